This design comes from an exercise in tuning for small area, a short achievable clock period and few clock cycles per item on the open sky130 flow, not from production work.
Where RTL was checked, it was by simulation tests only, not by an equivalence proof against the original.
Order is by start time. A run may have started before the one above it ended, and the first run may already hold edits.
Not every run is shown, and edits may drop behaviour that the tests do not exercise.
No functional check of the RTL was part of runs 2 to 10, 17 to 19, 26 and 27.
In runs 14 to 33 the design's own scripts or RTL, not TritonCTS, make the clock network.
No driver is modelled on the clock port, so clock power and skew are understated where the tree is cut down; a real chip needs a root buffer or a tree.
Power and IR drop assume default switching activity.

**flow/run.sh**
```bash
#!/bin/bash
# synth_recipe.tcl (not shown) runs the flow's synth.tcl, then flattens the netlist and writes it again
# the make line also repeats each setting of config.mk as NAME=value (left out here)
make -C /OpenROAD-flow-scripts/flow DESIGN_CONFIG=/design/flow/config.mk WORK_HOME=/design/flow/orfs CLKGATE_MAP_FILE= SYNTH_SCRIPT=/design/flow/synth_recipe.tcl finish
```
**flow/constraint.sdc**
```tcl
create_clock -name core_clock -period 11.0 [get_ports {clk}]
set_input_delay 2.2000 -clock core_clock [delete_from_list [all_inputs] [get_ports {clk}]]
set_output_delay 2.2000 -clock core_clock [all_outputs]
set_load 0.01 [all_outputs]
```
**flow/config.mk**
```make
export PLATFORM = sky130hd
export DESIGN_NAME = mac_neuron
export DESIGN_NICKNAME = mac_neuron
export VERILOG_FILES = /design/flow/design.v
export SDC_FILE = /design/flow/constraint.sdc
export NUM_CORES = 4
export LEC_CHECK = 0
export CAP_MARGIN = 20
export CORE_MARGIN = 2
export CORE_UTILIZATION = 40
export PLACE_DENSITY = 0.6
export SLEW_MARGIN = 20
```
**flow/design.v**
```verilog
module mac_neuron(
	input clk,
	input rst,
	input in_valid,
	output in_ready,
	input [15:0] in_x,
	input [15:0] in_w,
	input in_last,
	output reg out_valid,
	output [15:0] out_data
);
reg [15:0] mult;
reg mult_valid, mult_last;
reg first;
reg [15:0] result;
assign in_ready = 1'b1;
assign out_data = result;
always @(posedge clk) begin
	if (rst) begin
		mult_valid <= 1'b0;
		out_valid <= 1'b0;
		first <= 1'b1;
	end
	else begin
		mult_valid <= in_valid;
		if (in_valid) begin
			mult <= multiplication(in_x, in_w);
			mult_last <= in_last;
		end
		out_valid <= mult_valid & mult_last;
		if (mult_valid) begin
			result <= signed_addition(first ? 16'h0000 : result, mult);
			first <= mult_last;
		end
	end
end
function [15:0] signed_addition(input [15:0] a, b);
reg signed [16:0] sum;
begin
	sum = $signed({a[15], a}) + $signed({b[15], b});
	if (sum > 17'sd32767) signed_addition = 16'h7FFF;
	else if (sum < -17'sd32767) signed_addition = 16'h8001;
	else signed_addition = sum[15:0];
end
endfunction
function [15:0] multiplication(input [15:0] a, b);
reg signed [31:0] temp;
reg signed [22:0] q;
reg round_up;
begin
	temp = $signed(a) * $signed(b);
	round_up = temp[8] & (temp[9] | (|temp[7:0]));
	q = $signed(temp[31:9]) + $signed({22'd0, round_up});
	if (q > 23'sd32767) multiplication = 16'h7FFF;
	else if (q < -23'sd32767) multiplication = 16'h8001;
	else multiplication = q[15:0];
end
endfunction
endmodule
```
==> flow_metrics.env, run 1 <==
export IMPL_outcome="complete, no violations"
export IMPL_timing_hold_ws_ns=0.477
export IMPL_synth_warnings=1
export IMPL_die_w_um=187
export IMPL_avgSynthCellArea_um2=9.07
export IMPL_worstPathRequired_ns=11.03
export IMPL_worstSetupPathType="input port to flop"
export IMPL_cts_made_buffers=5
export IMPL_dp_hpwl_um=25400
export IMPL_viasPerCell=5.09
export IMPL_grt_pass1_wl_um=52800
export IMPL_crit_path_end_kind="flop"
export IMPL_slew_limit_headroom=0.494
export IMPL_drive_gt1_frac=0.0494
export IMPL_drcViolationCount=0
export IMPL_cp_max_fo=16
export IMPL_clock_sinks=36
export IMPL_min_path_type="flop to flop"
export IMPL_fin_nets=1896
export IMPL_synth_cell_types=91
export IMPL_antenna_found_initial=0
export IMPL_dpl_instance_area_um2=14300
export IMPL_mostFrequentLayoutCell="inv_1"
export IMPL_slowest_delay_ns=0.70
export IMPL_antenna_cells=0
export IMPL_track_usage=0.182
export IMPL_yosysSeqAreaShare=0.0786
export IMPL_grt_pass1_vias=10700
export IMPL_synthCells=1474
export IMPL_ant_nets=0
export IMPL_wl_per_cell_um=15.4
export IMPL_initial_core_util=0.409
export IMPL_clock_skew_ns=0.00589
export IMPL_post_route_period_util=0.943
export IMPL_multiInputGateArea_um2=10900
export IMPL_rsz0062_at_grt="no"
export IMPL_num_vias=9887
export IMPL_grt_max_degree=18
export IMPL_firstDrtPassIters=5
export IMPL_cts_tree="done"
export IMPL_area_growth_pct=8.55
export IMPL_wl_um=29900
export IMPL_cp_slowest_cell="clkdlybuf4s50_1"
export IMPL_ys_ff_latch=36
export IMPL_pin_count=54
export IMPL_drtIter0Drc=503
export IMPL_cap_violations=0
export IMPL_die_area_um2=34900
export IMPL_crit_family="adder cells"
export IMPL_clock_latency_ns=0.28
export IMPL_die_h_um=187
export IMPL_final_area_um2=14500
export IMPL_path_common_cell="fa_1"
export IMPL_cts_setup_buffers=0
export IMPL_coreArea_um2=32700
export IMPL_synth_area_um2=13400
export IMPL_synthArstFlopShare=0
export IMPL_cp_arrival_ns=10.41
export IMPL_fillers=3273
export IMPL_cts_buffer_depth=2
export IMPL_final_cell_mix="inv_1 (325), fa_1 (263), nand2_1 (158)"
export IMPL_critPathBufInv=7
export IMPL_clk_pin_slew_ns=0.06
export IMPL_final_seq_area_um2=1050
export IMPL_tightest_slew_ns=0.757
export IMPL_finalSetupViolCount=0
export IMPL_yosys_most_used_dff="edfxtp_1"
export IMPL_setup_worst_path_start_class="input port"
export IMPL_tns_ns=0
export IMPL_portBuffers=52
export IMPL_synth_edff_count=33
export IMPL_h_tree_depth=2
export IMPL_slew_viol_final=0
export IMPL_hold_violations=0
export IMPL_gp_congestion=0.860
export IMPL_min_period_ns=10.38
export IMPL_fp_row_count=66
export IMPL_root_buffer="clkbuf_16"
export IMPL_fmax_mhz=96.4
export IMPL_grt_remaining_overflow=0
==> registers in the layout (all words and copies together) (netlist names) <==
| name | count |
|---|---|
| out_valid | 1 |
| mult_valid | 1 |
| mult | 16 |
| first | 1 |
| result | 16 |
| mult_last | 1 |
==> synth_stat cells (6+ instances only) <==
master      n  area, um2
a21o_1     13       97.6
a21oi_1    53        265
a21oi_2    11       96.3
and2_1    116        726
and3_1      7       43.8
buf_2       6       30.0
clkbuf_1   41        154
edfxtp_1   33        991
fa_1      263       5270
ha_1       99       1240
inv_1     325       1220
maj3_1      7       70.1
nand2_1   158        593
nand2b_1    9       56.3
nand3_1    22        110
nand4_1    10       62.6
nor2_1     43        161
nor2b_1    24        150
nor3_1      6       30.0
o21ai_0    27        135
o21bai_1    6       45.0
or3_1       6       37.5
xnor2_1    39        342
xor2_1     19        166
==> final timing paths <==
check / startpoint / end / slack (ns) / cells past startpoint
setup / recovery: in_x[15] / mult[0] / 0.62 / 27
hold / removal: mult_last / first / 0.48 / 1
setup reg to reg: first / result[2] / 6.02 / 15
hold reg to reg: mult_last / first / 0.48 / 1
==> worst reg2reg max path: stages, from the launching register on <==
cell	delay [ns]
dfxtp_1	0.75
nor2b_1	0.13
ha_1	0.24
fa_1	0.41
a21o_1	0.19
a21oi_1	0.21
o21bai_1	0.08
a21oi_1	0.24
o21ba_2	0.19
o21bai_1	0.08
xor2_1	0.16
nor3_1	0.22
nor4bb_1	0.47
or4b_2	0.66
a21oi_1	0.56
nor2_1	0.11
==> routing by layer <==
metal / vias up / GRT usage / wire length (um)
li1: 4643 / - / -
met1: 5029 / 0.244 / 13100
met2: 187 / 0.330 / 15400
met3: 28 / 0.0111 / 961
met4: 0 / 0.0284 / 433
met5: - / 0 / 0
==> cell families (layout without fill, tap and decap cells) <==
kind of cell,Yosys count,in the layout,share of synthesized area
AND/OR/NAND/NOR,439,439,0.173
buffers and inverters,377,402,0.108
adder cells (fa/ha/maj),369,369,0.492
AO/OA/AOI/OAI,187,187,0.102
XOR/XNOR,61,61,0.0433
flip-flops,36,36,0.0786
multiplexers,4,4,0.00300
other,1,1,0.000281
==> timing repair <==
action	4_1_cts	5_1_grt
gates resized for setup	0	1
hold buffers	0	0
setup endpoints to repair	0	1
==> metrics by stage <==
stage	worst slack, ns	std cells	utilization
2_1_floorplan	1.56	1474	-
3_3_place_gp	0.369	1933	0.438
3_5_place_dp	0.215	1933	0.438
4_1_cts	0.477	1941	0.443
5_1_grt	0.0721	1941	0.444
6_report	0.623	1941	0.444
==> area by class of cell <==
| type | instances | share of cell area |
|---|---|---|
| inverter | 326 | 0.0843 |
| multi-input combinational | 1061 | 0.750 |
| sequential | 36 | 0.0724 |
| clock buffer | 6 | 0.00888 |
| clock inverter | 2 | 0.00241 |
| timing repair buffer | 68 | 0.0442 |
| tap | 442 | 0.0381 |
Testbench counts, summed over its fixed seeds: cycles 8,208, items 8,192.
Power of run 1 is left out: the tool's default activity adds up to more than one toggle a clock period on the data nets, which glitch-free logic cannot reach.
==> inputs of run 2 (changes only) <==
==> flow/design.v (replaced) <==
module mac_neuron(
	input clk,
	input rst,
	input in_valid,
	output in_ready,
	input [15:0] in_x,
	input [15:0] in_w,
	input in_last,
	output reg out_valid,
	output [15:0] out_data
);
assign in_ready = 1'b1;
reg [15:0] xr, wr;
reg v0, l0;
always @(posedge clk) begin
	xr <= in_x;
	wr <= in_w;
	l0 <= in_last;
	v0 <= in_valid & ~rst;
end
wire b1_1;
wire b2_2;
wire bn_3;
wire pp4;
wire pp5;
wire pp6;
wire pp7;
wire pp8;
wire pp9;
wire pp10;
wire pp11;
wire pp12;
wire pp13;
wire pp14;
wire pp15;
wire pp16;
wire pp17;
wire pp18;
wire pp19;
wire pp20;
wire pp21;
wire b1_22;
wire b2_23;
wire bn_24;
wire pp25;
wire pp26;
wire pp27;
wire pp28;
wire pp29;
wire pp30;
wire pp31;
wire pp32;
wire pp33;
wire pp34;
wire pp35;
wire pp36;
wire pp37;
wire pp38;
wire pp39;
wire pp40;
wire pp41;
wire pp42;
wire b1_43;
wire b2_44;
wire bn_45;
wire pp46;
wire pp47;
wire pp48;
wire pp49;
wire pp50;
wire pp51;
wire pp52;
wire pp53;
wire pp54;
wire pp55;
wire pp56;
wire pp57;
wire pp58;
wire pp59;
wire pp60;
wire pp61;
wire pp62;
wire pp63;
wire b1_64;
wire b2_65;
wire bn_66;
wire pp67;
wire pp68;
wire pp69;
wire pp70;
wire pp71;
wire pp72;
wire pp73;
wire pp74;
wire pp75;
wire pp76;
wire pp77;
wire pp78;
wire pp79;
wire pp80;
wire pp81;
wire pp82;
wire pp83;
wire pp84;
wire b1_85;
wire b2_86;
wire bn_87;
wire pp88;
wire pp89;
wire pp90;
wire pp91;
wire pp92;
wire pp93;
wire pp94;
wire pp95;
wire pp96;
wire pp97;
wire pp98;
wire pp99;
wire pp100;
wire pp101;
wire pp102;
wire pp103;
wire pp104;
wire pp105;
wire b1_106;
wire b2_107;
wire bn_108;
wire pp109;
wire pp110;
wire pp111;
wire pp112;
wire pp113;
wire pp114;
wire pp115;
wire pp116;
wire pp117;
wire pp118;
wire pp119;
wire pp120;
wire pp121;
wire pp122;
wire pp123;
wire pp124;
wire pp125;
wire pp126;
wire b1_127;
wire b2_128;
wire bn_129;
wire pp130;
wire pp131;
wire pp132;
wire pp133;
wire pp134;
wire pp135;
wire pp136;
wire pp137;
wire pp138;
wire pp139;
wire pp140;
wire pp141;
wire pp142;
wire pp143;
wire pp144;
wire pp145;
wire pp146;
wire pp147;
wire b1_148;
wire b2_149;
wire bn_150;
wire pp151;
wire pp152;
wire pp153;
wire pp154;
wire pp155;
wire pp156;
wire pp157;
wire pp158;
wire pp159;
wire pp160;
wire pp161;
wire pp162;
wire pp163;
wire pp164;
wire pp165;
wire pp166;
wire pp167;
wire pp168;
wire s169;
wire s170;
wire c171;
wire s172;
wire c173;
wire s174;
wire c175;
wire s176;
wire c177;
wire s178;
wire c179;
wire s180;
wire c181;
wire s182;
wire c183;
wire s184;
wire c185;
wire s186;
wire c187;
wire s188;
wire c189;
wire s190;
wire c191;
wire s192;
wire c193;
wire s194;
wire c195;
wire s196;
wire c197;
wire s198;
wire c199;
wire s200;
wire c201;
wire s202;
wire c203;
wire s204;
wire c205;
wire s206;
wire c207;
wire s208;
wire c209;
wire s210;
wire c211;
wire s212;
wire c213;
wire s214;
wire c215;
wire s216;
wire s217;
wire c218;
wire s219;
wire c220;
wire s221;
wire c222;
wire s223;
wire c224;
wire s225;
wire c226;
wire s227;
wire c228;
wire s229;
wire c230;
wire s231;
wire c232;
wire s233;
wire c234;
wire s235;
wire c236;
wire s237;
wire c238;
wire s239;
wire c240;
wire s241;
wire c242;
wire s243;
wire c244;
wire s245;
wire c246;
wire s247;
wire c248;
wire s249;
wire c250;
wire s251;
wire c252;
wire s253;
wire c254;
wire s255;
wire c256;
wire s257;
wire c258;
wire s259;
wire c260;
wire s261;
wire c262;
wire s263;
wire c264;
wire s265;
wire c266;
wire s267;
wire c268;
wire s269;
wire c270;
wire s271;
wire c272;
wire s273;
wire c274;
wire s275;
wire c276;
wire s277;
wire c278;
wire s279;
wire c280;
wire s281;
wire c282;
wire s283;
wire c284;
wire s285;
wire c286;
wire s287;
wire s288;
wire c289;
wire s290;
wire c291;
wire s292;
wire c293;
wire s294;
wire c295;
wire s296;
wire c297;
wire s298;
wire c299;
wire s300;
wire c301;
wire s302;
wire c303;
wire s304;
wire c305;
wire s306;
wire c307;
wire s308;
wire c309;
wire s310;
wire c311;
wire s312;
wire c313;
wire s314;
wire c315;
wire s316;
wire c317;
wire s318;
wire c319;
wire s320;
wire c321;
wire s322;
wire c323;
wire s324;
wire c325;
wire s326;
wire c327;
wire s328;
wire c329;
wire s330;
wire c331;
wire s332;
wire c333;
wire s334;
wire s335;
wire c336;
wire s337;
wire c338;
wire s339;
wire c340;
wire s341;
wire c342;
wire s343;
wire c344;
wire s345;
wire c346;
wire s347;
wire c348;
wire s349;
wire c350;
wire s351;
wire c352;
wire s353;
wire c354;
wire s355;
wire c356;
wire s357;
wire c358;
wire s359;
wire c360;
wire s361;
wire c362;
wire s363;
wire c364;
wire s365;
wire c366;
wire s367;
wire c368;
wire s369;
wire c370;
wire s371;
wire c372;
wire s373;
wire c374;
wire s375;
wire c376;
wire s377;
wire c378;
wire s379;
wire c380;
wire s381;
wire c382;
wire s383;
wire c384;
wire s385;
wire c386;
wire s387;
wire c388;
wire s389;
assign b1_1 = wr[0] ^ 1'b0;
assign b2_2 = (wr[1] & ~wr[0] & ~1'b0) | (~wr[1] & wr[0] & 1'b0);
assign bn_3 = wr[1];
assign pp4 = ((b1_1 & xr[0]) | (b2_2 & 1'b0)) ^ bn_3;
assign pp5 = ((b1_1 & xr[1]) | (b2_2 & xr[0])) ^ bn_3;
assign pp6 = ((b1_1 & xr[2]) | (b2_2 & xr[1])) ^ bn_3;
assign pp7 = ((b1_1 & xr[3]) | (b2_2 & xr[2])) ^ bn_3;
assign pp8 = ((b1_1 & xr[4]) | (b2_2 & xr[3])) ^ bn_3;
assign pp9 = ((b1_1 & xr[5]) | (b2_2 & xr[4])) ^ bn_3;
assign pp10 = ((b1_1 & xr[6]) | (b2_2 & xr[5])) ^ bn_3;
assign pp11 = ((b1_1 & xr[7]) | (b2_2 & xr[6])) ^ bn_3;
assign pp12 = ((b1_1 & xr[8]) | (b2_2 & xr[7])) ^ bn_3;
assign pp13 = ((b1_1 & xr[9]) | (b2_2 & xr[8])) ^ bn_3;
assign pp14 = ((b1_1 & xr[10]) | (b2_2 & xr[9])) ^ bn_3;
assign pp15 = ((b1_1 & xr[11]) | (b2_2 & xr[10])) ^ bn_3;
assign pp16 = ((b1_1 & xr[12]) | (b2_2 & xr[11])) ^ bn_3;
assign pp17 = ((b1_1 & xr[13]) | (b2_2 & xr[12])) ^ bn_3;
assign pp18 = ((b1_1 & xr[14]) | (b2_2 & xr[13])) ^ bn_3;
assign pp19 = ((b1_1 & xr[15]) | (b2_2 & xr[14])) ^ bn_3;
assign pp20 = ((b1_1 & xr[15]) | (b2_2 & xr[15])) ^ bn_3;
assign pp21 = ~pp20;
assign b1_22 = wr[2] ^ wr[1];
assign b2_23 = (wr[3] & ~wr[2] & ~wr[1]) | (~wr[3] & wr[2] & wr[1]);
assign bn_24 = wr[3];
assign pp25 = ((b1_22 & xr[0]) | (b2_23 & 1'b0)) ^ bn_24;
assign pp26 = ((b1_22 & xr[1]) | (b2_23 & xr[0])) ^ bn_24;
assign pp27 = ((b1_22 & xr[2]) | (b2_23 & xr[1])) ^ bn_24;
assign pp28 = ((b1_22 & xr[3]) | (b2_23 & xr[2])) ^ bn_24;
assign pp29 = ((b1_22 & xr[4]) | (b2_23 & xr[3])) ^ bn_24;
assign pp30 = ((b1_22 & xr[5]) | (b2_23 & xr[4])) ^ bn_24;
assign pp31 = ((b1_22 & xr[6]) | (b2_23 & xr[5])) ^ bn_24;
assign pp32 = ((b1_22 & xr[7]) | (b2_23 & xr[6])) ^ bn_24;
assign pp33 = ((b1_22 & xr[8]) | (b2_23 & xr[7])) ^ bn_24;
assign pp34 = ((b1_22 & xr[9]) | (b2_23 & xr[8])) ^ bn_24;
assign pp35 = ((b1_22 & xr[10]) | (b2_23 & xr[9])) ^ bn_24;
assign pp36 = ((b1_22 & xr[11]) | (b2_23 & xr[10])) ^ bn_24;
assign pp37 = ((b1_22 & xr[12]) | (b2_23 & xr[11])) ^ bn_24;
assign pp38 = ((b1_22 & xr[13]) | (b2_23 & xr[12])) ^ bn_24;
assign pp39 = ((b1_22 & xr[14]) | (b2_23 & xr[13])) ^ bn_24;
assign pp40 = ((b1_22 & xr[15]) | (b2_23 & xr[14])) ^ bn_24;
assign pp41 = ((b1_22 & xr[15]) | (b2_23 & xr[15])) ^ bn_24;
assign pp42 = ~pp41;
assign b1_43 = wr[4] ^ wr[3];
assign b2_44 = (wr[5] & ~wr[4] & ~wr[3]) | (~wr[5] & wr[4] & wr[3]);
assign bn_45 = wr[5];
assign pp46 = ((b1_43 & xr[0]) | (b2_44 & 1'b0)) ^ bn_45;
assign pp47 = ((b1_43 & xr[1]) | (b2_44 & xr[0])) ^ bn_45;
assign pp48 = ((b1_43 & xr[2]) | (b2_44 & xr[1])) ^ bn_45;
assign pp49 = ((b1_43 & xr[3]) | (b2_44 & xr[2])) ^ bn_45;
assign pp50 = ((b1_43 & xr[4]) | (b2_44 & xr[3])) ^ bn_45;
assign pp51 = ((b1_43 & xr[5]) | (b2_44 & xr[4])) ^ bn_45;
assign pp52 = ((b1_43 & xr[6]) | (b2_44 & xr[5])) ^ bn_45;
assign pp53 = ((b1_43 & xr[7]) | (b2_44 & xr[6])) ^ bn_45;
assign pp54 = ((b1_43 & xr[8]) | (b2_44 & xr[7])) ^ bn_45;
assign pp55 = ((b1_43 & xr[9]) | (b2_44 & xr[8])) ^ bn_45;
assign pp56 = ((b1_43 & xr[10]) | (b2_44 & xr[9])) ^ bn_45;
assign pp57 = ((b1_43 & xr[11]) | (b2_44 & xr[10])) ^ bn_45;
assign pp58 = ((b1_43 & xr[12]) | (b2_44 & xr[11])) ^ bn_45;
assign pp59 = ((b1_43 & xr[13]) | (b2_44 & xr[12])) ^ bn_45;
assign pp60 = ((b1_43 & xr[14]) | (b2_44 & xr[13])) ^ bn_45;
assign pp61 = ((b1_43 & xr[15]) | (b2_44 & xr[14])) ^ bn_45;
assign pp62 = ((b1_43 & xr[15]) | (b2_44 & xr[15])) ^ bn_45;
assign pp63 = ~pp62;
assign b1_64 = wr[6] ^ wr[5];
assign b2_65 = (wr[7] & ~wr[6] & ~wr[5]) | (~wr[7] & wr[6] & wr[5]);
assign bn_66 = wr[7];
assign pp67 = ((b1_64 & xr[0]) | (b2_65 & 1'b0)) ^ bn_66;
assign pp68 = ((b1_64 & xr[1]) | (b2_65 & xr[0])) ^ bn_66;
assign pp69 = ((b1_64 & xr[2]) | (b2_65 & xr[1])) ^ bn_66;
assign pp70 = ((b1_64 & xr[3]) | (b2_65 & xr[2])) ^ bn_66;
assign pp71 = ((b1_64 & xr[4]) | (b2_65 & xr[3])) ^ bn_66;
assign pp72 = ((b1_64 & xr[5]) | (b2_65 & xr[4])) ^ bn_66;
assign pp73 = ((b1_64 & xr[6]) | (b2_65 & xr[5])) ^ bn_66;
assign pp74 = ((b1_64 & xr[7]) | (b2_65 & xr[6])) ^ bn_66;
assign pp75 = ((b1_64 & xr[8]) | (b2_65 & xr[7])) ^ bn_66;
assign pp76 = ((b1_64 & xr[9]) | (b2_65 & xr[8])) ^ bn_66;
assign pp77 = ((b1_64 & xr[10]) | (b2_65 & xr[9])) ^ bn_66;
assign pp78 = ((b1_64 & xr[11]) | (b2_65 & xr[10])) ^ bn_66;
assign pp79 = ((b1_64 & xr[12]) | (b2_65 & xr[11])) ^ bn_66;
assign pp80 = ((b1_64 & xr[13]) | (b2_65 & xr[12])) ^ bn_66;
assign pp81 = ((b1_64 & xr[14]) | (b2_65 & xr[13])) ^ bn_66;
assign pp82 = ((b1_64 & xr[15]) | (b2_65 & xr[14])) ^ bn_66;
assign pp83 = ((b1_64 & xr[15]) | (b2_65 & xr[15])) ^ bn_66;
assign pp84 = ~pp83;
assign b1_85 = wr[8] ^ wr[7];
assign b2_86 = (wr[9] & ~wr[8] & ~wr[7]) | (~wr[9] & wr[8] & wr[7]);
assign bn_87 = wr[9];
assign pp88 = ((b1_85 & xr[0]) | (b2_86 & 1'b0)) ^ bn_87;
assign pp89 = ((b1_85 & xr[1]) | (b2_86 & xr[0])) ^ bn_87;
assign pp90 = ((b1_85 & xr[2]) | (b2_86 & xr[1])) ^ bn_87;
assign pp91 = ((b1_85 & xr[3]) | (b2_86 & xr[2])) ^ bn_87;
assign pp92 = ((b1_85 & xr[4]) | (b2_86 & xr[3])) ^ bn_87;
assign pp93 = ((b1_85 & xr[5]) | (b2_86 & xr[4])) ^ bn_87;
assign pp94 = ((b1_85 & xr[6]) | (b2_86 & xr[5])) ^ bn_87;
assign pp95 = ((b1_85 & xr[7]) | (b2_86 & xr[6])) ^ bn_87;
assign pp96 = ((b1_85 & xr[8]) | (b2_86 & xr[7])) ^ bn_87;
assign pp97 = ((b1_85 & xr[9]) | (b2_86 & xr[8])) ^ bn_87;
assign pp98 = ((b1_85 & xr[10]) | (b2_86 & xr[9])) ^ bn_87;
assign pp99 = ((b1_85 & xr[11]) | (b2_86 & xr[10])) ^ bn_87;
assign pp100 = ((b1_85 & xr[12]) | (b2_86 & xr[11])) ^ bn_87;
assign pp101 = ((b1_85 & xr[13]) | (b2_86 & xr[12])) ^ bn_87;
assign pp102 = ((b1_85 & xr[14]) | (b2_86 & xr[13])) ^ bn_87;
assign pp103 = ((b1_85 & xr[15]) | (b2_86 & xr[14])) ^ bn_87;
assign pp104 = ((b1_85 & xr[15]) | (b2_86 & xr[15])) ^ bn_87;
assign pp105 = ~pp104;
assign b1_106 = wr[10] ^ wr[9];
assign b2_107 = (wr[11] & ~wr[10] & ~wr[9]) | (~wr[11] & wr[10] & wr[9]);
assign bn_108 = wr[11];
assign pp109 = ((b1_106 & xr[0]) | (b2_107 & 1'b0)) ^ bn_108;
assign pp110 = ((b1_106 & xr[1]) | (b2_107 & xr[0])) ^ bn_108;
assign pp111 = ((b1_106 & xr[2]) | (b2_107 & xr[1])) ^ bn_108;
assign pp112 = ((b1_106 & xr[3]) | (b2_107 & xr[2])) ^ bn_108;
assign pp113 = ((b1_106 & xr[4]) | (b2_107 & xr[3])) ^ bn_108;
assign pp114 = ((b1_106 & xr[5]) | (b2_107 & xr[4])) ^ bn_108;
assign pp115 = ((b1_106 & xr[6]) | (b2_107 & xr[5])) ^ bn_108;
assign pp116 = ((b1_106 & xr[7]) | (b2_107 & xr[6])) ^ bn_108;
assign pp117 = ((b1_106 & xr[8]) | (b2_107 & xr[7])) ^ bn_108;
assign pp118 = ((b1_106 & xr[9]) | (b2_107 & xr[8])) ^ bn_108;
assign pp119 = ((b1_106 & xr[10]) | (b2_107 & xr[9])) ^ bn_108;
assign pp120 = ((b1_106 & xr[11]) | (b2_107 & xr[10])) ^ bn_108;
assign pp121 = ((b1_106 & xr[12]) | (b2_107 & xr[11])) ^ bn_108;
assign pp122 = ((b1_106 & xr[13]) | (b2_107 & xr[12])) ^ bn_108;
assign pp123 = ((b1_106 & xr[14]) | (b2_107 & xr[13])) ^ bn_108;
assign pp124 = ((b1_106 & xr[15]) | (b2_107 & xr[14])) ^ bn_108;
assign pp125 = ((b1_106 & xr[15]) | (b2_107 & xr[15])) ^ bn_108;
assign pp126 = ~pp125;
assign b1_127 = wr[12] ^ wr[11];
assign b2_128 = (wr[13] & ~wr[12] & ~wr[11]) | (~wr[13] & wr[12] & wr[11]);
assign bn_129 = wr[13];
assign pp130 = ((b1_127 & xr[0]) | (b2_128 & 1'b0)) ^ bn_129;
assign pp131 = ((b1_127 & xr[1]) | (b2_128 & xr[0])) ^ bn_129;
assign pp132 = ((b1_127 & xr[2]) | (b2_128 & xr[1])) ^ bn_129;
assign pp133 = ((b1_127 & xr[3]) | (b2_128 & xr[2])) ^ bn_129;
assign pp134 = ((b1_127 & xr[4]) | (b2_128 & xr[3])) ^ bn_129;
assign pp135 = ((b1_127 & xr[5]) | (b2_128 & xr[4])) ^ bn_129;
assign pp136 = ((b1_127 & xr[6]) | (b2_128 & xr[5])) ^ bn_129;
assign pp137 = ((b1_127 & xr[7]) | (b2_128 & xr[6])) ^ bn_129;
assign pp138 = ((b1_127 & xr[8]) | (b2_128 & xr[7])) ^ bn_129;
assign pp139 = ((b1_127 & xr[9]) | (b2_128 & xr[8])) ^ bn_129;
assign pp140 = ((b1_127 & xr[10]) | (b2_128 & xr[9])) ^ bn_129;
assign pp141 = ((b1_127 & xr[11]) | (b2_128 & xr[10])) ^ bn_129;
assign pp142 = ((b1_127 & xr[12]) | (b2_128 & xr[11])) ^ bn_129;
assign pp143 = ((b1_127 & xr[13]) | (b2_128 & xr[12])) ^ bn_129;
assign pp144 = ((b1_127 & xr[14]) | (b2_128 & xr[13])) ^ bn_129;
assign pp145 = ((b1_127 & xr[15]) | (b2_128 & xr[14])) ^ bn_129;
assign pp146 = ((b1_127 & xr[15]) | (b2_128 & xr[15])) ^ bn_129;
assign pp147 = ~pp146;
assign b1_148 = wr[14] ^ wr[13];
assign b2_149 = (wr[15] & ~wr[14] & ~wr[13]) | (~wr[15] & wr[14] & wr[13]);
assign bn_150 = wr[15];
assign pp151 = ((b1_148 & xr[0]) | (b2_149 & 1'b0)) ^ bn_150;
assign pp152 = ((b1_148 & xr[1]) | (b2_149 & xr[0])) ^ bn_150;
assign pp153 = ((b1_148 & xr[2]) | (b2_149 & xr[1])) ^ bn_150;
assign pp154 = ((b1_148 & xr[3]) | (b2_149 & xr[2])) ^ bn_150;
assign pp155 = ((b1_148 & xr[4]) | (b2_149 & xr[3])) ^ bn_150;
assign pp156 = ((b1_148 & xr[5]) | (b2_149 & xr[4])) ^ bn_150;
assign pp157 = ((b1_148 & xr[6]) | (b2_149 & xr[5])) ^ bn_150;
assign pp158 = ((b1_148 & xr[7]) | (b2_149 & xr[6])) ^ bn_150;
assign pp159 = ((b1_148 & xr[8]) | (b2_149 & xr[7])) ^ bn_150;
assign pp160 = ((b1_148 & xr[9]) | (b2_149 & xr[8])) ^ bn_150;
assign pp161 = ((b1_148 & xr[10]) | (b2_149 & xr[9])) ^ bn_150;
assign pp162 = ((b1_148 & xr[11]) | (b2_149 & xr[10])) ^ bn_150;
assign pp163 = ((b1_148 & xr[12]) | (b2_149 & xr[11])) ^ bn_150;
assign pp164 = ((b1_148 & xr[13]) | (b2_149 & xr[12])) ^ bn_150;
assign pp165 = ((b1_148 & xr[14]) | (b2_149 & xr[13])) ^ bn_150;
assign pp166 = ((b1_148 & xr[15]) | (b2_149 & xr[14])) ^ bn_150;
assign pp167 = ((b1_148 & xr[15]) | (b2_149 & xr[15])) ^ bn_150;
assign pp168 = ~pp167;
assign s169 = ~pp12;
assign s170 = pp14 ^ pp33;
assign c171 = pp14 & pp33;
assign s172 = pp15 ^ pp34;
assign c173 = pp15 & pp34;
assign s174 = pp16 ^ pp35 ^ pp54;
assign c175 = (pp16 & pp35) | (pp16 & pp54) | (pp35 & pp54);
assign s176 = pp73 ^ pp92;
assign c177 = pp73 & pp92;
assign s178 = pp17 ^ pp36 ^ pp55;
assign c179 = (pp17 & pp36) | (pp17 & pp55) | (pp36 & pp55);
assign s180 = pp74 ^ pp93;
assign c181 = pp74 & pp93;
assign s182 = pp18 ^ pp37 ^ pp56;
assign c183 = (pp18 & pp37) | (pp18 & pp56) | (pp37 & pp56);
assign s184 = pp75 ^ pp94 ^ pp113;
assign c185 = (pp75 & pp94) | (pp75 & pp113) | (pp94 & pp113);
assign s186 = pp132 ^ pp151;
assign c187 = pp132 & pp151;
assign s188 = pp19 ^ pp38 ^ pp57;
assign c189 = (pp19 & pp38) | (pp19 & pp57) | (pp38 & pp57);
assign s190 = pp76 ^ pp95 ^ pp114;
assign c191 = (pp76 & pp95) | (pp76 & pp114) | (pp95 & pp114);
assign s192 = pp133 ^ pp152;
assign c193 = pp133 & pp152;
assign s194 = ~(pp21 ^ pp39);
assign c195 = pp21 | pp39;
assign s196 = pp58 ^ pp77 ^ pp96;
assign c197 = (pp58 & pp77) | (pp58 & pp96) | (pp77 & pp96);
assign s198 = pp115 ^ pp134 ^ pp153;
assign c199 = (pp115 & pp134) | (pp115 & pp153) | (pp134 & pp153);
assign s200 = ~(pp40 ^ pp59);
assign c201 = pp40 | pp59;
assign s202 = pp78 ^ pp97 ^ pp116;
assign c203 = (pp78 & pp97) | (pp78 & pp116) | (pp97 & pp116);
assign s204 = pp135 ^ pp154;
assign c205 = pp135 & pp154;
assign s206 = pp42 ^ pp60 ^ pp79;
assign c207 = (pp42 & pp60) | (pp42 & pp79) | (pp60 & pp79);
assign s208 = pp98 ^ pp117 ^ pp136;
assign c209 = (pp98 & pp117) | (pp98 & pp136) | (pp117 & pp136);
assign s210 = ~(pp61 ^ pp80);
assign c211 = pp61 | pp80;
assign s212 = pp99 ^ pp118;
assign c213 = pp99 & pp118;
assign s214 = pp63 ^ pp81 ^ pp100;
assign c215 = (pp63 & pp81) | (pp63 & pp100) | (pp81 & pp100);
assign s216 = ~pp82;
assign s217 = pp10 ^ pp29;
assign c218 = pp10 & pp29;
assign s219 = pp11 ^ pp30;
assign c220 = pp11 & pp30;
assign s221 = pp31 ^ pp50 ^ pp69;
assign c222 = (pp31 & pp50) | (pp31 & pp69) | (pp50 & pp69);
assign s223 = pp88 ^ bn_87;
assign c224 = pp88 & bn_87;
assign s225 = pp12 ^ pp13 ^ pp32;
assign c226 = (pp12 & pp13) | (pp12 & pp32) | (pp13 & pp32);
assign s227 = pp51 ^ pp70 ^ pp89;
assign c228 = (pp51 & pp70) | (pp51 & pp89) | (pp70 & pp89);
assign s229 = pp52 ^ pp71 ^ pp90;
assign c230 = (pp52 & pp71) | (pp52 & pp90) | (pp71 & pp90);
assign s231 = pp109 ^ bn_108 ^ s170;
assign c232 = (pp109 & bn_108) | (pp109 & s170) | (bn_108 & s170);
assign s233 = c171 ^ pp53 ^ pp72;
assign c234 = (c171 & pp53) | (c171 & pp72) | (pp53 & pp72);
assign s235 = pp91 ^ pp110 ^ s172;
assign c236 = (pp91 & pp110) | (pp91 & s172) | (pp110 & s172);
assign s237 = c173 ^ pp111 ^ pp130;
assign c238 = (c173 & pp111) | (c173 & pp130) | (pp111 & pp130);
assign s239 = bn_129 ^ s174 ^ s176;
assign c240 = (bn_129 & s174) | (bn_129 & s176) | (s174 & s176);
assign s241 = c175 ^ c177 ^ pp112;
assign c242 = (c175 & c177) | (c175 & pp112) | (c177 & pp112);
assign s243 = pp131 ^ s178 ^ s180;
assign c244 = (pp131 & s178) | (pp131 & s180) | (s178 & s180);
assign s245 = c179 ^ c181 ^ bn_150;
assign c246 = (c179 & c181) | (c179 & bn_150) | (c181 & bn_150);
assign s247 = s182 ^ s184 ^ s186;
assign c248 = (s182 & s184) | (s182 & s186) | (s184 & s186);
assign s249 = c183 ^ c185 ^ c187;
assign c250 = (c183 & c185) | (c183 & c187) | (c185 & c187);
assign s251 = s188 ^ s190 ^ s192;
assign c252 = (s188 & s190) | (s188 & s192) | (s190 & s192);
assign s253 = c189 ^ c191 ^ c193;
assign c254 = (c189 & c191) | (c189 & c193) | (c191 & c193);
assign s255 = s194 ^ s196 ^ s198;
assign c256 = (s194 & s196) | (s194 & s198) | (s196 & s198);
assign s257 = c195 ^ c197 ^ c199;
assign c258 = (c195 & c197) | (c195 & c199) | (c197 & c199);
assign s259 = s200 ^ s202 ^ s204;
assign c260 = (s200 & s202) | (s200 & s204) | (s202 & s204);
assign s261 = c201 ^ c203 ^ c205;
assign c262 = (c201 & c203) | (c201 & c205) | (c203 & c205);
assign s263 = pp155 ^ s206 ^ s208;
assign c264 = (pp155 & s206) | (pp155 & s208) | (s206 & s208);
assign s265 = c207 ^ c209 ^ pp137;
assign c266 = (c207 & c209) | (c207 & pp137) | (c209 & pp137);
assign s267 = pp156 ^ s210 ^ s212;
assign c268 = (pp156 & s210) | (pp156 & s212) | (s210 & s212);
assign s269 = c211 ^ c213 ^ pp119;
assign c270 = (c211 & c213) | (c211 & pp119) | (c213 & pp119);
assign s271 = pp138 ^ pp157 ^ s214;
assign c272 = (pp138 & pp157) | (pp138 & s214) | (pp157 & s214);
assign s273 = c215 ^ pp101 ^ pp120;
assign c274 = (c215 & pp101) | (c215 & pp120) | (pp101 & pp120);
assign s275 = pp139 ^ pp158 ^ s216;
assign c276 = (pp139 & pp158) | (pp139 & s216) | (pp158 & s216);
assign s277 = pp82 ^ pp84 ^ pp102;
assign c278 = (pp82 & pp84) | (pp82 & pp102) | (pp84 & pp102);
assign s279 = pp121 ^ pp140 ^ pp159;
assign c280 = (pp121 & pp140) | (pp121 & pp159) | (pp140 & pp159);
assign s281 = ~(pp103 ^ pp122);
assign c282 = pp103 | pp122;
assign s283 = pp141 ^ pp160;
assign c284 = pp141 & pp160;
assign s285 = pp105 ^ pp123 ^ pp142;
assign c286 = (pp105 & pp123) | (pp105 & pp142) | (pp123 & pp142);
assign s287 = ~pp124;
assign s288 = pp8 ^ pp27;
assign c289 = pp8 & pp27;
assign s290 = pp9 ^ pp28;
assign c291 = pp9 & pp28;
assign s292 = pp48 ^ pp67 ^ bn_66;
assign c293 = (pp48 & pp67) | (pp48 & bn_66) | (pp67 & bn_66);
assign s294 = c218 ^ pp49 ^ pp68;
assign c295 = (c218 & pp49) | (c218 & pp68) | (pp49 & pp68);
assign s296 = c220 ^ s169 ^ s221;
assign c297 = (c220 & s169) | (c220 & s221) | (s169 & s221);
assign s298 = c222 ^ c224 ^ s225;
assign c299 = (c222 & c224) | (c222 & s225) | (c224 & s225);
assign s300 = c226 ^ c228 ^ s229;
assign c301 = (c226 & c228) | (c226 & s229) | (c228 & s229);
assign s302 = c230 ^ c232 ^ s233;
assign c303 = (c230 & c232) | (c230 & s233) | (c232 & s233);
assign s304 = c234 ^ c236 ^ s237;
assign c305 = (c234 & c236) | (c234 & s237) | (c236 & s237);
assign s306 = c238 ^ c240 ^ s241;
assign c307 = (c238 & c240) | (c238 & s241) | (c240 & s241);
assign s308 = c242 ^ c244 ^ s245;
assign c309 = (c242 & c244) | (c242 & s245) | (c244 & s245);
assign s310 = c246 ^ c248 ^ s249;
assign c311 = (c246 & c248) | (c246 & s249) | (c248 & s249);
assign s312 = c250 ^ c252 ^ s253;
assign c313 = (c250 & c252) | (c250 & s253) | (c252 & s253);
assign s314 = c254 ^ c256 ^ s257;
assign c315 = (c254 & c256) | (c254 & s257) | (c256 & s257);
assign s316 = c258 ^ c260 ^ s261;
assign c317 = (c258 & c260) | (c258 & s261) | (c260 & s261);
assign s318 = c262 ^ c264 ^ s265;
assign c319 = (c262 & c264) | (c262 & s265) | (c264 & s265);
assign s320 = c266 ^ c268 ^ s269;
assign c321 = (c266 & c268) | (c266 & s269) | (c268 & s269);
assign s322 = c270 ^ c272 ^ s273;
assign c323 = (c270 & c272) | (c270 & s273) | (c272 & s273);
assign s324 = c274 ^ c276 ^ s277;
assign c325 = (c274 & c276) | (c274 & s277) | (c276 & s277);
assign s326 = c278 ^ c280 ^ s281;
assign c327 = (c278 & c280) | (c278 & s281) | (c280 & s281);
assign s328 = c282 ^ c284 ^ pp161;
assign c329 = (c282 & c284) | (c282 & pp161) | (c284 & pp161);
assign s330 = c286 ^ pp143 ^ pp162;
assign c331 = (c286 & pp143) | (c286 & pp162) | (pp143 & pp162);
assign s332 = pp124 ^ pp126 ^ pp144;
assign c333 = (pp124 & pp126) | (pp124 & pp144) | (pp126 & pp144);
assign s334 = ~pp145;
assign s335 = pp6 ^ pp25;
assign c336 = pp6 & pp25;
assign s337 = pp7 ^ pp26;
assign c338 = pp7 & pp26;
assign s339 = pp46 ^ bn_45 ^ s288;
assign c340 = (pp46 & bn_45) | (pp46 & s288) | (bn_45 & s288);
assign s341 = c289 ^ pp47 ^ s290;
assign c342 = (c289 & pp47) | (c289 & s290) | (pp47 & s290);
assign s343 = c291 ^ s217 ^ s292;
assign c344 = (c291 & s217) | (c291 & s292) | (s217 & s292);
assign s345 = c293 ^ s219 ^ s294;
assign c346 = (c293 & s219) | (c293 & s294) | (s219 & s294);
assign s347 = c295 ^ s223 ^ s296;
assign c348 = (c295 & s223) | (c295 & s296) | (s223 & s296);
assign s349 = c297 ^ s227 ^ s298;
assign c350 = (c297 & s227) | (c297 & s298) | (s227 & s298);
assign s351 = c299 ^ s231 ^ s300;
assign c352 = (c299 & s231) | (c299 & s300) | (s231 & s300);
assign s353 = c301 ^ s235 ^ s302;
assign c354 = (c301 & s235) | (c301 & s302) | (s235 & s302);
assign s355 = c303 ^ s239 ^ s304;
assign c356 = (c303 & s239) | (c303 & s304) | (s239 & s304);
assign s357 = c305 ^ s243 ^ s306;
assign c358 = (c305 & s243) | (c305 & s306) | (s243 & s306);
assign s359 = c307 ^ s247 ^ s308;
assign c360 = (c307 & s247) | (c307 & s308) | (s247 & s308);
assign s361 = c309 ^ s251 ^ s310;
assign c362 = (c309 & s251) | (c309 & s310) | (s251 & s310);
assign s363 = c311 ^ s255 ^ s312;
assign c364 = (c311 & s255) | (c311 & s312) | (s255 & s312);
assign s365 = c313 ^ s259 ^ s314;
assign c366 = (c313 & s259) | (c313 & s314) | (s259 & s314);
assign s367 = c315 ^ s263 ^ s316;
assign c368 = (c315 & s263) | (c315 & s316) | (s263 & s316);
assign s369 = c317 ^ s267 ^ s318;
assign c370 = (c317 & s267) | (c317 & s318) | (s267 & s318);
assign s371 = c319 ^ s271 ^ s320;
assign c372 = (c319 & s271) | (c319 & s320) | (s271 & s320);
assign s373 = c321 ^ s275 ^ s322;
assign c374 = (c321 & s275) | (c321 & s322) | (s275 & s322);
assign s375 = c323 ^ s279 ^ s324;
assign c376 = (c323 & s279) | (c323 & s324) | (s279 & s324);
assign s377 = c325 ^ s283 ^ s326;
assign c378 = (c325 & s283) | (c325 & s326) | (s283 & s326);
assign s379 = c327 ^ s285 ^ s328;
assign c380 = (c327 & s285) | (c327 & s328) | (s285 & s328);
assign s381 = c329 ^ s287 ^ s330;
assign c382 = (c329 & s287) | (c329 & s330) | (s287 & s330);
assign s383 = c331 ^ pp163 ^ s332;
assign c384 = (c331 & pp163) | (c331 & s332) | (pp163 & s332);
assign s385 = c333 ^ pp164 ^ s334;
assign c386 = (c333 & pp164) | (c333 & s334) | (pp164 & s334);
assign s387 = pp145 ^ pp147 ^ pp165;
assign c388 = (pp145 & pp147) | (pp145 & pp165) | (pp147 & pp165);
assign s389 = ~pp166;
wire [8:0] lowsum = {1'b0, c344, c342, c340, c338, c336, bn_24, pp5, pp4} + {1'b0, s345, s343, s341, s339, s337, s335, 1'b0, bn_3};
wire zlow = ~|lowsum[7:0];
wire c_low = lowsum[8];
reg [23:0] ha_r, hb_r;
reg cl_r, zl_r, v1, l1;
always @(posedge clk) begin
	ha_r <= {1'b1, pp166, c388, c386, c384, c382, c380, c378, c376, c374, c372, c370, c368, c366, c364, c362, c360, c358, c356, c354, c352, c350, c348, c346};
	hb_r <= {1'b0, pp168, s389, s387, s385, s383, s381, s379, s377, s375, s373, s371, s369, s367, s365, s363, s361, s359, s357, s355, s353, s351, s349, s347};
	cl_r <= c_low;
	zl_r <= zlow;
	l1 <= l0;
	v1 <= v0 & ~rst;
end
wire [23:0] s_hi = ha_r + hb_r + {23'd0, cl_r};
wire tie = zl_r & ~s_hi[0];
wire [22:0] q = {s_hi[23:2], s_hi[1] & ~tie};
wire q_pos = ~q[22] & (|q[21:15]);
wire q_neg = q[22] & (~&q[21:15] | ~|q[14:0]);
wire [15:0] m = q_pos ? 16'h7FFF : q_neg ? 16'h8001 : q[15:0];
reg [15:0] m_r;
reg v2, l2;
always @(posedge clk) begin
	m_r <= v1 ? m : 16'h0000;
	l2 <= l1;
	v2 <= v1 & ~rst;
end
reg [15:0] acc;
reg first;
wire signed [16:0] sum = $signed({acc[15], acc}) + $signed({m_r[15], m_r});
wire [15:0] acc_sat = (sum > 17'sd32767) ? 16'h7FFF : (sum < -17'sd32767) ? 16'h8001 : sum[15:0];
always @(posedge clk) begin
	acc <= first ? m_r : acc_sat;
	if (rst) begin
		first <= 1'b1;
		out_valid <= 1'b0;
	end else begin
		if (v2) first <= l2;
		out_valid <= v2 & l2;
	end
end
assign out_data = acc;
endmodule
--- a/flow/config.mk
+++ b/flow/config.mk
@@ -6,4 +6,5 @@
 export NUM_CORES = 4
 export LEC_CHECK = 0
+export ABC_AREA = 1
 export CAP_MARGIN = 20
 export CORE_MARGIN = 2
==> run 2 against run 1 <==
  * Via count fell by 7.0%
  * Clock skew increased by 0.014 ns
  * Hold slack got worse by 0.15 ns
  * Largest cell class unchanged
  * Highest routed layer unchanged
  * Clock-buffer cell count is 13 higher
  * Synthesized cell count is 2.5% lower
  * Critical path type is now flop to flop
==> flow_metrics.env, run 2 <==
export IMPL_outcome="complete, no violations"
export IMPL_cp_arrival_ns=5.18
export IMPL_cp_max_fo=15
export IMPL_dpl_instance_area_um2=11600
export IMPL_pin_count=54
export IMPL_r2r_start="wr[5]"
export IMPL_synth_top_family_by_area="adder cells"
export IMPL_crit_path_end_kind="flop"
export IMPL_fillers=2666
export IMPL_mostFrequentLayoutCell="nand2_1"
export IMPL_track_usage=0.199
export IMPL_final_cell_mix="nand2_1 (293), inv_1 (254), xor2_1 (132)"
export IMPL_avgSynthCellArea_um2=7.56
export IMPL_slew_limit_headroom=0.238
export IMPL_synth_simple_gate_area_share=0.193
export IMPL_cts_tree="done"
export IMPL_synthXorXnorAreaFrac=0.112
export IMPL_yosys_most_used_dff="dfxtp_1"
export IMPL_ir_drop_mv=0.107
export IMPL_h_tree_depth=4
export IMPL_grt_pass1_wl_um=45300
export IMPL_min_path_type="flop to flop"
export IMPL_cts_setup_buffers=0
export IMPL_ys_top_cells_by_area="dfxtp_1 (22%), fa_1 (16%), xor2_1 (11%)"
export IMPL_yosys_area_top_type="dfxtp_1"
export IMPL_synth_area_um2=10900
export IMPL_min_from="l1"
export IMPL_ys_ff_latch=120
export IMPL_area_growth_pct=12.6
export IMPL_antenna_found_initial=0
export IMPL_coreArea_um2=26800
export IMPL_initial_core_util=0.405
export IMPL_grt_max_degree=19
export IMPL_drive_gt1_frac=0.0619
export IMPL_grt_pass1_vias=9122
export IMPL_final_area_um2=12200
export IMPL_synthMuxAreaShare=0.00184
export IMPL_drtIter0Drc=718
export IMPL_synthCells=1437
export IMPL_leakagePower_uw=0.00611
export IMPL_synthArstFlopShare=0
export IMPL_fp_row_count=60
export IMPL_num_vias=9191
export IMPL_finalSetupViolCount=0
export IMPL_clock_sinks=120
export IMPL_synth_compound_area_frac=0.119
export IMPL_clk_pin_slew_ns=0.07
export IMPL_hold_violations=0
export IMPL_firstDrtPassIters=5
export IMPL_timing_rr_end="hb_r[11]"
export IMPL_synth_warnings=1
export IMPL_tightest_slew_ns=1.14
export IMPL_wl_per_cell_um=15.0
export IMPL_cts_made_buffers=17
export IMPL_worstPathRequired_ns=11.29
export IMPL_fmax_mhz=204
export IMPL_cts_buffer_depth=2
export IMPL_viasPerCell=5.08
export IMPL_clock_skew_ns=0.0202
export IMPL_fin_nets=1646
export IMPL_top_regs="ha_r (23), hb_r (23)"
export IMPL_min_path_cells=0
export IMPL_tns_ns=0
export IMPL_reg2reg_depth=10
export IMPL_slew_viol_final=0
export IMPL_wl_um=27100
export IMPL_synthAdderAreaFrac=0.238
export IMPL_synth_most_common_cell="nand2_1"
export IMPL_post_route_period_util=0.445
export IMPL_die_h_um=169
export IMPL_ff2ff_setup_slack_ns=6.11
export IMPL_power_density_nw_per_um2=258
export IMPL_yosysTopAreaCellShare=0.221
export IMPL_root_buffer="clkbuf_16"
export IMPL_worstSetupPathType="flop to flop"
export IMPL_portBuffers=52
export IMPL_gp_congestion=0.901
export IMPL_synth_edff_count=0
export IMPL_yosysSeqAreaShare=0.221
export IMPL_cap_violations=0
export IMPL_drcViolationCount=0
export IMPL_die_area_um2=28500
export IMPL_synth_cell_types=46
export IMPL_clock_latency_ns=0.43
export IMPL_grt_remaining_overflow=0
export IMPL_post_route_util=0.456
export IMPL_min_period_ns=4.89
export IMPL_die_w_um=169
export IMPL_ant_nets=0
export IMPL_dp_hpwl_um=20800
export IMPL_cts_resized=0
export IMPL_antenna_cells=0
export IMPL_rsz0062_at_grt="no"
export IMPL_hold_buffers=0
export IMPL_setup_worst_path_start_class="flop"
export IMPL_yosys_top_cells_count="nand2_1 (293), inv_1 (254), xor2_1 (132)"
export IMPL_finalPower_uw=3160
export IMPL_hold_path_endpoint="l2"
export IMPL_timing_hold_ws_ns=0.323
-- run 2: changes by cell type after synthesis, sizes merged, moves of 45 or more --
cell	before	now
and2	117	3
nand2	159	316
inv	326	262
nor2	43	88
o22ai	3	118
fa	263	88
xor2	20	132
dfxtp	3	120
-- run 2: layer usage --
| layer | track usage | wire (um) | vias to the layer above |
|---|---|---|---|
| li1 | - | - | 4565 |
| met1 | 0.253 | 12000 | 4282 |
| met2 | 0.334 | 12600 | 290 |
| met3 | 0.0435 | 1660 | 54 |
| met4 | 0.0723 | 823 | 0 |
| met5 | 0 | 0 | - |
-- run 2: final cells by class --
cell class / instances / area (um2) / area share
Clock inverter: 13 / 194 / 0.0159
Multi-Input combinational cell: 997 / 7220 / 0.591
Tap cell: 341 / 427 / 0.0349
Sequential cell: 120 / 2400 / 0.197
Clock buffer: 19 / 443 / 0.0362
Timing Repair Buffer: 55 / 543 / 0.0444
Inverter: 265 / 995 / 0.0814
-- run 2: power breakdown --
part | leakage [uW] | switching (uW) | total, uW | internal, uW
Clock | 0.000308 | 228 | 616 | 388
Combinational | 0.00480 | 1200 | 1920 | 724
Sequential | 0.00100 | 52.8 | 616 | 563
Total | 0.00611 | 1480 | 3160 | 1680
-- run 2: metrics by stage --
step | worst slack [ns] | std cells
global route | 5.93 | 1810
finish | 6.11 | 1810
CTS | 6.22 | 1810
floorplan | 7.44 | 1437
detailed placement | 6.25 | 1778
global placement | 6.41 | 1778
-- run 2: cells by family after synthesis --
logic type                 Yosys count
other                                1
AOI/OAI and AO/OA                  214
buffers and inverters              320
muxes                                2
adders and majority gates          154
DFF                                120
xor gates and xnor gates           139
and+or+nand+nor                    487
-- run 2: worst max-delay path by stage --
stage	start	end	slack (ns)	cells after the start
final	wr[5]	hb_r[11]	6.11	10
after global routing	wr[5]	hb_r[11]	5.93	10
after CTS	wr[5]	hb_r[11]	6.22	10
after detailed placement	wr[5]	hb_r[11]	6.25	10
after global placement	wr[5]	hb_r[11]	6.41	10
after floorplan	wr[5]	hb_r[9]	7.44	13
-- run 2: critical path, stage by stage (launching register included) --
cell and delay, ns:
dfxtp_1 0.63, clkinv_1 0.62, o21ai_1 1.02, o22ai_1 0.19, xor2_1 0.24, fa_1 0.54
inv_1 0.06, fa_1 0.43, fa_1 0.54, inv_1 0.05, fa_1 0.43
==> inputs of run 3 (changes only) <==
--- a/flow/config.mk
+++ b/flow/config.mk
@@ -6,5 +6,4 @@
 export NUM_CORES = 4
 export LEC_CHECK = 0
-export ABC_AREA = 1
 export CAP_MARGIN = 20
 export CORE_MARGIN = 2
==> run 3 against run 2 <==
  * Critical path type unchanged
  * Non-clock buffer count rose by 26
  * Maximum frequency rose by 4.7%
  * Sequential power rose by 0.6%
  * Worst setup slack improved by 0.22 ns
  * Sequential cell count did not move
  * Highest routed layer unchanged
  * Hold slack improved by 0.0057 ns
  * Clock skew fell by 0.0083 ns
  * Synthesized cell count rose by 22%
==> flow_metrics.env, run 3 <==
export IMPL_synthArstFlopShare=0
export IMPL_grt_met3_usage=0.0364
export IMPL_pin_count=54
export IMPL_num_vias=12100
export IMPL_drtIter0Drc=1032
export IMPL_antenna_cells=0
export IMPL_mostFrequentLayoutCell="nand2_1"
export IMPL_ir_drop_mv=0.137
export IMPL_yosys_top_cells_count="nand2_1 (192), a21oi_1 (167), nor2_1 (148)"
export IMPL_cp_arrival_ns=5.01
export IMPL_clock_skew_ns=0.0119
export IMPL_min_path_type="flop to flop"
export IMPL_antenna_found_initial=0
export IMPL_use_met1=0.282
export IMPL_wl_um=35200
export IMPL_final_area_um2=14200
export IMPL_coreArea_um2=32400
export IMPL_p_clk_frac=0.184
export IMPL_power_density_nw_per_um2=206
export IMPL_synth_warnings=1
export IMPL_setup_ws_ns=6.33
export IMPL_die_area_um2=34200
export IMPL_grt_busiest_layer="met2"
export IMPL_wl_per_cell_um=16.5
export IMPL_synth_area_um2=13100
export IMPL_dpl_worst_slack_ns=6.44
export IMPL_cts_tree="done"
export IMPL_swShare=0.461
export IMPL_cts_buffer_depth=2
export IMPL_initial_core_util=0.404
export IMPL_drcViolationCount=0
export IMPL_final_cell_mix="nand2_1 (192), a21oi_1 (167), nor2_1 (147)"
export IMPL_min_from="l0"
export IMPL_cp_max_fo=32
export IMPL_yosysSeqAreaShare=0.184
export IMPL_avgSynthCellArea_um2=7.45
export IMPL_clock_sinks=120
export IMPL_p_switching_uw=1350
export IMPL_rsz0062_at_grt="no"
export IMPL_r2r_start="wr[2]"
export IMPL_grt_max_degree=111
export IMPL_yosysTopAreaCellShare=0.184
export IMPL_outcome="complete, no violations"
export IMPL_leakagePower_uw=0.00570
export IMPL_clk_pin_slew_ns=0.06
export IMPL_grt_met2_usage=0.342
export IMPL_slew_limit_headroom=0.262
export IMPL_synth_most_common_cell="nand2_1"
export IMPL_portBuffers=52
export IMPL_ff2ff_setup_slack_ns=6.33
export IMPL_dpl_instance_area_um2=13700
export IMPL_tightest_slew_ns=1.10
export IMPL_synthCells=1757
export IMPL_cts_made_buffers=17
export IMPL_grt_pass1_wl_um=57000
export IMPL_fillers=3287
export IMPL_combPwrFrac=0.605
export IMPL_ant_nets=0
export IMPL_fin_nets=1869
export IMPL_gp_congestion=0.883
export IMPL_dp_hpwl_um=24700
export IMPL_synth_cell_types=80
export IMPL_grt_remaining_overflow=0
export IMPL_viasPerCell=5.68
export IMPL_critPathLaunch="wr[2]"
export IMPL_area_growth_pct=8.84
export IMPL_setup_worst_path_start_class="flop"
export IMPL_worstPathRequired_ns=11.34
export IMPL_ys_top_cells_by_area="dfxtp_1 (18%), fa_1 (13%), a21oi_1 (6.4%)"
export IMPL_top_regs="ha_r (23), hb_r (23)"
export IMPL_yosys_most_used_dff="dfxtp_1"
export IMPL_tns_ns=0
export IMPL_crit_path_end_kind="flop"
export IMPL_grt_pass1_vias=11100
export IMPL_min_period_ns=4.67
export IMPL_clock_latency_ns=0.44
export IMPL_p_int_uw=1580
export IMPL_yosys_area_top_type="dfxtp_1"
export IMPL_die_w_um=185
export IMPL_post_route_period_util=0.425
export IMPL_cts_setup_buffers=0
export IMPL_synth_edff_count=0
export IMPL_drive_gt1_frac=0.0567
export IMPL_hold_buffers=0
export IMPL_finalSetupViolCount=0
export IMPL_root_buffer="clkbuf_16"
export IMPL_cts_resized=0
export IMPL_slew_viol_final=0
export IMPL_cap_violations=0
export IMPL_finalPower_uw=2930
export IMPL_ys_ff_latch=120
export IMPL_fp_row_count=66
export IMPL_fmax_mhz=214
export IMPL_seq_power_share=0.211
export IMPL_hold_violations=0
export IMPL_worstSetupPathType="flop to flop"
export IMPL_track_usage=0.210
export IMPL_die_h_um=185
export IMPL_h_tree_depth=4
export IMPL_firstDrtPassIters=5
[run 3: cell types whose count changed in the layout (fill, tap and decap cells not counted), moves of 35 or more]
cell	delta
a21oi_1	+117
inv_1	-126
maj3_1	+46
nand2_1	-101
nor2_1	+68
nor2b_1	+35
o21ai_0	+122
o22ai_1	-54
xor2_1	-117
[run 3: cell families (layout without fill, tap and decap cells)]
family,after synthesis,after routing,synth area share
multiplexers,20,20,0.0158
XOR/XNOR,42,42,0.0281
adder cells (fa/ha/maj),200,200,0.233
AO/OA/AOI/OAI,586,586,0.284
flip-flops,120,120,0.184
other,1,1,0.000286
AND/OR/NAND/NOR,482,482,0.164
buffers and inverters,306,241,0.0907
[run 3: layer usage]
layer / vias up / wire (um) / part of all wire
li1: 5983 / - / -
met1: 5732 / 16000 / 0.46
met2: 372 / 16500 / 0.47
met3: 36 / 2080 / 0.059
met4: 0 / 600 / 0.017
met5: - / 0 / 0
[run 3: area by class of cell]
| cell class | count | area (um2) | share of cell area |
|---|---|---|---|
| multi-input cells | 1331 | 9500 | 0.667 |
| flip-flops and latches | 120 | 2410 | 0.169 |
| repair buffers | 81 | 738 | 0.0518 |
| well taps | 442 | 553 | 0.0388 |
| inverters | 128 | 480 | 0.0337 |
| clock buffers | 19 | 453 | 0.0318 |
| clock inverters | 13 | 110 | 0.00773 |
[run 3: worst paths after layout]
| path | endpoint | cells after the start |
|---|---|---|
| min | l1 | 0 |
| min reg2reg | l1 | 0 |
| max reg2reg | zl_r | 15 |
| max | zl_r | 15 |
[run 3: worst max-delay path: stages, from the launching register on]
cell,delay [ns]
dfxtp_1,0.98
nand2_1,0.56
o22ai_1,0.26
nor2_1,0.07
nor2_1,0.10
a221oi_1,0.07
ha_1,0.26
inv_1,0.06
fa_1,0.46
fa_1,0.55
inv_1,0.04
ha_1,0.30
inv_1,0.06
a2111oi_0,0.38
o2111ai_1,0.18
nor4_1,0.27
[run 3: power groups by stage]
stage / sequential [uW] / combinational, uW / clock (uW)
after floorplan: 606 / 1380 / 0
after CTS: 620 / 1770 / 552
final: 620 / 1770 / 539
after global placement: 627 / 1740 / 0
after detailed placement: 629 / 1760 / 0
after global routing: 632 / 2010 / 572
[run 3: per-stage QoR]
stage | utilization | hold WS [ns] | std cells
6_report | 0.440 | 0.328 | 2134
5_1_grt | 0.440 | 0.348 | 2134
4_1_cts | 0.440 | 0.331 | 2134
3_5_place_dp | 0.423 | 0.316 | 2102
3_3_place_gp | 0.423 | 0.316 | 2102
2_1_floorplan | - | 0.310 | 1757
==> inputs of run 4 (changes only) <==
--- a/flow/config.mk
+++ b/flow/config.mk
@@ -6,7 +6,9 @@
 export NUM_CORES = 4
 export LEC_CHECK = 0
-export CAP_MARGIN = 20
+export ABC_AREA = 1
+export CAP_MARGIN = 50
 export CORE_MARGIN = 2
 export CORE_UTILIZATION = 40
 export PLACE_DENSITY = 0.6
-export SLEW_MARGIN = 20
+export SETUP_SLACK_MARGIN = 5
+export SLEW_MARGIN = 50
==> run 4 against run 3 <==
  * Via count down 24%
  * Final area down 14%
  * Sequential cell count unchanged
  * Routed wire length down 22%
  * Sequential share of layout area up 2.8 points
  * First-iteration DRC count down 41%
  * Final cell count down 15%
  * Hold slack worse by 0.0070 ns
  * Maximum frequency up 1.5%
  * Clock power up 8.0%
  * Largest power group unchanged
  * Combinational power up 8%
  * Global-route usage down 0.93 points
  * Critical endpoint is now hb_r[11]
==> flow_metrics.env, run 4 <==
export IMPL_outcome="complete, no violations"
export IMPL_min_from="l1"
export IMPL_tns_ns=0
export IMPL_wl_per_cell_um=15.1
export IMPL_drcViolationCount=0
export IMPL_antenna_found_initial=0
export IMPL_ff2ff_setup_slack_ns=6.40
export IMPL_rsz0062_at_grt="no"
export IMPL_cts_setup_buffers=0
export IMPL_dpl_instance_area_um2=11600
export IMPL_leakagePower_uw=0.00609
export IMPL_finalSetupViolCount=0
export IMPL_mostFrequentLayoutCell="nand2_1"
export IMPL_antenna_cells=0
export IMPL_critPathLaunch="wr[5]"
export IMPL_grt_max_degree=19
export IMPL_die_h_um=169
export IMPL_yosysSeqAreaShare=0.221
export IMPL_ant_nets=0
export IMPL_worstSetupPathType="flop to flop"
export IMPL_final_cell_count_no_fill=1809
export IMPL_fmax_mhz=217
export IMPL_yosys_area_top_type="dfxtp_1"
export IMPL_cts_buffer_depth=2
export IMPL_min_period_ns=4.60
export IMPL_hold_violations=0
export IMPL_synth_most_common_cell="nand2_1"
export IMPL_yosys_top_cells_count="nand2_1 (293), inv_1 (254), xor2_1 (132)"
export IMPL_initial_core_util=0.405
export IMPL_root_buffer="clkbuf_16"
export IMPL_synth_edff_count=0
export IMPL_final_cell_mix="nand2_1 (293), inv_1 (254), xor2_1 (132)"
export IMPL_drtIter0Drc=613
export IMPL_die_w_um=169
export IMPL_track_usage=0.200
export IMPL_tightest_slew_ns=0.730
export IMPL_gp_congestion=0.901
export IMPL_cp_max_fo=15
export IMPL_clk_pin_slew_ns=0.06
export IMPL_hold_buffers=0
export IMPL_num_vias=9179
export IMPL_clock_latency_ns=0.43
export IMPL_worstPathRequired_ns=11.30
export IMPL_cts_made_buffers=17
export IMPL_synth_cell_types=46
export IMPL_portBuffers=52
export IMPL_die_area_um2=28500
export IMPL_clock_skew_ns=0.0133
export IMPL_synthArstFlopShare=0
export IMPL_synth_warnings=1
export IMPL_crit_path_end_kind="flop"
export IMPL_pin_count=54
export IMPL_avgSynthCellArea_um2=7.56
export IMPL_grt_remaining_overflow=0
export IMPL_ys_top_cells_by_area="dfxtp_1 (22%), fa_1 (16%), xor2_1 (11%)"
export IMPL_yosysTopAreaCellShare=0.221
export IMPL_dp_hpwl_um=20900
export IMPL_synth_area_um2=10900
export IMPL_post_place_cells=1778
export IMPL_ys_ff_latch=120
export IMPL_drive_gt1_frac=0.0661
export IMPL_clock_sinks=120
export IMPL_cts_tree="done"
export IMPL_wl_um=27400
export IMPL_viasPerCell=5.07
export IMPL_coreArea_um2=26800
export IMPL_fin_nets=1646
export IMPL_min_path_type="flop to flop"
export IMPL_synthCells=1437
export IMPL_cts_resized=0
export IMPL_r2r_start="wr[5]"
export IMPL_slew_limit_headroom=0.513
export IMPL_post_route_util=0.456
export IMPL_cp_arrival_ns=4.90
export IMPL_firstDrtPassIters=5
export IMPL_finalPower_uw=3120
export IMPL_slew_viol_final=0
export IMPL_fillers=2653
export IMPL_fp_row_count=60
export IMPL_yosys_most_used_dff="dfxtp_1"
export IMPL_ir_drop_mv=0.106
export IMPL_grt_pass1_vias=9152
export IMPL_area_growth_pct=12.4
export IMPL_power_density_nw_per_um2=256
export IMPL_post_route_period_util=0.418
export IMPL_setup_worst_path_start_class="flop"
export IMPL_final_area_um2=12200
export IMPL_grt_pass1_wl_um=45300
export IMPL_h_tree_depth=4
export IMPL_cap_violations=0
export IMPL_top_regs="ha_r (23), hb_r (23)"
==> run 4: changes by cell type after synthesis, moves of 33 or more <==
cell,change
maj3_1,-46
xor2_1,+117
a21oi_1,-117
o22ai_1,+54
nor2_1,-69
nor2b_1,-35
a22oi_1,-33
o21ai_0,-122
inv_1,+126
nand2_1,+101
clkbuf_1,-93
==> run 4: metrics by stage <==
stage | setup slack (ns) | hold slack, ns
after floorplan | 7.44 | 0.310
after global placement | 6.41 | 0.314
after detailed placement | 6.55 | 0.312
after global routing | 6.26 | 0.351
final | 6.40 | 0.321
after CTS | 6.49 | 0.326
==> run 4: worst max-delay path, stage by stage (launching register included) <==
cell and delay, ns:
dfxtp_1 0.61, clkinv_1 0.66, o21ai_2 0.75, o22ai_1 0.16
xor2_1 0.22, fa_1 0.47, fa_1 0.56, inv_1 0.07
fa_1 0.49, inv_1 0.05, fa_1 0.41
==> run 4: routing by layer <==
layer  vias up  global-route usage  part of all wire
met3        51              0.0367             0.057
li1       4584                   -                 -
met5         -                   0                 0
met2       275               0.333              0.46
met1      4269               0.258              0.45
met4         0              0.0817             0.029
==> run 4: worst paths after layout <==
kind	to	depth (start not counted)
max	hb_r[11]	10
min	l2	0
max reg2reg	hb_r[11]	10
min reg2reg	l2	0
==> run 4: layout make-up <==
cell class              instances  area [um2]  area share
repair buffers                 55         543      0.0445
flip-flops and latches        120        2410       0.197
well taps                     341         427      0.0349
clock inverters                12         151      0.0124
inverters                     265         995      0.0815
clock buffers                  19         443      0.0363
multi-input cells             997        7240       0.593
==> run 4: logic make-up (layout without fill, tap and decap cells) <==
| family | after synthesis | after routing | share of synthesized area |
|---|---|---|---|
| AND/OR/NAND/NOR | 487 | 487 | 0.193 |
| buffers and inverters | 320 | 351 | 0.114 |
| AO/OA/AOI/OAI | 214 | 214 | 0.119 |
| adder cells (fa/ha/maj) | 154 | 154 | 0.238 |
| XOR/XNOR | 139 | 139 | 0.112 |
| flip-flops | 120 | 120 | 0.221 |
| multiplexers | 2 | 2 | 0.00184 |
| other | 1 | 1 | 0.000345 |
==> run 4: where the power goes <==
group	total, uW	switching (uW)	internal [uW]	leakage [uW]
Combinational	1920	1200	723	0.00480
Sequential	617	53.4	563	0.00100
Clock	582	221	360	0.000289
==> inputs of run 5 (changes only) <==
--- a/flow/config.mk
+++ b/flow/config.mk
@@ -7,8 +7,8 @@
 export LEC_CHECK = 0
 export ABC_AREA = 1
-export CAP_MARGIN = 50
+export CAP_MARGIN = 20
 export CORE_MARGIN = 2
 export CORE_UTILIZATION = 40
 export PLACE_DENSITY = 0.6
 export SETUP_SLACK_MARGIN = 5
-export SLEW_MARGIN = 50
+export SLEW_MARGIN = 70
==> run 5 against run 4 <==
  * Via count is 0.70% lower
  * Utilization grew 0.63 points
  * Worst setup slack gained 0.64 ns
  * Largest cell class unchanged
  * Routed wire length shrank 1.5%
  * Final cell count grew 0.33%
  * Sequential power hardly changed
  * Clock skew hardly changed
  * Global-route usage fell by 0.098 points
  * Final area up 1.4%
  * Total power rose by 1.3%
  * Area after synthesis unchanged
  * Non-clock buffer count up 5
==> flow_metrics.env, run 5 <==
export IMPL_outcome="complete, no violations"
export IMPL_synthCells=1437
export IMPL_num_vias=9115
export IMPL_viasPerCell=5.02
export IMPL_hold_violations=0
export IMPL_synth_warnings=1
export IMPL_yosys_most_used_dff="dfxtp_1"
export IMPL_drive_gt1_frac=0.0950
export IMPL_tns_ns=0
export IMPL_cts_resized=0
export IMPL_yosysTopAreaCellShare=0.221
export IMPL_pin_count=54
export IMPL_slew_viol_final=0
export IMPL_post_route_period_util=0.360
export IMPL_yosys_top_cells_count="nand2_1 (293), inv_1 (254), xor2_1 (132)"
export IMPL_min_period_ns=3.96
export IMPL_synth_area_um2=10900
export IMPL_leakagePower_uw=0.00613
export IMPL_fin_nets=1651
export IMPL_cts_buffer_depth=2
export IMPL_crit_path_end_kind="flop"
export IMPL_power_density_nw_per_um2=255
export IMPL_fp_row_count=60
export IMPL_synth_most_common_cell="nand2_1"
export IMPL_grt_pass1_wl_um=45500
export IMPL_die_area_um2=28500
export IMPL_coreArea_um2=26800
export IMPL_cts_made_buffers=17
export IMPL_yosys_area_top_type="dfxtp_1"
export IMPL_mostFrequentLayoutCell="nand2_1"
export IMPL_timing_hold_ws_ns=0.321
export IMPL_hold_buffers=0
export IMPL_setup_worst_path_start_class="flop"
export IMPL_initial_core_util=0.405
export IMPL_antenna_cells=0
export IMPL_top_regs="ha_r (23), hb_r (23)"
export IMPL_cp_arrival_ns=4.28
export IMPL_dp_hpwl_um=20800
export IMPL_gp_congestion=0.901
export IMPL_die_w_um=169
export IMPL_rsz0062_at_grt="no"
export IMPL_root_buffer="clkbuf_16"
export IMPL_wl_um=27000
export IMPL_ant_nets=0
export IMPL_h_tree_depth=4
export IMPL_finalSetupViolCount=0
export IMPL_worstSetupPathType="flop to flop"
export IMPL_ys_top_cells_by_area="dfxtp_1 (22%), fa_1 (16%), xor2_1 (11%)"
export IMPL_cts_tree="done"
export IMPL_grt_remaining_overflow=0
export IMPL_fillers=2637
export IMPL_drtIter0Drc=639
export IMPL_firstDrtPassIters=5
export IMPL_synthArstFlopShare=0
export IMPL_yosysSeqAreaShare=0.221
export IMPL_grt_max_degree=19
export IMPL_die_h_um=169
export IMPL_synth_edff_count=0
export IMPL_track_usage=0.199
export IMPL_avgSynthCellArea_um2=7.56
export IMPL_cp_max_fo=15
export IMPL_ir_drop_mv=0.111
export IMPL_cap_violations=0
export IMPL_portBuffers=52
export IMPL_final_cell_mix="nand2_1 (284), inv_1 (234), xor2_1 (131)"
export IMPL_synth_cell_types=46
export IMPL_cts_setup_buffers=0
export IMPL_clk_pin_slew_ns=0.06
export IMPL_ys_ff_latch=120
export IMPL_min_path_type="flop to flop"
export IMPL_grt_pass1_vias=9198
export IMPL_clock_latency_ns=0.43
export IMPL_antenna_found_initial=0
export IMPL_clock_skew_ns=0.0138
export IMPL_drcViolationCount=0
export IMPL_clock_sinks=120
export IMPL_fmax_mhz=252
export IMPL_worstPathRequired_ns=11.32
export IMPL_wl_per_cell_um=14.9
export IMPL_area_growth_pct=14.0
[run 5: cell counts after synthesis]
No cell type changed its count.
[run 5: critical path: stages, from the launching register on]
cell and delay, ns:
dfxtp_2 0.57, inv_2 0.22, o21ai_4 0.42, o22ai_1 0.14, xor2_1 0.17, ha_1 0.34
xor2_1 0.18, ha_1 0.34, nand2_1 0.10, inv_1 0.06, a221oi_1 0.23, clkdlybuf4s50_1 0.55
nand2_1 0.06, nand2_1 0.07, nand2_1 0.05, a21oi_1 0.15, nand2_1 0.07, nand3_1 0.08
nor2_1 0.04
[run 5: kinds of logic (layout without fill, tap and decap cells)]
kind of cell    Yosys count  in the layout  synth area share
simple gates            487            487             0.193
buf+inv                 320            357             0.114
compound gates          214            214             0.119
fa+ha+maj               154            154             0.238
xor+xnor                139            139             0.112
flops                   120            120             0.221
mux                       2              2           0.00184
other cells               1              1          0.000345
[run 5: routing by layer]
layer  global-route usage  wire length (um)  part of all wire
met1                0.259             12200              0.45
met2                0.331             12300              0.46
met3               0.0320              1540             0.057
met4               0.0832               930             0.035
met5                    0                 0                 0
[run 5: worst paths after layout]
path	slack, ns	depth (start not counted)	end	from
worst max register to register	7.04	18	zl_r	wr[3]
worst min-delay path	0.32	0	l1	l0
worst max-delay path	7.04	18	zl_r	wr[3]
worst min register to register	0.32	0	l1	l0
[run 5: area by class of cell]
cell class              count  area, um2  share of cell area
clock buffers              19        443              0.0358
clock inverters            13        193              0.0156
multi-input cells         997       7320               0.591
flip-flops and latches    120       2410               0.195
well taps                 341        427              0.0345
inverters                 265        997              0.0806
repair buffers             60        583              0.0471
[run 5: metrics by stage]
stage / setup slack (ns) / std cells / cell area, um2 / utilization / total power (uW)
6_report: 7.04 / 1815 / 12400 / 0.462 / 3160
5_1_grt: 6.74 / 1815 / 12400 / 0.462 / 3530
4_1_cts: 7.25 / 1810 / 12300 / 0.460 / 3180
3_5_place_dp: 7.28 / 1778 / 11700 / 0.436 / 2550
3_3_place_gp: 6.41 / 1778 / 11600 / 0.432 / 2510
2_1_floorplan: 7.44 / 1437 / 10900 / - / 2100
[run 5: report_power, final]
| part | switching (uW) | internal [uW] | leakage [uW] |
|---|---|---|---|
| registers | 54.7 | 563 | 0.00100 |
| clock network | 229 | 388 | 0.000305 |
| logic | 1190 | 730 | 0.00482 |
| total | 1480 | 1680 | 0.00613 |
==> inputs of run 6 (changes only) <==
--- a/flow/design.v
+++ b/flow/design.v
@@ -577,223 +577,119 @@
 assign pp168 = ~pp167;
 assign s169 = ~pp12;
-assign s170 = pp14 ^ pp33;
-assign c171 = pp14 & pp33;
-assign s172 = pp15 ^ pp34;
-assign c173 = pp15 & pp34;
-assign s174 = pp16 ^ pp35 ^ pp54;
-assign c175 = (pp16 & pp35) | (pp16 & pp54) | (pp35 & pp54);
-assign s176 = pp73 ^ pp92;
-assign c177 = pp73 & pp92;
-assign s178 = pp17 ^ pp36 ^ pp55;
-assign c179 = (pp17 & pp36) | (pp17 & pp55) | (pp36 & pp55);
-assign s180 = pp74 ^ pp93;
-assign c181 = pp74 & pp93;
-assign s182 = pp18 ^ pp37 ^ pp56;
-assign c183 = (pp18 & pp37) | (pp18 & pp56) | (pp37 & pp56);
-assign s184 = pp75 ^ pp94 ^ pp113;
-assign c185 = (pp75 & pp94) | (pp75 & pp113) | (pp94 & pp113);
-assign s186 = pp132 ^ pp151;
-assign c187 = pp132 & pp151;
-assign s188 = pp19 ^ pp38 ^ pp57;
-assign c189 = (pp19 & pp38) | (pp19 & pp57) | (pp38 & pp57);
-assign s190 = pp76 ^ pp95 ^ pp114;
-assign c191 = (pp76 & pp95) | (pp76 & pp114) | (pp95 & pp114);
-assign s192 = pp133 ^ pp152;
-assign c193 = pp133 & pp152;
+ha_cell u_s170 (.a(pp14), .b(pp33), .s(s170), .co(c171));
+ha_cell u_s172 (.a(pp15), .b(pp34), .s(s172), .co(c173));
+fa_cell u_s174 (.a(pp16), .b(pp35), .c(pp54), .s(s174), .co(c175));
+ha_cell u_s176 (.a(pp73), .b(pp92), .s(s176), .co(c177));
+fa_cell u_s178 (.a(pp17), .b(pp36), .c(pp55), .s(s178), .co(c179));
+ha_cell u_s180 (.a(pp74), .b(pp93), .s(s180), .co(c181));
+fa_cell u_s182 (.a(pp18), .b(pp37), .c(pp56), .s(s182), .co(c183));
+fa_cell u_s184 (.a(pp75), .b(pp94), .c(pp113), .s(s184), .co(c185));
+ha_cell u_s186 (.a(pp132), .b(pp151), .s(s186), .co(c187));
+fa_cell u_s188 (.a(pp19), .b(pp38), .c(pp57), .s(s188), .co(c189));
+fa_cell u_s190 (.a(pp76), .b(pp95), .c(pp114), .s(s190), .co(c191));
+ha_cell u_s192 (.a(pp133), .b(pp152), .s(s192), .co(c193));
 assign s194 = ~(pp21 ^ pp39);
 assign c195 = pp21 | pp39;
-assign s196 = pp58 ^ pp77 ^ pp96;
-assign c197 = (pp58 & pp77) | (pp58 & pp96) | (pp77 & pp96);
-assign s198 = pp115 ^ pp134 ^ pp153;
-assign c199 = (pp115 & pp134) | (pp115 & pp153) | (pp134 & pp153);
+fa_cell u_s196 (.a(pp58), .b(pp77), .c(pp96), .s(s196), .co(c197));
+fa_cell u_s198 (.a(pp115), .b(pp134), .c(pp153), .s(s198), .co(c199));
 assign s200 = ~(pp40 ^ pp59);
 assign c201 = pp40 | pp59;
-assign s202 = pp78 ^ pp97 ^ pp116;
-assign c203 = (pp78 & pp97) | (pp78 & pp116) | (pp97 & pp116);
-assign s204 = pp135 ^ pp154;
-assign c205 = pp135 & pp154;
-assign s206 = pp42 ^ pp60 ^ pp79;
-assign c207 = (pp42 & pp60) | (pp42 & pp79) | (pp60 & pp79);
-assign s208 = pp98 ^ pp117 ^ pp136;
-assign c209 = (pp98 & pp117) | (pp98 & pp136) | (pp117 & pp136);
+fa_cell u_s202 (.a(pp78), .b(pp97), .c(pp116), .s(s202), .co(c203));
+ha_cell u_s204 (.a(pp135), .b(pp154), .s(s204), .co(c205));
+fa_cell u_s206 (.a(pp42), .b(pp60), .c(pp79), .s(s206), .co(c207));
+fa_cell u_s208 (.a(pp98), .b(pp117), .c(pp136), .s(s208), .co(c209));
 assign s210 = ~(pp61 ^ pp80);
 assign c211 = pp61 | pp80;
-assign s212 = pp99 ^ pp118;
-assign c213 = pp99 & pp118;
-assign s214 = pp63 ^ pp81 ^ pp100;
-assign c215 = (pp63 & pp81) | (pp63 & pp100) | (pp81 & pp100);
+ha_cell u_s212 (.a(pp99), .b(pp118), .s(s212), .co(c213));
+fa_cell u_s214 (.a(pp63), .b(pp81), .c(pp100), .s(s214), .co(c215));
 assign s216 = ~pp82;
-assign s217 = pp10 ^ pp29;
-assign c218 = pp10 & pp29;
-assign s219 = pp11 ^ pp30;
-assign c220 = pp11 & pp30;
-assign s221 = pp31 ^ pp50 ^ pp69;
-assign c222 = (pp31 & pp50) | (pp31 & pp69) | (pp50 & pp69);
-assign s223 = pp88 ^ bn_87;
-assign c224 = pp88 & bn_87;
-assign s225 = pp12 ^ pp13 ^ pp32;
-assign c226 = (pp12 & pp13) | (pp12 & pp32) | (pp13 & pp32);
-assign s227 = pp51 ^ pp70 ^ pp89;
-assign c228 = (pp51 & pp70) | (pp51 & pp89) | (pp70 & pp89);
-assign s229 = pp52 ^ pp71 ^ pp90;
-assign c230 = (pp52 & pp71) | (pp52 & pp90) | (pp71 & pp90);
-assign s231 = pp109 ^ bn_108 ^ s170;
-assign c232 = (pp109 & bn_108) | (pp109 & s170) | (bn_108 & s170);
-assign s233 = c171 ^ pp53 ^ pp72;
-assign c234 = (c171 & pp53) | (c171 & pp72) | (pp53 & pp72);
-assign s235 = pp91 ^ pp110 ^ s172;
-assign c236 = (pp91 & pp110) | (pp91 & s172) | (pp110 & s172);
-assign s237 = c173 ^ pp111 ^ pp130;
-assign c238 = (c173 & pp111) | (c173 & pp130) | (pp111 & pp130);
-assign s239 = bn_129 ^ s174 ^ s176;
-assign c240 = (bn_129 & s174) | (bn_129 & s176) | (s174 & s176);
-assign s241 = c175 ^ c177 ^ pp112;
-assign c242 = (c175 & c177) | (c175 & pp112) | (c177 & pp112);
-assign s243 = pp131 ^ s178 ^ s180;
-assign c244 = (pp131 & s178) | (pp131 & s180) | (s178 & s180);
-assign s245 = c179 ^ c181 ^ bn_150;
-assign c246 = (c179 & c181) | (c179 & bn_150) | (c181 & bn_150);
-assign s247 = s182 ^ s184 ^ s186;
-assign c248 = (s182 & s184) | (s182 & s186) | (s184 & s186);
-assign s249 = c183 ^ c185 ^ c187;
-assign c250 = (c183 & c185) | (c183 & c187) | (c185 & c187);
-assign s251 = s188 ^ s190 ^ s192;
-assign c252 = (s188 & s190) | (s188 & s192) | (s190 & s192);
-assign s253 = c189 ^ c191 ^ c193;
-assign c254 = (c189 & c191) | (c189 & c193) | (c191 & c193);
-assign s255 = s194 ^ s196 ^ s198;
-assign c256 = (s194 & s196) | (s194 & s198) | (s196 & s198);
-assign s257 = c195 ^ c197 ^ c199;
-assign c258 = (c195 & c197) | (c195 & c199) | (c197 & c199);
-assign s259 = s200 ^ s202 ^ s204;
-assign c260 = (s200 & s202) | (s200 & s204) | (s202 & s204);
-assign s261 = c201 ^ c203 ^ c205;
-assign c262 = (c201 & c203) | (c201 & c205) | (c203 & c205);
-assign s263 = pp155 ^ s206 ^ s208;
-assign c264 = (pp155 & s206) | (pp155 & s208) | (s206 & s208);
-assign s265 = c207 ^ c209 ^ pp137;
-assign c266 = (c207 & c209) | (c207 & pp137) | (c209 & pp137);
-assign s267 = pp156 ^ s210 ^ s212;
-assign c268 = (pp156 & s210) | (pp156 & s212) | (s210 & s212);
-assign s269 = c211 ^ c213 ^ pp119;
-assign c270 = (c211 & c213) | (c211 & pp119) | (c213 & pp119);
-assign s271 = pp138 ^ pp157 ^ s214;
-assign c272 = (pp138 & pp157) | (pp138 & s214) | (pp157 & s214);
-assign s273 = c215 ^ pp101 ^ pp120;
-assign c274 = (c215 & pp101) | (c215 & pp120) | (pp101 & pp120);
-assign s275 = pp139 ^ pp158 ^ s216;
-assign c276 = (pp139 & pp158) | (pp139 & s216) | (pp158 & s216);
-assign s277 = pp82 ^ pp84 ^ pp102;
-assign c278 = (pp82 & pp84) | (pp82 & pp102) | (pp84 & pp102);
-assign s279 = pp121 ^ pp140 ^ pp159;
-assign c280 = (pp121 & pp140) | (pp121 & pp159) | (pp140 & pp159);
+ha_cell u_s217 (.a(pp10), .b(pp29), .s(s217), .co(c218));
+ha_cell u_s219 (.a(pp11), .b(pp30), .s(s219), .co(c220));
+fa_cell u_s221 (.a(pp31), .b(pp50), .c(pp69), .s(s221), .co(c222));
+ha_cell u_s223 (.a(pp88), .b(bn_87), .s(s223), .co(c224));
+fa_cell u_s225 (.a(pp12), .b(pp13), .c(pp32), .s(s225), .co(c226));
+fa_cell u_s227 (.a(pp51), .b(pp70), .c(pp89), .s(s227), .co(c228));
+fa_cell u_s229 (.a(pp52), .b(pp71), .c(pp90), .s(s229), .co(c230));
+fa_cell u_s231 (.a(pp109), .b(bn_108), .c(s170), .s(s231), .co(c232));
+fa_cell u_s233 (.a(c171), .b(pp53), .c(pp72), .s(s233), .co(c234));
+fa_cell u_s235 (.a(pp91), .b(pp110), .c(s172), .s(s235), .co(c236));
+fa_cell u_s237 (.a(c173), .b(pp111), .c(pp130), .s(s237), .co(c238));
+fa_cell u_s239 (.a(bn_129), .b(s174), .c(s176), .s(s239), .co(c240));
+fa_cell u_s241 (.a(c175), .b(c177), .c(pp112), .s(s241), .co(c242));
+fa_cell u_s243 (.a(pp131), .b(s178), .c(s180), .s(s243), .co(c244));
+fa_cell u_s245 (.a(c179), .b(c181), .c(bn_150), .s(s245), .co(c246));
+fa_cell u_s247 (.a(s182), .b(s184), .c(s186), .s(s247), .co(c248));
+fa_cell u_s249 (.a(c183), .b(c185), .c(c187), .s(s249), .co(c250));
+fa_cell u_s251 (.a(s188), .b(s190), .c(s192), .s(s251), .co(c252));
+fa_cell u_s253 (.a(c189), .b(c191), .c(c193), .s(s253), .co(c254));
+fa_cell u_s255 (.a(s194), .b(s196), .c(s198), .s(s255), .co(c256));
+fa_cell u_s257 (.a(c195), .b(c197), .c(c199), .s(s257), .co(c258));
+fa_cell u_s259 (.a(s200), .b(s202), .c(s204), .s(s259), .co(c260));
+fa_cell u_s261 (.a(c201), .b(c203), .c(c205), .s(s261), .co(c262));
+fa_cell u_s263 (.a(pp155), .b(s206), .c(s208), .s(s263), .co(c264));
+fa_cell u_s265 (.a(c207), .b(c209), .c(pp137), .s(s265), .co(c266));
+fa_cell u_s267 (.a(pp156), .b(s210), .c(s212), .s(s267), .co(c268));
+fa_cell u_s269 (.a(c211), .b(c213), .c(pp119), .s(s269), .co(c270));
+fa_cell u_s271 (.a(pp138), .b(pp157), .c(s214), .s(s271), .co(c272));
+fa_cell u_s273 (.a(c215), .b(pp101), .c(pp120), .s(s273), .co(c274));
+fa_cell u_s275 (.a(pp139), .b(pp158), .c(s216), .s(s275), .co(c276));
+fa_cell u_s277 (.a(pp82), .b(pp84), .c(pp102), .s(s277), .co(c278));
+fa_cell u_s279 (.a(pp121), .b(pp140), .c(pp159), .s(s279), .co(c280));
 assign s281 = ~(pp103 ^ pp122);
 assign c282 = pp103 | pp122;
-assign s283 = pp141 ^ pp160;
-assign c284 = pp141 & pp160;
-assign s285 = pp105 ^ pp123 ^ pp142;
-assign c286 = (pp105 & pp123) | (pp105 & pp142) | (pp123 & pp142);
+ha_cell u_s283 (.a(pp141), .b(pp160), .s(s283), .co(c284));
+fa_cell u_s285 (.a(pp105), .b(pp123), .c(pp142), .s(s285), .co(c286));
 assign s287 = ~pp124;
-assign s288 = pp8 ^ pp27;
-assign c289 = pp8 & pp27;
-assign s290 = pp9 ^ pp28;
-assign c291 = pp9 & pp28;
-assign s292 = pp48 ^ pp67 ^ bn_66;
-assign c293 = (pp48 & pp67) | (pp48 & bn_66) | (pp67 & bn_66);
-assign s294 = c218 ^ pp49 ^ pp68;
-assign c295 = (c218 & pp49) | (c218 & pp68) | (pp49 & pp68);
-assign s296 = c220 ^ s169 ^ s221;
-assign c297 = (c220 & s169) | (c220 & s221) | (s169 & s221);
-assign s298 = c222 ^ c224 ^ s225;
-assign c299 = (c222 & c224) | (c222 & s225) | (c224 & s225);
-assign s300 = c226 ^ c228 ^ s229;
-assign c301 = (c226 & c228) | (c226 & s229) | (c228 & s229);
-assign s302 = c230 ^ c232 ^ s233;
-assign c303 = (c230 & c232) | (c230 & s233) | (c232 & s233);
-assign s304 = c234 ^ c236 ^ s237;
-assign c305 = (c234 & c236) | (c234 & s237) | (c236 & s237);
-assign s306 = c238 ^ c240 ^ s241;
-assign c307 = (c238 & c240) | (c238 & s241) | (c240 & s241);
-assign s308 = c242 ^ c244 ^ s245;
-assign c309 = (c242 & c244) | (c242 & s245) | (c244 & s245);
-assign s310 = c246 ^ c248 ^ s249;
-assign c311 = (c246 & c248) | (c246 & s249) | (c248 & s249);
-assign s312 = c250 ^ c252 ^ s253;
-assign c313 = (c250 & c252) | (c250 & s253) | (c252 & s253);
-assign s314 = c254 ^ c256 ^ s257;
-assign c315 = (c254 & c256) | (c254 & s257) | (c256 & s257);
-assign s316 = c258 ^ c260 ^ s261;
-assign c317 = (c258 & c260) | (c258 & s261) | (c260 & s261);
-assign s318 = c262 ^ c264 ^ s265;
-assign c319 = (c262 & c264) | (c262 & s265) | (c264 & s265);
-assign s320 = c266 ^ c268 ^ s269;
-assign c321 = (c266 & c268) | (c266 & s269) | (c268 & s269);
-assign s322 = c270 ^ c272 ^ s273;
-assign c323 = (c270 & c272) | (c270 & s273) | (c272 & s273);
-assign s324 = c274 ^ c276 ^ s277;
-assign c325 = (c274 & c276) | (c274 & s277) | (c276 & s277);
-assign s326 = c278 ^ c280 ^ s281;
-assign c327 = (c278 & c280) | (c278 & s281) | (c280 & s281);
-assign s328 = c282 ^ c284 ^ pp161;
-assign c329 = (c282 & c284) | (c282 & pp161) | (c284 & pp161);
-assign s330 = c286 ^ pp143 ^ pp162;
-assign c331 = (c286 & pp143) | (c286 & pp162) | (pp143 & pp162);
-assign s332 = pp124 ^ pp126 ^ pp144;
-assign c333 = (pp124 & pp126) | (pp124 & pp144) | (pp126 & pp144);
+ha_cell u_s288 (.a(pp8), .b(pp27), .s(s288), .co(c289));
+ha_cell u_s290 (.a(pp9), .b(pp28), .s(s290), .co(c291));
+fa_cell u_s292 (.a(pp48), .b(pp67), .c(bn_66), .s(s292), .co(c293));
+fa_cell u_s294 (.a(c218), .b(pp49), .c(pp68), .s(s294), .co(c295));
+fa_cell u_s296 (.a(c220), .b(s169), .c(s221), .s(s296), .co(c297));
+fa_cell u_s298 (.a(c222), .b(c224), .c(s225), .s(s298), .co(c299));
+fa_cell u_s300 (.a(c226), .b(c228), .c(s229), .s(s300), .co(c301));
+fa_cell u_s302 (.a(c230), .b(c232), .c(s233), .s(s302), .co(c303));
+fa_cell u_s304 (.a(c234), .b(c236), .c(s237), .s(s304), .co(c305));
+fa_cell u_s306 (.a(c238), .b(c240), .c(s241), .s(s306), .co(c307));
+fa_cell u_s308 (.a(c242), .b(c244), .c(s245), .s(s308), .co(c309));
+fa_cell u_s310 (.a(c246), .b(c248), .c(s249), .s(s310), .co(c311));
+fa_cell u_s312 (.a(c250), .b(c252), .c(s253), .s(s312), .co(c313));
+fa_cell u_s314 (.a(c254), .b(c256), .c(s257), .s(s314), .co(c315));
+fa_cell u_s316 (.a(c258), .b(c260), .c(s261), .s(s316), .co(c317));
+fa_cell u_s318 (.a(c262), .b(c264), .c(s265), .s(s318), .co(c319));
+fa_cell u_s320 (.a(c266), .b(c268), .c(s269), .s(s320), .co(c321));
+fa_cell u_s322 (.a(c270), .b(c272), .c(s273), .s(s322), .co(c323));
+fa_cell u_s324 (.a(c274), .b(c276), .c(s277), .s(s324), .co(c325));
+fa_cell u_s326 (.a(c278), .b(c280), .c(s281), .s(s326), .co(c327));
+fa_cell u_s328 (.a(c282), .b(c284), .c(pp161), .s(s328), .co(c329));
+fa_cell u_s330 (.a(c286), .b(pp143), .c(pp162), .s(s330), .co(c331));
+fa_cell u_s332 (.a(pp124), .b(pp126), .c(pp144), .s(s332), .co(c333));
 assign s334 = ~pp145;
-assign s335 = pp6 ^ pp25;
-assign c336 = pp6 & pp25;
-assign s337 = pp7 ^ pp26;
-assign c338 = pp7 & pp26;
-assign s339 = pp46 ^ bn_45 ^ s288;
-assign c340 = (pp46 & bn_45) | (pp46 & s288) | (bn_45 & s288);
-assign s341 = c289 ^ pp47 ^ s290;
-assign c342 = (c289 & pp47) | (c289 & s290) | (pp47 & s290);
-assign s343 = c291 ^ s217 ^ s292;
-assign c344 = (c291 & s217) | (c291 & s292) | (s217 & s292);
-assign s345 = c293 ^ s219 ^ s294;
-assign c346 = (c293 & s219) | (c293 & s294) | (s219 & s294);
-assign s347 = c295 ^ s223 ^ s296;
-assign c348 = (c295 & s223) | (c295 & s296) | (s223 & s296);
-assign s349 = c297 ^ s227 ^ s298;
-assign c350 = (c297 & s227) | (c297 & s298) | (s227 & s298);
-assign s351 = c299 ^ s231 ^ s300;
-assign c352 = (c299 & s231) | (c299 & s300) | (s231 & s300);
-assign s353 = c301 ^ s235 ^ s302;
-assign c354 = (c301 & s235) | (c301 & s302) | (s235 & s302);
-assign s355 = c303 ^ s239 ^ s304;
-assign c356 = (c303 & s239) | (c303 & s304) | (s239 & s304);
-assign s357 = c305 ^ s243 ^ s306;
-assign c358 = (c305 & s243) | (c305 & s306) | (s243 & s306);
-assign s359 = c307 ^ s247 ^ s308;
-assign c360 = (c307 & s247) | (c307 & s308) | (s247 & s308);
-assign s361 = c309 ^ s251 ^ s310;
-assign c362 = (c309 & s251) | (c309 & s310) | (s251 & s310);
-assign s363 = c311 ^ s255 ^ s312;
-assign c364 = (c311 & s255) | (c311 & s312) | (s255 & s312);
-assign s365 = c313 ^ s259 ^ s314;
-assign c366 = (c313 & s259) | (c313 & s314) | (s259 & s314);
-assign s367 = c315 ^ s263 ^ s316;
-assign c368 = (c315 & s263) | (c315 & s316) | (s263 & s316);
-assign s369 = c317 ^ s267 ^ s318;
-assign c370 = (c317 & s267) | (c317 & s318) | (s267 & s318);
-assign s371 = c319 ^ s271 ^ s320;
-assign c372 = (c319 & s271) | (c319 & s320) | (s271 & s320);
-assign s373 = c321 ^ s275 ^ s322;
-assign c374 = (c321 & s275) | (c321 & s322) | (s275 & s322);
-assign s375 = c323 ^ s279 ^ s324;
-assign c376 = (c323 & s279) | (c323 & s324) | (s279 & s324);
-assign s377 = c325 ^ s283 ^ s326;
-assign c378 = (c325 & s283) | (c325 & s326) | (s283 & s326);
-assign s379 = c327 ^ s285 ^ s328;
-assign c380 = (c327 & s285) | (c327 & s328) | (s285 & s328);
-assign s381 = c329 ^ s287 ^ s330;
-assign c382 = (c329 & s287) | (c329 & s330) | (s287 & s330);
-assign s383 = c331 ^ pp163 ^ s332;
-assign c384 = (c331 & pp163) | (c331 & s332) | (pp163 & s332);
-assign s385 = c333 ^ pp164 ^ s334;
-assign c386 = (c333 & pp164) | (c333 & s334) | (pp164 & s334);
-assign s387 = pp145 ^ pp147 ^ pp165;
-assign c388 = (pp145 & pp147) | (pp145 & pp165) | (pp147 & pp165);
+ha_cell u_s335 (.a(pp6), .b(pp25), .s(s335), .co(c336));
+ha_cell u_s337 (.a(pp7), .b(pp26), .s(s337), .co(c338));
+fa_cell u_s339 (.a(pp46), .b(bn_45), .c(s288), .s(s339), .co(c340));
+fa_cell u_s341 (.a(c289), .b(pp47), .c(s290), .s(s341), .co(c342));
+fa_cell u_s343 (.a(c291), .b(s217), .c(s292), .s(s343), .co(c344));
+fa_cell u_s345 (.a(c293), .b(s219), .c(s294), .s(s345), .co(c346));
+fa_cell u_s347 (.a(c295), .b(s223), .c(s296), .s(s347), .co(c348));
+fa_cell u_s349 (.a(c297), .b(s227), .c(s298), .s(s349), .co(c350));
+fa_cell u_s351 (.a(c299), .b(s231), .c(s300), .s(s351), .co(c352));
+fa_cell u_s353 (.a(c301), .b(s235), .c(s302), .s(s353), .co(c354));
+fa_cell u_s355 (.a(c303), .b(s239), .c(s304), .s(s355), .co(c356));
+fa_cell u_s357 (.a(c305), .b(s243), .c(s306), .s(s357), .co(c358));
+fa_cell u_s359 (.a(c307), .b(s247), .c(s308), .s(s359), .co(c360));
+fa_cell u_s361 (.a(c309), .b(s251), .c(s310), .s(s361), .co(c362));
+fa_cell u_s363 (.a(c311), .b(s255), .c(s312), .s(s363), .co(c364));
+fa_cell u_s365 (.a(c313), .b(s259), .c(s314), .s(s365), .co(c366));
+fa_cell u_s367 (.a(c315), .b(s263), .c(s316), .s(s367), .co(c368));
+fa_cell u_s369 (.a(c317), .b(s267), .c(s318), .s(s369), .co(c370));
+fa_cell u_s371 (.a(c319), .b(s271), .c(s320), .s(s371), .co(c372));
+fa_cell u_s373 (.a(c321), .b(s275), .c(s322), .s(s373), .co(c374));
+fa_cell u_s375 (.a(c323), .b(s279), .c(s324), .s(s375), .co(c376));
+fa_cell u_s377 (.a(c325), .b(s283), .c(s326), .s(s377), .co(c378));
+fa_cell u_s379 (.a(c327), .b(s285), .c(s328), .s(s379), .co(c380));
+fa_cell u_s381 (.a(c329), .b(s287), .c(s330), .s(s381), .co(c382));
+fa_cell u_s383 (.a(c331), .b(pp163), .c(s332), .s(s383), .co(c384));
+fa_cell u_s385 (.a(c333), .b(pp164), .c(s334), .s(s385), .co(c386));
+fa_cell u_s387 (.a(pp145), .b(pp147), .c(pp165), .s(s387), .co(c388));
 assign s389 = ~pp166;
 wire [8:0] lowsum = {1'b0, c344, c342, c340, c338, c336, bn_24, pp5, pp4} + {1'b0, s345, s343, s341, s339, s337, s335, 1'b0, bn_3};
@@ -839,2 +735,10 @@
 assign out_data = acc;
 endmodule
+module fa_cell(input a, input b, input c, output s, output co);
+assign s = a ^ b ^ c;
+assign co = (a & b) | (a & c) | (b & c);
+endmodule
+module ha_cell(input a, input b, output s, output co);
+assign s = a ^ b;
+assign co = a & b;
+endmodule
==> flow/flow/run.sh (new file) <==
#!/bin/bash
set -euo pipefail
MARGIN=$(cat flow/margin.txt)
export SETUP_SLACK_MARGIN=$MARGIN
bash standard.sh > std_flow.log 2>&1
==> flow/flow/margin.txt (new file) <==
7.6
==> flow/standard.sh (new file) <==
#!/bin/bash
# synth_recipe.tcl (not shown) runs the flow's synth.tcl, then flattens the netlist and writes it again
# the make line also repeats each setting of config.mk as NAME=value (left out here)
make -C /OpenROAD-flow-scripts/flow DESIGN_CONFIG=/design/flow/config.mk WORK_HOME=/design/flow/orfs CLKGATE_MAP_FILE= SYNTH_SCRIPT=/design/flow/synth_recipe.tcl "${@:-finish}"
--- a/flow/config.mk
+++ b/flow/config.mk
@@ -11,4 +11,4 @@
 export CORE_UTILIZATION = 40
 export PLACE_DENSITY = 0.6
-export SETUP_SLACK_MARGIN = 5
-export SLEW_MARGIN = 70
+export SLEW_MARGIN = 20
+export SYNTH_HIERARCHICAL = 1
removed: flow/run.sh
==> run 6 against run 5 <==
  * Worst setup slack improved by 0.59 ns
  * Sequential share of layout area down 0.50 points
  * Global-route usage fell by 0.45 points
  * Utilization up 3.1 points
  * Still clean
  * Clock skew down 0.00056 ns
==> flow_metrics.env, run 6 <==
export IMPL_outcome="complete, no violations"
export IMPL_cp_slowest_cell="fa_1"
export IMPL_grt_remaining_overflow=0
export IMPL_yosysSeqAreaShare=0.229
export IMPL_yosysTopAreaCellShare=0.229
export IMPL_r2r_start="wr[7]"
export IMPL_yosys_top_cells_count="nand2_1 (292), inv_1 (186), xor2_1 (130)"
export IMPL_path_cells="buf_12, clkinvlp_4, nand2_2, o21ai_4, buf_12, o22ai_1, xor2_1, fa_2, fa_2, fa_1, fa_1"
export IMPL_rsz0062_at_grt="yes"
export IMPL_top_regs="ha_r (23), hb_r (23)"
export IMPL_h_tree_depth=4
export IMPL_min_path_type="flop to flop"
export IMPL_final_seq_area_um2=2430
export IMPL_antenna_cells=0
export IMPL_cap_violations=0
export IMPL_final_cell_mix="nand2_1 (281), inv_1 (177), xor2_1 (129)"
export IMPL_critPathLaunch="wr[7]"
export IMPL_power_density_nw_per_um2=241
export IMPL_avgSynthCellArea_um2=7.72
export IMPL_track_usage=0.195
export IMPL_wl_per_cell_um=15.7
export IMPL_firstDrtPassIters=8
export IMPL_tns_ns=0
export IMPL_grt_pass1_wl_um=43400
export IMPL_worstPathRequired_ns=11.30
export IMPL_setup_worst_path_start_class="flop"
export IMPL_ant_nets=0
export IMPL_cp_max_fo=8
export IMPL_clock_sinks=120
export IMPL_fp_row_count=59
export IMPL_drtIter0Drc=726
export IMPL_yosys_most_used_dff="dfxtp_1"
export IMPL_cts_tree="done"
export IMPL_slew_limit_headroom=0.523
export IMPL_dp_hpwl_um=20000
export IMPL_die_h_um=166
export IMPL_cts_buffer_depth=2
export IMPL_crit_path_end_kind="flop"
export IMPL_die_w_um=166
export IMPL_min_from="l0"
export IMPL_finalSetupViolCount=0
export IMPL_root_buffer="clkbuf_16"
export IMPL_num_vias=9397
export IMPL_leakagePower_uw=0.00612
export IMPL_tightest_slew_ns=0.714
export IMPL_cts_made_buffers=17
export IMPL_area_growth_pct=21.9
export IMPL_fillers=2491
export IMPL_ys_top_cells_by_area="dfxtp_1 (23%), fa_1 (17%), xor2_1 (11%)"
export IMPL_drive_gt1_frac=0.127
export IMPL_antenna_found_initial=0
export IMPL_worstSetupPathType="flop to flop"
export IMPL_multiInputGateArea_um2=7400
export IMPL_coreArea_um2=25900
export IMPL_grt_max_degree=23
export IMPL_viasPerCell=5.26
export IMPL_fin_nets=1633
export IMPL_clock_latency_ns=0.43
export IMPL_synth_edff_count=0
export IMPL_ir_drop_mv=0.113
export IMPL_synth_area_um2=10500
export IMPL_synthArstFlopShare=0
export IMPL_final_area_um2=12800
export IMPL_synth_cell_types=38
export IMPL_cp_arrival_ns=3.67
export IMPL_timing_hold_ws_ns=0.325
export IMPL_gp_congestion=0.871
export IMPL_slew_viol_final=0
export IMPL_yosys_area_top_type="dfxtp_1"
export IMPL_synthCells=1357
export IMPL_synth_warnings=7
export IMPL_grt_pass1_vias=8872
export IMPL_dpl_instance_area_um2=11200
export IMPL_pin_count=54
export IMPL_die_area_um2=27500
export IMPL_fmax_mhz=296
export IMPL_wl_um=28100
export IMPL_post_route_period_util=0.307
export IMPL_clock_skew_ns=0.0132
export IMPL_hold_violations=0
export IMPL_ys_ff_latch=120
export IMPL_synth_most_common_cell="nand2_1"
export IMPL_initial_core_util=0.405
export IMPL_portBuffers=52
export IMPL_clk_pin_slew_ns=0.06
export IMPL_mostFrequentLayoutCell="nand2_1"
export IMPL_slowest_delay_ns=0.53
export IMPL_drcViolationCount=0
export IMPL_min_period_ns=3.37
==> run 6: path summary, 6_finish.rpt <==
path,endpoint,slack [ns],depth (start not counted)
hold / removal,l1,0.33,0
setup / recovery,hb_r[9],7.63,11
hold reg to reg,l1,0.33,0
setup reg to reg,hb_r[9],7.63,11
==> run 6: layout make-up <==
class | count | area share
Clock buffer | 20 | 0.0357
Clock inverter | 11 | 0.00970
Inverter | 189 | 0.0580
Timing Repair inverter | 1 | 0.000392
Tap cell | 335 | 0.0328
Multi-Input combinational cell | 991 | 0.579
Timing Repair Buffer | 120 | 0.0941
Sequential cell | 120 | 0.190
==> run 6: through the flow <==
| stage | util | total power [uW] | instances | setup slack (ns) |
|---|---|---|---|---|
| after detailed placement | 0.433 | 2450 | 1691 | 6.57 |
| after floorplan | - | 2020 | 1357 | 7.58 |
| after global placement | 0.433 | 2420 | 1691 | 6.64 |
| after global routing | 0.493 | 3400 | 1787 | 7.55 |
| final | 0.493 | 3070 | 1787 | 7.63 |
| after CTS | 0.471 | 3040 | 1743 | 7.58 |
==> run 6: layer usage <==
layer / up-vias / wire length [um] / global-route usage / part of all wire
met2: 346 / 13600 / 0.338 / 0.49
met5: - / 0 / 0 / 0
li1: 4571 / - / - / -
met3: 61 / 1680 / 0.0307 / 0.060
met1: 4419 / 12000 / 0.246 / 0.43
met4: 0 / 749 / 0.0696 / 0.027
==> run 6: worst max-delay path, delay by kind of cell (launching register included) <==
kind                     cells  cell delay [ns]
flip-flops                   1             0.35
AND/OR/NAND/NOR              1             0.12
AO/OA/AOI/OAI                2             0.26
adder cells (fa/ha/maj)      4             1.81
buffers and inverters        3             0.42
XOR/XNOR                     1             0.28
==> run 6: modules after synthesis, one instance, submodules excluded <==
module	cell area, um2	copies in the design	cells	flip-flops and latches
ha_cell	12.5	16	1	0
fa_cell	20.0	88	1	0
mac_neuron	8520	1	1253	120
==> run 6: timing repair <==
| item | in CTS | in global routing |
|---|---|---|
| buffers inserted | 19 | 41 |
| pin swaps | 13 | 30 |
| endpoints found under the setup margin | 60 | 25 |
| hold buffers | 0 | 0 |
| gates cloned | 2 | 3 |
| gates resized for setup | 67 | 47 |
==> run 6: where the power goes <==
| group | internal (uW) | switching [uW] |
|---|---|---|
| sequential | 563 | 58.2 |
| combinational | 741 | 1160 |
| clock | 344 | 212 |
==> run 6: logic make-up after synthesis <==
kind of cell    synth area share
flops                      0.229
simple gates               0.187
compound gates             0.128
buf+inv                   0.0906
other cells             0.000358
xor+xnor                   0.112
fa+ha+maj                  0.253
--- run 7: outline of the changes from run 6 ---
flow/design.v: 744 -> 1463 lines; modules unchanged: 2
  mac_neuron: edited, 736 -> 1412 lines, shown in part
  booth_enc: new, 7 lines
  inv_c: new, 3 lines
  nand2_c: new, 3 lines
  nor2_c: new, 3 lines
  or2_c: new, 3 lines
  xor2_c: new, 3 lines
  xnor2_c: new, 3 lines
  a22oi_c: new, 3 lines
  a21oi_c: new, 3 lines
  o21ai_c: new, 3 lines
  o22ai_c: new, 3 lines
  a21o_c: new, 3 lines
  and2_c: new, 3 lines
==> module mac_neuron, changes in run 7, first 140 of 1851 lines <==
@@ -11,299 +11,300 @@
 );
 assign in_ready = 1'b1;
-reg [15:0] xr, wr;
+reg [15:0] xn;
 reg v0, l0;
-always @(posedge clk) begin
-	xr <= in_x;
-	wr <= in_w;
-	l0 <= in_last;
-	v0 <= in_valid & ~rst;
-end
-wire b1_1;
-wire b2_2;
-wire bn_3;
+reg [7:0] b_onen, b_twon, b_neg;
+reg [23:0] ha_r, hb_r;
+reg cl_r, zl_r, v1, l1;
+reg [15:0] m_r;
+reg v2, l2;
+reg [15:0] acc;
+reg first;
+wire bs1;
+wire pp2;
+wire bs3;
 wire pp4;
-wire pp5;
+wire bs5;
 wire pp6;
-wire pp7;
+wire bs7;
 wire pp8;
-wire pp9;
+wire bs9;
 wire pp10;
-wire pp11;
+wire bs11;
 wire pp12;
-wire pp13;
+wire bs13;
 wire pp14;
-wire pp15;
+wire bs15;
 wire pp16;
-wire pp17;
+wire bs17;
 wire pp18;
-wire pp19;
+wire bs19;
 wire pp20;
-wire pp21;
-wire b1_22;
-wire b2_23;
-wire bn_24;
-wire pp25;
+wire bs21;
+wire pp22;
+wire bs23;
+wire pp24;
+wire bs25;
 wire pp26;
-wire pp27;
+wire bs27;
 wire pp28;
-wire pp29;
+wire bs29;
 wire pp30;
-wire pp31;
+wire bs31;
 wire pp32;
-wire pp33;
+wire bs33;
 wire pp34;
-wire pp35;
+wire bs35;
 wire pp36;
-wire pp37;
+wire bs37;
 wire pp38;
-wire pp39;
+wire bs39;
 wire pp40;
-wire pp41;
+wire bs41;
 wire pp42;
-wire b1_43;
-wire b2_44;
-wire bn_45;
+wire bs43;
+wire pp44;
+wire bs45;
 wire pp46;
-wire pp47;
+wire bs47;
 wire pp48;
-wire pp49;
+wire bs49;
 wire pp50;
-wire pp51;
+wire bs51;
 wire pp52;
-wire pp53;
+wire bs53;
 wire pp54;
-wire pp55;
+wire bs55;
 wire pp56;
-wire pp57;
+wire bs57;
 wire pp58;
-wire pp59;
+wire bs59;
 wire pp60;
-wire pp61;
+wire bs61;
 wire pp62;
-wire pp63;
-wire b1_64;
-wire b2_65;
-wire bn_66;
-wire pp67;
+wire bs63;
+wire pp64;
+wire bs65;
+wire pp66;
+wire bs67;
 wire pp68;
-wire pp69;
+wire bs69;
 wire pp70;
-wire pp71;
+wire bs71;
 wire pp72;
-wire pp73;
+wire bs73;
 wire pp74;
-wire pp75;
+wire bs75;
 wire pp76;
-wire pp77;
==> module booth_enc as of run 7 <==
module booth_enc(input [2:0] w, output onen, output twon, output neg);
wire t;
xnor2_c u_one (.a(w[1]), .b(w[0]), .y(onen));
xor2_c u_t (.a(w[2]), .b(w[1]), .y(t));
nand2_c u_two (.a(t), .b(onen), .y(twon));
assign neg = w[2];
endmodule
==> module inv_c as of run 7 <==
module inv_c(input a, output y);
assign y = ~a;
endmodule
==> module nand2_c as of run 7 <==
module nand2_c(input a, input b, output y);
assign y = ~(a & b);
endmodule
==> module nor2_c as of run 7 <==
module nor2_c(input a, input b, output y);
assign y = ~(a | b);
endmodule
==> module or2_c as of run 7 <==
module or2_c(input a, input b, output y);
assign y = a | b;
endmodule
==> module xor2_c as of run 7 <==
module xor2_c(input a, input b, output y);
assign y = a ^ b;
endmodule
==> module xnor2_c as of run 7 <==
module xnor2_c(input a, input b, output y);
assign y = ~(a ^ b);
endmodule
==> module a22oi_c as of run 7 <==
module a22oi_c(input a1, input a2, input b1, input b2, output y);
assign y = ~((a1 & a2) | (b1 & b2));
endmodule
==> module a21oi_c as of run 7 <==
module a21oi_c(input a1, input a2, input b1, output y);
assign y = ~((a1 & a2) | b1);
endmodule
==> module o21ai_c as of run 7 <==
module o21ai_c(input a1, input a2, input b1, output y);
assign y = ~((a1 | a2) & b1);
endmodule
==> module o22ai_c as of run 7 <==
module o22ai_c(input a1, input a2, input b1, input b2, output y);
assign y = ~((a1 | a2) & (b1 | b2));
endmodule
==> module a21o_c as of run 7 <==
module a21o_c(input a1, input a2, input b1, output y);
assign y = (a1 & a2) | b1;
endmodule
==> module and2_c as of run 7 <==
module and2_c(input a, input b, output y);
assign y = a & b;
endmodule
==> flow/flow/margin.txt (replaced) <==
7.7
--- a/flow/config.mk
+++ b/flow/config.mk
@@ -6,8 +6,9 @@
 export NUM_CORES = 4
 export LEC_CHECK = 0
-export ABC_AREA = 1
 export CAP_MARGIN = 20
 export CORE_MARGIN = 2
 export CORE_UTILIZATION = 40
+export CTS_BUF_LIST = sky130_fd_sc_hd__clkbuf_4 sky130_fd_sc_hd__clkbuf_8
+export CTS_CLUSTER_SIZE = 40
 export PLACE_DENSITY = 0.6
 export SLEW_MARGIN = 20
==> run 7 against run 6 <==
  * Critical path depth up 1
  * Sequential cell count grew 8
  * Global-route usage shrank 0.84 points
  * Utilization fell by 2.0 points
  * Sequential share of layout area up 5.1 points
  * Hold slack improved by 0.0073 ns
  * Area after synthesis is 10% lower
  * Clock skew rose by 0.011 ns
  * First-iteration DRC count is 33% lower
  * Non-clock buffer count down 45
  * Final cell count shrank 27%
  * Critical endpoint is now m_r[9]
==> flow_metrics.env, run 7 <==
export IMPL_leakagePower_uw=0.00503
export IMPL_cp_arrival_ns=3.64
export IMPL_drive_gt1_frac=0.120
export IMPL_clock_skew_ns=0.0241
export IMPL_rsz0062_at_grt="yes"
export IMPL_drcViolationCount=0
export IMPL_gp_congestion=0.863
export IMPL_ys_ff_latch=128
export IMPL_avgSynthCellArea_um2=10.6
export IMPL_ant_nets=0
export IMPL_synth_simple_gate_area_share=0.0526
export IMPL_clk_pin_slew_ns=0.08
export IMPL_hold_buffers=0
export IMPL_fin_nets=1158
export IMPL_cap_violations=0
export IMPL_synth_area_um2=9410
export IMPL_coreArea_um2=23300
export IMPL_mostFrequentLayoutCell="xor2_1"
export IMPL_die_w_um=157
export IMPL_synthArstFlopShare=0
export IMPL_synth_warnings=7
export IMPL_post_route_period_util=0.300
export IMPL_hold_path_endpoint="l2"
export IMPL_slew_viol_final=0
export IMPL_yosysTopAreaCellShare=0.272
export IMPL_ys_top_cells_by_area="dfxtp_1 (27%), fa_1 (19%), xor2_1 (17%)"
export IMPL_yosys_most_used_dff="dfxtp_1"
export IMPL_pin_count=54
export IMPL_synthCells=892
export IMPL_fp_row_count=56
export IMPL_final_cell_mix="xor2_1 (181), o22ai_1 (127), fa_1 (88), dfxtp_1 (88), a21o_1 (75)"
export IMPL_synthAdderAreaFrac=0.272
export IMPL_grt_pass1_vias=6903
export IMPL_tightest_slew_ns=0.959
export IMPL_worstSetupPathType="flop to flop"
export IMPL_synthMuxAreaShare=0
export IMPL_track_usage=0.186
export IMPL_crit_path_end_kind="flop"
export IMPL_setup_worst_path_start_class="flop"
export IMPL_min_from="l1"
export IMPL_viasPerCell=5.40
export IMPL_grt_busiest_layer="met2"
export IMPL_wl_um=22600
export IMPL_reg2reg_depth=12
export IMPL_yosys_area_top_type="dfxtp_1"
export IMPL_firstDrtPassIters=5
export IMPL_synth_compound_area_frac=0.192
export IMPL_hold_violations=0
export IMPL_cts_buffer_depth=2
export IMPL_area_growth_pct=16.9
export IMPL_grt_met3_usage=0.0347
export IMPL_die_h_um=157
export IMPL_synth_cell_types=35
export IMPL_cts_made_buffers=17
export IMPL_cp_slowest_cell="or4_4"
export IMPL_yosys_top_cells_count="xor2_1 (182), o22ai_1 (129), dfxtp_1 (128)"
export IMPL_tns_ns=0
export IMPL_path_common_cell="a21o_1"
export IMPL_min_path_type="flop to flop"
export IMPL_grt_remaining_overflow=0
export IMPL_finalSetupViolCount=0
export IMPL_num_vias=7022
export IMPL_grt_pass1_wl_um=35900
export IMPL_clock_latency_ns=0.46
export IMPL_root_buffer="clkbuf_8"
export IMPL_ir_drop_mv=0.110
export IMPL_worstPathRequired_ns=11.34
export IMPL_slew_limit_headroom=0.360
export IMPL_cts_tree="done"
export IMPL_portBuffers=52
export IMPL_setup_ws_ns=7.70
export IMPL_die_area_um2=24800
export IMPL_h_tree_depth=4
export IMPL_min_period_ns=3.30
export IMPL_synth_most_common_cell="xor2_1"
export IMPL_use_met1=0.258
export IMPL_timing_rr_end="m_r[9]"
export IMPL_power_density_nw_per_um2=264
export IMPL_antenna_cells=0
export IMPL_ff2ff_setup_slack_ns=7.70
export IMPL_wl_per_cell_um=17.4
export IMPL_yosysSeqAreaShare=0.272
export IMPL_drtIter0Drc=490
export IMPL_initial_core_util=0.405
export IMPL_grt_max_degree=31
export IMPL_top_regs="ha_r (23), hb_r (23)"
export IMPL_outcome="complete, no violations"
export IMPL_synth_top_family_by_area="adder cells"
export IMPL_synth_edff_count=0
export IMPL_r2r_start="ha_r[6]"
export IMPL_min_path_cells=0
export IMPL_antenna_found_initial=0
export IMPL_synthXorXnorAreaFrac=0.188
export IMPL_dpl_worst_slack_ns=7.30
export IMPL_cp_max_fo=7
export IMPL_path_cells="ha_1, and2_4, and2_1, a21o_1, a21o_1, a21o_1, buf_6, a21o_1, xor2_2, or4_4, o41a_4, o21a_1"
export IMPL_slowest_delay_ns=0.58
export IMPL_grt_met2_usage=0.294
export IMPL_dp_hpwl_um=15400
export IMPL_fmax_mhz=303
export IMPL_clock_sinks=128
run 7: changes by cell type in the layout (fill, tap and decap cells not counted), moves of 24 or more:
cell     before  now
dfxtp_1     112   88
a21oi_1      67    3
buf_4        54   22
inv_1       177   24
a21o_1        2   75
nand3_1      54    1
nand2_1     281   25
and2_1        0   29
nor2_1       72   13
xor2_1      129  181
run 7: per-layer routing:
layer / vias up / part of all wire
li1: 3333 / -
met1: 3358 / 0.47
met2: 296 / 0.45
met3: 35 / 0.061
met4: 0 / 0.021
met5: - / 0
run 7: power by group:
part / internal (uW) / switching, uW / total (uW)
combinational: 816 / 935 / 1750
sequential: 611 / 120 / 732
clock: 213 / 208 / 421
total: 1640 / 1260 / 2900
run 7: cells by family after synthesis:
| logic type | count (synthesis) |
|---|---|
| AOI/OAI and AO/OA | 271 |
| xor gates and xnor gates | 202 |
| adders and majority gates | 152 |
| buffers and inverters | 44 |
| DFF | 128 |
| other | 2 |
| and+or+nand+nor | 93 |
run 7: modules after synthesis (local to each module, per instance), a selection:
module,flip-flops and latches,times used,cells inside
mac_neuron,128,1,273
ha_cell,0,64,1
and2_c,0,30,1
or2_c,0,4,1
nand2_c,0,8,1
inv_c,0,5,1
fa_cell,0,88,1
nor2_c,0,8,1
xnor2_c,0,20,1
run 7: per-stage QoR:
step                power [uW]  area (um2)  hold slack (ns)  cells  utilization
detailed placement        2350       10300            0.313   1250        0.441
global placement          2300       10300            0.315   1250        0.441
CTS                       2860       10800            0.337   1289        0.464
global route              3170       11000            0.342   1301        0.473
finish                    2900       11000            0.333   1301        0.473
floorplan                 1930        9430            0.310    895            -
run 7: worst max path at each step:
stage | startpoint | end | slack (ns)
6_report | ha_r[6] | m_r[9] | 7.70
2_1_floorplan | b_neg[1] | zl_r | 7.70
3_5_place_dp | b_neg[1] | zl_r | 7.30
4_1_cts | b_twon[1] | zl_r | 7.44
5_1_grt | xn[3] | zl_r | 7.57
3_3_place_gp | b_neg[2] | zl_r | 7.43
run 7: cell type report:
type / count / area [um2]
Fill cell: 2224 / 12300
Tap cell: 319 / 399
Clock inverter: 12 / 134
Sequential cell: 128 / 2660
Timing Repair Buffer: 75 / 659
Inverter: 24 / 90.1
Multi-Input combinational cell: 724 / 6810
Clock buffer: 19 / 262
run 7: critical path: cells and delay by family, from the launching register on:
kind / cells / cell delay (ns)
buf+inv: 1 / 0.12
xor+xnor: 1 / 0.18
fa+ha+maj: 1 / 0.33
simple gates: 3 / 0.89
flops: 1 / 0.30
compound gates: 6 / 1.37
run 7: repair_timing:
item                       4_1_cts  5_1_grt
pin swaps                        8        7
gates cloned                     1        0
buffers inserted                 7       12
resized for setup               63       49
setup endpoints to repair       67       57
==> inputs of run 8 (changes only) <==
--- a/flow/config.mk
+++ b/flow/config.mk
@@ -9,6 +9,4 @@
 export CORE_MARGIN = 2
 export CORE_UTILIZATION = 40
-export CTS_BUF_LIST = sky130_fd_sc_hd__clkbuf_4 sky130_fd_sc_hd__clkbuf_8
-export CTS_CLUSTER_SIZE = 40
 export PLACE_DENSITY = 0.6
 export SLEW_MARGIN = 20
==> run 8 against run 7 <==
  * Critical path depth down 3
  * Clock-buffer cell count unchanged
  * Register-to-register slack got worse by 0.02 ns
  * Area after synthesis unchanged
  * Clock power rose by 35%
  * Maximum frequency shrank 0.62%
  * Combinational power down 3%
  * Sequential cell count unchanged
  * Largest power group unchanged
==> flow_metrics.env, run 8 <==
export IMPL_yosysTopAreaCellShare=0.272
export IMPL_drtIter0Drc=472
export IMPL_synth_edff_count=0
export IMPL_cp_slowest_cell="dfxtp_2"
export IMPL_synth_most_common_cell="xor2_1"
export IMPL_slowest_delay_ns=0.56
export IMPL_worstPathRequired_ns=11.34
export IMPL_antenna_found_initial=0
export IMPL_finalSetupViolCount=0
export IMPL_drcViolationCount=0
export IMPL_synth_area_um2=9410
export IMPL_die_h_um=157
export IMPL_clk_pin_slew_ns=0.06
export IMPL_grt_max_degree=31
export IMPL_die_area_um2=24800
export IMPL_gp_congestion=0.863
export IMPL_slew_viol_final=0
export IMPL_wl_um=22400
export IMPL_ys_ff_latch=128
export IMPL_yosys_top_cells_count="xor2_1 (182), o22ai_1 (129), dfxtp_1 (128)"
export IMPL_timing_hold_ws_ns=0.326
export IMPL_rsz0062_at_grt="yes"
export IMPL_fillers=2222
export IMPL_area_growth_pct=17.7
export IMPL_post_route_period_util=0.302
export IMPL_dp_hpwl_um=15400
export IMPL_cp_max_fo=16
export IMPL_final_cell_count_no_fill=1296
export IMPL_fmax_mhz=301
export IMPL_pin_count=54
export IMPL_crit_path_end_kind="flop"
export IMPL_grt_remaining_overflow=0
export IMPL_slew_limit_headroom=0.347
export IMPL_dpl_worst_slack_ns=7.30
export IMPL_tightest_slew_ns=0.980
export IMPL_synthArstFlopShare=0
export IMPL_cts_made_buffers=17
export IMPL_wl_per_cell_um=17.3
export IMPL_mostFrequentLayoutCell="xor2_1"
export IMPL_grt_pass1_wl_um=36000
export IMPL_power_density_nw_per_um2=270
export IMPL_h_tree_depth=4
export IMPL_initial_core_util=0.405
export IMPL_grt_pass1_vias=6913
export IMPL_setup_ws_ns=7.68
export IMPL_post_place_cells=1250
export IMPL_ant_nets=0
export IMPL_viasPerCell=5.35
export IMPL_dpl_instance_area_um2=10300
export IMPL_worstSetupPathType="flop to flop"
export IMPL_final_cell_mix="xor2_1 (182), o22ai_1 (127), dfxtp_1 (89)"
export IMPL_die_w_um=157
export IMPL_fp_row_count=56
export IMPL_leakagePower_uw=0.00513
export IMPL_synth_warnings=7
export IMPL_top_regs="ha_r (23), hb_r (23)"
export IMPL_hold_violations=0
export IMPL_portBuffers=52
export IMPL_ys_top_cells_by_area="dfxtp_1 (27%), fa_1 (19%), xor2_1 (17%)"
export IMPL_synthCells=892
export IMPL_drive_gt1_frac=0.100
export IMPL_yosys_area_top_type="dfxtp_1"
export IMPL_min_period_ns=3.32
export IMPL_min_path_type="flop to flop"
export IMPL_setup_worst_path_start_class="flop"
export IMPL_yosysSeqAreaShare=0.272
export IMPL_yosys_most_used_dff="dfxtp_1"
export IMPL_track_usage=0.187
export IMPL_clock_skew_ns=0.0127
export IMPL_firstDrtPassIters=5
export IMPL_ir_drop_mv=0.131
export IMPL_tns_ns=0
export IMPL_cp_arrival_ns=3.66
export IMPL_synth_cell_types=35
export IMPL_multiInputGateArea_um2=6730
export IMPL_cts_buffer_depth=2
export IMPL_final_seq_area_um2=2650
export IMPL_root_buffer="clkbuf_16"
export IMPL_final_area_um2=11100
export IMPL_fin_nets=1153
export IMPL_cts_tree="done"
export IMPL_antenna_cells=0
export IMPL_clock_latency_ns=0.42
export IMPL_path_cells="o22ai_1, xor2_1, ha_1, fa_1, fa_1, ha_1, xor2_1, or4_1, nor2_1"
export IMPL_avgSynthCellArea_um2=10.6
export IMPL_hold_buffers=0
export IMPL_clock_sinks=128
export IMPL_outcome="complete, no violations"
export IMPL_coreArea_um2=23300
export IMPL_num_vias=6937
export IMPL_cap_violations=0
-- run 8: final timing paths --
kind              start   end  slack [ns]  depth (start not counted)
hold / removal       l0    l1        0.33                          0
hold reg to reg      l0    l1        0.33                          0
setup reg to reg  xn[6]  zl_r        7.68                          9
setup / recovery  xn[6]  zl_r        7.68                          9
-- run 8: report_power, final --
part | switching [uW] | internal [uW]
Combinational | 922 | 783
Sequential | 111 | 612
Clock | 223 | 345
-- run 8: logic make-up after synthesis --
group	count (synthesis)	share of synthesized area
compound gates	271	0.192
fa+ha+maj	152	0.272
xor+xnor	202	0.188
buf+inv	44	0.0219
simple gates	93	0.0526
other cells	2	0.000798
flops	128	0.272
-- run 8: repair_timing --
action / 4_1_cts / 5_1_grt
resized for setup: 56 / 24
buffers inserted: 7 / 7
cloned: 1 / 0
endpoints found under the setup margin: 67 / 39
pin swaps: 4 / 0
-- run 8: area by class of cell --
cell class | instances | area share
Clock buffer | 19 | 0.0409
Clock inverter | 12 | 0.0121
Inverter | 24 | 0.00813
Multi-Input combinational cell | 724 | 0.607
Sequential cell | 128 | 0.239
Tap cell | 319 | 0.0360
Timing Repair Buffer | 70 | 0.0570
-- run 8: layer usage --
| layer | global-route usage | vias up | share of wire |
|---|---|---|---|
| met4 | 0.0684 | 0 | 0.017 |
| li1 | - | 3330 | - |
| met1 | 0.257 | 3318 | 0.47 |
| met2 | 0.297 | 265 | 0.46 |
| met3 | 0.0297 | 24 | 0.057 |
| met5 | 0 | - | 0 |
-- run 8: Yosys stat by module (local to each module, per instance) --
module / flip-flops and latches / cell area [um2] / copies in the design / cells inside
mac_neuron: 128 / 3370 / 1 / 273
fa_cell: 0 / 20.0 / 88 / 1
ha_cell: 0 / 12.5 / 64 / 1
xnor2_c: 0 / 8.76 / 20 / 1
xor2_c: 0 / 8.76 / 182 / 1
a21o_c: 0 / 7.51 / 74 / 1
booth_enc: 0 / 7.51 / 8 / 1
and2_c: 0 / 6.26 / 30 / 1
o22ai_c: 0 / 6.26 / 128 / 1
or2_c: 0 / 6.26 / 4 / 1
inv_c: 0 / 3.75 / 5 / 1
nand2_c: 0 / 3.75 / 8 / 1
nor2_c: 0 / 3.75 / 8 / 1
-- run 8: critical path, delay by kind of cell (launching register included) --
kind	cells	cell delay (ns)
AO/OA/AOI/OAI	1	0.16
XOR/XNOR	2	0.32
adder cells (fa/ha/maj)	4	1.60
flip-flops	1	0.56
AND/OR/NAND/NOR	2	0.61
-- run 8: stage by stage --
stage / power [uW] / util
after global routing: 3260 / 0.476
after detailed placement: 2350 / 0.441
after global placement: 2300 / 0.441
after floorplan: 1930 / -
after CTS: 3010 / 0.472
final: 2990 / 0.476
==> inputs of run 9 (changes only) <==
--- a/flow/design.v
+++ b/flow/design.v
@@ -16,4 +16,5 @@
 reg [23:0] ha_r, hb_r;
 reg cl_r, zl_r, v1, l1;
+reg zl0;
 reg [15:0] m_r;
 reg v2, l2;
@@ -293,51 +294,51 @@
 wire pp272;
 wire s273;
-wire s274;
-wire c275;
-wire s276;
-wire c277;
-wire s278;
-wire c279;
-wire s280;
-wire c281;
-wire s282;
-wire c283;
-wire s284;
-wire c285;
-wire s286;
-wire c287;
-wire s288;
-wire c289;
-wire s290;
-wire c291;
-wire s292;
-wire c293;
-wire s294;
-wire c295;
-wire s296;
-wire c297;
-wire s298;
-wire c299;
-wire s300;
-wire c301;
-wire s302;
-wire c303;
-wire s304;
-wire c305;
-wire s306;
-wire c307;
-wire s308;
-wire c309;
-wire s310;
-wire c311;
-wire s312;
-wire c313;
-wire s314;
-wire c315;
-wire s316;
-wire c317;
-wire s318;
-wire c319;
-wire s320;
+wire c274;
+wire s275;
+wire c276;
+wire s277;
+wire c278;
+wire s279;
+wire c280;
+wire s281;
+wire c282;
+wire s283;
+wire c284;
+wire s285;
+wire c286;
+wire s287;
+wire c288;
+wire s289;
+wire c290;
+wire s291;
+wire c292;
+wire s293;
+wire c294;
+wire s295;
+wire c296;
+wire s297;
+wire c298;
+wire s299;
+wire c300;
+wire s301;
+wire c302;
+wire s303;
+wire c304;
+wire s305;
+wire c306;
+wire s307;
+wire c308;
+wire s309;
+wire c310;
+wire s311;
+wire c312;
+wire s313;
+wire c314;
+wire s315;
+wire c316;
+wire s317;
+wire c318;
+wire s319;
+wire c320;
 wire s321;
 wire c322;
@@ -355,60 +356,60 @@
 wire c334;
 wire s335;
-wire c336;
-wire s337;
-wire c338;
-wire s339;
-wire c340;
-wire s341;
-wire c342;
-wire s343;
-wire c344;
-wire s345;
-wire c346;
-wire s347;
-wire c348;
-wire s349;
-wire c350;
-wire s351;
-wire c352;
-wire s353;
-wire c354;
-wire s355;
-wire c356;
-wire s357;
-wire c358;
-wire s359;
-wire c360;
-wire s361;
-wire c362;
-wire s363;
-wire c364;
-wire s365;
-wire c366;
-wire s367;
-wire c368;
-wire s369;
-wire c370;
-wire s371;
-wire c372;
-wire s373;
-wire c374;
-wire s375;
-wire c376;
-wire s377;
-wire c378;
-wire s379;
-wire c380;
-wire s381;
-wire c382;
-wire s383;
-wire c384;
-wire s385;
-wire c386;
-wire s387;
-wire c388;
-wire s389;
-wire c390;
-wire s391;
+wire s336;
+wire c337;
+wire s338;
+wire c339;
+wire s340;
+wire c341;
+wire s342;
+wire c343;
+wire s344;
+wire c345;
+wire s346;
+wire c347;
+wire s348;
+wire c349;
+wire s350;
+wire c351;
+wire s352;
+wire c353;
+wire s354;
+wire c355;
+wire s356;
+wire c357;
+wire s358;
+wire c359;
+wire s360;
+wire c361;
+wire s362;
+wire c363;
+wire s364;
+wire c365;
+wire s366;
+wire c367;
+wire s368;
+wire c369;
+wire s370;
+wire c371;
+wire s372;
+wire c373;
+wire s374;
+wire c375;
+wire s376;
+wire c377;
+wire s378;
+wire c379;
+wire s380;
+wire c381;
+wire s382;
+wire c383;
+wire s384;
+wire c385;
+wire s386;
+wire c387;
+wire s388;
+wire c389;
+wire s390;
+wire c391;
 wire s392;
 wire c393;
@@ -430,32 +431,32 @@
 wire c409;
 wire s410;
-wire c411;
-wire s412;
-wire c413;
-wire s414;
-wire c415;
-wire s416;
-wire c417;
-wire s418;
-wire c419;
-wire s420;
-wire c421;
-wire s422;
-wire c423;
-wire s424;
-wire c425;
-wire s426;
-wire c427;
-wire s428;
-wire c429;
-wire s430;
-wire c431;
-wire s432;
-wire c433;
-wire s434;
-wire c435;
-wire s436;
-wire c437;
-wire s438;
+wire s411;
+wire c412;
+wire s413;
+wire c414;
+wire s415;
+wire c416;
+wire s417;
+wire c418;
+wire s419;
+wire c420;
+wire s421;
+wire c422;
+wire s423;
+wire c424;
+wire s425;
+wire c426;
+wire s427;
+wire c428;
+wire s429;
+wire c430;
+wire s431;
+wire c432;
+wire s433;
+wire c434;
+wire s435;
+wire c436;
+wire s437;
+wire c438;
 wire s439;
 wire c440;
@@ -471,84 +472,84 @@
 wire c450;
 wire s451;
-wire c452;
-wire s453;
-wire c454;
-wire s455;
-wire c456;
-wire s457;
-wire c458;
-wire s459;
-wire c460;
-wire s461;
-wire c462;
-wire s463;
-wire c464;
-wire s465;
-wire c466;
-wire s467;
-wire c468;
-wire s469;
-wire c470;
-wire s471;
-wire c472;
-wire s473;
-wire c474;
-wire s475;
-wire c476;
-wire s477;
-wire c478;
-wire s479;
-wire c480;
-wire s481;
-wire c482;
-wire s483;
-wire c484;
-wire s485;
-wire c486;
-wire s487;
-wire c488;
-wire s489;
-wire c490;
-wire s491;
-wire c492;
-wire s493;
+wire s452;
+wire c453;
+wire s454;
+wire c455;
+wire s456;
+wire c457;
+wire s458;
+wire c459;
+wire s460;
+wire c461;
+wire s462;
+wire c463;
+wire s464;
+wire c465;
+wire s466;
+wire c467;
+wire s468;
+wire c469;
+wire s470;
+wire c471;
+wire s472;
+wire c473;
+wire s474;
+wire c475;
+wire s476;
+wire c477;
+wire s478;
+wire c479;
+wire s480;
+wire c481;
+wire s482;
+wire c483;
+wire s484;
+wire c485;
+wire s486;
+wire c487;
+wire s488;
+wire c489;
+wire s490;
+wire c491;
+wire s492;
+wire c493;
 wire s494;
-wire c495;
-wire s496;
-wire c497;
-wire s498;
-wire c499;
-wire s500;
-wire c501;
-wire s502;
-wire c503;
-wire s504;
-wire c505;
-wire s506;
-wire c507;
-wire s508;
-wire c509;
-wire g510;
+wire s495;
+wire c496;
+wire s497;
+wire c498;
+wire s499;
+wire c500;
+wire s501;
+wire c502;
+wire s503;
+wire c504;
+wire s505;
+wire c506;
+wire s507;
+wire c508;
+wire s509;
+wire c510;
 wire g511;
-wire p512;
-wire g513;
-wire p514;
-wire g515;
-wire p516;
-wire g517;
+wire g512;
+wire p513;
+wire g514;
+wire p515;
+wire g516;
+wire p517;
 wire g518;
-wire p519;
-wire g520;
+wire g519;
+wire p520;
 wire g521;
 wire g522;
 wire g523;
 wire g524;
-wire sm525;
-wire sm526;
-wire sm527;
-wire sm528;
-wire sm529;
-wire sm530;
-wire sm531;
+wire g525;
+wire s526;
+wire c527;
+wire s528;
+wire c529;
+wire s530;
+wire c531;
 wire s532;
 wire c533;
@@ -593,11 +594,11 @@
 wire s572;
 wire c573;
-wire s574;
-wire c575;
-wire s576;
-wire c577;
-wire s578;
-wire c579;
-wire g580;
+wire g574;
+wire g575;
+wire p576;
+wire g577;
+wire p578;
+wire g579;
+wire p580;
 wire g581;
 wire p582;
@@ -617,10 +618,10 @@
 wire p596;
 wire g597;
-wire p598;
-wire g599;
-wire p600;
-wire g601;
-wire p602;
-wire g603;
+wire g598;
+wire p599;
+wire g600;
+wire p601;
+wire g602;
+wire p603;
 wire g604;
 wire p605;
@@ -628,14 +629,14 @@
 wire p607;
 wire g608;
-wire p609;
-wire g610;
-wire p611;
-wire g612;
-wire p613;
+wire g609;
+wire p610;
+wire g611;
+wire p612;
+wire g613;
 wire g614;
 wire g615;
-wire p616;
+wire g616;
 wire g617;
-wire p618;
+wire g618;
 wire g619;
 wire g620;
@@ -653,10 +654,10 @@
 wire g632;
 wire g633;
-wire g634;
-wire g635;
-wire g636;
-wire g637;
-wire g638;
-wire g639;
+wire sm634;
+wire sm635;
+wire sm636;
+wire sm637;
+wire sm638;
+wire sm639;
 wire sm640;
 wire sm641;
@@ -677,10 +678,10 @@
 wire sm656;
 wire sm657;
-wire sm658;
-wire sm659;
-wire sm660;
-wire sm661;
-wire sm662;
-wire sm663;
+wire s658;
+wire c659;
+wire s660;
+wire c661;
+wire s662;
+wire c663;
 wire s664;
 wire c665;
@@ -709,11 +710,11 @@
 wire s688;
 wire c689;
-wire s690;
-wire c691;
-wire s692;
-wire c693;
-wire s694;
-wire c695;
-wire g696;
+wire g690;
+wire g691;
+wire p692;
+wire g693;
+wire p694;
+wire g695;
+wire p696;
 wire g697;
 wire p698;
@@ -725,19 +726,19 @@
 wire p704;
 wire g705;
-wire p706;
-wire g707;
-wire p708;
-wire g709;
-wire p710;
-wire g711;
+wire g706;
+wire p707;
+wire g708;
+wire p709;
+wire g710;
+wire p711;
 wire g712;
-wire p713;
-wire g714;
-wire p715;
+wire g713;
+wire p714;
+wire g715;
 wire g716;
-wire p717;
+wire g717;
 wire g718;
 wire g719;
-wire p720;
+wire g720;
 wire g721;
 wire g722;
@@ -746,10 +747,10 @@
 wire g725;
 wire g726;
-wire g727;
-wire g728;
-wire g729;
-wire g730;
-wire g731;
-wire g732;
+wire sm727;
+wire sm728;
+wire sm729;
+wire sm730;
+wire sm731;
+wire sm732;
 wire sm733;
 wire sm734;
@@ -761,10 +762,4 @@
 wire sm740;
 wire sm741;
-wire sm742;
-wire sm743;
-wire sm744;
-wire sm745;
-wire sm746;
-wire sm747;
 wire [7:0] e_onen, e_twon, e_neg;
 genvar gj;
@@ -772,4 +767,12 @@
 	booth_enc u_enc (.w({in_w[2*gj+1], in_w[2*gj], (gj == 0) ? 1'b0 : in_w[(gj == 0) ? 0 : 2*gj-1]}), .onen(e_onen[gj]), .twon(e_twon[gj]), .neg(e_neg[gj]));
 end endgenerate
+wire [8:0] zx, zw;
+assign zx[0] = 1'b1;
+assign zw[0] = 1'b1;
+generate for (gj = 1; gj < 9; gj = gj + 1) begin : tz
+	assign zx[gj] = zx[gj-1] & ~in_x[gj-1];
+	assign zw[gj] = zw[gj-1] & ~in_w[gj-1];
+end endgenerate
+wire zlow = |(zx & {zw[0], zw[1], zw[2], zw[3], zw[4], zw[5], zw[6], zw[7], zw[8]});
 always @(posedge clk) begin
 	b_onen <= e_onen;
@@ -777,4 +780,5 @@
 	b_neg <= e_neg;
 	xn <= ~in_x;
+	zl0 <= zlow;
 	l0 <= in_last;
 	v0 <= in_valid & ~rst;
@@ -1052,335 +1056,328 @@
 o22ai_c u_bs271 (.a1(b_onen[7]), .a2(xn[15]), .b1(b_twon[7]), .b2(xn[15]), .y(bs271));
 xnor2_c u_pp272 (.a(bs271), .b(b_neg[7]), .y(pp272));
-inv_c u_s273 (.a(pp18), .y(s273));
-ha_cell u_s274 (.a(pp22), .b(pp52), .s(s274), .co(c275));
-ha_cell u_s276 (.a(pp24), .b(pp54), .s(s276), .co(c277));
-fa_cell u_s278 (.a(pp26), .b(pp56), .c(pp86), .s(s278), .co(c279));
-ha_cell u_s280 (.a(pp116), .b(pp146), .s(s280), .co(c281));
-fa_cell u_s282 (.a(pp28), .b(pp58), .c(pp88), .s(s282), .co(c283));
-ha_cell u_s284 (.a(pp118), .b(pp148), .s(s284), .co(c285));
-fa_cell u_s286 (.a(pp30), .b(pp60), .c(pp90), .s(s286), .co(c287));
-fa_cell u_s288 (.a(pp120), .b(pp150), .c(pp180), .s(s288), .co(c289));
-ha_cell u_s290 (.a(pp210), .b(pp240), .s(s290), .co(c291));
-fa_cell u_s292 (.a(pp32), .b(pp62), .c(pp92), .s(s292), .co(c293));
-fa_cell u_s294 (.a(pp122), .b(pp152), .c(pp182), .s(s294), .co(c295));
-ha_cell u_s296 (.a(pp212), .b(pp242), .s(s296), .co(c297));
-xnor2_c u_s298 (.a(pp34), .b(pp64), .y(s298));
-or2_c u_c299 (.a(pp34), .b(pp64), .y(c299));
-fa_cell u_s300 (.a(pp94), .b(pp124), .c(pp154), .s(s300), .co(c301));
-fa_cell u_s302 (.a(pp184), .b(pp214), .c(pp244), .s(s302), .co(c303));
-xnor2_c u_s304 (.a(pp66), .b(pp96), .y(s304));
-or2_c u_c305 (.a(pp66), .b(pp96), .y(c305));
-fa_cell u_s306 (.a(pp126), .b(pp156), .c(pp186), .s(s306), .co(c307));
-ha_cell u_s308 (.a(pp216), .b(pp246), .s(s308), .co(c309));
-fa_cell u_s310 (.a(pp68), .b(pp98), .c(pp128), .s(s310), .co(c311));
-fa_cell u_s312 (.a(pp158), .b(pp188), .c(pp218), .s(s312), .co(c313));
-xnor2_c u_s314 (.a(pp100), .b(pp130), .y(s314));
-or2_c u_c315 (.a(pp100), .b(pp130), .y(c315));
-ha_cell u_s316 (.a(pp160), .b(pp190), .s(s316), .co(c317));
-fa_cell u_s318 (.a(pp102), .b(pp132), .c(pp162), .s(s318), .co(c319));
-inv_c u_s320 (.a(pp134), .y(s320));
-ha_cell u_s321 (.a(pp14), .b(pp44), .s(s321), .co(c322));
-ha_cell u_s323 (.a(pp16), .b(pp46), .s(s323), .co(c324));
-fa_cell u_s325 (.a(pp48), .b(pp78), .c(pp108), .s(s325), .co(c326));
-ha_cell u_s327 (.a(pp138), .b(b_neg[4]), .s(s327), .co(c328));
-fa_cell u_s329 (.a(pp20), .b(pp50), .c(pp80), .s(s329), .co(c330));
-fa_cell u_s331 (.a(pp110), .b(pp140), .c(pp18), .s(s331), .co(c332));
-fa_cell u_s333 (.a(pp82), .b(pp112), .c(pp142), .s(s333), .co(c334));
-fa_cell u_s335 (.a(pp172), .b(b_neg[5]), .c(s274), .s(s335), .co(c336));
-fa_cell u_s337 (.a(pp84), .b(pp114), .c(pp144), .s(s337), .co(c338));
-fa_cell u_s339 (.a(pp174), .b(s276), .c(c275), .s(s339), .co(c340));
-fa_cell u_s341 (.a(pp176), .b(pp206), .c(b_neg[6]), .s(s341), .co(c342));
-fa_cell u_s343 (.a(s278), .b(s280), .c(c277), .s(s343), .co(c344));
-fa_cell u_s345 (.a(pp178), .b(pp208), .c(s282), .s(s345), .co(c346));
-fa_cell u_s347 (.a(s284), .b(c279), .c(c281), .s(s347), .co(c348));
-fa_cell u_s349 (.a(b_neg[7]), .b(s286), .c(s288), .s(s349), .co(c350));
-fa_cell u_s351 (.a(s290), .b(c283), .c(c285), .s(s351), .co(c352));
-fa_cell u_s353 (.a(s292), .b(s294), .c(s296), .s(s353), .co(c354));
-fa_cell u_s355 (.a(c287), .b(c289), .c(c291), .s(s355), .co(c356));
-fa_cell u_s357 (.a(s298), .b(s300), .c(s302), .s(s357), .co(c358));
-fa_cell u_s359 (.a(c293), .b(c295), .c(c297), .s(s359), .co(c360));
-fa_cell u_s361 (.a(s304), .b(s306), .c(s308), .s(s361), .co(c362));
-fa_cell u_s363 (.a(c299), .b(c301), .c(c303), .s(s363), .co(c364));
-fa_cell u_s365 (.a(pp248), .b(s310), .c(s312), .s(s365), .co(c366));
-fa_cell u_s367 (.a(c305), .b(c307), .c(c309), .s(s367), .co(c368));
-fa_cell u_s369 (.a(pp220), .b(pp250), .c(s314), .s(s369), .co(c370));
-fa_cell u_s371 (.a(s316), .b(c311), .c(c313), .s(s371), .co(c372));
-fa_cell u_s373 (.a(pp192), .b(pp222), .c(pp252), .s(s373), .co(c374));
-fa_cell u_s375 (.a(s318), .b(c315), .c(c317), .s(s375), .co(c376));
-fa_cell u_s377 (.a(pp164), .b(pp194), .c(pp224), .s(s377), .co(c378));
-fa_cell u_s379 (.a(pp254), .b(s320), .c(c319), .s(s379), .co(c380));
-fa_cell u_s381 (.a(pp136), .b(pp166), .c(pp196), .s(s381), .co(c382));
-fa_cell u_s383 (.a(pp226), .b(pp256), .c(pp134), .s(s383), .co(c384));
-xnor2_c u_s385 (.a(pp168), .b(pp198), .y(s385));
-or2_c u_c386 (.a(pp168), .b(pp198), .y(c386));
-ha_cell u_s387 (.a(pp228), .b(pp258), .s(s387), .co(c388));
-fa_cell u_s389 (.a(pp170), .b(pp200), .c(pp230), .s(s389), .co(c390));
-inv_c u_s391 (.a(pp202), .y(s391));
-ha_cell u_s392 (.a(pp10), .b(pp40), .s(s392), .co(c393));
-ha_cell u_s394 (.a(pp12), .b(pp42), .s(s394), .co(c395));
-fa_cell u_s396 (.a(pp74), .b(pp104), .c(b_neg[3]), .s(s396), .co(c397));
-fa_cell u_s398 (.a(pp76), .b(pp106), .c(s323), .s(s398), .co(c399));
-fa_cell u_s400 (.a(s273), .b(s325), .c(s327), .s(s400), .co(c401));
-fa_cell u_s402 (.a(s329), .b(s331), .c(c326), .s(s402), .co(c403));
-fa_cell u_s404 (.a(s333), .b(s335), .c(c330), .s(s404), .co(c405));
-fa_cell u_s406 (.a(s337), .b(s339), .c(c334), .s(s406), .co(c407));
-fa_cell u_s408 (.a(s341), .b(s343), .c(c338), .s(s408), .co(c409));
-fa_cell u_s410 (.a(s345), .b(s347), .c(c342), .s(s410), .co(c411));
-fa_cell u_s412 (.a(s349), .b(s351), .c(c346), .s(s412), .co(c413));
-fa_cell u_s414 (.a(s353), .b(s355), .c(c350), .s(s414), .co(c415));
-fa_cell u_s416 (.a(s357), .b(s359), .c(c354), .s(s416), .co(c417));
-fa_cell u_s418 (.a(s361), .b(s363), .c(c358), .s(s418), .co(c419));
-fa_cell u_s420 (.a(s365), .b(s367), .c(c362), .s(s420), .co(c421));
-fa_cell u_s422 (.a(s369), .b(s371), .c(c366), .s(s422), .co(c423));
-fa_cell u_s424 (.a(s373), .b(s375), .c(c370), .s(s424), .co(c425));
-fa_cell u_s426 (.a(s377), .b(s379), .c(c374), .s(s426), .co(c427));
-fa_cell u_s428 (.a(s381), .b(s383), .c(c378), .s(s428), .co(c429));
-fa_cell u_s430 (.a(s385), .b(s387), .c(c382), .s(s430), .co(c431));
-fa_cell u_s432 (.a(pp260), .b(s389), .c(c386), .s(s432), .co(c433));
-fa_cell u_s434 (.a(pp232), .b(pp262), .c(s391), .s(s434), .co(c435));
-fa_cell u_s436 (.a(pp204), .b(pp234), .c(pp264), .s(s436), .co(c437));
-inv_c u_s438 (.a(pp236), .y(s438));
-ha_cell u_s439 (.a(pp6), .b(pp36), .s(s439), .co(c440));
-ha_cell u_s441 (.a(pp8), .b(pp38), .s(s441), .co(c442));
-fa_cell u_s443 (.a(pp70), .b(b_neg[2]), .c(s392), .s(s443), .co(c444));
-fa_cell u_s445 (.a(pp72), .b(s394), .c(c393), .s(s445), .co(c446));
-fa_cell u_s447 (.a(s321), .b(s396), .c(c395), .s(s447), .co(c448));
-fa_cell u_s449 (.a(c322), .b(s398), .c(c397), .s(s449), .co(c450));
-fa_cell u_s451 (.a(c324), .b(s400), .c(c399), .s(s451), .co(c452));
-fa_cell u_s453 (.a(c328), .b(s402), .c(c401), .s(s453), .co(c454));
-fa_cell u_s455 (.a(c332), .b(s404), .c(c403), .s(s455), .co(c456));
-fa_cell u_s457 (.a(c336), .b(s406), .c(c405), .s(s457), .co(c458));
-fa_cell u_s459 (.a(c340), .b(s408), .c(c407), .s(s459), .co(c460));
-fa_cell u_s461 (.a(c344), .b(s410), .c(c409), .s(s461), .co(c462));
-fa_cell u_s463 (.a(c348), .b(s412), .c(c411), .s(s463), .co(c464));
-fa_cell u_s465 (.a(c352), .b(s414), .c(c413), .s(s465), .co(c466));
-fa_cell u_s467 (.a(c356), .b(s416), .c(c415), .s(s467), .co(c468));
-fa_cell u_s469 (.a(c360), .b(s418), .c(c417), .s(s469), .co(c470));
-fa_cell u_s471 (.a(c364), .b(s420), .c(c419), .s(s471), .co(c472));
-fa_cell u_s473 (.a(c368), .b(s422), .c(c421), .s(s473), .co(c474));
-fa_cell u_s475 (.a(c372), .b(s424), .c(c423), .s(s475), .co(c476));
-fa_cell u_s477 (.a(c376), .b(s426), .c(c425), .s(s477), .co(c478));
-fa_cell u_s479 (.a(c380), .b(s428), .c(c427), .s(s479), .co(c480));
-fa_cell u_s481 (.a(c384), .b(s430), .c(c429), .s(s481), .co(c482));
-fa_cell u_s483 (.a(c388), .b(s432), .c(c431), .s(s483), .co(c484));
-fa_cell u_s485 (.a(c390), .b(s434), .c(c433), .s(s485), .co(c486));
-fa_cell u_s487 (.a(pp202), .b(s436), .c(c435), .s(s487), .co(c488));
-fa_cell u_s489 (.a(pp266), .b(s438), .c(c437), .s(s489), .co(c490));
-fa_cell u_s491 (.a(pp238), .b(pp268), .c(pp236), .s(s491), .co(c492));
-inv_c u_s493 (.a(pp270), .y(s493));
-ha_cell u_s494 (.a(pp2), .b(b_neg[0]), .s(s494), .co(c495));
-ha_cell u_s496 (.a(pp4), .b(1'b0), .s(s496), .co(c497));
-ha_cell u_s498 (.a(b_neg[1]), .b(s439), .s(s498), .co(c499));
-ha_cell u_s500 (.a(s441), .b(c440), .s(s500), .co(c501));
-ha_cell u_s502 (.a(s443), .b(c442), .s(s502), .co(c503));
-ha_cell u_s504 (.a(s445), .b(c444), .s(s504), .co(c505));
-ha_cell u_s506 (.a(s447), .b(c446), .s(s506), .co(c507));
-ha_cell u_s508 (.a(s449), .b(c448), .s(s508), .co(c509));
-a21o_c u_g510 (.a1(s496), .a2(c495), .b1(c497), .y(g510));
-a21o_c u_g511 (.a1(s500), .a2(c499), .b1(c501), .y(g511));
-and2_c u_p512 (.a(s500), .b(s498), .y(p512));
-a21o_c u_g513 (.a1(s504), .a2(c503), .b1(c505), .y(g513));
-and2_c u_p514 (.a(s504), .b(s502), .y(p514));
-a21o_c u_g515 (.a1(s508), .a2(c507), .b1(c509), .y(g515));
-and2_c u_p516 (.a(s508), .b(s506), .y(p516));
-a21o_c u_g517 (.a1(p512), .a2(g510), .b1(g511), .y(g517));
-a21o_c u_g518 (.a1(p516), .a2(g513), .b1(g515), .y(g518));
-and2_c u_p519 (.a(p516), .b(p514), .y(p519));
-a21o_c u_g520 (.a1(p519), .a2(g517), .b1(g518), .y(g520));
-a21o_c u_g521 (.a1(p514), .a2(g517), .b1(g513), .y(g521));
-a21o_c u_g522 (.a1(s498), .a2(g510), .b1(c499), .y(g522));
-a21o_c u_g523 (.a1(s502), .a2(g517), .b1(c503), .y(g523));
-a21o_c u_g524 (.a1(s506), .a2(g521), .b1(c507), .y(g524));
-xor2_c u_sm525 (.a(s496), .b(c495), .y(sm525));
-xor2_c u_sm526 (.a(s498), .b(g510), .y(sm526));
-xor2_c u_sm527 (.a(s500), .b(g522), .y(sm527));
-xor2_c u_sm528 (.a(s502), .b(g517), .y(sm528));
-xor2_c u_sm529 (.a(s504), .b(g523), .y(sm529));
-xor2_c u_sm530 (.a(s506), .b(g521), .y(sm530));
-xor2_c u_sm531 (.a(s508), .b(g524), .y(sm531));
-ha_cell u_s532 (.a(ha_r[0]), .b(hb_r[0]), .s(s532), .co(c533));
-ha_cell u_s534 (.a(ha_r[1]), .b(hb_r[1]), .s(s534), .co(c535));
-ha_cell u_s536 (.a(ha_r[2]), .b(hb_r[2]), .s(s536), .co(c537));
-ha_cell u_s538 (.a(ha_r[3]), .b(hb_r[3]), .s(s538), .co(c539));
-ha_cell u_s540 (.a(ha_r[4]), .b(hb_r[4]), .s(s540), .co(c541));
-ha_cell u_s542 (.a(ha_r[5]), .b(hb_r[5]), .s(s542), .co(c543));
-ha_cell u_s544 (.a(ha_r[6]), .b(hb_r[6]), .s(s544), .co(c545));
-ha_cell u_s546 (.a(ha_r[7]), .b(hb_r[7]), .s(s546), .co(c547));
-ha_cell u_s548 (.a(ha_r[8]), .b(hb_r[8]), .s(s548), .co(c549));
-ha_cell u_s550 (.a(ha_r[9]), .b(hb_r[9]), .s(s550), .co(c551));
-ha_cell u_s552 (.a(ha_r[10]), .b(hb_r[10]), .s(s552), .co(c553));
-ha_cell u_s554 (.a(ha_r[11]), .b(hb_r[11]), .s(s554), .co(c555));
-ha_cell u_s556 (.a(ha_r[12]), .b(hb_r[12]), .s(s556), .co(c557));
-ha_cell u_s558 (.a(ha_r[13]), .b(hb_r[13]), .s(s558), .co(c559));
-ha_cell u_s560 (.a(ha_r[14]), .b(hb_r[14]), .s(s560), .co(c561));
-ha_cell u_s562 (.a(ha_r[15]), .b(hb_r[15]), .s(s562), .co(c563));
-ha_cell u_s564 (.a(ha_r[16]), .b(hb_r[16]), .s(s564), .co(c565));
-ha_cell u_s566 (.a(ha_r[17]), .b(hb_r[17]), .s(s566), .co(c567));
-ha_cell u_s568 (.a(ha_r[18]), .b(hb_r[18]), .s(s568), .co(c569));
-ha_cell u_s570 (.a(ha_r[19]), .b(hb_r[19]), .s(s570), .co(c571));
-ha_cell u_s572 (.a(ha_r[20]), .b(hb_r[20]), .s(s572), .co(c573));
-ha_cell u_s574 (.a(ha_r[21]), .b(hb_r[21]), .s(s574), .co(c575));
-ha_cell u_s576 (.a(ha_r[22]), .b(hb_r[22]), .s(s576), .co(c577));
-ha_cell u_s578 (.a(ha_r[23]), .b(hb_r[23]), .s(s578), .co(c579));
-a21o_c u_g580 (.a1(s532), .a2(cl_r), .b1(c533), .y(g580));
-a21o_c u_g581 (.a1(s536), .a2(c535), .b1(c537), .y(g581));
-and2_c u_p582 (.a(s536), .b(s534), .y(p582));
-a21o_c u_g583 (.a1(s540), .a2(c539), .b1(c541), .y(g583));
-and2_c u_p584 (.a(s540), .b(s538), .y(p584));
-a21o_c u_g585 (.a1(s544), .a2(c543), .b1(c545), .y(g585));
-and2_c u_p586 (.a(s544), .b(s542), .y(p586));
-a21o_c u_g587 (.a1(s548), .a2(c547), .b1(c549), .y(g587));
-and2_c u_p588 (.a(s548), .b(s546), .y(p588));
-a21o_c u_g589 (.a1(s552), .a2(c551), .b1(c553), .y(g589));
-and2_c u_p590 (.a(s552), .b(s550), .y(p590));
-a21o_c u_g591 (.a1(s556), .a2(c555), .b1(c557), .y(g591));
-and2_c u_p592 (.a(s556), .b(s554), .y(p592));
-a21o_c u_g593 (.a1(s560), .a2(c559), .b1(c561), .y(g593));
-and2_c u_p594 (.a(s560), .b(s558), .y(p594));
-a21o_c u_g595 (.a1(s564), .a2(c563), .b1(c565), .y(g595));
-and2_c u_p596 (.a(s564), .b(s562), .y(p596));
-a21o_c u_g597 (.a1(s568), .a2(c567), .b1(c569), .y(g597));
-and2_c u_p598 (.a(s568), .b(s566), .y(p598));
-a21o_c u_g599 (.a1(s572), .a2(c571), .b1(c573), .y(g599));
-and2_c u_p600 (.a(s572), .b(s570), .y(p600));
-a21o_c u_g601 (.a1(s576), .a2(c575), .b1(c577), .y(g601));
-and2_c u_p602 (.a(s576), .b(s574), .y(p602));
-a21o_c u_g603 (.a1(p582), .a2(g580), .b1(g581), .y(g603));
-a21o_c u_g604 (.a1(p586), .a2(g583), .b1(g585), .y(g604));
-and2_c u_p605 (.a(p586), .b(p584), .y(p605));
-a21o_c u_g606 (.a1(p590), .a2(g587), .b1(g589), .y(g606));
-and2_c u_p607 (.a(p590), .b(p588), .y(p607));
-a21o_c u_g608 (.a1(p594), .a2(g591), .b1(g593), .y(g608));
-and2_c u_p609 (.a(p594), .b(p592), .y(p609));
-a21o_c u_g610 (.a1(p598), .a2(g595), .b1(g597), .y(g610));
-and2_c u_p611 (.a(p598), .b(p596), .y(p611));
-a21o_c u_g612 (.a1(p602), .a2(g599), .b1(g601), .y(g612));
-and2_c u_p613 (.a(p602), .b(p600), .y(p613));
-a21o_c u_g614 (.a1(p605), .a2(g603), .b1(g604), .y(g614));
-a21o_c u_g615 (.a1(p609), .a2(g606), .b1(g608), .y(g615));
-and2_c u_p616 (.a(p609), .b(p607), .y(p616));
-a21o_c u_g617 (.a1(p613), .a2(g610), .b1(g612), .y(g617));
-and2_c u_p618 (.a(p613), .b(p611), .y(p618));
-a21o_c u_g619 (.a1(p616), .a2(g614), .b1(g615), .y(g619));
-a21o_c u_g620 (.a1(p618), .a2(g619), .b1(g617), .y(g620));
-a21o_c u_g621 (.a1(p607), .a2(g614), .b1(g606), .y(g621));
-a21o_c u_g622 (.a1(p611), .a2(g619), .b1(g610), .y(g622));
-a21o_c u_g623 (.a1(p584), .a2(g603), .b1(g583), .y(g623));
-a21o_c u_g624 (.a1(p588), .a2(g614), .b1(g587), .y(g624));
-a21o_c u_g625 (.a1(p592), .a2(g621), .b1(g591), .y(g625));
-a21o_c u_g626 (.a1(p596), .a2(g619), .b1(g595), .y(g626));
-a21o_c u_g627 (.a1(p600), .a2(g622), .b1(g599), .y(g627));
-a21o_c u_g628 (.a1(s534), .a2(g580), .b1(c535), .y(g628));
-a21o_c u_g629 (.a1(s538), .a2(g603), .b1(c539), .y(g629));
-a21o_c u_g630 (.a1(s542), .a2(g623), .b1(c543), .y(g630));
-a21o_c u_g631 (.a1(s546), .a2(g614), .b1(c547), .y(g631));
-a21o_c u_g632 (.a1(s550), .a2(g624), .b1(c551), .y(g632));
-a21o_c u_g633 (.a1(s554), .a2(g621), .b1(c555), .y(g633));
-a21o_c u_g634 (.a1(s558), .a2(g625), .b1(c559), .y(g634));
-a21o_c u_g635 (.a1(s562), .a2(g619), .b1(c563), .y(g635));
-a21o_c u_g636 (.a1(s566), .a2(g626), .b1(c567), .y(g636));
-a21o_c u_g637 (.a1(s570), .a2(g622), .b1(c571), .y(g637));
-a21o_c u_g638 (.a1(s574), .a2(g627), .b1(c575), .y(g638));
-a21o_c u_g639 (.a1(s578), .a2(g620), .b1(c579), .y(g639));
-xor2_c u_sm640 (.a(s532), .b(cl_r), .y(sm640));
-xor2_c u_sm641 (.a(s534), .b(g580), .y(sm641));
-xor2_c u_sm642 (.a(s536), .b(g628), .y(sm642));
-xor2_c u_sm643 (.a(s538), .b(g603), .y(sm643));
-xor2_c u_sm644 (.a(s540), .b(g629), .y(sm644));
-xor2_c u_sm645 (.a(s542), .b(g623), .y(sm645));
-xor2_c u_sm646 (.a(s544), .b(g630), .y(sm646));
-xor2_c u_sm647 (.a(s546), .b(g614), .y(sm647));
-xor2_c u_sm648 (.a(s548), .b(g631), .y(sm648));
-xor2_c u_sm649 (.a(s550), .b(g624), .y(sm649));
-xor2_c u_sm650 (.a(s552), .b(g632), .y(sm650));
-xor2_c u_sm651 (.a(s554), .b(g621), .y(sm651));
-xor2_c u_sm652 (.a(s556), .b(g633), .y(sm652));
-xor2_c u_sm653 (.a(s558), .b(g625), .y(sm653));
-xor2_c u_sm654 (.a(s560), .b(g634), .y(sm654));
-xor2_c u_sm655 (.a(s562), .b(g619), .y(sm655));
-xor2_c u_sm656 (.a(s564), .b(g635), .y(sm656));
-xor2_c u_sm657 (.a(s566), .b(g626), .y(sm657));
-xor2_c u_sm658 (.a(s568), .b(g636), .y(sm658));
-xor2_c u_sm659 (.a(s570), .b(g622), .y(sm659));
-xor2_c u_sm660 (.a(s572), .b(g637), .y(sm660));
-xor2_c u_sm661 (.a(s574), .b(g627), .y(sm661));
-xor2_c u_sm662 (.a(s576), .b(g638), .y(sm662));
-xor2_c u_sm663 (.a(s578), .b(g620), .y(sm663));
-ha_cell u_s664 (.a(acc[0]), .b(m_r[0]), .s(s664), .co(c665));
-ha_cell u_s666 (.a(acc[1]), .b(m_r[1]), .s(s666), .co(c667));
-ha_cell u_s668 (.a(acc[2]), .b(m_r[2]), .s(s668), .co(c669));
-ha_cell u_s670 (.a(acc[3]), .b(m_r[3]), .s(s670), .co(c671));
-ha_cell u_s672 (.a(acc[4]), .b(m_r[4]), .s(s672), .co(c673));
-ha_cell u_s674 (.a(acc[5]), .b(m_r[5]), .s(s674), .co(c675));
-ha_cell u_s676 (.a(acc[6]), .b(m_r[6]), .s(s676), .co(c677));
-ha_cell u_s678 (.a(acc[7]), .b(m_r[7]), .s(s678), .co(c679));
-ha_cell u_s680 (.a(acc[8]), .b(m_r[8]), .s(s680), .co(c681));
-ha_cell u_s682 (.a(acc[9]), .b(m_r[9]), .s(s682), .co(c683));
-ha_cell u_s684 (.a(acc[10]), .b(m_r[10]), .s(s684), .co(c685));
-ha_cell u_s686 (.a(acc[11]), .b(m_r[11]), .s(s686), .co(c687));
-ha_cell u_s688 (.a(acc[12]), .b(m_r[12]), .s(s688), .co(c689));
-ha_cell u_s690 (.a(acc[13]), .b(m_r[13]), .s(s690), .co(c691));
-ha_cell u_s692 (.a(acc[14]), .b(m_r[14]), .s(s692), .co(c693));
-ha_cell u_s694 (.a(acc[15]), .b(m_r[15]), .s(s694), .co(c695));
-a21o_c u_g696 (.a1(s666), .a2(c665), .b1(c667), .y(g696));
-a21o_c u_g697 (.a1(s670), .a2(c669), .b1(c671), .y(g697));
-and2_c u_p698 (.a(s670), .b(s668), .y(p698));
-a21o_c u_g699 (.a1(s674), .a2(c673), .b1(c675), .y(g699));
-and2_c u_p700 (.a(s674), .b(s672), .y(p700));
-a21o_c u_g701 (.a1(s678), .a2(c677), .b1(c679), .y(g701));
-and2_c u_p702 (.a(s678), .b(s676), .y(p702));
-a21o_c u_g703 (.a1(s682), .a2(c681), .b1(c683), .y(g703));
-and2_c u_p704 (.a(s682), .b(s680), .y(p704));
-a21o_c u_g705 (.a1(s686), .a2(c685), .b1(c687), .y(g705));
-and2_c u_p706 (.a(s686), .b(s684), .y(p706));
-a21o_c u_g707 (.a1(s690), .a2(c689), .b1(c691), .y(g707));
-and2_c u_p708 (.a(s690), .b(s688), .y(p708));
-a21o_c u_g709 (.a1(s694), .a2(c693), .b1(c695), .y(g709));
-and2_c u_p710 (.a(s694), .b(s692), .y(p710));
-a21o_c u_g711 (.a1(p698), .a2(g696), .b1(g697), .y(g711));
-a21o_c u_g712 (.a1(p702), .a2(g699), .b1(g701), .y(g712));
-and2_c u_p713 (.a(p702), .b(p700), .y(p713));
-a21o_c u_g714 (.a1(p706), .a2(g703), .b1(g705), .y(g714));
-and2_c u_p715 (.a(p706), .b(p704), .y(p715));
-a21o_c u_g716 (.a1(p710), .a2(g707), .b1(g709), .y(g716));
-and2_c u_p717 (.a(p710), .b(p708), .y(p717));
-a21o_c u_g718 (.a1(p713), .a2(g711), .b1(g712), .y(g718));
-a21o_c u_g719 (.a1(p717), .a2(g714), .b1(g716), .y(g719));
-and2_c u_p720 (.a(p717), .b(p715), .y(p720));
-a21o_c u_g721 (.a1(p720), .a2(g718), .b1(g719), .y(g721));
-a21o_c u_g722 (.a1(p715), .a2(g718), .b1(g714), .y(g722));
-a21o_c u_g723 (.a1(p700), .a2(g711), .b1(g699), .y(g723));
-a21o_c u_g724 (.a1(p704), .a2(g718), .b1(g703), .y(g724));
-a21o_c u_g725 (.a1(p708), .a2(g722), .b1(g707), .y(g725));
-a21o_c u_g726 (.a1(s668), .a2(g696), .b1(c669), .y(g726));
-a21o_c u_g727 (.a1(s672), .a2(g711), .b1(c673), .y(g727));
-a21o_c u_g728 (.a1(s676), .a2(g723), .b1(c677), .y(g728));
-a21o_c u_g729 (.a1(s680), .a2(g718), .b1(c681), .y(g729));
-a21o_c u_g730 (.a1(s684), .a2(g724), .b1(c685), .y(g730));
-a21o_c u_g731 (.a1(s688), .a2(g722), .b1(c689), .y(g731));
-a21o_c u_g732 (.a1(s692), .a2(g725), .b1(c693), .y(g732));
-xor2_c u_sm733 (.a(s666), .b(c665), .y(sm733));
-xor2_c u_sm734 (.a(s668), .b(g696), .y(sm734));
-xor2_c u_sm735 (.a(s670), .b(g726), .y(sm735));
-xor2_c u_sm736 (.a(s672), .b(g711), .y(sm736));
-xor2_c u_sm737 (.a(s674), .b(g727), .y(sm737));
-xor2_c u_sm738 (.a(s676), .b(g723), .y(sm738));
-xor2_c u_sm739 (.a(s678), .b(g728), .y(sm739));
-xor2_c u_sm740 (.a(s680), .b(g718), .y(sm740));
-xor2_c u_sm741 (.a(s682), .b(g729), .y(sm741));
-xor2_c u_sm742 (.a(s684), .b(g724), .y(sm742));
-xor2_c u_sm743 (.a(s686), .b(g730), .y(sm743));
-xor2_c u_sm744 (.a(s688), .b(g722), .y(sm744));
-xor2_c u_sm745 (.a(s690), .b(g731), .y(sm745));
-xor2_c u_sm746 (.a(s692), .b(g725), .y(sm746));
-xor2_c u_sm747 (.a(s694), .b(g732), .y(sm747));
-wire [7:0] lo_sum = {sm531, sm530, sm529, sm528, sm527, sm526, sm525, s494};
-wire [23:0] s_hi = {sm663, sm662, sm661, sm660, sm659, sm658, sm657, sm656, sm655, sm654, sm653, sm652, sm651, sm650, sm649, sm648, sm647, sm646, sm645, sm644, sm643, sm642, sm641, sm640};
-wire [15:0] a_s = {sm747, sm746, sm745, sm744, sm743, sm742, sm741, sm740, sm739, sm738, sm737, sm736, sm735, sm734, sm733, s664};
+ha_cell u_s273 (.a(pp6), .b(pp36), .s(s273), .co(c274));
+ha_cell u_s275 (.a(pp8), .b(pp38), .s(s275), .co(c276));
+fa_cell u_s277 (.a(pp10), .b(pp40), .c(pp70), .s(s277), .co(c278));
+fa_cell u_s279 (.a(pp12), .b(pp42), .c(pp72), .s(s279), .co(c280));
+fa_cell u_s281 (.a(pp14), .b(pp44), .c(pp74), .s(s281), .co(c282));
+ha_cell u_s283 (.a(pp104), .b(b_neg[3]), .s(s283), .co(c284));
+fa_cell u_s285 (.a(pp16), .b(pp46), .c(pp76), .s(s285), .co(c286));
+xnor2_c u_s287 (.a(pp18), .b(pp48), .y(s287));
+or2_c u_c288 (.a(pp18), .b(pp48), .y(c288));
+ha_cell u_s289 (.a(pp22), .b(pp52), .s(s289), .co(c290));
+ha_cell u_s291 (.a(pp24), .b(pp54), .s(s291), .co(c292));
+fa_cell u_s293 (.a(pp26), .b(pp56), .c(pp86), .s(s293), .co(c294));
+ha_cell u_s295 (.a(pp116), .b(pp146), .s(s295), .co(c296));
+fa_cell u_s297 (.a(pp28), .b(pp58), .c(pp88), .s(s297), .co(c298));
+ha_cell u_s299 (.a(pp118), .b(pp148), .s(s299), .co(c300));
+fa_cell u_s301 (.a(pp30), .b(pp60), .c(pp90), .s(s301), .co(c302));
+fa_cell u_s303 (.a(pp120), .b(pp150), .c(pp180), .s(s303), .co(c304));
+ha_cell u_s305 (.a(pp210), .b(pp240), .s(s305), .co(c306));
+fa_cell u_s307 (.a(pp32), .b(pp62), .c(pp92), .s(s307), .co(c308));
+fa_cell u_s309 (.a(pp122), .b(pp152), .c(pp182), .s(s309), .co(c310));
+ha_cell u_s311 (.a(pp212), .b(pp242), .s(s311), .co(c312));
+xnor2_c u_s313 (.a(pp34), .b(pp64), .y(s313));
+or2_c u_c314 (.a(pp34), .b(pp64), .y(c314));
+fa_cell u_s315 (.a(pp94), .b(pp124), .c(pp154), .s(s315), .co(c316));
+fa_cell u_s317 (.a(pp184), .b(pp214), .c(pp244), .s(s317), .co(c318));
+xnor2_c u_s319 (.a(pp66), .b(pp96), .y(s319));
+or2_c u_c320 (.a(pp66), .b(pp96), .y(c320));
+fa_cell u_s321 (.a(pp126), .b(pp156), .c(pp186), .s(s321), .co(c322));
+ha_cell u_s323 (.a(pp216), .b(pp246), .s(s323), .co(c324));
+fa_cell u_s325 (.a(pp68), .b(pp98), .c(pp128), .s(s325), .co(c326));
+fa_cell u_s327 (.a(pp158), .b(pp188), .c(pp218), .s(s327), .co(c328));
+xnor2_c u_s329 (.a(pp100), .b(pp130), .y(s329));
+or2_c u_c330 (.a(pp100), .b(pp130), .y(c330));
+ha_cell u_s331 (.a(pp160), .b(pp190), .s(s331), .co(c332));
+fa_cell u_s333 (.a(pp102), .b(pp132), .c(pp162), .s(s333), .co(c334));
+inv_c u_s335 (.a(pp134), .y(s335));
+ha_cell u_s336 (.a(b_neg[2]), .b(s277), .s(s336), .co(c337));
+ha_cell u_s338 (.a(s279), .b(c278), .s(s338), .co(c339));
+fa_cell u_s340 (.a(s281), .b(s283), .c(c280), .s(s340), .co(c341));
+fa_cell u_s342 (.a(pp106), .b(s285), .c(c282), .s(s342), .co(c343));
+fa_cell u_s344 (.a(pp78), .b(pp108), .c(pp138), .s(s344), .co(c345));
+ha_cell u_s346 (.a(b_neg[4]), .b(s287), .s(s346), .co(c347));
+fa_cell u_s348 (.a(pp20), .b(pp50), .c(pp80), .s(s348), .co(c349));
+fa_cell u_s350 (.a(pp110), .b(pp140), .c(c288), .s(s350), .co(c351));
+fa_cell u_s352 (.a(pp82), .b(pp112), .c(pp142), .s(s352), .co(c353));
+fa_cell u_s354 (.a(pp172), .b(b_neg[5]), .c(s289), .s(s354), .co(c355));
+fa_cell u_s356 (.a(pp84), .b(pp114), .c(pp144), .s(s356), .co(c357));
+fa_cell u_s358 (.a(pp174), .b(s291), .c(c290), .s(s358), .co(c359));
+fa_cell u_s360 (.a(pp176), .b(pp206), .c(b_neg[6]), .s(s360), .co(c361));
+fa_cell u_s362 (.a(s293), .b(s295), .c(c292), .s(s362), .co(c363));
+fa_cell u_s364 (.a(pp178), .b(pp208), .c(s297), .s(s364), .co(c365));
+fa_cell u_s366 (.a(s299), .b(c294), .c(c296), .s(s366), .co(c367));
+fa_cell u_s368 (.a(b_neg[7]), .b(s301), .c(s303), .s(s368), .co(c369));
+fa_cell u_s370 (.a(s305), .b(c298), .c(c300), .s(s370), .co(c371));
+fa_cell u_s372 (.a(s307), .b(s309), .c(s311), .s(s372), .co(c373));
+fa_cell u_s374 (.a(c302), .b(c304), .c(c306), .s(s374), .co(c375));
+fa_cell u_s376 (.a(s313), .b(s315), .c(s317), .s(s376), .co(c377));
+fa_cell u_s378 (.a(c308), .b(c310), .c(c312), .s(s378), .co(c379));
+fa_cell u_s380 (.a(s319), .b(s321), .c(s323), .s(s380), .co(c381));
+fa_cell u_s382 (.a(c314), .b(c316), .c(c318), .s(s382), .co(c383));
+fa_cell u_s384 (.a(pp248), .b(s325), .c(s327), .s(s384), .co(c385));
+fa_cell u_s386 (.a(c320), .b(c322), .c(c324), .s(s386), .co(c387));
+fa_cell u_s388 (.a(pp220), .b(pp250), .c(s329), .s(s388), .co(c389));
+fa_cell u_s390 (.a(s331), .b(c326), .c(c328), .s(s390), .co(c391));
+fa_cell u_s392 (.a(pp192), .b(pp222), .c(pp252), .s(s392), .co(c393));
+fa_cell u_s394 (.a(s333), .b(c330), .c(c332), .s(s394), .co(c395));
+fa_cell u_s396 (.a(pp164), .b(pp194), .c(pp224), .s(s396), .co(c397));
+fa_cell u_s398 (.a(pp254), .b(s335), .c(c334), .s(s398), .co(c399));
+fa_cell u_s400 (.a(pp136), .b(pp166), .c(pp196), .s(s400), .co(c401));
+fa_cell u_s402 (.a(pp226), .b(pp256), .c(pp134), .s(s402), .co(c403));
+xnor2_c u_s404 (.a(pp168), .b(pp198), .y(s404));
+or2_c u_c405 (.a(pp168), .b(pp198), .y(c405));
+ha_cell u_s406 (.a(pp228), .b(pp258), .s(s406), .co(c407));
+fa_cell u_s408 (.a(pp170), .b(pp200), .c(pp230), .s(s408), .co(c409));
+inv_c u_s410 (.a(pp202), .y(s410));
+ha_cell u_s411 (.a(c284), .b(s342), .s(s411), .co(c412));
+fa_cell u_s413 (.a(c286), .b(s344), .c(s346), .s(s413), .co(c414));
+fa_cell u_s415 (.a(s348), .b(s350), .c(c345), .s(s415), .co(c416));
+fa_cell u_s417 (.a(s352), .b(s354), .c(c349), .s(s417), .co(c418));
+fa_cell u_s419 (.a(s356), .b(s358), .c(c353), .s(s419), .co(c420));
+fa_cell u_s421 (.a(s360), .b(s362), .c(c357), .s(s421), .co(c422));
+fa_cell u_s423 (.a(s364), .b(s366), .c(c361), .s(s423), .co(c424));
+fa_cell u_s425 (.a(s368), .b(s370), .c(c365), .s(s425), .co(c426));
+fa_cell u_s427 (.a(s372), .b(s374), .c(c369), .s(s427), .co(c428));
+fa_cell u_s429 (.a(s376), .b(s378), .c(c373), .s(s429), .co(c430));
+fa_cell u_s431 (.a(s380), .b(s382), .c(c377), .s(s431), .co(c432));
+fa_cell u_s433 (.a(s384), .b(s386), .c(c381), .s(s433), .co(c434));
+fa_cell u_s435 (.a(s388), .b(s390), .c(c385), .s(s435), .co(c436));
+fa_cell u_s437 (.a(s392), .b(s394), .c(c389), .s(s437), .co(c438));
+fa_cell u_s439 (.a(s396), .b(s398), .c(c393), .s(s439), .co(c440));
+fa_cell u_s441 (.a(s400), .b(s402), .c(c397), .s(s441), .co(c442));
+fa_cell u_s443 (.a(s404), .b(s406), .c(c401), .s(s443), .co(c444));
+fa_cell u_s445 (.a(pp260), .b(s408), .c(c405), .s(s445), .co(c446));
+fa_cell u_s447 (.a(pp232), .b(pp262), .c(s410), .s(s447), .co(c448));
+fa_cell u_s449 (.a(pp204), .b(pp234), .c(pp264), .s(s449), .co(c450));
+inv_c u_s451 (.a(pp236), .y(s451));
+ha_cell u_s452 (.a(c343), .b(s413), .s(s452), .co(c453));
+fa_cell u_s454 (.a(c347), .b(s415), .c(c414), .s(s454), .co(c455));
+fa_cell u_s456 (.a(c351), .b(s417), .c(c416), .s(s456), .co(c457));
+fa_cell u_s458 (.a(c355), .b(s419), .c(c418), .s(s458), .co(c459));
+fa_cell u_s460 (.a(c359), .b(s421), .c(c420), .s(s460), .co(c461));
+fa_cell u_s462 (.a(c363), .b(s423), .c(c422), .s(s462), .co(c463));
+fa_cell u_s464 (.a(c367), .b(s425), .c(c424), .s(s464), .co(c465));
+fa_cell u_s466 (.a(c371), .b(s427), .c(c426), .s(s466), .co(c467));
+fa_cell u_s468 (.a(c375), .b(s429), .c(c428), .s(s468), .co(c469));
+fa_cell u_s470 (.a(c379), .b(s431), .c(c430), .s(s470), .co(c471));
+fa_cell u_s472 (.a(c383), .b(s433), .c(c432), .s(s472), .co(c473));
+fa_cell u_s474 (.a(c387), .b(s435), .c(c434), .s(s474), .co(c475));
+fa_cell u_s476 (.a(c391), .b(s437), .c(c436), .s(s476), .co(c477));
+fa_cell u_s478 (.a(c395), .b(s439), .c(c438), .s(s478), .co(c479));
+fa_cell u_s480 (.a(c399), .b(s441), .c(c440), .s(s480), .co(c481));
+fa_cell u_s482 (.a(c403), .b(s443), .c(c442), .s(s482), .co(c483));
+fa_cell u_s484 (.a(c407), .b(s445), .c(c444), .s(s484), .co(c485));
+fa_cell u_s486 (.a(c409), .b(s447), .c(c446), .s(s486), .co(c487));
+fa_cell u_s488 (.a(pp202), .b(s449), .c(c448), .s(s488), .co(c489));
+fa_cell u_s490 (.a(pp266), .b(s451), .c(c450), .s(s490), .co(c491));
+fa_cell u_s492 (.a(pp238), .b(pp268), .c(pp236), .s(s492), .co(c493));
+inv_c u_s494 (.a(pp270), .y(s494));
+ha_cell u_s495 (.a(pp2), .b(b_neg[0]), .s(s495), .co(c496));
+ha_cell u_s497 (.a(pp4), .b(1'b0), .s(s497), .co(c498));
+ha_cell u_s499 (.a(b_neg[1]), .b(s273), .s(s499), .co(c500));
+ha_cell u_s501 (.a(s275), .b(c274), .s(s501), .co(c502));
+ha_cell u_s503 (.a(c276), .b(s336), .s(s503), .co(c504));
+ha_cell u_s505 (.a(s338), .b(c337), .s(s505), .co(c506));
+ha_cell u_s507 (.a(s340), .b(c339), .s(s507), .co(c508));
+ha_cell u_s509 (.a(c341), .b(s411), .s(s509), .co(c510));
+a21o_c u_g511 (.a1(s497), .a2(c496), .b1(c498), .y(g511));
+a21o_c u_g512 (.a1(s501), .a2(c500), .b1(c502), .y(g512));
+and2_c u_p513 (.a(s501), .b(s499), .y(p513));
+a21o_c u_g514 (.a1(s505), .a2(c504), .b1(c506), .y(g514));
+and2_c u_p515 (.a(s505), .b(s503), .y(p515));
+a21o_c u_g516 (.a1(s509), .a2(c508), .b1(c510), .y(g516));
+and2_c u_p517 (.a(s509), .b(s507), .y(p517));
+a21o_c u_g518 (.a1(p513), .a2(g511), .b1(g512), .y(g518));
+a21o_c u_g519 (.a1(p517), .a2(g514), .b1(g516), .y(g519));
+and2_c u_p520 (.a(p517), .b(p515), .y(p520));
+a21o_c u_g521 (.a1(p520), .a2(g518), .b1(g519), .y(g521));
+a21o_c u_g522 (.a1(p515), .a2(g518), .b1(g514), .y(g522));
+a21o_c u_g523 (.a1(s499), .a2(g511), .b1(c500), .y(g523));
+a21o_c u_g524 (.a1(s503), .a2(g518), .b1(c504), .y(g524));
+a21o_c u_g525 (.a1(s507), .a2(g522), .b1(c508), .y(g525));
+ha_cell u_s526 (.a(ha_r[0]), .b(hb_r[0]), .s(s526), .co(c527));
+ha_cell u_s528 (.a(ha_r[1]), .b(hb_r[1]), .s(s528), .co(c529));
+ha_cell u_s530 (.a(ha_r[2]), .b(hb_r[2]), .s(s530), .co(c531));
+ha_cell u_s532 (.a(ha_r[3]), .b(hb_r[3]), .s(s532), .co(c533));
+ha_cell u_s534 (.a(ha_r[4]), .b(hb_r[4]), .s(s534), .co(c535));
+ha_cell u_s536 (.a(ha_r[5]), .b(hb_r[5]), .s(s536), .co(c537));
+ha_cell u_s538 (.a(ha_r[6]), .b(hb_r[6]), .s(s538), .co(c539));
+ha_cell u_s540 (.a(ha_r[7]), .b(hb_r[7]), .s(s540), .co(c541));
+ha_cell u_s542 (.a(ha_r[8]), .b(hb_r[8]), .s(s542), .co(c543));
+ha_cell u_s544 (.a(ha_r[9]), .b(hb_r[9]), .s(s544), .co(c545));
+ha_cell u_s546 (.a(ha_r[10]), .b(hb_r[10]), .s(s546), .co(c547));
+ha_cell u_s548 (.a(ha_r[11]), .b(hb_r[11]), .s(s548), .co(c549));
+ha_cell u_s550 (.a(ha_r[12]), .b(hb_r[12]), .s(s550), .co(c551));
+ha_cell u_s552 (.a(ha_r[13]), .b(hb_r[13]), .s(s552), .co(c553));
+ha_cell u_s554 (.a(ha_r[14]), .b(hb_r[14]), .s(s554), .co(c555));
+ha_cell u_s556 (.a(ha_r[15]), .b(hb_r[15]), .s(s556), .co(c557));
+ha_cell u_s558 (.a(ha_r[16]), .b(hb_r[16]), .s(s558), .co(c559));
+ha_cell u_s560 (.a(ha_r[17]), .b(hb_r[17]), .s(s560), .co(c561));
+ha_cell u_s562 (.a(ha_r[18]), .b(hb_r[18]), .s(s562), .co(c563));
+ha_cell u_s564 (.a(ha_r[19]), .b(hb_r[19]), .s(s564), .co(c565));
+ha_cell u_s566 (.a(ha_r[20]), .b(hb_r[20]), .s(s566), .co(c567));
+ha_cell u_s568 (.a(ha_r[21]), .b(hb_r[21]), .s(s568), .co(c569));
+ha_cell u_s570 (.a(ha_r[22]), .b(hb_r[22]), .s(s570), .co(c571));
+ha_cell u_s572 (.a(ha_r[23]), .b(hb_r[23]), .s(s572), .co(c573));
+a21o_c u_g574 (.a1(s526), .a2(cl_r), .b1(c527), .y(g574));
+a21o_c u_g575 (.a1(s530), .a2(c529), .b1(c531), .y(g575));
+and2_c u_p576 (.a(s530), .b(s528), .y(p576));
+a21o_c u_g577 (.a1(s534), .a2(c533), .b1(c535), .y(g577));
+and2_c u_p578 (.a(s534), .b(s532), .y(p578));
+a21o_c u_g579 (.a1(s538), .a2(c537), .b1(c539), .y(g579));
+and2_c u_p580 (.a(s538), .b(s536), .y(p580));
+a21o_c u_g581 (.a1(s542), .a2(c541), .b1(c543), .y(g581));
+and2_c u_p582 (.a(s542), .b(s540), .y(p582));
+a21o_c u_g583 (.a1(s546), .a2(c545), .b1(c547), .y(g583));
+and2_c u_p584 (.a(s546), .b(s544), .y(p584));
+a21o_c u_g585 (.a1(s550), .a2(c549), .b1(c551), .y(g585));
+and2_c u_p586 (.a(s550), .b(s548), .y(p586));
+a21o_c u_g587 (.a1(s554), .a2(c553), .b1(c555), .y(g587));
+and2_c u_p588 (.a(s554), .b(s552), .y(p588));
+a21o_c u_g589 (.a1(s558), .a2(c557), .b1(c559), .y(g589));
+and2_c u_p590 (.a(s558), .b(s556), .y(p590));
+a21o_c u_g591 (.a1(s562), .a2(c561), .b1(c563), .y(g591));
+and2_c u_p592 (.a(s562), .b(s560), .y(p592));
+a21o_c u_g593 (.a1(s566), .a2(c565), .b1(c567), .y(g593));
+and2_c u_p594 (.a(s566), .b(s564), .y(p594));
+a21o_c u_g595 (.a1(s570), .a2(c569), .b1(c571), .y(g595));
+and2_c u_p596 (.a(s570), .b(s568), .y(p596));
+a21o_c u_g597 (.a1(p576), .a2(g574), .b1(g575), .y(g597));
+a21o_c u_g598 (.a1(p580), .a2(g577), .b1(g579), .y(g598));
+and2_c u_p599 (.a(p580), .b(p578), .y(p599));
+a21o_c u_g600 (.a1(p584), .a2(g581), .b1(g583), .y(g600));
+and2_c u_p601 (.a(p584), .b(p582), .y(p601));
+a21o_c u_g602 (.a1(p588), .a2(g585), .b1(g587), .y(g602));
+and2_c u_p603 (.a(p588), .b(p586), .y(p603));
+a21o_c u_g604 (.a1(p592), .a2(g589), .b1(g591), .y(g604));
+and2_c u_p605 (.a(p592), .b(p590), .y(p605));
+a21o_c u_g606 (.a1(p596), .a2(g593), .b1(g595), .y(g606));
+and2_c u_p607 (.a(p596), .b(p594), .y(p607));
+a21o_c u_g608 (.a1(p599), .a2(g597), .b1(g598), .y(g608));
+a21o_c u_g609 (.a1(p603), .a2(g600), .b1(g602), .y(g609));
+and2_c u_p610 (.a(p603), .b(p601), .y(p610));
+a21o_c u_g611 (.a1(p607), .a2(g604), .b1(g606), .y(g611));
+and2_c u_p612 (.a(p607), .b(p605), .y(p612));
+a21o_c u_g613 (.a1(p610), .a2(g608), .b1(g609), .y(g613));
+a21o_c u_g614 (.a1(p612), .a2(g613), .b1(g611), .y(g614));
+a21o_c u_g615 (.a1(p601), .a2(g608), .b1(g600), .y(g615));
+a21o_c u_g616 (.a1(p605), .a2(g613), .b1(g604), .y(g616));
+a21o_c u_g617 (.a1(p578), .a2(g597), .b1(g577), .y(g617));
+a21o_c u_g618 (.a1(p582), .a2(g608), .b1(g581), .y(g618));
+a21o_c u_g619 (.a1(p586), .a2(g615), .b1(g585), .y(g619));
+a21o_c u_g620 (.a1(p590), .a2(g613), .b1(g589), .y(g620));
+a21o_c u_g621 (.a1(p594), .a2(g616), .b1(g593), .y(g621));
+a21o_c u_g622 (.a1(s528), .a2(g574), .b1(c529), .y(g622));
+a21o_c u_g623 (.a1(s532), .a2(g597), .b1(c533), .y(g623));
+a21o_c u_g624 (.a1(s536), .a2(g617), .b1(c537), .y(g624));
+a21o_c u_g625 (.a1(s540), .a2(g608), .b1(c541), .y(g625));
+a21o_c u_g626 (.a1(s544), .a2(g618), .b1(c545), .y(g626));
+a21o_c u_g627 (.a1(s548), .a2(g615), .b1(c549), .y(g627));
+a21o_c u_g628 (.a1(s552), .a2(g619), .b1(c553), .y(g628));
+a21o_c u_g629 (.a1(s556), .a2(g613), .b1(c557), .y(g629));
+a21o_c u_g630 (.a1(s560), .a2(g620), .b1(c561), .y(g630));
+a21o_c u_g631 (.a1(s564), .a2(g616), .b1(c565), .y(g631));
+a21o_c u_g632 (.a1(s568), .a2(g621), .b1(c569), .y(g632));
+a21o_c u_g633 (.a1(s572), .a2(g614), .b1(c573), .y(g633));
+xor2_c u_sm634 (.a(s526), .b(cl_r), .y(sm634));
+xor2_c u_sm635 (.a(s528), .b(g574), .y(sm635));
+xor2_c u_sm636 (.a(s530), .b(g622), .y(sm636));
+xor2_c u_sm637 (.a(s532), .b(g597), .y(sm637));
+xor2_c u_sm638 (.a(s534), .b(g623), .y(sm638));
+xor2_c u_sm639 (.a(s536), .b(g617), .y(sm639));
+xor2_c u_sm640 (.a(s538), .b(g624), .y(sm640));
+xor2_c u_sm641 (.a(s540), .b(g608), .y(sm641));
+xor2_c u_sm642 (.a(s542), .b(g625), .y(sm642));
+xor2_c u_sm643 (.a(s544), .b(g618), .y(sm643));
+xor2_c u_sm644 (.a(s546), .b(g626), .y(sm644));
+xor2_c u_sm645 (.a(s548), .b(g615), .y(sm645));
+xor2_c u_sm646 (.a(s550), .b(g627), .y(sm646));
+xor2_c u_sm647 (.a(s552), .b(g619), .y(sm647));
+xor2_c u_sm648 (.a(s554), .b(g628), .y(sm648));
+xor2_c u_sm649 (.a(s556), .b(g613), .y(sm649));
+xor2_c u_sm650 (.a(s558), .b(g629), .y(sm650));
+xor2_c u_sm651 (.a(s560), .b(g620), .y(sm651));
+xor2_c u_sm652 (.a(s562), .b(g630), .y(sm652));
+xor2_c u_sm653 (.a(s564), .b(g616), .y(sm653));
+xor2_c u_sm654 (.a(s566), .b(g631), .y(sm654));
+xor2_c u_sm655 (.a(s568), .b(g621), .y(sm655));
+xor2_c u_sm656 (.a(s570), .b(g632), .y(sm656));
+xor2_c u_sm657 (.a(s572), .b(g614), .y(sm657));
+ha_cell u_s658 (.a(acc[0]), .b(m_r[0]), .s(s658), .co(c659));
+ha_cell u_s660 (.a(acc[1]), .b(m_r[1]), .s(s660), .co(c661));
+ha_cell u_s662 (.a(acc[2]), .b(m_r[2]), .s(s662), .co(c663));
+ha_cell u_s664 (.a(acc[3]), .b(m_r[3]), .s(s664), .co(c665));
+ha_cell u_s666 (.a(acc[4]), .b(m_r[4]), .s(s666), .co(c667));
+ha_cell u_s668 (.a(acc[5]), .b(m_r[5]), .s(s668), .co(c669));
+ha_cell u_s670 (.a(acc[6]), .b(m_r[6]), .s(s670), .co(c671));
+ha_cell u_s672 (.a(acc[7]), .b(m_r[7]), .s(s672), .co(c673));
+ha_cell u_s674 (.a(acc[8]), .b(m_r[8]), .s(s674), .co(c675));
+ha_cell u_s676 (.a(acc[9]), .b(m_r[9]), .s(s676), .co(c677));
+ha_cell u_s678 (.a(acc[10]), .b(m_r[10]), .s(s678), .co(c679));
+ha_cell u_s680 (.a(acc[11]), .b(m_r[11]), .s(s680), .co(c681));
+ha_cell u_s682 (.a(acc[12]), .b(m_r[12]), .s(s682), .co(c683));
+ha_cell u_s684 (.a(acc[13]), .b(m_r[13]), .s(s684), .co(c685));
+ha_cell u_s686 (.a(acc[14]), .b(m_r[14]), .s(s686), .co(c687));
+ha_cell u_s688 (.a(acc[15]), .b(m_r[15]), .s(s688), .co(c689));
+a21o_c u_g690 (.a1(s660), .a2(c659), .b1(c661), .y(g690));
+a21o_c u_g691 (.a1(s664), .a2(c663), .b1(c665), .y(g691));
+and2_c u_p692 (.a(s664), .b(s662), .y(p692));
+a21o_c u_g693 (.a1(s668), .a2(c667), .b1(c669), .y(g693));
+and2_c u_p694 (.a(s668), .b(s666), .y(p694));
+a21o_c u_g695 (.a1(s672), .a2(c671), .b1(c673), .y(g695));
+and2_c u_p696 (.a(s672), .b(s670), .y(p696));
+a21o_c u_g697 (.a1(s676), .a2(c675), .b1(c677), .y(g697));
+and2_c u_p698 (.a(s676), .b(s674), .y(p698));
+a21o_c u_g699 (.a1(s680), .a2(c679), .b1(c681), .y(g699));
+and2_c u_p700 (.a(s680), .b(s678), .y(p700));
+a21o_c u_g701 (.a1(s684), .a2(c683), .b1(c685), .y(g701));
+and2_c u_p702 (.a(s684), .b(s682), .y(p702));
+a21o_c u_g703 (.a1(s688), .a2(c687), .b1(c689), .y(g703));
+and2_c u_p704 (.a(s688), .b(s686), .y(p704));
+a21o_c u_g705 (.a1(p692), .a2(g690), .b1(g691), .y(g705));
+a21o_c u_g706 (.a1(p696), .a2(g693), .b1(g695), .y(g706));
+and2_c u_p707 (.a(p696), .b(p694), .y(p707));
+a21o_c u_g708 (.a1(p700), .a2(g697), .b1(g699), .y(g708));
+and2_c u_p709 (.a(p700), .b(p698), .y(p709));
+a21o_c u_g710 (.a1(p704), .a2(g701), .b1(g703), .y(g710));
+and2_c u_p711 (.a(p704), .b(p702), .y(p711));
+a21o_c u_g712 (.a1(p707), .a2(g705), .b1(g706), .y(g712));
+a21o_c u_g713 (.a1(p711), .a2(g708), .b1(g710), .y(g713));
+and2_c u_p714 (.a(p711), .b(p709), .y(p714));
+a21o_c u_g715 (.a1(p714), .a2(g712), .b1(g713), .y(g715));
+a21o_c u_g716 (.a1(p709), .a2(g712), .b1(g708), .y(g716));
+a21o_c u_g717 (.a1(p694), .a2(g705), .b1(g693), .y(g717));
+a21o_c u_g718 (.a1(p698), .a2(g712), .b1(g697), .y(g718));
+a21o_c u_g719 (.a1(p702), .a2(g716), .b1(g701), .y(g719));
+a21o_c u_g720 (.a1(s662), .a2(g690), .b1(c663), .y(g720));
+a21o_c u_g721 (.a1(s666), .a2(g705), .b1(c667), .y(g721));
+a21o_c u_g722 (.a1(s670), .a2(g717), .b1(c671), .y(g722));
+a21o_c u_g723 (.a1(s674), .a2(g712), .b1(c675), .y(g723));
+a21o_c u_g724 (.a1(s678), .a2(g718), .b1(c679), .y(g724));
+a21o_c u_g725 (.a1(s682), .a2(g716), .b1(c683), .y(g725));
+a21o_c u_g726 (.a1(s686), .a2(g719), .b1(c687), .y(g726));
+xor2_c u_sm727 (.a(s660), .b(c659), .y(sm727));
+xor2_c u_sm728 (.a(s662), .b(g690), .y(sm728));
+xor2_c u_sm729 (.a(s664), .b(g720), .y(sm729));
+xor2_c u_sm730 (.a(s666), .b(g705), .y(sm730));
+xor2_c u_sm731 (.a(s668), .b(g721), .y(sm731));
+xor2_c u_sm732 (.a(s670), .b(g717), .y(sm732));
+xor2_c u_sm733 (.a(s672), .b(g722), .y(sm733));
+xor2_c u_sm734 (.a(s674), .b(g712), .y(sm734));
+xor2_c u_sm735 (.a(s676), .b(g723), .y(sm735));
+xor2_c u_sm736 (.a(s678), .b(g718), .y(sm736));
+xor2_c u_sm737 (.a(s680), .b(g724), .y(sm737));
+xor2_c u_sm738 (.a(s682), .b(g716), .y(sm738));
+xor2_c u_sm739 (.a(s684), .b(g725), .y(sm739));
+xor2_c u_sm740 (.a(s686), .b(g719), .y(sm740));
+xor2_c u_sm741 (.a(s688), .b(g726), .y(sm741));
+wire [23:0] s_hi = {sm657, sm656, sm655, sm654, sm653, sm652, sm651, sm650, sm649, sm648, sm647, sm646, sm645, sm644, sm643, sm642, sm641, sm640, sm639, sm638, sm637, sm636, sm635, sm634};
+wire [15:0] a_s = {sm741, sm740, sm739, sm738, sm737, sm736, sm735, sm734, sm733, sm732, sm731, sm730, sm729, sm728, sm727, s658};
 always @(posedge clk) begin
-	ha_r <= {1'b1, pp272, s493, s491, s489, s487, s485, s483, s481, s479, s477, s475, s473, s471, s469, s467, s465, s463, s461, s459, s457, s455, s453, s451};
-	hb_r <= {1'b0, pp270, c492, c490, c488, c486, c484, c482, c480, c478, c476, c474, c472, c470, c468, c466, c464, c462, c460, c458, c456, c454, c452, c450};
-	cl_r <= g520;
-	zl_r <= ~|lo_sum;
+	ha_r <= {1'b1, pp272, s494, s492, s490, s488, s486, s484, s482, s480, s478, s476, s474, s472, s470, s468, s466, s464, s462, s460, s458, s456, s454, c412};
+	hb_r <= {1'b0, pp270, c493, c491, c489, c487, c485, c483, c481, c479, c477, c475, c473, c471, c469, c467, c465, c463, c461, c459, c457, c455, c453, s452};
+	cl_r <= g521;
+	zl_r <= zl0;
 	l1 <= l0;
 	v1 <= v0 & ~rst;
==> flow/flow/run.sh (replaced) <==
#!/bin/bash
set -euo pipefail
source flow/env.sh
bash standard.sh > std_flow.log 2>&1
==> flow/flow/env.sh (new file) <==
export SETUP_SLACK_MARGIN=7.7
--- a/flow/config.mk
+++ b/flow/config.mk
@@ -9,4 +9,6 @@
 export CORE_MARGIN = 2
 export CORE_UTILIZATION = 40
+export CTS_BUF_LIST = sky130_fd_sc_hd__clkbuf_4 sky130_fd_sc_hd__clkbuf_8
+export CTS_CLUSTER_SIZE = 40
 export PLACE_DENSITY = 0.6
 export SLEW_MARGIN = 20
removed: flow/flow/margin.txt
==> run 9 against run 8 <==
  * Total power fell by 7.8%
  * Largest power group unchanged
  * Critical endpoint is now m_r[9]
  * Die area fell by 1.1%
  * Worst setup slack improved by 0.049 ns
  * Utilization fell by 0.36 points
  * Still clean on timing, DRC and antenna
==> flow_metrics.env, run 9 <==
export IMPL_reg2reg_depth=12
export IMPL_die_area_um2=24500
export IMPL_post_route_period_util=0.297
export IMPL_setup_ws_ns=7.73
export IMPL_drtIter0Drc=524
export IMPL_dpl_instance_area_um2=10100
export IMPL_num_vias=6760
export IMPL_top_regs="ha_r (23), hb_r (23)"
export IMPL_clock_sinks=129
export IMPL_coreArea_um2=22700
export IMPL_min_period_ns=3.27
export IMPL_grt_met3_usage=0.0379
export IMPL_yosys_top_cells_count="xor2_1 (175), o22ai_1 (130), dfxtp_1 (129)"
export IMPL_die_w_um=157
export IMPL_cap_violations=0
export IMPL_clock_latency_ns=0.45
export IMPL_slew_viol_final=0
export IMPL_finalPower_uw=2760
export IMPL_fillers=2136
export IMPL_fp_row_count=55
export IMPL_slew_limit_headroom=0.565
export IMPL_root_buffer="clkbuf_8"
export IMPL_min_from="l1"
export IMPL_clk_pin_slew_ns=0.08
export IMPL_initial_core_util=0.410
export IMPL_slowest_delay_ns=0.47
export IMPL_final_cell_count_no_fill=1230
export IMPL_synth_most_common_cell="xor2_1"
export IMPL_synthAdderAreaFrac=0.275
export IMPL_wl_um=21800
export IMPL_cp_arrival_ns=3.61
export IMPL_dpl_worst_slack_ns=7.44
export IMPL_ys_ff_latch=129
export IMPL_cts_made_buffers=17
export IMPL_synth_warnings=7
export IMPL_path_common_cell="a21o_1"
export IMPL_area_growth_pct=15.4
export IMPL_synthMuxAreaShare=0
export IMPL_yosysTopAreaCellShare=0.278
export IMPL_cts_buffer_depth=2
export IMPL_yosys_most_used_dff="dfxtp_1"
export IMPL_pin_count=54
export IMPL_grt_met2_usage=0.291
export IMPL_leakagePower_uw=0.00502
export IMPL_hold_buffers=0
export IMPL_path_cells="ha_1, a21o_1, a21o_1, a21o_1, a21o_1, a21o_1, a21o_1, a21o_1, xor2_1, or4_4, o41a_4, o21a_1"
export IMPL_grt_pass1_wl_um=35200
export IMPL_avgSynthCellArea_um2=10.8
export IMPL_synthArstFlopShare=0
export IMPL_grt_busiest_layer="met2"
export IMPL_yosys_area_top_type="dfxtp_1"
export IMPL_tns_ns=0
export IMPL_cp_slowest_cell="or4_4"
export IMPL_min_path_type="flop to flop"
export IMPL_hold_violations=0
export IMPL_post_place_cells=1188
export IMPL_min_path_cells=0
export IMPL_setup_worst_path_start_class="flop"
export IMPL_portBuffers=52
export IMPL_critPathLaunch="ha_r[0]"
export IMPL_synthCells=860
export IMPL_grt_pass1_vias=6672
export IMPL_synth_compound_area_frac=0.184
export IMPL_tightest_slew_ns=0.652
export IMPL_grt_max_degree=25
export IMPL_fin_nets=1120
export IMPL_gp_congestion=0.841
export IMPL_viasPerCell=5.50
export IMPL_firstDrtPassIters=5
export IMPL_drive_gt1_frac=0.102
export IMPL_worstPathRequired_ns=11.34
export IMPL_synth_top_family_by_area="adder cells"
export IMPL_synth_area_um2=9310
export IMPL_clock_skew_ns=0.0146
export IMPL_ant_nets=0
export IMPL_rsz0062_at_grt="yes"
export IMPL_die_h_um=157
export IMPL_use_met1=0.255
export IMPL_grt_remaining_overflow=0
export IMPL_drcViolationCount=0
export IMPL_track_usage=0.183
export IMPL_wl_per_cell_um=17.7
export IMPL_synth_edff_count=0
export IMPL_ir_drop_mv=0.102
export IMPL_antenna_cells=0
export IMPL_h_tree_depth=4
export IMPL_synthXorXnorAreaFrac=0.184
export IMPL_worstSetupPathType="flop to flop"
export IMPL_synth_cell_types=37
export IMPL_crit_path_end_kind="flop"
export IMPL_final_area_um2=10700
export IMPL_r2r_start="ha_r[0]"
export IMPL_cts_tree="done"
export IMPL_dp_hpwl_um=15000
export IMPL_final_cell_mix="xor2_1 (175), o22ai_1 (129), dfxtp_1 (91)"
export IMPL_finalSetupViolCount=0
export IMPL_power_density_nw_per_um2=257
export IMPL_cp_max_fo=7
export IMPL_mostFrequentLayoutCell="xor2_1"
export IMPL_outcome="complete, no violations"
export IMPL_yosysSeqAreaShare=0.278
export IMPL_fmax_mhz=306
export IMPL_ys_top_cells_by_area="dfxtp_1 (28%), fa_1 (19%), xor2_1 (16%)"
export IMPL_synth_simple_gate_area_share=0.0580
export IMPL_antenna_found_initial=0
run 9: cell count changes in the layout (fill, tap and decap cells not counted), sizes merged, moves of 3 or more:
| cell | before | now |
|---|---|---|
| o21ai | 31 | 5 |
| nand2 | 25 | 10 |
| o211a | 0 | 14 |
| o211ai | 14 | 0 |
| or3 | 0 | 14 |
| dlygate4sd2 | 15 | 5 |
| clkdlybuf4s15 | 1 | 9 |
| xor2 | 182 | 175 |
| buf | 18 | 12 |
| a21o | 75 | 70 |
| clkbuf | 20 | 23 |
| nor3 | 1 | 4 |
run 9: cell type report:
cell class,instances,area [um2],share of cell area
Clock buffer,20,263,0.0245
Clock inverter,12,159,0.0148
Inverter,26,97.6,0.00909
Multi-Input combinational cell,694,6640,0.618
Sequential cell,129,2630,0.245
Tap cell,285,357,0.0332
Timing Repair Buffer,64,589,0.0549
run 9: power breakdown:
group          internal (uW)  switching (uW)
clock network            236             195
logic                    757             843
registers                613             119
run 9: cell families (layout without fill, tap and decap cells):
logic type | Yosys count | in the layout
AO/OA/AOI/OAI | 245 | 246
XOR/XNOR | 196 | 196
adder cells (fa/ha/maj) | 152 | 152
flip-flops | 129 | 129
AND/OR/NAND/NOR | 95 | 95
buffers and inverters | 41 | 122
other | 2 | 5
run 9: metal layers:
metal  up-vias  part of all wire  wire (um)
li1       3221                 -          -
met1      3252              0.47      10200
met2       264              0.46       9940
met3        23             0.067       1460
met4         0             0.010        221
met5         -                 0          0
run 9: timing repair:
action / CTS / global route
gates resized for setup: 53 / 26
setup buffers: 5 / 4
cloned: 1 / 0
pin swaps: 0 / 0
endpoints found under the setup margin: 52 / 52
run 9: final timing paths:
kind,slack (ns),endpoint
setup / recovery,7.73,m_r[9]
hold / removal,0.33,l2
setup reg to reg,7.73,m_r[9]
hold reg to reg,0.33,l2
run 9: worst max-delay path, delay by kind of cell, from the launching register on:
family                     cells  cell delay (ns)
AOI/OAI and AO/OA              9             1.92
and+or+nand+nor                1             0.47
DFF                            1             0.31
adders and majority gates      1             0.30
xor gates and xnor gates       1             0.17
run 9: per-stage QoR:
step                      hold WS [ns]   util
final                            0.330  0.473
after detailed placement         0.315  0.446
after floorplan                  0.310      -
after global routing             0.337  0.473
after CTS                        0.334  0.468
after global placement           0.314  0.446
run 9: modules after synthesis, one instance, submodules excluded, a selection:
module	copies in the design	flip-flops and latches
a21o_c	70	0
and2_c	30	0
booth_enc	8	0
fa_cell	87	0
ha_cell	65	0
inv_c	4	0
mac_neuron	1	129
nand2_c	8	0
nor2_c	8	0
or2_c	5	0
xnor2_c	21	0
==> inputs of run 10 (changes only) <==
==> flow/flow/env.sh (replaced) <==
export SETUP_SLACK_MARGIN=7.7
export BUFFER_PORTS_ARGS="-buffer_cell sky130_fd_sc_hd__buf_1"
==> run 10 against run 9 <==
  * Utilization fell by 1.2 points
  * Sequential power barely moved
  * Hold slack barely moved
  * Total power fell by 0.39%
  * Non-clock buffer count rose by 3
  * Final area fell by 2.6%
  * Largest cell class unchanged
  * Clock-buffer cell count rose by 1
  * Synthesized cell count did not move
  * Clock power barely moved
  * Sequential share of layout area rose by 0.63 points
==> flow_metrics.env, run 10 <==
export IMPL_outcome="complete, no violations"
export IMPL_cp_arrival_ns=3.62
export IMPL_finalSetupViolCount=0
export IMPL_drcViolationCount=0
export IMPL_synthCells=860
export IMPL_hold_violations=0
export IMPL_yosysSeqAreaShare=0.278
export IMPL_clock_skew_ns=0.0208
export IMPL_cts_made_buffers=17
export IMPL_p_int_uw=1600
export IMPL_track_usage=0.184
export IMPL_fp_row_count=55
export IMPL_h_tree_depth=4
export IMPL_crit_path_end_kind="flop"
export IMPL_cp_max_fo=7
export IMPL_post_place_cells=1190
export IMPL_grt_pass1_vias=6755
export IMPL_synth_edff_count=0
export IMPL_ir_drop_mv=0.112
export IMPL_cts_buffer_depth=2
export IMPL_min_path_type="flop to flop"
export IMPL_area_growth_pct=12.5
export IMPL_drtIter0Drc=349
export IMPL_pin_count=54
export IMPL_root_buffer="clkbuf_8"
export IMPL_p_clk_frac=0.156
export IMPL_tns_ns=0
export IMPL_finalPower_uw=2750
export IMPL_firstDrtPassIters=5
export IMPL_synth_area_um2=9310
export IMPL_portBuffers=52
export IMPL_yosys_most_used_dff="dfxtp_1"
export IMPL_min_period_ns=3.28
export IMPL_gp_congestion=0.845
export IMPL_final_area_um2=10500
export IMPL_mostFrequentLayoutCell="xor2_1"
export IMPL_cap_violations=0
export IMPL_crit_family="compound AO/OA/AOI/OAI gates"
export IMPL_synthArstFlopShare=0
export IMPL_tightest_slew_ns=0.677
export IMPL_yosys_area_top_type="dfxtp_1"
export IMPL_seq_power_share=0.266
export IMPL_ys_top_cells_by_area="dfxtp_1 (28%), fa_1 (19%), xor2_1 (16%)"
export IMPL_antenna_found_initial=0
export IMPL_critPathBufInv=0
export IMPL_fillers=2190
export IMPL_drive_gt1_frac=0.100
export IMPL_ys_ff_latch=129
export IMPL_grt_max_degree=25
export IMPL_path_common_cell="a21o_1"
export IMPL_coreArea_um2=22700
export IMPL_leakagePower_uw=0.00487
export IMPL_synth_cell_types=37
export IMPL_worstPathRequired_ns=11.34
export IMPL_wl_per_cell_um=17.6
export IMPL_dpl_instance_area_um2=9810
export IMPL_slowest_delay_ns=0.46
export IMPL_ant_nets=0
export IMPL_yosysTopAreaCellShare=0.278
export IMPL_initial_core_util=0.410
export IMPL_fin_nets=1123
export IMPL_final_cell_count_no_fill=1232
export IMPL_p_switching_uw=1150
export IMPL_rsz0062_at_grt="yes"
export IMPL_grt_pass1_wl_um=35400
export IMPL_viasPerCell=5.47
export IMPL_final_cell_mix="xor2_1 (175), o22ai_1 (129), dfxtp_1 (92)"
export IMPL_swShare=0.418
export IMPL_cp_slowest_cell="or4_4"
export IMPL_post_route_period_util=0.298
export IMPL_wl_um=21700
export IMPL_die_area_um2=24500
export IMPL_worstSetupPathType="flop to flop"
export IMPL_clk_pin_slew_ns=0.09
export IMPL_top_regs="ha_r (23), hb_r (23)"
export IMPL_power_density_nw_per_um2=263
export IMPL_synth_most_common_cell="xor2_1"
export IMPL_combPwrFrac=0.577
export IMPL_antenna_cells=0
export IMPL_post_route_util=0.461
export IMPL_fmax_mhz=305
export IMPL_avgSynthCellArea_um2=10.8
export IMPL_num_vias=6734
export IMPL_clock_sinks=129
export IMPL_die_h_um=157
export IMPL_setup_worst_path_start_class="flop"
export IMPL_path_cells="ha_4, a21o_1, a21o_1, a21o_1, a21o_1, a21o_1, a21o_1, a21o_1, xor2_1, or4_4, o41a_4, o21a_1"
export IMPL_cts_tree="done"
export IMPL_synth_warnings=7
export IMPL_slew_viol_final=0
export IMPL_grt_remaining_overflow=0
export IMPL_yosys_top_cells_count="xor2_1 (175), o22ai_1 (130), dfxtp_1 (129)"
export IMPL_clock_latency_ns=0.45
export IMPL_dp_hpwl_um=14900
export IMPL_slew_limit_headroom=0.548
export IMPL_die_w_um=157
run 10: cell count changes in the layout (fill, tap and decap cells not counted), moves of 2 or more:
| cell | change |
|---|---|
| buf_1 | +52 |
| clkdlybuf4s50_1 | -35 |
| clkdlybuf4s15_1 | -9 |
| dlygate4sd2_1 | -5 |
| buf_4 | +3 |
| clkbuf_2 | -3 |
| clkinv_2 | +3 |
| clkinvlp_4 | -3 |
| clkbuf_8 | +2 |
run 10: cell families (layout without fill, tap and decap cells):
family	count (synthesis)	after routing	synth area share
AO/OA/AOI/OAI	245	246	0.184
XOR/XNOR	196	196	0.184
adder cells (fa/ha/maj)	152	152	0.275
flip-flops	129	129	0.278
AND/OR/NAND/NOR	95	95	0.0580
buffers and inverters	41	124	0.0210
other	2	5	0.000807
run 10: final timing paths:
path / from / end / slack (ns) / cells after the start
max reg2reg: ha_r[0] / m_r[13] / 7.72 / 12
max: ha_r[0] / m_r[13] / 7.72 / 12
min: l1 / l2 / 0.33 / 0
min reg2reg: l1 / l2 / 0.33 / 0
run 10: layer usage:
metal  track usage  up-vias  wire (um)
met1         0.251     3267      10300
met5             0        -          0
met3        0.0487       31       1280
li1              -     3235          -
met2         0.291      201       9730
met4        0.0507        0        411
run 10: cell type report:
cell class	count	area (um2)	area share
Inverter	26	97.6	0.00933
Timing Repair Buffer	67	308	0.0294
Clock inverter	10	134	0.0128
Sequential cell	129	2630	0.251
Tap cell	285	357	0.0341
Multi-Input combinational cell	694	6650	0.636
Clock buffer	21	283	0.0270
run 10: worst reg2reg max path: cells and delay by family, from the launching register on:
family | cells | cell delay, ns
compound gates | 9 | 1.96
xor+xnor | 1 | 0.17
fa+ha+maj | 1 | 0.23
flops | 1 | 0.34
simple gates | 1 | 0.46
run 10: metrics by stage:
stage	worst slack, ns	hold WS [ns]
2_1_floorplan	7.71	0.310
3_3_place_gp	7.46	0.314
3_5_place_dp	7.45	0.312
4_1_cts	7.65	0.331
5_1_grt	7.61	0.355
6_report	7.72	0.331
run 10: power groups by stage:
| stage | combinational, uW | clock, uW | sequential [uW] |
|---|---|---|---|
| floorplan | 1150 | 0 | 696 |
| global placement | 1460 | 0 | 724 |
| detailed placement | 1490 | 0 | 725 |
| CTS | 1570 | 442 | 716 |
| global route | 1830 | 461 | 745 |
| finish | 1590 | 430 | 733 |
run 10: timing repair:
item,CTS,global route
hold buffers,0,0
buffers inserted,6,4
pin swaps,0,1
gates resized for setup,26,21
endpoints found under the setup margin,37,38
hold endpoints to repair,0,0
gates cloned,1,0
run 10: modules after synthesis, one instance, submodules excluded:
module      cell area, um2  times used
mac_neuron            3350           1
fa_cell               20.0          87
ha_cell               12.5          65
xnor2_c               8.76          21
xor2_c                8.76         175
a21o_c                7.51          70
booth_enc             7.51           8
and2_c                6.26          30
o22ai_c               6.26         128
or2_c                 6.26           5
inv_c                 3.75           4
nand2_c               3.75           8
nor2_c                3.75           8
==> inputs of run 11 (changes only) <==
--- a/flow/design.v
+++ b/flow/design.v
@@ -16,5 +16,5 @@
 reg [23:0] ha_r, hb_r;
 reg cl_r, zl_r, v1, l1;
-reg zl0;
+reg zl0, sg0, sg1;
 reg [15:0] m_r;
 reg v2, l2;
@@ -779,6 +779,7 @@
 	b_twon <= e_twon;
 	b_neg <= e_neg;
-	xn <= ~in_x;
+	xn <= ~(in_x & {16{in_valid & ~rst}});
 	zl0 <= zlow;
+	sg0 <= in_x[15] ^ in_w[15];
 	l0 <= in_last;
 	v0 <= in_valid & ~rst;
@@ -1380,4 +1381,5 @@
 	cl_r <= g521;
 	zl_r <= zl0;
+	sg1 <= sg0;
 	l1 <= l0;
 	v1 <= v0 & ~rst;
@@ -1385,9 +1387,17 @@
 wire tie = zl_r & ~s_hi[0];
 wire [22:0] q = {s_hi[23:2], s_hi[1] & ~tie};
-wire q_pos = ~q[22] & (|q[21:15]);
-wire q_neg = q[22] & (~&q[21:15] | ~|q[14:0]);
+wire [23:0] hp = {s572, s570, s568, s566, s564, s562, s560, s558, s556, s554, s552, s550, s548, s546, s544, s542, s540, s538, s536, s534, s532, s530, s528, s526};
+wire [23:0] hg = {c573, c571, c569, c567, c565, c563, c561, c559, c557, c555, c553, c551, c549, c547, c545, c543, c541, c539, c537, c535, c533, c531, c529, c527};
+wire [23:0] hor = ha_r | hb_r;
+wire z15 = (hp[2] == g622) & (hp[15:3] == hor[14:2]) & ~q[0];
+wire top_z = (hp[23:17] == hor[22:16]);
+wire top_o = (hp[23:17] == ~hg[22:16]);
+wire t16 = s_hi[16];
+wire top_eq = t16 ? top_o : top_z;
+wire q_pos = ~top_eq & ~sg1;
+wire q_neg = (~top_eq & sg1) | (t16 & top_o & z15);
 wire [15:0] m = q_pos ? 16'h7FFF : q_neg ? 16'h8001 : q[15:0];
 always @(posedge clk) begin
-	m_r <= v1 ? m : 16'h0000;
+	m_r <= m;
 	l2 <= l1;
 	v2 <= v1 & ~rst;
==> run 11 against run 10 <==
  * Via count is 4.5% higher
  * First-iteration DRC count is 40% higher
  * Global-route usage is 0.65 points lower
  * Worst setup slack better by 0.086 ns
  * Critical endpoint is now out_data[15]
  * Highest routed layer unchanged
  * Combinational power is 19% lower
==> flow_metrics.env, run 11 <==
export IMPL_synth_edff_count=0
export IMPL_gp_congestion=0.884
export IMPL_yosys_area_top_type="dfxtp_1"
export IMPL_initial_core_util=0.408
export IMPL_portBuffers=52
export IMPL_dp_hpwl_um=15900
export IMPL_finalPower_uw=2440
export IMPL_r2r_start="xn[15]"
export IMPL_outcome="complete, no violations"
export IMPL_grt_pass1_wl_um=36300
export IMPL_tns_ns=0
export IMPL_yosys_top_cells_count="xor2_1 (174), o22ai_1 (136), dfxtp_1 (131)"
export IMPL_worstPathRequired_ns=8.80
export IMPL_tightest_slew_ns=0.783
export IMPL_drtIter0Drc=490
export IMPL_synth_most_common_cell="xor2_1"
export IMPL_die_w_um=159
export IMPL_cts_setup_buffers=0
export IMPL_finalSetupViolCount=0
export IMPL_yosysSeqAreaShare=0.273
export IMPL_worstSetupPathType="flop to output port"
export IMPL_dpl_instance_area_um2=10100
export IMPL_clock_skew_ns=0.0192
export IMPL_clock_latency_ns=0.45
export IMPL_post_route_period_util=0.290
export IMPL_antenna_found_initial=0
export IMPL_critPathBufInv=1
export IMPL_rsz0062_at_grt="yes"
export IMPL_cts_tree="done"
export IMPL_viasPerCell=5.33
export IMPL_h_tree_depth=4
export IMPL_clock_sinks=131
export IMPL_p_int_uw=1430
export IMPL_ir_drop_mv=0.0782
export IMPL_die_h_um=159
export IMPL_min_from="l0"
export IMPL_wl_per_cell_um=16.7
export IMPL_cp_slowest_cell="dfxtp_2"
export IMPL_drcViolationCount=0
export IMPL_hold_violations=0
export IMPL_wl_um=22000
export IMPL_top_regs="ha_r (23), hb_r (23)"
export IMPL_fillers=2286
export IMPL_synth_area_um2=9600
export IMPL_yosys_most_used_dff="dfxtp_1"
export IMPL_mostFrequentLayoutCell="xor2_1"
export IMPL_ant_nets=0
export IMPL_synthArstFlopShare=0
export IMPL_p_clk_frac=0.174
export IMPL_grt_pass1_vias=7000
export IMPL_synth_cell_types=39
export IMPL_fin_nets=1179
export IMPL_firstDrtPassIters=5
export IMPL_root_buffer="clkbuf_8"
export IMPL_slew_viol_final=0
export IMPL_track_usage=0.178
export IMPL_hold_buffers=0
export IMPL_yosysTopAreaCellShare=0.273
export IMPL_pin_count=54
export IMPL_ys_ff_latch=131
export IMPL_crit_family="flip-flops"
export IMPL_post_route_util=0.449
export IMPL_slowest_delay_ns=0.38
export IMPL_coreArea_um2=23500
export IMPL_cts_made_buffers=17
export IMPL_drive_gt1_frac=0.0778
export IMPL_cap_violations=0
export IMPL_path_cells="buf_1"
export IMPL_crit_path_end_kind="output port"
export IMPL_final_cell_mix="xor2_1 (174), o22ai_1 (136), dfxtp_1 (93)"
export IMPL_area_growth_pct=10.1
export IMPL_combPwrFrac=0.525
export IMPL_grt_max_degree=25
export IMPL_slew_limit_headroom=0.474
export IMPL_leakagePower_uw=0.00463
export IMPL_setup_worst_path_start_class="flop"
export IMPL_p_switching_uw=1010
export IMPL_synthCells=932
export IMPL_seq_power_share=0.301
export IMPL_fp_row_count=56
export IMPL_cts_buffer_depth=2
export IMPL_final_area_um2=10600
export IMPL_avgSynthCellArea_um2=10.3
export IMPL_min_period_ns=3.19
export IMPL_min_path_type="flop to flop"
export IMPL_clk_pin_slew_ns=0.08
export IMPL_synth_warnings=7
export IMPL_num_vias=7040
export IMPL_ys_top_cells_by_area="dfxtp_1 (27%), fa_1 (18%), xor2_1 (16%)"
export IMPL_critPathLaunch="acc[15]"
export IMPL_antenna_cells=0
export IMPL_grt_remaining_overflow=0
export IMPL_fmax_mhz=313
export IMPL_cp_arrival_ns=0.99
export IMPL_die_area_um2=25300
export IMPL_swShare=0.415
export IMPL_power_density_nw_per_um2=231
export IMPL_cp_max_fo=5
[run 11: cell count changes after synthesis, sizes merged, moves of 11 or more]
| cell | previous run | this run |
|---|---|---|
| a21o | 70 | 59 |
| a21oi | 4 | 35 |
| nand2 | 10 | 31 |
| nand3 | 1 | 14 |
| nor3 | 4 | 15 |
| o211a | 14 | 0 |
| o211ai | 0 | 14 |
| or3 | 14 | 1 |
[run 11: what timing repair did]
action / CTS / global route
pin swaps: 0 / 1
setup endpoints to repair: 20 / 35
resized for setup: 19 / 20
[run 11: power groups by stage]
stage	Sequential, uW	Clock (uW)	Combinational [uW]
finish	734	425	1280
global route	750	461	1480
CTS	731	439	1300
detailed placement	741	0	1290
global placement	738	0	1260
floorplan	707	0	1030
[run 11: cell families (layout without fill, tap and decap cells)]
family          after synthesis  after routing  share of synthesized area
compound gates              265            265                      0.181
xor+xnor                    203            203                      0.185
fa+ha+maj                   152            152                      0.266
flops                       131            131                      0.273
simple gates                127            127                     0.0689
buf+inv                      52            119                     0.0253
other cells                   2              5                   0.000782
[run 11: path summary, 6_finish.rpt]
path / end / cells after the start / slack [ns]
min: l1 / 0 / 0.33
max reg2reg: ha_r[10] / 6 / 7.84
max: out_data[15] / 1 / 7.81
min reg2reg: l1 / 0 / 0.33
[run 11: cell type report]
type                            instances  area, um2  share of cell area
Tap cell                              319        399              0.0378
Timing Repair Buffer                   56        225              0.0213
Clock buffer                           18        241              0.0228
Inverter                               33        124              0.0117
Clock inverter                         12        160              0.0151
Multi-Input combinational cell        752       6750               0.639
Sequential cell                       131       2670               0.253
[run 11: per-stage QoR]
stage / cells / worst slack (ns) / hold WS, ns
floorplan: 935 / 7.85 / 0.310
finish: 1321 / 7.81 / 0.334
global route: 1321 / 7.69 / 0.348
CTS: 1321 / 7.69 / 0.338
global placement: 1291 / 7.57 / 0.311
detailed placement: 1291 / 7.56 / 0.319
[run 11: per-layer routing]
metal,part of all wire,up-vias,wire (um),track usage
met5,0,-,0,0
met2,0.45,250,9860,0.275
met4,0.020,0,450,0.0649
met1,0.47,3316,10300,0.243
met3,0.067,29,1480,0.0435
li1,-,3445,-,-
[run 11: per-module statistics from Yosys, one instance, submodules excluded]
| module | times used | cell area [um2] |
|---|---|---|
| ha_cell | 65 | 12.5 |
| nor2_c | 8 | 3.75 |
| o22ai_c | 128 | 6.26 |
| booth_enc | 8 | 7.51 |
| inv_c | 4 | 3.75 |
| xor2_c | 168 | 8.76 |
| mac_neuron | 1 | 3860 |
| a21o_c | 56 | 7.51 |
| xnor2_c | 21 | 8.76 |
| fa_cell | 87 | 20.0 |
| and2_c | 23 | 6.26 |
| or2_c | 5 | 6.26 |
| nand2_c | 8 | 3.75 |
Testbench counts for the RTL of run 11, summed over its fixed seeds: cycles 8,224, items 8,192.
==> inputs of run 12 (changes only) <==
==> flow/flow/env.sh (replaced) <==
export SETUP_SLACK_MARGIN=8.1
export BUFFER_PORTS_ARGS="-buffer_cell sky130_fd_sc_hd__buf_1"
==> run 12 against run 11 <==
  * Still clean
  * Worst setup slack improved by 0.085 ns
  * Via count increased by 15%
  * Maximum frequency increased by 2.7%
  * Synthesized cell count unchanged
  * Register-to-register slack improved by 0.10 ns
  * Global-route usage increased by 2.6 points
  * Sequential share of layout area decreased by 3.5 points
  * Clock skew decreased by 0.00074 ns
  * Critical path type unchanged
==> flow_metrics.env, run 12 <==
export IMPL_initial_core_util=0.408
export IMPL_synthCells=932
export IMPL_cap_violations=0
export IMPL_top_regs="ha_r (23), hb_r (23)"
export IMPL_grt_remaining_overflow=0
export IMPL_synthMuxAreaShare=0
export IMPL_ys_ff_latch=131
export IMPL_hold_violations=0
export IMPL_synthAdderAreaFrac=0.266
export IMPL_yosys_most_used_dff="dfxtp_1"
export IMPL_rsz0062_at_grt="yes"
export IMPL_antenna_found_initial=0
export IMPL_pin_count=54
export IMPL_worstSetupPathType="flop to output port"
export IMPL_fin_nets=1331
export IMPL_grt_pass1_wl_um=41400
export IMPL_mostFrequentLayoutCell="xor2_1"
export IMPL_cp_slowest_cell="dfxtp_2"
export IMPL_min_path_type="flop to flop"
export IMPL_die_area_um2=25300
export IMPL_clock_skew_ns=0.0184
export IMPL_grt_max_degree=20
export IMPL_clk_pin_slew_ns=0.09
export IMPL_ant_nets=0
export IMPL_slew_limit_headroom=0.300
export IMPL_power_density_nw_per_um2=218
export IMPL_avgSynthCellArea_um2=10.3
export IMPL_yosysSeqAreaShare=0.273
export IMPL_post_route_period_util=0.282
export IMPL_wl_um=27900
export IMPL_cts_tree="done"
export IMPL_synth_most_common_cell="xor2_1"
export IMPL_tightest_slew_ns=1.04
export IMPL_finalSetupViolCount=0
export IMPL_cp_arrival_ns=0.91
export IMPL_clock_latency_ns=0.46
export IMPL_synth_cell_types=39
export IMPL_leakagePower_uw=0.00553
export IMPL_root_buffer="clkbuf_8"
export IMPL_setup_worst_path_start_class="flop"
export IMPL_grt_pass1_vias=8011
export IMPL_worstPathRequired_ns=8.80
export IMPL_yosys_area_top_type="dfxtp_1"
export IMPL_crit_family="flip-flops"
export IMPL_viasPerCell=5.50
export IMPL_clock_sinks=131
export IMPL_path_cells="buf_6"
export IMPL_firstDrtPassIters=5
export IMPL_synthXorXnorAreaFrac=0.185
export IMPL_dpl_worst_slack_ns=7.54
export IMPL_fp_row_count=56
export IMPL_outcome="complete, no violations"
export IMPL_coreArea_um2=23500
export IMPL_area_growth_pct=33.8
export IMPL_yosys_top_cells_count="xor2_1 (174), o22ai_1 (136), dfxtp_1 (131)"
export IMPL_h_tree_depth=4
export IMPL_synth_warnings=7
export IMPL_portBuffers=52
export IMPL_ir_drop_mv=0.108
export IMPL_die_w_um=159
export IMPL_min_period_ns=3.11
export IMPL_setup_ws_ns=7.89
export IMPL_critPathBufInv=1
export IMPL_drive_gt1_frac=0.322
export IMPL_yosysTopAreaCellShare=0.273
export IMPL_drtIter0Drc=819
export IMPL_final_cell_mix="xor2_1 (160), buf_4 (135), o22ai_1 (101)"
export IMPL_fmax_mhz=322
export IMPL_drcViolationCount=0
export IMPL_antenna_cells=0
export IMPL_die_h_um=159
export IMPL_tns_ns=0
export IMPL_synth_area_um2=9600
export IMPL_ys_top_cells_by_area="dfxtp_1 (27%), fa_1 (18%), xor2_1 (16%)"
export IMPL_slew_viol_final=0
export IMPL_gp_congestion=0.861
export IMPL_num_vias=8111
export IMPL_synth_compound_area_frac=0.181
export IMPL_cts_made_buffers=17
export IMPL_cp_max_fo=2
export IMPL_synth_edff_count=0
export IMPL_synth_simple_gate_area_share=0.0689
export IMPL_crit_path_end_kind="output port"
export IMPL_dp_hpwl_um=15800
export IMPL_slowest_delay_ns=0.35
export IMPL_wl_per_cell_um=18.9
export IMPL_synth_top_family_by_area="adder cells"
export IMPL_cts_buffer_depth=2
export IMPL_track_usage=0.204
export IMPL_synthArstFlopShare=0
run 12: cell types whose count changed in the layout (fill, tap and decap cells not counted), moves of 19 or more:
cell,previous run,this run
o22ai_1,136,101
fa_1,87,67
dfxtp_2,38,18
o22ai_2,0,25
fa_2,0,20
dfxtp_1,93,74
buf_6,0,26
buf_4,4,135
dfxtp_4,0,39
run 12: routing by layer:
metal / share of wire / GRT usage / vias to the layer above
li1: - / - / 3748
met1: 0.42 / 0.265 / 3805
met2: 0.46 / 0.327 / 449
met3: 0.081 / 0.0503 / 109
met4: 0.045 / 0.0839 / 0
met5: 0 / 0 / -
run 12: kinds of logic (layout without fill, tap and decap cells):
| group | after synthesis | in the layout |
|---|---|---|
| AOI/OAI and AO/OA | 265 | 267 |
| and+or+nand+nor | 127 | 128 |
| DFF | 131 | 131 |
| other | 2 | 5 |
| adders and majority gates | 152 | 152 |
| xor gates and xnor gates | 203 | 203 |
| buffers and inverters | 52 | 269 |
run 12: what timing repair did:
| action | in CTS | in global routing |
|---|---|---|
| pin swaps | 53 | 69 |
| hold buffers | 0 | 0 |
| setup buffers | 113 | 39 |
| setup endpoints to repair | 85 | 73 |
| gates resized for setup | 135 | 102 |
| cloned | 2 | 1 |
run 12: area by class of cell:
cell class	instances	area [um2]
Tap cell	319	399
Multi-Input combinational cell	755	7550
Clock buffer	19	262
Inverter	33	124
Sequential cell	131	2790
Timing Repair Buffer	205	1570
Clock inverter	12	155
Fill cell	2043	10700
run 12: final timing paths:
path	depth (start not counted)	startpoint	end	slack [ns]
worst max register to register	7	xn[12]	ha_r[10]	7.94
worst min-delay path	0	l0	l1	0.33
worst min register to register	0	l0	l1	0.33
worst max-delay path	1	acc[15]	out_data[15]	7.89
run 12: Yosys stat by module, one instance, submodules excluded, excerpt:
module	cells inside	copies in the design	area, um2	flops+latches
a21o_c	1	56	7.51	0
fa_cell	1	87	20.0	0
nand2_c	1	8	3.75	0
o22ai_c	1	128	6.26	0
or2_c	1	5	6.26	0
xnor2_c	1	21	8.76	0
xor2_c	1	168	8.76	0
run 12: report_power, final:
part           switching, uW  leakage, uW  internal [uW]
Sequential               134      0.00110            605
Clock                    203     0.000208            236
Combinational            820      0.00421            797
Total                   1160      0.00553           1640
run 12: through the flow:
stage | hold WS, ns | cell area (um2) | util | total power, uW | instances
2_1_floorplan | 0.310 | 9670 | - | 1740 | 935
3_3_place_gp | 0.313 | 10100 | 0.431 | 2020 | 1288
3_5_place_dp | 0.317 | 10100 | 0.431 | 2050 | 1288
4_1_cts | 0.339 | 11900 | 0.507 | 2610 | 1434
5_1_grt | 0.346 | 12800 | 0.546 | 3030 | 1474
6_report | 0.335 | 12800 | 0.546 | 2800 | 1474
==> inputs of run 13 (changes only) <==
==> flow/flow/env.sh (replaced) <==
export SETUP_SLACK_MARGIN=7.5
export BUFFER_PORTS_ARGS="-buffer_cell sky130_fd_sc_hd__buf_1"
==> run 13 against run 12 <==
  * Area after synthesis did not move
  * Synthesized cell count is the same
  * Via count fell by 13%
  * First-iteration DRC count shrank 39%
  * Maximum frequency fell by 8.2%
  * Sequential cell count unchanged
  * Clock-buffer cell count fell by 1
  * Still clean
==> flow_metrics.env, run 13 <==
export IMPL_grt_met2_usage=0.276
export IMPL_viasPerCell=5.33
export IMPL_cp_max_fo=16
export IMPL_antenna_found_initial=0
export IMPL_slowest_delay_ns=0.80
export IMPL_outcome="complete, no violations"
export IMPL_drive_gt1_frac=0.0489
export IMPL_drcViolationCount=0
export IMPL_wl_per_cell_um=16.6
export IMPL_dp_hpwl_um=15900
export IMPL_grt_met3_usage=0.0435
export IMPL_clock_latency_ns=0.45
export IMPL_cts_buffer_depth=2
export IMPL_synth_cell_types=39
export IMPL_critPathBufInv=0
export IMPL_ys_top_cells_by_area="dfxtp_1 (27%), fa_1 (18%), xor2_1 (16%)"
export IMPL_fin_nets=1179
export IMPL_use_met1=0.242
export IMPL_r2r_start="xn[9]"
export IMPL_final_seq_area_um2=2640
export IMPL_coreArea_um2=23500
export IMPL_final_cell_mix="xor2_1 (174), o22ai_1 (136), dfxtp_1 (121)"
export IMPL_avgSynthCellArea_um2=10.3
export IMPL_mostFrequentLayoutCell="xor2_1"
export IMPL_antenna_cells=0
export IMPL_rsz0062_at_grt="no"
export IMPL_clock_sinks=131
export IMPL_yosys_most_used_dff="dfxtp_1"
export IMPL_cts_tree="done"
export IMPL_yosysSeqAreaShare=0.273
export IMPL_crit_family="adder cells"
export IMPL_grt_pass1_wl_um=36300
export IMPL_initial_core_util=0.408
export IMPL_synth_warnings=7
export IMPL_slew_viol_final=0
export IMPL_ys_ff_latch=131
export IMPL_grt_busiest_layer="met2"
export IMPL_num_vias=7041
export IMPL_synth_most_common_cell="xor2_1"
export IMPL_die_h_um=159
export IMPL_die_area_um2=25300
export IMPL_gp_congestion=0.884
export IMPL_clk_pin_slew_ns=0.08
export IMPL_setup_ws_ns=7.61
export IMPL_leakagePower_uw=0.00463
export IMPL_post_route_period_util=0.308
export IMPL_cts_resized=0
export IMPL_top_regs="ha_r (23), hb_r (23)"
export IMPL_fp_row_count=56
export IMPL_pin_count=54
export IMPL_cts_setup_buffers=0
export IMPL_firstDrtPassIters=5
export IMPL_cp_slowest_cell="dfxtp_1"
export IMPL_multiInputGateArea_um2=6750
export IMPL_worstPathRequired_ns=11.32
export IMPL_yosysTopAreaCellShare=0.273
export IMPL_ant_nets=0
export IMPL_tightest_slew_ns=0.995
export IMPL_fmax_mhz=295
export IMPL_cap_violations=0
export IMPL_yosys_top_cells_count="xor2_1 (174), o22ai_1 (136), dfxtp_1 (131)"
export IMPL_dpl_worst_slack_ns=7.56
export IMPL_area_growth_pct=9.69
export IMPL_critPathLaunch="xn[9]"
export IMPL_power_density_nw_per_um2=232
export IMPL_finalSetupViolCount=0
export IMPL_drtIter0Drc=502
export IMPL_tns_ns=0
export IMPL_die_w_um=159
export IMPL_synth_area_um2=9600
export IMPL_ir_drop_mv=0.0780
export IMPL_synth_edff_count=0
export IMPL_path_common_cell="fa_1"
export IMPL_grt_remaining_overflow=0
export IMPL_wl_um=22000
export IMPL_grt_max_degree=25
export IMPL_yosys_area_top_type="dfxtp_1"
export IMPL_finalPower_uw=2440
export IMPL_crit_path_end_kind="flop"
export IMPL_portBuffers=52
export IMPL_hold_violations=0
export IMPL_min_from="l0"
export IMPL_setup_worst_path_start_class="flop"
export IMPL_worstSetupPathType="flop to flop"
export IMPL_track_usage=0.178
export IMPL_min_path_type="flop to flop"
export IMPL_synthArstFlopShare=0
export IMPL_path_cells="o22ai_1, xor2_1, fa_1, fa_1, fa_1, fa_1"
export IMPL_grt_pass1_vias=6996
export IMPL_clock_skew_ns=0.0196
export IMPL_hold_buffers=0
export IMPL_cp_arrival_ns=3.71
export IMPL_h_tree_depth=4
export IMPL_fillers=2296
export IMPL_min_period_ns=3.39
export IMPL_synthCells=932
export IMPL_slew_limit_headroom=0.336
export IMPL_root_buffer="clkbuf_8"
export IMPL_cts_made_buffers=17
==> run 13: cell counts after synthesis <==
No cell type changed its count.
==> run 13: final cells by class <==
cell class                      instances  share of cell area
Multi-Input combinational cell        752               0.641
Sequential cell                       131               0.250
Tap cell                              319              0.0379
Clock buffer                           18              0.0229
Timing Repair Buffer                   56              0.0214
Clock inverter                         12              0.0152
Inverter                               33              0.0118
==> run 13: kinds of logic (layout without fill, tap and decap cells) <==
kind of cell	Yosys count	count (layout)	synth area share
compound gates	265	265	0.181
xor+xnor	203	203	0.185
fa+ha+maj	152	152	0.266
flops	131	131	0.273
simple gates	127	127	0.0689
buf+inv	52	119	0.0253
other cells	2	5	0.000782
==> run 13: worst paths after layout <==
| kind | endpoint | slack, ns | cells past startpoint |
|---|---|---|---|
| max | ha_r[4] | 7.61 | 6 |
| min | l1 | 0.33 | 0 |
| max reg2reg | ha_r[4] | 7.61 | 6 |
| min reg2reg | l1 | 0.33 | 0 |
==> run 13: Yosys stat by module, one instance, submodules excluded <==
module | flip-flops and latches | cell area [um2] | copies in the design
or2_c | 0 | 6.26 | 5
and2_c | 0 | 6.26 | 23
fa_cell | 0 | 20.0 | 87
inv_c | 0 | 3.75 | 4
mac_neuron | 131 | 3860 | 1
ha_cell | 0 | 12.5 | 65
nand2_c | 0 | 3.75 | 8
xnor2_c | 0 | 8.76 | 21
nor2_c | 0 | 3.75 | 8
xor2_c | 0 | 8.76 | 168
o22ai_c | 0 | 6.26 | 128
booth_enc | 0 | 7.51 | 8
a21o_c | 0 | 7.51 | 56
==> run 13: power breakdown <==
group	switching, uW	leakage (uW)	total, uW	internal, uW
logic	683	0.00335	1280	600
registers	129	0.00110	732	603
clock network	201	0.000191	426	225
==> run 13: per-stage QoR <==
step	hold WS (ns)	utilization	instance area (um2)	std cells
floorplan	0.310	-	9620	935
global placement	0.311	0.430	10100	1291
detailed placement	0.319	0.430	10100	1291
CTS	0.338	0.447	10500	1321
global route	0.348	0.447	10500	1321
finish	0.334	0.447	10500	1321
==> run 13: routing by layer <==
layer / routed length, um / vias to the layer above
li1: - / 3442
met5: 0 / -
met4: 486 / 0
met1: 10200 / 3294
met3: 1520 / 34
met2: 9810 / 271
==> inputs of run 14 (changes only) <==
==> flow/flow/env.sh (replaced) <==
export SETUP_SLACK_MARGIN=7.7
export BUFFER_PORTS_ARGS="-buffer_cell sky130_fd_sc_hd__buf_1"
export PRE_CTS_TCL=$PWD/flow/manual_cts.tcl
export MCTS_NBUF=8
export MCTS_NROOT=2
==> flow/flow/manual_cts.tcl (new file) <==
# Clock tree of one or two levels: the clock port drives MCTS_NROOT buffers (or, with
# MCTS_NROOT 0, the leaf buffers directly); the leaf buffers each drive the flip-flops of
# one cluster (balanced k-means on their placement). Sourced as PRE_CTS_TCL: it replaces
# clock_tree_synthesis for this design.
rename clock_tree_synthesis orig_clock_tree_synthesis

# balanced k-means: returns {assign mx my used}
proc mcts_kmeans {xs ys k} {
  set n [llength $xs]
  set cx 0; set cy 0
  foreach x $xs y $ys { set cx [expr {$cx + $x}]; set cy [expr {$cy + $y}] }
  set cx [expr {$cx / $n}]; set cy [expr {$cy / $n}]
  set order {}
  for {set i 0} {$i < $n} {incr i} {
    lappend order [list $i [expr {atan2([lindex $ys $i] - $cy, [lindex $xs $i] - $cx)}]]
  }
  set order [lsort -real -index 1 $order]
  set assign [lrepeat $n 0]
  for {set j 0} {$j < $n} {incr j} { lset assign [lindex $order $j 0] [expr {$j * $k / $n}] }
  set cap [expr {int(ceil(double($n) / $k)) + 1}]
  set used [lrepeat $k 0]
  for {set iter 0} {$iter < 30} {incr iter} {
    set mx [lrepeat $k 0.0]; set my [lrepeat $k 0.0]; set cnt [lrepeat $k 0]
    for {set i 0} {$i < $n} {incr i} {
      set c [lindex $assign $i]
      lset mx $c [expr {[lindex $mx $c] + [lindex $xs $i]}]
      lset my $c [expr {[lindex $my $c] + [lindex $ys $i]}]
      lset cnt $c [expr {[lindex $cnt $c] + 1}]
    }
    for {set c 0} {$c < $k} {incr c} {
      if {[lindex $cnt $c] > 0} {
        lset mx $c [expr {[lindex $mx $c] / [lindex $cnt $c]}]
        lset my $c [expr {[lindex $my $c] / [lindex $cnt $c]}]
      }
    }
    set pairs {}
    for {set i 0} {$i < $n} {incr i} {
      for {set c 0} {$c < $k} {incr c} {
        set d [expr {abs([lindex $xs $i] - [lindex $mx $c]) + abs([lindex $ys $i] - [lindex $my $c])}]
        lappend pairs [list $d $i $c]
      }
    }
    set pairs [lsort -real -index 0 $pairs]
    set done [lrepeat $n 0]; set used [lrepeat $k 0]
    set new [lrepeat $n 0]
    foreach p $pairs {
      lassign $p d i c
      if {[lindex $done $i]} continue
      if {[lindex $used $c] >= $cap} continue
      lset new $i $c; lset done $i 1; lset used $c [expr {[lindex $used $c] + 1}]
    }
    set assign $new
  }
  return [list $assign $mx $my $used]
}

proc clock_tree_synthesis {args} {
  set nleaf [expr {[info exists ::env(MCTS_NBUF)] ? $::env(MCTS_NBUF) : 8}]
  set nroot [expr {[info exists ::env(MCTS_NROOT)] ? $::env(MCTS_NROOT) : 2}]
  set leafm [expr {[info exists ::env(MCTS_CELL)] ? $::env(MCTS_CELL) : "sky130_fd_sc_hd__clkbuf_16"}]
  set rootm [expr {[info exists ::env(MCTS_ROOT_CELL)] ? $::env(MCTS_ROOT_CELL) : "sky130_fd_sc_hd__clkbuf_16"}]
  set block [ord::get_db_block]
  set db [ord::get_db]
  set clknet [$block findNet clk]
  set sinks [$clknet getITerms]
  set n [llength $sinks]
  puts "manual cts: $n sinks, $nleaf leaf buffers ($leafm), $nroot root buffers ($rootm)"
  set xs {}; set ys {}
  foreach it $sinks {
    set bb [[$it getInst] getBBox]
    lappend xs [expr {([$bb xMin] + [$bb xMax]) / 2.0}]
    lappend ys [expr {([$bb yMin] + [$bb yMax]) / 2.0}]
  }
  lassign [mcts_kmeans $xs $ys $nleaf] assign mx my used
  puts "manual cts: leaf cluster sizes $used"
  set lnets {}
  for {set c 0} {$c < $nleaf} {incr c} {
    set inst [odb::dbInst_create $block [$db findMaster $leafm] "mcts_leaf_$c"]
    set net [odb::dbNet_create $block "mcts_clk_leaf_$c"]
    $net setSigType CLOCK
    [$inst findITerm X] connect $net
    $inst setLocation [expr {int([lindex $mx $c])}] [expr {int([lindex $my $c])}]
    $inst setPlacementStatus PLACED
    lappend leaves $inst
    set bnet($c) $net
  }
  for {set i 0} {$i < $n} {incr i} {
    set it [lindex $sinks $i]
    $it disconnect
    $it connect $bnet([lindex $assign $i])
  }
  if {$nroot == 0} {
    foreach inst $leaves { [$inst findITerm A] connect $clknet }
    return
  }
  lassign [mcts_kmeans $mx $my $nroot] rassign rx ry rused
  puts "manual cts: root cluster sizes $rused"
  for {set r 0} {$r < $nroot} {incr r} {
    set inst [odb::dbInst_create $block [$db findMaster $rootm] "mcts_root_$r"]
    set net [odb::dbNet_create $block "mcts_clk_root_$r"]
    $net setSigType CLOCK
    [$inst findITerm A] connect $clknet
    [$inst findITerm X] connect $net
    $inst setLocation [expr {int([lindex $rx $r])}] [expr {int([lindex $ry $r])}]
    $inst setPlacementStatus PLACED
    set rnet($r) $net
  }
  for {set c 0} {$c < $nleaf} {incr c} {
    [[lindex $leaves $c] findITerm A] connect $rnet([lindex $rassign $c])
  }
}
==> run 14 against run 13 <==
  * Still clean on timing, DRC and antenna
  * Worst setup slack improved by 0.24 ns
  * Global-route usage fell by 0.97 points
  * Die area did not move
  * First-iteration DRC count fell by 4.2%
  * Largest power group unchanged
==> flow_metrics.env, run 14 <==
export IMPL_synth_top_family_by_area="adder cells"
export IMPL_wl_met1_um=10100
export IMPL_synthXorXnorAreaFrac=0.185
export IMPL_ir_drop_mv=0.0918
export IMPL_yosysTopAreaCellShare=0.273
export IMPL_area_growth_pct=8.48
export IMPL_final_seq_area_um2=2670
export IMPL_gp_congestion=0.884
export IMPL_min_period_ns=3.14
export IMPL_yosysSeqAreaShare=0.273
export IMPL_pin_count=54
export IMPL_grt_pass1_wl_um=35700
export IMPL_post_route_period_util=0.286
export IMPL_drive_gt1_frac=0.0580
export IMPL_outcome="complete, no violations"
export IMPL_antenna_found_initial=0
export IMPL_die_h_um=159
export IMPL_synthMuxAreaShare=0
export IMPL_routed_wl_met2_um=9530
export IMPL_synth_edff_count=0
export IMPL_tightest_slew_ns=0.782
export IMPL_dp_hpwl_um=15900
export IMPL_firstDrtPassIters=5
export IMPL_timing_hold_ws_ns=0.332
export IMPL_die_w_um=159
export IMPL_grt_remaining_overflow=0
export IMPL_avgSynthCellArea_um2=10.3
export IMPL_fin_nets=1172
export IMPL_synthAdderAreaFrac=0.266
export IMPL_drcViolationCount=0
export IMPL_min_path_type="flop to flop"
export IMPL_synthArstFlopShare=0
export IMPL_cp_max_fo=24
export IMPL_drtIter0Drc=481
export IMPL_wl_um=21600
export IMPL_multiInputGateArea_um2=6750
export IMPL_power_density_nw_per_um2=224
export IMPL_met3RoutedLength_um=1470
export IMPL_synth_most_common_cell="xor2_1"
export IMPL_yosys_area_top_type="dfxtp_1"
export IMPL_coreArea_um2=23500
export IMPL_yosys_most_used_dff="dfxtp_1"
export IMPL_finalPower_uw=2330
export IMPL_wl_per_cell_um=16.6
export IMPL_synth_simple_gate_area_share=0.0689
export IMPL_fp_row_count=56
export IMPL_final_cell_mix="xor2_1 (174), o22ai_1 (136), dfxtp_1 (94)"
export IMPL_rsz0062_at_grt="no"
export IMPL_track_usage=0.168
export IMPL_hold_buffers=0
export IMPL_ys_ff_latch=131
export IMPL_slew_limit_headroom=0.475
export IMPL_path_cells="o22ai_1, xnor2_1, fa_1, fa_1, fa_1, fa_1"
export IMPL_synth_cell_types=39
export IMPL_top_layer_used="met4"
export IMPL_synth_warnings=7
export IMPL_ant_nets=0
export IMPL_slew_viol_final=0
export IMPL_worstPathRequired_ns=11.19
export IMPL_initial_core_util=0.408
export IMPL_hold_violations=0
export IMPL_die_area_um2=25300
export IMPL_worstSetupPathType="flop to flop"
export IMPL_grt_max_degree=25
export IMPL_crit_path_end_kind="flop"
export IMPL_ys_top_cells_by_area="dfxtp_1 (27%), fa_1 (18%), xor2_1 (16%)"
export IMPL_clk_pin_slew_ns=0.09
export IMPL_num_vias=6937
export IMPL_synth_compound_area_frac=0.181
export IMPL_synth_area_um2=9600
export IMPL_viasPerCell=5.33
export IMPL_path_common_cell="fa_1"
export IMPL_cp_slowest_cell="dfxtp_2"
export IMPL_tns_ns=0
export IMPL_leakagePower_uw=0.00456
export IMPL_clock_skew_ns=0.0350
export IMPL_synthCells=932
export IMPL_finalSetupViolCount=0
export IMPL_slowest_delay_ns=0.61
export IMPL_top_regs="ha_r (23), hb_r (23)"
export IMPL_portBuffers=52
export IMPL_fmax_mhz=318
export IMPL_antenna_cells=0
export IMPL_cap_violations=0
export IMPL_yosys_top_cells_count="xor2_1 (174), o22ai_1 (136), dfxtp_1 (131)"
export IMPL_clock_latency_ns=0.32
export IMPL_cp_arrival_ns=3.33
export IMPL_grt_pass1_vias=6868
export IMPL_fillers=2298
export IMPL_mostFrequentLayoutCell="xor2_1"
export IMPL_setup_worst_path_start_class="flop"
## run 14: per-stage QoR
step,cells,util,cell area [um2],setup WS (ns)
3_3_place_gp,1291,0.430,10100,7.57
4_1_cts,1301,0.442,10400,7.70
6_report,1301,0.443,10400,7.86
5_1_grt,1301,0.443,10400,7.70
2_1_floorplan,935,-,9620,7.85
3_5_place_dp,1291,0.430,10100,7.56
## run 14: per-module statistics from Yosys (local to each module, per instance)
module | cell area (um2) | cells | flops+latches
nand2_c | 3.75 | 1 | 0
or2_c | 6.26 | 1 | 0
ha_cell | 12.5 | 1 | 0
and2_c | 6.26 | 1 | 0
a21o_c | 7.51 | 1 | 0
nor2_c | 3.75 | 1 | 0
xnor2_c | 8.76 | 1 | 0
fa_cell | 20.0 | 1 | 0
o22ai_c | 6.26 | 1 | 0
xor2_c | 8.76 | 1 | 0
inv_c | 3.75 | 1 | 0
booth_enc | 7.51 | 1 | 0
mac_neuron | 3860 | 351 | 131
## run 14: repair_timing
item	CTS	global route
endpoints found under the hold margin	0	0
pin swaps	0	1
buffers inserted	0	0
endpoints found under the setup margin	17	34
gates resized for setup	19	19
## run 14: worst max-delay path: cells and delay by family, from the launching register on
family          cells  cell delay (ns)
fa+ha+maj           4             2.04
compound gates      1             0.18
flops               1             0.61
xor+xnor            1             0.18
## run 14: final cells by class
type / count / share of cell area
Buffer: 10 / 0.0240
Sequential cell: 131 / 0.256
Tap cell: 319 / 0.0383
Inverter: 33 / 0.0119
Multi-Input combinational cell: 752 / 0.648
Timing Repair Buffer: 56 / 0.0216
## run 14: per-layer routing
metal,global-route usage,vias to the layer above
met4,0.0372,0
li1,-,3411
met3,0.0224,30
met5,0,-
met2,0.271,243
met1,0.242,3253
## run 14: final timing paths
check	slack, ns	cells after the start	start	to
min	0.33	0	l0	l1
max reg2reg	7.86	6	xn[15]	ha_r[10]
max	7.86	6	xn[15]	ha_r[10]
min reg2reg	0.33	0	l0	l1
## run 14: kinds of logic after synthesis
group,count (synthesis)
adder cells (fa/ha/maj),152
AO/OA/AOI/OAI,265
XOR/XNOR,203
AND/OR/NAND/NOR,127
buffers and inverters,52
other,2
flip-flops,131
## run 14: power by group
part	leakage, uW	internal [uW]	switching (uW)
Clock	0.000123	162	157
Combinational	0.00335	599	682
Sequential	0.00109	605	129
Total	0.00456	1370	967
==> inputs of run 15 (changes only) <==
--- a/flow/config.mk
+++ b/flow/config.mk
@@ -8,8 +8,8 @@
 export CAP_MARGIN = 20
 export CORE_MARGIN = 2
-export CORE_UTILIZATION = 40
+export CORE_UTILIZATION = 60.0
 export CTS_BUF_LIST = sky130_fd_sc_hd__clkbuf_4 sky130_fd_sc_hd__clkbuf_8
 export CTS_CLUSTER_SIZE = 40
-export PLACE_DENSITY = 0.6
+export PLACE_DENSITY = 0.8
 export SLEW_MARGIN = 20
 export SYNTH_HIERARCHICAL = 1
==> run 15 against run 14 <==
  * Still clean
  * Sequential power about the same
  * Worst setup slack lost 0.077 ns
  * Hold slack better by 0.0017 ns
  * Register-to-register slack worse by 0.08 ns
  * Final cell count down 7.9%
  * Sequential share of layout area up 0.26 points
  * Die area down 33%
  * Area after synthesis stayed put
  * Routed wire length down 2.2%
  * Global-route usage increased by 8.5 points
  * Critical path type unchanged
  * Largest power group unchanged
==> flow_metrics.env, run 15 <==
export IMPL_fp_row_count=46
export IMPL_initial_core_util=0.609
export IMPL_grt_pass1_vias=7247
export IMPL_area_growth_pct=7.30
export IMPL_yosys_top_cells_count="xor2_1 (174), o22ai_1 (136), dfxtp_1 (131)"
export IMPL_die_h_um=131
export IMPL_synthCells=932
export IMPL_ys_top_cells_by_area="dfxtp_1 (27%), fa_1 (18%), xor2_1 (16%)"
export IMPL_wl_per_cell_um=17.7
export IMPL_cp_slowest_cell="dfxtp_1"
export IMPL_slew_viol_final=0
export IMPL_min_period_ns=3.22
export IMPL_track_usage=0.253
export IMPL_dp_hpwl_um=15300
export IMPL_slowest_delay_ns=0.76
export IMPL_top_regs="ha_r (23), hb_r (23)"
export IMPL_clock_latency_ns=0.31
export IMPL_cp_arrival_ns=3.40
export IMPL_finalPower_uw=2350
export IMPL_min_path_type="flop to flop"
export IMPL_setup_worst_path_start_class="flop"
export IMPL_critPathBufInv=0
export IMPL_cap_violations=0
export IMPL_synth_area_um2=9600
export IMPL_fmax_mhz=311
export IMPL_synth_most_common_cell="xor2_1"
export IMPL_final_cell_mix="xor2_1 (174), o22ai_1 (136), dfxtp_1 (96)"
export IMPL_ir_drop_mv=0.126
export IMPL_rsz0062_at_grt="yes"
export IMPL_ant_nets=0
export IMPL_clk_pin_slew_ns=0.07
export IMPL_drcViolationCount=0
export IMPL_grt_max_degree=25
export IMPL_avgSynthCellArea_um2=10.3
export IMPL_coreArea_um2=15800
export IMPL_yosys_most_used_dff="dfxtp_1"
export IMPL_path_common_cell="fa_1"
export IMPL_cp_max_fo=16
export IMPL_synth_edff_count=0
export IMPL_dpl_instance_area_um2=9980
export IMPL_drtIter0Drc=606
export IMPL_path_cells="o22ai_1, xor2_1, fa_1, fa_1, fa_1, fa_1"
export IMPL_grt_remaining_overflow=0
export IMPL_clock_skew_ns=0.0190
export IMPL_fin_nets=1172
export IMPL_finalSetupViolCount=0
export IMPL_synth_warnings=7
export IMPL_tns_ns=0
export IMPL_synthArstFlopShare=0
export IMPL_outcome="complete, no violations"
export IMPL_gp_congestion=0.951
export IMPL_hold_violations=0
export IMPL_drive_gt1_frac=0.0580
export IMPL_firstDrtPassIters=5
export IMPL_pin_count=54
export IMPL_dpl_worst_slack_ns=7.47
export IMPL_viasPerCell=6.01
export IMPL_antenna_cells=0
export IMPL_yosys_area_top_type="dfxtp_1"
export IMPL_leakagePower_uw=0.00457
export IMPL_wl_um=21100
export IMPL_setup_ws_ns=7.78
export IMPL_crit_family="adder cells"
export IMPL_synth_cell_types=39
export IMPL_num_vias=7195
export IMPL_yosysSeqAreaShare=0.273
export IMPL_grt_pass1_wl_um=34900
export IMPL_crit_path_end_kind="flop"
export IMPL_die_area_um2=17000
export IMPL_ys_ff_latch=131
export IMPL_portBuffers=52
export IMPL_worstSetupPathType="flop to flop"
export IMPL_antenna_found_initial=0
export IMPL_fillers=1263
export IMPL_slew_limit_headroom=0.531
export IMPL_die_w_um=131
export IMPL_post_route_period_util=0.293
export IMPL_yosysTopAreaCellShare=0.273
export IMPL_power_density_nw_per_um2=228
export IMPL_timing_hold_ws_ns=0.333
export IMPL_tightest_slew_ns=0.703
export IMPL_final_area_um2=10300
export IMPL_worstPathRequired_ns=11.18
export IMPL_mostFrequentLayoutCell="xor2_1"
==> run 15: cell types whose count changed in the layout (fill, tap and decap cells not counted) <==
cell / change
dfxtp_2: -2
nor2b_2: +1
buf_4: -1
dfxtp_1: +2
nor2b_1: -1
nand2_2: +1
nand2_1: -1
buf_12: +1
==> run 15: modules after synthesis, one instance, submodules excluded <==
module | flops+latches | cell area [um2] | cells inside
a21o_c | 0 | 7.51 | 1
o22ai_c | 0 | 6.26 | 1
xnor2_c | 0 | 8.76 | 1
nor2_c | 0 | 3.75 | 1
or2_c | 0 | 6.26 | 1
mac_neuron | 131 | 3860 | 351
ha_cell | 0 | 12.5 | 1
xor2_c | 0 | 8.76 | 1
fa_cell | 0 | 20.0 | 1
booth_enc | 0 | 7.51 | 1
nand2_c | 0 | 3.75 | 1
inv_c | 0 | 3.75 | 1
and2_c | 0 | 6.26 | 1
==> run 15: power breakdown <==
part           internal (uW)  switching, uW  leakage (uW)
clock                    162            147      0.000123
sequential               605            128       0.00109
combinational            609            700       0.00335
total                   1380            976       0.00457
==> run 15: worst paths after layout <==
kind / cells after the start / slack [ns] / endpoint / start
max: 6 / 7.78 / ha_r[10] / b_twon[6]
min: 0 / 0.33 / l1 / l0
max reg2reg: 6 / 7.78 / ha_r[10] / b_twon[6]
min reg2reg: 0 / 0.33 / l1 / l0
==> run 15: cells by family after synthesis <==
family                   count (synthesis)  share of synthesized area
AO/OA/AOI/OAI                          265                      0.181
XOR/XNOR                               203                      0.185
adder cells (fa/ha/maj)                152                      0.266
buffers and inverters                   52                     0.0253
flip-flops                             131                      0.273
other                                    2                   0.000782
AND/OR/NAND/NOR                        127                     0.0689
==> run 15: through the flow <==
| stage | cells | utilization |
|---|---|---|
| 2_1_floorplan | 935 | - |
| 3_3_place_gp | 1187 | 0.633 |
| 3_5_place_dp | 1187 | 0.633 |
| 4_1_cts | 1197 | 0.650 |
| 5_1_grt | 1198 | 0.653 |
| 6_report | 1198 | 0.653 |
==> run 15: layout make-up <==
cell class                      count  area, um2  area share
Multi-Input combinational cell    752       6760       0.656
Sequential cell                   131       2670       0.259
Tap cell                          216        270      0.0262
Buffer                             10        250      0.0243
Timing Repair Buffer               56        238      0.0231
Inverter                           33        124      0.0120
==> run 15: layer usage <==
| layer | share of wire | track usage | vias up |
|---|---|---|---|
| met4 | 0.029 | 0.0770 | 0 |
| li1 | - | - | 3413 |
| met5 | 0 | 0 | - |
| met2 | 0.47 | 0.441 | 349 |
| met1 | 0.42 | 0.323 | 3368 |
| met3 | 0.086 | 0.0448 | 65 |
==> run 15: what timing repair did <==
action | 4_1_cts | 5_1_grt
setup endpoints to repair | 39 | 33
gates resized for setup | 16 | 22
pin swaps | 0 | 1
hold buffers | 0 | 0
setup buffers | 0 | 1
==> inputs of run 16 (changes only) <==
--- a/flow/config.mk
+++ b/flow/config.mk
@@ -8,8 +8,8 @@
 export CAP_MARGIN = 20
 export CORE_MARGIN = 2
-export CORE_UTILIZATION = 60.0
+export CORE_UTILIZATION = 50.0
 export CTS_BUF_LIST = sky130_fd_sc_hd__clkbuf_4 sky130_fd_sc_hd__clkbuf_8
 export CTS_CLUSTER_SIZE = 40
-export PLACE_DENSITY = 0.8
+export PLACE_DENSITY = 0.7
 export SLEW_MARGIN = 20
 export SYNTH_HIERARCHICAL = 1
==> run 16 against run 15 <==
  * Still clean on timing, DRC and antenna
  * First-iteration DRC count down 4.8%
  * Total power down 0.81%
  * Routed wire length down 0.21%
  * Hold slack worse by 0.0089 ns
  * Register-to-register slack worse by 0.03 ns
  * Combinational power about the same
  * Critical endpoint is now ha_r[8]
  * Largest power group unchanged
==> flow_metrics.env, run 16 <==
export IMPL_post_route_period_util=0.296
export IMPL_die_h_um=143
export IMPL_initial_core_util=0.512
export IMPL_clock_latency_ns=0.31
export IMPL_final_cell_mix="xor2_1 (174), o22ai_1 (136), dfxtp_1 (95)"
export IMPL_synthCells=932
export IMPL_yosys_area_top_type="dfxtp_1"
export IMPL_worstSetupPathType="flop to flop"
export IMPL_power_density_nw_per_um2=226
export IMPL_gp_congestion=0.902
export IMPL_drive_gt1_frac=0.0622
export IMPL_dpl_instance_area_um2=10000
export IMPL_dp_hpwl_um=15000
export IMPL_slew_limit_headroom=0.495
export IMPL_drtIter0Drc=577
export IMPL_worstPathRequired_ns=11.18
export IMPL_grt_remaining_overflow=0
export IMPL_slowest_delay_ns=0.77
export IMPL_slew_viol_final=0
export IMPL_clock_skew_ns=0.0194
export IMPL_synth_edff_count=0
export IMPL_fmax_mhz=308
export IMPL_track_usage=0.210
export IMPL_leakagePower_uw=0.00456
export IMPL_ys_top_cells_by_area="dfxtp_1 (27%), fa_1 (18%), xor2_1 (16%)"
export IMPL_viasPerCell=5.83
export IMPL_firstDrtPassIters=5
export IMPL_grt_pass1_vias=7184
export IMPL_grt_pass1_wl_um=35200
export IMPL_top_regs="ha_r (23), hb_r (23)"
export IMPL_drcViolationCount=0
export IMPL_yosysSeqAreaShare=0.273
export IMPL_cp_max_fo=16
export IMPL_antenna_found_initial=0
export IMPL_crit_path_end_kind="flop"
export IMPL_wl_per_cell_um=17.4
export IMPL_post_place_cells=1205
export IMPL_mostFrequentLayoutCell="xor2_1"
export IMPL_finalPower_uw=2330
export IMPL_wl_um=21100
export IMPL_rsz0062_at_grt="no"
export IMPL_area_growth_pct=7.44
export IMPL_cp_slowest_cell="dfxtp_1"
export IMPL_synthArstFlopShare=0
export IMPL_min_path_cells=0
export IMPL_synth_most_common_cell="xor2_1"
export IMPL_reg2reg_depth=6
export IMPL_die_area_um2=20300
export IMPL_die_w_um=143
export IMPL_r2r_start="b_twon[7]"
export IMPL_hold_violations=0
export IMPL_cap_violations=0
export IMPL_outcome="complete, no violations"
export IMPL_portBuffers=52
export IMPL_yosys_top_cells_count="xor2_1 (174), o22ai_1 (136), dfxtp_1 (131)"
export IMPL_ff2ff_setup_slack_ns=7.75
export IMPL_cts_setup_buffers=0
export IMPL_finalSetupViolCount=0
export IMPL_grt_max_degree=25
export IMPL_pin_count=54
export IMPL_ys_ff_latch=131
export IMPL_min_from="l1"
export IMPL_yosysTopAreaCellShare=0.273
export IMPL_coreArea_um2=18800
export IMPL_fin_nets=1171
export IMPL_num_vias=7083
export IMPL_min_period_ns=3.25
export IMPL_path_cells="o22ai_1, xor2_1, fa_1, fa_1, fa_1, fa_1"
export IMPL_tns_ns=0
export IMPL_tightest_slew_ns=0.752
export IMPL_hold_buffers=0
export IMPL_path_common_cell="fa_1"
export IMPL_yosys_most_used_dff="dfxtp_1"
export IMPL_fp_row_count=50
export IMPL_avgSynthCellArea_um2=10.3
export IMPL_timing_rr_end="ha_r[8]"
export IMPL_synth_warnings=7
export IMPL_antenna_cells=0
export IMPL_ant_nets=0
export IMPL_clk_pin_slew_ns=0.08
export IMPL_setup_worst_path_start_class="flop"
export IMPL_hold_path_endpoint="l2"
export IMPL_min_path_type="flop to flop"
export IMPL_ir_drop_mv=0.117
export IMPL_final_cell_count_no_fill=1215
export IMPL_final_area_um2=10300
export IMPL_cp_arrival_ns=3.43
export IMPL_synth_cell_types=39
export IMPL_synth_area_um2=9600
-- run 16: routing by layer --
layer | up-vias | global-route usage | part of all wire
li1 | 3400 | - | -
met1 | 3349 | 0.283 | 0.45
met2 | 298 | 0.356 | 0.47
met3 | 36 | 0.0246 | 0.070
met4 | 0 | 0.0615 | 0.016
met5 | - | 0 | 0
-- run 16: final cells by class --
type / count / area, um2
plain buffers: 10 / 250
fillers: 1672 / 8450
inverters: 33 / 124
multi-input cells: 752 / 6760
flip-flops and latches: 131 / 2670
well taps: 234 / 293
repair buffers: 55 / 220
-- run 16: power breakdown --
group          internal [uW]  leakage, uW  switching [uW]  total, uW
registers                605      0.00109             129        734
clock network            162     0.000123             148        309
logic                    605      0.00335             685       1290
total                   1370      0.00456             962       2330
-- run 16: repair_timing --
item,4_1_cts,5_1_grt
endpoints found under the setup margin,22,36
gates resized for setup,25,18
pin swaps,2,1
-- run 16: worst max-delay path, delay by kind of cell (launching register included) --
family	cells	cell delay, ns
adders and majority gates	4	1.98
DFF	1	0.77
xor gates and xnor gates	1	0.22
AOI/OAI and AO/OA	1	0.17
-- run 16: cell families (layout without fill, tap and decap cells) --
group                    after synthesis  in the layout  share of synthesized area
buffers and inverters                 52             98                     0.0253
AO/OA/AOI/OAI                        265            265                      0.181
other                                  2              5                   0.000782
flip-flops                           131            131                      0.273
XOR/XNOR                             203            203                      0.185
adder cells (fa/ha/maj)              152            152                      0.266
AND/OR/NAND/NOR                      127            127                     0.0689
-- run 16: stage by stage --
step                setup WS, ns  utilization  hold WS [ns]
floorplan                   7.85            -         0.310
global placement            7.45        0.533         0.311
detailed placement          7.52        0.533         0.315
CTS                         7.70        0.549         0.317
global route                7.70        0.550         0.328
finish                      7.75        0.550         0.324
-- run 16: worst max path at each step --
| stage | to | start | cells past startpoint | slack [ns] |
|---|---|---|---|---|
| 5_1_grt | ha_r[8] | b_twon[7] | 6 | 7.70 |
| 2_1_floorplan | ha_r[7] | xn[15] | 6 | 7.85 |
| 3_5_place_dp | ha_r[7] | xn[15] | 6 | 7.52 |
| 3_3_place_gp | xn[14] | rst | 3 | 7.45 |
| 6_report | ha_r[8] | b_twon[7] | 6 | 7.75 |
| 4_1_cts | ha_r[7] | b_onen[1] | 6 | 7.70 |
-- run 16: Yosys stat by module, one instance, submodules excluded, a selection --
| module | flops+latches | cell area (um2) | copies in the design | cells inside |
|---|---|---|---|---|
| fa_cell | 0 | 20.0 | 87 | 1 |
| mac_neuron | 131 | 3860 | 1 | 351 |
| nor2_c | 0 | 3.75 | 8 | 1 |
| nand2_c | 0 | 3.75 | 8 | 1 |
| ha_cell | 0 | 12.5 | 65 | 1 |
| o22ai_c | 0 | 6.26 | 128 | 1 |
| inv_c | 0 | 3.75 | 4 | 1 |
| booth_enc | 0 | 7.51 | 8 | 1 |
| xor2_c | 0 | 8.76 | 168 | 1 |
| xnor2_c | 0 | 8.76 | 21 | 1 |
==> inputs of run 17 (changes only) <==
--- a/flow/design.v
+++ b/flow/design.v
@@ -1395,7 +1395,6 @@
 wire t16 = s_hi[16];
 wire top_eq = t16 ? top_o : top_z;
-wire q_pos = ~top_eq & ~sg1;
-wire q_neg = (~top_eq & sg1) | (t16 & top_o & z15);
-wire [15:0] m = q_pos ? 16'h7FFF : q_neg ? 16'h8001 : q[15:0];
+wire q_is8000 = t16 & top_o & z15;
+wire [15:0] m = top_eq ? {q[15:1], q[0] | q_is8000} : {sg1, {14{~sg1}}, 1'b1};
 always @(posedge clk) begin
 	m_r <= m;
@@ -1403,7 +1402,10 @@
 	v2 <= v1 & ~rst;
 end
-wire a_pos = ~acc[15] & ~m_r[15] & a_s[15];
-wire a_neg = acc[15] & m_r[15] & (~a_s[15] | ~|a_s[14:0]);
-wire [15:0] acc_sat = a_pos ? 16'h7FFF : a_neg ? 16'h8001 : a_s;
+wire [15:0] ap = {s688, s686, s684, s682, s680, s678, s676, s674, s672, s670, s668, s666, s664, s662, s660, s658};
+wire [15:0] aor = acc | m_r;
+wire a_ovf = ~ap[15] & (g726 ^ acc[15]);
+wire a_z15 = ~ap[0] & (ap[14:1] == aor[13:0]);
+wire a_is8000 = a_s[15] & a_z15;
+wire [15:0] acc_sat = a_ovf ? {acc[15], {14{~acc[15]}}, 1'b1} : {a_s[15:1], a_s[0] | a_is8000};
 always @(posedge clk) begin
 	acc <= first ? m_r : acc_sat;
--- a/flow/config.mk
+++ b/flow/config.mk
@@ -8,8 +8,8 @@
 export CAP_MARGIN = 20
 export CORE_MARGIN = 2
-export CORE_UTILIZATION = 50.0
+export CORE_UTILIZATION = 40
 export CTS_BUF_LIST = sky130_fd_sc_hd__clkbuf_4 sky130_fd_sc_hd__clkbuf_8
 export CTS_CLUSTER_SIZE = 40
-export PLACE_DENSITY = 0.7
+export PLACE_DENSITY = 0.6
 export SLEW_MARGIN = 20
 export SYNTH_HIERARCHICAL = 1
==> run 17 against run 16 <==
  * Still clean on timing, DRC and antenna
  * Maximum frequency increased by 1.7%
  * Area after synthesis increased by 0.34%
  * Synthesized cell count decreased by 0.21%
  * Sequential share of layout area decreased by 0.25 points
==> flow_metrics.env, run 17 <==
export IMPL_min_path_type="flop to flop"
export IMPL_yosysTopAreaCellShare=0.270
export IMPL_synth_area_um2=9640
export IMPL_die_h_um=159
export IMPL_outcome="complete, no violations"
export IMPL_tightest_slew_ns=1.01
export IMPL_avgSynthCellArea_um2=10.4
export IMPL_setup_worst_path_start_class="flop"
export IMPL_synthAdderAreaFrac=0.265
export IMPL_top_regs="ha_r (23), hb_r (23)"
export IMPL_hold_violations=0
export IMPL_timing_hold_ws_ns=0.329
export IMPL_crit_family="flip-flops"
export IMPL_wl_um=21500
export IMPL_mostFrequentLayoutCell="xor2_1"
export IMPL_yosys_area_top_type="dfxtp_1"
export IMPL_area_growth_pct=8.54
export IMPL_synth_top_family_by_area="adder cells"
export IMPL_ant_nets=0
export IMPL_seq_power_share=0.316
export IMPL_initial_core_util=0.409
export IMPL_p_int_uw=1380
export IMPL_synthCells=930
export IMPL_final_cell_mix="xor2_1 (191), o22ai_1 (133), dfxtp_1 (94)"
export IMPL_yosys_most_used_dff="dfxtp_1"
export IMPL_fmax_mhz=313
export IMPL_p_clk_frac=0.136
export IMPL_portBuffers=52
export IMPL_ys_top_cells_by_area="dfxtp_1 (27%), fa_1 (18%), xor2_1 (17%)"
export IMPL_antenna_found_initial=0
export IMPL_fillers=2340
export IMPL_grt_pass1_vias=6874
export IMPL_grt_pass1_wl_um=35600
export IMPL_grt_max_degree=35
export IMPL_yosysSeqAreaShare=0.273
export IMPL_finalSetupViolCount=0
export IMPL_drtIter0Drc=406
export IMPL_synth_simple_gate_area_share=0.0708
export IMPL_post_route_period_util=0.290
export IMPL_drcViolationCount=0
export IMPL_power_density_nw_per_um2=222
export IMPL_coreArea_um2=23500
export IMPL_synthArstFlopShare=0
export IMPL_p_switching_uw=941
export IMPL_ys_ff_latch=131
export IMPL_firstDrtPassIters=5
export IMPL_combPwrFrac=0.548
export IMPL_tns_ns=0
export IMPL_synth_edff_count=1
export IMPL_worstPathRequired_ns=8.80
export IMPL_cp_max_fo=4
export IMPL_cp_arrival_ns=1.00
export IMPL_synth_warnings=7
export IMPL_hold_buffers=0
export IMPL_ir_drop_mv=0.104
export IMPL_die_w_um=159
export IMPL_clock_skew_ns=0.0139
export IMPL_die_area_um2=25300
export IMPL_slowest_delay_ns=0.51
export IMPL_viasPerCell=5.30
export IMPL_synthXorXnorAreaFrac=0.205
export IMPL_worstSetupPathType="flop to output port"
export IMPL_antenna_cells=0
export IMPL_crit_path_end_kind="output port"
export IMPL_synth_cell_types=34
export IMPL_dp_hpwl_um=15400
export IMPL_min_period_ns=3.20
export IMPL_clock_latency_ns=0.31
export IMPL_post_route_util=0.444
export IMPL_track_usage=0.167
export IMPL_swShare=0.405
export IMPL_drive_gt1_frac=0.0592
export IMPL_fp_row_count=56
export IMPL_grt_remaining_overflow=0
export IMPL_path_cells="buf_1"
export IMPL_clk_pin_slew_ns=0.07
export IMPL_slew_limit_headroom=0.328
export IMPL_fin_nets=1170
export IMPL_pin_count=54
export IMPL_yosys_top_cells_count="xor2_1 (191), o22ai_1 (133), dfxtp_1 (130)"
export IMPL_synthMuxAreaShare=0
export IMPL_critPathBufInv=1
export IMPL_synth_compound_area_frac=0.168
export IMPL_num_vias=6879
export IMPL_wl_per_cell_um=16.5
export IMPL_leakagePower_uw=0.00464
export IMPL_slew_viol_final=0
export IMPL_gp_congestion=0.869
export IMPL_finalPower_uw=2320
export IMPL_rsz0062_at_grt="no"
export IMPL_cap_violations=0
export IMPL_cp_slowest_cell="edfxtp_1"
export IMPL_synth_most_common_cell="xor2_1"
-- run 17: cell types whose count changed after synthesis, moves of 4 or more --
cell      change
nor3_1        -7
a21oi_1      -30
nand4_1       +4
nand2_1      +13
o211ai_1     -12
xor2_1       +17
nor2_1       +21
o21ai_0      +26
nand3_1      -11
inv_1        -26
o21a_1        -8
a21o_1       +12
xnor2_1       +6
-- run 17: logic make-up after synthesis --
family	Yosys count
AOI/OAI and AO/OA	250
xor gates and xnor gates	226
adders and majority gates	152
buffers and inverters	27
DFF	131
other	2
and+or+nand+nor	142
-- run 17: repair_timing --
item	in CTS	in global routing
pin swaps	0	1
resized for setup	27	17
setup endpoints to repair	35	48
buffers inserted	0	1
-- run 17: power groups by stage --
stage | registers, uW | clock network, uW | logic (uW)
2_1_floorplan | 705 | 0 | 1020
3_3_place_gp | 737 | 0 | 1260
3_5_place_dp | 740 | 0 | 1270
4_1_cts | 742 | 252 | 1280
5_1_grt | 751 | 341 | 1460
6_report | 733 | 315 | 1270
-- run 17: final timing paths --
path | start | to | slack (ns) | cells past startpoint
max | acc[15] | out_data[15] | 7.80 | 1
min | l0 | l1 | 0.33 | 0
max reg2reg | xn[9] | ha_r[7] | 7.84 | 6
min reg2reg | l0 | l1 | 0.33 | 0
-- run 17: stage by stage --
stage          worst slack [ns]  area (um2)  std cells
6_report                   7.80       10500       1299
2_1_floorplan              7.85        9650        933
4_1_cts                    7.70       10400       1298
3_3_place_gp               7.29       10100       1288
3_5_place_dp               7.22       10100       1288
5_1_grt                    7.72       10500       1299
-- run 17: metal layers --
metal / global-route usage / up-vias / part of all wire
li1: - / 3370 / -
met1: 0.233 / 3242 / 0.47
met5: 0 / - / 0
met4: 0.0331 / 0 / 0.021
met3: 0.0198 / 41 / 0.061
met2: 0.280 / 226 / 0.45
-- run 17: area by class of cell --
type | count | area [um2] | share of cell area
multi-input cells | 775 | 6870 | 0.657
repair buffers | 57 | 235 | 0.0225
well taps | 319 | 399 | 0.0382
plain buffers | 10 | 250 | 0.0239
inverters | 7 | 26.3 | 0.00251
flip-flops and latches | 131 | 2680 | 0.256
-- run 17: per-module statistics from Yosys, one instance, submodules excluded --
module	cell area (um2)	copies in the design	cells inside	flops+latches
booth_enc	7.51	8	1	0
ha_cell	12.5	65	1	0
xnor2_c	8.76	21	1	0
xor2_c	8.76	168	1	0
and2_c	6.26	23	1	0
fa_cell	20.0	87	1	0
or2_c	6.26	5	1	0
nand2_c	3.75	8	1	0
nor2_c	3.75	8	1	0
mac_neuron	3890	1	349	131
o22ai_c	6.26	128	1	0
inv_c	3.75	4	1	0
a21o_c	7.51	56	1	0
==> inputs of run 18 (changes only) <==
==> flow/flow/env.sh (replaced) <==
export SETUP_SLACK_MARGIN=7.9
export BUFFER_PORTS_ARGS="-buffer_cell sky130_fd_sc_hd__buf_1"
export PRE_CTS_TCL=$PWD/flow/manual_cts.tcl
export MCTS_NBUF=8
export MCTS_NROOT=2
export MCTS_CELL=sky130_fd_sc_hd__clkbuf_8
==> run 18 against run 17 <==
  * Total power decreased by 2.2%
  * Still clean on timing, DRC and antenna
  * Critical path depth unchanged
  * Clock skew increased by 0.013 ns
==> flow_metrics.env, run 18 <==
export IMPL_synth_area_um2=9640
export IMPL_antenna_cells=0
export IMPL_die_w_um=159
export IMPL_synthXorXnorAreaFrac=0.205
export IMPL_pin_count=54
export IMPL_tns_ns=0
export IMPL_dpl_worst_slack_ns=7.16
export IMPL_ff2ff_setup_slack_ns=7.99
export IMPL_firstDrtPassIters=5
export IMPL_cap_violations=0
export IMPL_min_path_type="flop to flop"
export IMPL_path_cells="clkbuf_2"
export IMPL_yosys_area_top_type="dfxtp_1"
export IMPL_synth_top_family_by_area="adder cells"
export IMPL_slew_limit_headroom=0.319
export IMPL_cp_arrival_ns=0.93
export IMPL_yosys_most_used_dff="dfxtp_1"
export IMPL_crit_family="flip-flops"
export IMPL_ir_drop_mv=0.0971
export IMPL_grt_pass1_vias=6998
export IMPL_synth_warnings=7
export IMPL_setup_worst_path_start_class="flop"
export IMPL_worstSetupPathType="flop to output port"
export IMPL_synthCells=930
export IMPL_fillers=2270
export IMPL_clk_pin_slew_ns=0.11
export IMPL_avgSynthCellArea_um2=10.4
export IMPL_initial_core_util=0.409
export IMPL_portBuffers=52
export IMPL_coreArea_um2=23500
export IMPL_grt_remaining_overflow=0
export IMPL_outcome="complete, no violations"
export IMPL_finalPower_uw=2270
export IMPL_yosysSeqAreaShare=0.273
export IMPL_worstPathRequired_ns=8.80
export IMPL_min_period_ns=3.13
export IMPL_cp_max_fo=3
export IMPL_slowest_delay_ns=0.45
export IMPL_timing_hold_ws_ns=0.339
export IMPL_fin_nets=1176
export IMPL_die_h_um=159
export IMPL_drcViolationCount=0
export IMPL_viasPerCell=5.35
export IMPL_fmax_mhz=319
export IMPL_synthArstFlopShare=0
export IMPL_setup_ws_ns=7.87
export IMPL_dpl_instance_area_um2=10100
export IMPL_synthAdderAreaFrac=0.265
export IMPL_ys_top_cells_by_area="dfxtp_1 (27%), fa_1 (18%), xor2_1 (17%)"
export IMPL_num_vias=6976
export IMPL_final_area_um2=10600
export IMPL_yosysTopAreaCellShare=0.270
export IMPL_final_cell_mix="xor2_1 (190), o22ai_1 (131), fa_1 (87)"
export IMPL_track_usage=0.171
export IMPL_critPathBufInv=1
export IMPL_synth_cell_types=34
export IMPL_cp_slowest_cell="edfxtp_1"
export IMPL_wl_per_cell_um=16.9
export IMPL_ys_ff_latch=131
export IMPL_wl_um=22000
export IMPL_die_area_um2=25300
export IMPL_mostFrequentLayoutCell="xor2_1"
export IMPL_rsz0062_at_grt="yes"
export IMPL_tightest_slew_ns=1.02
export IMPL_slew_viol_final=0
export IMPL_power_density_nw_per_um2=214
export IMPL_yosys_top_cells_count="xor2_1 (191), o22ai_1 (133), dfxtp_1 (130)"
export IMPL_clock_skew_ns=0.0269
export IMPL_grt_max_degree=35
export IMPL_hold_buffers=0
export IMPL_drtIter0Drc=510
export IMPL_gp_congestion=0.846
export IMPL_crit_path_end_kind="output port"
export IMPL_area_growth_pct=9.79
export IMPL_fp_row_count=56
export IMPL_grt_pass1_wl_um=36500
export IMPL_leakagePower_uw=0.00469
export IMPL_top_regs="ha_r (23), hb_r (23)"
export IMPL_synth_simple_gate_area_share=0.0708
export IMPL_dp_hpwl_um=15700
export IMPL_antenna_found_initial=0
export IMPL_ant_nets=0
export IMPL_synth_edff_count=1
export IMPL_post_route_period_util=0.285
export IMPL_hold_violations=0
export IMPL_finalSetupViolCount=0
export IMPL_drive_gt1_frac=0.0943
export IMPL_synth_most_common_cell="xor2_1"
export IMPL_synthMuxAreaShare=0
export IMPL_synth_compound_area_frac=0.168
export IMPL_clock_latency_ns=0.32
[run 18: cell count changes in the layout (fill, tap and decap cells not counted), moves of 2 or more]
| cell | previous run | this run |
|---|---|---|
| dfxtp_4 | 1 | 33 |
| dfxtp_2 | 35 | 13 |
| buf_1 | 50 | 37 |
| clkbuf_2 | 0 | 12 |
| dfxtp_1 | 94 | 84 |
| clkbuf_16 | 10 | 2 |
| clkbuf_8 | 0 | 8 |
| buf_4 | 5 | 11 |
| o22ai_1 | 133 | 131 |
| o22ai_2 | 0 | 2 |
[run 18: per-module statistics from Yosys, one instance, submodules excluded, a selection]
module,copies in the design,cells inside,flops+latches,cell area (um2)
inv_c,4,1,0,3.75
fa_cell,87,1,0,20.0
nor2_c,8,1,0,3.75
ha_cell,65,1,0,12.5
and2_c,23,1,0,6.26
or2_c,5,1,0,6.26
mac_neuron,1,349,131,3890
xnor2_c,21,1,0,8.76
[run 18: worst paths after layout]
| path | to | from | cells after the start |
|---|---|---|---|
| setup / recovery | out_data[15] | acc[15] | 1 |
| hold / removal | l1 | l0 | 0 |
| setup reg to reg | ha_r[6] | b_onen[1] | 6 |
| hold reg to reg | l1 | l0 | 0 |
[run 18: per-stage QoR]
stage	instances	util
6_report	1305	0.449
3_5_place_dp	1288	0.431
3_3_place_gp	1288	0.431
4_1_cts	1299	0.442
2_1_floorplan	933	-
5_1_grt	1305	0.449
[run 18: layout make-up]
type,instances,area [um2],area share
Inverter,7,26.3,0.00248
Multi-Input combinational cell,775,6910,0.653
Sequential cell,131,2770,0.262
Buffer,10,160,0.0151
Tap cell,319,399,0.0377
Timing Repair Buffer,63,313,0.0296
[run 18: kinds of logic after synthesis]
group | after synthesis
AOI/OAI and AO/OA | 250
xor gates and xnor gates | 226
adders and majority gates | 152
and+or+nand+nor | 142
DFF | 131
buffers and inverters | 27
other | 2
[run 18: per-layer routing]
metal	up-vias	wire length (um)	GRT usage
li1	3377	-	-
met1	3318	10300	0.244
met2	253	9850	0.279
met3	28	1560	0.0276
met4	0	282	0.0244
met5	-	0	0
[run 18: what timing repair did]
item	4_1_cts	5_1_grt
resized for setup	48	57
pin swaps	3	5
endpoints found under the setup margin	55	61
setup buffers	1	6
gates cloned	0	0
[run 18: power breakdown]
part,switching [uW],total [uW],internal (uW)
Clock,144,244,99.1
Sequential,127,730,603
Combinational,669,1300,626
==> inputs of run 19 (changes only) <==
==> flow/flow/env.sh (replaced) <==
export SETUP_SLACK_MARGIN=8.0
export BUFFER_PORTS_ARGS="-buffer_cell sky130_fd_sc_hd__buf_1"
export PRE_CTS_TCL=$PWD/flow/manual_cts.tcl
export MCTS_NBUF=8
export MCTS_NROOT=2
export MCTS_CELL=sky130_fd_sc_hd__clkbuf_8
==> run 19 against run 18 <==
  * Global-route usage down 0.36 points
  * Via count increased by 3.3%
  * Worst setup slack got worse by 0.012 ns
  * Sequential power about the same
  * Register-to-register slack improved by 0.02 ns
  * Critical endpoint unchanged
  * Highest routed layer unchanged
==> flow_metrics.env, run 19 <==
export IMPL_ys_top_cells_by_area="dfxtp_1 (27%), fa_1 (18%), xor2_1 (17%)"
export IMPL_cap_violations=0
export IMPL_min_period_ns=3.14
export IMPL_yosys_most_used_dff="dfxtp_1"
export IMPL_die_area_um2=25300
export IMPL_setup_ws_ns=7.86
export IMPL_clock_skew_ns=0.0285
export IMPL_yosysSeqAreaShare=0.273
export IMPL_viasPerCell=5.31
export IMPL_slew_viol_final=0
export IMPL_p_switching_uw=960
export IMPL_combPwrFrac=0.585
export IMPL_drtIter0Drc=529
export IMPL_p_clk_frac=0.104
export IMPL_p_int_uw=1370
export IMPL_dp_hpwl_um=15700
export IMPL_synth_most_common_cell="xor2_1"
export IMPL_ys_ff_latch=131
export IMPL_area_growth_pct=17.5
export IMPL_cp_arrival_ns=0.94
export IMPL_min_path_type="flop to flop"
export IMPL_synth_edff_count=1
export IMPL_ir_drop_mv=0.0999
export IMPL_ant_nets=0
export IMPL_dpl_worst_slack_ns=7.24
export IMPL_grt_max_degree=35
export IMPL_clock_latency_ns=0.32
export IMPL_tns_ns=0
export IMPL_dpl_instance_area_um2=10100
export IMPL_seq_power_share=0.312
export IMPL_rsz0062_at_grt="yes"
export IMPL_wl_um=23000
export IMPL_yosys_area_top_type="dfxtp_1"
export IMPL_fillers=2260
export IMPL_antenna_cells=0
export IMPL_synth_cell_types=34
export IMPL_final_area_um2=11300
export IMPL_num_vias=7206
export IMPL_antenna_found_initial=0
export IMPL_grt_pass1_vias=6889
export IMPL_die_w_um=159
export IMPL_gp_congestion=0.832
export IMPL_slowest_delay_ns=0.46
export IMPL_yosys_top_cells_count="xor2_1 (191), o22ai_1 (133), dfxtp_1 (130)"
export IMPL_cp_slowest_cell="edfxtp_1"
export IMPL_synthCells=930
export IMPL_wl_per_cell_um=16.9
export IMPL_coreArea_um2=23500
export IMPL_yosysTopAreaCellShare=0.270
export IMPL_synthArstFlopShare=0
export IMPL_critPathBufInv=1
export IMPL_top_regs="ha_r (23), hb_r (23)"
export IMPL_worstSetupPathType="flop to output port"
export IMPL_die_h_um=159
export IMPL_final_cell_mix="xor2_1 (184), o22ai_1 (118), fa_1 (82)"
export IMPL_drcViolationCount=0
export IMPL_grt_pass1_wl_um=35800
export IMPL_synth_warnings=7
export IMPL_post_route_period_util=0.286
export IMPL_power_density_nw_per_um2=206
export IMPL_hold_violations=0
export IMPL_swShare=0.411
export IMPL_mostFrequentLayoutCell="xor2_1"
export IMPL_fp_row_count=56
export IMPL_tightest_slew_ns=1.05
export IMPL_slew_limit_headroom=0.296
export IMPL_finalSetupViolCount=0
export IMPL_hold_buffers=0
export IMPL_crit_path_end_kind="output port"
export IMPL_grt_remaining_overflow=0
export IMPL_portBuffers=52
export IMPL_track_usage=0.167
export IMPL_fmax_mhz=318
export IMPL_fin_nets=1229
export IMPL_cp_max_fo=3
export IMPL_drive_gt1_frac=0.180
export IMPL_firstDrtPassIters=5
export IMPL_crit_family="flip-flops"
export IMPL_setup_worst_path_start_class="flop"
export IMPL_pin_count=54
export IMPL_outcome="complete, no violations"
export IMPL_initial_core_util=0.409
export IMPL_worstPathRequired_ns=8.80
export IMPL_clk_pin_slew_ns=0.11
export IMPL_synth_area_um2=9640
export IMPL_avgSynthCellArea_um2=10.4
export IMPL_path_cells="clkbuf_2"
export IMPL_leakagePower_uw=0.00501
[run 19: cell count changes in the layout (fill, tap and decap cells not counted), moves of 6 or more]
cell	delta
buf_4	+46
buf_6	+16
o22ai_1	-13
clkbuf_2	-11
o22ai_2	+10
dfxtp_1	-9
dfxtp_4	+7
xor2_1	-6
xor2_2	+6
[run 19: cells by family after synthesis]
group                      share of synthesized area
AOI/OAI and AO/OA                              0.168
xor gates and xnor gates                       0.205
adders and majority gates                      0.265
buffers and inverters                         0.0166
DFF                                            0.273
other                                       0.000779
and+or+nand+nor                               0.0708
[run 19: what timing repair did]
action / 4_1_cts / 5_1_grt
setup endpoints to repair: 58 / 60
cloned: 0 / 1
setup buffers: 3 / 58
endpoints found under the hold margin: 0 / 0
resized for setup: 80 / 113
pin swaps: 4 / 29
[run 19: path summary, 6_finish.rpt]
| check | from | end | slack (ns) | cells after the start |
|---|---|---|---|---|
| hold reg to reg | zl0 | zl_r | 0.34 | 0 |
| hold / removal | zl0 | zl_r | 0.34 | 0 |
| setup / recovery | acc[15] | out_data[15] | 7.86 | 1 |
| setup reg to reg | b_twon[2] | cl_r | 8.01 | 9 |
[run 19: cell type report]
class                      count  area, um2  share of cell area
multi-input combinational    776       7120               0.629
sequential                   131       2800               0.247
timing repair buffer         115        820              0.0724
tap                          319        399              0.0352
buffer                        10        160              0.0141
inverter                       7       26.3             0.00232
[run 19: per-stage QoR]
step	util	std cells	power, uW	hold slack [ns]
2_1_floorplan	-	933	1720	0.310
5_1_grt	0.481	1358	2560	0.345
3_3_place_gp	0.431	1286	2000	0.311
4_1_cts	0.445	1299	2210	0.312
3_5_place_dp	0.431	1286	2020	0.312
6_report	0.481	1358	2330	0.339
[run 19: layer usage]
layer  vias up  share of wire  GRT usage
met2       248           0.46      0.279
met1      3446           0.46      0.238
met3        27          0.059     0.0175
li1       3485              -          -
met4         0          0.014     0.0260
met5         -              0          0
[run 19: Yosys stat by module (local to each module, per instance), a selection]
module | copies in the design | flip-flops and latches | cells inside
and2_c | 23 | 0 | 1
o22ai_c | 128 | 0 | 1
a21o_c | 56 | 0 | 1
or2_c | 5 | 0 | 1
mac_neuron | 1 | 131 | 349
nor2_c | 8 | 0 | 1
xor2_c | 168 | 0 | 1
inv_c | 4 | 0 | 1
xnor2_c | 21 | 0 | 1
booth_enc | 8 | 0 | 1
nand2_c | 8 | 0 | 1
[run 19: power by group through the flow]
| stage | combinational (uW) | clock (uW) | sequential [uW] |
|---|---|---|---|
| 4_1_cts | 1290 | 180 | 741 |
| 2_1_floorplan | 1020 | 0 | 706 |
| 5_1_grt | 1550 | 271 | 743 |
| 3_5_place_dp | 1270 | 0 | 742 |
| 6_report | 1370 | 242 | 727 |
| 3_3_place_gp | 1260 | 0 | 740 |
==> inputs of run 20 (changes only) <==
--- a/flow/design.v
+++ b/flow/design.v
@@ -1407,5 +1407,5 @@
 wire a_z15 = ~ap[0] & (ap[14:1] == aor[13:0]);
 wire a_is8000 = a_s[15] & a_z15;
-wire [15:0] acc_sat = a_ovf ? {acc[15], {14{~acc[15]}}, 1'b1} : {a_s[15:1], a_s[0] | a_is8000};
+wire [15:0] acc_sat = a_ovf ? {m_r[15], {14{~m_r[15]}}, 1'b1} : {a_s[15:1], a_s[0] | a_is8000};
 always @(posedge clk) begin
 	acc <= first ? m_r : acc_sat;
==> flow/flow/env.sh (replaced) <==
export SETUP_SLACK_MARGIN=7.8
export BUFFER_PORTS_ARGS="-buffer_cell sky130_fd_sc_hd__buf_1"
export PRE_CTS_TCL=$PWD/flow/manual_cts.tcl
export MCTS_NBUF=8
export MCTS_NROOT=2
==> run 20 against run 19 <==
  * Routed wire length is 5.6% lower
  * Sequential cell count did not move
  * Clock power grew 29%
  * Global-route usage is 0.93 points higher
  * Critical path depth up 4
  * Register-to-register slack got worse by 0.14 ns
  * Hold slack worse by 0.0089 ns
  * Worst setup slack improved by 0.011 ns
  * Largest cell class unchanged
==> flow_metrics.env, run 20 <==
export IMPL_grt_max_degree=25
export IMPL_setup_ws_ns=7.87
export IMPL_hold_violations=0
export IMPL_pin_count=54
export IMPL_path_cells="xor2_1, fa_1, fa_1, fa_1, fa_1"
export IMPL_critPathBufInv=0
export IMPL_synthArstFlopShare=0
export IMPL_synthMuxAreaShare=0.00118
export IMPL_cp_max_fo=18
export IMPL_yosys_area_top_type="dfxtp_1"
export IMPL_yosys_top_cells_count="xor2_1 (191), o22ai_1 (133), dfxtp_1 (131)"
export IMPL_synthAdderAreaFrac=0.267
export IMPL_cap_violations=0
export IMPL_tightest_slew_ns=0.806
export IMPL_wl_met1_um=10200
export IMPL_grt_pass1_wl_um=35900
export IMPL_yosys_most_used_dff="dfxtp_1"
export IMPL_yosysTopAreaCellShare=0.274
export IMPL_grt_pass1_vias=6899
export IMPL_portBuffers=52
export IMPL_post_place_cells=1259
export IMPL_rsz0062_at_grt="no"
export IMPL_synth_simple_gate_area_share=0.0642
export IMPL_synth_area_um2=9560
export IMPL_initial_core_util=0.407
export IMPL_leakagePower_uw=0.00464
export IMPL_clk_pin_slew_ns=0.07
export IMPL_track_usage=0.176
export IMPL_outcome="complete, no violations"
export IMPL_synth_top_family_by_area="adder cells"
export IMPL_coreArea_um2=23500
export IMPL_cp_slowest_cell="dfxtp_2"
export IMPL_avgSynthCellArea_um2=10.7
export IMPL_path_common_cell="fa_1"
export IMPL_hold_buffers=0
export IMPL_crit_path_end_kind="flop"
export IMPL_ant_nets=0
export IMPL_ir_drop_mv=0.0862
export IMPL_final_cell_mix="xor2_1 (190), o22ai_1 (133), dfxtp_1 (94)"
export IMPL_die_h_um=159
export IMPL_finalSetupViolCount=0
export IMPL_num_vias=6838
export IMPL_synth_warnings=7
export IMPL_fmax_mhz=319
export IMPL_synth_cell_types=36
export IMPL_clock_skew_ns=0.0188
export IMPL_area_growth_pct=9.75
export IMPL_yosysSeqAreaShare=0.274
export IMPL_synth_most_common_cell="xor2_1"
export IMPL_die_w_um=159
export IMPL_ys_top_cells_by_area="dfxtp_1 (27%), fa_1 (18%), xor2_1 (17%)"
export IMPL_worstPathRequired_ns=11.18
export IMPL_firstDrtPassIters=5
export IMPL_antenna_cells=0
export IMPL_antenna_found_initial=0
export IMPL_synth_compound_area_frac=0.169
export IMPL_clock_latency_ns=0.32
export IMPL_grt_remaining_overflow=0
export IMPL_top_regs="ha_r (23), hb_r (23)"
export IMPL_min_period_ns=3.13
export IMPL_min_path_type="flop to flop"
export IMPL_die_area_um2=25200
export IMPL_met3RoutedLength_um=1320
export IMPL_post_route_period_util=0.285
export IMPL_top_layer_used="met4"
export IMPL_final_cell_count_no_fill=1273
export IMPL_dp_hpwl_um=15700
export IMPL_ys_ff_latch=131
export IMPL_routed_wl_met2_um=9840
export IMPL_slew_limit_headroom=0.462
export IMPL_crit_family="adder cells"
export IMPL_setup_worst_path_start_class="flop"
export IMPL_wl_per_cell_um=17.0
export IMPL_mostFrequentLayoutCell="xor2_1"
export IMPL_drtIter0Drc=449
export IMPL_drive_gt1_frac=0.0713
export IMPL_synthXorXnorAreaFrac=0.207
export IMPL_viasPerCell=5.37
export IMPL_dpl_worst_slack_ns=7.50
export IMPL_power_density_nw_per_um2=220
export IMPL_fp_row_count=56
export IMPL_gp_congestion=0.861
export IMPL_tns_ns=0
export IMPL_slowest_delay_ns=0.73
export IMPL_synth_edff_count=0
export IMPL_cp_arrival_ns=3.31
export IMPL_worstSetupPathType="flop to flop"
export IMPL_drcViolationCount=0
export IMPL_wl_um=21700
export IMPL_fin_nets=1144
export IMPL_slew_viol_final=0
export IMPL_synthCells=898
run 20: where the power goes:
group	switching [uW]	internal [uW]	total (uW)	leakage, uW
registers	126	604	731	0.00109
logic	656	615	1270	0.00342
clock network	151	162	313	0.000123
run 20: path summary, 6_finish.rpt:
| check | from | to | slack (ns) | depth (start not counted) |
|---|---|---|---|---|
| max | b_neg[6] | ha_r[10] | 7.87 | 5 |
| min | l1 | l2 | 0.33 | 0 |
| max reg2reg | b_neg[6] | ha_r[10] | 7.87 | 5 |
| min reg2reg | l1 | l2 | 0.33 | 0 |
run 20: kinds of logic after synthesis:
group / after synthesis
mux: 1
buf+inv: 27
flops: 131
compound gates: 234
fa+ha+maj: 152
other cells: 2
xor+xnor: 226
simple gates: 125
run 20: metal layers:
| metal | GRT usage | vias to the layer above |
|---|---|---|
| met5 | 0 | - |
| met4 | 0.0335 | 0 |
| met3 | 0.0220 | 26 |
| met2 | 0.288 | 239 |
| met1 | 0.252 | 3269 |
| li1 | - | 3304 |
run 20: modules after synthesis (local to each module, per instance), excerpt:
module   copies in the design  area, um2  cells  flip-flops and latches
o22ai_c                   128       6.26      1                       0
a21o_c                     56       7.51      1                       0
fa_cell                    87       20.0      1                       0
xnor2_c                    21       8.76      1                       0
inv_c                       4       3.75      1                       0
or2_c                       5       6.26      1                       0
nor2_c                      8       3.75      1                       0
run 20: repair_timing:
item	CTS	global route
resized for setup	51	9
setup buffers	1	3
pin swaps	3	2
setup endpoints to repair	27	21
run 20: cell type report:
cell class	instances	area, um2
fillers	2278	13000
well taps	319	399
repair buffers	61	298
plain buffers	10	250
flip-flops and latches	131	2680
inverters	9	33.8
multi-input cells	743	6830
run 20: stage by stage:
stage / util / power (uW) / hold WS, ns / instance area (um2)
3_3_place_gp: 0.430 / 1980 / 0.312 / 10100
2_1_floorplan: - / 1700 / 0.310 / 9580
6_report: 0.447 / 2310 / 0.330 / 10500
5_1_grt: 0.447 / 2540 / 0.344 / 10500
3_5_place_dp: 0.430 / 2010 / 0.312 / 10100
4_1_cts: 0.445 / 2280 / 0.312 / 10400
Testbench counts for the RTL of run 20, summed over its fixed seeds: cycles 8,224, items 8,192.
==> inputs of run 21 (changes only) <==
==> flow/flow/env.sh (replaced) <==
export SETUP_SLACK_MARGIN=7.9
export BUFFER_PORTS_ARGS="-buffer_cell sky130_fd_sc_hd__buf_1"
export PRE_CTS_TCL=$PWD/flow/manual_cts.tcl
export MCTS_NBUF=8
export MCTS_NROOT=2
==> run 21 against run 20 <==
  * Still clean on timing, DRC and antenna
  * Sequential share of layout area grew 0.39 points
  * Maximum frequency grew 2.5%
  * Critical path depth shrank 4
  * Total power grew 0.19%
  * Final cell count is the same
  * Final area grew 0.99%
  * First-iteration DRC count shrank 2.4%
  * Synthesized cell count is the same
  * Global-route usage shrank 0.33 points
  * Combinational power is essentially flat
  * Area after synthesis is the same
  * Utilization grew 0.44 points
  * Largest power group unchanged
  * Highest routed layer unchanged
==> flow_metrics.env, run 21 <==
export IMPL_grt_pass1_wl_um=35200
export IMPL_min_period_ns=3.06
export IMPL_num_vias=6786
export IMPL_seq_power_share=0.314
export IMPL_top_regs="ha_r (23), hb_r (23)"
export IMPL_p_switching_uw=932
export IMPL_ys_ff_latch=131
export IMPL_antenna_found_initial=0
export IMPL_wl_met1_um=10400
export IMPL_yosysTopAreaCellShare=0.274
export IMPL_antenna_cells=0
export IMPL_ir_drop_mv=0.0930
export IMPL_slew_limit_headroom=0.425
export IMPL_crit_family="flip-flops"
export IMPL_wl_per_cell_um=16.8
export IMPL_crit_path_end_kind="output port"
export IMPL_grt_max_degree=25
export IMPL_clk_pin_slew_ns=0.08
export IMPL_setup_ws_ns=7.94
export IMPL_cp_max_fo=3
export IMPL_avgSynthCellArea_um2=10.7
export IMPL_min_path_type="flop to flop"
export IMPL_dp_hpwl_um=15500
export IMPL_p_clk_frac=0.135
export IMPL_outcome="complete, no violations"
export IMPL_final_cell_mix="xor2_1 (190), o22ai_1 (132), dfxtp_1 (90)"
export IMPL_synth_most_common_cell="xor2_1"
export IMPL_grt_pass1_vias=6736
export IMPL_synth_cell_types=36
export IMPL_fmax_mhz=327
export IMPL_combPwrFrac=0.551
export IMPL_grt_remaining_overflow=0
export IMPL_worstSetupPathType="flop to output port"
export IMPL_gp_congestion=0.853
export IMPL_crit_end="out_data[9]"
export IMPL_finalSetupViolCount=0
export IMPL_rsz0062_at_grt="yes"
export IMPL_routed_wl_met2_um=9470
export IMPL_synth_area_um2=9560
export IMPL_wl_um=21500
export IMPL_clock_latency_ns=0.31
export IMPL_synth_warnings=7
export IMPL_setup_worst_path_start_class="flop"
export IMPL_drcViolationCount=0
export IMPL_path_cells="buf_1"
export IMPL_initial_core_util=0.407
export IMPL_die_w_um=159
export IMPL_slowest_delay_ns=0.37
export IMPL_cp_depth=1
export IMPL_hold_violations=0
export IMPL_cp_slowest_cell="dfxtp_1"
export IMPL_power_density_nw_per_um2=219
export IMPL_critPathLaunch="acc[9]"
export IMPL_r2r_start="b_twon[4]"
export IMPL_final_area_um2=10600
export IMPL_yosys_most_used_dff="dfxtp_1"
export IMPL_hold_buffers=0
export IMPL_mostFrequentLayoutCell="xor2_1"
export IMPL_slew_viol_final=0
export IMPL_critPathBufInv=1
export IMPL_fin_nets=1144
export IMPL_synthCells=898
export IMPL_firstDrtPassIters=5
export IMPL_ff2ff_setup_slack_ns=7.99
export IMPL_cp_arrival_ns=0.86
export IMPL_leakagePower_uw=0.00466
export IMPL_portBuffers=52
export IMPL_die_area_um2=25200
export IMPL_p_int_uw=1390
export IMPL_fp_row_count=56
export IMPL_ant_nets=0
export IMPL_synthArstFlopShare=0
export IMPL_pin_count=54
export IMPL_top_layer_used="met4"
export IMPL_swShare=0.402
export IMPL_synth_edff_count=0
export IMPL_fillers=2229
export IMPL_post_route_period_util=0.278
export IMPL_drive_gt1_frac=0.0881
export IMPL_viasPerCell=5.33
export IMPL_tightest_slew_ns=0.861
export IMPL_dpl_instance_area_um2=10100
export IMPL_yosys_area_top_type="dfxtp_1"
export IMPL_tns_ns=0
export IMPL_track_usage=0.173
export IMPL_reg2reg_depth=6
export IMPL_yosysSeqAreaShare=0.274
export IMPL_yosys_top_cells_count="xor2_1 (191), o22ai_1 (133), dfxtp_1 (131)"
export IMPL_min_from="l1"
export IMPL_worstPathRequired_ns=8.80
export IMPL_drtIter0Drc=438
export IMPL_timing_rr_end="ha_r[12]"
export IMPL_coreArea_um2=23500
export IMPL_dpl_worst_slack_ns=7.56
export IMPL_area_growth_pct=10.8
export IMPL_clock_skew_ns=0.0197
export IMPL_die_h_um=159
export IMPL_cap_violations=0
export IMPL_ys_top_cells_by_area="dfxtp_1 (27%), fa_1 (18%), xor2_1 (17%)"
export IMPL_met3RoutedLength_um=1400
-- run 21: cell counts after synthesis --
No cell type changed its count.
-- run 21: cells by family (layout without fill, tap and decap cells) --
| family | Yosys count | count (layout) | synth area share |
|---|---|---|---|
| fa+ha+maj | 152 | 152 | 0.267 |
| buf+inv | 27 | 80 | 0.0167 |
| compound gates | 234 | 234 | 0.169 |
| mux | 1 | 1 | 0.00118 |
| flops | 131 | 131 | 0.274 |
| other cells | 2 | 5 | 0.000785 |
| xor+xnor | 226 | 226 | 0.207 |
| simple gates | 125 | 125 | 0.0642 |
-- run 21: worst min path at each step --
stage / end / cells past startpoint
final: l2 / 0
after CTS: l2 / 0
after global placement: l2 / 0
after global routing: l1 / 0
after floorplan: l1 / 0
after detailed placement: l2 / 0
-- run 21: through the flow --
stage          instances  power [uW]   util  hold WS, ns
3_5_place_dp        1259        2010  0.430        0.313
5_1_grt             1273        2550  0.452        0.342
6_report            1273        2320  0.452        0.329
4_1_cts             1272        2270  0.445        0.313
3_3_place_gp        1259        1990  0.430        0.311
2_1_floorplan        901        1700      -        0.310
-- run 21: layer usage --
| metal | track usage | vias to the layer above |
|---|---|---|
| li1 | - | 3305 |
| met2 | 0.281 | 215 |
| met4 | 0.0236 | 0 |
| met3 | 0.0215 | 25 |
| met1 | 0.253 | 3241 |
| met5 | 0 | - |
-- run 21: cell type report --
| cell class | count | area (um2) | share of cell area |
|---|---|---|---|
| repair buffers | 61 | 293 | 0.0276 |
| well taps | 319 | 399 | 0.0377 |
| inverters | 9 | 33.8 | 0.00319 |
| flip-flops and latches | 131 | 2750 | 0.260 |
| multi-input cells | 743 | 6870 | 0.648 |
| plain buffers | 10 | 250 | 0.0236 |
-- run 21: repair_timing --
item	CTS	global route
setup buffers	3	1
pin swaps	4	1
endpoints found under the setup margin	52	46
hold endpoints to repair	0	0
resized for setup	47	47
cloned	0	0
-- run 21: per-module statistics from Yosys (local to each module, per instance), excerpt --
module,copies in the design,cells inside
nor2_c,8,1
a21o_c,56,1
mac_neuron,1,317
and2_c,23,1
xor2_c,168,1
inv_c,4,1
-- run 21: power by group through the flow --
| stage | combinational (uW) | clock (uW) | sequential (uW) |
|---|---|---|---|
| 6_report | 1280 | 312 | 729 |
| 5_1_grt | 1460 | 343 | 746 |
| 4_1_cts | 1280 | 252 | 740 |
| 3_5_place_dp | 1270 | 0 | 738 |
| 3_3_place_gp | 1250 | 0 | 736 |
| 2_1_floorplan | 998 | 0 | 706 |
==> inputs of run 22 (changes only) <==
==> flow/flow/env.sh (replaced) <==
export SETUP_SLACK_MARGIN=8.0
export BUFFER_PORTS_ARGS="-buffer_cell sky130_fd_sc_hd__buf_1"
export PRE_CTS_TCL=$PWD/flow/manual_cts.tcl
export MCTS_NBUF=8
export MCTS_NROOT=2
==> run 22 against run 21 <==
  * Still clean
  * Worst setup slack better by 0.054 ns
  * Final cell count is 4.0% higher
  * Die area is the same
  * Clock skew decreased by 0.0015 ns
  * Hold slack got worse by 0.0027 ns
  * Register-to-register slack gained 0.07 ns
  * Area after synthesis stayed put
  * Sequential cell count did not move
  * Global-route usage decreased by 0.43 points
==> flow_metrics.env, run 22 <==
export IMPL_fp_row_count=56
export IMPL_hold_buffers=0
export IMPL_p_clk_frac=0.132
export IMPL_dp_hpwl_um=15300
export IMPL_antenna_found_initial=0
export IMPL_antenna_cells=0
export IMPL_avgSynthCellArea_um2=10.7
export IMPL_combPwrFrac=0.562
export IMPL_clock_skew_ns=0.0183
export IMPL_tightest_slew_ns=0.872
export IMPL_power_density_nw_per_um2=212
export IMPL_portBuffers=52
export IMPL_synth_edff_count=0
export IMPL_fillers=2195
export IMPL_slew_viol_final=0
export IMPL_path_cells="buf_2"
export IMPL_post_place_cells=1257
export IMPL_fmax_mhz=333
export IMPL_p_switching_uw=949
export IMPL_crit_end="out_data[15]"
export IMPL_top_regs="ha_r (23), hb_r (23)"
export IMPL_drtIter0Drc=418
export IMPL_firstDrtPassIters=5
export IMPL_clock_latency_ns=0.31
export IMPL_swShare=0.398
export IMPL_post_route_period_util=0.273
export IMPL_outcome="complete, no violations"
export IMPL_viasPerCell=5.32
export IMPL_drcViolationCount=0
export IMPL_cp_depth=1
export IMPL_gp_congestion=0.849
export IMPL_tns_ns=0
export IMPL_initial_core_util=0.407
export IMPL_clk_pin_slew_ns=0.08
export IMPL_grt_pass1_wl_um=34400
export IMPL_seq_power_share=0.306
export IMPL_drive_gt1_frac=0.178
export IMPL_critPathLaunch="acc[15]"
export IMPL_ys_ff_latch=131
export IMPL_worstSetupPathType="flop to output port"
export IMPL_fin_nets=1195
export IMPL_synth_cell_types=36
export IMPL_die_h_um=159
export IMPL_synth_most_common_cell="xor2_1"
export IMPL_area_growth_pct=17.5
export IMPL_critPathBufInv=1
export IMPL_cp_arrival_ns=0.80
export IMPL_synth_area_um2=9560
export IMPL_cp_max_fo=3
export IMPL_crit_path_end_kind="output port"
export IMPL_reg2reg_depth=11
export IMPL_timing_rr_end="acc[0]"
export IMPL_yosysTopAreaCellShare=0.274
export IMPL_finalSetupViolCount=0
export IMPL_min_path_type="flop to flop"
export IMPL_die_area_um2=25200
export IMPL_p_int_uw=1430
export IMPL_cap_violations=0
export IMPL_final_cell_count_no_fill=1324
export IMPL_yosys_top_cells_count="xor2_1 (191), o22ai_1 (133), dfxtp_1 (131)"
export IMPL_yosysSeqAreaShare=0.274
export IMPL_grt_remaining_overflow=0
export IMPL_rsz0062_at_grt="yes"
export IMPL_wl_um=22100
export IMPL_pin_count=54
export IMPL_final_cell_mix="xor2_1 (187), o22ai_1 (120), fa_1 (85)"
export IMPL_yosys_area_top_type="dfxtp_1"
export IMPL_cp_slowest_cell="dfxtp_4"
export IMPL_timing_hold_ws_ns=0.327
export IMPL_leakagePower_uw=0.00496
export IMPL_synthCells=898
export IMPL_hold_violations=0
export IMPL_num_vias=7038
export IMPL_slowest_delay_ns=0.36
export IMPL_die_w_um=159
export IMPL_wl_per_cell_um=16.7
export IMPL_synthArstFlopShare=0
export IMPL_crit_family="flip-flops"
export IMPL_ff2ff_setup_slack_ns=8.06
export IMPL_ys_top_cells_by_area="dfxtp_1 (27%), fa_1 (18%), xor2_1 (17%)"
export IMPL_post_route_util=0.479
export IMPL_coreArea_um2=23500
export IMPL_setup_worst_path_start_class="flop"
export IMPL_grt_max_degree=19
export IMPL_mostFrequentLayoutCell="xor2_1"
export IMPL_slew_limit_headroom=0.418
export IMPL_r2r_start="acc[1]"
export IMPL_ir_drop_mv=0.107
export IMPL_synth_warnings=7
export IMPL_yosys_most_used_dff="dfxtp_1"
export IMPL_ant_nets=0
export IMPL_worstPathRequired_ns=8.80
export IMPL_track_usage=0.169
export IMPL_finalPower_uw=2380
export IMPL_grt_pass1_vias=6553
export IMPL_min_period_ns=3.00
==> run 22: cell counts after synthesis <==
No cell type changed its count.
==> run 22: how the worst min path moves through the flow <==
stage / startpoint / to / slack, ns / cells past startpoint
final: zl0 / zl_r / 0.33 / 0
after floorplan: l0 / l1 / 0.31 / 0
after global routing: zl0 / zl_r / 0.34 / 0
after global placement: l1 / l2 / 0.31 / 0
after CTS: zl0 / zl_r / 0.31 / 0
after detailed placement: zl0 / zl_r / 0.31 / 0
==> run 22: per-module statistics from Yosys, one instance, submodules excluded, excerpt <==
module | cells inside | cell area [um2] | flip-flops and latches
a21o_c | 1 | 7.51 | 0
and2_c | 1 | 6.26 | 0
fa_cell | 1 | 20.0 | 0
ha_cell | 1 | 12.5 | 0
inv_c | 1 | 3.75 | 0
mac_neuron | 317 | 3820 | 131
nand2_c | 1 | 3.75 | 0
nor2_c | 1 | 3.75 | 0
or2_c | 1 | 6.26 | 0
xnor2_c | 1 | 8.76 | 0
xor2_c | 1 | 8.76 | 0
==> run 22: routing by layer <==
layer	global-route usage	wire length, um	up-vias
li1	-	-	3405
met1	0.242	10400	3358
met2	0.272	9830	239
met3	0.0231	1430	36
met4	0.0335	441	0
met5	0	0	-
==> run 22: cells by family after synthesis <==
group	synth area share
AO/OA/AOI/OAI	0.169
XOR/XNOR	0.207
adder cells (fa/ha/maj)	0.267
buffers and inverters	0.0167
flip-flops	0.274
multiplexers	0.00118
other	0.000785
AND/OR/NAND/NOR	0.0642
==> run 22: layout make-up <==
| type | instances | area [um2] | area share |
|---|---|---|---|
| inverters | 9 | 33.8 | 0.00301 |
| well taps | 319 | 399 | 0.0355 |
| multi-input cells | 743 | 7000 | 0.623 |
| repair buffers | 112 | 757 | 0.0673 |
| plain buffers | 10 | 250 | 0.0223 |
| flip-flops and latches | 131 | 2800 | 0.249 |
==> run 22: power groups by stage <==
stage | clock [uW] | combinational, uW | sequential (uW)
floorplan | 0 | 998 | 706
global placement | 0 | 1240 | 739
detailed placement | 0 | 1260 | 740
CTS | 252 | 1270 | 740
global route | 345 | 1530 | 745
finish | 314 | 1340 | 728
==> run 22: through the flow <==
stage	cell area (um2)	setup slack, ns
final	11200	8.00
after global routing	11200	7.92
after CTS	10600	7.79
after detailed placement	10100	7.60
after global placement	10100	7.42
after floorplan	9590	7.96
==> run 22: what timing repair did <==
item / 4_1_cts / 5_1_grt
endpoints found under the setup margin: 58 / 61
setup buffers: 4 / 53
gates resized for setup: 79 / 100
cloned: 0 / 0
pin swaps: 5 / 13
==> inputs of run 23 (changes only) <==
--- a/flow/design.v
+++ b/flow/design.v
@@ -16,5 +16,5 @@
 reg [23:0] ha_r, hb_r;
 reg cl_r, zl_r, v1, l1;
-reg zl0, sg0, sg1;
+reg zl0, sg1;
 reg [15:0] m_r;
 reg v2, l2;
@@ -781,5 +781,4 @@
 	xn <= ~(in_x & {16{in_valid & ~rst}});
 	zl0 <= zlow;
-	sg0 <= in_x[15] ^ in_w[15];
 	l0 <= in_last;
 	v0 <= in_valid & ~rst;
@@ -1381,5 +1380,5 @@
 	cl_r <= g521;
 	zl_r <= zl0;
-	sg1 <= sg0;
+	sg1 <= ~xn[15] ^ b_neg[7];   
 	l1 <= l0;
 	v1 <= v0 & ~rst;
==> flow/flow/env.sh (replaced) <==
export SETUP_SLACK_MARGIN=7.9
export BUFFER_PORTS_ARGS="-buffer_cell sky130_fd_sc_hd__buf_1"
export PRE_CTS_TCL=$PWD/flow/manual_cts.tcl
export MCTS_NBUF=6
export MCTS_NROOT=2
==> run 23 against run 22 <==
  * Still clean
  * Final cell count decreased by 3.2%
  * Critical path depth unchanged
  * Hold slack improved by 0.0048 ns
  * Sequential share of layout area increased by 0.81 points
  * Synthesized cell count decreased by 0.11%
  * Critical path type unchanged
  * Critical endpoint is now out_data[1]
  * Largest power group unchanged
==> flow_metrics.env, run 23 <==
export IMPL_outcome="complete, no violations"
export IMPL_ys_top_cells_by_area="dfxtp_1 (27%), fa_1 (18%), xor2_1 (17%)"
export IMPL_die_h_um=158
export IMPL_num_vias=6926
export IMPL_grt_remaining_overflow=0
export IMPL_min_from="l0"
export IMPL_initial_core_util=0.407
export IMPL_reg2reg_depth=7
export IMPL_cp_arrival_ns=0.85
export IMPL_ir_drop_mv=0.0917
export IMPL_coreArea_um2=23500
export IMPL_gp_congestion=0.847
export IMPL_viasPerCell=5.40
export IMPL_yosys_top_cells_count="xor2_1 (190), o22ai_1 (133), dfxtp_1 (130)"
export IMPL_post_route_period_util=0.277
export IMPL_synthCells=897
export IMPL_tightest_slew_ns=0.809
export IMPL_min_path_cells=0
export IMPL_grt_pass1_vias=6762
export IMPL_cap_violations=0
export IMPL_mostFrequentLayoutCell="xor2_1"
export IMPL_power_density_nw_per_um2=213
export IMPL_dpl_instance_area_um2=10100
export IMPL_synth_edff_count=0
export IMPL_antenna_found_initial=0
export IMPL_slew_viol_final=0
export IMPL_cp_slowest_cell="dfxtp_2"
export IMPL_grt_max_degree=26
export IMPL_slowest_delay_ns=0.38
export IMPL_grt_pass1_wl_um=36100
export IMPL_leakagePower_uw=0.00469
export IMPL_wl_um=22200
export IMPL_drcViolationCount=0
export IMPL_final_area_um2=10600
export IMPL_portBuffers=52
export IMPL_track_usage=0.177
export IMPL_clk_pin_slew_ns=0.09
export IMPL_avgSynthCellArea_um2=10.6
export IMPL_min_period_ns=3.05
export IMPL_timing_rr_end="ha_r[9]"
export IMPL_yosysTopAreaCellShare=0.273
export IMPL_hold_buffers=0
export IMPL_synthArstFlopShare=0
export IMPL_yosys_area_top_type="dfxtp_1"
export IMPL_area_growth_pct=11.5
export IMPL_die_area_um2=25100
export IMPL_hold_violations=0
export IMPL_firstDrtPassIters=5
export IMPL_r2r_start="xn[6]"
export IMPL_tns_ns=0
export IMPL_crit_path_end_kind="output port"
export IMPL_clock_latency_ns=0.31
export IMPL_drtIter0Drc=515
export IMPL_crit_family="flip-flops"
export IMPL_antenna_cells=0
export IMPL_path_cells="clkbuf_2"
export IMPL_dp_hpwl_um=15700
export IMPL_synth_warnings=7
export IMPL_wl_per_cell_um=17.3
export IMPL_hold_path_endpoint="l1"
export IMPL_ant_nets=0
export IMPL_drive_gt1_frac=0.102
export IMPL_top_regs="ha_r (23), hb_r (23)"
export IMPL_synth_area_um2=9540
export IMPL_synth_cell_types=36
export IMPL_fillers=2261
export IMPL_ys_ff_latch=130
export IMPL_synth_most_common_cell="xor2_1"
export IMPL_slew_limit_headroom=0.460
export IMPL_min_path_type="flop to flop"
export IMPL_yosys_most_used_dff="dfxtp_1"
export IMPL_setup_worst_path_start_class="flop"
export IMPL_fin_nets=1153
export IMPL_worstSetupPathType="flop to output port"
export IMPL_cp_max_fo=3
export IMPL_die_w_um=158
export IMPL_ff2ff_setup_slack_ns=7.97
export IMPL_pin_count=54
export IMPL_clock_skew_ns=0.0114
export IMPL_rsz0062_at_grt="no"
export IMPL_finalSetupViolCount=0
export IMPL_fp_row_count=56
export IMPL_worstPathRequired_ns=8.80
export IMPL_critPathBufInv=1
export IMPL_fmax_mhz=328
export IMPL_final_cell_mix="xor2_1 (188), o22ai_1 (131), dfxtp_1 (88)"
export IMPL_yosysSeqAreaShare=0.273
run 23: changes by cell type in the layout (fill, tap and decap cells not counted), sizes merged:
cell   previous run  this run
dfxtp           131       130
xnor2            35        36
buf             105        64
xor2            191       190
run 23: power by group:
group          switching, uW  internal, uW  total, uW
Combinational            656           618       1270
Sequential               126           597        723
Clock                    143           131        274
Total                    926          1350       2270
run 23: worst max-delay path by stage:
stage	slack (ns)	cells after the start	end	startpoint
after CTS	7.76	5	zl0	in_w[0]
after detailed placement	7.54	5	ha_r[9]	b_neg[4]
final	7.95	1	out_data[1]	acc[1]
after global placement	7.43	11	acc[15]	acc[1]
after global routing	7.90	9	cl_r	xn[3]
after floorplan	7.92	5	ha_r[7]	b_neg[4]
run 23: layout make-up:
cell class                 count  area [um2]  area share
buffer                         8         200      0.0188
inverter                       9        33.8     0.00317
multi-input combinational    743        6880       0.646
sequential                   130        2740       0.257
tap                          319         399      0.0375
timing repair buffer          73         392      0.0368
run 23: stage by stage:
step                       util  setup slack (ns)  hold WS, ns  total power [uW]  cells
after floorplan               -              7.92        0.310              1690    900
after global placement    0.429              7.43        0.312              1960   1258
after detailed placement  0.430              7.54        0.312              1990   1259
after CTS                 0.442              7.76        0.312              2220   1268
after global routing      0.453              7.90        0.338              2510   1282
final                     0.453              7.95        0.331              2270   1282
run 23: kinds of logic after synthesis:
group | after synthesis | share of synthesized area
fa+ha+maj | 152 | 0.268
flops | 130 | 0.273
buf+inv | 27 | 0.0168
xor+xnor | 226 | 0.207
other cells | 2 | 0.000787
compound gates | 234 | 0.169
simple gates | 125 | 0.0644
mux | 1 | 0.00118
run 23: modules after synthesis (local to each module, per instance):
module,cells inside,times used
a21o_c,1,56
inv_c,1,4
nand2_c,1,8
o22ai_c,1,128
xnor2_c,1,21
mac_neuron,316,1
and2_c,1,23
booth_enc,1,8
nor2_c,1,8
ha_cell,1,65
or2_c,1,5
xor2_c,1,168
fa_cell,1,87
run 23: routing by layer:
layer  wire length, um  GRT usage  vias to the layer above
li1                  -          -                     3308
met1             10400      0.263                     3314
met2              9870      0.282                      281
met3              1640     0.0215                       23
met4               235     0.0266                        0
met5                 0          0                        -
run 23: repair_timing:
item                                    in CTS  in global routing
pin swaps                                    3                  5
buffers inserted                             1                 14
gates resized for setup                     47                 54
endpoints found under the setup margin      51                 55
gates cloned                                 0                  0
Testbench counts for the RTL of run 23, summed over its fixed seeds: cycles 8,224, items 8,192.
==> inputs of run 24 (changes only) <==
==> flow/flow/env.sh (replaced) <==
export SETUP_SLACK_MARGIN=8.0
export BUFFER_PORTS_ARGS="-buffer_cell sky130_fd_sc_hd__buf_1"
export PRE_CTS_TCL=$PWD/flow/manual_cts.tcl
export MCTS_NBUF=4
export MCTS_NROOT=0
--- a/flow/config.mk
+++ b/flow/config.mk
@@ -8,8 +8,8 @@
 export CAP_MARGIN = 20
 export CORE_MARGIN = 2
-export CORE_UTILIZATION = 40
+export CORE_UTILIZATION = 60
 export CTS_BUF_LIST = sky130_fd_sc_hd__clkbuf_4 sky130_fd_sc_hd__clkbuf_8
 export CTS_CLUSTER_SIZE = 40
-export PLACE_DENSITY = 0.6
+export PLACE_DENSITY = 0.8
 export SLEW_MARGIN = 20
 export SYNTH_HIERARCHICAL = 1
==> run 24 against run 23 <==
  * Sequential cell count is the same
  * Global-route usage grew 7.1 points
  * Utilization grew 25 points
  * Hold slack gained 0.012 ns
  * Routed wire length grew 5.6%
  * Clock skew is essentially flat
  * Via count grew 10%
  * Total power shrank 2.0%
  * Critical endpoint is now ha_r[8]
  * Largest cell class unchanged
==> flow_metrics.env, run 24 <==
export IMPL_outcome="complete, no violations"
export IMPL_die_h_um=130
export IMPL_portBuffers=52
export IMPL_cap_violations=0
export IMPL_ys_ff_latch=130
export IMPL_gp_congestion=0.906
export IMPL_antenna_found_initial=1
export IMPL_fin_nets=1204
export IMPL_worstPathRequired_ns=11.07
export IMPL_synth_top_family_by_area="adder cells"
export IMPL_rsz0062_at_grt="yes"
export IMPL_dp_hpwl_um=14800
export IMPL_ff2ff_setup_slack_ns=7.92
export IMPL_crit_path_end_kind="flop"
export IMPL_grt_remaining_overflow=0
export IMPL_synthMuxAreaShare=0.00118
export IMPL_setup_ws_ns=7.92
export IMPL_r2r_start="xn[4]"
export IMPL_ir_drop_mv=0.108
export IMPL_setup_worst_path_start_class="flop"
export IMPL_synth_cell_types=36
export IMPL_yosys_most_used_dff="dfxtp_1"
export IMPL_hold_path_endpoint="zl_r"
export IMPL_leakagePower_uw=0.00490
export IMPL_die_w_um=130
export IMPL_initial_core_util=0.607
export IMPL_grt_pass1_wl_um=34100
export IMPL_path_cells="o22ai_2, xor2_1, fa_1, fa_1, fa_1, fa_1"
export IMPL_slowest_delay_ns=0.55
export IMPL_grt_max_degree=35
export IMPL_power_density_nw_per_um2=202
export IMPL_grt_pass1_vias=6896
export IMPL_tightest_slew_ns=0.779
export IMPL_synth_compound_area_frac=0.169
export IMPL_clk_pin_slew_ns=0.12
export IMPL_wl_um=23400
export IMPL_slew_viol_final=0
export IMPL_synth_most_common_cell="xor2_1"
export IMPL_synthXorXnorAreaFrac=0.207
export IMPL_synthCells=897
export IMPL_timing_rr_end="ha_r[8]"
export IMPL_drcViolationCount=0
export IMPL_cp_arrival_ns=3.14
export IMPL_min_period_ns=3.08
export IMPL_worstSetupPathType="flop to flop"
export IMPL_fp_row_count=46
export IMPL_slew_limit_headroom=0.480
export IMPL_seq_power_share=0.320
export IMPL_drtIter0Drc=972
export IMPL_synthArstFlopShare=0
export IMPL_synth_warnings=7
export IMPL_p_clk_frac=0.085
export IMPL_dpl_worst_slack_ns=7.37
export IMPL_reg2reg_depth=6
export IMPL_antenna_cells=0
export IMPL_coreArea_um2=15700
export IMPL_synth_edff_count=0
export IMPL_fillers=1127
export IMPL_yosys_top_cells_count="xor2_1 (190), o22ai_1 (133), dfxtp_1 (130)"
export IMPL_mostFrequentLayoutCell="xor2_1"
export IMPL_area_growth_pct=15.5
export IMPL_min_from="zl0"
export IMPL_min_path_type="flop to flop"
export IMPL_synth_simple_gate_area_share=0.0644
export IMPL_min_path_cells=0
export IMPL_combPwrFrac=0.595
export IMPL_p_int_uw=1310
export IMPL_ant_nets=0
export IMPL_wl_per_cell_um=19.0
export IMPL_p_switching_uw=920
export IMPL_synthAdderAreaFrac=0.268
export IMPL_ys_top_cells_by_area="dfxtp_1 (27%), fa_1 (18%), xor2_1 (17%)"
export IMPL_cp_max_fo=7
export IMPL_die_area_um2=16900
export IMPL_top_regs="ha_r (23), hb_r (23)"
export IMPL_yosysSeqAreaShare=0.273
export IMPL_hold_violations=0
export IMPL_final_seq_area_um2=2760
export IMPL_path_common_cell="fa_1"
export IMPL_post_route_util=0.702
export IMPL_post_route_period_util=0.280
export IMPL_avgSynthCellArea_um2=10.6
export IMPL_yosysTopAreaCellShare=0.273
export IMPL_synth_area_um2=9540
export IMPL_finalSetupViolCount=0
export IMPL_clock_latency_ns=0.18
export IMPL_firstDrtPassIters=6
export IMPL_multiInputGateArea_um2=7040
export IMPL_final_cell_mix="xor2_1 (185), o22ai_1 (121), dfxtp_1 (86)"
export IMPL_pin_count=54
export IMPL_yosys_area_top_type="dfxtp_1"
export IMPL_num_vias=7623
export IMPL_swShare=0.413
export IMPL_cp_slowest_cell="fa_1"
export IMPL_clock_skew_ns=0.0114
export IMPL_fmax_mhz=325
export IMPL_viasPerCell=6.20
export IMPL_drive_gt1_frac=0.164
export IMPL_track_usage=0.248
export IMPL_tns_ns=0
## run 24: worst max-delay path, delay by kind of cell, from the launching register on
family          cells  cell delay [ns]
flops               1             0.42
xor+xnor            1             0.31
fa+ha+maj           4             2.01
compound gates      1             0.24
## run 24: what timing repair did
| item | in CTS | in global routing |
|---|---|---|
| hold buffers | 0 | 0 |
| cloned | 0 | 0 |
| buffers inserted | 2 | 71 |
| setup endpoints to repair | 56 | 51 |
| gates resized for setup | 79 | 47 |
| pin swaps | 3 | 42 |
## run 24: through the flow
| stage | instances | power (uW) | area (um2) | hold slack, ns |
|---|---|---|---|---|
| after floorplan | 900 | 1690 | 9570 | 0.310 |
| after global placement | 1153 | 1920 | 9940 | 0.310 |
| after detailed placement | 1153 | 1970 | 9940 | 0.315 |
| after CTS | 1159 | 2120 | 10200 | 0.315 |
| after global routing | 1230 | 2420 | 11000 | 0.355 |
| final | 1230 | 2230 | 11000 | 0.343 |
## run 24: Yosys stat by module, one instance, submodules excluded, a selection
module,copies in the design,cells inside,area (um2),flip-flops and latches
nor2_c,8,1,3.75,0
o22ai_c,128,1,6.26,0
or2_c,5,1,6.26,0
xnor2_c,21,1,8.76,0
ha_cell,65,1,12.5,0
a21o_c,56,1,7.51,0
inv_c,4,1,3.75,0
nand2_c,8,1,3.75,0
booth_enc,8,1,7.51,0
xor2_c,168,1,8.76,0
and2_c,23,1,6.26,0
## run 24: per-layer routing
| metal | share of wire | wire length (um) | up-vias | track usage |
|---|---|---|---|---|
| li1 | - | - | 3422 | - |
| met2 | 0.47 | 11100 | 482 | 0.427 |
| met4 | 0.043 | 1000 | 0 | 0.0531 |
| met3 | 0.097 | 2260 | 114 | 0.0340 |
| met5 | 0 | 0 | - | 0 |
| met1 | 0.39 | 9040 | 3605 | 0.338 |
## run 24: worst max-delay path by stage
stage,start,endpoint,slack (ns),cells after the start
2_1_floorplan,in_w[1],zl0,7.96,4
3_3_place_gp,acc[1],acc[15],7.49,11
3_5_place_dp,acc[1],acc[15],7.37,11
4_1_cts,in_w[0],zl0,7.78,5
5_1_grt,b_onen[2],cl_r,7.89,11
6_report,xn[4],ha_r[8],7.92,6
## run 24: kinds of logic (layout without fill, tap and decap cells)
kind of cell               Yosys count  count (layout)
adders and majority gates          152             152
muxes                                1               1
and+or+nand+nor                    125             125
buffers and inverters               27             141
AOI/OAI and AO/OA                  234             234
other                                2               5
DFF                                130             130
xor gates and xnor gates           226             226
## run 24: final cells by class
cell class                 instances  share of cell area
buffer                             4             0.00908
inverter                           9             0.00306
tap                              216              0.0245
multi-input combinational        743               0.639
sequential                       130               0.250
timing repair buffer             128              0.0745
## run 24: power groups by stage
stage / logic (uW) / registers [uW] / clock network, uW
final: 1320 / 712 / 190
after floorplan: 987 / 699 / 0
after global placement: 1190 / 727 / 0
after detailed placement: 1240 / 732 / 0
after CTS: 1250 / 731 / 138
after global routing: 1490 / 727 / 208
==> inputs of run 25 (changes only) <==
==> flow/flow/env.sh (replaced) <==
export SETUP_SLACK_MARGIN=7.9
export BUFFER_PORTS_ARGS="-buffer_cell sky130_fd_sc_hd__buf_1"
export PRE_CTS_TCL=$PWD/flow/manual_cts.tcl
export MCTS_NBUF=4
export MCTS_NROOT=0
==> run 25 against run 24 <==
  * Total power down 3.3%
  * Die area is the same
  * Final cell count decreased by 4.8%
  * Critical endpoint is now zl0
  * Critical path depth fell by 1
  * First-iteration DRC count shrank 28%
  * Largest power group unchanged
==> flow_metrics.env, run 25 <==
export IMPL_outcome="complete, no violations"
export IMPL_path_common_cell="a21oi_1"
export IMPL_min_period_ns=3.03
export IMPL_dpl_worst_slack_ns=7.40
export IMPL_slowest_delay_ns=0.53
export IMPL_synth_warnings=7
export IMPL_synth_cell_types=36
export IMPL_drive_gt1_frac=0.0764
export IMPL_coreArea_um2=15700
export IMPL_firstDrtPassIters=7
export IMPL_num_vias=6987
export IMPL_grt_remaining_overflow=0
export IMPL_cp_slowest_cell="or4_4"
export IMPL_yosysTopAreaCellShare=0.273
export IMPL_antenna_found_initial=0
export IMPL_grt_pass1_wl_um=33600
export IMPL_path_cells="buf_8, or4_4, nor2_1, a21oi_1, a21oi_1"
export IMPL_grt_max_degree=35
export IMPL_synthCells=897
export IMPL_clock_skew_ns=0.0106
export IMPL_cap_violations=0
export IMPL_antenna_cells=0
export IMPL_clk_pin_slew_ns=0.12
export IMPL_dp_hpwl_um=14600
export IMPL_portBuffers=52
export IMPL_tightest_slew_ns=0.787
export IMPL_drcViolationCount=0
export IMPL_worstSetupPathType="input port to flop"
export IMPL_wl_um=20500
export IMPL_synthArstFlopShare=0
export IMPL_tns_ns=0
export IMPL_synthAdderAreaFrac=0.268
export IMPL_ys_top_cells_by_area="dfxtp_1 (27%), fa_1 (18%), xor2_1 (17%)"
export IMPL_final_cell_mix="xor2_1 (189), o22ai_1 (133), dfxtp_1 (91)"
export IMPL_wl_per_cell_um=17.5
export IMPL_synth_area_um2=9540
export IMPL_synth_edff_count=0
export IMPL_synth_simple_gate_area_share=0.0644
export IMPL_hold_buffers=0
export IMPL_synth_top_family_by_area="adder cells"
export IMPL_ant_nets=0
export IMPL_mostFrequentLayoutCell="xor2_1"
export IMPL_rsz0062_at_grt="no"
export IMPL_leakagePower_uw=0.00460
export IMPL_synth_most_common_cell="xor2_1"
export IMPL_setup_worst_path_start_class="input port"
export IMPL_pin_count=54
export IMPL_finalPower_uw=2150
export IMPL_final_cell_count_no_fill=1171
export IMPL_drtIter0Drc=695
export IMPL_post_route_period_util=0.275
export IMPL_post_place_cells=1155
export IMPL_synth_compound_area_frac=0.169
export IMPL_avgSynthCellArea_um2=10.6
export IMPL_fin_nets=1145
export IMPL_yosys_most_used_dff="dfxtp_1"
export IMPL_fmax_mhz=330
export IMPL_die_h_um=130
export IMPL_cp_max_fo=2
export IMPL_slew_viol_final=0
export IMPL_reg2reg_depth=6
export IMPL_clock_latency_ns=0.18
export IMPL_slew_limit_headroom=0.475
export IMPL_min_path_type="flop to flop"
export IMPL_min_path_cells=0
export IMPL_synthXorXnorAreaFrac=0.207
export IMPL_fp_row_count=46
export IMPL_ir_drop_mv=0.122
export IMPL_crit_family="simple AND/OR/NAND/NOR gates"
export IMPL_crit_path_end_kind="flop"
export IMPL_post_route_util=0.660
export IMPL_area_growth_pct=8.63
export IMPL_yosys_area_top_type="dfxtp_1"
export IMPL_critPathBufInv=1
export IMPL_viasPerCell=5.97
export IMPL_gp_congestion=0.904
export IMPL_grt_pass1_vias=6958
export IMPL_track_usage=0.242
export IMPL_yosys_top_cells_count="xor2_1 (190), o22ai_1 (133), dfxtp_1 (130)"
export IMPL_power_density_nw_per_um2=208
export IMPL_initial_core_util=0.607
export IMPL_setup_ws_ns=7.97
export IMPL_cp_depth=5
export IMPL_top_regs="ha_r (23), hb_r (23)"
export IMPL_cp_arrival_ns=3.14
export IMPL_die_area_um2=16900
export IMPL_synthMuxAreaShare=0.00118
export IMPL_die_w_um=130
export IMPL_finalSetupViolCount=0
export IMPL_hold_violations=0
export IMPL_worstPathRequired_ns=11.12
export IMPL_ys_ff_latch=130
export IMPL_yosysSeqAreaShare=0.273
[run 25: repair_timing]
action,in CTS,in global routing
setup buffers,1,11
pin swaps,3,5
gates resized for setup,44,40
setup endpoints to repair,38,31
[run 25: per-layer routing]
metal / wire, um / up-vias / GRT usage
met5: 0 / - / 0
met4: 277 / 0 / 0.0588
met3: 1630 / 36 / 0.0336
met2: 9790 / 330 / 0.408
met1: 8800 / 3313 / 0.333
li1: - / 3308 / -
[run 25: path summary, 6_finish.rpt]
check / startpoint / end / slack, ns
worst min register to register: l1 / l2 / 0.34
worst min-delay path: l1 / l2 / 0.34
worst max-delay path: in_w[0] / zl0 / 7.97
worst max register to register: xn[14] / ha_r[6] / 7.98
[run 25: cell families after synthesis]
kind of cell,count (synthesis)
AO/OA/AOI/OAI,234
multiplexers,1
other,2
AND/OR/NAND/NOR,125
flip-flops,130
adder cells (fa/ha/maj),152
XOR/XNOR,226
buffers and inverters,27
[run 25: area by class of cell]
type / count / area (um2)
multi-input combinational: 743 / 6860
tap: 216 / 270
timing repair buffer: 69 / 372
sequential: 130 / 2730
buffer: 4 / 100
inverter: 9 / 33.8
fill: 1226 / 5350
[run 25: power breakdown]
part           switching [uW]  internal [uW]
clock network             117           68.0
logic                     637            611
registers                 124            596
total                     877           1280
[run 25: Yosys stat by module (local to each module, per instance)]
module	flops+latches	area, um2	cells inside	copies in the design
xor2_c	0	8.76	1	168
nand2_c	0	3.75	1	8
ha_cell	0	12.5	1	65
nor2_c	0	3.75	1	8
fa_cell	0	20.0	1	87
o22ai_c	0	6.26	1	128
mac_neuron	130	3800	316	1
a21o_c	0	7.51	1	56
booth_enc	0	7.51	1	8
and2_c	0	6.26	1	23
or2_c	0	6.26	1	5
inv_c	0	3.75	1	4
xnor2_c	0	8.76	1	21
[run 25: metrics by stage]
step | hold slack [ns] | instance area, um2
3_3_place_gp | 0.312 | 9950
2_1_floorplan | 0.310 | 9560
4_1_cts | 0.314 | 10100
5_1_grt | 0.352 | 10400
6_report | 0.339 | 10400
3_5_place_dp | 0.314 | 9950
==> inputs of run 26 (changes only) <==
--- a/flow/design.v
+++ b/flow/design.v
@@ -727,16 +727,16 @@
 wire g705;
 wire g706;
-wire p707;
-wire g708;
-wire p709;
-wire g710;
-wire p711;
-wire g712;
+wire g707;
+wire p708;
+wire g709;
+wire p710;
+wire g711;
+wire p712;
 wire g713;
 wire p714;
 wire g715;
-wire g716;
+wire p716;
 wire g717;
-wire g718;
+wire p718;
 wire g719;
 wire g720;
@@ -744,22 +744,34 @@
 wire g722;
 wire g723;
-wire g724;
+wire p724;
 wire g725;
-wire g726;
-wire sm727;
-wire sm728;
-wire sm729;
-wire sm730;
-wire sm731;
-wire sm732;
-wire sm733;
-wire sm734;
-wire sm735;
-wire sm736;
-wire sm737;
-wire sm738;
+wire p726;
+wire g727;
+wire p728;
+wire g729;
+wire p730;
+wire g731;
+wire g732;
+wire g733;
+wire g734;
+wire g735;
+wire g736;
+wire g737;
+wire g738;
 wire sm739;
 wire sm740;
 wire sm741;
+wire sm742;
+wire sm743;
+wire sm744;
+wire sm745;
+wire sm746;
+wire sm747;
+wire sm748;
+wire sm749;
+wire sm750;
+wire sm751;
+wire sm752;
+wire sm753;
 wire [7:0] e_onen, e_twon, e_neg;
 genvar gj;
@@ -1336,43 +1348,55 @@
 a21o_c u_g703 (.a1(s688), .a2(c687), .b1(c689), .y(g703));
 and2_c u_p704 (.a(s688), .b(s686), .y(p704));
-a21o_c u_g705 (.a1(p692), .a2(g690), .b1(g691), .y(g705));
-a21o_c u_g706 (.a1(p696), .a2(g693), .b1(g695), .y(g706));
-and2_c u_p707 (.a(p696), .b(p694), .y(p707));
-a21o_c u_g708 (.a1(p700), .a2(g697), .b1(g699), .y(g708));
-and2_c u_p709 (.a(p700), .b(p698), .y(p709));
-a21o_c u_g710 (.a1(p704), .a2(g701), .b1(g703), .y(g710));
-and2_c u_p711 (.a(p704), .b(p702), .y(p711));
-a21o_c u_g712 (.a1(p707), .a2(g705), .b1(g706), .y(g712));
-a21o_c u_g713 (.a1(p711), .a2(g708), .b1(g710), .y(g713));
-and2_c u_p714 (.a(p711), .b(p709), .y(p714));
-a21o_c u_g715 (.a1(p714), .a2(g712), .b1(g713), .y(g715));
-a21o_c u_g716 (.a1(p709), .a2(g712), .b1(g708), .y(g716));
-a21o_c u_g717 (.a1(p694), .a2(g705), .b1(g693), .y(g717));
-a21o_c u_g718 (.a1(p698), .a2(g712), .b1(g697), .y(g718));
-a21o_c u_g719 (.a1(p702), .a2(g716), .b1(g701), .y(g719));
-a21o_c u_g720 (.a1(s662), .a2(g690), .b1(c663), .y(g720));
-a21o_c u_g721 (.a1(s666), .a2(g705), .b1(c667), .y(g721));
-a21o_c u_g722 (.a1(s670), .a2(g717), .b1(c671), .y(g722));
-a21o_c u_g723 (.a1(s674), .a2(g712), .b1(c675), .y(g723));
-a21o_c u_g724 (.a1(s678), .a2(g718), .b1(c679), .y(g724));
-a21o_c u_g725 (.a1(s682), .a2(g716), .b1(c683), .y(g725));
-a21o_c u_g726 (.a1(s686), .a2(g719), .b1(c687), .y(g726));
-xor2_c u_sm727 (.a(s660), .b(c659), .y(sm727));
-xor2_c u_sm728 (.a(s662), .b(g690), .y(sm728));
-xor2_c u_sm729 (.a(s664), .b(g720), .y(sm729));
-xor2_c u_sm730 (.a(s666), .b(g705), .y(sm730));
-xor2_c u_sm731 (.a(s668), .b(g721), .y(sm731));
-xor2_c u_sm732 (.a(s670), .b(g717), .y(sm732));
-xor2_c u_sm733 (.a(s672), .b(g722), .y(sm733));
-xor2_c u_sm734 (.a(s674), .b(g712), .y(sm734));
-xor2_c u_sm735 (.a(s676), .b(g723), .y(sm735));
-xor2_c u_sm736 (.a(s678), .b(g718), .y(sm736));
-xor2_c u_sm737 (.a(s680), .b(g724), .y(sm737));
-xor2_c u_sm738 (.a(s682), .b(g716), .y(sm738));
-xor2_c u_sm739 (.a(s684), .b(g725), .y(sm739));
-xor2_c u_sm740 (.a(s686), .b(g719), .y(sm740));
-xor2_c u_sm741 (.a(s688), .b(g726), .y(sm741));
+a21o_c u_g705 (.a1(s662), .a2(g690), .b1(c663), .y(g705));
+a21o_c u_g706 (.a1(p692), .a2(g690), .b1(g691), .y(g706));
+a21o_c u_g707 (.a1(s670), .a2(g693), .b1(c671), .y(g707));
+and2_c u_p708 (.a(s670), .b(p694), .y(p708));
+a21o_c u_g709 (.a1(p696), .a2(g693), .b1(g695), .y(g709));
+and2_c u_p710 (.a(p696), .b(p694), .y(p710));
+a21o_c u_g711 (.a1(s678), .a2(g697), .b1(c679), .y(g711));
+and2_c u_p712 (.a(s678), .b(p698), .y(p712));
+a21o_c u_g713 (.a1(p700), .a2(g697), .b1(g699), .y(g713));
+and2_c u_p714 (.a(p700), .b(p698), .y(p714));
+a21o_c u_g715 (.a1(s686), .a2(g701), .b1(c687), .y(g715));
+and2_c u_p716 (.a(s686), .b(p702), .y(p716));
+a21o_c u_g717 (.a1(p704), .a2(g701), .b1(g703), .y(g717));
+and2_c u_p718 (.a(p704), .b(p702), .y(p718));
+a21o_c u_g719 (.a1(s666), .a2(g706), .b1(c667), .y(g719));
+a21o_c u_g720 (.a1(p694), .a2(g706), .b1(g693), .y(g720));
+a21o_c u_g721 (.a1(p708), .a2(g706), .b1(g707), .y(g721));
+a21o_c u_g722 (.a1(p710), .a2(g706), .b1(g709), .y(g722));
+a21o_c u_g723 (.a1(s682), .a2(g713), .b1(c683), .y(g723));
+and2_c u_p724 (.a(s682), .b(p714), .y(p724));
+a21o_c u_g725 (.a1(p702), .a2(g713), .b1(g701), .y(g725));
+and2_c u_p726 (.a(p702), .b(p714), .y(p726));
+a21o_c u_g727 (.a1(p716), .a2(g713), .b1(g715), .y(g727));
+and2_c u_p728 (.a(p716), .b(p714), .y(p728));
+a21o_c u_g729 (.a1(p718), .a2(g713), .b1(g717), .y(g729));
+and2_c u_p730 (.a(p718), .b(p714), .y(p730));
+a21o_c u_g731 (.a1(s674), .a2(g722), .b1(c675), .y(g731));
+a21o_c u_g732 (.a1(p698), .a2(g722), .b1(g697), .y(g732));
+a21o_c u_g733 (.a1(p712), .a2(g722), .b1(g711), .y(g733));
+a21o_c u_g734 (.a1(p714), .a2(g722), .b1(g713), .y(g734));
+a21o_c u_g735 (.a1(p724), .a2(g722), .b1(g723), .y(g735));
+a21o_c u_g736 (.a1(p726), .a2(g722), .b1(g725), .y(g736));
+a21o_c u_g737 (.a1(p728), .a2(g722), .b1(g727), .y(g737));
+a21o_c u_g738 (.a1(p730), .a2(g722), .b1(g729), .y(g738));
+xor2_c u_sm739 (.a(s660), .b(c659), .y(sm739));
+xor2_c u_sm740 (.a(s662), .b(g690), .y(sm740));
+xor2_c u_sm741 (.a(s664), .b(g705), .y(sm741));
+xor2_c u_sm742 (.a(s666), .b(g706), .y(sm742));
+xor2_c u_sm743 (.a(s668), .b(g719), .y(sm743));
+xor2_c u_sm744 (.a(s670), .b(g720), .y(sm744));
+xor2_c u_sm745 (.a(s672), .b(g721), .y(sm745));
+xor2_c u_sm746 (.a(s674), .b(g722), .y(sm746));
+xor2_c u_sm747 (.a(s676), .b(g731), .y(sm747));
+xor2_c u_sm748 (.a(s678), .b(g732), .y(sm748));
+xor2_c u_sm749 (.a(s680), .b(g733), .y(sm749));
+xor2_c u_sm750 (.a(s682), .b(g734), .y(sm750));
+xor2_c u_sm751 (.a(s684), .b(g735), .y(sm751));
+xor2_c u_sm752 (.a(s686), .b(g736), .y(sm752));
+xor2_c u_sm753 (.a(s688), .b(g737), .y(sm753));
 wire [23:0] s_hi = {sm657, sm656, sm655, sm654, sm653, sm652, sm651, sm650, sm649, sm648, sm647, sm646, sm645, sm644, sm643, sm642, sm641, sm640, sm639, sm638, sm637, sm636, sm635, sm634};
-wire [15:0] a_s = {sm741, sm740, sm739, sm738, sm737, sm736, sm735, sm734, sm733, sm732, sm731, sm730, sm729, sm728, sm727, s658};
+wire [15:0] a_s = {sm753, sm752, sm751, sm750, sm749, sm748, sm747, sm746, sm745, sm744, sm743, sm742, sm741, sm740, sm739, s658};
 always @(posedge clk) begin
 	ha_r <= {1'b1, pp272, s494, s492, s490, s488, s486, s484, s482, s480, s478, s476, s474, s472, s470, s468, s466, s464, s462, s460, s458, s456, s454, c412};
@@ -1403,5 +1427,5 @@
 wire [15:0] ap = {s688, s686, s684, s682, s680, s678, s676, s674, s672, s670, s668, s666, s664, s662, s660, s658};
 wire [15:0] aor = acc | m_r;
-wire a_ovf = ~ap[15] & (g726 ^ acc[15]);
+wire a_ovf = ~ap[15] & (g737 ^ acc[15]);
 wire a_z15 = ~ap[0] & (ap[14:1] == aor[13:0]);
 wire a_is8000 = a_s[15] & a_z15;
==> flow/flow/env.sh (replaced) <==
export SETUP_SLACK_MARGIN=7.9
export BUFFER_PORTS_ARGS="-buffer_cell sky130_fd_sc_hd__buf_1"
export PRE_CTS_TCL=$PWD/flow/manual_cts.tcl
export MCTS_NBUF=8
export MCTS_NROOT=2
--- a/flow/config.mk
+++ b/flow/config.mk
@@ -8,8 +8,8 @@
 export CAP_MARGIN = 20
 export CORE_MARGIN = 2
-export CORE_UTILIZATION = 60
+export CORE_UTILIZATION = 40.0
 export CTS_BUF_LIST = sky130_fd_sc_hd__clkbuf_4 sky130_fd_sc_hd__clkbuf_8
 export CTS_CLUSTER_SIZE = 40
-export PLACE_DENSITY = 0.8
+export PLACE_DENSITY = 0.6
 export SLEW_MARGIN = 20
 export SYNTH_HIERARCHICAL = 1
==> run 26 against run 25 <==
  * Clock power up 68%
  * Synthesized cell count up 1.3%
  * Die area is 50% higher
  * Total power up 7.1%
  * Global-route usage shrank 7.1 points
  * Clock skew rose by 0.011 ns
  * Sequential share of layout area fell by 0.98 points
  * Final cell count rose by 11%
  * Critical path depth fell by 4
  * Sequential power hardly changed
  * Area after synthesis is 0.87% higher
  * Largest power group unchanged
==> flow_metrics.env, run 26 <==
export IMPL_synth_compound_area_frac=0.172
export IMPL_leakagePower_uw=0.00480
export IMPL_top_regs="ha_r (23), hb_r (23)"
export IMPL_synth_area_um2=9630
export IMPL_critPathBufInv=1
export IMPL_tns_ns=0
export IMPL_pin_count=54
export IMPL_crit_family="flip-flops"
export IMPL_post_place_cells=1270
export IMPL_synth_top_family_by_area="adder cells"
export IMPL_grt_pass1_wl_um=36400
export IMPL_slew_viol_final=0
export IMPL_yosys_area_top_type="dfxtp_1"
export IMPL_grt_max_degree=26
export IMPL_synthMuxAreaShare=0.00117
export IMPL_hold_violations=0
export IMPL_final_cell_mix="xor2_1 (190), o22ai_1 (130), dfxtp_1 (90)"
export IMPL_worstSetupPathType="flop to output port"
export IMPL_clock_latency_ns=0.31
export IMPL_dp_hpwl_um=15900
export IMPL_initial_core_util=0.409
export IMPL_yosysSeqAreaShare=0.270
export IMPL_antenna_cells=0
export IMPL_path_cells="buf_1"
export IMPL_synth_edff_count=0
export IMPL_worstPathRequired_ns=8.80
export IMPL_wl_per_cell_um=17.2
export IMPL_grt_remaining_overflow=0
export IMPL_antenna_found_initial=0
export IMPL_yosys_most_used_dff="dfxtp_1"
export IMPL_min_path_type="flop to flop"
export IMPL_power_density_nw_per_um2=214
export IMPL_synthCells=909
export IMPL_ant_nets=0
export IMPL_timing_hold_ws_ns=0.330
export IMPL_fillers=2276
export IMPL_die_area_um2=25300
export IMPL_slowest_delay_ns=0.37
export IMPL_setup_worst_path_start_class="flop"
export IMPL_synthAdderAreaFrac=0.265
export IMPL_slew_limit_headroom=0.471
export IMPL_cp_slowest_cell="dfxtp_1"
export IMPL_ys_ff_latch=130
export IMPL_fp_row_count=56
export IMPL_area_growth_pct=11.9
export IMPL_tightest_slew_ns=0.792
export IMPL_viasPerCell=5.39
export IMPL_drtIter0Drc=564
export IMPL_gp_congestion=0.855
export IMPL_synth_simple_gate_area_share=0.0677
export IMPL_clk_pin_slew_ns=0.07
export IMPL_min_period_ns=3.06
export IMPL_portBuffers=52
export IMPL_finalSetupViolCount=0
export IMPL_synthXorXnorAreaFrac=0.206
export IMPL_fin_nets=1173
export IMPL_ys_top_cells_by_area="dfxtp_1 (27%), fa_1 (18%), xor2_1 (17%)"
export IMPL_coreArea_um2=23500
export IMPL_wl_um=22400
export IMPL_drcViolationCount=0
export IMPL_firstDrtPassIters=5
export IMPL_crit_path_end_kind="output port"
export IMPL_outcome="complete, no violations"
export IMPL_synth_most_common_cell="xor2_1"
export IMPL_clock_skew_ns=0.0214
export IMPL_fmax_mhz=326
export IMPL_cp_max_fo=3
export IMPL_drive_gt1_frac=0.0956
export IMPL_grt_pass1_vias=6901
export IMPL_track_usage=0.172
export IMPL_synth_warnings=7
export IMPL_mostFrequentLayoutCell="xor2_1"
export IMPL_die_w_um=159
export IMPL_synth_cell_types=36
export IMPL_yosysTopAreaCellShare=0.270
export IMPL_post_route_period_util=0.279
export IMPL_synthArstFlopShare=0
export IMPL_final_cell_count_no_fill=1302
export IMPL_cp_arrival_ns=0.86
export IMPL_yosys_top_cells_count="xor2_1 (190), o22ai_1 (133), dfxtp_1 (130)"
export IMPL_die_h_um=159
export IMPL_rsz0062_at_grt="yes"
export IMPL_ir_drop_mv=0.133
export IMPL_avgSynthCellArea_um2=10.6
export IMPL_cap_violations=0
export IMPL_num_vias=7021
[run 26: cell count changes in the layout (fill, tap and decap cells not counted), moves of 6 or more]
cell       delta
a21o_1        +6
and2_1        +6
buf_4        +11
clkbuf_16     +6
[run 26: routing by layer]
metal | part of all wire | track usage
met5 | 0 | 0
met2 | 0.46 | 0.280
met4 | 0.012 | 0.0298
met3 | 0.065 | 0.0211
met1 | 0.46 | 0.248
[run 26: what timing repair did]
item | 4_1_cts | 5_1_grt
endpoints found under the setup margin | 55 | 33
buffers inserted | 1 | 20
pin swaps | 3 | 4
hold buffers | 0 | 0
gates cloned | 0 | 1
resized for setup | 49 | 40
[run 26: through the flow]
step	setup slack (ns)	cell area (um2)	total power [uW]	utilization
6_report	7.94	10800	2310	0.458
5_1_grt	7.89	10800	2530	0.458
4_1_cts	7.77	10500	2260	0.446
3_5_place_dp	7.40	10200	2000	0.431
3_3_place_gp	7.42	10200	1970	0.431
2_1_floorplan	7.92	9650	1700	-
[run 26: cell families after synthesis]
logic type | count (synthesis)
adder cells (fa/ha/maj) | 152
AO/OA/AOI/OAI | 240
AND/OR/NAND/NOR | 131
other | 2
flip-flops | 130
multiplexers | 1
XOR/XNOR | 226
buffers and inverters | 27
[run 26: worst paths after layout]
path                            startpoint           to  slack [ns]  cells after the start
worst max-delay path                acc[1]  out_data[1]        7.94                      1
worst min-delay path                    l1           l2        0.33                      0
worst max register to register      xn[10]      ha_r[8]        8.01                      6
worst min register to register          l1           l2        0.33                      0
[run 26: cell type report]
class	instances	area, um2	share of cell area
Multi-Input combinational cell	756	6930	0.643
Sequential cell	130	2740	0.254
Timing Repair Buffer	78	429	0.0398
Tap cell	319	399	0.0371
Buffer	10	250	0.0232
Inverter	9	33.8	0.00314
[run 26: Yosys stat by module, one instance, submodules excluded]
| module | cells inside | flops+latches |
|---|---|---|
| a21o_c | 1 | 0 |
| and2_c | 1 | 0 |
| booth_enc | 1 | 0 |
| fa_cell | 1 | 0 |
| ha_cell | 1 | 0 |
| inv_c | 1 | 0 |
| mac_neuron | 316 | 130 |
| nand2_c | 1 | 0 |
| nor2_c | 1 | 0 |
| o22ai_c | 1 | 0 |
| or2_c | 1 | 0 |
| xnor2_c | 1 | 0 |
| xor2_c | 1 | 0 |
[run 26: report_power, final]
group          internal (uW)  total (uW)  switching, uW  leakage, uW
logic                    615        1270            657      0.00358
registers                597         722            125      0.00109
clock network            162         311            149     0.000123
==> inputs of run 27 (changes only) <==
--- a/flow/config.mk
+++ b/flow/config.mk
@@ -8,8 +8,8 @@
 export CAP_MARGIN = 20
 export CORE_MARGIN = 2
-export CORE_UTILIZATION = 40.0
+export CORE_UTILIZATION = 60.0
 export CTS_BUF_LIST = sky130_fd_sc_hd__clkbuf_4 sky130_fd_sc_hd__clkbuf_8
 export CTS_CLUSTER_SIZE = 40
-export PLACE_DENSITY = 0.6
+export PLACE_DENSITY = 0.8
 export SLEW_MARGIN = 20
 export SYNTH_HIERARCHICAL = 1
==> run 27 against run 26 <==
  * First-iteration DRC count fell by 0.71%
  * Clock power about the same
  * Total power shrank 0.32%
  * Clock skew is essentially flat
  * Synthesized cell count unchanged
  * Via count increased by 1.5%
  * Largest cell class unchanged
  * Highest routed layer unchanged
==> flow_metrics.env, run 27 <==
export IMPL_outcome="complete, no violations"
export IMPL_synthAdderAreaFrac=0.265
export IMPL_track_usage=0.245
export IMPL_initial_core_util=0.610
export IMPL_avgSynthCellArea_um2=10.6
export IMPL_synth_cell_types=36
export IMPL_clk_pin_slew_ns=0.08
export IMPL_crit_family="flip-flops"
export IMPL_path_cells="buf_1"
export IMPL_area_growth_pct=8.94
export IMPL_ys_top_cells_by_area="dfxtp_1 (27%), fa_1 (18%), xor2_1 (17%)"
export IMPL_pin_count=54
export IMPL_slew_limit_headroom=0.516
export IMPL_fmax_mhz=327
export IMPL_yosys_area_top_type="dfxtp_1"
export IMPL_final_seq_area_um2=2730
export IMPL_drcViolationCount=0
export IMPL_dpl_worst_slack_ns=7.65
export IMPL_cp_slowest_cell="dfxtp_1"
export IMPL_ant_nets=0
export IMPL_viasPerCell=6.03
export IMPL_coreArea_um2=15800
export IMPL_yosys_most_used_dff="dfxtp_1"
export IMPL_drtIter0Drc=560
export IMPL_ir_drop_mv=0.119
export IMPL_grt_max_degree=26
export IMPL_firstDrtPassIters=5
export IMPL_gp_congestion=0.929
export IMPL_leakagePower_uw=0.00471
export IMPL_synth_area_um2=9630
export IMPL_clock_latency_ns=0.31
export IMPL_cp_max_fo=3
export IMPL_fp_row_count=46
export IMPL_antenna_cells=0
export IMPL_slew_viol_final=0
export IMPL_post_route_util=0.665
export IMPL_drive_gt1_frac=0.0787
export IMPL_portBuffers=52
export IMPL_num_vias=7123
export IMPL_post_route_period_util=0.278
export IMPL_synth_edff_count=0
export IMPL_synthArstFlopShare=0
export IMPL_mostFrequentLayoutCell="xor2_1"
export IMPL_yosys_top_cells_count="xor2_1 (190), o22ai_1 (133), dfxtp_1 (130)"
export IMPL_final_area_um2=10500
export IMPL_synth_compound_area_frac=0.172
export IMPL_die_h_um=131
export IMPL_synthXorXnorAreaFrac=0.206
export IMPL_finalSetupViolCount=0
export IMPL_synthMuxAreaShare=0.00117
export IMPL_synth_top_family_by_area="adder cells"
export IMPL_min_path_type="flop to flop"
export IMPL_hold_violations=0
export IMPL_crit_path_end_kind="output port"
export IMPL_slowest_delay_ns=0.38
export IMPL_die_area_um2=17100
export IMPL_yosysTopAreaCellShare=0.270
export IMPL_grt_remaining_overflow=0
export IMPL_cp_arrival_ns=0.86
export IMPL_power_density_nw_per_um2=219
export IMPL_ys_ff_latch=130
export IMPL_dpl_instance_area_um2=10000
export IMPL_die_w_um=131
export IMPL_top_regs="ha_r (23), hb_r (23)"
export IMPL_tns_ns=0
export IMPL_wl_per_cell_um=17.5
export IMPL_worstSetupPathType="flop to output port"
export IMPL_fillers=1246
export IMPL_worstPathRequired_ns=8.80
export IMPL_tightest_slew_ns=0.725
export IMPL_setup_ws_ns=7.94
export IMPL_yosysSeqAreaShare=0.270
export IMPL_rsz0062_at_grt="yes"
export IMPL_final_cell_mix="xor2_1 (190), o22ai_1 (130), dfxtp_1 (90)"
export IMPL_grt_pass1_vias=7031
export IMPL_synth_most_common_cell="xor2_1"
export IMPL_synth_warnings=7
export IMPL_wl_um=20700
export IMPL_clock_skew_ns=0.0210
export IMPL_critPathBufInv=1
export IMPL_setup_worst_path_start_class="flop"
export IMPL_antenna_found_initial=0
export IMPL_dp_hpwl_um=14900
export IMPL_min_period_ns=3.06
export IMPL_cap_violations=0
export IMPL_fin_nets=1156
export IMPL_grt_pass1_wl_um=34100
export IMPL_multiInputGateArea_um2=6910
export IMPL_synthCells=909
export IMPL_synth_simple_gate_area_share=0.0677
==> run 27: cells by family (layout without fill, tap and decap cells) <==
kind of cell | count (synthesis) | count (layout)
fa+ha+maj | 152 | 152
xor+xnor | 226 | 226
compound gates | 240 | 240
simple gates | 131 | 131
other cells | 2 | 5
buf+inv | 27 | 81
flops | 130 | 130
mux | 1 | 1
==> run 27: per-layer routing <==
layer | up-vias | part of all wire | GRT usage
li1 | 3343 | - | -
met1 | 3395 | 0.43 | 0.335
met2 | 327 | 0.47 | 0.413
met3 | 58 | 0.075 | 0.0366
met4 | 0 | 0.025 | 0.0613
met5 | - | 0 | 0
==> run 27: worst paths after layout <==
check,start,endpoint,slack [ns],cells after the start
setup / recovery,acc[7],out_data[7],7.94,1
hold / removal,l0,l1,0.33,0
setup reg to reg,xn[7],cl_r,7.96,9
hold reg to reg,l0,l1,0.33,0
==> run 27: report_power, final <==
| group | total [uW] | switching [uW] | internal (uW) |
|---|---|---|---|
| clock | 313 | 151 | 162 |
| combinational | 1260 | 654 | 610 |
| sequential | 721 | 124 | 597 |
==> run 27: modules after synthesis (local to each module, per instance), a selection <==
module,times used,cells
xnor2_c,21,1
fa_cell,87,1
xor2_c,168,1
and2_c,29,1
or2_c,5,1
o22ai_c,128,1
nand2_c,8,1
ha_cell,65,1
inv_c,4,1
nor2_c,8,1
booth_enc,8,1
==> run 27: area by class of cell <==
type	instances	area share
tap	216	0.0258
sequential	130	0.260
multi-input combinational	755	0.659
inverter	9	0.00322
buffer	10	0.0239
timing repair buffer	62	0.0285
==> run 27: per-stage QoR <==
step	hold slack, ns	power, uW	std cells
floorplan	0.310	1700	912
global placement	0.313	1930	1167
detailed placement	0.316	1980	1168
CTS	0.316	2250	1179
global route	0.336	2510	1182
finish	0.330	2300	1182
==> run 27: timing repair <==
action	4_1_cts	5_1_grt
setup endpoints to repair	24	18
hold buffers	0	0
buffers inserted	1	3
gates cloned	0	0
gates resized for setup	46	36
pin swaps	3	1
==> inputs of run 28 (changes only) <==
--- a/flow/design.v
+++ b/flow/design.v
@@ -529,7 +529,7 @@
 wire s507;
 wire c508;
-wire s509;
-wire c510;
-wire g511;
+wire g509;
+wire g510;
+wire p511;
 wire g512;
 wire p513;
@@ -537,13 +537,13 @@
 wire p515;
 wire g516;
-wire p517;
-wire g518;
+wire g517;
+wire p518;
 wire g519;
-wire p520;
+wire g520;
 wire g521;
 wire g522;
 wire g523;
-wire g524;
-wire g525;
+wire s524;
+wire c525;
 wire s526;
 wire c527;
@@ -590,9 +590,9 @@
 wire s568;
 wire c569;
-wire s570;
-wire c571;
-wire s572;
-wire c573;
-wire g574;
+wire g570;
+wire g571;
+wire p572;
+wire g573;
+wire p574;
 wire g575;
 wire p576;
@@ -614,8 +614,8 @@
 wire p592;
 wire g593;
-wire p594;
-wire g595;
-wire p596;
-wire g597;
+wire g594;
+wire p595;
+wire g596;
+wire p597;
 wire g598;
 wire p599;
@@ -625,12 +625,12 @@
 wire p603;
 wire g604;
-wire p605;
-wire g606;
-wire p607;
-wire g608;
+wire g605;
+wire p606;
+wire g607;
+wire p608;
 wire g609;
-wire p610;
+wire g610;
 wire g611;
-wire p612;
+wire g612;
 wire g613;
 wire g614;
@@ -649,9 +649,9 @@
 wire g627;
 wire g628;
-wire g629;
-wire g630;
-wire g631;
-wire g632;
-wire g633;
+wire sm629;
+wire sm630;
+wire sm631;
+wire sm632;
+wire sm633;
 wire sm634;
 wire sm635;
@@ -673,52 +673,52 @@
 wire sm651;
 wire sm652;
-wire sm653;
-wire sm654;
-wire sm655;
-wire sm656;
-wire sm657;
-wire s658;
-wire c659;
-wire s660;
-wire c661;
-wire s662;
-wire c663;
-wire s664;
-wire c665;
-wire s666;
-wire c667;
-wire s668;
-wire c669;
-wire s670;
-wire c671;
-wire s672;
-wire c673;
-wire s674;
-wire c675;
-wire s676;
-wire c677;
-wire s678;
-wire c679;
-wire s680;
-wire c681;
-wire s682;
-wire c683;
-wire s684;
-wire c685;
-wire s686;
-wire c687;
-wire s688;
-wire c689;
+wire s653;
+wire c654;
+wire s655;
+wire c656;
+wire s657;
+wire c658;
+wire s659;
+wire c660;
+wire s661;
+wire c662;
+wire s663;
+wire c664;
+wire s665;
+wire c666;
+wire s667;
+wire c668;
+wire s669;
+wire c670;
+wire s671;
+wire c672;
+wire s673;
+wire c674;
+wire s675;
+wire c676;
+wire s677;
+wire c678;
+wire s679;
+wire c680;
+wire s681;
+wire c682;
+wire s683;
+wire c684;
+wire g685;
+wire g686;
+wire p687;
+wire g688;
+wire p689;
 wire g690;
-wire g691;
-wire p692;
-wire g693;
-wire p694;
-wire g695;
-wire p696;
-wire g697;
-wire p698;
-wire g699;
-wire p700;
+wire p691;
+wire g692;
+wire p693;
+wire g694;
+wire p695;
+wire g696;
+wire p697;
+wire g698;
+wire p699;
+wire g700;
 wire g701;
 wire p702;
@@ -726,56 +726,43 @@
 wire p704;
 wire g705;
-wire g706;
+wire p706;
 wire g707;
-wire p708;
-wire g709;
-wire p710;
+wire g708;
+wire p709;
+wire g710;
 wire g711;
-wire p712;
+wire g712;
 wire g713;
-wire p714;
+wire g714;
 wire g715;
-wire p716;
+wire g716;
 wire g717;
-wire p718;
+wire g718;
 wire g719;
 wire g720;
 wire g721;
-wire g722;
-wire g723;
-wire p724;
-wire g725;
-wire p726;
-wire g727;
-wire p728;
-wire g729;
-wire p730;
-wire g731;
-wire g732;
-wire g733;
-wire g734;
-wire g735;
-wire g736;
-wire g737;
-wire g738;
-wire sm739;
-wire sm740;
-wire sm741;
-wire sm742;
-wire sm743;
-wire sm744;
-wire sm745;
-wire sm746;
-wire sm747;
-wire sm748;
-wire sm749;
-wire sm750;
-wire sm751;
-wire sm752;
-wire sm753;
+wire sm722;
+wire sm723;
+wire sm724;
+wire sm725;
+wire sm726;
+wire sm727;
+wire sm728;
+wire sm729;
+wire sm730;
+wire sm731;
+wire sm732;
+wire sm733;
+wire sm734;
+wire sm735;
+wire sm736;
 wire [7:0] e_onen, e_twon, e_neg;
 genvar gj;
 generate for (gj = 0; gj < 8; gj = gj + 1) begin : enc
-	booth_enc u_enc (.w({in_w[2*gj+1], in_w[2*gj], (gj == 0) ? 1'b0 : in_w[(gj == 0) ? 0 : 2*gj-1]}), .onen(e_onen[gj]), .twon(e_twon[gj]), .neg(e_neg[gj]));
+	if (gj == 0) begin : e0
+		booth_enc0 u_enc (.w(in_w[1:0]), .onen(e_onen[0]), .twon(e_twon[0]), .neg(e_neg[0]));
+	end else begin : en
+		booth_enc u_enc (.w(in_w[2*gj+1:2*gj-1]), .onen(e_onen[gj]), .twon(e_twon[gj]), .neg(e_neg[gj]));
+	end
 end endgenerate
 wire [8:0] zx, zw;
@@ -1187,220 +1174,205 @@
 inv_c u_s494 (.a(pp270), .y(s494));
 ha_cell u_s495 (.a(pp2), .b(b_neg[0]), .s(s495), .co(c496));
-ha_cell u_s497 (.a(pp4), .b(1'b0), .s(s497), .co(c498));
-ha_cell u_s499 (.a(b_neg[1]), .b(s273), .s(s499), .co(c500));
-ha_cell u_s501 (.a(s275), .b(c274), .s(s501), .co(c502));
-ha_cell u_s503 (.a(c276), .b(s336), .s(s503), .co(c504));
-ha_cell u_s505 (.a(s338), .b(c337), .s(s505), .co(c506));
-ha_cell u_s507 (.a(s340), .b(c339), .s(s507), .co(c508));
-ha_cell u_s509 (.a(c341), .b(s411), .s(s509), .co(c510));
-a21o_c u_g511 (.a1(s497), .a2(c496), .b1(c498), .y(g511));
-a21o_c u_g512 (.a1(s501), .a2(c500), .b1(c502), .y(g512));
-and2_c u_p513 (.a(s501), .b(s499), .y(p513));
-a21o_c u_g514 (.a1(s505), .a2(c504), .b1(c506), .y(g514));
-and2_c u_p515 (.a(s505), .b(s503), .y(p515));
-a21o_c u_g516 (.a1(s509), .a2(c508), .b1(c510), .y(g516));
-and2_c u_p517 (.a(s509), .b(s507), .y(p517));
-a21o_c u_g518 (.a1(p513), .a2(g511), .b1(g512), .y(g518));
-a21o_c u_g519 (.a1(p517), .a2(g514), .b1(g516), .y(g519));
-and2_c u_p520 (.a(p517), .b(p515), .y(p520));
-a21o_c u_g521 (.a1(p520), .a2(g518), .b1(g519), .y(g521));
-a21o_c u_g522 (.a1(p515), .a2(g518), .b1(g514), .y(g522));
-a21o_c u_g523 (.a1(s499), .a2(g511), .b1(c500), .y(g523));
-a21o_c u_g524 (.a1(s503), .a2(g518), .b1(c504), .y(g524));
-a21o_c u_g525 (.a1(s507), .a2(g522), .b1(c508), .y(g525));
-ha_cell u_s526 (.a(ha_r[0]), .b(hb_r[0]), .s(s526), .co(c527));
-ha_cell u_s528 (.a(ha_r[1]), .b(hb_r[1]), .s(s528), .co(c529));
-ha_cell u_s530 (.a(ha_r[2]), .b(hb_r[2]), .s(s530), .co(c531));
-ha_cell u_s532 (.a(ha_r[3]), .b(hb_r[3]), .s(s532), .co(c533));
-ha_cell u_s534 (.a(ha_r[4]), .b(hb_r[4]), .s(s534), .co(c535));
-ha_cell u_s536 (.a(ha_r[5]), .b(hb_r[5]), .s(s536), .co(c537));
-ha_cell u_s538 (.a(ha_r[6]), .b(hb_r[6]), .s(s538), .co(c539));
-ha_cell u_s540 (.a(ha_r[7]), .b(hb_r[7]), .s(s540), .co(c541));
-ha_cell u_s542 (.a(ha_r[8]), .b(hb_r[8]), .s(s542), .co(c543));
-ha_cell u_s544 (.a(ha_r[9]), .b(hb_r[9]), .s(s544), .co(c545));
-ha_cell u_s546 (.a(ha_r[10]), .b(hb_r[10]), .s(s546), .co(c547));
-ha_cell u_s548 (.a(ha_r[11]), .b(hb_r[11]), .s(s548), .co(c549));
-ha_cell u_s550 (.a(ha_r[12]), .b(hb_r[12]), .s(s550), .co(c551));
-ha_cell u_s552 (.a(ha_r[13]), .b(hb_r[13]), .s(s552), .co(c553));
-ha_cell u_s554 (.a(ha_r[14]), .b(hb_r[14]), .s(s554), .co(c555));
-ha_cell u_s556 (.a(ha_r[15]), .b(hb_r[15]), .s(s556), .co(c557));
-ha_cell u_s558 (.a(ha_r[16]), .b(hb_r[16]), .s(s558), .co(c559));
-ha_cell u_s560 (.a(ha_r[17]), .b(hb_r[17]), .s(s560), .co(c561));
-ha_cell u_s562 (.a(ha_r[18]), .b(hb_r[18]), .s(s562), .co(c563));
-ha_cell u_s564 (.a(ha_r[19]), .b(hb_r[19]), .s(s564), .co(c565));
-ha_cell u_s566 (.a(ha_r[20]), .b(hb_r[20]), .s(s566), .co(c567));
-ha_cell u_s568 (.a(ha_r[21]), .b(hb_r[21]), .s(s568), .co(c569));
-ha_cell u_s570 (.a(ha_r[22]), .b(hb_r[22]), .s(s570), .co(c571));
-ha_cell u_s572 (.a(ha_r[23]), .b(hb_r[23]), .s(s572), .co(c573));
-a21o_c u_g574 (.a1(s526), .a2(cl_r), .b1(c527), .y(g574));
-a21o_c u_g575 (.a1(s530), .a2(c529), .b1(c531), .y(g575));
-and2_c u_p576 (.a(s530), .b(s528), .y(p576));
-a21o_c u_g577 (.a1(s534), .a2(c533), .b1(c535), .y(g577));
-and2_c u_p578 (.a(s534), .b(s532), .y(p578));
-a21o_c u_g579 (.a1(s538), .a2(c537), .b1(c539), .y(g579));
-and2_c u_p580 (.a(s538), .b(s536), .y(p580));
-a21o_c u_g581 (.a1(s542), .a2(c541), .b1(c543), .y(g581));
-and2_c u_p582 (.a(s542), .b(s540), .y(p582));
-a21o_c u_g583 (.a1(s546), .a2(c545), .b1(c547), .y(g583));
-and2_c u_p584 (.a(s546), .b(s544), .y(p584));
-a21o_c u_g585 (.a1(s550), .a2(c549), .b1(c551), .y(g585));
-and2_c u_p586 (.a(s550), .b(s548), .y(p586));
-a21o_c u_g587 (.a1(s554), .a2(c553), .b1(c555), .y(g587));
-and2_c u_p588 (.a(s554), .b(s552), .y(p588));
-a21o_c u_g589 (.a1(s558), .a2(c557), .b1(c559), .y(g589));
-and2_c u_p590 (.a(s558), .b(s556), .y(p590));
-a21o_c u_g591 (.a1(s562), .a2(c561), .b1(c563), .y(g591));
-and2_c u_p592 (.a(s562), .b(s560), .y(p592));
-a21o_c u_g593 (.a1(s566), .a2(c565), .b1(c567), .y(g593));
-and2_c u_p594 (.a(s566), .b(s564), .y(p594));
-a21o_c u_g595 (.a1(s570), .a2(c569), .b1(c571), .y(g595));
-and2_c u_p596 (.a(s570), .b(s568), .y(p596));
-a21o_c u_g597 (.a1(p576), .a2(g574), .b1(g575), .y(g597));
-a21o_c u_g598 (.a1(p580), .a2(g577), .b1(g579), .y(g598));
-and2_c u_p599 (.a(p580), .b(p578), .y(p599));
-a21o_c u_g600 (.a1(p584), .a2(g581), .b1(g583), .y(g600));
-and2_c u_p601 (.a(p584), .b(p582), .y(p601));
-a21o_c u_g602 (.a1(p588), .a2(g585), .b1(g587), .y(g602));
-and2_c u_p603 (.a(p588), .b(p586), .y(p603));
-a21o_c u_g604 (.a1(p592), .a2(g589), .b1(g591), .y(g604));
-and2_c u_p605 (.a(p592), .b(p590), .y(p605));
-a21o_c u_g606 (.a1(p596), .a2(g593), .b1(g595), .y(g606));
-and2_c u_p607 (.a(p596), .b(p594), .y(p607));
-a21o_c u_g608 (.a1(p599), .a2(g597), .b1(g598), .y(g608));
-a21o_c u_g609 (.a1(p603), .a2(g600), .b1(g602), .y(g609));
-and2_c u_p610 (.a(p603), .b(p601), .y(p610));
-a21o_c u_g611 (.a1(p607), .a2(g604), .b1(g606), .y(g611));
-and2_c u_p612 (.a(p607), .b(p605), .y(p612));
-a21o_c u_g613 (.a1(p610), .a2(g608), .b1(g609), .y(g613));
-a21o_c u_g614 (.a1(p612), .a2(g613), .b1(g611), .y(g614));
-a21o_c u_g615 (.a1(p601), .a2(g608), .b1(g600), .y(g615));
-a21o_c u_g616 (.a1(p605), .a2(g613), .b1(g604), .y(g616));
-a21o_c u_g617 (.a1(p578), .a2(g597), .b1(g577), .y(g617));
-a21o_c u_g618 (.a1(p582), .a2(g608), .b1(g581), .y(g618));
-a21o_c u_g619 (.a1(p586), .a2(g615), .b1(g585), .y(g619));
-a21o_c u_g620 (.a1(p590), .a2(g613), .b1(g589), .y(g620));
-a21o_c u_g621 (.a1(p594), .a2(g616), .b1(g593), .y(g621));
-a21o_c u_g622 (.a1(s528), .a2(g574), .b1(c529), .y(g622));
-a21o_c u_g623 (.a1(s532), .a2(g597), .b1(c533), .y(g623));
-a21o_c u_g624 (.a1(s536), .a2(g617), .b1(c537), .y(g624));
-a21o_c u_g625 (.a1(s540), .a2(g608), .b1(c541), .y(g625));
-a21o_c u_g626 (.a1(s544), .a2(g618), .b1(c545), .y(g626));
-a21o_c u_g627 (.a1(s548), .a2(g615), .b1(c549), .y(g627));
-a21o_c u_g628 (.a1(s552), .a2(g619), .b1(c553), .y(g628));
-a21o_c u_g629 (.a1(s556), .a2(g613), .b1(c557), .y(g629));
-a21o_c u_g630 (.a1(s560), .a2(g620), .b1(c561), .y(g630));
-a21o_c u_g631 (.a1(s564), .a2(g616), .b1(c565), .y(g631));
-a21o_c u_g632 (.a1(s568), .a2(g621), .b1(c569), .y(g632));
-a21o_c u_g633 (.a1(s572), .a2(g614), .b1(c573), .y(g633));
-xor2_c u_sm634 (.a(s526), .b(cl_r), .y(sm634));
-xor2_c u_sm635 (.a(s528), .b(g574), .y(sm635));
-xor2_c u_sm636 (.a(s530), .b(g622), .y(sm636));
-xor2_c u_sm637 (.a(s532), .b(g597), .y(sm637));
-xor2_c u_sm638 (.a(s534), .b(g623), .y(sm638));
-xor2_c u_sm639 (.a(s536), .b(g617), .y(sm639));
-xor2_c u_sm640 (.a(s538), .b(g624), .y(sm640));
-xor2_c u_sm641 (.a(s540), .b(g608), .y(sm641));
-xor2_c u_sm642 (.a(s542), .b(g625), .y(sm642));
-xor2_c u_sm643 (.a(s544), .b(g618), .y(sm643));
-xor2_c u_sm644 (.a(s546), .b(g626), .y(sm644));
-xor2_c u_sm645 (.a(s548), .b(g615), .y(sm645));
-xor2_c u_sm646 (.a(s550), .b(g627), .y(sm646));
-xor2_c u_sm647 (.a(s552), .b(g619), .y(sm647));
-xor2_c u_sm648 (.a(s554), .b(g628), .y(sm648));
-xor2_c u_sm649 (.a(s556), .b(g613), .y(sm649));
-xor2_c u_sm650 (.a(s558), .b(g629), .y(sm650));
-xor2_c u_sm651 (.a(s560), .b(g620), .y(sm651));
-xor2_c u_sm652 (.a(s562), .b(g630), .y(sm652));
-xor2_c u_sm653 (.a(s564), .b(g616), .y(sm653));
-xor2_c u_sm654 (.a(s566), .b(g631), .y(sm654));
-xor2_c u_sm655 (.a(s568), .b(g621), .y(sm655));
-xor2_c u_sm656 (.a(s570), .b(g632), .y(sm656));
-xor2_c u_sm657 (.a(s572), .b(g614), .y(sm657));
-ha_cell u_s658 (.a(acc[0]), .b(m_r[0]), .s(s658), .co(c659));
-ha_cell u_s660 (.a(acc[1]), .b(m_r[1]), .s(s660), .co(c661));
-ha_cell u_s662 (.a(acc[2]), .b(m_r[2]), .s(s662), .co(c663));
-ha_cell u_s664 (.a(acc[3]), .b(m_r[3]), .s(s664), .co(c665));
-ha_cell u_s666 (.a(acc[4]), .b(m_r[4]), .s(s666), .co(c667));
-ha_cell u_s668 (.a(acc[5]), .b(m_r[5]), .s(s668), .co(c669));
-ha_cell u_s670 (.a(acc[6]), .b(m_r[6]), .s(s670), .co(c671));
-ha_cell u_s672 (.a(acc[7]), .b(m_r[7]), .s(s672), .co(c673));
-ha_cell u_s674 (.a(acc[8]), .b(m_r[8]), .s(s674), .co(c675));
-ha_cell u_s676 (.a(acc[9]), .b(m_r[9]), .s(s676), .co(c677));
-ha_cell u_s678 (.a(acc[10]), .b(m_r[10]), .s(s678), .co(c679));
-ha_cell u_s680 (.a(acc[11]), .b(m_r[11]), .s(s680), .co(c681));
-ha_cell u_s682 (.a(acc[12]), .b(m_r[12]), .s(s682), .co(c683));
-ha_cell u_s684 (.a(acc[13]), .b(m_r[13]), .s(s684), .co(c685));
-ha_cell u_s686 (.a(acc[14]), .b(m_r[14]), .s(s686), .co(c687));
-ha_cell u_s688 (.a(acc[15]), .b(m_r[15]), .s(s688), .co(c689));
-a21o_c u_g690 (.a1(s660), .a2(c659), .b1(c661), .y(g690));
-a21o_c u_g691 (.a1(s664), .a2(c663), .b1(c665), .y(g691));
-and2_c u_p692 (.a(s664), .b(s662), .y(p692));
-a21o_c u_g693 (.a1(s668), .a2(c667), .b1(c669), .y(g693));
-and2_c u_p694 (.a(s668), .b(s666), .y(p694));
-a21o_c u_g695 (.a1(s672), .a2(c671), .b1(c673), .y(g695));
-and2_c u_p696 (.a(s672), .b(s670), .y(p696));
-a21o_c u_g697 (.a1(s676), .a2(c675), .b1(c677), .y(g697));
-and2_c u_p698 (.a(s676), .b(s674), .y(p698));
-a21o_c u_g699 (.a1(s680), .a2(c679), .b1(c681), .y(g699));
-and2_c u_p700 (.a(s680), .b(s678), .y(p700));
-a21o_c u_g701 (.a1(s684), .a2(c683), .b1(c685), .y(g701));
-and2_c u_p702 (.a(s684), .b(s682), .y(p702));
-a21o_c u_g703 (.a1(s688), .a2(c687), .b1(c689), .y(g703));
-and2_c u_p704 (.a(s688), .b(s686), .y(p704));
-a21o_c u_g705 (.a1(s662), .a2(g690), .b1(c663), .y(g705));
-a21o_c u_g706 (.a1(p692), .a2(g690), .b1(g691), .y(g706));
-a21o_c u_g707 (.a1(s670), .a2(g693), .b1(c671), .y(g707));
-and2_c u_p708 (.a(s670), .b(p694), .y(p708));
-a21o_c u_g709 (.a1(p696), .a2(g693), .b1(g695), .y(g709));
-and2_c u_p710 (.a(p696), .b(p694), .y(p710));
-a21o_c u_g711 (.a1(s678), .a2(g697), .b1(c679), .y(g711));
-and2_c u_p712 (.a(s678), .b(p698), .y(p712));
-a21o_c u_g713 (.a1(p700), .a2(g697), .b1(g699), .y(g713));
-and2_c u_p714 (.a(p700), .b(p698), .y(p714));
-a21o_c u_g715 (.a1(s686), .a2(g701), .b1(c687), .y(g715));
-and2_c u_p716 (.a(s686), .b(p702), .y(p716));
-a21o_c u_g717 (.a1(p704), .a2(g701), .b1(g703), .y(g717));
-and2_c u_p718 (.a(p704), .b(p702), .y(p718));
-a21o_c u_g719 (.a1(s666), .a2(g706), .b1(c667), .y(g719));
-a21o_c u_g720 (.a1(p694), .a2(g706), .b1(g693), .y(g720));
-a21o_c u_g721 (.a1(p708), .a2(g706), .b1(g707), .y(g721));
-a21o_c u_g722 (.a1(p710), .a2(g706), .b1(g709), .y(g722));
-a21o_c u_g723 (.a1(s682), .a2(g713), .b1(c683), .y(g723));
-and2_c u_p724 (.a(s682), .b(p714), .y(p724));
-a21o_c u_g725 (.a1(p702), .a2(g713), .b1(g701), .y(g725));
-and2_c u_p726 (.a(p702), .b(p714), .y(p726));
-a21o_c u_g727 (.a1(p716), .a2(g713), .b1(g715), .y(g727));
-and2_c u_p728 (.a(p716), .b(p714), .y(p728));
-a21o_c u_g729 (.a1(p718), .a2(g713), .b1(g717), .y(g729));
-and2_c u_p730 (.a(p718), .b(p714), .y(p730));
-a21o_c u_g731 (.a1(s674), .a2(g722), .b1(c675), .y(g731));
-a21o_c u_g732 (.a1(p698), .a2(g722), .b1(g697), .y(g732));
-a21o_c u_g733 (.a1(p712), .a2(g722), .b1(g711), .y(g733));
-a21o_c u_g734 (.a1(p714), .a2(g722), .b1(g713), .y(g734));
-a21o_c u_g735 (.a1(p724), .a2(g722), .b1(g723), .y(g735));
-a21o_c u_g736 (.a1(p726), .a2(g722), .b1(g725), .y(g736));
-a21o_c u_g737 (.a1(p728), .a2(g722), .b1(g727), .y(g737));
-a21o_c u_g738 (.a1(p730), .a2(g722), .b1(g729), .y(g738));
-xor2_c u_sm739 (.a(s660), .b(c659), .y(sm739));
-xor2_c u_sm740 (.a(s662), .b(g690), .y(sm740));
-xor2_c u_sm741 (.a(s664), .b(g705), .y(sm741));
-xor2_c u_sm742 (.a(s666), .b(g706), .y(sm742));
-xor2_c u_sm743 (.a(s668), .b(g719), .y(sm743));
-xor2_c u_sm744 (.a(s670), .b(g720), .y(sm744));
-xor2_c u_sm745 (.a(s672), .b(g721), .y(sm745));
-xor2_c u_sm746 (.a(s674), .b(g722), .y(sm746));
-xor2_c u_sm747 (.a(s676), .b(g731), .y(sm747));
-xor2_c u_sm748 (.a(s678), .b(g732), .y(sm748));
-xor2_c u_sm749 (.a(s680), .b(g733), .y(sm749));
-xor2_c u_sm750 (.a(s682), .b(g734), .y(sm750));
-xor2_c u_sm751 (.a(s684), .b(g735), .y(sm751));
-xor2_c u_sm752 (.a(s686), .b(g736), .y(sm752));
-xor2_c u_sm753 (.a(s688), .b(g737), .y(sm753));
-wire [23:0] s_hi = {sm657, sm656, sm655, sm654, sm653, sm652, sm651, sm650, sm649, sm648, sm647, sm646, sm645, sm644, sm643, sm642, sm641, sm640, sm639, sm638, sm637, sm636, sm635, sm634};
-wire [15:0] a_s = {sm753, sm752, sm751, sm750, sm749, sm748, sm747, sm746, sm745, sm744, sm743, sm742, sm741, sm740, sm739, s658};
+ha_cell u_s497 (.a(b_neg[1]), .b(s273), .s(s497), .co(c498));
+ha_cell u_s499 (.a(s275), .b(c274), .s(s499), .co(c500));
+ha_cell u_s501 (.a(c276), .b(s336), .s(s501), .co(c502));
+ha_cell u_s503 (.a(s338), .b(c337), .s(s503), .co(c504));
+ha_cell u_s505 (.a(s340), .b(c339), .s(s505), .co(c506));
+ha_cell u_s507 (.a(c341), .b(s411), .s(s507), .co(c508));
+and2_c u_g509 (.a(pp4), .b(c496), .y(g509));
+a21o_c u_g510 (.a1(s499), .a2(c498), .b1(c500), .y(g510));
+and2_c u_p511 (.a(s499), .b(s497), .y(p511));
+a21o_c u_g512 (.a1(s503), .a2(c502), .b1(c504), .y(g512));
+and2_c u_p513 (.a(s503), .b(s501), .y(p513));
+a21o_c u_g514 (.a1(s507), .a2(c506), .b1(c508), .y(g514));
+and2_c u_p515 (.a(s507), .b(s505), .y(p515));
+a21o_c u_g516 (.a1(p511), .a2(g509), .b1(g510), .y(g516));
+a21o_c u_g517 (.a1(p515), .a2(g512), .b1(g514), .y(g517));
+and2_c u_p518 (.a(p515), .b(p513), .y(p518));
+a21o_c u_g519 (.a1(p518), .a2(g516), .b1(g517), .y(g519));
+a21o_c u_g520 (.a1(p513), .a2(g516), .b1(g512), .y(g520));
+a21o_c u_g521 (.a1(s497), .a2(g509), .b1(c498), .y(g521));
+a21o_c u_g522 (.a1(s501), .a2(g516), .b1(c502), .y(g522));
+a21o_c u_g523 (.a1(s505), .a2(g520), .b1(c506), .y(g523));
+ha_cell u_s524 (.a(ha_r[0]), .b(hb_r[0]), .s(s524), .co(c525));
+ha_cell u_s526 (.a(ha_r[1]), .b(hb_r[1]), .s(s526), .co(c527));
+ha_cell u_s528 (.a(ha_r[2]), .b(hb_r[2]), .s(s528), .co(c529));
+ha_cell u_s530 (.a(ha_r[3]), .b(hb_r[3]), .s(s530), .co(c531));
+ha_cell u_s532 (.a(ha_r[4]), .b(hb_r[4]), .s(s532), .co(c533));
+ha_cell u_s534 (.a(ha_r[5]), .b(hb_r[5]), .s(s534), .co(c535));
+ha_cell u_s536 (.a(ha_r[6]), .b(hb_r[6]), .s(s536), .co(c537));
+ha_cell u_s538 (.a(ha_r[7]), .b(hb_r[7]), .s(s538), .co(c539));
+ha_cell u_s540 (.a(ha_r[8]), .b(hb_r[8]), .s(s540), .co(c541));
+ha_cell u_s542 (.a(ha_r[9]), .b(hb_r[9]), .s(s542), .co(c543));
+ha_cell u_s544 (.a(ha_r[10]), .b(hb_r[10]), .s(s544), .co(c545));
+ha_cell u_s546 (.a(ha_r[11]), .b(hb_r[11]), .s(s546), .co(c547));
+ha_cell u_s548 (.a(ha_r[12]), .b(hb_r[12]), .s(s548), .co(c549));
+ha_cell u_s550 (.a(ha_r[13]), .b(hb_r[13]), .s(s550), .co(c551));
+ha_cell u_s552 (.a(ha_r[14]), .b(hb_r[14]), .s(s552), .co(c553));
+ha_cell u_s554 (.a(ha_r[15]), .b(hb_r[15]), .s(s554), .co(c555));
+ha_cell u_s556 (.a(ha_r[16]), .b(hb_r[16]), .s(s556), .co(c557));
+ha_cell u_s558 (.a(ha_r[17]), .b(hb_r[17]), .s(s558), .co(c559));
+ha_cell u_s560 (.a(ha_r[18]), .b(hb_r[18]), .s(s560), .co(c561));
+ha_cell u_s562 (.a(ha_r[19]), .b(hb_r[19]), .s(s562), .co(c563));
+ha_cell u_s564 (.a(ha_r[20]), .b(hb_r[20]), .s(s564), .co(c565));
+ha_cell u_s566 (.a(ha_r[21]), .b(hb_r[21]), .s(s566), .co(c567));
+ha_cell u_s568 (.a(ha_r[22]), .b(hb_r[22]), .s(s568), .co(c569));
+a21o_c u_g570 (.a1(s524), .a2(cl_r), .b1(c525), .y(g570));
+a21o_c u_g571 (.a1(s528), .a2(c527), .b1(c529), .y(g571));
+and2_c u_p572 (.a(s528), .b(s526), .y(p572));
+a21o_c u_g573 (.a1(s532), .a2(c531), .b1(c533), .y(g573));
+and2_c u_p574 (.a(s532), .b(s530), .y(p574));
+a21o_c u_g575 (.a1(s536), .a2(c535), .b1(c537), .y(g575));
+and2_c u_p576 (.a(s536), .b(s534), .y(p576));
+a21o_c u_g577 (.a1(s540), .a2(c539), .b1(c541), .y(g577));
+and2_c u_p578 (.a(s540), .b(s538), .y(p578));
+a21o_c u_g579 (.a1(s544), .a2(c543), .b1(c545), .y(g579));
+and2_c u_p580 (.a(s544), .b(s542), .y(p580));
+a21o_c u_g581 (.a1(s548), .a2(c547), .b1(c549), .y(g581));
+and2_c u_p582 (.a(s548), .b(s546), .y(p582));
+a21o_c u_g583 (.a1(s552), .a2(c551), .b1(c553), .y(g583));
+and2_c u_p584 (.a(s552), .b(s550), .y(p584));
+a21o_c u_g585 (.a1(s556), .a2(c555), .b1(c557), .y(g585));
+and2_c u_p586 (.a(s556), .b(s554), .y(p586));
+a21o_c u_g587 (.a1(s560), .a2(c559), .b1(c561), .y(g587));
+and2_c u_p588 (.a(s560), .b(s558), .y(p588));
+a21o_c u_g589 (.a1(s564), .a2(c563), .b1(c565), .y(g589));
+and2_c u_p590 (.a(s564), .b(s562), .y(p590));
+a21o_c u_g591 (.a1(s568), .a2(c567), .b1(c569), .y(g591));
+and2_c u_p592 (.a(s568), .b(s566), .y(p592));
+a21o_c u_g593 (.a1(p572), .a2(g570), .b1(g571), .y(g593));
+a21o_c u_g594 (.a1(p576), .a2(g573), .b1(g575), .y(g594));
+and2_c u_p595 (.a(p576), .b(p574), .y(p595));
+a21o_c u_g596 (.a1(p580), .a2(g577), .b1(g579), .y(g596));
+and2_c u_p597 (.a(p580), .b(p578), .y(p597));
+a21o_c u_g598 (.a1(p584), .a2(g581), .b1(g583), .y(g598));
+and2_c u_p599 (.a(p584), .b(p582), .y(p599));
+a21o_c u_g600 (.a1(p588), .a2(g585), .b1(g587), .y(g600));
+and2_c u_p601 (.a(p588), .b(p586), .y(p601));
+a21o_c u_g602 (.a1(p592), .a2(g589), .b1(g591), .y(g602));
+and2_c u_p603 (.a(p592), .b(p590), .y(p603));
+a21o_c u_g604 (.a1(p595), .a2(g593), .b1(g594), .y(g604));
+a21o_c u_g605 (.a1(p599), .a2(g596), .b1(g598), .y(g605));
+and2_c u_p606 (.a(p599), .b(p597), .y(p606));
+a21o_c u_g607 (.a1(p603), .a2(g600), .b1(g602), .y(g607));
+and2_c u_p608 (.a(p603), .b(p601), .y(p608));
+a21o_c u_g609 (.a1(p606), .a2(g604), .b1(g605), .y(g609));
+a21o_c u_g610 (.a1(p608), .a2(g609), .b1(g607), .y(g610));
+a21o_c u_g611 (.a1(p597), .a2(g604), .b1(g596), .y(g611));
+a21o_c u_g612 (.a1(p601), .a2(g609), .b1(g600), .y(g612));
+a21o_c u_g613 (.a1(p574), .a2(g593), .b1(g573), .y(g613));
+a21o_c u_g614 (.a1(p578), .a2(g604), .b1(g577), .y(g614));
+a21o_c u_g615 (.a1(p582), .a2(g611), .b1(g581), .y(g615));
+a21o_c u_g616 (.a1(p586), .a2(g609), .b1(g585), .y(g616));
+a21o_c u_g617 (.a1(p590), .a2(g612), .b1(g589), .y(g617));
+a21o_c u_g618 (.a1(s526), .a2(g570), .b1(c527), .y(g618));
+a21o_c u_g619 (.a1(s530), .a2(g593), .b1(c531), .y(g619));
+a21o_c u_g620 (.a1(s534), .a2(g613), .b1(c535), .y(g620));
+a21o_c u_g621 (.a1(s538), .a2(g604), .b1(c539), .y(g621));
+a21o_c u_g622 (.a1(s542), .a2(g614), .b1(c543), .y(g622));
+a21o_c u_g623 (.a1(s546), .a2(g611), .b1(c547), .y(g623));
+a21o_c u_g624 (.a1(s550), .a2(g615), .b1(c551), .y(g624));
+a21o_c u_g625 (.a1(s554), .a2(g609), .b1(c555), .y(g625));
+a21o_c u_g626 (.a1(s558), .a2(g616), .b1(c559), .y(g626));
+a21o_c u_g627 (.a1(s562), .a2(g612), .b1(c563), .y(g627));
+a21o_c u_g628 (.a1(s566), .a2(g617), .b1(c567), .y(g628));
+xor2_c u_sm629 (.a(s524), .b(cl_r), .y(sm629));
+xor2_c u_sm630 (.a(s526), .b(g570), .y(sm630));
+xor2_c u_sm631 (.a(s528), .b(g618), .y(sm631));
+xor2_c u_sm632 (.a(s530), .b(g593), .y(sm632));
+xor2_c u_sm633 (.a(s532), .b(g619), .y(sm633));
+xor2_c u_sm634 (.a(s534), .b(g613), .y(sm634));
+xor2_c u_sm635 (.a(s536), .b(g620), .y(sm635));
+xor2_c u_sm636 (.a(s538), .b(g604), .y(sm636));
+xor2_c u_sm637 (.a(s540), .b(g621), .y(sm637));
+xor2_c u_sm638 (.a(s542), .b(g614), .y(sm638));
+xor2_c u_sm639 (.a(s544), .b(g622), .y(sm639));
+xor2_c u_sm640 (.a(s546), .b(g611), .y(sm640));
+xor2_c u_sm641 (.a(s548), .b(g623), .y(sm641));
+xor2_c u_sm642 (.a(s550), .b(g615), .y(sm642));
+xor2_c u_sm643 (.a(s552), .b(g624), .y(sm643));
+xor2_c u_sm644 (.a(s554), .b(g609), .y(sm644));
+xor2_c u_sm645 (.a(s556), .b(g625), .y(sm645));
+xor2_c u_sm646 (.a(s558), .b(g616), .y(sm646));
+xor2_c u_sm647 (.a(s560), .b(g626), .y(sm647));
+xor2_c u_sm648 (.a(s562), .b(g612), .y(sm648));
+xor2_c u_sm649 (.a(s564), .b(g627), .y(sm649));
+xor2_c u_sm650 (.a(s566), .b(g617), .y(sm650));
+xor2_c u_sm651 (.a(s568), .b(g628), .y(sm651));
+xor2_c u_sm652 (.a(1'b1), .b(g610), .y(sm652));
+ha_cell u_s653 (.a(acc[0]), .b(m_r[0]), .s(s653), .co(c654));
+ha_cell u_s655 (.a(acc[1]), .b(m_r[1]), .s(s655), .co(c656));
+ha_cell u_s657 (.a(acc[2]), .b(m_r[2]), .s(s657), .co(c658));
+ha_cell u_s659 (.a(acc[3]), .b(m_r[3]), .s(s659), .co(c660));
+ha_cell u_s661 (.a(acc[4]), .b(m_r[4]), .s(s661), .co(c662));
+ha_cell u_s663 (.a(acc[5]), .b(m_r[5]), .s(s663), .co(c664));
+ha_cell u_s665 (.a(acc[6]), .b(m_r[6]), .s(s665), .co(c666));
+ha_cell u_s667 (.a(acc[7]), .b(m_r[7]), .s(s667), .co(c668));
+ha_cell u_s669 (.a(acc[8]), .b(m_r[8]), .s(s669), .co(c670));
+ha_cell u_s671 (.a(acc[9]), .b(m_r[9]), .s(s671), .co(c672));
+ha_cell u_s673 (.a(acc[10]), .b(m_r[10]), .s(s673), .co(c674));
+ha_cell u_s675 (.a(acc[11]), .b(m_r[11]), .s(s675), .co(c676));
+ha_cell u_s677 (.a(acc[12]), .b(m_r[12]), .s(s677), .co(c678));
+ha_cell u_s679 (.a(acc[13]), .b(m_r[13]), .s(s679), .co(c680));
+ha_cell u_s681 (.a(acc[14]), .b(m_r[14]), .s(s681), .co(c682));
+ha_cell u_s683 (.a(acc[15]), .b(m_r[15]), .s(s683), .co(c684));
+a21o_c u_g685 (.a1(s655), .a2(c654), .b1(c656), .y(g685));
+a21o_c u_g686 (.a1(s659), .a2(c658), .b1(c660), .y(g686));
+and2_c u_p687 (.a(s659), .b(s657), .y(p687));
+a21o_c u_g688 (.a1(s663), .a2(c662), .b1(c664), .y(g688));
+and2_c u_p689 (.a(s663), .b(s661), .y(p689));
+a21o_c u_g690 (.a1(s667), .a2(c666), .b1(c668), .y(g690));
+and2_c u_p691 (.a(s667), .b(s665), .y(p691));
+a21o_c u_g692 (.a1(s671), .a2(c670), .b1(c672), .y(g692));
+and2_c u_p693 (.a(s671), .b(s669), .y(p693));
+a21o_c u_g694 (.a1(s675), .a2(c674), .b1(c676), .y(g694));
+and2_c u_p695 (.a(s675), .b(s673), .y(p695));
+a21o_c u_g696 (.a1(s679), .a2(c678), .b1(c680), .y(g696));
+and2_c u_p697 (.a(s679), .b(s677), .y(p697));
+a21o_c u_g698 (.a1(s683), .a2(c682), .b1(c684), .y(g698));
+and2_c u_p699 (.a(s683), .b(s681), .y(p699));
+a21o_c u_g700 (.a1(p687), .a2(g685), .b1(g686), .y(g700));
+a21o_c u_g701 (.a1(p691), .a2(g688), .b1(g690), .y(g701));
+and2_c u_p702 (.a(p691), .b(p689), .y(p702));
+a21o_c u_g703 (.a1(p695), .a2(g692), .b1(g694), .y(g703));
+and2_c u_p704 (.a(p695), .b(p693), .y(p704));
+a21o_c u_g705 (.a1(p699), .a2(g696), .b1(g698), .y(g705));
+and2_c u_p706 (.a(p699), .b(p697), .y(p706));
+a21o_c u_g707 (.a1(p702), .a2(g700), .b1(g701), .y(g707));
+a21o_c u_g708 (.a1(p706), .a2(g703), .b1(g705), .y(g708));
+and2_c u_p709 (.a(p706), .b(p704), .y(p709));
+a21o_c u_g710 (.a1(p709), .a2(g707), .b1(g708), .y(g710));
+a21o_c u_g711 (.a1(p704), .a2(g707), .b1(g703), .y(g711));
+a21o_c u_g712 (.a1(p689), .a2(g700), .b1(g688), .y(g712));
+a21o_c u_g713 (.a1(p693), .a2(g707), .b1(g692), .y(g713));
+a21o_c u_g714 (.a1(p697), .a2(g711), .b1(g696), .y(g714));
+a21o_c u_g715 (.a1(s657), .a2(g685), .b1(c658), .y(g715));
+a21o_c u_g716 (.a1(s661), .a2(g700), .b1(c662), .y(g716));
+a21o_c u_g717 (.a1(s665), .a2(g712), .b1(c666), .y(g717));
+a21o_c u_g718 (.a1(s669), .a2(g707), .b1(c670), .y(g718));
+a21o_c u_g719 (.a1(s673), .a2(g713), .b1(c674), .y(g719));
+a21o_c u_g720 (.a1(s677), .a2(g711), .b1(c678), .y(g720));
+a21o_c u_g721 (.a1(s681), .a2(g714), .b1(c682), .y(g721));
+xor2_c u_sm722 (.a(s655), .b(c654), .y(sm722));
+xor2_c u_sm723 (.a(s657), .b(g685), .y(sm723));
+xor2_c u_sm724 (.a(s659), .b(g715), .y(sm724));
+xor2_c u_sm725 (.a(s661), .b(g700), .y(sm725));
+xor2_c u_sm726 (.a(s663), .b(g716), .y(sm726));
+xor2_c u_sm727 (.a(s665), .b(g712), .y(sm727));
+xor2_c u_sm728 (.a(s667), .b(g717), .y(sm728));
+xor2_c u_sm729 (.a(s669), .b(g707), .y(sm729));
+xor2_c u_sm730 (.a(s671), .b(g718), .y(sm730));
+xor2_c u_sm731 (.a(s673), .b(g713), .y(sm731));
+xor2_c u_sm732 (.a(s675), .b(g719), .y(sm732));
+xor2_c u_sm733 (.a(s677), .b(g711), .y(sm733));
+xor2_c u_sm734 (.a(s679), .b(g720), .y(sm734));
+xor2_c u_sm735 (.a(s681), .b(g714), .y(sm735));
+xor2_c u_sm736 (.a(s683), .b(g721), .y(sm736));
+wire [23:0] s_hi = {sm652, sm651, sm650, sm649, sm648, sm647, sm646, sm645, sm644, sm643, sm642, sm641, sm640, sm639, sm638, sm637, sm636, sm635, sm634, sm633, sm632, sm631, sm630, sm629};
+wire [15:0] a_s = {sm736, sm735, sm734, sm733, sm732, sm731, sm730, sm729, sm728, sm727, sm726, sm725, sm724, sm723, sm722, s653};
 always @(posedge clk) begin
 	ha_r <= {1'b1, pp272, s494, s492, s490, s488, s486, s484, s482, s480, s478, s476, s474, s472, s470, s468, s466, s464, s462, s460, s458, s456, s454, c412};
 	hb_r <= {1'b0, pp270, c493, c491, c489, c487, c485, c483, c481, c479, c477, c475, c473, c471, c469, c467, c465, c463, c461, c459, c457, c455, c453, s452};
-	cl_r <= g521;
+	cl_r <= g519;
 	zl_r <= zl0;
 	sg1 <= ~xn[15] ^ b_neg[7];   
@@ -1410,8 +1382,8 @@
 wire tie = zl_r & ~s_hi[0];
 wire [22:0] q = {s_hi[23:2], s_hi[1] & ~tie};
-wire [23:0] hp = {s572, s570, s568, s566, s564, s562, s560, s558, s556, s554, s552, s550, s548, s546, s544, s542, s540, s538, s536, s534, s532, s530, s528, s526};
-wire [23:0] hg = {c573, c571, c569, c567, c565, c563, c561, c559, c557, c555, c553, c551, c549, c547, c545, c543, c541, c539, c537, c535, c533, c531, c529, c527};
-wire [23:0] hor = ha_r | hb_r;
-wire z15 = (hp[2] == g622) & (hp[15:3] == hor[14:2]) & ~q[0];
+wire [23:0] hp = {1'b1, s568, s566, s564, s562, s560, s558, s556, s554, s552, s550, s548, s546, s544, s542, s540, s538, s536, s534, s532, s530, s528, s526, s524};
+wire [23:0] hg = {1'b0, c569, c567, c565, c563, c561, c559, c557, c555, c553, c551, c549, c547, c545, c543, c541, c539, c537, c535, c533, c531, c529, c527, c525};
+wire [23:0] hor = {1'b1, ha_r[22], ha_r[21], ha_r[20], ha_r[19], ha_r[18], ha_r[17], ha_r[16], ha_r[15], ha_r[14], ha_r[13], ha_r[12], ha_r[11], ha_r[10], ha_r[9], ha_r[8], ha_r[7], ha_r[6], ha_r[5], ha_r[4], ha_r[3], ha_r[2], ha_r[1], ha_r[0]} | {1'b0, hb_r[22], hb_r[21], hb_r[20], hb_r[19], hb_r[18], hb_r[17], hb_r[16], hb_r[15], hb_r[14], hb_r[13], hb_r[12], hb_r[11], hb_r[10], hb_r[9], hb_r[8], hb_r[7], hb_r[6], hb_r[5], hb_r[4], hb_r[3], hb_r[2], hb_r[1], hb_r[0]};
+wire z15 = ~|q[14:0];
 wire top_z = (hp[23:17] == hor[22:16]);
 wire top_o = (hp[23:17] == ~hg[22:16]);
@@ -1425,7 +1397,7 @@
 	v2 <= v1 & ~rst;
 end
-wire [15:0] ap = {s688, s686, s684, s682, s680, s678, s676, s674, s672, s670, s668, s666, s664, s662, s660, s658};
+wire [15:0] ap = {s683, s681, s679, s677, s675, s673, s671, s669, s667, s665, s663, s661, s659, s657, s655, s653};
 wire [15:0] aor = acc | m_r;
-wire a_ovf = ~ap[15] & (g737 ^ acc[15]);
+wire a_ovf = ~ap[15] & (g721 ^ acc[15]);
 wire a_z15 = ~ap[0] & (ap[14:1] == aor[13:0]);
 wire a_is8000 = a_s[15] & a_z15;
@@ -1450,4 +1422,9 @@
 assign neg = w[2];
 endmodule
+module booth_enc0(input [1:0] w, output onen, output twon, output neg);
+inv_c u_one (.a(w[0]), .y(onen));
+nand2_c u_two (.a(w[1]), .b(onen), .y(twon));
+assign neg = w[1];
+endmodule
 module inv_c(input a, output y);
 assign y = ~a;
--- a/flow/config.mk
+++ b/flow/config.mk
@@ -8,8 +8,8 @@
 export CAP_MARGIN = 20
 export CORE_MARGIN = 2
-export CORE_UTILIZATION = 60.0
+export CORE_UTILIZATION = 40
 export CTS_BUF_LIST = sky130_fd_sc_hd__clkbuf_4 sky130_fd_sc_hd__clkbuf_8
 export CTS_CLUSTER_SIZE = 40
-export PLACE_DENSITY = 0.8
+export PLACE_DENSITY = 0.6
 export SLEW_MARGIN = 20
 export SYNTH_HIERARCHICAL = 1
==> run 28 against run 27 <==
  * Critical path depth did not move
  * Area after synthesis down 2.7%
  * Sequential share of layout area about the same
  * First-iteration DRC count down 7.0%
  * Clock power about the same
  * Register-to-register slack better by 0.03 ns
  * Maximum frequency down 1.3%
  * Final area up 0.41%
  * Worst setup slack got worse by 0.039 ns
  * Final cell count is 6.1% higher
  * Routed wire length grew 0.46%
  * Largest cell class unchanged
==> flow_metrics.env, run 28 <==
export IMPL_min_period_ns=3.10
export IMPL_slew_limit_headroom=0.446
export IMPL_met3RoutedLength_um=1070
export IMPL_mostFrequentLayoutCell="xor2_1"
export IMPL_critPathBufInv=1
export IMPL_outcome="complete, no violations"
export IMPL_tns_ns=0
export IMPL_cap_violations=0
export IMPL_initial_core_util=0.411
export IMPL_min_path_type="flop to flop"
export IMPL_synth_most_common_cell="xor2_1"
export IMPL_final_cell_mix="xor2_1 (184), o22ai_1 (129), dfxtp_1 (89)"
export IMPL_grt_pass1_wl_um=33900
export IMPL_ant_nets=0
export IMPL_hold_violations=0
export IMPL_wl_met1_um=10200
export IMPL_die_area_um2=24600
export IMPL_cp_slowest_cell="dfxtp_1"
export IMPL_yosys_top_cells_count="xor2_1 (185), dfxtp_1 (130), o22ai_1 (129)"
export IMPL_portBuffers=52
export IMPL_path_cells="buf_1"
export IMPL_final_area_um2=10500
export IMPL_grt_pass1_vias=6514
export IMPL_tightest_slew_ns=0.829
export IMPL_top_layer_used="met4"
export IMPL_track_usage=0.167
export IMPL_num_vias=6656
export IMPL_synth_area_um2=9360
export IMPL_die_h_um=157
export IMPL_power_density_nw_per_um2=217
export IMPL_clock_skew_ns=0.0222
export IMPL_die_w_um=157
export IMPL_slowest_delay_ns=0.41
export IMPL_cp_max_fo=3
export IMPL_gp_congestion=0.829
export IMPL_setup_ws_ns=7.90
export IMPL_dp_hpwl_um=14800
export IMPL_cp_arrival_ns=0.90
export IMPL_ys_ff_latch=130
export IMPL_drtIter0Drc=521
export IMPL_crit_family="flip-flops"
export IMPL_yosysTopAreaCellShare=0.278
export IMPL_drcViolationCount=0
export IMPL_synth_warnings=7
export IMPL_clock_latency_ns=0.32
export IMPL_clk_pin_slew_ns=0.08
export IMPL_cp_depth=1
export IMPL_ys_top_cells_by_area="dfxtp_1 (28%), fa_1 (19%), xor2_1 (17%)"
export IMPL_top_regs="ha_r (23), hb_r (23)"
export IMPL_fp_row_count=55
export IMPL_pin_count=54
export IMPL_grt_max_degree=26
export IMPL_wl_per_cell_um=16.6
export IMPL_antenna_cells=0
export IMPL_fin_nets=1129
export IMPL_firstDrtPassIters=5
export IMPL_crit_path_end_kind="output port"
export IMPL_area_growth_pct=12.5
export IMPL_yosys_most_used_dff="dfxtp_1"
export IMPL_synth_edff_count=0
export IMPL_dpl_worst_slack_ns=7.61
export IMPL_finalSetupViolCount=0
export IMPL_yosysSeqAreaShare=0.278
export IMPL_leakagePower_uw=0.00462
export IMPL_routed_wl_met2_um=9240
export IMPL_synthArstFlopShare=0
export IMPL_avgSynthCellArea_um2=10.7
export IMPL_synth_cell_types=38
export IMPL_drive_gt1_frac=0.0999
export IMPL_slew_viol_final=0
export IMPL_grt_remaining_overflow=0
export IMPL_antenna_found_initial=0
export IMPL_fmax_mhz=323
export IMPL_coreArea_um2=22800
export IMPL_ir_drop_mv=0.108
export IMPL_post_route_util=0.462
export IMPL_rsz0062_at_grt="yes"
export IMPL_worstPathRequired_ns=8.80
export IMPL_wl_um=20800
export IMPL_synthCells=874
export IMPL_setup_worst_path_start_class="flop"
export IMPL_yosys_area_top_type="dfxtp_1"
export IMPL_min_path_cells=0
export IMPL_reg2reg_depth=6
export IMPL_viasPerCell=5.31
export IMPL_worstSetupPathType="flop to output port"
export IMPL_post_route_period_util=0.282
export IMPL_dpl_instance_area_um2=9880
export IMPL_fillers=2185
-- run 28: report_power, final --
group	internal, uW	total (uW)	switching (uW)	leakage (uW)
combinational	615	1260	647	0.00340
clock	162	313	151	0.000123
sequential	598	709	111	0.00109
total	1380	2280	908	0.00462
-- run 28: worst paths after layout --
| check | start | endpoint | slack (ns) |
|---|---|---|---|
| max reg2reg | xn[13] | ha_r[7] | 7.99 |
| max | acc[2] | out_data[2] | 7.90 |
| min reg2reg | l0 | l1 | 0.33 |
| min | l0 | l1 | 0.33 |
-- run 28: cell type report --
| cell class | count | area, um2 | share of cell area |
|---|---|---|---|
| multi-input cells | 705 | 6670 | 0.634 |
| flip-flops and latches | 130 | 2730 | 0.260 |
| repair buffers | 73 | 397 | 0.0377 |
| well taps | 313 | 392 | 0.0372 |
| plain buffers | 10 | 250 | 0.0238 |
| inverters | 23 | 86.3 | 0.00820 |
-- run 28: kinds of logic after synthesis --
logic type                 Yosys count  synth area share
other                                1          0.000401
AOI/OAI and AO/OA                  214             0.156
muxes                               15            0.0162
adders and majority gates          150             0.270
xor gates and xnor gates           211             0.197
buffers and inverters               40            0.0215
DFF                                130             0.278
and+or+nand+nor                    113            0.0601
-- run 28: per-module statistics from Yosys, one instance, submodules excluded, a selection --
module,flops+latches,copies in the design
a21o_c,0,55
fa_cell,0,87
ha_cell,0,63
inv_c,0,5
mac_neuron,130,1
nand2_c,0,8
nor2_c,0,8
o22ai_c,0,128
or2_c,0,5
xnor2_c,0,20
xor2_c,0,167
-- run 28: routing by layer --
metal  vias up  GRT usage
met1      3222      0.245
met4         0     0.0271
met3        21     0.0201
met5         -          0
met2       186      0.270
li1       3227          -
-- run 28: what timing repair did --
item / in CTS / in global routing
resized for setup: 43 / 50
setup buffers: 9 / 8
hold buffers: 0 / 0
endpoints found under the setup margin: 47 / 51
gates cloned: 0 / 1
pin swaps: 7 / 10
-- run 28: metrics by stage --
step / instances / hold WS [ns] / power, uW
6_report: 1254 / 0.331 / 2280
5_1_grt: 1254 / 0.344 / 2520
4_1_cts: 1245 / 0.312 / 2210
3_5_place_dp: 1226 / 0.312 / 1930
3_3_place_gp: 1226 / 0.312 / 1910
2_1_floorplan: 874 / 0.310 / 1640
Testbench counts for the RTL of run 28, summed over its fixed seeds: cycles 8,224, items 8,192.
==> inputs of run 29 (changes only) <==
==> flow/flow/env.sh (replaced) <==
export SETUP_SLACK_MARGIN=7.8
export BUFFER_PORTS_ARGS="-buffer_cell sky130_fd_sc_hd__buf_1"
export PRE_CTS_TCL=$PWD/flow/manual_cts.tcl
export MCTS_NBUF=8
export MCTS_NROOT=2
==> run 29 against run 28 <==
  * Clock skew decreased by 0.00051 ns
  * First-iteration DRC count decreased by 20%
  * Clock power about the same
  * Critical path depth increased by 10
  * Die area unchanged
  * Area after synthesis unchanged
==> flow_metrics.env, run 29 <==
export IMPL_yosys_area_top_type="dfxtp_1"
export IMPL_outcome="complete, no violations"
export IMPL_hold_buffers=0
export IMPL_ir_drop_mv=0.114
export IMPL_firstDrtPassIters=5
export IMPL_cp_arrival_ns=3.43
export IMPL_fp_row_count=55
export IMPL_combPwrFrac=0.548
export IMPL_clock_latency_ns=0.31
export IMPL_drtIter0Drc=416
export IMPL_power_density_nw_per_um2=217
export IMPL_final_area_um2=10300
export IMPL_fillers=2181
export IMPL_timing_rr_end="acc[1]"
export IMPL_synthCells=874
export IMPL_ys_ff_latch=130
export IMPL_cp_max_fo=8
export IMPL_track_usage=0.175
export IMPL_die_w_um=157
export IMPL_pin_count=54
export IMPL_synth_area_um2=9360
export IMPL_hold_violations=0
export IMPL_synth_edff_count=0
export IMPL_avgSynthCellArea_um2=10.7
export IMPL_crit_path_end_kind="flop"
export IMPL_setup_worst_path_start_class="flop"
export IMPL_cap_violations=0
export IMPL_tightest_slew_ns=0.800
export IMPL_synth_warnings=7
export IMPL_viasPerCell=5.37
export IMPL_antenna_found_initial=0
export IMPL_gp_congestion=0.845
export IMPL_die_h_um=157
export IMPL_rsz0062_at_grt="yes"
export IMPL_tns_ns=0
export IMPL_worstSetupPathType="flop to flop"
export IMPL_grt_pass1_vias=6845
export IMPL_drive_gt1_frac=0.0759
export IMPL_fmax_mhz=315
export IMPL_min_path_type="flop to flop"
export IMPL_r2r_start="acc[1]"
export IMPL_ant_nets=0
export IMPL_mostFrequentLayoutCell="xor2_1"
export IMPL_die_area_um2=24600
export IMPL_yosys_most_used_dff="dfxtp_1"
export IMPL_crit_end="acc[1]"
export IMPL_drcViolationCount=0
export IMPL_initial_core_util=0.411
export IMPL_num_vias=6708
export IMPL_yosysSeqAreaShare=0.278
export IMPL_leakagePower_uw=0.00456
export IMPL_area_growth_pct=10.4
export IMPL_min_period_ns=3.18
export IMPL_clock_skew_ns=0.0217
export IMPL_grt_remaining_overflow=0
export IMPL_slew_viol_final=0
export IMPL_yosys_top_cells_count="xor2_1 (185), dfxtp_1 (130), o22ai_1 (129)"
export IMPL_synthArstFlopShare=0
export IMPL_clk_pin_slew_ns=0.07
export IMPL_grt_pass1_wl_um=35300
export IMPL_ys_top_cells_by_area="dfxtp_1 (28%), fa_1 (19%), xor2_1 (17%)"
export IMPL_wl_per_cell_um=17.0
export IMPL_grt_max_degree=26
export IMPL_fin_nets=1124
export IMPL_swShare=0.402
export IMPL_critPathLaunch="acc[1]"
export IMPL_antenna_cells=0
export IMPL_post_route_period_util=0.289
export IMPL_ff2ff_setup_slack_ns=7.82
export IMPL_p_clk_frac=0.139
export IMPL_p_int_uw=1340
export IMPL_portBuffers=52
export IMPL_reg2reg_depth=11
export IMPL_dpl_instance_area_um2=9900
export IMPL_finalSetupViolCount=0
export IMPL_seq_power_share=0.313
export IMPL_final_cell_mix="xor2_1 (185), o22ai_1 (129), dfxtp_1 (97)"
export IMPL_wl_um=21300
export IMPL_yosysTopAreaCellShare=0.278
export IMPL_slew_limit_headroom=0.466
export IMPL_coreArea_um2=22800
export IMPL_worstPathRequired_ns=11.25
export IMPL_top_regs="ha_r (23), hb_r (23)"
export IMPL_p_switching_uw=902
export IMPL_synth_most_common_cell="xor2_1"
export IMPL_dp_hpwl_um=15000
export IMPL_synth_cell_types=38
[run 29: cells by family after synthesis]
| logic type | count (synthesis) | synth area share |
|---|---|---|
| simple gates | 113 | 0.0601 |
| compound gates | 214 | 0.156 |
| flops | 130 | 0.278 |
| fa+ha+maj | 150 | 0.270 |
| other cells | 1 | 0.000401 |
| buf+inv | 40 | 0.0215 |
| mux | 15 | 0.0162 |
| xor+xnor | 211 | 0.197 |
[run 29: power groups by stage]
stage	Clock, uW	Sequential, uW	Combinational [uW]
after floorplan	0	690	955
after global routing	344	717	1430
after CTS	252	714	1230
final	312	703	1230
after detailed placement	0	711	1220
after global placement	0	710	1200
[run 29: repair_timing]
item                       CTS  global route
gates cloned                 1             0
setup endpoints to repair   54            30
buffers inserted             4             4
resized for setup           42            15
pin swaps                    6             3
[run 29: how the worst min path moves through the flow]
stage | startpoint | end | cells past startpoint
after floorplan | l0 | l1 | 0
after global placement | l0 | l1 | 0
after detailed placement | zl0 | zl_r | 0
after CTS | zl0 | zl_r | 0
after global routing | l0 | l1 | 0
final | l1 | l2 | 0
[run 29: modules after synthesis (local to each module, per instance), excerpt]
module / copies in the design / cell area (um2) / flip-flops and latches
xnor2_c: 20 / 8.76 / 0
a21o_c: 55 / 7.51 / 0
or2_c: 5 / 6.26 / 0
and2_c: 24 / 6.26 / 0
booth_enc: 7 / 7.51 / 0
ha_cell: 63 / 12.5 / 0
fa_cell: 87 / 20.0 / 0
mac_neuron: 1 / 3660 / 130
nor2_c: 8 / 3.75 / 0
[run 29: critical path, cell delays in order, from the launching register on]
cell and delay, ns:
dfxtp_1 0.33, ha_1 0.35, a21o_1 0.24, a21o_1 0.22
a21o_1 0.23, a21o_1 0.21, a21o_1 0.18, a21o_1 0.19
xnor2_1 0.15, nor4_2 0.60, buf_4 0.30, a221o_1 0.13
[run 29: final cells by class]
class / instances / area, um2 / share of cell area
Sequential cell: 130 / 2670 / 0.258
Timing Repair Buffer: 68 / 332 / 0.0321
Inverter: 23 / 86.3 / 0.00835
Buffer: 10 / 250 / 0.0242
Multi-Input combinational cell: 705 / 6610 / 0.639
Tap cell: 313 / 392 / 0.0379
[run 29: through the flow]
step / power (uW) / utilization / setup slack (ns) / std cells / hold slack, ns
after floorplan: 1640 / - / 7.81 / 874 / 0.310
after global placement: 1910 / 0.435 / 7.44 / 1230 / 0.312
after detailed placement: 1930 / 0.435 / 7.37 / 1230 / 0.312
after CTS: 2200 / 0.450 / 7.80 / 1245 / 0.312
after global routing: 2490 / 0.454 / 7.71 / 1249 / 0.334
final: 2240 / 0.454 / 7.82 / 1249 / 0.325
[run 29: routing by layer]
metal / wire length (um) / global-route usage / vias up
met1: 9880 / 0.244 / 3199
met3: 1490 / 0.0259 / 37
met4: 403 / 0.0380 / 0
met5: 0 / 0 / -
li1: - / - / 3232
met2: 9490 / 0.288 / 240
==> inputs of run 30 (changes only) <==
==> flow/design.v: back to that of run 23 <==
==> flow/flow/env.sh (replaced) <==
export SETUP_SLACK_MARGIN=7.9
export BUFFER_PORTS_ARGS="-buffer_cell sky130_fd_sc_hd__buf_1"
export PRE_CTS_TCL=$PWD/flow/manual_cts.tcl
export MCTS_NBUF=8
export MCTS_NROOT=2
==> run 30 against run 29 <==
  * Still clean
  * Global-route usage rose by 0.31 points
  * Die area increased by 1.9%
  * Sequential share of layout area about the same
==> flow_metrics.env, run 30 <==
export IMPL_synth_edff_count=0
export IMPL_antenna_found_initial=0
export IMPL_yosysTopAreaCellShare=0.273
export IMPL_final_cell_mix="xor2_1 (188), o22ai_1 (132), dfxtp_1 (90)"
export IMPL_final_cell_count_no_fill=1271
export IMPL_num_vias=6962
export IMPL_synthMuxAreaShare=0.00118
export IMPL_dp_hpwl_um=15700
export IMPL_cp_slowest_cell="dfxtp_2"
export IMPL_track_usage=0.178
export IMPL_min_from="zl0"
export IMPL_ir_drop_mv=0.122
export IMPL_yosys_top_cells_count="xor2_1 (190), o22ai_1 (133), dfxtp_1 (130)"
export IMPL_hold_violations=0
export IMPL_die_area_um2=25100
export IMPL_drive_gt1_frac=0.0903
export IMPL_drtIter0Drc=616
export IMPL_rsz0062_at_grt="yes"
export IMPL_critPathBufInv=1
export IMPL_synthArstFlopShare=0
export IMPL_setup_worst_path_start_class="flop"
export IMPL_synth_cell_types=36
export IMPL_wl_per_cell_um=17.5
export IMPL_grt_met3_usage=0.0220
export IMPL_ff2ff_setup_slack_ns=7.99
export IMPL_ant_nets=0
export IMPL_yosys_area_top_type="dfxtp_1"
export IMPL_setup_ws_ns=7.94
export IMPL_critPathLaunch="acc[1]"
export IMPL_synth_top_family_by_area="adder cells"
export IMPL_grt_remaining_overflow=0
export IMPL_area_growth_pct=10.8
export IMPL_synthXorXnorAreaFrac=0.207
export IMPL_fp_row_count=56
export IMPL_grt_pass1_wl_um=36300
export IMPL_antenna_cells=0
export IMPL_firstDrtPassIters=5
export IMPL_min_period_ns=3.06
export IMPL_r2r_start="m_r[1]"
export IMPL_clock_skew_ns=0.0157
export IMPL_clk_pin_slew_ns=0.08
export IMPL_min_path_cells=0
export IMPL_crit_path_end_kind="output port"
export IMPL_finalSetupViolCount=0
export IMPL_tightest_slew_ns=0.816
export IMPL_slew_viol_final=0
export IMPL_gp_congestion=0.847
export IMPL_die_w_um=158
export IMPL_hold_path_endpoint="zl_r"
export IMPL_clock_latency_ns=0.31
export IMPL_min_path_type="flop to flop"
export IMPL_slowest_delay_ns=0.38
export IMPL_tns_ns=0
export IMPL_grt_max_degree=26
export IMPL_mostFrequentLayoutCell="xor2_1"
export IMPL_yosys_most_used_dff="dfxtp_1"
export IMPL_cap_violations=0
export IMPL_worstPathRequired_ns=8.80
export IMPL_path_cells="clkbuf_2"
export IMPL_pin_count=54
export IMPL_use_met1=0.264
export IMPL_wl_um=22300
export IMPL_initial_core_util=0.407
export IMPL_cp_max_fo=3
export IMPL_yosysSeqAreaShare=0.273
export IMPL_cp_arrival_ns=0.86
export IMPL_post_route_period_util=0.278
export IMPL_top_regs="ha_r (23), hb_r (23)"
export IMPL_power_density_nw_per_um2=218
export IMPL_synth_compound_area_frac=0.169
export IMPL_synth_area_um2=9540
export IMPL_ys_ff_latch=130
export IMPL_slew_limit_headroom=0.455
export IMPL_grt_met2_usage=0.282
export IMPL_outcome="complete, no violations"
export IMPL_synth_simple_gate_area_share=0.0644
export IMPL_viasPerCell=5.48
export IMPL_dpl_worst_slack_ns=7.54
export IMPL_fin_nets=1142
export IMPL_leakagePower_uw=0.00466
export IMPL_fmax_mhz=327
export IMPL_synth_warnings=7
export IMPL_synthAdderAreaFrac=0.268
export IMPL_synthCells=897
export IMPL_worstSetupPathType="flop to output port"
export IMPL_crit_family="flip-flops"
export IMPL_reg2reg_depth=11
export IMPL_grt_busiest_layer="met2"
export IMPL_synth_most_common_cell="xor2_1"
export IMPL_portBuffers=52
export IMPL_ys_top_cells_by_area="dfxtp_1 (27%), fa_1 (18%), xor2_1 (17%)"
export IMPL_coreArea_um2=23500
export IMPL_grt_pass1_vias=6779
export IMPL_hold_buffers=0
export IMPL_die_h_um=158
export IMPL_timing_rr_end="acc[0]"
export IMPL_drcViolationCount=0
export IMPL_post_place_cells=1259
export IMPL_avgSynthCellArea_um2=10.6
[run 30: repair_timing]
action / CTS / global route
setup buffers: 1 / 1
endpoints found under the setup margin: 51 / 55
pin swaps: 3 / 2
gates resized for setup: 47 / 52
[run 30: cell type report]
cell class	instances	area (um2)
Buffer	10	250
Fill cell	2260	12900
Inverter	9	33.8
Multi-Input combinational cell	743	6860
Sequential cell	130	2730
Tap cell	319	399
Timing Repair Buffer	60	304
[run 30: metrics by stage]
step / total power (uW) / utilization / cell area, um2 / hold WS [ns]
global placement: 1960 / 0.429 / 10100 / 0.312
CTS: 2250 / 0.444 / 10400 / 0.312
detailed placement: 1990 / 0.430 / 10100 / 0.312
global route: 2540 / 0.451 / 10600 / 0.333
floorplan: 1690 / - / 9560 / 0.310
finish: 2300 / 0.451 / 10600 / 0.328
[run 30: worst max path at each step]
stage,end,slack (ns),depth (start not counted)
floorplan,ha_r[7],7.92,5
global placement,acc[15],7.43,11
detailed placement,ha_r[9],7.54,5
CTS,zl0,7.76,5
global route,acc[0],7.87,11
finish,out_data[1],7.94,1
[run 30: per-layer routing]
metal  vias up  wire length (um)
met5         -                 0
met1      3342             10400
li1       3293                 -
met2       285              9880
met4         0               401
met3        42              1590
[run 30: report_power, final]
part	internal [uW]	switching (uW)
Combinational	613	654
Clock	162	149
Sequential	597	127
[run 30: kinds of logic (layout without fill, tap and decap cells)]
kind of cell / Yosys count / count (layout)
AND/OR/NAND/NOR: 125 / 125
multiplexers: 1 / 1
XOR/XNOR: 226 / 226
AO/OA/AOI/OAI: 234 / 234
other: 2 / 5
flip-flops: 130 / 130
adder cells (fa/ha/maj): 152 / 152
buffers and inverters: 27 / 79
[run 30: modules after synthesis, one instance, submodules excluded, excerpt]
module   flops+latches  times used
fa_cell              0          87
ha_cell              0          65
xor2_c               0         168
a21o_c               0          56
and2_c               0          23
o22ai_c              0         128
or2_c                0           5
nor2_c               0           8
inv_c                0           4
Testbench counts for the RTL of run 30, summed over its fixed seeds: cycles 8,224, items 8,192.
==> inputs of run 31 (changes only) <==
==> flow/design.v: back to that of run 28 <==
==> flow/flow/env.sh (replaced) <==
export SETUP_SLACK_MARGIN=8.0
export BUFFER_PORTS_ARGS="-buffer_cell sky130_fd_sc_hd__buf_1"
export PRE_CTS_TCL=$PWD/flow/manual_cts.tcl
export MCTS_NBUF=8
export MCTS_NROOT=2
export MCTS_OUTBUF=sky130_fd_sc_hd__buf_4
export MCTS_OUTFF=sky130_fd_sc_hd__dfxtp_2
--- a/flow/flow/manual_cts.tcl
+++ b/flow/flow/manual_cts.tcl
@@ -90,4 +90,5 @@
     $it connect $bnet([lindex $assign $i])
   }
+  mcts_size_outputs
   if {$nroot == 0} {
     foreach inst $leaves { [$inst findITerm A] connect $clknet }
@@ -110,2 +111,33 @@
   }
 }
+
+# Output ports: their buffers (inserted by buffer_ports) are sized up, as are the
+# flip-flops that drive them, when MCTS_OUTBUF names a cell.
+proc mcts_size_outputs {} {
+  if {![info exists ::env(MCTS_OUTBUF)]} { return }
+  set block [ord::get_db_block]
+  set db [ord::get_db]
+  set bm [$db findMaster $::env(MCTS_OUTBUF)]
+  foreach bt [$block getBTerms] {
+    if {[$bt getIoType] ne "OUTPUT"} continue
+    set net [$bt getNet]
+    foreach it [$net getITerms] {
+      if {![$it isOutputSignal]} continue
+      set inst [$it getInst]
+      set m [[$inst getMaster] getName]
+      if {[string match "sky130_fd_sc_hd__buf_*" $m] || [string match "sky130_fd_sc_hd__clkdlybuf*" $m]} {
+        $inst swapMaster $bm
+        if {[info exists ::env(MCTS_OUTFF)]} {
+          set a [$inst findITerm A]
+          foreach it2 [[$a getNet] getITerms] {
+            if {![$it2 isOutputSignal]} continue
+            set ff [$it2 getInst]
+            if {[string match "sky130_fd_sc_hd__dfxtp_*" [[$ff getMaster] getName]]} {
+              $ff swapMaster [$db findMaster $::env(MCTS_OUTFF)]
+            }
+          }
+        }
+      }
+    }
+  }
+}
==> run 31 against run 30 <==
  * Global-route usage shrank 0.53 points
  * Combinational power up 4%
  * Clock skew increased by 0.0095 ns
  * Final area grew 6.5%
  * Final cell count rose by 2.7%
  * Sequential share of layout area decreased by 1.1 points
  * Still clean on timing, DRC and antenna
  * Critical path type unchanged
  * Die area down 1.9%
  * Total power up 1.9%
==> flow_metrics.env, run 31 <==
export IMPL_grt_max_degree=20
export IMPL_track_usage=0.173
export IMPL_yosysTopAreaCellShare=0.278
export IMPL_tns_ns=0
export IMPL_yosys_top_cells_count="xor2_1 (185), dfxtp_1 (130), o22ai_1 (129)"
export IMPL_crit_family="flip-flops"
export IMPL_ir_drop_mv=0.107
export IMPL_min_period_ns=3.01
export IMPL_die_area_um2=24600
export IMPL_avgSynthCellArea_um2=10.7
export IMPL_clk_pin_slew_ns=0.08
export IMPL_clock_skew_ns=0.0252
export IMPL_swShare=0.393
export IMPL_wl_um=21900
export IMPL_post_route_util=0.494
export IMPL_fin_nets=1180
export IMPL_cp_arrival_ns=0.81
export IMPL_die_h_um=157
export IMPL_combPwrFrac=0.562
export IMPL_drive_gt1_frac=0.202
export IMPL_ant_nets=0
export IMPL_yosys_most_used_dff="dfxtp_1"
export IMPL_grt_remaining_overflow=0
export IMPL_top_regs="ha_r (23), hb_r (23)"
export IMPL_fmax_mhz=332
export IMPL_synth_edff_count=0
export IMPL_area_growth_pct=20.3
export IMPL_critPathBufInv=1
export IMPL_antenna_cells=0
export IMPL_synthCells=874
export IMPL_cp_slowest_cell="dfxtp_4"
export IMPL_dp_hpwl_um=14900
export IMPL_drcViolationCount=0
export IMPL_cap_violations=0
export IMPL_setup_worst_path_start_class="flop"
export IMPL_finalSetupViolCount=0
export IMPL_min_path_type="flop to flop"
export IMPL_post_route_period_util=0.274
export IMPL_cp_depth=1
export IMPL_tightest_slew_ns=0.821
export IMPL_final_cell_mix="xor2_1 (182), o22ai_1 (114), fa_1 (86)"
export IMPL_synth_cell_types=38
export IMPL_hold_violations=0
export IMPL_cp_max_fo=3
export IMPL_synthArstFlopShare=0
export IMPL_power_density_nw_per_um2=208
export IMPL_grt_pass1_vias=6769
export IMPL_worstSetupPathType="flop to output port"
export IMPL_ys_top_cells_by_area="dfxtp_1 (28%), fa_1 (19%), xor2_1 (17%)"
export IMPL_crit_path_end_kind="output port"
export IMPL_slew_viol_final=0
export IMPL_firstDrtPassIters=5
export IMPL_num_vias=6966
export IMPL_mostFrequentLayoutCell="xor2_1"
export IMPL_slowest_delay_ns=0.37
export IMPL_worstPathRequired_ns=8.80
export IMPL_portBuffers=52
export IMPL_die_w_um=157
export IMPL_reg2reg_depth=7
export IMPL_ff2ff_setup_slack_ns=8.03
export IMPL_hold_buffers=0
export IMPL_drtIter0Drc=412
export IMPL_finalPower_uw=2350
export IMPL_p_clk_frac=0.131
export IMPL_path_cells="buf_6"
export IMPL_critPathLaunch="acc[7]"
export IMPL_p_switching_uw=923
export IMPL_slew_limit_headroom=0.452
export IMPL_rsz0062_at_grt="yes"
export IMPL_p_int_uw=1420
export IMPL_coreArea_um2=22800
export IMPL_clock_latency_ns=0.31
export IMPL_timing_rr_end="ha_r[12]"
export IMPL_seq_power_share=0.307
export IMPL_pin_count=54
export IMPL_outcome="complete, no violations"
export IMPL_yosysSeqAreaShare=0.278
export IMPL_leakagePower_uw=0.00494
export IMPL_r2r_start="b_onen[2]"
export IMPL_synth_most_common_cell="xor2_1"
export IMPL_synth_warnings=7
export IMPL_grt_pass1_wl_um=34900
export IMPL_antenna_found_initial=0
export IMPL_ys_ff_latch=130
export IMPL_yosys_area_top_type="dfxtp_1"
export IMPL_viasPerCell=5.34
export IMPL_synth_area_um2=9360
export IMPL_gp_congestion=0.846
export IMPL_wl_per_cell_um=16.8
export IMPL_timing_hold_ws_ns=0.328
export IMPL_crit_end="out_data[7]"
export IMPL_initial_core_util=0.411
export IMPL_fp_row_count=55
## run 31: metrics by stage
| step | setup WS [ns] | std cells | area (um2) |
|---|---|---|---|
| final | 7.99 | 1305 | 11300 |
| after global routing | 7.94 | 1305 | 11300 |
| after CTS | 7.80 | 1251 | 10500 |
| after detailed placement | 7.61 | 1225 | 9880 |
| after global placement | 7.43 | 1224 | 9870 |
| after floorplan | 7.96 | 874 | 9380 |
## run 31: layout make-up
| class | instances | area (um2) |
|---|---|---|
| Multi-Input combinational cell | 705 | 6860 |
| Fill cell | 2119 | 11500 |
| Buffer | 10 | 250 |
| Timing Repair Buffer | 124 | 888 |
| Inverter | 23 | 86.3 |
| Sequential cell | 130 | 2780 |
| Tap cell | 313 | 392 |
## run 31: logic make-up (layout without fill, tap and decap cells)
group,Yosys count,after routing,share of synthesized area
buf+inv,40,157,0.0215
xor+xnor,211,211,0.197
other cells,1,1,0.000401
compound gates,214,214,0.156
flops,130,130,0.278
simple gates,113,114,0.0601
mux,15,15,0.0162
fa+ha+maj,150,150,0.270
## run 31: how the worst min path moves through the flow
stage	from	end	slack (ns)	cells past startpoint
2_1_floorplan	l0	l1	0.31	0
3_3_place_gp	zl0	zl_r	0.31	0
3_5_place_dp	l0	l1	0.31	0
4_1_cts	l0	l1	0.31	0
5_1_grt	zl0	zl_r	0.34	0
6_report	l1	l2	0.33	0
## run 31: timing repair
action,CTS,global route
cloned,1,0
pin swaps,9,33
setup endpoints to repair,60,52
buffers inserted,15,54
gates resized for setup,83,59
## run 31: layer usage
layer / vias to the layer above / part of all wire / track usage
met2: 259 / 0.46 / 0.293
met1: 3347 / 0.46 / 0.238
met4: 0 / 0.018 / 0.0288
li1: 3322 / - / -
met3: 38 / 0.065 / 0.0242
met5: - / 0 / 0
## run 31: modules after synthesis, one instance, submodules excluded, excerpt
module      cells  copies in the design  cell area (um2)
xnor2_c         1                    20             8.76
mac_neuron    296                     1             3660
nand2_c         1                     8             3.75
inv_c           1                     5             3.75
and2_c          1                    24             6.26
booth_enc0      1                     1             7.51
xor2_c          1                   167             8.76
o22ai_c         1                   128             6.26
nor2_c          1                     8             3.75
## run 31: power groups by stage
stage | Sequential, uW | Clock (uW) | Combinational [uW]
finish | 721 | 308 | 1320
global route | 735 | 338 | 1510
CTS | 726 | 251 | 1250
detailed placement | 723 | 0 | 1200
global placement | 720 | 0 | 1190
floorplan | 690 | 0 | 955
Testbench counts for the RTL of run 31, summed over its fixed seeds: cycles 8,224, items 8,192.
==> inputs of run 32 (changes only) <==
--- a/flow/flow/env.sh
+++ b/flow/flow/env.sh
@@ -1,3 +1,3 @@
-export SETUP_SLACK_MARGIN=8.0
+export SETUP_SLACK_MARGIN=7.9
 export BUFFER_PORTS_ARGS="-buffer_cell sky130_fd_sc_hd__buf_1"
 export PRE_CTS_TCL=$PWD/flow/manual_cts.tcl
==> run 32 against run 31 <==
  * First-iteration DRC count increased by 20%
  * Area after synthesis unchanged
  * Register-to-register slack got worse by 0.04 ns
  * Still clean
  * Largest cell class unchanged
  * Worst setup slack got worse by 0.0085 ns
  * Critical path type unchanged
==> flow_metrics.env, run 32 <==
export IMPL_outcome="complete, no violations"
export IMPL_finalSetupViolCount=0
export IMPL_worstSetupPathType="flop to output port"
export IMPL_wl_per_cell_um=16.5
export IMPL_initial_core_util=0.411
export IMPL_wl_met1_um=10100
export IMPL_coreArea_um2=22800
export IMPL_yosys_top_cells_count="xor2_1 (185), dfxtp_1 (130), o22ai_1 (129)"
export IMPL_drive_gt1_frac=0.127
export IMPL_grt_remaining_overflow=0
export IMPL_num_vias=6730
export IMPL_grt_pass1_wl_um=33900
export IMPL_tightest_slew_ns=0.836
export IMPL_die_h_um=157
export IMPL_yosysSeqAreaShare=0.278
export IMPL_mostFrequentLayoutCell="xor2_1"
export IMPL_routed_wl_met2_um=9290
export IMPL_grt_pass1_vias=6520
export IMPL_power_density_nw_per_um2=216
export IMPL_ys_top_cells_by_area="dfxtp_1 (28%), fa_1 (19%), xor2_1 (17%)"
export IMPL_synthCells=874
export IMPL_crit_path_end_kind="output port"
export IMPL_final_cell_mix="xor2_1 (184), o22ai_1 (129), fa_1 (87)"
export IMPL_cp_arrival_ns=0.82
export IMPL_top_layer_used="met4"
export IMPL_rsz0062_at_grt="no"
export IMPL_hold_violations=0
export IMPL_post_place_cells=1226
export IMPL_grt_max_degree=26
export IMPL_worstPathRequired_ns=8.80
export IMPL_drcViolationCount=0
export IMPL_cp_max_fo=3
export IMPL_ant_nets=0
export IMPL_cap_violations=0
export IMPL_dp_hpwl_um=14800
export IMPL_yosysTopAreaCellShare=0.278
export IMPL_cp_slowest_cell="dfxtp_2"
export IMPL_min_period_ns=3.02
export IMPL_final_cell_count_no_fill=1256
export IMPL_die_w_um=157
export IMPL_drtIter0Drc=496
export IMPL_wl_um=20800
export IMPL_clock_latency_ns=0.32
export IMPL_synth_area_um2=9360
export IMPL_ir_drop_mv=0.108
export IMPL_yosys_area_top_type="dfxtp_1"
export IMPL_post_route_period_util=0.275
export IMPL_clk_pin_slew_ns=0.08
export IMPL_met3RoutedLength_um=1160
export IMPL_fp_row_count=55
export IMPL_synth_warnings=7
export IMPL_synth_edff_count=0
export IMPL_firstDrtPassIters=5
export IMPL_track_usage=0.167
export IMPL_antenna_cells=0
export IMPL_path_cells="buf_4"
export IMPL_leakagePower_uw=0.00467
export IMPL_min_path_type="flop to flop"
export IMPL_timing_hold_ws_ns=0.329
export IMPL_synth_most_common_cell="xor2_1"
export IMPL_fmax_mhz=331
export IMPL_die_area_um2=24600
export IMPL_critPathBufInv=1
export IMPL_area_growth_pct=13.2
export IMPL_slowest_delay_ns=0.37
export IMPL_portBuffers=52
export IMPL_post_route_util=0.465
export IMPL_crit_family="flip-flops"
export IMPL_fillers=2181
export IMPL_slew_limit_headroom=0.442
export IMPL_tns_ns=0
export IMPL_synth_cell_types=38
export IMPL_ys_ff_latch=130
export IMPL_setup_worst_path_start_class="flop"
export IMPL_fin_nets=1131
export IMPL_top_regs="ha_r (23), hb_r (23)"
export IMPL_pin_count=54
export IMPL_hold_buffers=0
export IMPL_antenna_found_initial=0
export IMPL_slew_viol_final=0
export IMPL_avgSynthCellArea_um2=10.7
export IMPL_yosys_most_used_dff="dfxtp_1"
export IMPL_clock_skew_ns=0.0217
export IMPL_synthArstFlopShare=0
export IMPL_viasPerCell=5.36
export IMPL_gp_congestion=0.829
-- run 32: final timing paths --
path	cells past startpoint	from	slack [ns]	endpoint
worst max register to register	6	xn[13]	7.99	ha_r[7]
worst min-delay path	0	l0	0.33	l1
worst min register to register	0	l0	0.33	l1
worst max-delay path	1	acc[15]	7.98	out_data[15]
-- run 32: logic make-up (layout without fill, tap and decap cells) --
kind of cell             count (synthesis)  in the layout  synth area share
XOR/XNOR                               211            211             0.197
adder cells (fa/ha/maj)                150            150             0.270
AND/OR/NAND/NOR                        113            114            0.0601
buffers and inverters                   40            108            0.0215
multiplexers                            15             15            0.0162
AO/OA/AOI/OAI                          214            214             0.156
flip-flops                             130            130             0.278
other                                    1              1          0.000401
-- run 32: metal layers --
| metal | vias to the layer above | global-route usage |
|---|---|---|
| li1 | 3236 | - |
| met1 | 3259 | 0.244 |
| met2 | 212 | 0.270 |
| met3 | 23 | 0.0201 |
| met4 | 0 | 0.0271 |
| met5 | - | 0 |
-- run 32: per-module statistics from Yosys, one instance, submodules excluded --
module      copies in the design  cells  flip-flops and latches
fa_cell                       87      1                       0
booth_enc0                     1      1                       0
o22ai_c                      128      1                       0
inv_c                          5      1                       0
a21o_c                        55      1                       0
mac_neuron                     1    296                     130
or2_c                          5      1                       0
xor2_c                       167      1                       0
and2_c                        24      1                       0
nand2_c                        8      1                       0
booth_enc                      7      1                       0
nor2_c                         8      1                       0
xnor2_c                       20      1                       0
ha_cell                       63      1                       0
-- run 32: area by class of cell --
class / instances / area [um2] / share of cell area
inverters: 23 / 86.3 / 0.00815
repair buffers: 75 / 468 / 0.0442
multi-input cells: 705 / 6650 / 0.627
well taps: 313 / 392 / 0.0370
plain buffers: 10 / 250 / 0.0236
flip-flops and latches: 130 / 2750 / 0.260
-- run 32: where the power goes --
group          switching [uW]  internal (uW)  leakage [uW]
Combinational             647            625       0.00346
Clock                     148            162      0.000123
Sequential                109            601       0.00109
Total                     905           1390       0.00467
-- run 32: what timing repair did --
item                                    in CTS  in global routing
buffers inserted                             9                 10
hold endpoints to repair                     0                  0
gates resized for setup                     43                 40
endpoints found under the setup margin      48                 45
gates cloned                                 0                  1
pin swaps                                    7                 11
-- run 32: per-stage QoR --
step	worst slack (ns)	area (um2)	power, uW
6_report	7.98	10600	2290
5_1_grt	7.90	10600	2530
4_1_cts	7.79	10400	2220
3_5_place_dp	7.61	9880	1930
3_3_place_gp	7.41	9880	1910
2_1_floorplan	7.92	9370	1640
==> inputs of run 33 (changes only) <==
--- a/flow/config.mk
+++ b/flow/config.mk
@@ -8,8 +8,8 @@
 export CAP_MARGIN = 20
 export CORE_MARGIN = 2
-export CORE_UTILIZATION = 40
+export CORE_UTILIZATION = 50
 export CTS_BUF_LIST = sky130_fd_sc_hd__clkbuf_4 sky130_fd_sc_hd__clkbuf_8
 export CTS_CLUSTER_SIZE = 40
-export PLACE_DENSITY = 0.6
+export PLACE_DENSITY = 0.7
 export SLEW_MARGIN = 20
 export SYNTH_HIERARCHICAL = 1
==> run 33 against run 32 <==
  * Largest cell class unchanged
  * Worst setup slack got worse by 0.047 ns
  * Register-to-register slack got worse by 0.06 ns
  * Highest routed layer unchanged
  * Global-route usage up 3.7 points
  * Sequential cell count unchanged
  * Utilization is 9.7 points higher
==> flow_metrics.env, run 33 <==
export IMPL_synth_warnings=7
export IMPL_ant_nets=0
export IMPL_yosys_area_top_type="dfxtp_1"
export IMPL_hold_violations=0
export IMPL_drtIter0Drc=486
export IMPL_hold_buffers=0
export IMPL_ys_top_cells_by_area="dfxtp_1 (28%), fa_1 (19%), xor2_1 (17%)"
export IMPL_path_cells="ha_1, a21o_1, a21o_1, a21o_1, a21o_1, a21o_1, a21o_1, xor2_2, nand4_1, or4_1, a32oi_1"
export IMPL_leakagePower_uw=0.00463
export IMPL_firstDrtPassIters=5
export IMPL_rsz0062_at_grt="yes"
export IMPL_slew_viol_final=0
export IMPL_clock_skew_ns=0.0257
export IMPL_grt_max_degree=26
export IMPL_clock_latency_ns=0.31
export IMPL_cap_violations=0
export IMPL_slowest_delay_ns=0.54
export IMPL_grt_pass1_vias=6842
export IMPL_wl_per_cell_um=17.5
export IMPL_synth_area_um2=9360
export IMPL_outcome="complete, no violations"
export IMPL_mostFrequentLayoutCell="xor2_1"
export IMPL_post_route_period_util=0.279
export IMPL_min_period_ns=3.07
export IMPL_power_density_nw_per_um2=217
export IMPL_wl_um=20500
export IMPL_drcViolationCount=0
export IMPL_setup_worst_path_start_class="flop"
export IMPL_cp_arrival_ns=3.29
export IMPL_path_common_cell="a21o_1"
export IMPL_die_h_um=141
export IMPL_final_cell_count_no_fill=1172
export IMPL_drive_gt1_frac=0.122
export IMPL_synth_most_common_cell="xor2_1"
export IMPL_fp_row_count=50
export IMPL_avgSynthCellArea_um2=10.7
export IMPL_clk_pin_slew_ns=0.08
export IMPL_yosysTopAreaCellShare=0.278
export IMPL_grt_pass1_wl_um=33700
export IMPL_crit_path_end_kind="flop"
export IMPL_area_growth_pct=11.3
export IMPL_yosys_most_used_dff="dfxtp_1"
export IMPL_antenna_cells=0
export IMPL_synth_cell_types=38
export IMPL_die_w_um=141
export IMPL_fmax_mhz=326
export IMPL_track_usage=0.205
export IMPL_die_area_um2=19800
export IMPL_portBuffers=52
export IMPL_tns_ns=0
export IMPL_cp_slowest_cell="or4_1"
export IMPL_worstPathRequired_ns=11.22
export IMPL_antenna_found_initial=0
export IMPL_ir_drop_mv=0.106
export IMPL_fin_nets=1126
export IMPL_final_cell_mix="xor2_1 (183), o22ai_1 (128), fa_1 (87)"
export IMPL_viasPerCell=5.76
export IMPL_yosysSeqAreaShare=0.278
export IMPL_gp_congestion=0.861
export IMPL_slew_limit_headroom=0.471
export IMPL_synthCells=874
export IMPL_tightest_slew_ns=0.792
export IMPL_synthArstFlopShare=0
export IMPL_dp_hpwl_um=14600
export IMPL_synth_edff_count=0
export IMPL_coreArea_um2=18500
export IMPL_cp_max_fo=4
export IMPL_pin_count=54
export IMPL_yosys_top_cells_count="xor2_1 (185), dfxtp_1 (130), o22ai_1 (129)"
export IMPL_top_regs="ha_r (23), hb_r (23)"
export IMPL_worstSetupPathType="flop to flop"
export IMPL_finalSetupViolCount=0
export IMPL_grt_remaining_overflow=0
export IMPL_min_path_type="flop to flop"
export IMPL_post_place_cells=1147
export IMPL_ys_ff_latch=130
export IMPL_num_vias=6747
export IMPL_initial_core_util=0.506
run 33: cell counts after synthesis:
No cell type changed its count.
run 33: logic make-up (layout without fill, tap and decap cells):
group / Yosys count / after routing / synth area share
AO/OA/AOI/OAI: 214 / 214 / 0.156
XOR/XNOR: 211 / 211 / 0.197
adder cells (fa/ha/maj): 150 / 150 / 0.270
flip-flops: 130 / 130 / 0.278
AND/OR/NAND/NOR: 113 / 113 / 0.0601
buffers and inverters: 40 / 104 / 0.0215
multiplexers: 15 / 15 / 0.0162
other: 1 / 1 / 0.000401
run 33: per-layer routing:
layer	part of all wire	GRT usage	up-vias
li1	-	-	3223
met3	0.055	0.0207	29
met2	0.48	0.358	247
met4	0.014	0.0389	0
met1	0.46	0.279	3248
met5	0	0	-
run 33: timing repair:
item / CTS / global route
endpoints found under the hold margin: 0 / 0
buffers inserted: 8 / 7
resized for setup: 44 / 34
pin swaps: 6 / 6
setup endpoints to repair: 54 / 36
run 33: worst paths after layout:
check        slack (ns)   start      to  depth (start not counted)
max                7.93  acc[1]  acc[0]                         11
min                0.33     zl0    zl_r                          0
max reg2reg        7.93  acc[1]  acc[0]                         11
min reg2reg        0.33     zl0    zl_r                          0
run 33: Yosys stat by module (local to each module, per instance):
module	cell area [um2]	flip-flops and latches
and2_c	6.26	0
booth_enc	7.51	0
xor2_c	8.76	0
nand2_c	3.75	0
or2_c	6.26	0
o22ai_c	6.26	0
xnor2_c	8.76	0
fa_cell	20.0	0
nor2_c	3.75	0
a21o_c	7.51	0
mac_neuron	3660	130
ha_cell	12.5	0
inv_c	3.75	0
booth_enc0	7.51	0
run 33: metrics by stage:
step	hold slack [ns]	cell area (um2)	power (uW)	setup slack [ns]	util
finish	0.328	10400	2260	7.93	0.563
global route	0.332	10400	2500	7.75	0.563
CTS	0.313	10300	2210	7.76	0.554
detailed placement	0.313	9780	1930	7.42	0.528
global placement	0.312	9780	1880	7.47	0.528
floorplan	0.310	9370	1640	7.92	-
run 33: power breakdown:
| group | internal [uW] | switching (uW) |
|---|---|---|
| clock | 162 | 149 |
| combinational | 600 | 644 |
| sequential | 601 | 110 |
run 33: final cells by class:
| class | instances | area, um2 |
|---|---|---|
| timing repair buffer | 71 | 418 |
| buffer | 10 | 250 |
| inverter | 23 | 86.3 |
| multi-input combinational | 704 | 6620 |
| tap | 234 | 293 |
| fill | 1614 | 8100 |
| sequential | 130 | 2750 |
run 33: critical path: cells and delay by family (launching register included):
| kind | cells | cell delay [ns] |
|---|---|---|
| AND/OR/NAND/NOR | 2 | 0.63 |
| adder cells (fa/ha/maj) | 1 | 0.34 |
| AO/OA/AOI/OAI | 7 | 1.47 |
| flip-flops | 1 | 0.34 |
| XOR/XNOR | 1 | 0.20 |

==> port drivers added, routing unchanged <==
No port has a modelled driver above. Below, the same layouts with a new extraction and two added sets of constraints. Step 1: set_driving_cell puts a clkbuf_16 on clk and a buf_2 on each other input, an assumption about the parent block. Step 2, shift: input delay + t, output delay - t, t = (earliest + latest rising clock arrival at the registers) / 2. This alone moves slack from input paths to output paths. a / b / c = ideal / step 1 / step 2; a / b = the first two.
| run | shift t [ns] | slack for setup (ns) | slew at the worst register clock pin (ns) | worst data-port slew with drivers (ns) |
|---|---|---|---|---|
| run 1 | 0.308 | 0.623 / 0.635 / 0.326 | 0.06 / 0.06 | 0.04 |
| run 2 | 0.466 | 6.107 / 6.107 / 6.107 | 0.07 / 0.07 | 0.03 |
| run 3 | 0.482 | 6.327 / 6.327 / 6.327 | 0.06 / 0.06 | 0.03 |
| run 4 | 0.468 | 6.397 / 6.397 / 6.397 | 0.06 / 0.06 | 0.03 |
| run 5 | 0.465 | 7.039 / 7.039 / 7.039 | 0.07 / 0.07 | 0.03 |
| run 6 | 0.472 | 7.625 / 7.625 / 7.625 | 0.06 / 0.06 | 0.03 |
| run 7 | 0.483 | 7.703 / 7.703 / 7.703 | 0.10 / 0.10 | 0.03 |
| run 8 | 0.460 | 7.683 / 7.683 / 7.683 | 0.07 / 0.07 | 0.03 |
| run 9 | 0.481 | 7.731 / 7.711 / 7.495 | 0.08 / 0.08 | 0.03 |
| run 10 | 0.485 | 7.723 / 7.723 / 7.723 | 0.09 / 0.09 | 0.03 |
| run 11 | 0.485 | 7.809 / 7.764 / 7.708 | 0.09 / 0.09 | 0.03 |
| run 12 | 0.487 | 7.894 / 7.854 / 7.732 | 0.09 / 0.09 | 0.03 |
| run 13 | 0.486 | 7.615 / 7.615 / 7.615 | 0.09 / 0.09 | 0.03 |
| run 14 | 0.365 | 7.857 / 7.823 / 7.702 | 0.09 / 0.09 | 0.03 |
| run 15 | 0.359 | 7.780 / 7.780 / 7.667 | 0.08 / 0.08 | 0.03 |
| run 16 | 0.363 | 7.749 / 7.749 / 7.688 | 0.08 / 0.08 | 0.03 |
| run 17 | 0.367 | 7.805 / 7.742 / 7.722 | 0.08 / 0.08 | 0.03 |
| run 18 | 0.370 | 7.869 / 7.807 / 7.763 | 0.12 / 0.12 | 0.05 |
| run 19 | 0.371 | 7.857 / 7.794 / 7.736 | 0.11 / 0.11 | 0.05 |
| run 20 | 0.365 | 7.868 / 7.844 / 7.765 | 0.08 / 0.08 | 0.05 |
| run 21 | 0.362 | 7.944 / 7.885 / 7.715 | 0.08 / 0.08 | 0.05 |
| run 22 | 0.362 | 7.998 / 7.937 / 7.746 | 0.08 / 0.08 | 0.05 |
| run 23 | 0.358 | 7.948 / 7.891 / 7.740 | 0.09 / 0.09 | 0.05 |
| run 24 | 0.268 | 7.923 / 7.922 / 7.748 | 0.12 / 0.12 | 0.06 |
| run 25 | 0.264 | 7.972 / 7.943 / 7.750 | 0.12 / 0.12 | 0.06 |
| run 26 | 0.359 | 7.936 / 7.874 / 7.761 | 0.08 / 0.08 | 0.05 |
| run 27 | 0.361 | 7.941 / 7.883 / 7.767 | 0.08 / 0.08 | 0.05 |
| run 28 | 0.366 | 7.901 / 7.839 / 7.755 | 0.08 / 0.08 | 0.04 |
| run 29 | 0.362 | 7.820 / 7.807 / 7.768 | 0.08 / 0.08 | 0.04 |
| run 30 | 0.365 | 7.940 / 7.877 / 7.736 | 0.08 / 0.08 | 0.05 |
| run 31 | 0.366 | 7.988 / 7.925 / 7.729 | 0.08 / 0.08 | 0.05 |
| run 32 | 0.366 | 7.979 / 7.916 / 7.755 | 0.08 / 0.08 | 0.04 |
| run 33 | 0.364 | 7.932 / 7.918 / 7.716 | 0.08 / 0.08 | 0.04 |
After both steps every run listed still meets setup and hold. The setup slack of run 1, which loses most, moves by +0.012 ns with the drivers and by -0.297 ns with both steps.
